This is an optimization exercise on Yosys and OpenROAD, whose aim is small area, not a production implementation.
At most, simulation tests tie the RTL to the original design; equivalence was not proved.
The runs stand in the order in which they began. Some may have run side by side, so a run need not build on the results above it, and the first need not be the original design.
Some runs may be left out. An edit can pass the tests and still lose a function that they never use.
Only the layout flow was run in runs 2, 3, 5 to 7, 12, 14 to 16, 20 to 22, 27, 28, 32 to 34, 36, 37, 40 and 41; the RTL was not checked for function there.
The flow treats the clock pin as an ideal source. Dropping or thinning the clock tree relies on that and would not hold on a real chip.
Power is estimated from default activity; no workload was simulated.

--- design/flow/design.v ---
module main(in, op, apply, tail, valid, empty, clk, reset);
    parameter WIDTH = 8;
    parameter QUEUE_SIZE = 5;
    input clk, reset, apply;
    input [WIDTH - 1 : 0] in;
    input [2 : 0] op;
    output reg [WIDTH - 1 : 0] tail;
    output reg valid;
    output reg empty;
    reg [WIDTH - 1 : 0] queue [QUEUE_SIZE-1 : 0];
    reg [2 : 0] size;
    reg [WIDTH - 1 : 0] op1, op2;
    integer i;
    always @(posedge clk or posedge reset)
        if (reset) begin
            valid <= 1;
            empty <= 1;
            size <= 0;
        end
        else
            if (apply) begin
                if (op === 0) begin
                    if (size === 5) valid <= 0;
                    else begin
                        size <= size + 1;
                        queue[size] <= in;
                        tail <= in;
                        empty <= 0;
                    end
                end
                else if (op === 1) begin
                    if (size === 0) valid <= 0;
                    else begin
                        for (i = 0; i < QUEUE_SIZE - 1; i = i + 1) begin
                            queue[i] <= queue[i+1];
                        end;
                        queue[size - 1] <= 8'bx;
                        if (size === 1) empty <= 1;
                        size <= size - 1;
                    end
                end
                else if (op === 2) begin
                    if (size < 2) valid <= 0;
                    else begin
                        for (i = 0; i < QUEUE_SIZE - 2; i = i + 1) begin
                            queue[i] <= queue[i+2];
                        end;
                        queue[size - 1] <= 8'bx;
                        queue[size - 2] <= queue[0] + queue[1];
                        size <= size - 1;
                        tail <= queue[0] + queue[1];
                    end
                end
                else if (op === 3) begin
                    if (size < 2) valid <= 0;
                    else begin
                        for (i = 0; i < QUEUE_SIZE - 2; i = i + 1) begin
                            queue[i] <= queue[i+2];
                        end;
                        queue[size - 1] <= 8'bx;
                        queue[size - 2] <= queue[0] * queue[1];
                        size <= size - 1;
                        tail <= queue[0] * queue[1];
                    end
                end
                else if (op === 4) begin
                    if (size < 2) valid <= 0;
                    else begin
                        for (i = 0; i < QUEUE_SIZE - 2; i = i + 1) begin
                            queue[i] <= queue[i+2];
                        end;
                        queue[size - 1] <= 8'bx;
                        queue[size - 2] <= queue[1] - queue[0];
                        size <= size - 1;
                        tail <= queue[1] - queue[0];
                    end
                end
                else if (op === 5) begin
                    if (size < 2) valid <= 0;
                    else begin
                        if (queue[0] === 0) valid <= 0;
                        else begin
                            for (i = 0; i < QUEUE_SIZE - 2; i = i + 1) begin
                                queue[i] <= queue[i+2];
                            end;
                            queue[size - 1] <= 8'bx;
                            queue[size - 2] <= queue[1] / queue[0];
                            size <= size - 1;
                            tail <= queue[1] / queue[0];
                        end
                    end
                end
                else if (op === 6) begin
                    if (size < 2) valid <= 0;
                    else begin
                        if (queue[0] === 0) valid <= 0;
                        else begin
                            for (i = 0; i < QUEUE_SIZE - 2; i = i + 1) begin
                                queue[i] <= queue[i+2];
                            end;
                            queue[size - 1] <= 8'bx;
                            queue[size - 2] <= queue[1] % queue[0];
                            size <= size - 1;
                            tail <= queue[1] % queue[0];
                        end
                    end
                end
                else begin
                    valid <= 0;
                end
            end
endmodule  
--- design/flow/run.sh ---
#!/bin/bash
# synth_recipe.tcl (not shown) runs the flow's synth.tcl, then flattens the netlist and writes it again
# the make line also repeats each setting of config.mk as NAME=value (left out here)
make -C /OpenROAD-flow-scripts/flow DESIGN_CONFIG=/design/flow/config.mk WORK_HOME=/design/flow/orfs CLKGATE_MAP_FILE= SYNTH_SCRIPT=/design/flow/synth_recipe.tcl finish
--- design/flow/config.mk ---
export PLATFORM = sky130hd
export DESIGN_NAME = main
export DESIGN_NICKNAME = main
export VERILOG_FILES = /design/flow/design.v
export SDC_FILE = /design/flow/constraint.sdc
export NUM_CORES = 4
export LEC_CHECK = 0
export CAP_MARGIN = 20
export CORE_MARGIN = 2
export CORE_UTILIZATION = 40
export SLEW_MARGIN = 20
--- design/flow/constraint.sdc ---
create_clock -name core_clock -period 15.0 [get_ports {clk}]
set_input_delay 3.0000 -clock core_clock [delete_from_list [all_inputs] [get_ports {clk}]]
set_output_delay 3.0000 -clock core_clock [all_outputs]
set_load 0.01 [all_outputs]
==> run notes, run 1 <==
MaxCap Viol Count 0; share of flip-flops with an asynchronous set or reset 0.09434; count of unresolved DRC violations after routing 0; total routed wirelength about 22,000 microns; count of vias placed by the detailed router around 6,700; total power per unit cell area 167.6 mW/mm^2; dominant synthesized flop cell sky130_fd_sc_hd__edfxtp_1; Worst IR Drop VDD between 90 and 100 uV; floorplan row count 48; clock sink total 53; Lkg Pwr approximately 0.0030 uW; run status timing/DRC/antenna clean; #FFs+latches synth 53; post-route ant nets 0; final cell utilization of the core 0.4375; # diodes 0; Final Power roughly 1300 uW; setup repair after global routing missed its margin false; wire length per cell after detailed routing between 20 and 25 microns; final-report max-slew violation count 0; floorplan die height 136.1 microns; vias in the first global route 6,228; average footprint of a synthesized cell approximately 8.0 sq um; I/O pins 24; number of nets in the synthesized netlist between 900 and 1,000; input/output buffers 23; switching power between 600 and 700 uW; sequential element share of the synthesized area 0.2249; min Tclk post-route between 10,000 and 15,000 ps; critical-path maximum fanout 10; largest incremental delay on the critical path 930 ps; part of the power in registers 0.191; core area 0.01718 sq mm; Worst-Skew Late Latency ~300 ps; layout overhead on the synthesized area 7.731%; post-detailed-placement half-perimeter wirelength ~17,000 microns; Max clock buf depth 2; post-route setup TNS 0 ps; Final Cycle Share 0.9106; worst min path class flip-flop to flip-flop; width of the chip roughly 140 microns; number of levels the H-tree was split into 2; setup clock skew after layout between 4 and 5 ps; Resized cells post-CTS 0; Startpoint Class flip-flop; 1st-pass router iterations 5; arrival time worst endpoint between 10,000 and 15,000 ps; final hold viol count 0; gate count of the mapped netlist roughly 870; overflow left after global routing 0; GRT Resource Usage Total 0.2436; Most Frequent Cell on Critical Path sky130_fd_sc_hd__ha_1; Syn. warnings 2; part of the power in combinational logic 0.710; cell chosen for the clock root sky130_fd_sc_hd__clkbuf_16; layout cells sized above 1 0.04603; initial antenna violation count 0; Setup Viol. Count Final 0; placer congestion estimate 0.9150; Clk pin slew, worst setup/hold paths around 80 ps; critical path endpoint category flip-flop; setup bufs post-CTS 0; Clk pwr share 0.099; dominant cells by area after synthesis sky130_fd_sc_hd__edfxtp_1 21%, sky130_fd_sc_hd__ha_1 14%, sky130_fd_sc_hd__a21oi_1 5.4%; number of nets in the final layout 973; number of buffers added by the clock tree synthesis step 5; EDFF count, synth 48; Synth Cell Area ~0.007 sq mm; Relative slew margins 0.2776; data required time at the worst endpoint about 15,000 ps; largest net degree at the start of global routing 56; cell type contributing the most total cell area after synthesis sky130_fd_sc_hd__edfxtp_1; Vias per Instance slightly above 6; TritonCTS clock tree yes; number of library cell types mapped by synthesis slightly below 80; first-pass GRT wire length about 35,000 microns; Net Sw Frac 0.5109; master of the slowest instance on the critical path sky130_fd_sc_hd__o41ai_1; initial detailed-routing violation count roughly 620; number of fill cells 1,759; critical path class flip-flop to flip-flop; area share of the largest cell type after synthesis 0.2066; worst-margin pin slew approximately 1100 ps; maximum achievable frequency roughly 73 MHz; die area roughly 0.019 sq mm; effective utilization at floorplan 0.4061; Cell Int Power 615.9 uW; total of hold buffers inserted after clock tree synthesis 0
## metrics by stage
| stage | hold slack, ps | cells | instance area, sq um | worst slack [ps] |
|---|---|---|---|---|
| finish | 467.7 | 1094 | 7515 | 1340 |
| global route | 491.6 | 1094 | 7515 | 340.3 |
| CTS | 469.7 | 1093 | 7503 | 1595 |
| detailed placement | 453.0 | 1085 | 7352 | 1649 |
| global placement | 464.5 | 1085 | 7352 | 1898 |
| floorplan | 466.0 | 874 | 6975 | 3991 |
## area by class of cell
cell class,count,area (sq um),share of cell area
clock inverter,3,26.28,0.003497
clock buffer,5,125.1,0.01665
tap,225,281.5,0.03746
timing repair buffer,28,262.8,0.03497
sequential,53,1569,0.2088
multi-input combinational,721,5029,0.6692
inverter,59,221.5,0.02947
## worst paths after layout
check	start	end	slack [ps]	cells past startpoint
max in group asynchronous	reset	empty	11820	2
min in group asynchronous	reset	size[0]	2940	2
min reg2reg	valid	valid	470	1
max	queue[0][6]	queue[1][3]	1340	46
min	valid	valid	470	1
max reg2reg	queue[0][6]	queue[1][3]	1340	46
## layout by cell type (no fill, tap or decap), drive strengths merged, types with 22 or more instances in the layout
cell / Yosys / layout
a21oi: 79 / 79
clkdlybuf4s50: 0 / 22
edfxtp: 48 / 48
ha: 76 / 76
inv: 59 / 60
nand2: 95 / 95
nor2: 86 / 86
nor3: 28 / 28
o21ai: 48 / 48
xnor2: 27 / 27
## registers in the layout (all words and copies together), names as in the netlist
signal  count
tail        8
valid       1
size        3
empty       1
queue      40
## cells in the mapped netlist (13+ instances only)
cell type and number:
sky130_fd_sc_hd__a211oi_1 15, sky130_fd_sc_hd__nor2b_1 15, sky130_fd_sc_hd__o21a_1 19, sky130_fd_sc_hd__fa_1 15, sky130_fd_sc_hd__nand2_1 95, sky130_fd_sc_hd__edfxtp_1 48
sky130_fd_sc_hd__o21ai_0 27, sky130_fd_sc_hd__ha_1 76, sky130_fd_sc_hd__nand3_1 19, sky130_fd_sc_hd__nor2_1 86, sky130_fd_sc_hd__clkbuf_1 36, sky130_fd_sc_hd__inv_1 59
sky130_fd_sc_hd__a21oi_1 75, sky130_fd_sc_hd__nor3_1 28, sky130_fd_sc_hd__a31oi_1 14, sky130_fd_sc_hd__o21ai_1 20, sky130_fd_sc_hd__and2_1 13, sky130_fd_sc_hd__xnor2_1 27
## power groups by stage
stage                     logic (uW)  registers, uW  clock network, uW
after floorplan                  661            230                  0
after global placement           879            243                  0
after detailed placement         877            243                  0
after CTS                        883            240                125
after global routing             984            244                129
final                            894            241                124
## per-layer routing
layer | part of all wire | up-vias | wire (microns) | GRT usage
li1 | - | 3216 | - | -
met1 | 0.47 | 3195 | 10460 | 0.3609
met2 | 0.46 | 271 | 10200 | 0.3925
met3 | 0.057 | 25 | 1273 | 0.01641
met4 | 0.014 | 0 | 311 | 0.04456
met5 | 0 | - | 0 | 0
## worst max-delay path: cells and delay by family (launching register included)
kind	cells	cell delay (ps)
AND/OR/NAND/NOR	14	3540
AO/OA/AOI/OAI	25	7120
adder cells (fa/ha/maj)	7	2170
flip-flops	1	550
## kinds of logic after synthesis
logic type | synth area share
DFF | 0.2249
adders and majority gates | 0.1794
AOI/OAI and AO/OA | 0.2766
buffers and inverters | 0.05542
xor gates and xnor gates | 0.04520
muxes | 0.01686
and+or+nand+nor | 0.2016
==> inputs of run 2 (changes only) <==
==> design/flow/design.v (replaced) <==
module main(in, op, apply, tail, valid, empty, clk, reset);
    input clk, reset, apply;
    input [7:0] in;
    input [2:0] op;
    output [7:0] tail;
    output reg valid;
    output empty;
    reg [7:0] t, f0, f1, f2, f3;
    reg [2:0] size;
    assign tail = t;
    assign empty = (size == 3'd0);
    wire [7:0] a = f0;                         
    wire [7:0] b = (size == 3'd2) ? t : f1;    
    wire is_add = (op == 3'd2);
    wire is_mul = (op == 3'd3);
    wire is_sub = (op == 3'd4);
    wire is_div = (op == 3'd5) | (op == 3'd6);
    wire is_quo = (op == 3'd5);
    wire is_as  = is_add | is_sub;
    wire [7:0] hz;
    assign hz[0] = 1'b1;
    genvar j;
    generate
        for (j = 1; j < 8; j = j + 1) begin : g_hz
            assign hz[j] = hz[j-1] & ~a[8-j];
        end
    endgenerate
    wire [7:0] rr [0:8];
    wire [7:0] quo;
    assign rr[8] = 8'd0;
    generate
        for (j = 7; j >= 0; j = j - 1) begin : g_row
            localparam W = 8 - j;
            wire [W-1:0] x, y, s, r;
            wire c;
            if (j == 0) begin : g_last
                assign x = is_as ? b : {rr[1][W-2:0], is_div & b[0]};
                assign y = is_add ? a : (is_mul ? (a & {8{b[0]}}) : ~a);
                assign {c, s} = x + y + {7'd0, ~(is_add | is_mul)};
            end else begin : g_mid
                if (W == 1) begin : g_one
                    assign x = is_div & b[j];
                end else begin : g_more
                    assign x = {rr[j+1][W-2:0], is_div & b[j]};
                end
                assign y = is_mul ? (a[W-1:0] & {W{b[j]}}) : ~a[W-1:0];
                assign {c, s} = x + y + {{(W-1){1'b0}}, ~is_mul};
            end
            assign quo[j] = c & hz[j];
            assign r = (~is_div | quo[j]) ? s : x;
            assign rr[j] = r;
        end
    endgenerate
    wire [7:0] res = is_quo ? quo : rr[0];
    wire push = (op == 3'd0);
    wire pop  = (op == 3'd1);
    wire two  = (size[2] | size[1]);           
    wire good = push ? (size != 3'd5) :
                pop  ? (size != 3'd0) :
                (op == 3'd7) ? 1'b0 :
                is_div ? (two & (a != 8'd0)) : two;
    wire ok = apply & good;
    wire arith = ~push & ~pop;
    wire [7:0] nv = push ? in : res;
    always @(posedge clk or posedge reset)
        if (reset) begin
            valid <= 1'b1;
            size <= 3'd0;
        end else if (apply) begin
            if (!good) valid <= 1'b0;
            else size <= push ? size + 3'd1 : size - 3'd1;
        end
    always @(posedge clk)
        if (ok) begin
            if (!pop) t <= nv;
            if (push) begin
                if (size <= 3'd1) f0 <= t;
                if (size <= 3'd2) f1 <= t;
                if (size <= 3'd3) f2 <= t;
                f3 <= t;
            end else if (pop) begin
                f0 <= f1;
                f1 <= f2;
                f2 <= f3;
            end else begin
                f0 <= (size > 3'd3) ? f2 : t;
                f1 <= (size > 3'd4) ? f3 : t;
                f2 <= t;
                f3 <= t;
            end
        end
endmodule
==> run 2 against run 1 <==
Via count shrank 20%; sequential share of layout area shrank 1.2 points; synthesized cell count decreased by 24%; first-iteration DRC count shrank 20%; clock skew up 2.1 ps; still clean; register-to-register slack improved by 1300 ps.
==> run notes, run 2 <==
gate count of the mapped netlist roughly 660; number of library cell types mapped by synthesis 97; floorplan row count 43; 1st-pass router iterations 5; sequential element share of the synthesized area 0.2289; EDFF count, synth 40; floorplan die height between 100 and 150 microns; critical-path maximum fanout 11; layout overhead on the synthesized area 16.45%; GRT Resource Usage Total 0.2281; I/O pins 24; final hold viol count 0; critical path endpoint category flip-flop; number of nets in the final layout between 700 and 800; TritonCTS clock tree yes; final cell utilization of the core 0.4774; startpoint of the most critical setup path op[2]; Register-to-Register Setup Slack 2660 ps; Syn. warnings 1; # diodes 0; maximum achievable frequency around 70 MHz; die area 0.01520 sq mm; largest incremental delay on the critical path about 520 ps; Most Frequent Cell on Critical Path sky130_fd_sc_hd__ha_1; average footprint of a synthesized cell around 8.6 sq um; final critical-path setup slack approximately 640 ps; Clk pin slew, worst setup/hold paths ~70 ps; cell type contributing the most total cell area after synthesis sky130_fd_sc_hd__edfxtp_1; run status timing/DRC/antenna clean; effective utilization at floorplan 0.4100; Vias per Instance roughly 6.1; input/output buffers 23; vias in the first global route approximately 5,300; largest net degree at the start of global routing 31; initial detailed-routing violation count between 400 and 500; #FFs+latches synth 44; overflow left after global routing 0; data required time at the worst endpoint between 15,000 and 20,000 ps; top library cells by usage in the layout, fill and taps aside 62 x sky130_fd_sc_hd__nor2_1, 62 x sky130_fd_sc_hd__a21oi_1, 61 x sky130_fd_sc_hd__nand2_1; dominant cells by area after synthesis sky130_fd_sc_hd__edfxtp_1 21%, sky130_fd_sc_hd__ha_1 6.2%, sky130_fd_sc_hd__a21oi_1 5.8%; share of flip-flops with an asynchronous set or reset 0.09091; width of the chip roughly 120 microns; Startpoint Class input pin; wire length per cell after detailed routing 19.42 microns; launching point of the worst reg2reg path size[0]; Worst setup endpoint t[7]; min Tclk post-route between 10,000 and 15,000 ps; placer congestion estimate ~0.96; total routed wirelength 17,230 microns; critical path class input pin to flip-flop; setup clock skew after layout approximately 7 ps; number of levels the H-tree was split into 2; setup slack after placement -156.7 ps; Worst-Skew Late Latency 280 ps; number of nets in the synthesized netlist between 700 and 800; layout cells sized above 1 0.1825; worst min path class flip-flop to flip-flop; cell chosen for the clock root sky130_fd_sc_hd__clkbuf_16; dominant synthesized flop cell sky130_fd_sc_hd__edfxtp_1; first-pass GRT wire length 27,230 microns; core area 0.01388 sq mm; post-route cell area 0.006626 sq mm; Relative slew margins 0.4271; initial antenna violation count 0; total of hold buffers inserted after clock tree synthesis 0; Synth Cell Area roughly 0.0057 sq mm; master of the slowest instance on the critical path sky130_fd_sc_hd__fa_1; leading cell type by number of instances after synthesis sky130_fd_sc_hd__a21oi_1; R2R depth between 50 and 60; count of unresolved DRC violations after routing 0; Setup Viol. Count Final 0; capturing point of the worst reg2reg path t[7]; post-route ant nets 0; post-detailed-placement half-perimeter wirelength roughly 14,000 microns; Commonest cells post-synth 66 x sky130_fd_sc_hd__a21oi_1, 64 x sky130_fd_sc_hd__nor2_1, 62 x sky130_fd_sc_hd__nand2_1; post-detailed-placement cell area between 0.006 and 0.007 sq mm; Max clock buf depth 2; number of fill cells 1,320; MaxCap Viol Count 0; count of vias placed by the detailed router 5,392; arrival time worst endpoint 14,370 ps; worst-margin pin slew approximately 840 ps; clock sink total 44; final-report max-slew violation count 0; number of buffers added by the clock tree synthesis step 5; area share of the largest cell type after synthesis 0.2111; Final Cycle Share 0.9573
-- run 2: changes by cell type after synthesis, moves of 12 or more --
cell | previous run | this run
sky130_fd_sc_hd__nor2_1 | 86 | 64
sky130_fd_sc_hd__nor3_1 | 28 | 10
sky130_fd_sc_hd__clkbuf_1 | 36 | 18
sky130_fd_sc_hd__o22ai_1 | 6 | 23
sky130_fd_sc_hd__nand2_1 | 95 | 62
sky130_fd_sc_hd__o21ai_1 | 20 | 7
sky130_fd_sc_hd__inv_1 | 59 | 27
sky130_fd_sc_hd__mux2i_1 | 5 | 22
sky130_fd_sc_hd__ha_1 | 76 | 28
sky130_fd_sc_hd__o21a_1 | 19 | 5
sky130_fd_sc_hd__nor2b_1 | 15 | 3
-- run 2: how the worst min path moves through the flow --
stage | end | slack (ps) | cells past startpoint | start
final | valid | 460 | 1 | valid
after global routing | valid | 470 | 1 | valid
after CTS | valid | 460 | 1 | valid
after detailed placement | valid | 450 | 1 | valid
after global placement | valid | 450 | 1 | valid
after floorplan | valid | 470 | 1 | valid
-- run 2: cell type report --
| class | count | area, sq um | area share |
|---|---|---|---|
| multi-input combinational | 564 | 4287 | 0.6469 |
| tap | 180 | 225.2 | 0.03399 |
| sequential | 44 | 1303 | 0.1966 |
| clock inverter | 3 | 46.29 | 0.006986 |
| timing repair buffer | 63 | 535.5 | 0.08082 |
| clock buffer | 5 | 125.1 | 0.01888 |
| inverter | 28 | 105.1 | 0.01586 |
-- run 2: logic make-up after synthesis --
kind of cell | count (synthesis) | synth area share
simple gates | 213 | 0.1906
buf+inv | 56 | 0.04507
flops | 44 | 0.2289
mux | 41 | 0.08091
fa+ha+maj | 41 | 0.1020
compound gates | 232 | 0.2878
xor+xnor | 37 | 0.06465
-- run 2: critical path, delay by kind of cell --
family | cells | cell delay, ps
simple gates | 13 | 1850
buf+inv | 6 | 1070
mux | 2 | 550
fa+ha+maj | 8 | 2870
xor+xnor | 2 | 250
compound gates | 25 | 4780
-- run 2: stage by stage --
stage	instances	hold WS, ps	setup TNS, ps
floorplan	664	466.1	0
global placement	876	446.6	0
detailed placement	876	452.9	-590.7
CTS	884	459.7	0
global route	887	466.5	-70.07
finish	887	458.6	0
-- run 2: per-layer routing --
| layer | vias to the layer above | share of wire | track usage |
|---|---|---|---|
| met2 | 192 | 0.48 | 0.3815 |
| met1 | 2606 | 0.45 | 0.3132 |
| met5 | - | 0 | 0 |
| li1 | 2559 | - | - |
| met4 | 0 | 0.020 | 0.06179 |
| met3 | 35 | 0.046 | 0.02399 |
-- run 2: repair_timing --
action | 4_1_cts | 5_1_grt
gates resized for setup | 0 | 37
setup buffers | 0 | 3
setup endpoints to repair | 0 | 8
Power of run 2 is left out: the tool's default activity adds up to more than one toggle a clock period on the data nets, which glitch-free logic cannot reach.
==> inputs of run 3 (changes only) <==
--- a/design/flow/design.v
+++ b/design/flow/design.v
@@ -32,11 +32,11 @@
         for (j = 7; j >= 0; j = j - 1) begin : g_row
             localparam W = 8 - j;
             wire [W-1:0] x, y, s, r;
-            wire c;
+            wire [W:0] c;
             if (j == 0) begin : g_last
                 assign x = is_as ? b : {rr[1][W-2:0], is_div & b[0]};
                 assign y = is_add ? a : (is_mul ? (a & {8{b[0]}}) : ~a);
-                assign {c, s} = x + y + {7'd0, ~(is_add | is_mul)};
+                assign c[0] = ~(is_add | is_mul);
             end else begin : g_mid
                 if (W == 1) begin : g_one
                     assign x = is_div & b[j];
@@ -44,9 +44,14 @@
                     assign x = {rr[j+1][W-2:0], is_div & b[j]};
                 end
                 assign y = is_mul ? (a[W-1:0] & {W{b[j]}}) : ~a[W-1:0];
-                assign {c, s} = x + y + {{(W-1){1'b0}}, ~is_mul};
+                assign c[0] = ~is_mul;
             end
-            assign quo[j] = c & hz[j];
+            genvar i;
+            for (i = 0; i < W; i = i + 1) begin : g_bit
+                assign s[i] = x[i] ^ y[i] ^ c[i];
+                assign c[i+1] = (x[i] & y[i]) | (c[i] & (x[i] ^ y[i]));
+            end
+            assign quo[j] = c[W] & hz[j];
             assign r = (~is_div | quo[j]) ? s : x;
             assign rr[j] = r;
         end
==> run 3 against run 2 <==
The layout now fails its checks (setup timing); non-clock buffer count grew 95; via count shrank 17%; clock skew shrank 0.95 ps; synthesized area shrank 22%; die area shrank 22%; worst setup slack lost 4300 ps; register-to-register slack lost 4200 ps; critical path depth grew 18; wire length shrank 14%; final cell count shrank 11%; cell area shrank 6.6%; core utilization grew 9.6 points; critical path type unchanged.
==> run notes, run 3 <==
post-detailed-placement half-perimeter wirelength roughly 11,000 microns; dominant cells by area after synthesis sky130_fd_sc_hd__edfxtp_1 27%, sky130_fd_sc_hd__fa_1 15%, sky130_fd_sc_hd__nor2_1 5.9%; Most Frequent Cell on Critical Path sky130_fd_sc_hd__fa_2; critical path endpoint category flip-flop; area share of the largest cell type after synthesis 0.2716; capturing point of the worst reg2reg path t[7]; floorplan row count 38; overflow left after global routing 0; Setup Viol. Count Final 8; input/output buffers 23; floorplan die height 109.1 microns; count of unresolved DRC violations after routing 0; Inst Count DP about 750; R2R depth 76; final hold viol count 0; setup repair after global routing missed its margin true; min Tclk post-route 18,640 ps; initial detailed-routing violation count around 370; die area 0.01191 sq mm; setup clock skew after layout between 6 and 7 ps; average footprint of a synthesized cell around 8.7 sq um; Clk pin slew, worst setup/hold paths 90 ps; Vias per Instance ~5.6; TritonCTS clock tree yes; post-route ant nets 0; I/O pins 24; top library cells by usage in the layout, fill and taps aside 131 x sky130_fd_sc_hd__buf_4, 64 x sky130_fd_sc_hd__nor2_1, 55 x sky130_fd_sc_hd__nand2_1; wire length per cell after detailed routing between 15 and 20 microns; Startpoint Class input pin; share of flip-flops with an asynchronous set or reset 0.09091; layout overhead on the synthesized area 39.90%; critical-path maximum fanout 4; number of nets in the synthesized netlist approximately 560; largest net degree at the start of global routing 29; clock sink total 44; EDFF count, synth 40; cell type contributing the most total cell area after synthesis sky130_fd_sc_hd__edfxtp_1; master of the slowest instance on the critical path sky130_fd_sc_hd__or4_4; GRT Resource Usage Total 0.2642; reasons for failing final setup timing; # diodes 0; total of hold buffers inserted after clock tree synthesis 0; critical path class input pin to flip-flop; number of buffers added by the clock tree synthesis step 5; Register-to-Register Setup Slack -1510 ps; cell chosen for the clock root sky130_fd_sc_hd__clkbuf_8; setup slack after placement -4459 ps; number of library cell types mapped by synthesis 64; Syn. warnings 1; number of levels the H-tree was split into 2; Final Cycle Share 1.243; worst min path class flip-flop to flip-flop; first-pass GRT wire length between 20,000 and 25,000 microns; data required time at the worst endpoint around 15,000 ps; layout cells sized above 1 0.3611; startpoint of the most critical setup path op[1]; sequential element share of the synthesized area 0.2946; largest incremental delay on the critical path around 460 ps; 1st-pass router iterations 5; leading cell type by number of instances after synthesis sky130_fd_sc_hd__nor2_1; final std cells w/o fill 788; MaxCap Viol Count 0; gate count of the mapped netlist about 510; dominant synthesized flop cell sky130_fd_sc_hd__edfxtp_1; most common library cell in the layout ignoring fill and taps sky130_fd_sc_hd__buf_4; initial antenna violation count 0; placer congestion estimate around 0.95; combined area of the multi-input logic cells around 0.0032 sq mm; Relative slew margins 0.3605; final-report max-slew violation count 0; worst-margin pin slew roughly 960 ps; final critical-path setup slack -3642 ps; effective utilization at floorplan 0.4097; launching point of the worst reg2reg path size[0]; #FFs+latches synth between 40 and 50; post-detailed-placement cell area approximately 0.0057 sq mm; FF/Latch Area 0.001303 sq mm; Max clock buf depth 2; vias in the first global route 4,554; Worst setup endpoint t[7]; post-route cell area roughly 0.0062 sq mm; Worst-Skew Late Latency 300 ps; run status complete, but fails checks; maximum achievable frequency ~54 MHz; Commonest cells post-synth 69 x sky130_fd_sc_hd__nor2_1, 59 x sky130_fd_sc_hd__nand2_1, 48 x sky130_fd_sc_hd__a21oi_1; arrival time worst endpoint around 19,000 ps; core area roughly 0.011 sq mm; count of vias placed by the detailed router 4,449; width of the chip 109.1 microns; number of nets in the final layout between 700 and 800; Synth Cell Area approximately 0.0044 sq mm; number of fill cells about 970; total routed wirelength approximately 15,000 microns
run 3: cell count changes after synthesis, moves of 8 or more:
| cell | change |
|---|---|
| sky130_fd_sc_hd__fa_1 | +23 |
| sky130_fd_sc_hd__xnor2_1 | -22 |
| sky130_fd_sc_hd__ha_1 | -19 |
| sky130_fd_sc_hd__a21o_1 | +9 |
| sky130_fd_sc_hd__a21oi_1 | -18 |
| sky130_fd_sc_hd__and2_1 | -8 |
| sky130_fd_sc_hd__mux2_2 | -8 |
| sky130_fd_sc_hd__o21ai_0 | -14 |
| sky130_fd_sc_hd__o211ai_1 | -8 |
run 3: stage by stage:
| step | TNS [ps] | hold WS, ps | util |
|---|---|---|---|
| detailed placement | -34960 | 475.0 | 0.5305 |
| global placement | -32850 | 472.8 | 0.5305 |
| global route | -33610 | 508.7 | 0.5732 |
| floorplan | -27520 | 488.0 | - |
| finish | -28610 | 485.4 | 0.5732 |
| CTS | -27920 | 487.9 | 0.5698 |
run 3: worst min-delay path by stage:
stage,start,to,slack (ps),cells past startpoint
after floorplan,valid,valid,490,1
after global placement,valid,valid,470,1
after detailed placement,valid,valid,470,1
after CTS,valid,valid,490,1
after global routing,valid,valid,510,1
final,valid,valid,490,1
run 3: kinds of logic (layout without fill, tap and decap cells):
kind of cell    after synthesis  in the layout  synth area share
simple gates                188            188            0.2009
compound gates              152            152            0.2190
buf+inv                      54            194           0.04782
flops                        44             44            0.2946
fa+ha+maj                    42             42            0.1749
mux                          21             21           0.04895
xor+xnor                      7              7           0.01387
run 3: critical path, delay by kind of cell:
kind,cells,cell delay (ps)
XOR/XNOR,3,490
AND/OR/NAND/NOR,19,3650
multiplexers,4,680
buffers and inverters,9,520
AO/OA/AOI/OAI,10,1430
adder cells (fa/ha/maj),29,8930
run 3: cell type report:
type | count | share of cell area
well taps | 140 | 0.02832
inverters | 28 | 0.01699
clock buffers | 5 | 0.01112
clock inverters | 3 | 0.006068
flip-flops and latches | 44 | 0.2106
multi-input cells | 410 | 0.5233
repair buffers | 158 | 0.2037
run 3: metal layers:
metal / share of wire / vias to the layer above / GRT usage / wire length (microns)
met2: 0.46 / 168 / 0.4148 / 6839
li1: - / 2098 / - / -
met3: 0.068 / 28 / 0.04124 / 1008
met4: 0.025 / 0 / 0.07692 / 367
met5: 0 / - / 0 / 0
met1: 0.44 / 2155 / 0.3767 / 6515
run 3: what timing repair did:
item                                    in CTS  in global routing
pin swaps                                   56                 14
setup buffers                               25                  2
gates resized for setup                     54                  7
endpoints found under the setup margin       8                  8
Power of run 3 is left out for the same reason.
==> inputs of run 4 (changes only) <==
==> design/flow/design.v (replaced) <==
module main(in, op, apply, tail, valid, empty, clk, reset);
    input clk, reset, apply;
    input [7:0] in;
    input [2:0] op;
    output [7:0] tail;
    output reg valid;
    output empty;
    reg [7:0] t, f0, f1, f2, f3;
    reg [2:0] size;
    assign tail = t;
    assign empty = (size == 3'd0);
    wire [7:0] a = f0;                         
    wire [7:0] b = (size == 3'd2) ? t : f1;    
    wire is_add = (op == 3'd2);
    wire is_mul = (op == 3'd3);
    wire is_sub = (op == 3'd4);
    wire is_quo = (op == 3'd5);
    wire is_rem = (op == 3'd6);
    wire is_div = is_quo | is_rem;
    wire [7:0] hz;
    assign hz[0] = 1'b1;
    assign hz[1] = hz[0] & ~a[7];
    assign hz[2] = hz[1] & ~a[6];
    assign hz[3] = hz[2] & ~a[5];
    assign hz[4] = hz[3] & ~a[4];
    assign hz[5] = hz[4] & ~a[3];
    assign hz[6] = hz[5] & ~a[2];
    assign hz[7] = hz[6] & ~a[1];
    wire [7:0] quo;
    wire [7:0] m0;   
    wire [0:0] d7_x, d7_y, d7_s, d7_r;
    wire [1:0] d7_c;
    assign d7_x = b[7];
    assign d7_y = ~a[0:0];
    assign d7_c[0] = 1'b1;
    assign d7_s[0] = d7_x[0] ^ d7_y[0] ^ d7_c[0];
    assign d7_c[1] = (d7_x[0] & d7_y[0]) | (d7_c[0] & (d7_x[0] ^ d7_y[0]));
    assign quo[7] = d7_c[1] & hz[7];
    assign d7_r = quo[7] ? d7_s : d7_x;
    wire [1:0] d6_x, d6_y, d6_s, d6_r;
    wire [2:0] d6_c;
    assign d6_x = {d7_r, b[6]};
    assign d6_y = ~a[1:0];
    assign d6_c[0] = 1'b1;
    assign d6_s[0] = d6_x[0] ^ d6_y[0] ^ d6_c[0];
    assign d6_c[1] = (d6_x[0] & d6_y[0]) | (d6_c[0] & (d6_x[0] ^ d6_y[0]));
    assign d6_s[1] = d6_x[1] ^ d6_y[1] ^ d6_c[1];
    assign d6_c[2] = (d6_x[1] & d6_y[1]) | (d6_c[1] & (d6_x[1] ^ d6_y[1]));
    assign quo[6] = d6_c[2] & hz[6];
    assign d6_r = quo[6] ? d6_s : d6_x;
    wire [2:0] d5_x, d5_y, d5_s, d5_r;
    wire [3:0] d5_c;
    assign d5_x = {d6_r, b[5]};
    assign d5_y = ~a[2:0];
    assign d5_c[0] = 1'b1;
    assign d5_s[0] = d5_x[0] ^ d5_y[0] ^ d5_c[0];
    assign d5_c[1] = (d5_x[0] & d5_y[0]) | (d5_c[0] & (d5_x[0] ^ d5_y[0]));
    assign d5_s[1] = d5_x[1] ^ d5_y[1] ^ d5_c[1];
    assign d5_c[2] = (d5_x[1] & d5_y[1]) | (d5_c[1] & (d5_x[1] ^ d5_y[1]));
    assign d5_s[2] = d5_x[2] ^ d5_y[2] ^ d5_c[2];
    assign d5_c[3] = (d5_x[2] & d5_y[2]) | (d5_c[2] & (d5_x[2] ^ d5_y[2]));
    assign quo[5] = d5_c[3] & hz[5];
    assign d5_r = quo[5] ? d5_s : d5_x;
    wire [3:0] d4_x, d4_y, d4_s, d4_r;
    wire [4:0] d4_c;
    assign d4_x = {d5_r, b[4]};
    assign d4_y = ~a[3:0];
    assign d4_c[0] = 1'b1;
    assign d4_s[0] = d4_x[0] ^ d4_y[0] ^ d4_c[0];
    assign d4_c[1] = (d4_x[0] & d4_y[0]) | (d4_c[0] & (d4_x[0] ^ d4_y[0]));
    assign d4_s[1] = d4_x[1] ^ d4_y[1] ^ d4_c[1];
    assign d4_c[2] = (d4_x[1] & d4_y[1]) | (d4_c[1] & (d4_x[1] ^ d4_y[1]));
    assign d4_s[2] = d4_x[2] ^ d4_y[2] ^ d4_c[2];
    assign d4_c[3] = (d4_x[2] & d4_y[2]) | (d4_c[2] & (d4_x[2] ^ d4_y[2]));
    assign d4_s[3] = d4_x[3] ^ d4_y[3] ^ d4_c[3];
    assign d4_c[4] = (d4_x[3] & d4_y[3]) | (d4_c[3] & (d4_x[3] ^ d4_y[3]));
    assign quo[4] = d4_c[4] & hz[4];
    assign d4_r = quo[4] ? d4_s : d4_x;
    wire [4:0] d3_x, d3_y, d3_s, d3_r;
    wire [5:0] d3_c;
    assign d3_x = {d4_r, b[3]};
    assign d3_y = ~a[4:0];
    assign d3_c[0] = 1'b1;
    assign d3_s[0] = d3_x[0] ^ d3_y[0] ^ d3_c[0];
    assign d3_c[1] = (d3_x[0] & d3_y[0]) | (d3_c[0] & (d3_x[0] ^ d3_y[0]));
    assign d3_s[1] = d3_x[1] ^ d3_y[1] ^ d3_c[1];
    assign d3_c[2] = (d3_x[1] & d3_y[1]) | (d3_c[1] & (d3_x[1] ^ d3_y[1]));
    assign d3_s[2] = d3_x[2] ^ d3_y[2] ^ d3_c[2];
    assign d3_c[3] = (d3_x[2] & d3_y[2]) | (d3_c[2] & (d3_x[2] ^ d3_y[2]));
    assign d3_s[3] = d3_x[3] ^ d3_y[3] ^ d3_c[3];
    assign d3_c[4] = (d3_x[3] & d3_y[3]) | (d3_c[3] & (d3_x[3] ^ d3_y[3]));
    assign d3_s[4] = d3_x[4] ^ d3_y[4] ^ d3_c[4];
    assign d3_c[5] = (d3_x[4] & d3_y[4]) | (d3_c[4] & (d3_x[4] ^ d3_y[4]));
    assign quo[3] = d3_c[5] & hz[3];
    assign d3_r = quo[3] ? d3_s : d3_x;
    wire [5:0] d2_x, d2_y, d2_s, d2_r;
    wire [6:0] d2_c;
    assign d2_x = {d3_r, b[2]};
    assign d2_y = ~a[5:0];
    assign d2_c[0] = 1'b1;
    assign d2_s[0] = d2_x[0] ^ d2_y[0] ^ d2_c[0];
    assign d2_c[1] = (d2_x[0] & d2_y[0]) | (d2_c[0] & (d2_x[0] ^ d2_y[0]));
    assign d2_s[1] = d2_x[1] ^ d2_y[1] ^ d2_c[1];
    assign d2_c[2] = (d2_x[1] & d2_y[1]) | (d2_c[1] & (d2_x[1] ^ d2_y[1]));
    assign d2_s[2] = d2_x[2] ^ d2_y[2] ^ d2_c[2];
    assign d2_c[3] = (d2_x[2] & d2_y[2]) | (d2_c[2] & (d2_x[2] ^ d2_y[2]));
    assign d2_s[3] = d2_x[3] ^ d2_y[3] ^ d2_c[3];
    assign d2_c[4] = (d2_x[3] & d2_y[3]) | (d2_c[3] & (d2_x[3] ^ d2_y[3]));
    assign d2_s[4] = d2_x[4] ^ d2_y[4] ^ d2_c[4];
    assign d2_c[5] = (d2_x[4] & d2_y[4]) | (d2_c[4] & (d2_x[4] ^ d2_y[4]));
    assign d2_s[5] = d2_x[5] ^ d2_y[5] ^ d2_c[5];
    assign d2_c[6] = (d2_x[5] & d2_y[5]) | (d2_c[5] & (d2_x[5] ^ d2_y[5]));
    assign quo[2] = d2_c[6] & hz[2];
    assign d2_r = quo[2] ? d2_s : d2_x;
    wire [6:0] d1_x, d1_y, d1_s, d1_r;
    wire [7:0] d1_c;
    assign d1_x = {d2_r, b[1]};
    assign d1_y = ~a[6:0];
    assign d1_c[0] = 1'b1;
    assign d1_s[0] = d1_x[0] ^ d1_y[0] ^ d1_c[0];
    assign d1_c[1] = (d1_x[0] & d1_y[0]) | (d1_c[0] & (d1_x[0] ^ d1_y[0]));
    assign d1_s[1] = d1_x[1] ^ d1_y[1] ^ d1_c[1];
    assign d1_c[2] = (d1_x[1] & d1_y[1]) | (d1_c[1] & (d1_x[1] ^ d1_y[1]));
    assign d1_s[2] = d1_x[2] ^ d1_y[2] ^ d1_c[2];
    assign d1_c[3] = (d1_x[2] & d1_y[2]) | (d1_c[2] & (d1_x[2] ^ d1_y[2]));
    assign d1_s[3] = d1_x[3] ^ d1_y[3] ^ d1_c[3];
    assign d1_c[4] = (d1_x[3] & d1_y[3]) | (d1_c[3] & (d1_x[3] ^ d1_y[3]));
    assign d1_s[4] = d1_x[4] ^ d1_y[4] ^ d1_c[4];
    assign d1_c[5] = (d1_x[4] & d1_y[4]) | (d1_c[4] & (d1_x[4] ^ d1_y[4]));
    assign d1_s[5] = d1_x[5] ^ d1_y[5] ^ d1_c[5];
    assign d1_c[6] = (d1_x[5] & d1_y[5]) | (d1_c[5] & (d1_x[5] ^ d1_y[5]));
    assign d1_s[6] = d1_x[6] ^ d1_y[6] ^ d1_c[6];
    assign d1_c[7] = (d1_x[6] & d1_y[6]) | (d1_c[6] & (d1_x[6] ^ d1_y[6]));
    assign quo[1] = d1_c[7] & hz[1];
    assign d1_r = quo[1] ? d1_s : d1_x;
    wire [7:0] d0_x, d0_y, d0_s, d0_r;
    wire [8:0] d0_c;
    assign d0_x = {d1_r, b[0]};
    assign d0_y = ~a[7:0];
    assign d0_c[0] = 1'b1;
    assign d0_s[0] = d0_x[0] ^ d0_y[0] ^ d0_c[0];
    assign d0_c[1] = (d0_x[0] & d0_y[0]) | (d0_c[0] & (d0_x[0] ^ d0_y[0]));
    assign d0_s[1] = d0_x[1] ^ d0_y[1] ^ d0_c[1];
    assign d0_c[2] = (d0_x[1] & d0_y[1]) | (d0_c[1] & (d0_x[1] ^ d0_y[1]));
    assign d0_s[2] = d0_x[2] ^ d0_y[2] ^ d0_c[2];
    assign d0_c[3] = (d0_x[2] & d0_y[2]) | (d0_c[2] & (d0_x[2] ^ d0_y[2]));
    assign d0_s[3] = d0_x[3] ^ d0_y[3] ^ d0_c[3];
    assign d0_c[4] = (d0_x[3] & d0_y[3]) | (d0_c[3] & (d0_x[3] ^ d0_y[3]));
    assign d0_s[4] = d0_x[4] ^ d0_y[4] ^ d0_c[4];
    assign d0_c[5] = (d0_x[4] & d0_y[4]) | (d0_c[4] & (d0_x[4] ^ d0_y[4]));
    assign d0_s[5] = d0_x[5] ^ d0_y[5] ^ d0_c[5];
    assign d0_c[6] = (d0_x[5] & d0_y[5]) | (d0_c[5] & (d0_x[5] ^ d0_y[5]));
    assign d0_s[6] = d0_x[6] ^ d0_y[6] ^ d0_c[6];
    assign d0_c[7] = (d0_x[6] & d0_y[6]) | (d0_c[6] & (d0_x[6] ^ d0_y[6]));
    assign d0_s[7] = d0_x[7] ^ d0_y[7] ^ d0_c[7];
    assign d0_c[8] = (d0_x[7] & d0_y[7]) | (d0_c[7] & (d0_x[7] ^ d0_y[7]));
    assign quo[0] = d0_c[8] & hz[0];
    assign d0_r = quo[0] ? d0_s : d0_x;
    wire [0:0] m7_r;
    assign m7_r = a[0] & b[7];
    wire [1:0] m6_r;
    wire [1:0] m6_s;
    wire [2:0] m6_c;
    assign m6_s[0] = a[0] & b[6];
    assign m6_c[1] = 1'b0;
    assign m6_s[1] = m7_r[0] ^ (a[1] & b[6]) ^ m6_c[1];
    assign m6_c[2] = (m7_r[0] & (a[1] & b[6])) | (m6_c[1] & (m7_r[0] ^ (a[1] & b[6])));
    assign m6_r = m6_s;
    wire [2:0] m5_r;
    wire [2:0] m5_s;
    wire [3:0] m5_c;
    assign m5_s[0] = a[0] & b[5];
    assign m5_c[1] = 1'b0;
    assign m5_s[1] = m6_r[0] ^ (a[1] & b[5]) ^ m5_c[1];
    assign m5_c[2] = (m6_r[0] & (a[1] & b[5])) | (m5_c[1] & (m6_r[0] ^ (a[1] & b[5])));
    assign m5_s[2] = m6_r[1] ^ (a[2] & b[5]) ^ m5_c[2];
    assign m5_c[3] = (m6_r[1] & (a[2] & b[5])) | (m5_c[2] & (m6_r[1] ^ (a[2] & b[5])));
    assign m5_r = m5_s;
    wire [3:0] m4_r;
    wire [3:0] m4_s;
    wire [4:0] m4_c;
    assign m4_s[0] = a[0] & b[4];
    assign m4_c[1] = 1'b0;
    assign m4_s[1] = m5_r[0] ^ (a[1] & b[4]) ^ m4_c[1];
    assign m4_c[2] = (m5_r[0] & (a[1] & b[4])) | (m4_c[1] & (m5_r[0] ^ (a[1] & b[4])));
    assign m4_s[2] = m5_r[1] ^ (a[2] & b[4]) ^ m4_c[2];
    assign m4_c[3] = (m5_r[1] & (a[2] & b[4])) | (m4_c[2] & (m5_r[1] ^ (a[2] & b[4])));
    assign m4_s[3] = m5_r[2] ^ (a[3] & b[4]) ^ m4_c[3];
    assign m4_c[4] = (m5_r[2] & (a[3] & b[4])) | (m4_c[3] & (m5_r[2] ^ (a[3] & b[4])));
    assign m4_r = m4_s;
    wire [4:0] m3_r;
    wire [4:0] m3_s;
    wire [5:0] m3_c;
    assign m3_s[0] = a[0] & b[3];
    assign m3_c[1] = 1'b0;
    assign m3_s[1] = m4_r[0] ^ (a[1] & b[3]) ^ m3_c[1];
    assign m3_c[2] = (m4_r[0] & (a[1] & b[3])) | (m3_c[1] & (m4_r[0] ^ (a[1] & b[3])));
    assign m3_s[2] = m4_r[1] ^ (a[2] & b[3]) ^ m3_c[2];
    assign m3_c[3] = (m4_r[1] & (a[2] & b[3])) | (m3_c[2] & (m4_r[1] ^ (a[2] & b[3])));
    assign m3_s[3] = m4_r[2] ^ (a[3] & b[3]) ^ m3_c[3];
    assign m3_c[4] = (m4_r[2] & (a[3] & b[3])) | (m3_c[3] & (m4_r[2] ^ (a[3] & b[3])));
    assign m3_s[4] = m4_r[3] ^ (a[4] & b[3]) ^ m3_c[4];
    assign m3_c[5] = (m4_r[3] & (a[4] & b[3])) | (m3_c[4] & (m4_r[3] ^ (a[4] & b[3])));
    assign m3_r = m3_s;
    wire [5:0] m2_r;
    wire [5:0] m2_s;
    wire [6:0] m2_c;
    assign m2_s[0] = a[0] & b[2];
    assign m2_c[1] = 1'b0;
    assign m2_s[1] = m3_r[0] ^ (a[1] & b[2]) ^ m2_c[1];
    assign m2_c[2] = (m3_r[0] & (a[1] & b[2])) | (m2_c[1] & (m3_r[0] ^ (a[1] & b[2])));
    assign m2_s[2] = m3_r[1] ^ (a[2] & b[2]) ^ m2_c[2];
    assign m2_c[3] = (m3_r[1] & (a[2] & b[2])) | (m2_c[2] & (m3_r[1] ^ (a[2] & b[2])));
    assign m2_s[3] = m3_r[2] ^ (a[3] & b[2]) ^ m2_c[3];
    assign m2_c[4] = (m3_r[2] & (a[3] & b[2])) | (m2_c[3] & (m3_r[2] ^ (a[3] & b[2])));
    assign m2_s[4] = m3_r[3] ^ (a[4] & b[2]) ^ m2_c[4];
    assign m2_c[5] = (m3_r[3] & (a[4] & b[2])) | (m2_c[4] & (m3_r[3] ^ (a[4] & b[2])));
    assign m2_s[5] = m3_r[4] ^ (a[5] & b[2]) ^ m2_c[5];
    assign m2_c[6] = (m3_r[4] & (a[5] & b[2])) | (m2_c[5] & (m3_r[4] ^ (a[5] & b[2])));
    assign m2_r = m2_s;
    wire [6:0] m1_r;
    wire [6:0] m1_s;
    wire [7:0] m1_c;
    assign m1_s[0] = a[0] & b[1];
    assign m1_c[1] = 1'b0;
    assign m1_s[1] = m2_r[0] ^ (a[1] & b[1]) ^ m1_c[1];
    assign m1_c[2] = (m2_r[0] & (a[1] & b[1])) | (m1_c[1] & (m2_r[0] ^ (a[1] & b[1])));
    assign m1_s[2] = m2_r[1] ^ (a[2] & b[1]) ^ m1_c[2];
    assign m1_c[3] = (m2_r[1] & (a[2] & b[1])) | (m1_c[2] & (m2_r[1] ^ (a[2] & b[1])));
    assign m1_s[3] = m2_r[2] ^ (a[3] & b[1]) ^ m1_c[3];
    assign m1_c[4] = (m2_r[2] & (a[3] & b[1])) | (m1_c[3] & (m2_r[2] ^ (a[3] & b[1])));
    assign m1_s[4] = m2_r[3] ^ (a[4] & b[1]) ^ m1_c[4];
    assign m1_c[5] = (m2_r[3] & (a[4] & b[1])) | (m1_c[4] & (m2_r[3] ^ (a[4] & b[1])));
    assign m1_s[5] = m2_r[4] ^ (a[5] & b[1]) ^ m1_c[5];
    assign m1_c[6] = (m2_r[4] & (a[5] & b[1])) | (m1_c[5] & (m2_r[4] ^ (a[5] & b[1])));
    assign m1_s[6] = m2_r[5] ^ (a[6] & b[1]) ^ m1_c[6];
    assign m1_c[7] = (m2_r[5] & (a[6] & b[1])) | (m1_c[6] & (m2_r[5] ^ (a[6] & b[1])));
    assign m1_r = m1_s;
    wire [7:0] m0_r;
    wire [7:0] m0_s;
    wire [8:0] m0_c;
    assign m0_s[0] = a[0] & b[0];
    assign m0_c[1] = 1'b0;
    assign m0_s[1] = m1_r[0] ^ (a[1] & b[0]) ^ m0_c[1];
    assign m0_c[2] = (m1_r[0] & (a[1] & b[0])) | (m0_c[1] & (m1_r[0] ^ (a[1] & b[0])));
    assign m0_s[2] = m1_r[1] ^ (a[2] & b[0]) ^ m0_c[2];
    assign m0_c[3] = (m1_r[1] & (a[2] & b[0])) | (m0_c[2] & (m1_r[1] ^ (a[2] & b[0])));
    assign m0_s[3] = m1_r[2] ^ (a[3] & b[0]) ^ m0_c[3];
    assign m0_c[4] = (m1_r[2] & (a[3] & b[0])) | (m0_c[3] & (m1_r[2] ^ (a[3] & b[0])));
    assign m0_s[4] = m1_r[3] ^ (a[4] & b[0]) ^ m0_c[4];
    assign m0_c[5] = (m1_r[3] & (a[4] & b[0])) | (m0_c[4] & (m1_r[3] ^ (a[4] & b[0])));
    assign m0_s[5] = m1_r[4] ^ (a[5] & b[0]) ^ m0_c[5];
    assign m0_c[6] = (m1_r[4] & (a[5] & b[0])) | (m0_c[5] & (m1_r[4] ^ (a[5] & b[0])));
    assign m0_s[6] = m1_r[5] ^ (a[6] & b[0]) ^ m0_c[6];
    assign m0_c[7] = (m1_r[5] & (a[6] & b[0])) | (m0_c[6] & (m1_r[5] ^ (a[6] & b[0])));
    assign m0_s[7] = m1_r[6] ^ (a[7] & b[0]) ^ m0_c[7];
    assign m0_c[8] = (m1_r[6] & (a[7] & b[0])) | (m0_c[7] & (m1_r[6] ^ (a[7] & b[0])));
    assign m0_r = m0_s;
    wire [7:0] prod = m0_r;
    wire [7:0] rem = d0_r;
    wire [7:0] as_s;
    wire [8:0] as_c;
    wire [7:0] as_y = a ^ {8{is_sub}};
    assign as_c[0] = is_sub;
    assign as_s[0] = b[0] ^ as_y[0] ^ as_c[0];
    assign as_c[1] = (b[0] & as_y[0]) | (as_c[0] & (b[0] ^ as_y[0]));
    assign as_s[1] = b[1] ^ as_y[1] ^ as_c[1];
    assign as_c[2] = (b[1] & as_y[1]) | (as_c[1] & (b[1] ^ as_y[1]));
    assign as_s[2] = b[2] ^ as_y[2] ^ as_c[2];
    assign as_c[3] = (b[2] & as_y[2]) | (as_c[2] & (b[2] ^ as_y[2]));
    assign as_s[3] = b[3] ^ as_y[3] ^ as_c[3];
    assign as_c[4] = (b[3] & as_y[3]) | (as_c[3] & (b[3] ^ as_y[3]));
    assign as_s[4] = b[4] ^ as_y[4] ^ as_c[4];
    assign as_c[5] = (b[4] & as_y[4]) | (as_c[4] & (b[4] ^ as_y[4]));
    assign as_s[5] = b[5] ^ as_y[5] ^ as_c[5];
    assign as_c[6] = (b[5] & as_y[5]) | (as_c[5] & (b[5] ^ as_y[5]));
    assign as_s[6] = b[6] ^ as_y[6] ^ as_c[6];
    assign as_c[7] = (b[6] & as_y[6]) | (as_c[6] & (b[6] ^ as_y[6]));
    assign as_s[7] = b[7] ^ as_y[7] ^ as_c[7];
    assign as_c[8] = (b[7] & as_y[7]) | (as_c[7] & (b[7] ^ as_y[7]));
    wire [7:0] as = as_s;
    wire [7:0] res = is_quo ? quo : is_rem ? rem : is_mul ? prod : as;
    wire push = (op == 3'd0);
    wire pop  = (op == 3'd1);
    wire two  = size[2] | size[1];             
    wire good = push ? (size != 3'd5) :
                pop  ? (size != 3'd0) :
                (op == 3'd7) ? 1'b0 :
                is_div ? (two & (a != 8'd0)) : two;
    wire ok = apply & good;
    wire [7:0] nv = push ? in : res;
    always @(posedge clk or posedge reset)
        if (reset) begin
            valid <= 1'b1;
            size <= 3'd0;
        end else if (apply) begin
            if (!good) valid <= 1'b0;
            else size <= push ? size + 3'd1 : size - 3'd1;
        end
    always @(posedge clk)
        if (ok) begin
            if (!pop) t <= nv;
            if (push) begin
                if (size <= 3'd1) f0 <= t;
                if (size <= 3'd2) f1 <= t;
                if (size <= 3'd3) f2 <= t;
                f3 <= t;
            end else if (pop) begin
                f0 <= f1;
                f1 <= f2;
                f2 <= f3;
            end else begin
                f0 <= (size > 3'd3) ? f2 : t;
                f1 <= (size > 3'd4) ? f3 : t;
                f2 <= t;
                f3 <= t;
            end
        end
endmodule
==> run 4 against run 3 <==
Now clean on timing, DRC and antenna; global-route usage shrank 5.6 points; via count decreased by 12%; final cell count fell by 11%; synthesized area up 12%; critical path depth decreased by 12; register-to-register slack improved by 2200 ps; critical endpoint unchanged.
==> run notes, run 4 <==
run status timing/DRC/antenna clean; post-detailed-placement cell area roughly 0.0054 sq mm; master of the slowest instance on the critical path sky130_fd_sc_hd__fa_1; gate count of the mapped netlist about 520; sequential element share of the synthesized area 0.2640; overflow left after global routing 0; initial antenna violation count 0; top library cells by usage in the layout, fill and taps aside 87 x sky130_fd_sc_hd__nor2_1, 55 x sky130_fd_sc_hd__nand2_1, 45 x sky130_fd_sc_hd__inv_1; floorplan row count 40; cell chosen for the clock root sky130_fd_sc_hd__clkbuf_16; critical path endpoint category flip-flop; largest incremental delay on the critical path roughly 430 ps; worst-margin pin slew about 990 ps; wire length per cell after detailed routing 18.41 microns; count of vias placed by the detailed router 3,937; Synth Cell Area around 0.0049 sq mm; critical path class flip-flop to flip-flop; dominant cells by area after synthesis sky130_fd_sc_hd__edfxtp_1 24%, sky130_fd_sc_hd__fa_1 20%, sky130_fd_sc_hd__ha_1 7.1%; Setup Viol. Count Final 0; post-route cell area 0.005710 sq mm; total of hold buffers inserted after clock tree synthesis 0; effective utilization at floorplan 0.4107; GRT Resource Usage Total 0.2078; number of buffers added by the clock tree synthesis step 5; number of levels the H-tree was split into 2; largest net degree at the start of global routing 34; dominant synthesized flop cell sky130_fd_sc_hd__edfxtp_1; post-route ant nets 0; Most Frequent Cell on Critical Path sky130_fd_sc_hd__fa_1; core area approximately 0.012 sq mm; die area between 0.01 and 0.015 sq mm; min Tclk post-route approximately 14,000 ps; # diodes 0; most common library cell in the layout ignoring fill and taps sky130_fd_sc_hd__nor2_1; worst min path class flip-flop to flip-flop; setup clock skew after layout 6.036 ps; data required time at the worst endpoint around 15,000 ps; Vias per Instance approximately 5.6; final-layout worst hold slack ~460 ps; #FFs+latches synth 44; layout overhead on the synthesized area 15.75%; 1st-pass router iterations 4; post-detailed-placement half-perimeter wirelength between 10,000 and 15,000 microns; Worst-Skew Late Latency ~290 ps; vias in the first global route slightly above 4,000; EDFF count, synth 40; Inst Count DP around 700; final hold viol count 0; number of fill cells about 1,100; arrival time worst endpoint roughly 14,000 ps; number of library cell types mapped by synthesis between 60 and 70; placer congestion estimate 0.9275; floorplan die height 115.1 microns; share of flip-flops with an asynchronous set or reset 0.09091; first-pass GRT wire length 21,360 microns; layout cells sized above 1 0.1487; average footprint of a synthesized cell around 9.5 sq um; leading cell type by number of instances after synthesis sky130_fd_sc_hd__nor2_1; total routed wirelength 12,980 microns; Relative slew margins 0.3362; Clk pin slew, worst setup/hold paths 60 ps; TritonCTS clock tree yes; final std cells w/o fill around 700; clock sink total 44; final-report max-slew violation count 0; final cell utilization of the core 0.4754; input/output buffers 23; Startpoint Class flip-flop; Syn. warnings 1; number of nets in the synthesized netlist slightly above 600; maximum achievable frequency approximately 70 MHz; Commonest cells post-synth 87 x sky130_fd_sc_hd__nor2_1, 55 x sky130_fd_sc_hd__nand2_1, 49 x sky130_fd_sc_hd__fa_1; critical-path maximum fanout 6; area share of the largest cell type after synthesis 0.2435; cell type contributing the most total cell area after synthesis sky130_fd_sc_hd__edfxtp_1; width of the chip ~120 microns; MaxCap Viol Count 0; initial detailed-routing violation count between 300 and 400; count of unresolved DRC violations after routing 0; number of nets in the final layout 648; Max clock buf depth 2; Final Cycle Share 0.9523; I/O pins 24
## run 4: cell count changes after synthesis, moves of 8 or more
cell / change
sky130_fd_sc_hd__a21oi_1: -25
sky130_fd_sc_hd__a21o_1: -19
sky130_fd_sc_hd__ha_1: +19
sky130_fd_sc_hd__nor2_1: +18
sky130_fd_sc_hd__inv_1: +17
sky130_fd_sc_hd__xnor2_1: +17
sky130_fd_sc_hd__fa_1: +16
sky130_fd_sc_hd__clkbuf_1: -10
sky130_fd_sc_hd__mux2_2: +8
sky130_fd_sc_hd__nor3_1: -8
## run 4: path summary, 6_finish.rpt
path / end / cells past startpoint / slack [ps] / startpoint
max reg2reg: t[7] / 62 / 710 / size[2]
max: t[7] / 62 / 710 / size[2]
min in group asynchronous: size[0] / 2 / 2890 / reset
max in group asynchronous: valid / 2 / 11890 / reset
min: valid / 1 / 460 / valid
min reg2reg: valid / 1 / 460 / valid
## run 4: cell families (layout without fill, tap and decap cells)
kind of cell | Yosys count | after routing | share of synthesized area
AND/OR/NAND/NOR | 175 | 175 | 0.1547
AO/OA/AOI/OAI | 95 | 95 | 0.1268
adder cells (fa/ha/maj) | 82 | 82 | 0.2800
buffers and inverters | 69 | 106 | 0.05478
flip-flops | 44 | 44 | 0.2640
multiplexers | 33 | 33 | 0.07887
XOR/XNOR | 23 | 23 | 0.04083
## run 4: timing repair
action	CTS	global route
setup endpoints to repair	6	8
pin swaps	0	8
gates resized for setup	4	23
setup buffers	0	3
cloned	0	0
## run 4: cell type report
class / count / area (sq um) / share of cell area
Tap cell: 147 / 183.9 / 0.03221
Multi-Input combinational cell: 408 / 3455 / 0.6050
Sequential cell: 44 / 1303 / 0.2281
Clock buffer: 5 / 125.1 / 0.02191
Clock inverter: 3 / 42.54 / 0.007450
Inverter: 51 / 191.4 / 0.03352
Timing Repair Buffer: 47 / 410.4 / 0.07187
## run 4: layer usage
layer,vias to the layer above,routed length [microns],track usage
li1,1850,-,-
met1,1974,5662,0.2763
met2,91,6493,0.3576
met3,22,522,0.02056
met4,0,302,0.06747
met5,-,0,0
## run 4: worst max-delay path, delay by kind of cell (launching register included)
kind | cells | cell delay [ps]
compound gates | 8 | 940
fa+ha+maj | 29 | 9050
buf+inv | 7 | 460
flops | 1 | 400
mux | 4 | 960
simple gates | 14 | 2210
## run 4: per-stage QoR
step	setup TNS (ps)	setup slack [ps]
global placement	0	339.4
floorplan	0	234.8
CTS	0	2.979
finish	0	715.0
global route	-85.01	-58.34
detailed placement	-544.7	-255.0
Power of run 4 is left out for the same reason.
==> inputs of run 5 (changes only) <==
--- a/design/flow/design.v
+++ b/design/flow/design.v
@@ -9,8 +9,14 @@
     reg [2:0] size;
     assign tail = t;
     assign empty = (size == 3'd0);
-    wire [7:0] a = f0;                         
-    wire [7:0] b = (size == 3'd2) ? t : f1;    
+    reg [7:0] a, b;                            
+    always @(*)
+        case (size)
+            3'd2: begin a = f3; b = t;  end
+            3'd3: begin a = f2; b = f3; end
+            3'd4: begin a = f1; b = f2; end
+            default: begin a = f0; b = f1; end
+        endcase
     wire is_add = (op == 3'd2);
     wire is_mul = (op == 3'd3);
     wire is_sub = (op == 3'd4);
@@ -298,22 +304,11 @@
             else size <= push ? size + 3'd1 : size - 3'd1;
         end
     always @(posedge clk)
-        if (ok) begin
-            if (!pop) t <= nv;
-            if (push) begin
-                if (size <= 3'd1) f0 <= t;
-                if (size <= 3'd2) f1 <= t;
-                if (size <= 3'd3) f2 <= t;
-                f3 <= t;
-            end else if (pop) begin
-                f0 <= f1;
-                f1 <= f2;
-                f2 <= f3;
-            end else begin
-                f0 <= (size > 3'd3) ? f2 : t;
-                f1 <= (size > 3'd4) ? f3 : t;
-                f2 <= t;
-                f3 <= t;
-            end
+        if (ok & ~pop) begin
+            t <= nv;
+            f0 <= f1;
+            f1 <= f2;
+            f2 <= f3;
+            f3 <= t;
         end
 endmodule
==> run 5 against run 4 <==
Now fails the layout checks on setup timing; synthesized area increased by 5.2%; worst hold slack improved by 9.7 ps; wire length increased by 25%; first-iteration DRC count increased by 40%; non-clock buffer count increased by 69; final cell count increased by 15%; core utilization increased by 5.6 points; clock skew about the same; highest routed layer unchanged.
==> run notes, run 5 <==
Startpoint Class flip-flop; sequential element share of the synthesized area 0.2510; width of the chip 117.9 microns; dominant cells by area after synthesis sky130_fd_sc_hd__edfxtp_1 23%, sky130_fd_sc_hd__fa_1 19%, sky130_fd_sc_hd__ha_1 5.3%; largest net degree at the start of global routing 26; number of library cell types mapped by synthesis slightly below 80; critical path endpoint category flip-flop; top library cells by usage in the layout, fill and taps aside 85 x sky130_fd_sc_hd__buf_4, 45 x sky130_fd_sc_hd__inv_1, 43 x sky130_fd_sc_hd__nand2_1; final hold viol count 0; floorplan row count ~40; post-route ant nets 0; average footprint of a synthesized cell about 9.5 sq um; cell type contributing the most total cell area after synthesis sky130_fd_sc_hd__edfxtp_1; Most Frequent Cell on Critical Path sky130_fd_sc_hd__fa_2; die area 0.01390 sq mm; Inst Count DP 785; largest incremental delay on the critical path between 400 and 500 ps; master of the slowest instance on the critical path sky130_fd_sc_hd__fa_2; most common library cell in the layout ignoring fill and taps sky130_fd_sc_hd__buf_4; #FFs+latches synth 44; # diodes 0; post-detailed-placement cell area between 0.006 and 0.007 sq mm; final-report max-slew violation count 0; number of fill cells 1,189; Register-to-Register Setup Slack -370 ps; Setup Viol. Count Final 8; GRT Resource Usage Total 0.2346; first-pass GRT wire length ~25,000 microns; number of buffers added by the clock tree synthesis step 5; layout overhead on the synthesized area 29.17%; final-layout worst hold slack around 470 ps; count of vias placed by the detailed router approximately 4,600; FF/Latch Area 0.001303 sq mm; capturing point of the worst reg2reg path t[7]; vias in the first global route 4,620; Final Cycle Share 1.025; area share of the largest cell type after synthesis 0.2314; post-detailed-placement half-perimeter wirelength 12,540 microns; TritonCTS clock tree yes; setup repair after global routing missed its margin true; initial antenna violation count 0; number of levels the H-tree was split into 2; data required time at the worst endpoint 15,010 ps; MaxCap Viol Count 0; Worst setup endpoint t[7]; total of hold buffers inserted after clock tree synthesis 0; number of nets in the synthesized netlist 630; effective utilization at floorplan 0.4113; count of unresolved DRC violations after routing 0; launching point of the worst reg2reg path size[0]; startpoint of the most critical setup path size[0]; Syn. warnings 1; min-delay src valid; maximum achievable frequency approximately 65 MHz; wire length per cell after detailed routing a little under 20 microns; gate count of the mapped netlist 544; share of flip-flops with an asynchronous set or reset 0.09091; overflow left after global routing 0; leading cell type by number of instances after synthesis sky130_fd_sc_hd__inv_1; total routed wirelength 16,160 microns; dominant synthesized flop cell sky130_fd_sc_hd__edfxtp_1; reasons for failing final setup timing; cell chosen for the clock root sky130_fd_sc_hd__clkbuf_16; layout cells sized above 1 0.3027; worst-margin pin slew ~900 ps; initial detailed-routing violation count 441; Commonest cells post-synth 55 x sky130_fd_sc_hd__inv_1, 50 x sky130_fd_sc_hd__fa_1, 43 x sky130_fd_sc_hd__nand2_1; placer congestion estimate around 1; post-route cell area approximately 0.0067 sq mm; worst min path class flip-flop to flip-flop; setup clock skew after layout 6.198 ps; Synth Cell Area between 0.005 and 0.006 sq mm; input/output buffers 23; final std cells w/o fill approximately 800; min Tclk post-route between 15,000 and 20,000 ps; 1st-pass router iterations 5; clock sink total 44; number of nets in the final layout roughly 730; Relative slew margins 0.3861; Clk pin slew, worst setup/hold paths approximately 70 ps; combined area of the multi-input logic cells around 0.0038 sq mm; depth of the worst hold-timing path 1; critical path class flip-flop to flip-flop; post-route setup TNS -2373 ps; Max clock buf depth 2; final critical-path setup slack -368.7 ps; EDFF count, synth 40; R2R depth 64; Vias per Instance ~5.6; core area 0.01262 sq mm; floorplan die height around 120 microns; I/O pins 24; run status complete, but fails checks; Worst-Skew Late Latency roughly 290 ps; arrival time worst endpoint 15,380 ps; critical-path maximum fanout 8
run 5: cell count changes after synthesis, moves of 5 or more:
cell,previous run,this run
sky130_fd_sc_hd__ha_1,28,22
sky130_fd_sc_hd__nor2_1,87,39
sky130_fd_sc_hd__a211oi_1,1,12
sky130_fd_sc_hd__inv_1,45,55
sky130_fd_sc_hd__mux2_2,13,6
sky130_fd_sc_hd__o21ai_0,17,30
sky130_fd_sc_hd__nand2_1,55,43
sky130_fd_sc_hd__nor3_1,2,7
sky130_fd_sc_hd__mux2i_1,14,20
sky130_fd_sc_hd__a31oi_1,2,7
sky130_fd_sc_hd__nor2b_1,1,11
run 5: timing repair:
item	4_1_cts	5_1_grt
endpoints found under the setup margin	8	8
resized for setup	28	12
pin swaps	25	15
buffers inserted	16	4
run 5: worst min-delay path by stage:
stage            end
6_report       valid
4_1_cts        valid
3_3_place_gp   valid
2_1_floorplan  f2[2]
3_5_place_dp   f3[2]
5_1_grt        valid
run 5: layer usage:
| metal | up-vias | global-route usage | routed length [microns] |
|---|---|---|---|
| met5 | - | 0 | 0 |
| met4 | 0 | 0.06627 | 447 |
| met3 | 27 | 0.02665 | 862 |
| met2 | 153 | 0.3924 | 7791 |
| met1 | 2291 | 0.3214 | 7062 |
| li1 | 2118 | - | - |
run 5: final cells by class:
type	instances	share of cell area
Timing Repair Buffer	116	0.1443
Inverter	58	0.03359
Sequential cell	44	0.1943
Tap cell	172	0.03210
Clock inverter	3	0.006346
Clock buffer	5	0.01866
Multi-Input combinational cell	415	0.5707
run 5: worst max-delay path: cells and delay by family, from the launching register on:
kind / cells / cell delay [ps]
buffers and inverters: 12 / 810
and+or+nand+nor: 8 / 1480
adders and majority gates: 28 / 9270
muxes: 3 / 960
DFF: 1 / 410
AOI/OAI and AO/OA: 13 / 2120
run 5: metrics by stage:
| step | util | setup WS (ps) |
|---|---|---|
| finish | 0.5312 | -368.7 |
| floorplan | - | -406.1 |
| global route | 0.5312 | -864.8 |
| CTS | 0.5250 | -383.5 |
| detailed placement | 0.4932 | -696.2 |
| global placement | 0.4932 | -393.2 |
run 5: cell families (layout without fill, tap and decap cells):
group / after synthesis / count (layout) / share of synthesized area
AO/OA/AOI/OAI: 146 / 146 / 0.1909
AND/OR/NAND/NOR: 143 / 143 / 0.1439
buffers and inverters: 85 / 182 / 0.06726
adder cells (fa/ha/maj): 73 / 73 / 0.2478
flip-flops: 44 / 44 / 0.2510
multiplexers: 29 / 29 / 0.05858
XOR/XNOR: 24 / 24 / 0.04050
Power of run 5 is left out for the same reason.
==> inputs of run 6 (changes only) <==
--- a/design/flow/design.v
+++ b/design/flow/design.v
@@ -243,48 +243,31 @@
     assign m1_c[7] = (m2_r[5] & (a[6] & b[1])) | (m1_c[6] & (m2_r[5] ^ (a[6] & b[1])));
     assign m1_r = m1_s;
     wire [7:0] m0_r;
-    wire [7:0] m0_s;
+    wire [7:0] m0_x = is_mul ? {m1_r, 1'b0} : b;
+    wire [7:0] m0_y = is_mul ? (a & {8{b[0]}}) : (a ^ {8{is_sub}});
     wire [8:0] m0_c;
-    assign m0_s[0] = a[0] & b[0];
-    assign m0_c[1] = 1'b0;
-    assign m0_s[1] = m1_r[0] ^ (a[1] & b[0]) ^ m0_c[1];
-    assign m0_c[2] = (m1_r[0] & (a[1] & b[0])) | (m0_c[1] & (m1_r[0] ^ (a[1] & b[0])));
-    assign m0_s[2] = m1_r[1] ^ (a[2] & b[0]) ^ m0_c[2];
-    assign m0_c[3] = (m1_r[1] & (a[2] & b[0])) | (m0_c[2] & (m1_r[1] ^ (a[2] & b[0])));
-    assign m0_s[3] = m1_r[2] ^ (a[3] & b[0]) ^ m0_c[3];
-    assign m0_c[4] = (m1_r[2] & (a[3] & b[0])) | (m0_c[3] & (m1_r[2] ^ (a[3] & b[0])));
-    assign m0_s[4] = m1_r[3] ^ (a[4] & b[0]) ^ m0_c[4];
-    assign m0_c[5] = (m1_r[3] & (a[4] & b[0])) | (m0_c[4] & (m1_r[3] ^ (a[4] & b[0])));
-    assign m0_s[5] = m1_r[4] ^ (a[5] & b[0]) ^ m0_c[5];
-    assign m0_c[6] = (m1_r[4] & (a[5] & b[0])) | (m0_c[5] & (m1_r[4] ^ (a[5] & b[0])));
-    assign m0_s[6] = m1_r[5] ^ (a[6] & b[0]) ^ m0_c[6];
-    assign m0_c[7] = (m1_r[5] & (a[6] & b[0])) | (m0_c[6] & (m1_r[5] ^ (a[6] & b[0])));
-    assign m0_s[7] = m1_r[6] ^ (a[7] & b[0]) ^ m0_c[7];
-    assign m0_c[8] = (m1_r[6] & (a[7] & b[0])) | (m0_c[7] & (m1_r[6] ^ (a[7] & b[0])));
+    wire [7:0] m0_s;
+    assign m0_c[0] = ~is_mul & is_sub;
+    assign m0_s[0] = m0_x[0] ^ m0_y[0] ^ m0_c[0];
+    assign m0_c[1] = (m0_x[0] & m0_y[0]) | (m0_c[0] & (m0_x[0] ^ m0_y[0]));
+    assign m0_s[1] = m0_x[1] ^ m0_y[1] ^ m0_c[1];
+    assign m0_c[2] = (m0_x[1] & m0_y[1]) | (m0_c[1] & (m0_x[1] ^ m0_y[1]));
+    assign m0_s[2] = m0_x[2] ^ m0_y[2] ^ m0_c[2];
+    assign m0_c[3] = (m0_x[2] & m0_y[2]) | (m0_c[2] & (m0_x[2] ^ m0_y[2]));
+    assign m0_s[3] = m0_x[3] ^ m0_y[3] ^ m0_c[3];
+    assign m0_c[4] = (m0_x[3] & m0_y[3]) | (m0_c[3] & (m0_x[3] ^ m0_y[3]));
+    assign m0_s[4] = m0_x[4] ^ m0_y[4] ^ m0_c[4];
+    assign m0_c[5] = (m0_x[4] & m0_y[4]) | (m0_c[4] & (m0_x[4] ^ m0_y[4]));
+    assign m0_s[5] = m0_x[5] ^ m0_y[5] ^ m0_c[5];
+    assign m0_c[6] = (m0_x[5] & m0_y[5]) | (m0_c[5] & (m0_x[5] ^ m0_y[5]));
+    assign m0_s[6] = m0_x[6] ^ m0_y[6] ^ m0_c[6];
+    assign m0_c[7] = (m0_x[6] & m0_y[6]) | (m0_c[6] & (m0_x[6] ^ m0_y[6]));
+    assign m0_s[7] = m0_x[7] ^ m0_y[7] ^ m0_c[7];
+    assign m0_c[8] = (m0_x[7] & m0_y[7]) | (m0_c[7] & (m0_x[7] ^ m0_y[7]));
     assign m0_r = m0_s;
     wire [7:0] prod = m0_r;
     wire [7:0] rem = d0_r;
-    wire [7:0] as_s;
-    wire [8:0] as_c;
-    wire [7:0] as_y = a ^ {8{is_sub}};
-    assign as_c[0] = is_sub;
-    assign as_s[0] = b[0] ^ as_y[0] ^ as_c[0];
-    assign as_c[1] = (b[0] & as_y[0]) | (as_c[0] & (b[0] ^ as_y[0]));
-    assign as_s[1] = b[1] ^ as_y[1] ^ as_c[1];
-    assign as_c[2] = (b[1] & as_y[1]) | (as_c[1] & (b[1] ^ as_y[1]));
-    assign as_s[2] = b[2] ^ as_y[2] ^ as_c[2];
-    assign as_c[3] = (b[2] & as_y[2]) | (as_c[2] & (b[2] ^ as_y[2]));
-    assign as_s[3] = b[3] ^ as_y[3] ^ as_c[3];
-    assign as_c[4] = (b[3] & as_y[3]) | (as_c[3] & (b[3] ^ as_y[3]));
-    assign as_s[4] = b[4] ^ as_y[4] ^ as_c[4];
-    assign as_c[5] = (b[4] & as_y[4]) | (as_c[4] & (b[4] ^ as_y[4]));
-    assign as_s[5] = b[5] ^ as_y[5] ^ as_c[5];
-    assign as_c[6] = (b[5] & as_y[5]) | (as_c[5] & (b[5] ^ as_y[5]));
-    assign as_s[6] = b[6] ^ as_y[6] ^ as_c[6];
-    assign as_c[7] = (b[6] & as_y[6]) | (as_c[6] & (b[6] ^ as_y[6]));
-    assign as_s[7] = b[7] ^ as_y[7] ^ as_c[7];
-    assign as_c[8] = (b[7] & as_y[7]) | (as_c[7] & (b[7] ^ as_y[7]));
-    wire [7:0] as = as_s;
+    wire [7:0] as = m0_r;
     wire [7:0] res = is_quo ? quo : is_rem ? rem : is_mul ? prod : as;
     wire push = (op == 3'd0);
     wire pop  = (op == 3'd1);
==> run 6 against run 5 <==
The layout still fails its checks (setup timing); register-to-register slack got worse by 160 ps; flip-flop and latch count unchanged; wire length is 9.5% lower; sequential share of layout area is 0.42 points higher.
==> run notes, run 6 <==
run status complete, but fails checks; reasons for failing final setup timing; final std cells w/o fill 797; number of library cell types mapped by synthesis 78; final-layout worst hold slack 456.1 ps; Startpoint Class flip-flop; Syn. warnings 1; total of hold buffers inserted after clock tree synthesis 0; wire length per cell after detailed routing roughly 18 microns; Synth Cell Area a little under 0.005 sq mm; Clk pin slew, worst setup/hold paths about 60 ps; number of fill cells around 1,000; area share of the largest cell type after synthesis 0.2423; initial detailed-routing violation count 280; MaxCap Viol Count 0; first-pass GRT wire length roughly 23,000 microns; Max clock buf depth 2; top library cells by usage in the layout, fill and taps aside 105 x sky130_fd_sc_hd__buf_4, 46 x sky130_fd_sc_hd__nand2_1, 46 x sky130_fd_sc_hd__nor2_1; count of unresolved DRC violations after routing 0; dominant cells by area after synthesis sky130_fd_sc_hd__edfxtp_1 24%, sky130_fd_sc_hd__fa_1 19%, sky130_fd_sc_hd__ha_1 5.3%; #FFs+latches synth 44; GRT Resource Usage Total 0.2284; share of flip-flops with an asynchronous set or reset 0.09091; cell type contributing the most total cell area after synthesis sky130_fd_sc_hd__edfxtp_1; floorplan row count 40; Vias per Instance roughly 5.4; vias in the first global route 4,404; sequential element share of the synthesized area 0.2627; average footprint of a synthesized cell ~9.6 sq um; dominant synthesized flop cell sky130_fd_sc_hd__edfxtp_1; total routed wirelength around 15,000 microns; count of vias placed by the detailed router 4,340; Most Frequent Cell on Critical Path sky130_fd_sc_hd__fa_2; arrival time worst endpoint 15,680 ps; largest net degree at the start of global routing a little over 40; setup clock skew after layout 4.425 ps; number of nets in the final layout between 700 and 800; setup repair after global routing missed its margin true; final-report max-slew violation count 0; gate count of the mapped netlist about 510; # diodes 0; critical path class flip-flop to flip-flop; maximum achievable frequency 64.39 MHz; worst-margin pin slew around 970 ps; input/output buffers 23; TritonCTS clock tree yes; EDFF count, synth 40; floorplan die height roughly 120 microns; layout cells sized above 1 0.3625; 1st-pass router iterations 5; critical path endpoint category flip-flop; overflow left after global routing 0; largest incremental delay on the critical path approximately 460 ps; master of the slowest instance on the critical path sky130_fd_sc_hd__dfrtp_2; layout overhead on the synthesized area 32.76%; worst min path class flip-flop to flip-flop; die area about 0.013 sq mm; leading cell type by number of instances after synthesis sky130_fd_sc_hd__inv_1; core area between 0.01 and 0.015 sq mm; initial antenna violation count 0; clock sink total between 40 and 50; data required time at the worst endpoint 15,150 ps; number of nets in the synthesized netlist between 500 and 600; final hold viol count 0; Relative slew margins 0.3536; Worst-Skew Late Latency approximately 290 ps; width of the chip roughly 120 microns; post-detailed-placement half-perimeter wirelength 11,090 microns; Final Cycle Share 1.035; number of buffers added by the clock tree synthesis step 5; min Tclk post-route roughly 16,000 ps; cell chosen for the clock root sky130_fd_sc_hd__clkbuf_16; setup slack after placement -709.1 ps; critical-path maximum fanout 7; Inst Count DP roughly 760; final critical-path setup slack -531.2 ps; placer congestion estimate slightly above 0.9; most common library cell in the layout ignoring fill and taps sky130_fd_sc_hd__buf_4; Commonest cells post-synth 49 x sky130_fd_sc_hd__inv_1, 48 x sky130_fd_sc_hd__nand2_1, 47 x sky130_fd_sc_hd__nor2_1; I/O pins 24; Setup Viol. Count Final 8; effective utilization at floorplan 0.4110; number of levels the H-tree was split into 2; post-route ant nets 0
## run 6: cell types whose count changed after synthesis, moves of 7 or more
cell                       previous run  this run
sky130_fd_sc_hd__nor2_1              39        47
sky130_fd_sc_hd__nor3b_1              0         7
sky130_fd_sc_hd__nor2b_1             11         0
sky130_fd_sc_hd__or3b_1               0         8
sky130_fd_sc_hd__o22ai_1             19         8
sky130_fd_sc_hd__buf_2                4        11
sky130_fd_sc_hd__a211oi_1            12         5
sky130_fd_sc_hd__mux2i_1             20         6
sky130_fd_sc_hd__clkbuf_1            16         9
## run 6: cells by family after synthesis
group / share of synthesized area
AND/OR/NAND/NOR: 0.1716
XOR/XNOR: 0.03483
buffers and inverters: 0.06941
flip-flops: 0.2627
multiplexers: 0.03710
adder cells (fa/ha/maj): 0.2428
AO/OA/AOI/OAI: 0.1815
## run 6: layout make-up
class | count | area (sq um) | share of cell area
repair buffers | 134 | 1086 | 0.1650
clock buffers | 7 | 132.6 | 0.02015
inverters | 51 | 191.4 | 0.02909
clock inverters | 1 | 30.03 | 0.004563
well taps | 168 | 210.2 | 0.03194
flip-flops and latches | 44 | 1306 | 0.1985
multi-input cells | 392 | 3625 | 0.5508
## run 6: timing repair
action / CTS / global route
setup endpoints to repair: 8 / 8
setup buffers: 29 / 3
resized for setup: 29 / 11
cloned: 1 / 0
endpoints found under the hold margin: 0 / 0
pin swaps: 14 / 10
## run 6: worst max-delay path: cells and delay by family (launching register included)
family / cells / cell delay, ps
fa+ha+maj: 28 / 9610
simple gates: 12 / 1820
mux: 5 / 1580
compound gates: 8 / 1190
buf+inv: 9 / 680
flops: 1 / 460
## run 6: worst paths after layout
check	to	start	slack, ps	depth (start not counted)
worst max-delay path	t[1]	size[1]	-530	62
worst max register to register	t[1]	size[1]	-530	62
min in group asynchronous	size[2]	reset	2890	2
worst min-delay path	f2[1]	f3[1]	460	0
max in group asynchronous	valid	reset	11880	2
worst min register to register	f2[1]	f3[1]	460	0
## run 6: routing by layer
layer / track usage / up-vias / share of wire
li1: - / 2040 / -
met1: 0.3003 / 2155 / 0.44
met2: 0.3965 / 119 / 0.50
met3: 0.01898 / 26 / 0.036
met4: 0.07871 / 0 / 0.022
met5: 0 / - / 0
## run 6: stage by stage
stage                     utilization  setup TNS (ps)  cell area (sq um)
after global routing           0.5456           -7479               6581
after detailed placement       0.4982           -4332               6010
after CTS                      0.5398           -3221               6511
final                          0.5456           -3352               6581
after global placement         0.4982           -2821               6010
after floorplan                     -           -1868               5170
Power of run 6 is left out for the same reason.
==> inputs of run 7 (changes only) <==
--- a/design/flow/design.v
+++ b/design/flow/design.v
@@ -84,9 +84,9 @@
     assign d4_r = quo[4] ? d4_s : d4_x;
     wire [4:0] d3_x, d3_y, d3_s, d3_r;
     wire [5:0] d3_c;
-    assign d3_x = {d4_r, b[3]};
-    assign d3_y = ~a[4:0];
-    assign d3_c[0] = 1'b1;
+    assign d3_x = is_div ? {d4_r, b[3]} : {m4_r, 1'b0};
+    assign d3_y = is_div ? ~a[4:0] : (a[4:0] & {5{b[3]}});
+    assign d3_c[0] = is_div;
     assign d3_s[0] = d3_x[0] ^ d3_y[0] ^ d3_c[0];
     assign d3_c[1] = (d3_x[0] & d3_y[0]) | (d3_c[0] & (d3_x[0] ^ d3_y[0]));
     assign d3_s[1] = d3_x[1] ^ d3_y[1] ^ d3_c[1];
@@ -98,12 +98,12 @@
     assign d3_s[4] = d3_x[4] ^ d3_y[4] ^ d3_c[4];
     assign d3_c[5] = (d3_x[4] & d3_y[4]) | (d3_c[4] & (d3_x[4] ^ d3_y[4]));
     assign quo[3] = d3_c[5] & hz[3];
-    assign d3_r = quo[3] ? d3_s : d3_x;
+    assign d3_r = (quo[3] | ~is_div) ? d3_s : d3_x;
     wire [5:0] d2_x, d2_y, d2_s, d2_r;
     wire [6:0] d2_c;
-    assign d2_x = {d3_r, b[2]};
-    assign d2_y = ~a[5:0];
-    assign d2_c[0] = 1'b1;
+    assign d2_x = {d3_r, is_div & b[2]};
+    assign d2_y = is_div ? ~a[5:0] : (a[5:0] & {6{b[2]}});
+    assign d2_c[0] = is_div;
     assign d2_s[0] = d2_x[0] ^ d2_y[0] ^ d2_c[0];
     assign d2_c[1] = (d2_x[0] & d2_y[0]) | (d2_c[0] & (d2_x[0] ^ d2_y[0]));
     assign d2_s[1] = d2_x[1] ^ d2_y[1] ^ d2_c[1];
@@ -117,12 +117,12 @@
     assign d2_s[5] = d2_x[5] ^ d2_y[5] ^ d2_c[5];
     assign d2_c[6] = (d2_x[5] & d2_y[5]) | (d2_c[5] & (d2_x[5] ^ d2_y[5]));
     assign quo[2] = d2_c[6] & hz[2];
-    assign d2_r = quo[2] ? d2_s : d2_x;
+    assign d2_r = (quo[2] | ~is_div) ? d2_s : d2_x;
     wire [6:0] d1_x, d1_y, d1_s, d1_r;
     wire [7:0] d1_c;
-    assign d1_x = {d2_r, b[1]};
-    assign d1_y = ~a[6:0];
-    assign d1_c[0] = 1'b1;
+    assign d1_x = {d2_r, is_div & b[1]};
+    assign d1_y = is_div ? ~a[6:0] : (a[6:0] & {7{b[1]}});
+    assign d1_c[0] = is_div;
     assign d1_s[0] = d1_x[0] ^ d1_y[0] ^ d1_c[0];
     assign d1_c[1] = (d1_x[0] & d1_y[0]) | (d1_c[0] & (d1_x[0] ^ d1_y[0]));
     assign d1_s[1] = d1_x[1] ^ d1_y[1] ^ d1_c[1];
@@ -138,12 +138,12 @@
     assign d1_s[6] = d1_x[6] ^ d1_y[6] ^ d1_c[6];
     assign d1_c[7] = (d1_x[6] & d1_y[6]) | (d1_c[6] & (d1_x[6] ^ d1_y[6]));
     assign quo[1] = d1_c[7] & hz[1];
-    assign d1_r = quo[1] ? d1_s : d1_x;
+    assign d1_r = (quo[1] | ~is_div) ? d1_s : d1_x;
     wire [7:0] d0_x, d0_y, d0_s, d0_r;
     wire [8:0] d0_c;
-    assign d0_x = {d1_r, b[0]};
-    assign d0_y = ~a[7:0];
-    assign d0_c[0] = 1'b1;
+    assign d0_x = {d1_r, is_div & b[0]};
+    assign d0_y = is_div ? ~a[7:0] : (a[7:0] & {8{b[0]}});
+    assign d0_c[0] = is_div;
     assign d0_s[0] = d0_x[0] ^ d0_y[0] ^ d0_c[0];
     assign d0_c[1] = (d0_x[0] & d0_y[0]) | (d0_c[0] & (d0_x[0] ^ d0_y[0]));
     assign d0_s[1] = d0_x[1] ^ d0_y[1] ^ d0_c[1];
@@ -161,7 +161,7 @@
     assign d0_s[7] = d0_x[7] ^ d0_y[7] ^ d0_c[7];
     assign d0_c[8] = (d0_x[7] & d0_y[7]) | (d0_c[7] & (d0_x[7] ^ d0_y[7]));
     assign quo[0] = d0_c[8] & hz[0];
-    assign d0_r = quo[0] ? d0_s : d0_x;
+    assign d0_r = (quo[0] | ~is_div) ? d0_s : d0_x;
     wire [0:0] m7_r;
     assign m7_r = a[0] & b[7];
     wire [1:0] m6_r;
@@ -194,80 +194,29 @@
     assign m4_s[3] = m5_r[2] ^ (a[3] & b[4]) ^ m4_c[3];
     assign m4_c[4] = (m5_r[2] & (a[3] & b[4])) | (m4_c[3] & (m5_r[2] ^ (a[3] & b[4])));
     assign m4_r = m4_s;
-    wire [4:0] m3_r;
-    wire [4:0] m3_s;
-    wire [5:0] m3_c;
-    assign m3_s[0] = a[0] & b[3];
-    assign m3_c[1] = 1'b0;
-    assign m3_s[1] = m4_r[0] ^ (a[1] & b[3]) ^ m3_c[1];
-    assign m3_c[2] = (m4_r[0] & (a[1] & b[3])) | (m3_c[1] & (m4_r[0] ^ (a[1] & b[3])));
-    assign m3_s[2] = m4_r[1] ^ (a[2] & b[3]) ^ m3_c[2];
-    assign m3_c[3] = (m4_r[1] & (a[2] & b[3])) | (m3_c[2] & (m4_r[1] ^ (a[2] & b[3])));
-    assign m3_s[3] = m4_r[2] ^ (a[3] & b[3]) ^ m3_c[3];
-    assign m3_c[4] = (m4_r[2] & (a[3] & b[3])) | (m3_c[3] & (m4_r[2] ^ (a[3] & b[3])));
-    assign m3_s[4] = m4_r[3] ^ (a[4] & b[3]) ^ m3_c[4];
-    assign m3_c[5] = (m4_r[3] & (a[4] & b[3])) | (m3_c[4] & (m4_r[3] ^ (a[4] & b[3])));
-    assign m3_r = m3_s;
-    wire [5:0] m2_r;
-    wire [5:0] m2_s;
-    wire [6:0] m2_c;
-    assign m2_s[0] = a[0] & b[2];
-    assign m2_c[1] = 1'b0;
-    assign m2_s[1] = m3_r[0] ^ (a[1] & b[2]) ^ m2_c[1];
-    assign m2_c[2] = (m3_r[0] & (a[1] & b[2])) | (m2_c[1] & (m3_r[0] ^ (a[1] & b[2])));
-    assign m2_s[2] = m3_r[1] ^ (a[2] & b[2]) ^ m2_c[2];
-    assign m2_c[3] = (m3_r[1] & (a[2] & b[2])) | (m2_c[2] & (m3_r[1] ^ (a[2] & b[2])));
-    assign m2_s[3] = m3_r[2] ^ (a[3] & b[2]) ^ m2_c[3];
-    assign m2_c[4] = (m3_r[2] & (a[3] & b[2])) | (m2_c[3] & (m3_r[2] ^ (a[3] & b[2])));
-    assign m2_s[4] = m3_r[3] ^ (a[4] & b[2]) ^ m2_c[4];
-    assign m2_c[5] = (m3_r[3] & (a[4] & b[2])) | (m2_c[4] & (m3_r[3] ^ (a[4] & b[2])));
-    assign m2_s[5] = m3_r[4] ^ (a[5] & b[2]) ^ m2_c[5];
-    assign m2_c[6] = (m3_r[4] & (a[5] & b[2])) | (m2_c[5] & (m3_r[4] ^ (a[5] & b[2])));
-    assign m2_r = m2_s;
-    wire [6:0] m1_r;
-    wire [6:0] m1_s;
-    wire [7:0] m1_c;
-    assign m1_s[0] = a[0] & b[1];
-    assign m1_c[1] = 1'b0;
-    assign m1_s[1] = m2_r[0] ^ (a[1] & b[1]) ^ m1_c[1];
-    assign m1_c[2] = (m2_r[0] & (a[1] & b[1])) | (m1_c[1] & (m2_r[0] ^ (a[1] & b[1])));
-    assign m1_s[2] = m2_r[1] ^ (a[2] & b[1]) ^ m1_c[2];
-    assign m1_c[3] = (m2_r[1] & (a[2] & b[1])) | (m1_c[2] & (m2_r[1] ^ (a[2] & b[1])));
-    assign m1_s[3] = m2_r[2] ^ (a[3] & b[1]) ^ m1_c[3];
-    assign m1_c[4] = (m2_r[2] & (a[3] & b[1])) | (m1_c[3] & (m2_r[2] ^ (a[3] & b[1])));
-    assign m1_s[4] = m2_r[3] ^ (a[4] & b[1]) ^ m1_c[4];
-    assign m1_c[5] = (m2_r[3] & (a[4] & b[1])) | (m1_c[4] & (m2_r[3] ^ (a[4] & b[1])));
-    assign m1_s[5] = m2_r[4] ^ (a[5] & b[1]) ^ m1_c[5];
-    assign m1_c[6] = (m2_r[4] & (a[5] & b[1])) | (m1_c[5] & (m2_r[4] ^ (a[5] & b[1])));
-    assign m1_s[6] = m2_r[5] ^ (a[6] & b[1]) ^ m1_c[6];
-    assign m1_c[7] = (m2_r[5] & (a[6] & b[1])) | (m1_c[6] & (m2_r[5] ^ (a[6] & b[1])));
-    assign m1_r = m1_s;
-    wire [7:0] m0_r;
-    wire [7:0] m0_x = is_mul ? {m1_r, 1'b0} : b;
-    wire [7:0] m0_y = is_mul ? (a & {8{b[0]}}) : (a ^ {8{is_sub}});
-    wire [8:0] m0_c;
-    wire [7:0] m0_s;
-    assign m0_c[0] = ~is_mul & is_sub;
-    assign m0_s[0] = m0_x[0] ^ m0_y[0] ^ m0_c[0];
-    assign m0_c[1] = (m0_x[0] & m0_y[0]) | (m0_c[0] & (m0_x[0] ^ m0_y[0]));
-    assign m0_s[1] = m0_x[1] ^ m0_y[1] ^ m0_c[1];
-    assign m0_c[2] = (m0_x[1] & m0_y[1]) | (m0_c[1] & (m0_x[1] ^ m0_y[1]));
-    assign m0_s[2] = m0_x[2] ^ m0_y[2] ^ m0_c[2];
-    assign m0_c[3] = (m0_x[2] & m0_y[2]) | (m0_c[2] & (m0_x[2] ^ m0_y[2]));
-    assign m0_s[3] = m0_x[3] ^ m0_y[3] ^ m0_c[3];
-    assign m0_c[4] = (m0_x[3] & m0_y[3]) | (m0_c[3] & (m0_x[3] ^ m0_y[3]));
-    assign m0_s[4] = m0_x[4] ^ m0_y[4] ^ m0_c[4];
-    assign m0_c[5] = (m0_x[4] & m0_y[4]) | (m0_c[4] & (m0_x[4] ^ m0_y[4]));
-    assign m0_s[5] = m0_x[5] ^ m0_y[5] ^ m0_c[5];
-    assign m0_c[6] = (m0_x[5] & m0_y[5]) | (m0_c[5] & (m0_x[5] ^ m0_y[5]));
-    assign m0_s[6] = m0_x[6] ^ m0_y[6] ^ m0_c[6];
-    assign m0_c[7] = (m0_x[6] & m0_y[6]) | (m0_c[6] & (m0_x[6] ^ m0_y[6]));
-    assign m0_s[7] = m0_x[7] ^ m0_y[7] ^ m0_c[7];
-    assign m0_c[8] = (m0_x[7] & m0_y[7]) | (m0_c[7] & (m0_x[7] ^ m0_y[7]));
-    assign m0_r = m0_s;
-    wire [7:0] prod = m0_r;
+    wire [7:0] prod = d0_r;
     wire [7:0] rem = d0_r;
-    wire [7:0] as = m0_r;
+    wire [7:0] as_s;
+    wire [8:0] as_c;
+    wire [7:0] as_y = a ^ {8{is_sub}};
+    assign as_c[0] = is_sub;
+    assign as_s[0] = b[0] ^ as_y[0] ^ as_c[0];
+    assign as_c[1] = (b[0] & as_y[0]) | (as_c[0] & (b[0] ^ as_y[0]));
+    assign as_s[1] = b[1] ^ as_y[1] ^ as_c[1];
+    assign as_c[2] = (b[1] & as_y[1]) | (as_c[1] & (b[1] ^ as_y[1]));
+    assign as_s[2] = b[2] ^ as_y[2] ^ as_c[2];
+    assign as_c[3] = (b[2] & as_y[2]) | (as_c[2] & (b[2] ^ as_y[2]));
+    assign as_s[3] = b[3] ^ as_y[3] ^ as_c[3];
+    assign as_c[4] = (b[3] & as_y[3]) | (as_c[3] & (b[3] ^ as_y[3]));
+    assign as_s[4] = b[4] ^ as_y[4] ^ as_c[4];
+    assign as_c[5] = (b[4] & as_y[4]) | (as_c[4] & (b[4] ^ as_y[4]));
+    assign as_s[5] = b[5] ^ as_y[5] ^ as_c[5];
+    assign as_c[6] = (b[5] & as_y[5]) | (as_c[5] & (b[5] ^ as_y[5]));
+    assign as_s[6] = b[6] ^ as_y[6] ^ as_c[6];
+    assign as_c[7] = (b[6] & as_y[6]) | (as_c[6] & (b[6] ^ as_y[6]));
+    assign as_s[7] = b[7] ^ as_y[7] ^ as_c[7];
+    assign as_c[8] = (b[7] & as_y[7]) | (as_c[7] & (b[7] ^ as_y[7]));
+    wire [7:0] as = as_s;
     wire [7:0] res = is_quo ? quo : is_rem ? rem : is_mul ? prod : as;
     wire push = (op == 3'd0);
     wire pop  = (op == 3'd1);
==> run 7 against run 6 <==
The layout still fails its checks (setup timing); final cell count is 3.9% lower; clock skew is 1.3 ps higher; cell area is 1.9% higher; first-iteration DRC count is 16% higher; synthesized cell count is 3.1% lower; fmax is 2.7% higher.
==> run notes, run 7 <==
leading cell type by number of instances after synthesis sky130_fd_sc_hd__o21ai_0; xor-xnor portion of the synthesized cell area 0.03233; I/O pins 24; die area ~0.013 sq mm; number of levels the H-tree was split into 2; critical-path maximum fanout 6; adder and majority cell fraction of the synthesized area 0.2034; Startpoint Class flip-flop; first-pass GRT wire length roughly 24,000 microns; overflow left after global routing 0; multiplexer share of the synthesized area 0.08778; Relative slew margins 0.3735; sequential element share of the synthesized area 0.2736; Stages on worst setup path just under 70; GRT Resource Usage Total 0.2353; setup slack after placement -590.8 ps; effective utilization at floorplan 0.4134; initial detailed-routing violation count around 330; post-detailed-placement half-perimeter wirelength between 10,000 and 15,000 microns; wire length per cell after detailed routing 19.39 microns; TritonCTS clock tree yes; cell class contributing the biggest share of worst-path delay adder cells; post-route ant nets 0; average footprint of a synthesized cell roughly 9.6 sq um; initial antenna violation count 0; master of the slowest instance on the critical path sky130_fd_sc_hd__dfrtp_2; R2R depth 68; # diodes 0; final hold viol count 0; fraction of the mapped netlist area in simple logic gates 0.1422; area share of the largest cell type after synthesis 0.2523; number of buffers added by the clock tree synthesis step 5; share of flip-flops with an asynchronous set or reset 0.09091; input/output buffers 23; gate count of the mapped netlist about 500; number of nets in the synthesized netlist between 500 and 600; floorplan die height 113.1 microns; Max clock buf depth 2; largest net degree at the start of global routing 28; EDFF count, synth 40; setup clock skew after layout 5.730 ps; number of fill cells 1,006; final critical-path setup slack -119.0 ps; placer congestion estimate 0.9574; count of vias placed by the detailed router 4,360; critical path class flip-flop to flip-flop; #FFs+latches synth 44; Worst-Skew Late Latency around 290 ps; maximum achievable frequency 66.14 MHz; top library cells by usage in the layout, fill and taps aside 115 x sky130_fd_sc_hd__buf_4, 40 x sky130_fd_sc_hd__edfxtp_1, 35 x sky130_fd_sc_hd__nand2_1; worst-margin pin slew 932.6 ps; reasons for failing final setup timing; Syn. warnings 1; arrival time worst endpoint about 15,000 ps; data required time at the worst endpoint 15,040 ps; worst min path class flip-flop to flip-flop; vias in the first global route 4,403; cell type contributing the most total cell area after synthesis sky130_fd_sc_hd__edfxtp_1; number of library cell types mapped by synthesis 71; floorplan row count 39; largest incremental delay on the critical path about 460 ps; Vias per Instance between 5 and 6; critical path endpoint category flip-flop; width of the chip about 110 microns; total routed wirelength 14,850 microns; Synth Cell Area roughly 0.0048 sq mm; total of hold buffers inserted after clock tree synthesis 0; Final Cycle Share 1.008; Setup Viol. Count Final 7; core area 0.01152 sq mm; dominant synthesized flop cell sky130_fd_sc_hd__edfxtp_1; Clk pin slew, worst setup/hold paths 60 ps; cell chosen for the clock root sky130_fd_sc_hd__clkbuf_16; depth of the worst hold-timing path 0; Most Frequent Cell on Critical Path sky130_fd_sc_hd__fa_2; final-report max-slew violation count 0; run status complete, but fails checks; Inst Count DP a little over 700; number of nets in the final layout roughly 690; Commonest cells post-synth 42 x sky130_fd_sc_hd__o21ai_0, 40 x sky130_fd_sc_hd__edfxtp_1, 40 x sky130_fd_sc_hd__fa_1; critical path buffer and inverter count 12; layout cells sized above 1 0.4045; final std cells w/o fill 766; MaxCap Viol Count 0; post-route cell area roughly 0.0067 sq mm; combinational family with the most area after synthesis adder cells; Compound-Gate Fraction of Synth Area 0.2024; dominant cells by area after synthesis sky130_fd_sc_hd__edfxtp_1 25%, sky130_fd_sc_hd__fa_1 17%, sky130_fd_sc_hd__mux2i_1 5.5%; most common library cell in the layout ignoring fill and taps sky130_fd_sc_hd__buf_4; clock sink total between 40 and 50; 1st-pass router iterations 15; setup repair after global routing missed its margin true; count of unresolved DRC violations after routing 0; layout overhead on the synthesized area 40.84%; min Tclk post-route approximately 15,000 ps; post-detailed-placement cell area between 0.006 and 0.007 sq mm
[run 7: worst paths after layout]
path,from,end,slack (ps)
max,size[0],t[4],-120
min,f3[2],f2[2],470
max reg2reg,size[0],t[4],-120
min reg2reg,f3[2],f2[2],470
max in group asynchronous,reset,valid,11870
min in group asynchronous,reset,size[1],2900
[run 7: cells by family after synthesis]
family                     after synthesis
AOI/OAI and AO/OA                      141
and+or+nand+nor                        135
xor gates and xnor gates                16
adders and majority gates               54
muxes                                   39
DFF                                     44
buffers and inverters                   69
[run 7: area by class of cell]
type	instances	area, sq um	share of cell area
flip-flops and latches	44	1305	0.1946
inverters	39	146.4	0.02183
clock inverters	3	13.76	0.002053
repair buffers	146	1204	0.1795
multi-input cells	386	3732	0.5566
well taps	143	178.9	0.02668
clock buffers	5	125.1	0.01866
[run 7: routing by layer]
metal	up-vias	routed length [microns]	GRT usage
li1	2041	-	-
met5	-	0	0
met1	2180	6467	0.3178
met3	17	555	0.02357
met4	0	381	0.07561
met2	122	7448	0.3996
[run 7: stage by stage]
step	hold slack (ps)	setup TNS, ps	utilization
2_1_floorplan	435.7	-320.3	-
3_3_place_gp	444.1	-3172	0.5263
3_5_place_dp	450.3	-3996	0.5263
4_1_cts	465.0	-222.3	0.5668
5_1_grt	481.9	-5138	0.5822
6_report	474.9	-455.2	0.5822
[run 7: repair_timing]
action | in CTS | in global routing
pin swaps | 24 | 15
cloned | 1 | 0
buffers inserted | 22 | 10
gates resized for setup | 47 | 21
setup endpoints to repair | 8 | 8
hold endpoints to repair | 0 | 0
[run 7: worst reg2reg max path, delay by kind of cell (launching register included)]
family	cells	cell delay [ps]
adder cells (fa/ha/maj)	28	9040
AO/OA/AOI/OAI	15	2490
multiplexers	4	1160
AND/OR/NAND/NOR	9	930
buffers and inverters	12	760
flip-flops	1	460
Power of run 7 is left out for the same reason.
==> inputs of run 8 (changes only) <==
==> design/flow/design.v: back to that of run 4 <==
--- a/design/flow/config.mk
+++ b/design/flow/config.mk
@@ -5,6 +5,7 @@
 export SDC_FILE = /design/flow/constraint.sdc
 export NUM_CORES = 4
 export LEC_CHECK = 0
+export ABC_AREA = 1
 export CAP_MARGIN = 20
 export CORE_MARGIN = 2
 export CORE_UTILIZATION = 40
==> run 8 against run 7 <==
The run now finishes clean; global-route usage fell by 1.4 points; flip-flop and latch count did not move; register-to-register slack improved by 830 ps; core utilization fell by 11 points; via count fell by 2.0%; final cell count rose by 5.9%; worst setup slack improved by 830 ps; synthesized area rose by 4.9%; critical path depth fell by 1; fmax rose by 5.8%; critical path type unchanged; critical endpoint is now t[5]; highest routed layer unchanged.
==> run notes, run 8 <==
leading cell type by number of instances after synthesis sky130_fd_sc_hd__nand2_1; number of levels the H-tree was split into 2; Relative slew margins 0.3405; top library cells by usage in the layout, fill and taps aside 120 x sky130_fd_sc_hd__nand2_1, 86 x sky130_fd_sc_hd__inv_1, 56 x sky130_fd_sc_hd__o21ai_0; number of buffers added by the clock tree synthesis step 5; # diodes 0; post-detailed-placement half-perimeter wirelength 10,890 microns; Most Frequent Cell on Critical Path sky130_fd_sc_hd__fa_1; final hold viol count 0; Syn. warnings 1; gate count of the mapped netlist roughly 600; Vias per Instance about 5.3; Worst-Skew Late Latency roughly 290 ps; final critical-path setup slack between 700 and 800 ps; EDFF count, synth 40; total routed wirelength 13,860 microns; critical path endpoint category flip-flop; effective utilization at floorplan 0.4124; depth of the worst hold-timing path 1; vias in the first global route ~4,300; input/output buffers 23; number of nets in the synthesized netlist 701; core area about 0.012 sq mm; worst min path class flip-flop to flip-flop; most common library cell in the layout ignoring fill and taps sky130_fd_sc_hd__nand2_1; 1st-pass router iterations 5; floorplan row count 40; count of vias placed by the detailed router around 4,300; Setup Viol. Count Final 0; critical path class flip-flop to flip-flop; clock sink total between 40 and 50; number of nets in the final layout about 730; dominant cells by area after synthesis sky130_fd_sc_hd__edfxtp_1 24%, sky130_fd_sc_hd__fa_1 20%, sky130_fd_sc_hd__nand2_1 9.2%; master of the slowest instance on the critical path sky130_fd_sc_hd__dfrtp_2; layout overhead on the synthesized area 15.16%; Max clock buf depth 2; area share of the largest cell type after synthesis 0.2405; I/O pins 24; arrival time worst endpoint about 14,000 ps; wire length per cell after detailed routing ~17 microns; run status timing/DRC/antenna clean; overflow left after global routing 0; count of unresolved DRC violations after routing 0; MaxCap Viol Count 0; Inst Count DP between 700 and 800; cell type contributing the most total cell area after synthesis sky130_fd_sc_hd__edfxtp_1; critical-path maximum fanout 14; worst-margin pin slew approximately 1000 ps; layout cells sized above 1 0.1244; Synth Cell Area approximately 0.0050 sq mm; data required time at the worst endpoint roughly 15,000 ps; Commonest cells post-synth 123 x sky130_fd_sc_hd__nand2_1, 88 x sky130_fd_sc_hd__inv_1, 58 x sky130_fd_sc_hd__o21ai_0; largest net degree at the start of global routing 34; #FFs+latches synth 44; number of fill cells 1,245; maximum achievable frequency about 70 MHz; setup slack after placement -255.6 ps; placer congestion estimate 0.8880; Startpoint Class flip-flop; TritonCTS clock tree yes; initial detailed-routing violation count ~380; average footprint of a synthesized cell about 8 sq um; Clk pin slew, worst setup/hold paths ~70 ps; final std cells w/o fill between 800 and 900; number of library cell types mapped by synthesis 47; dominant synthesized flop cell sky130_fd_sc_hd__edfxtp_1; setup clock skew after layout 4.120 ps; die area ~0.013 sq mm; initial antenna violation count 0; largest incremental delay on the critical path 440 ps; Final Cycle Share 0.9523; post-route ant nets 0; share of flip-flops with an asynchronous set or reset 0.09091; final-report max-slew violation count 0; floorplan die height between 100 and 150 microns; first-pass GRT wire length 22,590 microns; width of the chip between 100 and 150 microns; sequential element share of the synthesized area 0.2608; R2R depth between 60 and 70; min Tclk post-route roughly 14,000 ps; cell chosen for the clock root sky130_fd_sc_hd__clkbuf_16; GRT Resource Usage Total 0.2210
-- run 8: cell count changes after synthesis, moves of 16 or more --
cell                      change
sky130_fd_sc_hd__nor2_1      +21
sky130_fd_sc_hd__o21ai_0     +16
sky130_fd_sc_hd__nand2_1     +88
sky130_fd_sc_hd__ha_1        +17
sky130_fd_sc_hd__inv_1       +49
sky130_fd_sc_hd__mux2i_1     -24
sky130_fd_sc_hd__nand3_1     +22
-- run 8: stage by stage --
step / area, sq um / hold slack [ps] / TNS, ps / utilization
2_1_floorplan: 4995 / 488.0 / 0 / -
3_3_place_gp: 5435 / 473.2 / 0 / 0.4488
6_report: 5752 / 482.5 / 0 / 0.4749
3_5_place_dp: 5435 / 475.1 / -1025 / 0.4488
4_1_cts: 5609 / 485.7 / 0 / 0.4631
5_1_grt: 5752 / 512.0 / -82.76 / 0.4749
-- run 8: repair_timing --
action | in CTS | in global routing
endpoints found under the setup margin | 6 | 8
hold buffers | 0 | 0
pin swaps | 0 | 5
resized for setup | 3 | 20
setup buffers | 0 | 8
-- run 8: area by class of cell --
type,count,area [sq um],area share
Multi-Input combinational cell,452,3319,0.5771
Timing Repair Buffer,42,377.9,0.06569
Clock buffer,5,125.1,0.02175
Sequential cell,44,1305,0.2269
Clock inverter,3,46.29,0.008049
Inverter,97,367.9,0.06395
Tap cell,168,210.2,0.03655
-- run 8: logic make-up after synthesis --
group           synth area share
simple gates              0.2172
compound gates            0.1423
buf+inv                  0.08993
fa+ha+maj                 0.2665
flops                     0.2608
xor+xnor                 0.01929
mux                     0.004008
-- run 8: worst paths after layout --
path | to | slack, ps | start
setup / recovery | t[5] | 720 | size[2]
hold / removal | valid | 480 | valid
hold reg to reg | valid | 480 | valid
max in group asynchronous | valid | 11870 | reset
setup reg to reg | t[5] | 720 | size[2]
min in group asynchronous | size[1] | 2900 | reset
-- run 8: critical path, delay by kind of cell, from the launching register on --
kind,cells,cell delay (ps)
buf+inv,16,1410
compound gates,9,990
fa+ha+maj,29,9680
simple gates,13,1530
flops,1,440
-- run 8: per-layer routing --
layer	global-route usage	wire length [microns]
met5	0	0
met2	0.3649	6629
met4	0.08333	510
met3	0.02929	727
met1	0.2980	5995
Power of run 8 is not shown: the default activity estimate is doubtful for this run.
==> inputs of run 9 (changes only) <==
--- a/design/flow/config.mk
+++ b/design/flow/config.mk
@@ -5,8 +5,8 @@
 export SDC_FILE = /design/flow/constraint.sdc
 export NUM_CORES = 4
 export LEC_CHECK = 0
-export ABC_AREA = 1
 export CAP_MARGIN = 20
 export CORE_MARGIN = 2
 export CORE_UTILIZATION = 40
+export CTS_BUF_LIST = sky130_fd_sc_hd__clkbuf_8
 export SLEW_MARGIN = 20
==> run 9 against run 8 <==
Still clean; worst setup slack better by 83 ps; final cell count decreased by 13%; global-route usage decreased by 1.4 points; synthesized cell count is 15% lower; fmax up 0.58%; critical path depth fell by 5.
==> run notes, run 9 <==
setup slack after placement -255.0 ps; Worst-Skew Late Latency roughly 300 ps; maximum achievable frequency between 70 and 80 MHz; dominant synthesized flop cell sky130_fd_sc_hd__edfxtp_1; worst-margin pin slew 1014 ps; first-pass GRT wire length approximately 21,000 microns; cell chosen for the clock root sky130_fd_sc_hd__clkbuf_8; width of the chip ~120 microns; final-report max-slew violation count 0; die area about 0.013 sq mm; number of nets in the synthesized netlist just over 600; Syn. warnings 1; final critical-path setup slack between 700 and 800 ps; vias in the first global route 4,115; Synth Cell Area 0.004933 sq mm; critical-path maximum fanout 6; initial detailed-routing violation count 245; min Tclk post-route ~14,000 ps; Setup Viol. Count Final 0; # diodes 0; 1st-pass router iterations 4; largest net degree at the start of global routing 34; initial antenna violation count 0; Vias per Instance about 5.5; clock sink total 44; dominant cells by area after synthesis sky130_fd_sc_hd__edfxtp_1 24%, sky130_fd_sc_hd__fa_1 20%, sky130_fd_sc_hd__ha_1 7.1%; cell type contributing the most total cell area after synthesis sky130_fd_sc_hd__edfxtp_1; final hold viol count 0; #FFs+latches synth 44; overflow left after global routing 0; setup clock skew after layout ~8.2 ps; final cell utilization of the core 0.4709; average footprint of a synthesized cell about 9.5 sq um; run status timing/DRC/antenna clean; worst min path class flip-flop to flip-flop; post-detailed-placement half-perimeter wirelength slightly above 10,000 microns; setup repair after global routing missed its margin false; Commonest cells post-synth 87 x sky130_fd_sc_hd__nor2_1, 55 x sky130_fd_sc_hd__nand2_1, 49 x sky130_fd_sc_hd__fa_1; EDFF count, synth 40; core area 0.01201 sq mm; Max clock buf depth 2; arrival time worst endpoint 14,250 ps; count of vias placed by the detailed router 3,912; total routed wirelength around 13,000 microns; placer congestion estimate a little over 0.9; final std cells w/o fill between 700 and 800; number of nets in the final layout 648; floorplan die height 115.1 microns; count of unresolved DRC violations after routing 0; top library cells by usage in the layout, fill and taps aside 87 x sky130_fd_sc_hd__nor2_1, 55 x sky130_fd_sc_hd__nand2_1, 45 x sky130_fd_sc_hd__inv_1; layout overhead on the synthesized area 14.66%; input/output buffers 23; GRT Resource Usage Total 0.2068; gate count of the mapped netlist ~520; area share of the largest cell type after synthesis 0.2435; Clk pin slew, worst setup/hold paths ~80 ps; most common library cell in the layout ignoring fill and taps sky130_fd_sc_hd__nor2_1; I/O pins 24; wire length per cell after detailed routing 18.36 microns; number of levels the H-tree was split into 2; data required time at the worst endpoint approximately 15,000 ps; largest incremental delay on the critical path approximately 430 ps; number of library cell types mapped by synthesis 64; critical path class flip-flop to flip-flop; effective utilization at floorplan 0.4107; TritonCTS clock tree yes; Inst Count DP roughly 690; Relative slew margins 0.3219; share of flip-flops with an asynchronous set or reset 0.09091; MaxCap Viol Count 0; floorplan row count 40; leading cell type by number of instances after synthesis sky130_fd_sc_hd__nor2_1; number of buffers added by the clock tree synthesis step 5; Most Frequent Cell on Critical Path sky130_fd_sc_hd__fa_1; Final Cycle Share 0.9468; master of the slowest instance on the critical path sky130_fd_sc_hd__fa_1; layout cells sized above 1 0.1505; critical path endpoint category flip-flop; sequential element share of the synthesized area 0.2640; Startpoint Class flip-flop; post-route ant nets 0
[run 9: cell count changes in the layout (fill, tap and decap cells not counted), moves of 7 or more]
| cell | delta |
|---|---|
| sky130_fd_sc_hd__inv_1 | -41 |
| sky130_fd_sc_hd__xor2_1 | -7 |
| sky130_fd_sc_hd__mux2i_1 | +10 |
| sky130_fd_sc_hd__nand2_1 | -65 |
| sky130_fd_sc_hd__mux2_2 | +13 |
| sky130_fd_sc_hd__o22ai_1 | +12 |
| sky130_fd_sc_hd__nor2_1 | +36 |
| sky130_fd_sc_hd__o21ai_0 | -43 |
| sky130_fd_sc_hd__nand3_1 | -27 |
| sky130_fd_sc_hd__xnor2_1 | +19 |
[run 9: area by class of cell]
cell class | count | area, sq um
inverters | 51 | 191.4
repair buffers | 47 | 410.4
flip-flops and latches | 44 | 1303
fillers | 1140 | 6355
multi-input cells | 408 | 3457
clock buffers | 5 | 68.82
clock inverters | 3 | 42.54
well taps | 147 | 183.9
[run 9: cell families (layout without fill, tap and decap cells)]
kind of cell / Yosys count / after routing / synth area share
adders and majority gates: 82 / 82 / 0.2800
DFF: 44 / 44 / 0.2640
and+or+nand+nor: 175 / 175 / 0.1547
xor gates and xnor gates: 23 / 23 / 0.04083
muxes: 33 / 33 / 0.07887
buffers and inverters: 69 / 106 / 0.05478
AOI/OAI and AO/OA: 95 / 95 / 0.1268
[run 9: critical path, delay by kind of cell (launching register included)]
kind,cells,cell delay [ps]
flops,1,410
mux,4,960
buf+inv,7,460
compound gates,8,910
fa+ha+maj,29,9000
simple gates,14,2210
[run 9: timing repair]
action | in CTS | in global routing
hold buffers | 0 | 0
gates resized for setup | 5 | 24
pin swaps | 0 | 8
buffers inserted | 0 | 3
setup endpoints to repair | 6 | 8
[run 9: path summary, 6_finish.rpt]
path | start | end | slack, ps | depth (start not counted)
min | valid | valid | 460 | 1
max in group asynchronous | reset | valid | 11910 | 2
min reg2reg | valid | valid | 460 | 1
max | size[2] | t[7] | 800 | 62
min in group asynchronous | reset | size[0] | 2870 | 2
max reg2reg | size[2] | t[7] | 800 | 62
[run 9: metal layers]
| metal | track usage | wire length [microns] | vias to the layer above | part of all wire |
|---|---|---|---|---|
| met2 | 0.3573 | 6473 | 90 | 0.50 |
| met4 | 0.06747 | 202 | 0 | 0.016 |
| met3 | 0.01740 | 510 | 14 | 0.039 |
| li1 | - | - | 1859 | - |
| met5 | 0 | 0 | - | 0 |
| met1 | 0.2757 | 5759 | 1949 | 0.44 |
[run 9: stage by stage]
stage	TNS [ps]	instance area [sq um]	hold WS [ps]
floorplan	0	4933	466.1
global placement	0	5426	446.9
detailed placement	-544.7	5426	459.7
CTS	0	5549	471.9
global route	0	5657	473.4
finish	0	5657	464.0
Power of run 9 is not shown: default switching activity piles up to over one toggle a cycle in this logic, so the estimate is an artifact.
==> inputs of run 10 (changes only) <==
==> design/flow/flow/run.sh (new file) <==
#!/bin/bash
# The standard layout (standard.sh: ORFS synthesis to final layout), with two changes:
#  - each port gets a sky130_fd_sc_hd__buf_1 as its buffer (buffer_ports -buffer_cell)
#    instead of the default clkdlybuf4s50_1;
#  - clock tree synthesis builds from clkbuf_8 and adds no dummy loads.
# The make output goes to standard.log in the work folder; ORFS's per-step logs stay under
# orfs/logs/.
set -euo pipefail
export BUFFER_PORTS_ARGS="-buffer_cell sky130_fd_sc_hd__buf_1"
export CTS_ARGS="-sink_clustering_enable -repair_clock_nets -dont_use_dummy_load -buf_list sky130_fd_sc_hd__clkbuf_8"
bash standard.sh finish > standard.log 2>&1
==> design/flow/standard.sh (new file) <==
#!/bin/bash
# synth_recipe.tcl (not shown) runs the flow's synth.tcl, then flattens the netlist and writes it again
# the make line also repeats each setting of config.mk as NAME=value (left out here)
make -C /OpenROAD-flow-scripts/flow DESIGN_CONFIG=/design/flow/config.mk WORK_HOME=/design/flow/orfs CLKGATE_MAP_FILE= SYNTH_SCRIPT=/design/flow/synth_recipe.tcl "${@:-finish}"
--- a/design/flow/config.mk
+++ b/design/flow/config.mk
@@ -8,5 +8,4 @@
 export CAP_MARGIN = 20
 export CORE_MARGIN = 2
 export CORE_UTILIZATION = 40
-export CTS_BUF_LIST = sky130_fd_sc_hd__clkbuf_8
 export SLEW_MARGIN = 20
removed: design/flow/run.sh
==> run 10 against run 9 <==
Core utilization fell by 1.5 points; count of clock-buffer cells in the layout did not move; die area stayed put; critical path depth down 1; cell area fell by 3.3%; sequential share of layout area rose by 0.77 points; non-clock buffer count grew 1; critical path type unchanged.
==> run notes, run 10 <==
Synth Cell Area 0.004933 sq mm; number of fill cells 1,154; Worst-Skew Late Latency 300 ps; Register-to-Register Setup Slack between 600 and 700 ps; xor-xnor portion of the synthesized cell area 0.04083; Vias per Instance roughly 5.5; maximum achievable frequency ~70 MHz; data required time at the worst endpoint about 15,000 ps; critical path endpoint category flip-flop; number of nets in the synthesized netlist approximately 610; fraction of the mapped netlist area in simple logic gates 0.1547; largest incremental delay on the critical path 430 ps; Setup Viol. Count Final 0; final-layout worst hold slack 458.7 ps; master of the slowest instance on the critical path sky130_fd_sc_hd__fa_1; gate count of the mapped netlist 521; number of buffers added by the clock tree synthesis step 5; arrival time worst endpoint 14,370 ps; width of the chip around 120 microns; layout cells sized above 1 0.1475; launching point of the worst reg2reg path size[2]; combinational family with the most area after synthesis adder cells; run status timing/DRC/antenna clean; combined area of the multi-input logic cells 0.003452 sq mm; number of levels the H-tree was split into 2; final hold viol count 0; dominant synthesized flop cell sky130_fd_sc_hd__edfxtp_1; floorplan die height 115.1 microns; floorplan row count 40; count of unresolved DRC violations after routing 0; FF/Latch Area 0.001303 sq mm; GRT Resource Usage Total 0.2004; capturing point of the worst reg2reg path t[7]; MaxCap Viol Count 0; TritonCTS clock tree yes; cell chosen for the clock root sky130_fd_sc_hd__clkbuf_8; Syn. warnings 1; post-route setup TNS 0 ps; core area about 0.012 sq mm; Compound-Gate Fraction of Synth Area 0.1268; final-report max-slew violation count 0; post-detailed-placement half-perimeter wirelength between 9000 and 10,000 microns; Worst setup endpoint t[7]; overflow left after global routing 0; leading cell type by number of instances after synthesis sky130_fd_sc_hd__nor2_1; Max clock buf depth 2; setup slack after placement -125.5 ps; wire length per cell after detailed routing around 18 microns; Final Cycle Share 0.9567; first-pass GRT wire length around 21,000 microns; adder and majority cell fraction of the synthesized area 0.2800; placer congestion estimate 0.9458; vias in the first global route just under 4,000; die area roughly 0.013 sq mm; min Tclk post-route 14,350 ps; Commonest cells post-synth 87 x sky130_fd_sc_hd__nor2_1, 55 x sky130_fd_sc_hd__nand2_1, 49 x sky130_fd_sc_hd__fa_1; dominant cells by area after synthesis sky130_fd_sc_hd__edfxtp_1 24%, sky130_fd_sc_hd__fa_1 20%, sky130_fd_sc_hd__ha_1 7.1%; worst min path class flip-flop to flip-flop; Startpoint Class flip-flop; share of flip-flops with an asynchronous set or reset 0.09091; Relative slew margins 0.4091; R2R depth 61; largest net degree at the start of global routing 34; effective utilization at floorplan 0.4107; initial detailed-routing violation count between 200 and 250; cell type contributing the most total cell area after synthesis sky130_fd_sc_hd__edfxtp_1; #FFs+latches synth 44; min-delay src valid; EDFF count, synth 40; 1st-pass router iterations 7; count of vias placed by the detailed router slightly below 4,000; final critical-path setup slack about 650 ps; total routed wirelength 12,610 microns; # diodes 0; Clk pin slew, worst setup/hold paths around 70 ps; most common library cell in the layout ignoring fill and taps sky130_fd_sc_hd__nor2_1; Most Frequent Cell on Critical Path sky130_fd_sc_hd__fa_1; post-route ant nets 0; number of library cell types mapped by synthesis 64; input/output buffers 23; area share of the largest cell type after synthesis 0.2435; startpoint of the most critical setup path size[2]; initial antenna violation count 0; total of hold buffers inserted after clock tree synthesis 0; number of nets in the final layout 649; worst-margin pin slew 883.1 ps; critical path class flip-flop to flip-flop; multiplexer share of the synthesized area 0.07887; average footprint of a synthesized cell around 9.5 sq um; setup clock skew after layout around 25 ps; critical-path maximum fanout 6; top library cells by usage in the layout, fill and taps aside 87 x sky130_fd_sc_hd__nor2_1, 55 x sky130_fd_sc_hd__nand2_1, 45 x sky130_fd_sc_hd__inv_1, 45 x sky130_fd_sc_hd__fa_1, 40 x sky130_fd_sc_hd__edfxtp_1; layout overhead on the synthesized area 10.93%; clock sink total 44; I/O pins 24; sequential element share of the synthesized area 0.2640
-- run 10: cell counts after synthesis --
No cell type changed its count.
-- run 10: critical path, delay by kind of cell, from the launching register on --
| family | cells | cell delay (ps) |
|---|---|---|
| compound gates | 8 | 1220 |
| fa+ha+maj | 29 | 9010 |
| buf+inv | 7 | 450 |
| flops | 1 | 410 |
| mux | 4 | 950 |
| simple gates | 13 | 2060 |
-- run 10: per-layer routing --
layer / routed length (microns) / vias to the layer above / part of all wire / track usage
li1: - / 1848 / - / -
met1: 5591 / 1879 / 0.44 / 0.2773
met2: 6249 / 120 / 0.50 / 0.3400
met3: 483 / 29 / 0.038 / 0.01792
met4: 282 / 0 / 0.022 / 0.05221
met5: 0 / - / 0 / 0
-- run 10: cells by family (layout without fill, tap and decap cells) --
group / count (synthesis) / in the layout
AO/OA/AOI/OAI: 95 / 95
XOR/XNOR: 23 / 23
buffers and inverters: 69 / 104
AND/OR/NAND/NOR: 175 / 175
multiplexers: 33 / 33
flip-flops: 44 / 44
adder cells (fa/ha/maj): 82 / 82
-- run 10: timing repair --
item / in CTS / in global routing
cloned: 0 / 0
endpoints found under the setup margin: 1 / 8
resized for setup: 5 / 19
pin swaps: 0 / 4
setup buffers: 0 / 3
-- run 10: how the worst min path moves through the flow --
stage                        to  slack, ps  cells past startpoint
after floorplan           valid        470                      1
after CTS                 valid        460                      1
final                     valid        460                      1
after global placement    valid        450                      1
after detailed placement  valid        460                      1
after global routing      valid        460                      1
-- run 10: final cells by class --
| type | count | area share |
|---|---|---|
| multi-input combinational | 408 | 0.6308 |
| tap | 147 | 0.03361 |
| sequential | 44 | 0.2380 |
| timing repair buffer | 48 | 0.05007 |
| clock buffer | 5 | 0.01257 |
| inverter | 51 | 0.03498 |
-- run 10: stage by stage --
| stage | instance area [sq um] | utilization | cells |
|---|---|---|---|
| global placement | 5290 | 0.4404 | 695 |
| floorplan | 4933 | - | 521 |
| CTS | 5370 | 0.4471 | 700 |
| detailed placement | 5290 | 0.4404 | 695 |
| global route | 5473 | 0.4556 | 703 |
| finish | 5473 | 0.4556 | 703 |
Power of run 10 is left out for the same reason.
==> inputs of run 11 (changes only) <==
==> design/flow/flow/run.sh (replaced) <==
#!/bin/bash
# The standard layout (standard.sh: ORFS synthesis to final layout), with two changes:
#  - each port gets a sky130_fd_sc_hd__buf_1 as its buffer (buffer_ports -buffer_cell)
#    instead of the default clkdlybuf4s50_1;
#  - clock tree synthesis builds from clkbuf_4/clkbuf_8 and adds no dummy loads.
# The make output goes to standard.log in the work folder; ORFS's per-step logs stay under
# orfs/logs/.
set -euo pipefail
export BUFFER_PORTS_ARGS="-buffer_cell sky130_fd_sc_hd__buf_1"
export CTS_ARGS="-sink_clustering_enable -repair_clock_nets -dont_use_dummy_load -buf_list {sky130_fd_sc_hd__clkbuf_4 sky130_fd_sc_hd__clkbuf_8}"
bash standard.sh finish > standard.log 2>&1
==> run 11 against run 10 <==
Count of clock-buffer cells in the layout is the same; global-route usage stayed put; synthesized cell count unchanged; die area unchanged; via count stayed put; register-to-register slack about the same; flip-flop and latch count is the same; worst hold slack unchanged; fmax unchanged; sequential share of layout area unchanged; final cell count unchanged; largest cell class unchanged.
==> run notes, run 11 <==
wire length per cell after detailed routing about 18 microns; min Tclk post-route between 10,000 and 15,000 ps; worst min path class flip-flop to flip-flop; Synth Cell Area just under 0.005 sq mm; vias in the first global route 3,929; area share of the largest cell type after synthesis 0.2435; number of buffers added by the clock tree synthesis step 5; Setup Viol. Count Final 0; worst-margin pin slew 883.1 ps; TritonCTS clock tree yes; share of flip-flops with an asynchronous set or reset 0.09091; #FFs+latches synth 44; gate count of the mapped netlist about 520; Register-to-Register Setup Slack between 600 and 700 ps; combined area of the multi-input logic cells between 0.003 and 0.004 sq mm; die area between 0.01 and 0.015 sq mm; initial antenna violation count 0; I/O pins 24; critical-path maximum fanout 6; EDFF count, synth 40; 1st-pass router iterations 7; input/output buffers 23; cell class contributing the biggest share of worst-path delay adder cells; Final Cycle Share 0.9567; number of levels the H-tree was split into 2; core area between 0.01 and 0.015 sq mm; master of the slowest instance on the critical path sky130_fd_sc_hd__fa_1; number of nets in the synthesized netlist a little over 600; Max clock buf depth 2; Startpoint Class flip-flop; count of unresolved DRC violations after routing 0; clock sink total 44; cell chosen for the clock root sky130_fd_sc_hd__clkbuf_8; FF/Latch Area 0.001303 sq mm; critical path endpoint category flip-flop; final hold viol count 0; first-pass GRT wire length just over 20,000 microns; post-route ant nets 0; average footprint of a synthesized cell 9.469 sq um; effective utilization at floorplan 0.4107; top library cells by usage in the layout, fill and taps aside 87 x sky130_fd_sc_hd__nor2_1, 55 x sky130_fd_sc_hd__nand2_1, 45 x sky130_fd_sc_hd__inv_1, 45 x sky130_fd_sc_hd__fa_1, 40 x sky130_fd_sc_hd__edfxtp_1; layout overhead on the synthesized area 10.93%; layout cells sized above 1 0.1475; critical path buffer and inverter count 7; overflow left after global routing 0; cell type contributing the most total cell area after synthesis sky130_fd_sc_hd__edfxtp_1; dominant cells by area after synthesis sky130_fd_sc_hd__edfxtp_1 24%, sky130_fd_sc_hd__fa_1 20%, sky130_fd_sc_hd__ha_1 7.1%; arrival time worst endpoint between 10,000 and 15,000 ps; Syn. warnings 1; floorplan die height around 120 microns; count of vias placed by the detailed router about 3,900; post-route setup TNS 0 ps; most common library cell in the layout ignoring fill and taps sky130_fd_sc_hd__nor2_1; placer congestion estimate 0.9458; Vias per Instance 5.514; run status timing/DRC/antenna clean; floorplan row count 40; Most Frequent Cell on Critical Path sky130_fd_sc_hd__fa_1; largest incremental delay on the critical path about 430 ps; largest net degree at the start of global routing 34; data required time at the worst endpoint between 15,000 and 20,000 ps; final-report max-slew violation count 0; GRT Resource Usage Total 0.2004; leading cell type by number of instances after synthesis sky130_fd_sc_hd__nor2_1; MaxCap Viol Count 0; Commonest cells post-synth 87 x sky130_fd_sc_hd__nor2_1, 55 x sky130_fd_sc_hd__nand2_1, 49 x sky130_fd_sc_hd__fa_1; maximum achievable frequency around 70 MHz; total routed wirelength around 13,000 microns; width of the chip 115.1 microns; initial detailed-routing violation count between 200 and 250; dominant synthesized flop cell sky130_fd_sc_hd__edfxtp_1; number of fill cells 1,154; setup clock skew after layout ~25 ps; number of library cell types mapped by synthesis 64; Worst-Skew Late Latency around 300 ps; Relative slew margins 0.4091; sequential element share of the synthesized area 0.2640; post-detailed-placement half-perimeter wirelength approximately 10000 microns; Clk pin slew, worst setup/hold paths around 70 ps; critical path class flip-flop to flip-flop; number of nets in the final layout ~650; final cell utilization of the core 0.4556; # diodes 0
[run 11: cells by family (layout without fill, tap and decap cells)]
family | count (synthesis) | in the layout | share of synthesized area
mux | 33 | 33 | 0.07887
compound gates | 95 | 95 | 0.1268
fa+ha+maj | 82 | 82 | 0.2800
buf+inv | 69 | 104 | 0.05478
simple gates | 175 | 175 | 0.1547
xor+xnor | 23 | 23 | 0.04083
flops | 44 | 44 | 0.2640
[run 11: worst reg2reg max path, delay by kind of cell, from the launching register on]
kind / cells / cell delay, ps
compound gates: 8 / 1220
fa+ha+maj: 29 / 9010
buf+inv: 7 / 450
flops: 1 / 410
mux: 4 / 960
simple gates: 13 / 2060
[run 11: final timing paths]
kind / start / endpoint / cells after the start
hold reg to reg: valid / valid / 1
max in group asynchronous: reset / valid / 2
min in group asynchronous: reset / size[0] / 2
hold / removal: valid / valid / 1
setup / recovery: size[2] / t[7] / 61
setup reg to reg: size[2] / t[7] / 61
[run 11: stage by stage]
| step | hold slack, ps | cell area, sq um | setup slack (ps) | cells |
|---|---|---|---|---|
| finish | 458.7 | 5473 | 649.2 | 703 |
| global route | 464.1 | 5473 | -61.68 | 703 |
| CTS | 460.6 | 5370 | 52.59 | 700 |
| detailed placement | 455.9 | 5290 | -125.5 | 695 |
| global placement | 446.5 | 5290 | 321.5 | 695 |
| floorplan | 466.1 | 4933 | 234.8 | 521 |
[run 11: final cells by class]
| type | count | area share |
|---|---|---|
| inverters | 51 | 0.03498 |
| repair buffers | 48 | 0.05007 |
| flip-flops and latches | 44 | 0.2380 |
| multi-input cells | 408 | 0.6308 |
| well taps | 147 | 0.03361 |
| clock buffers | 5 | 0.01257 |
[run 11: routing by layer]
| layer | wire length, microns | up-vias | global-route usage |
|---|---|---|---|
| met5 | 0 | - | 0 |
| met4 | 282 | 0 | 0.05221 |
| met3 | 483 | 29 | 0.01792 |
| met2 | 6249 | 120 | 0.3400 |
| met1 | 5591 | 1879 | 0.2773 |
| li1 | - | 1848 | - |
[run 11: repair_timing]
action	in CTS	in global routing
pin swaps	0	4
setup endpoints to repair	1	8
buffers inserted	0	3
hold buffers	0	0
resized for setup	5	19
Power of run 11 is left out for the same reason.
--- run 12: outline of the changes from run 11 ---
design/flow/design.v: 319 -> 326 lines; modules unchanged: 0
  main: edited, 319 -> 326 lines, shown in part
==> module main, changes in run 12, first 35 of 218 lines <==
@@ -6,11 +6,21 @@
     output reg valid;
     output empty;
     reg [7:0] t, f0, f1, f2, f3;
-    reg [2:0] size;
+    reg [2:0] sz;
+    wire n0  = ~sz[2] & ~sz[0];    
+    wire n1  = ~sz[1] &  sz[0];
+    wire n2  = ~sz[2] &  sz[1];
+    wire n5  =  sz[2] & ~sz[1];
+    wire le1 = ~sz[2] & ~sz[1];
+    wire le2 = ~sz[2];
+    wire le3 = ~sz[2] |  sz[0];
+    wire two =  sz[2] |  sz[1];    
+    wire [2:0] sz_up = {sz[1:0], ~sz[2]};
+    wire [2:0] sz_dn = {~sz[0], sz[2:1]};
     assign tail = t;
-    assign empty = (size == 3'd0);
+    assign empty = n0;
     wire [7:0] a = f0;                         
-    wire [7:0] b = (size == 3'd2) ? t : f1;    
+    wire [7:0] b = n2 ? t : f1;                
     wire is_add = (op == 3'd2);
     wire is_mul = (op == 3'd3);
     wire is_sub = (op == 3'd4);
@@ -27,47 +37,43 @@
     assign hz[6] = hz[5] & ~a[2];
     assign hz[7] = hz[6] & ~a[1];
     wire [7:0] quo;
-    wire [7:0] m0;   
     wire [0:0] d7_x, d7_y, d7_s, d7_r;
     wire [1:0] d7_c;
     assign d7_x = b[7];
     assign d7_y = ~a[0:0];
-    assign d7_c[0] = 1'b1;
==> design/flow/flow/run.sh (replaced) <==
#!/bin/bash
# The standard layout (standard.sh: ORFS from synthesis to the final layout), with these
# changes, all made through ORFS's own variables:
#  - each port gets a sky130_fd_sc_hd__buf_1 as its buffer (buffer_ports -buffer_cell)
#    instead of the default clkdlybuf4s50_1;
#  - clock tree synthesis builds from clkbuf_4/clkbuf_8 and adds no dummy loads;
#  - after global routing's timing repair, repair_timing -recover_power downsizes gates
#    that have slack to spare (RECOVER_POWER).
# Synthesis is the standard one, unchanged. The make output goes to standard.log in the
# work folder; ORFS's per-step logs stay under orfs/logs/.
set -euo pipefail
bash standard.sh synth > synth.log 2>&1
export BUFFER_PORTS_ARGS="-buffer_cell sky130_fd_sc_hd__buf_1"
export CTS_ARGS="-sink_clustering_enable -repair_clock_nets -dont_use_dummy_load -buf_list {sky130_fd_sc_hd__clkbuf_4 sky130_fd_sc_hd__clkbuf_8}"
export RECOVER_POWER=${RECOVER_POWER_PCT:-100}
bash standard.sh finish > standard.log 2>&1
==> run 12 against run 11 <==
Synthesized cell count is 5.6% higher; worst hold slack barely moved; cell area shrank 0.27%; clock skew is 5.2 ps lower; still clean; sequential share of layout area increased by 0.065 points; register-to-register slack about the same; first-iteration DRC count rose by 9.8%; critical path depth did not move; non-clock buffer count grew 8.
==> run notes, run 12 <==
run status timing/DRC/antenna clean; floorplan die height between 100 and 150 microns; worst-margin pin slew about 1200 ps; total routed wirelength ~14,000 microns; width of the chip roughly 110 microns; largest incremental delay on the critical path 450 ps; number of nets in the synthesized netlist between 600 and 700; dominant synthesized flop cell sky130_fd_sc_hd__edfxtp_1; sequential element share of the synthesized area 0.2650; layout overhead on the synthesized area 11.02%; effective utilization at floorplan 0.4093; placer congestion estimate around 0.97; final hold viol count 0; Vias per Instance between 5 and 6; xor-xnor portion of the synthesized cell area 0.05447; vias in the first global route 4,294; clock sink total 44; top library cells by usage in the layout, fill and taps aside 96 x sky130_fd_sc_hd__nand2_1, 65 x sky130_fd_sc_hd__nor2_1, 40 x sky130_fd_sc_hd__edfxtp_1; layout cells sized above 1 0.1314; Final Cycle Share 0.9575; largest net degree at the start of global routing 34; total of hold buffers inserted after clock tree synthesis 0; core area around 0.012 sq mm; EDFF count, synth 40; # diodes 0; TritonCTS clock tree yes; critical-path maximum fanout 8; post-detailed-placement half-perimeter wirelength 10,790 microns; Relative slew margins 0.1750; post-route setup TNS 0 ps; leading cell type by number of instances after synthesis sky130_fd_sc_hd__nand2_1; post-detailed-placement cell area around 0.0053 sq mm; adder and majority cell fraction of the synthesized area 0.2240; FF/Latch Area roughly 0.0013 sq mm; arrival time worst endpoint between 10,000 and 15,000 ps; final-report max-slew violation count 0; cell chosen for the clock root sky130_fd_sc_hd__clkbuf_8; combined area of the multi-input logic cells around 0.0034 sq mm; worst min path class flip-flop to flip-flop; post-route cell area between 0.005 and 0.006 sq mm; critical path endpoint category flip-flop; number of levels the H-tree was split into 2; Startpoint Class flip-flop; wire length per cell after detailed routing approximately 20 microns; #FFs+latches synth between 40 and 50; initial antenna violation count 0; Syn. warnings 1; data required time at the worst endpoint 15,040 ps; setup slack after placement -15.95 ps; Met2 Routed Length 7048 microns; most common library cell in the layout ignoring fill and taps sky130_fd_sc_hd__nand2_1; critical path class flip-flop to flip-flop; final-layout worst hold slack 458.5 ps; Synth Cell Area just under 0.005 sq mm; GRT Resource Usage Total 0.2240; setup repair after global routing missed its margin false; initial detailed-routing violation count between 200 and 300; Worst-Skew Late Latency 300 ps; input/output buffers 23; number of buffers added by the clock tree synthesis step 5; die area around 0.013 sq mm; number of library cell types mapped by synthesis between 60 and 70; MaxCap Viol Count 0; setup clock skew after layout between 15 and 20 ps; count of vias placed by the detailed router ~4,200; Clk pin slew, worst setup/hold paths ~70 ps; multiplexer share of the synthesized area 0.04632; min Tclk post-route around 14,000 ps; floorplan row count 40; maximum achievable frequency between 60 and 70 MHz; met3 WL slightly above 600 microns; combinational family with the most area after synthesis adder cells; Max Used Layer met4; count of unresolved DRC violations after routing 0; final critical-path setup slack between 600 and 700 ps; Setup Viol. Count Final 0; share of flip-flops with an asynchronous set or reset 0.09091; first-pass GRT wire length roughly 23,000 microns; I/O pins 24; fraction of the mapped netlist area in simple logic gates 0.1942; Commonest cells post-synth 96 x sky130_fd_sc_hd__nand2_1, 66 x sky130_fd_sc_hd__nor2_1, 49 x sky130_fd_sc_hd__fa_1; overflow left after global routing 0; number of fill cells ~1,200; area share of the largest cell type after synthesis 0.2443; met1 routed wirelength after detailed routing 6198 microns; cell type contributing the most total cell area after synthesis sky130_fd_sc_hd__edfxtp_1; master of the slowest instance on the critical path sky130_fd_sc_hd__fa_2; dominant cells by area after synthesis sky130_fd_sc_hd__edfxtp_1 24%, sky130_fd_sc_hd__fa_1 20%, sky130_fd_sc_hd__nand2_1 7.3%; Max clock buf depth 2; 1st-pass router iterations 6; average footprint of a synthesized cell around 9 sq um; Most Frequent Cell on Critical Path sky130_fd_sc_hd__fa_1; gate count of the mapped netlist between 500 and 600; Compound-Gate Fraction of Synth Area 0.1603; post-route ant nets 0; number of nets in the final layout 659
[run 12: kinds of logic after synthesis]
logic type | count (synthesis)
DFF | 44
xor gates and xnor gates | 29
and+or+nand+nor | 214
muxes | 20
AOI/OAI and AO/OA | 116
buffers and inverters | 68
adders and majority gates | 59
[run 12: timing repair]
item / 4_1_cts / 5_1_grt
gates cloned: 0 / 0
setup endpoints to repair: 3 / 8
gates resized for setup: 1 / 25
endpoints found under the hold margin: 0 / 0
pin swaps: 0 / 9
setup buffers: 0 / 7
[run 12: cell type report]
type | count | area share
clock buffer | 5 | 0.01261
tap | 147 | 0.03370
multi-input combinational | 438 | 0.6263
inverter | 43 | 0.02957
sequential | 44 | 0.2387
timing repair buffer | 56 | 0.05915
[run 12: path summary, 6_finish.rpt]
| check | startpoint | to | slack (ps) | cells past startpoint |
|---|---|---|---|---|
| setup reg to reg | sz[1] | t[3] | 640 | 61 |
| max in group asynchronous | reset | valid | 12230 | 2 |
| hold reg to reg | valid | valid | 460 | 1 |
| hold / removal | valid | valid | 460 | 1 |
| min in group asynchronous | reset | sz[2] | 2550 | 2 |
| setup / recovery | sz[1] | t[3] | 640 | 61 |
[run 12: per-layer routing]
metal  up-vias  global-route usage
met5         -                   0
met1      2087              0.2945
li1       1955                   -
met4         0             0.06667
met3        32             0.02267
met2       138              0.3918
[run 12: per-stage QoR]
stage / instances / util
2_1_floorplan: 550 / -
3_3_place_gp: 721 / 0.4386
3_5_place_dp: 721 / 0.4386
4_1_cts: 726 / 0.4446
5_1_grt: 733 / 0.4544
6_report: 733 / 0.4544
[run 12: critical path, delay by kind of cell (launching register included)]
family	cells	cell delay, ps
AND/OR/NAND/NOR	13	1850
adder cells (fa/ha/maj)	28	9210
flip-flops	1	410
multiplexers	1	190
AO/OA/AOI/OAI	3	620
XOR/XNOR	6	900
buffers and inverters	10	950
Power of run 12 is left out for the same reason.
==> inputs of run 13 (changes only) <==
==> design/flow/design.v: back to that of run 4 <==
==> run 13 against run 12 <==
Still clean on timing, DRC and antenna; worst setup slack better by 8.9 ps; global-route usage down 2.4 points; final cell count is 4.1% lower; sequential share of layout area barely moved; clock skew is 4.0 ps higher; synthesized area rose by 0.36%; critical path depth stayed put; cell area up 0.14%; worst hold slack about the same; via count fell by 8.0%; die area rose by 0.34%.
==> run notes, run 13 <==
run status timing/DRC/antenna clean; input/output buffers 23; maximum achievable frequency 69.67 MHz; gate count of the mapped netlist 521; area share of the largest cell type after synthesis 0.2435; count of unresolved DRC violations after routing 0; Max clock buf depth 2; Startpoint Class flip-flop; Relative slew margins 0.1194; Vias per Instance between 5 and 6; master of the slowest instance on the critical path sky130_fd_sc_hd__fa_1; dominant cells by area after synthesis sky130_fd_sc_hd__edfxtp_1 24%, sky130_fd_sc_hd__fa_1 20%, sky130_fd_sc_hd__ha_1 7.1%; GRT Resource Usage Total 0.2004; initial antenna violation count 0; share of flip-flops with an asynchronous set or reset 0.09091; Setup Viol. Count Final 0; critical-path maximum fanout 6; core area around 0.012 sq mm; largest net degree at the start of global routing 34; Syn. warnings 1; setup clock skew after layout ~23 ps; Commonest cells post-synth 87 x sky130_fd_sc_hd__nor2_1, 55 x sky130_fd_sc_hd__nand2_1, 49 x sky130_fd_sc_hd__fa_1; dominant synthesized flop cell sky130_fd_sc_hd__edfxtp_1; floorplan row count 40; number of buffers added by the clock tree synthesis step 5; layout cells sized above 1 0.1313; clock sink total between 40 and 50; FF/Latch Area approximately 0.0013 sq mm; leading cell type by number of instances after synthesis sky130_fd_sc_hd__nor2_1; most common library cell in the layout ignoring fill and taps sky130_fd_sc_hd__nor2_1; post-detailed-placement cell area 0.005290 sq mm; die area ~0.013 sq mm; effective utilization at floorplan 0.4107; placer congestion estimate 0.9458; number of levels the H-tree was split into 2; met1 track demand over resource 0.2773; # diodes 0; Worst-Skew Late Latency about 300 ps; final cell utilization of the core 0.4550; final-report max-slew violation count 0; total routed wirelength approximately 13,000 microns; Synth Cell Area around 0.0049 sq mm; min Tclk post-route between 10,000 and 15,000 ps; number of nets in the final layout around 650; met3 capacity usage during global routing 0.01792; floorplan die height about 120 microns; worst-margin pin slew around 1300 ps; total of hold buffers inserted after clock tree synthesis 0; number of library cell types mapped by synthesis between 60 and 70; routing usage on met2 0.3400; count of vias placed by the detailed router a little under 4,000; post-route cell area 0.005465 sq mm; wire length per cell after detailed routing approximately 18 microns; overflow left after global routing 0; final hold viol count 0; post-detailed-placement half-perimeter wirelength about 10000 microns; initial detailed-routing violation count roughly 240; Most Frequent Cell on Critical Path sky130_fd_sc_hd__fa_1; number of fill cells ~1,200; width of the chip roughly 120 microns; data required time at the worst endpoint roughly 15,000 ps; cell type contributing the most total cell area after synthesis sky130_fd_sc_hd__edfxtp_1; 1st-pass router iterations 5; cell chosen for the clock root sky130_fd_sc_hd__clkbuf_8; worst min path class flip-flop to flip-flop; TritonCTS clock tree yes; EDFF count, synth 40; Clk pin slew, worst setup/hold paths ~70 ps; average footprint of a synthesized cell 9.469 sq um; arrival time worst endpoint 14,370 ps; I/O pins 24; #FFs+latches synth 44; top library cells by usage in the layout, fill and taps aside 87 x sky130_fd_sc_hd__nor2_1, 55 x sky130_fd_sc_hd__nand2_1, 45 x sky130_fd_sc_hd__inv_1, 45 x sky130_fd_sc_hd__fa_1, 40 x sky130_fd_sc_hd__edfxtp_1; combined area of the multi-input logic cells ~0.0035 sq mm; critical path endpoint category flip-flop; critical path class flip-flop to flip-flop; MaxCap Viol Count 0; sequential element share of the synthesized area 0.2640; post-route ant nets 0; number of nets in the synthesized netlist roughly 600; most crowded layer after global routing met2; layout overhead on the synthesized area 10.78%; Final Cycle Share 0.9569; vias in the first global route around 3,900; largest incremental delay on the critical path between 400 and 500 ps; first-pass GRT wire length ~21,000 microns
## run 13: cell types whose count changed in the layout (fill, tap and decap cells not counted), moves of 9 or more
| cell | delta |
|---|---|
| sky130_fd_sc_hd__ha_1 | +20 |
| sky130_fd_sc_hd__nor2_1 | +22 |
| sky130_fd_sc_hd__a22oi_1 | -18 |
| sky130_fd_sc_hd__nand2_1 | -41 |
| sky130_fd_sc_hd__o22ai_1 | +9 |
## run 13: layout make-up
| cell class | count | share of cell area |
|---|---|---|
| Timing Repair Buffer | 48 | 0.04876 |
| Sequential cell | 44 | 0.2383 |
| Multi-Input combinational cell | 408 | 0.6316 |
| Tap cell | 147 | 0.03365 |
| Clock buffer | 5 | 0.01259 |
| Inverter | 51 | 0.03503 |
## run 13: routing by layer
metal | part of all wire | wire [microns]
met1 | 0.44 | 5531
met2 | 0.50 | 6252
met3 | 0.041 | 520
met4 | 0.022 | 279
met5 | 0 | 0
## run 13: cells by family after synthesis
kind of cell,synth area share
xor gates and xnor gates,0.04083
adders and majority gates,0.2800
AOI/OAI and AO/OA,0.1268
muxes,0.07887
DFF,0.2640
and+or+nand+nor,0.1547
buffers and inverters,0.05478
## run 13: metrics by stage
step,TNS (ps),worst slack (ps),hold WS [ps],std cells
after floorplan,0,234.8,466.1,521
after global placement,0,321.5,446.5,695
after detailed placement,-125.5,-125.5,455.9,695
after CTS,0,52.59,460.6,700
after global routing,-62.55,-62.55,464.1,703
final,0,646.7,458.8,703
## run 13: repair_timing
item,in CTS,in global routing
gates resized for setup,5,19
endpoints found under the hold margin,0,0
pin swaps,0,4
setup buffers,0,3
setup endpoints to repair,1,8
## run 13: path summary, 6_finish.rpt
path | start | depth (start not counted) | to | slack (ps)
max | size[2] | 61 | t[7] | 650
min | valid | 1 | valid | 460
max reg2reg | size[2] | 61 | t[7] | 650
min reg2reg | valid | 1 | valid | 460
max in group asynchronous | reset | 2 | valid | 12220
min in group asynchronous | reset | 2 | size[0] | 2560
## run 13: worst max-delay path: cells and delay by family, from the launching register on
family | cells | cell delay [ps]
compound gates | 8 | 1220
fa+ha+maj | 29 | 9000
buf+inv | 7 | 450
flops | 1 | 410
mux | 4 | 950
simple gates | 13 | 2060
Power of run 13 is left out for the same reason.
==> inputs of run 14 (changes only) <==
--- a/design/flow/design.v
+++ b/design/flow/design.v
@@ -6,11 +6,23 @@
     output reg valid;
     output empty;
     reg [7:0] t, f0, f1, f2, f3;
-    reg [2:0] size;
+    reg [2:0] sz;
+    wire n0  = ~sz[2] & ~sz[0];    
+    wire n1  = ~sz[1] &  sz[0];
+    wire n2  = ~sz[2] &  sz[1];
+    wire n3  =  sz[2] &  sz[0];
+    wire n4  =  sz[1] & ~sz[0];
+    wire n5  =  sz[2] & ~sz[1];
+    wire le1 = ~sz[2] & ~sz[1];
+    wire le2 = ~sz[2];
+    wire le3 = ~sz[2] |  sz[0];
+    wire two =  sz[2] |  sz[1];    
+    wire [2:0] sz_up = {sz[1:0], ~sz[2]};
+    wire [2:0] sz_dn = {~sz[0], sz[2:1]};
     assign tail = t;
-    assign empty = (size == 3'd0);
+    assign empty = n0;
     wire [7:0] a = f0;                         
-    wire [7:0] b = (size == 3'd2) ? t : f1;    
+    wire [7:0] b = f1;                         
     wire is_add = (op == 3'd2);
     wire is_mul = (op == 3'd3);
     wire is_sub = (op == 3'd4);
@@ -27,47 +39,43 @@
     assign hz[6] = hz[5] & ~a[2];
     assign hz[7] = hz[6] & ~a[1];
     wire [7:0] quo;
-    wire [7:0] m0;   
     wire [0:0] d7_x, d7_y, d7_s, d7_r;
     wire [1:0] d7_c;
     assign d7_x = b[7];
     assign d7_y = ~a[0:0];
-    assign d7_c[0] = 1'b1;
-    assign d7_s[0] = d7_x[0] ^ d7_y[0] ^ d7_c[0];
-    assign d7_c[1] = (d7_x[0] & d7_y[0]) | (d7_c[0] & (d7_x[0] ^ d7_y[0]));
+    assign d7_c[1] = d7_x[0] | ~a[0];
     assign quo[7] = d7_c[1] & hz[7];
-    assign d7_r = quo[7] ? d7_s : d7_x;
+    assign d7_s[0] = 1'b0;   
+    assign d7_r[0] = d7_x[0] ^ (quo[7] & a[0]);
     wire [1:0] d6_x, d6_y, d6_s, d6_r;
     wire [2:0] d6_c;
     assign d6_x = {d7_r, b[6]};
     assign d6_y = ~a[1:0];
-    assign d6_c[0] = 1'b1;
-    assign d6_s[0] = d6_x[0] ^ d6_y[0] ^ d6_c[0];
-    assign d6_c[1] = (d6_x[0] & d6_y[0]) | (d6_c[0] & (d6_x[0] ^ d6_y[0]));
+    assign d6_c[1] = d6_x[0] | ~a[0];
     assign d6_s[1] = d6_x[1] ^ d6_y[1] ^ d6_c[1];
     assign d6_c[2] = (d6_x[1] & d6_y[1]) | (d6_c[1] & (d6_x[1] ^ d6_y[1]));
     assign quo[6] = d6_c[2] & hz[6];
-    assign d6_r = quo[6] ? d6_s : d6_x;
+    assign d6_s[0] = 1'b0;   
+    assign d6_r[0] = d6_x[0] ^ (quo[6] & a[0]);
+    assign d6_r[1:1] = quo[6] ? d6_s[1:1] : d6_x[1:1];
     wire [2:0] d5_x, d5_y, d5_s, d5_r;
     wire [3:0] d5_c;
     assign d5_x = {d6_r, b[5]};
     assign d5_y = ~a[2:0];
-    assign d5_c[0] = 1'b1;
-    assign d5_s[0] = d5_x[0] ^ d5_y[0] ^ d5_c[0];
-    assign d5_c[1] = (d5_x[0] & d5_y[0]) | (d5_c[0] & (d5_x[0] ^ d5_y[0]));
+    assign d5_c[1] = d5_x[0] | ~a[0];
     assign d5_s[1] = d5_x[1] ^ d5_y[1] ^ d5_c[1];
     assign d5_c[2] = (d5_x[1] & d5_y[1]) | (d5_c[1] & (d5_x[1] ^ d5_y[1]));
     assign d5_s[2] = d5_x[2] ^ d5_y[2] ^ d5_c[2];
     assign d5_c[3] = (d5_x[2] & d5_y[2]) | (d5_c[2] & (d5_x[2] ^ d5_y[2]));
     assign quo[5] = d5_c[3] & hz[5];
-    assign d5_r = quo[5] ? d5_s : d5_x;
+    assign d5_s[0] = 1'b0;   
+    assign d5_r[0] = d5_x[0] ^ (quo[5] & a[0]);
+    assign d5_r[2:1] = quo[5] ? d5_s[2:1] : d5_x[2:1];
     wire [3:0] d4_x, d4_y, d4_s, d4_r;
     wire [4:0] d4_c;
     assign d4_x = {d5_r, b[4]};
     assign d4_y = ~a[3:0];
-    assign d4_c[0] = 1'b1;
-    assign d4_s[0] = d4_x[0] ^ d4_y[0] ^ d4_c[0];
-    assign d4_c[1] = (d4_x[0] & d4_y[0]) | (d4_c[0] & (d4_x[0] ^ d4_y[0]));
+    assign d4_c[1] = d4_x[0] | ~a[0];
     assign d4_s[1] = d4_x[1] ^ d4_y[1] ^ d4_c[1];
     assign d4_c[2] = (d4_x[1] & d4_y[1]) | (d4_c[1] & (d4_x[1] ^ d4_y[1]));
     assign d4_s[2] = d4_x[2] ^ d4_y[2] ^ d4_c[2];
@@ -75,14 +83,14 @@
     assign d4_s[3] = d4_x[3] ^ d4_y[3] ^ d4_c[3];
     assign d4_c[4] = (d4_x[3] & d4_y[3]) | (d4_c[3] & (d4_x[3] ^ d4_y[3]));
     assign quo[4] = d4_c[4] & hz[4];
-    assign d4_r = quo[4] ? d4_s : d4_x;
+    assign d4_s[0] = 1'b0;   
+    assign d4_r[0] = d4_x[0] ^ (quo[4] & a[0]);
+    assign d4_r[3:1] = quo[4] ? d4_s[3:1] : d4_x[3:1];
     wire [4:0] d3_x, d3_y, d3_s, d3_r;
     wire [5:0] d3_c;
     assign d3_x = {d4_r, b[3]};
     assign d3_y = ~a[4:0];
-    assign d3_c[0] = 1'b1;
-    assign d3_s[0] = d3_x[0] ^ d3_y[0] ^ d3_c[0];
-    assign d3_c[1] = (d3_x[0] & d3_y[0]) | (d3_c[0] & (d3_x[0] ^ d3_y[0]));
+    assign d3_c[1] = d3_x[0] | ~a[0];
     assign d3_s[1] = d3_x[1] ^ d3_y[1] ^ d3_c[1];
     assign d3_c[2] = (d3_x[1] & d3_y[1]) | (d3_c[1] & (d3_x[1] ^ d3_y[1]));
     assign d3_s[2] = d3_x[2] ^ d3_y[2] ^ d3_c[2];
@@ -92,14 +100,14 @@
     assign d3_s[4] = d3_x[4] ^ d3_y[4] ^ d3_c[4];
     assign d3_c[5] = (d3_x[4] & d3_y[4]) | (d3_c[4] & (d3_x[4] ^ d3_y[4]));
     assign quo[3] = d3_c[5] & hz[3];
-    assign d3_r = quo[3] ? d3_s : d3_x;
+    assign d3_s[0] = 1'b0;   
+    assign d3_r[0] = d3_x[0] ^ (quo[3] & a[0]);
+    assign d3_r[4:1] = quo[3] ? d3_s[4:1] : d3_x[4:1];
     wire [5:0] d2_x, d2_y, d2_s, d2_r;
     wire [6:0] d2_c;
     assign d2_x = {d3_r, b[2]};
     assign d2_y = ~a[5:0];
-    assign d2_c[0] = 1'b1;
-    assign d2_s[0] = d2_x[0] ^ d2_y[0] ^ d2_c[0];
-    assign d2_c[1] = (d2_x[0] & d2_y[0]) | (d2_c[0] & (d2_x[0] ^ d2_y[0]));
+    assign d2_c[1] = d2_x[0] | ~a[0];
     assign d2_s[1] = d2_x[1] ^ d2_y[1] ^ d2_c[1];
     assign d2_c[2] = (d2_x[1] & d2_y[1]) | (d2_c[1] & (d2_x[1] ^ d2_y[1]));
     assign d2_s[2] = d2_x[2] ^ d2_y[2] ^ d2_c[2];
@@ -111,14 +119,14 @@
     assign d2_s[5] = d2_x[5] ^ d2_y[5] ^ d2_c[5];
     assign d2_c[6] = (d2_x[5] & d2_y[5]) | (d2_c[5] & (d2_x[5] ^ d2_y[5]));
     assign quo[2] = d2_c[6] & hz[2];
-    assign d2_r = quo[2] ? d2_s : d2_x;
+    assign d2_s[0] = 1'b0;   
+    assign d2_r[0] = d2_x[0] ^ (quo[2] & a[0]);
+    assign d2_r[5:1] = quo[2] ? d2_s[5:1] : d2_x[5:1];
     wire [6:0] d1_x, d1_y, d1_s, d1_r;
     wire [7:0] d1_c;
     assign d1_x = {d2_r, b[1]};
     assign d1_y = ~a[6:0];
-    assign d1_c[0] = 1'b1;
-    assign d1_s[0] = d1_x[0] ^ d1_y[0] ^ d1_c[0];
-    assign d1_c[1] = (d1_x[0] & d1_y[0]) | (d1_c[0] & (d1_x[0] ^ d1_y[0]));
+    assign d1_c[1] = d1_x[0] | ~a[0];
     assign d1_s[1] = d1_x[1] ^ d1_y[1] ^ d1_c[1];
     assign d1_c[2] = (d1_x[1] & d1_y[1]) | (d1_c[1] & (d1_x[1] ^ d1_y[1]));
     assign d1_s[2] = d1_x[2] ^ d1_y[2] ^ d1_c[2];
@@ -132,14 +140,14 @@
     assign d1_s[6] = d1_x[6] ^ d1_y[6] ^ d1_c[6];
     assign d1_c[7] = (d1_x[6] & d1_y[6]) | (d1_c[6] & (d1_x[6] ^ d1_y[6]));
     assign quo[1] = d1_c[7] & hz[1];
-    assign d1_r = quo[1] ? d1_s : d1_x;
+    assign d1_s[0] = 1'b0;   
+    assign d1_r[0] = d1_x[0] ^ (quo[1] & a[0]);
+    assign d1_r[6:1] = quo[1] ? d1_s[6:1] : d1_x[6:1];
     wire [7:0] d0_x, d0_y, d0_s, d0_r;
     wire [8:0] d0_c;
     assign d0_x = {d1_r, b[0]};
     assign d0_y = ~a[7:0];
-    assign d0_c[0] = 1'b1;
-    assign d0_s[0] = d0_x[0] ^ d0_y[0] ^ d0_c[0];
-    assign d0_c[1] = (d0_x[0] & d0_y[0]) | (d0_c[0] & (d0_x[0] ^ d0_y[0]));
+    assign d0_c[1] = d0_x[0] | ~a[0];
     assign d0_s[1] = d0_x[1] ^ d0_y[1] ^ d0_c[1];
     assign d0_c[2] = (d0_x[1] & d0_y[1]) | (d0_c[1] & (d0_x[1] ^ d0_y[1]));
     assign d0_s[2] = d0_x[2] ^ d0_y[2] ^ d0_c[2];
@@ -155,7 +163,9 @@
     assign d0_s[7] = d0_x[7] ^ d0_y[7] ^ d0_c[7];
     assign d0_c[8] = (d0_x[7] & d0_y[7]) | (d0_c[7] & (d0_x[7] ^ d0_y[7]));
     assign quo[0] = d0_c[8] & hz[0];
-    assign d0_r = quo[0] ? d0_s : d0_x;
+    assign d0_s[0] = 1'b0;   
+    assign d0_r[0] = d0_x[0] ^ (quo[0] & a[0]);
+    assign d0_r[7:1] = quo[0] ? d0_s[7:1] : d0_x[7:1];
     wire [0:0] m7_r;
     assign m7_r = a[0] & b[7];
     wire [1:0] m6_r;
@@ -282,9 +292,8 @@
     wire [7:0] res = is_quo ? quo : is_rem ? rem : is_mul ? prod : as;
     wire push = (op == 3'd0);
     wire pop  = (op == 3'd1);
-    wire two  = size[2] | size[1];             
-    wire good = push ? (size != 3'd5) :
-                pop  ? (size != 3'd0) :
+    wire good = push ? ~n5 :
+                pop  ? ~n0 :
                 (op == 3'd7) ? 1'b0 :
                 is_div ? (two & (a != 8'd0)) : two;
     wire ok = apply & good;
@@ -292,26 +301,27 @@
     always @(posedge clk or posedge reset)
         if (reset) begin
             valid <= 1'b1;
-            size <= 3'd0;
+            sz <= 3'd0;
         end else if (apply) begin
             if (!good) valid <= 1'b0;
-            else size <= push ? size + 3'd1 : size - 3'd1;
+            else sz <= push ? sz_up : sz_dn;
         end
+    wire arith = ~push & ~pop;
     always @(posedge clk)
         if (ok) begin
             if (!pop) t <= nv;
             if (push) begin
-                if (size <= 3'd1) f0 <= t;
-                if (size <= 3'd2) f1 <= t;
-                if (size <= 3'd3) f2 <= t;
+                if (le1) f0 <= t;
+                if (le1) f1 <= nv;
+                if (le3) f2 <= t;
                 f3 <= t;
             end else if (pop) begin
                 f0 <= f1;
-                f1 <= f2;
+                f1 <= n3 ? t : f2;
                 f2 <= f3;
             end else begin
-                f0 <= (size > 3'd3) ? f2 : t;
-                f1 <= (size > 3'd4) ? f3 : t;
+                f0 <= le3 ? t : f2;
+                f1 <= n3 ? nv : n4 ? t : f3;
                 f2 <= t;
                 f3 <= t;
             end
==> run 14 against run 13 <==
Still clean; critical endpoint unchanged; via count is 24% higher; clock skew shrank 9.0 ps; worst hold slack better by 30 ps; register-to-register slack worse by 120 ps; synthesized cell count up 18%; final cell count grew 17%.
==> run notes, run 14 <==
run status timing/DRC/antenna clean; arrival time worst endpoint between 10,000 and 15,000 ps; cell type contributing the most total cell area after synthesis sky130_fd_sc_hd__edfxtp_1; largest incremental delay on the critical path approximately 440 ps; worst-margin pin slew approximately 1200 ps; Synth Cell Area roughly 0.0054 sq mm; leading cell type by number of instances after synthesis sky130_fd_sc_hd__nand2_1; worst min path class flip-flop to flip-flop; maximum achievable frequency roughly 69 MHz; Most Frequent Cell on Critical Path sky130_fd_sc_hd__fa_2; critical path class flip-flop to flip-flop; critical-path maximum fanout 6; dominant cells by area after synthesis sky130_fd_sc_hd__edfxtp_1 22%, sky130_fd_sc_hd__fa_1 18%, sky130_fd_sc_hd__nand2_1 6.2%; number of nets in the synthesized netlist 685; clock sink total 44; MaxCap Viol Count 0; floorplan die height ~120 microns; wire length per cell after detailed routing approximately 20 microns; data required time at the worst endpoint about 15,000 ps; area share of the largest cell type after synthesis 0.2239; cell chosen for the clock root sky130_fd_sc_hd__clkbuf_8; Final Cycle Share 0.9651; input/output buffers 23; Clk pin slew, worst setup/hold paths 80 ps; count of unresolved DRC violations after routing 0; Setup Viol. Count Final 0; share of flip-flops with an asynchronous set or reset 0.09091; number of nets in the final layout about 720; Worst-Skew Late Latency 300 ps; total routed wirelength around 17,000 microns; 1st-pass router iterations 5; gate count of the mapped netlist between 600 and 700; initial antenna violation count 0; Commonest cells post-synth 89 x sky130_fd_sc_hd__nand2_1, 85 x sky130_fd_sc_hd__nor2_1, 49 x sky130_fd_sc_hd__fa_1; I/O pins 24; TritonCTS clock tree yes; layout overhead on the synthesized area 12.62%; core area between 0.01 and 0.015 sq mm; top library cells by usage in the layout, fill and taps aside 87 x sky130_fd_sc_hd__nand2_1, 81 x sky130_fd_sc_hd__nor2_1, 41 x sky130_fd_sc_hd__buf_4; initial detailed-routing violation count ~340; dominant synthesized flop cell sky130_fd_sc_hd__edfxtp_1; GRT Resource Usage Total 0.2357; vias in the first global route around 4,800; min Tclk post-route 14,480 ps; sequential element share of the synthesized area 0.2428; critical path endpoint category flip-flop; die area ~0.014 sq mm; average footprint of a synthesized cell about 8.7 sq um; overflow left after global routing 0; largest net degree at the start of global routing 39; layout cells sized above 1 0.1972; #FFs+latches synth 44; setup slack after placement -300.7 ps; post-route ant nets 0; count of vias placed by the detailed router between 4,000 and 5,000; final-report max-slew violation count 0; placer congestion estimate between 0.9 and 1; number of levels the H-tree was split into 2; effective utilization at floorplan 0.4067; final critical-path setup slack 523.9 ps; # diodes 0; Syn. warnings 1; master of the slowest instance on the critical path sky130_fd_sc_hd__edfxtp_1; Startpoint Class flip-flop; post-detailed-placement half-perimeter wirelength about 12,000 microns; final hold viol count 0; setup clock skew after layout around 14 ps; number of buffers added by the clock tree synthesis step 5; Max clock buf depth 2; Relative slew margins 0.1780; floorplan row count 42; width of the chip approximately 120 microns; Vias per Instance a little under 6; number of library cell types mapped by synthesis 75; EDFF count, synth 40; most common library cell in the layout ignoring fill and taps sky130_fd_sc_hd__nand2_1; first-pass GRT wire length about 26,000 microns
==> run 14: final timing paths <==
kind                        from    end  slack (ps)  cells after the start
max                        f0[7]   t[7]         520                     60
min                        valid  valid         490                      1
max reg2reg                f0[7]   t[7]         520                     60
min reg2reg                valid  valid         490                      1
max in group asynchronous  reset  valid       12250                      2
min in group asynchronous  reset  sz[1]        2550                      2
==> run 14: cell type report <==
| class | count | area (sq um) |
|---|---|---|
| fillers | 1286 | 7149 |
| well taps | 176 | 220.2 |
| flip-flops and latches | 44 | 1303 |
| clock buffers | 5 | 68.82 |
| inverters | 42 | 157.7 |
| repair buffers | 67 | 419.2 |
| multi-input cells | 491 | 3872 |
==> run 14: per-stage QoR <==
stage / util / TNS [ps] / hold slack [ps] / std cells / instance area (sq um)
after floorplan: - / 0 / 488.0 / 614 / 5388
after global placement: 0.4283 / 0 / 469.1 / 800 / 5649
after detailed placement: 0.4283 / -1557 / 481.5 / 800 / 5649
after CTS: 0.4424 / 0 / 490.3 / 813 / 5836
after global routing: 0.4580 / -45.54 / 508.5 / 825 / 6041
final: 0.4580 / 0 / 489.1 / 825 / 6041
==> run 14: critical path, delay by kind of cell (launching register included) <==
| kind | cells | cell delay [ps] |
|---|---|---|
| flip-flops | 1 | 440 |
| adder cells (fa/ha/maj) | 27 | 8370 |
| buffers and inverters | 9 | 840 |
| AO/OA/AOI/OAI | 5 | 1350 |
| XOR/XNOR | 4 | 730 |
| AND/OR/NAND/NOR | 15 | 2420 |
==> run 14: cell families (layout without fill, tap and decap cells) <==
group | after synthesis | in the layout | share of synthesized area
AND/OR/NAND/NOR | 243 | 243 | 0.2069
AO/OA/AOI/OAI | 140 | 140 | 0.1794
buffers and inverters | 79 | 114 | 0.06998
adder cells (fa/ha/maj) | 61 | 61 | 0.2090
flip-flops | 44 | 44 | 0.2428
XOR/XNOR | 24 | 24 | 0.04432
multiplexers | 23 | 23 | 0.04759
==> run 14: what timing repair did <==
action,CTS,global route
hold buffers,0,0
setup endpoints to repair,11,16
pin swaps,10,27
setup buffers,8,12
resized for setup,14,35
==> run 14: per-layer routing <==
metal  share of wire  up-vias  GRT usage
met4           0.034        0     0.1096
met5               0        -          0
met2            0.48      189     0.3861
met1            0.43     2385     0.3070
li1                -     2214          -
met3           0.055       31    0.03707
Power of run 14 is not shown: the default activity estimate is doubtful for this run.
==> inputs of run 15 (changes only) <==
--- a/design/flow/design.v
+++ b/design/flow/design.v
@@ -247,48 +247,31 @@
     assign m1_c[7] = (m2_r[5] & (a[6] & b[1])) | (m1_c[6] & (m2_r[5] ^ (a[6] & b[1])));
     assign m1_r = m1_s;
     wire [7:0] m0_r;
-    wire [7:0] m0_s;
+    wire [7:0] m0_x = is_mul ? {m1_r, 1'b0} : b;
+    wire [7:0] m0_y = is_mul ? (a & {8{b[0]}}) : (a ^ {8{is_sub}});
     wire [8:0] m0_c;
-    assign m0_s[0] = a[0] & b[0];
-    assign m0_c[1] = 1'b0;
-    assign m0_s[1] = m1_r[0] ^ (a[1] & b[0]) ^ m0_c[1];
-    assign m0_c[2] = (m1_r[0] & (a[1] & b[0])) | (m0_c[1] & (m1_r[0] ^ (a[1] & b[0])));
-    assign m0_s[2] = m1_r[1] ^ (a[2] & b[0]) ^ m0_c[2];
-    assign m0_c[3] = (m1_r[1] & (a[2] & b[0])) | (m0_c[2] & (m1_r[1] ^ (a[2] & b[0])));
-    assign m0_s[3] = m1_r[2] ^ (a[3] & b[0]) ^ m0_c[3];
-    assign m0_c[4] = (m1_r[2] & (a[3] & b[0])) | (m0_c[3] & (m1_r[2] ^ (a[3] & b[0])));
-    assign m0_s[4] = m1_r[3] ^ (a[4] & b[0]) ^ m0_c[4];
-    assign m0_c[5] = (m1_r[3] & (a[4] & b[0])) | (m0_c[4] & (m1_r[3] ^ (a[4] & b[0])));
-    assign m0_s[5] = m1_r[4] ^ (a[5] & b[0]) ^ m0_c[5];
-    assign m0_c[6] = (m1_r[4] & (a[5] & b[0])) | (m0_c[5] & (m1_r[4] ^ (a[5] & b[0])));
-    assign m0_s[6] = m1_r[5] ^ (a[6] & b[0]) ^ m0_c[6];
-    assign m0_c[7] = (m1_r[5] & (a[6] & b[0])) | (m0_c[6] & (m1_r[5] ^ (a[6] & b[0])));
-    assign m0_s[7] = m1_r[6] ^ (a[7] & b[0]) ^ m0_c[7];
-    assign m0_c[8] = (m1_r[6] & (a[7] & b[0])) | (m0_c[7] & (m1_r[6] ^ (a[7] & b[0])));
+    wire [7:0] m0_s;
+    assign m0_c[0] = ~is_mul & is_sub;
+    assign m0_s[0] = m0_x[0] ^ m0_y[0] ^ m0_c[0];
+    assign m0_c[1] = (m0_x[0] & m0_y[0]) | (m0_c[0] & (m0_x[0] ^ m0_y[0]));
+    assign m0_s[1] = m0_x[1] ^ m0_y[1] ^ m0_c[1];
+    assign m0_c[2] = (m0_x[1] & m0_y[1]) | (m0_c[1] & (m0_x[1] ^ m0_y[1]));
+    assign m0_s[2] = m0_x[2] ^ m0_y[2] ^ m0_c[2];
+    assign m0_c[3] = (m0_x[2] & m0_y[2]) | (m0_c[2] & (m0_x[2] ^ m0_y[2]));
+    assign m0_s[3] = m0_x[3] ^ m0_y[3] ^ m0_c[3];
+    assign m0_c[4] = (m0_x[3] & m0_y[3]) | (m0_c[3] & (m0_x[3] ^ m0_y[3]));
+    assign m0_s[4] = m0_x[4] ^ m0_y[4] ^ m0_c[4];
+    assign m0_c[5] = (m0_x[4] & m0_y[4]) | (m0_c[4] & (m0_x[4] ^ m0_y[4]));
+    assign m0_s[5] = m0_x[5] ^ m0_y[5] ^ m0_c[5];
+    assign m0_c[6] = (m0_x[5] & m0_y[5]) | (m0_c[5] & (m0_x[5] ^ m0_y[5]));
+    assign m0_s[6] = m0_x[6] ^ m0_y[6] ^ m0_c[6];
+    assign m0_c[7] = (m0_x[6] & m0_y[6]) | (m0_c[6] & (m0_x[6] ^ m0_y[6]));
+    assign m0_s[7] = m0_x[7] ^ m0_y[7] ^ m0_c[7];
+    assign m0_c[8] = (m0_x[7] & m0_y[7]) | (m0_c[7] & (m0_x[7] ^ m0_y[7]));
     assign m0_r = m0_s;
     wire [7:0] prod = m0_r;
     wire [7:0] rem = d0_r;
-    wire [7:0] as_s;
-    wire [8:0] as_c;
-    wire [7:0] as_y = a ^ {8{is_sub}};
-    assign as_c[0] = is_sub;
-    assign as_s[0] = b[0] ^ as_y[0] ^ as_c[0];
-    assign as_c[1] = (b[0] & as_y[0]) | (as_c[0] & (b[0] ^ as_y[0]));
-    assign as_s[1] = b[1] ^ as_y[1] ^ as_c[1];
-    assign as_c[2] = (b[1] & as_y[1]) | (as_c[1] & (b[1] ^ as_y[1]));
-    assign as_s[2] = b[2] ^ as_y[2] ^ as_c[2];
-    assign as_c[3] = (b[2] & as_y[2]) | (as_c[2] & (b[2] ^ as_y[2]));
-    assign as_s[3] = b[3] ^ as_y[3] ^ as_c[3];
-    assign as_c[4] = (b[3] & as_y[3]) | (as_c[3] & (b[3] ^ as_y[3]));
-    assign as_s[4] = b[4] ^ as_y[4] ^ as_c[4];
-    assign as_c[5] = (b[4] & as_y[4]) | (as_c[4] & (b[4] ^ as_y[4]));
-    assign as_s[5] = b[5] ^ as_y[5] ^ as_c[5];
-    assign as_c[6] = (b[5] & as_y[5]) | (as_c[5] & (b[5] ^ as_y[5]));
-    assign as_s[6] = b[6] ^ as_y[6] ^ as_c[6];
-    assign as_c[7] = (b[6] & as_y[6]) | (as_c[6] & (b[6] ^ as_y[6]));
-    assign as_s[7] = b[7] ^ as_y[7] ^ as_c[7];
-    assign as_c[8] = (b[7] & as_y[7]) | (as_c[7] & (b[7] ^ as_y[7]));
-    wire [7:0] as = as_s;
+    wire [7:0] as = m0_r;
     wire [7:0] res = is_quo ? quo : is_rem ? rem : is_mul ? prod : as;
     wire push = (op == 3'd0);
     wire pop  = (op == 3'd1);
==> run 15 against run 14 <==
Fmax rose by 1.1%; critical path depth decreased by 7; non-clock buffer count increased by 7; core utilization rose by 0.092 points; synthesized area shrank 6.0%.
==> run notes, run 15 <==
run status timing/DRC/antenna clean; Clk pin slew, worst setup/hold paths ~80 ps; R2R depth between 50 and 60; post-route setup TNS 0 ps; # diodes 0; MaxCap Viol Count 0; initial antenna violation count 0; data required time at the worst endpoint about 15,000 ps; placer congestion estimate approximately 0.94; critical-path maximum fanout 8; Most Frequent Cell on Critical Path sky130_fd_sc_hd__fa_1; Setup Viol. Count Final 0; Syn. warnings 1; launching point of the worst reg2reg path f0[5]; final cell utilization of the core 0.4589; area share of the largest cell type after synthesis 0.2383; 1st-pass router iterations 6; layout cells sized above 1 0.1726; post-route ant nets 0; effective utilization at floorplan 0.4043; dominant synthesized flop cell sky130_fd_sc_hd__edfxtp_1; Commonest cells post-synth 86 x sky130_fd_sc_hd__nand2_1, 57 x sky130_fd_sc_hd__nor2_1, 45 x sky130_fd_sc_hd__fa_1; worst min path class flip-flop to flip-flop; min-delay src valid; capturing point of the worst reg2reg path f1[7]; largest incremental delay on the critical path about 460 ps; maximum achievable frequency 69.81 MHz; Synth Cell Area 0.005040 sq mm; TritonCTS clock tree yes; number of levels the H-tree was split into 2; input/output buffers 23; final hold viol count 0; first-pass GRT wire length around 25,000 microns; GRT Resource Usage Total 0.2394; dominant cells by area after synthesis sky130_fd_sc_hd__edfxtp_1 24%, sky130_fd_sc_hd__fa_1 18%, sky130_fd_sc_hd__nand2_1 6.4%; post-detailed-placement half-perimeter wirelength roughly 11,000 microns; post-detailed-placement cell area around 0.0054 sq mm; top library cells by usage in the layout, fill and taps aside 85 x sky130_fd_sc_hd__nand2_1, 56 x sky130_fd_sc_hd__nor2_1, 51 x sky130_fd_sc_hd__buf_4; die area ~0.014 sq mm; number of nets in the synthesized netlist 642; Final Cycle Share 0.9550; post-route cell area 0.005720 sq mm; min Tclk post-route 14,330 ps; Relative slew margins 0.1491; EDFF count, synth 40; I/O pins 24; core area about 0.012 sq mm; sequential element share of the synthesized area 0.2584; clock sink total between 40 and 50; setup clock skew after layout about 19 ps; critical path endpoint category flip-flop; count of unresolved DRC violations after routing 0; arrival time worst endpoint 14,400 ps; Max clock buf depth 2; leading cell type by number of instances after synthesis sky130_fd_sc_hd__nand2_1; Worst-Skew Late Latency between 300 and 400 ps; Vias per Instance 5.848; initial detailed-routing violation count 361; number of library cell types mapped by synthesis 64; worst-margin pin slew roughly 1300 ps; wire length per cell after detailed routing 19.65 microns; FF/Latch Area around 0.0013 sq mm; final-report max-slew violation count 0; number of fill cells roughly 1,200; number of buffers added by the clock tree synthesis step 5; Startpoint Class flip-flop; critical path class flip-flop to flip-flop; overflow left after global routing 0; combined area of the multi-input logic cells approximately 0.0035 sq mm; width of the chip between 100 and 150 microns; Register-to-Register Setup Slack roughly 670 ps; #FFs+latches synth 44; cell type contributing the most total cell area after synthesis sky130_fd_sc_hd__edfxtp_1; most common library cell in the layout ignoring fill and taps sky130_fd_sc_hd__nand2_1; floorplan row count 41; share of flip-flops with an asynchronous set or reset 0.09091; total routed wirelength about 16,000 microns; number of nets in the final layout roughly 700; cell chosen for the clock root sky130_fd_sc_hd__clkbuf_8; largest net degree at the start of global routing 53; layout overhead on the synthesized area 13.51%; depth of the worst hold-timing path 1; count of vias placed by the detailed router between 4,000 and 5,000; setup repair after global routing missed its margin false; endpoint with the worst hold slack valid; average footprint of a synthesized cell between 8 and 9 sq um; floorplan die height around 120 microns; gate count of the mapped netlist ~580; master of the slowest instance on the critical path sky130_fd_sc_hd__fa_2; vias in the first global route around 4,600
-- run 15: changes by cell type after synthesis, sizes merged, moves of 5 or more --
cell | previous run | this run
nor2 | 85 | 57
a21oi | 36 | 24
xor2 | 1 | 6
nand3 | 6 | 19
xnor2 | 21 | 12
nand2b | 13 | 4
o21ai | 12 | 34
and2 | 11 | 17
-- run 15: how the worst max path moves through the flow --
| stage | start | to | slack [ps] |
|---|---|---|---|
| floorplan | f0[2] | f1[7] | 40 |
| global placement | f0[5] | f1[7] | 70 |
| detailed placement | f0[5] | f1[7] | -390 |
| CTS | f0[5] | f1[7] | 110 |
| global route | f0[5] | f1[0] | 30 |
| finish | f0[5] | f1[7] | 670 |
-- run 15: critical path, delay by kind of cell, from the launching register on --
family / cells / cell delay [ps]
AOI/OAI and AO/OA: 8 / 1690
xor gates and xnor gates: 3 / 620
adders and majority gates: 26 / 9190
buffers and inverters: 5 / 270
DFF: 1 / 410
and+or+nand+nor: 11 / 1850
-- run 15: cell families (layout without fill, tap and decap cells) --
| kind of cell | after synthesis | in the layout | synth area share |
|---|---|---|---|
| AO/OA/AOI/OAI | 140 | 140 | 0.1822 |
| XOR/XNOR | 19 | 19 | 0.03575 |
| adder cells (fa/ha/maj) | 50 | 50 | 0.1912 |
| buffers and inverters | 77 | 119 | 0.06008 |
| flip-flops | 44 | 44 | 0.2584 |
| multiplexers | 30 | 30 | 0.06380 |
| AND/OR/NAND/NOR | 218 | 218 | 0.2085 |
-- run 15: final cells by class --
type,count,area share
multi-input cells,457,0.6142
flip-flops and latches,44,0.2277
repair buffers,74,0.08224
well taps,172,0.03762
inverters,40,0.02625
clock buffers,5,0.01203
-- run 15: metrics by stage --
step	cells	setup WS [ps]	hold slack [ps]
3_3_place_gp	762	67.38	444.9
6_report	792	674.5	467.5
3_5_place_dp	762	-389.6	458.5
4_1_cts	788	115.0	468.0
2_1_floorplan	578	37.01	466.1
5_1_grt	792	29.48	474.8
-- run 15: routing by layer --
metal | vias to the layer above | GRT usage | share of wire
met3 | 30 | 0.03010 | 0.060
li1 | 2112 | - | -
met2 | 209 | 0.4008 | 0.49
met1 | 2281 | 0.3238 | 0.43
met5 | - | 0 | 0
met4 | 0 | 0.07778 | 0.022
-- run 15: timing repair --
item / in CTS / in global routing
pin swaps: 3 / 7
hold buffers: 0 / 0
endpoints found under the setup margin: 14 / 16
gates resized for setup: 9 / 14
setup buffers: 21 / 4
hold endpoints to repair: 0 / 0
Power of run 15 is not shown: the default activity estimate is doubtful for this run.
==> inputs of run 16 (changes only) <==
--- a/design/flow/design.v
+++ b/design/flow/design.v
@@ -22,7 +22,7 @@
     assign tail = t;
     assign empty = n0;
     wire [7:0] a = f0;                         
-    wire [7:0] b = f1;                         
+    wire [7:0] b = n2 ? t : f1;                
     wire is_add = (op == 3'd2);
     wire is_mul = (op == 3'd3);
     wire is_sub = (op == 3'd4);
@@ -148,24 +148,24 @@
     assign d0_x = {d1_r, b[0]};
     assign d0_y = ~a[7:0];
     assign d0_c[1] = d0_x[0] | ~a[0];
-    assign d0_s[1] = d0_x[1] ^ d0_y[1] ^ d0_c[1];
-    assign d0_c[2] = (d0_x[1] & d0_y[1]) | (d0_c[1] & (d0_x[1] ^ d0_y[1]));
-    assign d0_s[2] = d0_x[2] ^ d0_y[2] ^ d0_c[2];
-    assign d0_c[3] = (d0_x[2] & d0_y[2]) | (d0_c[2] & (d0_x[2] ^ d0_y[2]));
-    assign d0_s[3] = d0_x[3] ^ d0_y[3] ^ d0_c[3];
-    assign d0_c[4] = (d0_x[3] & d0_y[3]) | (d0_c[3] & (d0_x[3] ^ d0_y[3]));
-    assign d0_s[4] = d0_x[4] ^ d0_y[4] ^ d0_c[4];
-    assign d0_c[5] = (d0_x[4] & d0_y[4]) | (d0_c[4] & (d0_x[4] ^ d0_y[4]));
-    assign d0_s[5] = d0_x[5] ^ d0_y[5] ^ d0_c[5];
-    assign d0_c[6] = (d0_x[5] & d0_y[5]) | (d0_c[5] & (d0_x[5] ^ d0_y[5]));
-    assign d0_s[6] = d0_x[6] ^ d0_y[6] ^ d0_c[6];
-    assign d0_c[7] = (d0_x[6] & d0_y[6]) | (d0_c[6] & (d0_x[6] ^ d0_y[6]));
-    assign d0_s[7] = d0_x[7] ^ d0_y[7] ^ d0_c[7];
-    assign d0_c[8] = (d0_x[7] & d0_y[7]) | (d0_c[7] & (d0_x[7] ^ d0_y[7]));
+    assign d0_c[2] = (d0_x[1] ^ d0_y[1]) ? d0_c[1] : d0_x[1];
+    assign d0_s[1] = 1'b0;   
+    assign d0_c[3] = (d0_x[2] ^ d0_y[2]) ? d0_c[2] : d0_x[2];
+    assign d0_s[2] = 1'b0;   
+    assign d0_c[4] = (d0_x[3] ^ d0_y[3]) ? d0_c[3] : d0_x[3];
+    assign d0_s[3] = 1'b0;   
+    assign d0_c[5] = (d0_x[4] ^ d0_y[4]) ? d0_c[4] : d0_x[4];
+    assign d0_s[4] = 1'b0;   
+    assign d0_c[6] = (d0_x[5] ^ d0_y[5]) ? d0_c[5] : d0_x[5];
+    assign d0_s[5] = 1'b0;   
+    assign d0_c[7] = (d0_x[6] ^ d0_y[6]) ? d0_c[6] : d0_x[6];
+    assign d0_s[6] = 1'b0;   
+    assign d0_c[8] = (d0_x[7] ^ d0_y[7]) ? d0_c[7] : d0_x[7];
+    assign d0_s[7] = 1'b0;   
     assign quo[0] = d0_c[8] & hz[0];
     assign d0_s[0] = 1'b0;   
     assign d0_r[0] = d0_x[0] ^ (quo[0] & a[0]);
-    assign d0_r[7:1] = quo[0] ? d0_s[7:1] : d0_x[7:1];
+    assign d0_r[7:1] = d0_x[7:1] ^ ({7{quo[0]}} & (d0_y[7:1] ^ d0_c[7:1]));
     wire [0:0] m7_r;
     assign m7_r = a[0] & b[7];
     wire [1:0] m6_r;
@@ -247,31 +247,48 @@
     assign m1_c[7] = (m2_r[5] & (a[6] & b[1])) | (m1_c[6] & (m2_r[5] ^ (a[6] & b[1])));
     assign m1_r = m1_s;
     wire [7:0] m0_r;
-    wire [7:0] m0_x = is_mul ? {m1_r, 1'b0} : b;
-    wire [7:0] m0_y = is_mul ? (a & {8{b[0]}}) : (a ^ {8{is_sub}});
-    wire [8:0] m0_c;
     wire [7:0] m0_s;
-    assign m0_c[0] = ~is_mul & is_sub;
-    assign m0_s[0] = m0_x[0] ^ m0_y[0] ^ m0_c[0];
-    assign m0_c[1] = (m0_x[0] & m0_y[0]) | (m0_c[0] & (m0_x[0] ^ m0_y[0]));
-    assign m0_s[1] = m0_x[1] ^ m0_y[1] ^ m0_c[1];
-    assign m0_c[2] = (m0_x[1] & m0_y[1]) | (m0_c[1] & (m0_x[1] ^ m0_y[1]));
-    assign m0_s[2] = m0_x[2] ^ m0_y[2] ^ m0_c[2];
-    assign m0_c[3] = (m0_x[2] & m0_y[2]) | (m0_c[2] & (m0_x[2] ^ m0_y[2]));
-    assign m0_s[3] = m0_x[3] ^ m0_y[3] ^ m0_c[3];
-    assign m0_c[4] = (m0_x[3] & m0_y[3]) | (m0_c[3] & (m0_x[3] ^ m0_y[3]));
-    assign m0_s[4] = m0_x[4] ^ m0_y[4] ^ m0_c[4];
-    assign m0_c[5] = (m0_x[4] & m0_y[4]) | (m0_c[4] & (m0_x[4] ^ m0_y[4]));
-    assign m0_s[5] = m0_x[5] ^ m0_y[5] ^ m0_c[5];
-    assign m0_c[6] = (m0_x[5] & m0_y[5]) | (m0_c[5] & (m0_x[5] ^ m0_y[5]));
-    assign m0_s[6] = m0_x[6] ^ m0_y[6] ^ m0_c[6];
-    assign m0_c[7] = (m0_x[6] & m0_y[6]) | (m0_c[6] & (m0_x[6] ^ m0_y[6]));
-    assign m0_s[7] = m0_x[7] ^ m0_y[7] ^ m0_c[7];
-    assign m0_c[8] = (m0_x[7] & m0_y[7]) | (m0_c[7] & (m0_x[7] ^ m0_y[7]));
+    wire [8:0] m0_c;
+    assign m0_s[0] = a[0] & b[0];
+    assign m0_c[1] = 1'b0;
+    assign m0_s[1] = m1_r[0] ^ (a[1] & b[0]) ^ m0_c[1];
+    assign m0_c[2] = (m1_r[0] & (a[1] & b[0])) | (m0_c[1] & (m1_r[0] ^ (a[1] & b[0])));
+    assign m0_s[2] = m1_r[1] ^ (a[2] & b[0]) ^ m0_c[2];
+    assign m0_c[3] = (m1_r[1] & (a[2] & b[0])) | (m0_c[2] & (m1_r[1] ^ (a[2] & b[0])));
+    assign m0_s[3] = m1_r[2] ^ (a[3] & b[0]) ^ m0_c[3];
+    assign m0_c[4] = (m1_r[2] & (a[3] & b[0])) | (m0_c[3] & (m1_r[2] ^ (a[3] & b[0])));
+    assign m0_s[4] = m1_r[3] ^ (a[4] & b[0]) ^ m0_c[4];
+    assign m0_c[5] = (m1_r[3] & (a[4] & b[0])) | (m0_c[4] & (m1_r[3] ^ (a[4] & b[0])));
+    assign m0_s[5] = m1_r[4] ^ (a[5] & b[0]) ^ m0_c[5];
+    assign m0_c[6] = (m1_r[4] & (a[5] & b[0])) | (m0_c[5] & (m1_r[4] ^ (a[5] & b[0])));
+    assign m0_s[6] = m1_r[5] ^ (a[6] & b[0]) ^ m0_c[6];
+    assign m0_c[7] = (m1_r[5] & (a[6] & b[0])) | (m0_c[6] & (m1_r[5] ^ (a[6] & b[0])));
+    assign m0_s[7] = m1_r[6] ^ (a[7] & b[0]) ^ m0_c[7];
+    assign m0_c[8] = (m1_r[6] & (a[7] & b[0])) | (m0_c[7] & (m1_r[6] ^ (a[7] & b[0])));
     assign m0_r = m0_s;
     wire [7:0] prod = m0_r;
     wire [7:0] rem = d0_r;
-    wire [7:0] as = m0_r;
+    wire [7:0] as_s;
+    wire [8:0] as_c;
+    wire [7:0] as_y = a ^ {8{is_sub}};
+    assign as_c[0] = is_sub;
+    assign as_s[0] = b[0] ^ as_y[0] ^ as_c[0];
+    assign as_c[1] = (b[0] & as_y[0]) | (as_c[0] & (b[0] ^ as_y[0]));
+    assign as_s[1] = b[1] ^ as_y[1] ^ as_c[1];
+    assign as_c[2] = (b[1] & as_y[1]) | (as_c[1] & (b[1] ^ as_y[1]));
+    assign as_s[2] = b[2] ^ as_y[2] ^ as_c[2];
+    assign as_c[3] = (b[2] & as_y[2]) | (as_c[2] & (b[2] ^ as_y[2]));
+    assign as_s[3] = b[3] ^ as_y[3] ^ as_c[3];
+    assign as_c[4] = (b[3] & as_y[3]) | (as_c[3] & (b[3] ^ as_y[3]));
+    assign as_s[4] = b[4] ^ as_y[4] ^ as_c[4];
+    assign as_c[5] = (b[4] & as_y[4]) | (as_c[4] & (b[4] ^ as_y[4]));
+    assign as_s[5] = b[5] ^ as_y[5] ^ as_c[5];
+    assign as_c[6] = (b[5] & as_y[5]) | (as_c[5] & (b[5] ^ as_y[5]));
+    assign as_s[6] = b[6] ^ as_y[6] ^ as_c[6];
+    assign as_c[7] = (b[6] & as_y[6]) | (as_c[6] & (b[6] ^ as_y[6]));
+    assign as_s[7] = b[7] ^ as_y[7] ^ as_c[7];
+    assign as_c[8] = (b[7] & as_y[7]) | (as_c[7] & (b[7] ^ as_y[7]));
+    wire [7:0] as = as_s;
     wire [7:0] res = is_quo ? quo : is_rem ? rem : is_mul ? prod : as;
     wire push = (op == 3'd0);
     wire pop  = (op == 3'd1);
@@ -289,22 +306,21 @@
             if (!good) valid <= 1'b0;
             else sz <= push ? sz_up : sz_dn;
         end
-    wire arith = ~push & ~pop;
     always @(posedge clk)
         if (ok) begin
             if (!pop) t <= nv;
             if (push) begin
                 if (le1) f0 <= t;
-                if (le1) f1 <= nv;
+                if (le2) f1 <= t;
                 if (le3) f2 <= t;
                 f3 <= t;
             end else if (pop) begin
                 f0 <= f1;
-                f1 <= n3 ? t : f2;
+                f1 <= f2;
                 f2 <= f3;
             end else begin
                 f0 <= le3 ? t : f2;
-                f1 <= n3 ? nv : n4 ? t : f3;
+                f1 <= n5 ? f3 : t;
                 f2 <= t;
                 f3 <= t;
             end
==> run 16 against run 15 <==
Still clean on timing, DRC and antenna; wire length down 10%; cell area down 6.6%; critical path depth down 3; count of clock-buffer cells in the layout unchanged; clock skew down 3.2 ps; worst hold slack better by 18 ps; final cell count down 4.5%; core utilization down 1.6 points; non-clock buffer count down 35; critical path type unchanged; highest routed layer unchanged.
==> run notes, run 16 <==
I/O pins 24; width of the chip around 120 microns; Worst-Skew Late Latency approximately 300 ps; Max clock buf depth 2; critical path endpoint category flip-flop; cell chosen for the clock root sky130_fd_sc_hd__clkbuf_8; min Tclk post-route 14,180 ps; # diodes 0; count of vias placed by the detailed router around 4,300; met3 WL 920 microns; min-delay src valid; overflow left after global routing 0; critical path class flip-flop to flip-flop; number of nets in the final layout 654; final-layout worst hold slack around 490 ps; Syn. warnings 1; dominant cells by area after synthesis sky130_fd_sc_hd__edfxtp_1 24%, sky130_fd_sc_hd__fa_1 17%, sky130_fd_sc_hd__nor2_1 6.5%; post-route cell area about 0.0053 sq mm; gate count of the mapped netlist about 570; first-pass GRT wire length between 20,000 and 25,000 microns; Relative slew margins 0.3950; leading cell type by number of instances after synthesis sky130_fd_sc_hd__nor2_1; FF/Latch Area around 0.0013 sq mm; Met2 Routed Length roughly 6300 microns; met1 routed wirelength after detailed routing approximately 6500 microns; final hold viol count 0; run status timing/DRC/antenna clean; final-report max-slew violation count 0; Startpoint Class flip-flop; number of library cell types mapped by synthesis 66; Max Used Layer met4; Clk pin slew, worst setup/hold paths 80 ps; floorplan row count 40; initial detailed-routing violation count between 300 and 400; floorplan die height 115.3 microns; post-route ant nets 0; data required time at the worst endpoint between 15,000 and 20,000 ps; final cell utilization of the core 0.4429; #FFs+latches synth 44; setup clock skew after layout roughly 16 ps; combined area of the multi-input logic cells approximately 0.0034 sq mm; maximum achievable frequency 70.52 MHz; core area 0.01206 sq mm; setup repair after global routing missed its margin false; post-detailed-placement cell area 0.005204 sq mm; critical-path maximum fanout 13; placer congestion estimate around 0.9; largest net degree at the start of global routing 46; sequential element share of the synthesized area 0.2627; share of flip-flops with an asynchronous set or reset 0.09091; largest incremental delay on the critical path about 540 ps; EDFF count, synth 40; effective utilization at floorplan 0.4110; worst-margin pin slew about 910 ps; dominant synthesized flop cell sky130_fd_sc_hd__edfxtp_1; die area about 0.013 sq mm; worst min path class flip-flop to flip-flop; initial antenna violation count 0; GRT Resource Usage Total 0.2206; number of levels the H-tree was split into 2; total routed wirelength 13,950 microns; layout overhead on the synthesized area 7.774%; post-route setup TNS 0 ps; number of buffers added by the clock tree synthesis step 5; average footprint of a synthesized cell around 8.7 sq um; top library cells by usage in the layout, fill and taps aside 86 x sky130_fd_sc_hd__nor2_1, 78 x sky130_fd_sc_hd__nand2_1, 41 x sky130_fd_sc_hd__fa_1; wire length per cell after detailed routing ~18 microns; post-detailed-placement half-perimeter wirelength around 11,000 microns; Final Cycle Share 0.9454; Commonest cells post-synth 86 x sky130_fd_sc_hd__nor2_1, 78 x sky130_fd_sc_hd__nand2_1, 42 x sky130_fd_sc_hd__fa_1; total of hold buffers inserted after clock tree synthesis 0; number of fill cells 1,192; Vias per Instance 5.677; vias in the first global route between 4,000 and 5,000; layout cells sized above 1 0.08163; Setup Viol. Count Final 0; master of the slowest instance on the critical path sky130_fd_sc_hd__or4_1; launching point of the worst reg2reg path sz[2]; count of unresolved DRC violations after routing 0; MaxCap Viol Count 0; arrival time worst endpoint 14,230 ps; area share of the largest cell type after synthesis 0.2423; startpoint of the most critical setup path sz[2]; cell type contributing the most total cell area after synthesis sky130_fd_sc_hd__edfxtp_1; most common library cell in the layout ignoring fill and taps sky130_fd_sc_hd__nor2_1; input/output buffers 23; number of nets in the synthesized netlist ~640; clock sink total 44; Synth Cell Area 0.004957 sq mm; TritonCTS clock tree yes; Most Frequent Cell on Critical Path sky130_fd_sc_hd__fa_1; 1st-pass router iterations 5
[run 16: cell types whose count changed in the layout (fill, tap and decap cells not counted), moves of 7 or more]
cell / previous run / this run
sky130_fd_sc_hd__xnor2_1: 12 / 32
sky130_fd_sc_hd__nand2_1: 85 / 78
sky130_fd_sc_hd__o21ai_0: 33 / 17
sky130_fd_sc_hd__and2_1: 16 / 7
sky130_fd_sc_hd__mux2_2: 17 / 5
sky130_fd_sc_hd__nor3_1: 3 / 14
sky130_fd_sc_hd__fa_2: 10 / 1
sky130_fd_sc_hd__nand3_1: 18 / 9
sky130_fd_sc_hd__nor2_1: 56 / 86
sky130_fd_sc_hd__buf_4: 51 / 16
[run 16: worst paths after layout]
check                      cells after the start  slack [ps]    end
setup reg to reg                              50         820   t[4]
max in group asynchronous                      2       12230  valid
hold / removal                                 1         490  valid
min in group asynchronous                      2        2540  sz[0]
hold reg to reg                                1         490  valid
setup / recovery                              50         820   t[4]
[run 16: critical path, delay by kind of cell, from the launching register on]
| family | cells | cell delay [ps] |
|---|---|---|
| adders and majority gates | 25 | 8730 |
| buffers and inverters | 4 | 300 |
| muxes | 1 | 250 |
| DFF | 1 | 530 |
| AOI/OAI and AO/OA | 5 | 1200 |
| xor gates and xnor gates | 6 | 1030 |
| and+or+nand+nor | 9 | 1850 |
[run 16: through the flow]
step	setup slack [ps]	cells
after floorplan	1715	573
after global placement	548.3	744
after detailed placement	174.1	744
after CTS	170.8	749
after global routing	26.28	756
final	818.7	756
[run 16: area by class of cell]
type | instances | share of cell area
timing repair buffer | 39 | 0.03888
sequential | 44 | 0.2438
clock buffer | 5 | 0.01288
inverter | 36 | 0.02529
multi-input combinational | 464 | 0.6398
tap | 168 | 0.03934
[run 16: timing repair]
| action | in CTS | in global routing |
|---|---|---|
| buffers inserted | 0 | 7 |
| setup endpoints to repair | 0 | 8 |
| resized for setup | 0 | 5 |
[run 16: layer usage]
layer  vias up  global-route usage
li1       2013                   -
met2       169              0.3396
met1      2089              0.3279
met4         0             0.05382
met5         -                   0
met3        21             0.03057
[run 16: cells by family (layout without fill, tap and decap cells)]
kind of cell / after synthesis / in the layout / share of synthesized area
buffers and inverters: 65 / 80 / 0.05124
DFF: 44 / 44 / 0.2627
muxes: 15 / 15 / 0.03912
xor gates and xnor gates: 40 / 40 / 0.07067
adders and majority gates: 55 / 55 / 0.2009
and+or+nand+nor: 240 / 240 / 0.2236
AOI/OAI and AO/OA: 114 / 114 / 0.1517
Power of run 16 is not shown: default switching activity piles up to over one toggle a cycle in this logic, so the estimate is an artifact.
==> inputs of run 17 (changes only) <==
--- a/design/flow/design.v
+++ b/design/flow/design.v
@@ -52,12 +52,12 @@
     assign d6_x = {d7_r, b[6]};
     assign d6_y = ~a[1:0];
     assign d6_c[1] = d6_x[0] | ~a[0];
-    assign d6_s[1] = d6_x[1] ^ d6_y[1] ^ d6_c[1];
-    assign d6_c[2] = (d6_x[1] & d6_y[1]) | (d6_c[1] & (d6_x[1] ^ d6_y[1]));
+    assign d6_c[2] = (d6_x[1] ^ d6_y[1]) ? d6_c[1] : d6_x[1];
+    assign d6_s[1] = 1'b0;   
     assign quo[6] = d6_c[2] & hz[6];
     assign d6_s[0] = 1'b0;   
     assign d6_r[0] = d6_x[0] ^ (quo[6] & a[0]);
-    assign d6_r[1:1] = quo[6] ? d6_s[1:1] : d6_x[1:1];
+    assign d6_r[1:1] = d6_x[1:1] ^ ({1{quo[6]}} & (d6_y[1:1] ^ d6_c[1:1]));
     wire [2:0] d5_x, d5_y, d5_s, d5_r;
     wire [3:0] d5_c;
     assign d5_x = {d6_r, b[5]};
==> run 17 against run 16 <==
Non-clock buffer count decreased by 6; sequential share of layout area grew 0.60 points; die area fell by 0.59%; via count shrank 0.12%; global-route usage increased by 0.68 points; critical path depth fell by 2; worst setup slack better by 110 ps; first-iteration DRC count shrank 6.9%; critical endpoint is now t[2]; largest cell class unchanged; highest routed layer unchanged.
==> run notes, run 17 <==
met1 track demand over resource 0.3077; Startpoint Class flip-flop; critical path endpoint category flip-flop; run status timing/DRC/antenna clean; met3 capacity usage during global routing 0.02478; floorplan die height 115.0 microns; total routed wirelength approximately 14,000 microns; sequential element share of the synthesized area 0.2643; cell type contributing the most total cell area after synthesis sky130_fd_sc_hd__edfxtp_1; GRT Resource Usage Total 0.2274; leading cell type by number of instances after synthesis sky130_fd_sc_hd__nor2_1; number of nets in the final layout roughly 650; Worst setup endpoint t[2]; critical path buffer and inverter count 5; wire length per cell after detailed routing between 15 and 20 microns; number of nets in the synthesized netlist roughly 640; master of the slowest instance on the critical path sky130_fd_sc_hd__mux2i_2; setup repair after global routing missed its margin false; maximum achievable frequency between 70 and 80 MHz; largest net degree at the start of global routing 34; I/O pins 24; input/output buffers 23; Most Frequent Cell on Critical Path sky130_fd_sc_hd__fa_1; width of the chip 115.0 microns; clock sink total between 40 and 50; final-report max-slew violation count 0; cell class contributing the biggest share of worst-path delay adder cells; number of fill cells 1,214; number of buffers added by the clock tree synthesis step 5; launching point of the worst reg2reg path sz[2]; final hold viol count 0; Clk pin slew, worst setup/hold paths approximately 70 ps; final cell utilization of the core 0.4342; post-detailed-placement half-perimeter wirelength about 11,000 microns; TritonCTS clock tree yes; #FFs+latches synth 44; post-route setup TNS 0 ps; most crowded layer after global routing met2; arrival time worst endpoint about 14,000 ps; capturing point of the worst reg2reg path t[2]; floorplan row count 40; critical-path maximum fanout 16; # diodes 0; 1st-pass router iterations 5; Relative slew margins 0.3516; setup slack after placement between 900 and 1000 ps; Max clock buf depth 2; setup clock skew after layout about 17 ps; worst min path class flip-flop to flip-flop; post-route ant nets 0; vias in the first global route about 4,300; Syn. warnings 1; Register-to-Register Setup Slack about 930 ps; dominant cells by area after synthesis sky130_fd_sc_hd__edfxtp_1 24%, sky130_fd_sc_hd__fa_1 17%, sky130_fd_sc_hd__nor2_1 6.6%; routing usage on met2 0.3847; first-pass GRT wire length 23,380 microns; placer congestion estimate about 0.95; gate count of the mapped netlist 574; Stages on worst setup path 48; Final Cycle Share 0.9381; FF/Latch Area around 0.0013 sq mm; startpoint of the most critical setup path sz[2]; layout overhead on the synthesized area 5.840%; Setup Viol. Count Final 0; Vias per Instance between 5 and 6; number of levels the H-tree was split into 2; share of flip-flops with an asynchronous set or reset 0.09091; core area 0.01201 sq mm; final critical-path setup slack just over 900 ps; Worst-Skew Late Latency ~300 ps; combined area of the multi-input logic cells roughly 0.0033 sq mm; total of hold buffers inserted after clock tree synthesis 0; MaxCap Viol Count 0; initial antenna violation count 0; count of vias placed by the detailed router 4,287; min Tclk post-route between 10,000 and 15,000 ps; die area between 0.01 and 0.015 sq mm; critical path class flip-flop to flip-flop; largest incremental delay on the critical path ~630 ps; Synth Cell Area approximately 0.005 sq mm; number of library cell types mapped by synthesis 69; worst-margin pin slew 972.6 ps; cell chosen for the clock root sky130_fd_sc_hd__clkbuf_8; EDFF count, synth 40; overflow left after global routing 0; most common library cell in the layout ignoring fill and taps sky130_fd_sc_hd__nor2_1; layout cells sized above 1 0.05651; count of unresolved DRC violations after routing 0; dominant synthesized flop cell sky130_fd_sc_hd__edfxtp_1; data required time at the worst endpoint roughly 15,000 ps; average footprint of a synthesized cell about 8.6 sq um; Commonest cells post-synth 86 x sky130_fd_sc_hd__nor2_1, 80 x sky130_fd_sc_hd__nand2_1, 41 x sky130_fd_sc_hd__fa_1; effective utilization at floorplan 0.4102; area share of the largest cell type after synthesis 0.2438; initial detailed-routing violation count ~310; top library cells by usage in the layout, fill and taps aside 86 x sky130_fd_sc_hd__nor2_1, 80 x sky130_fd_sc_hd__nand2_1, 41 x sky130_fd_sc_hd__fa_1; R2R depth 48
-- run 17: logic make-up after synthesis --
| kind of cell | share of synthesized area |
|---|---|
| DFF | 0.2643 |
| adders and majority gates | 0.1958 |
| buffers and inverters | 0.05510 |
| muxes | 0.02438 |
| xor gates and xnor gates | 0.07110 |
| and+or+nand+nor | 0.2158 |
| AOI/OAI and AO/OA | 0.1734 |
-- run 17: worst register-to-register path, delay by kind of cell, from the launching register on --
kind / cells / cell delay, ps
DFF: 1 / 550
adders and majority gates: 21 / 7680
AOI/OAI and AO/OA: 4 / 950
and+or+nand+nor: 13 / 2860
buffers and inverters: 5 / 490
xor gates and xnor gates: 4 / 640
muxes: 1 / 630
-- run 17: cell type report --
type                       instances  area share
inverter                          40     0.02879
tap                              147     0.03527
sequential                        44      0.2498
clock buffer                       5     0.01320
multi-input combinational        462      0.6420
timing repair buffer              33     0.03095
-- run 17: worst min-delay path by stage --
stage / startpoint / slack [ps] / to / depth (start not counted)
2_1_floorplan: valid / 490 / valid / 1
3_3_place_gp: valid / 470 / valid / 1
3_5_place_dp: valid / 470 / valid / 1
4_1_cts: valid / 490 / valid / 1
5_1_grt: valid / 510 / valid / 1
6_report: valid / 490 / valid / 1
-- run 17: metal layers --
layer	vias to the layer above	part of all wire	wire (microns)
met2	134	0.49	7110
met1	2120	0.44	6369
met5	-	0	0
met4	0	0.020	284
met3	20	0.046	663
li1	2013	-	-
-- run 17: per-stage QoR --
step / instance area (sq um) / instances / hold slack (ps)
after floorplan: 4927 / 574 / 488.0
after detailed placement: 5151 / 726 / 474.0
final: 5215 / 731 / 486.7
after CTS: 5220 / 731 / 488.3
after global placement: 5151 / 726 / 471.2
after global routing: 5215 / 731 / 512.8
-- run 17: repair_timing --
item / 4_1_cts / 5_1_grt
setup endpoints to repair: 0 / 2
resized for setup: 0 / 1
setup buffers: 0 / 0
Power of run 17 is not shown: the default activity estimate is doubtful for this run.
==> inputs of run 18 (changes only) <==
--- a/design/flow/config.mk
+++ b/design/flow/config.mk
@@ -7,5 +7,6 @@
 export LEC_CHECK = 0
 export CAP_MARGIN = 20
 export CORE_MARGIN = 2
-export CORE_UTILIZATION = 40
+export CORE_UTILIZATION = 60
+export PLACE_DENSITY = 0.7
 export SLEW_MARGIN = 20
==> run 18 against run 17 <==
The layout now fails its checks (capacitance limit, slew limit); final cell count fell by 5.7%; largest cell class unchanged; sequential share of layout area rose by 0.27 points; core utilization rose by 20 points; die area fell by 32%; non-clock buffer count did not move; synthesized cell count did not move; global-route usage rose by 8.9 points; worst hold slack improved by 4.7 ps; worst setup slack got worse by 250 ps; critical path type unchanged; highest routed layer unchanged; flip-flop and latch count did not move; first-iteration DRC count fell by 6.4%; via count rose by 0.12%.
==> run notes, run 18 <==
wire length per cell after detailed routing 19.67 microns; setup repair after global routing missed its margin false; leading cell type by number of instances after synthesis sky130_fd_sc_hd__nor2_1; post-route ant nets 0; capturing point of the worst reg2reg path t[1]; Most Frequent Cell on Critical Path sky130_fd_sc_hd__fa_1; number of nets in the synthesized netlist between 600 and 700; final hold viol count 0; # diodes 0; setup bufs post-CTS 0; I/O pins 24; Syn. warnings 1; number of fill cells around 740; R2R depth 46; area share of the largest cell type after synthesis 0.2438; most common library cell in the layout ignoring fill and taps sky130_fd_sc_hd__nor2_1; min-delay src valid; min Tclk post-route between 10,000 and 15,000 ps; Register-to-Register Setup Slack just under 700 ps; layout cells sized above 1 0.05651; launching point of the worst reg2reg path sz[1]; clock sink total 44; arrival time worst endpoint roughly 14,000 ps; average footprint of a synthesized cell around 8.6 sq um; maximum achievable frequency approximately 70 MHz; Final Cycle Share 0.9547; Met2 Routed Length between 6000 and 7000 microns; met3 WL 800 microns; total routed wirelength ~14,000 microns; Clk pin slew, worst setup/hold paths roughly 70 ps; Commonest cells post-synth 86 x sky130_fd_sc_hd__nor2_1, 80 x sky130_fd_sc_hd__nand2_1, 41 x sky130_fd_sc_hd__fa_1; #FFs+latches synth 44; Startpoint Class flip-flop; largest incremental delay on the critical path 730 ps; worst-margin pin slew around 1500 ps; Synth Cell Area 0.004927 sq mm; Vias per Instance 6.229; cell chosen for the clock root sky130_fd_sc_hd__clkbuf_8; post-route setup TNS 0 ps; critical path endpoint category flip-flop; Worst-Skew Late Latency approximately 300 ps; largest net degree at the start of global routing 34; FF/Latch Area 0.001303 sq mm; Max clock buf depth 2; reasons for failing layout checks capacitance limit, slew limit; number of library cell types mapped by synthesis 69; endpoint with the worst hold slack valid; MaxCap Viol Count 1; post-detailed-placement half-perimeter wirelength 10,240 microns; die area between 0.008 and 0.009 sq mm; TritonCTS clock tree yes; run status complete, but fails checks; Resized cells post-CTS 0; combined area of the multi-input logic cells approximately 0.0034 sq mm; total of hold buffers inserted after clock tree synthesis 0; worst min path class flip-flop to flip-flop; floorplan row count 33; met1 routed wirelength after detailed routing between 5000 and 6000 microns; share of flip-flops with an asynchronous set or reset 0.09091; input/output buffers 23; width of the chip ~95 microns; sequential element share of the synthesized area 0.2643; depth of the worst hold-timing path 1; core area approximately 0.008 sq mm; initial detailed-routing violation count about 300; initial antenna violation count 0; count of vias placed by the detailed router between 4,000 and 5,000; gate count of the mapped netlist approximately 570; dominant cells by area after synthesis sky130_fd_sc_hd__edfxtp_1 24%, sky130_fd_sc_hd__fa_1 17%, sky130_fd_sc_hd__nor2_1 6.6%; count of unresolved DRC violations after routing 0; critical-path maximum fanout 12; data required time at the worst endpoint around 15,000 ps; EDFF count, synth 40; Max Used Layer met4; floorplan die height about 95 microns; first-pass GRT wire length around 22,000 microns; layout overhead on the synthesized area 4.723%; overflow left after global routing 0; vias in the first global route 4,182; number of levels the H-tree was split into 2; GRT Resource Usage Total 0.3161; number of nets in the final layout 649; number of buffers added by the clock tree synthesis step 5; Relative slew margins -0.02569; critical path class flip-flop to flip-flop; setup clock skew after layout approximately 26 ps; placer congestion estimate ~0.95; final-report max-slew violation count 34; 1st-pass router iterations 7; top library cells by usage in the layout, fill and taps aside 86 x sky130_fd_sc_hd__nor2_1, 80 x sky130_fd_sc_hd__nand2_1, 41 x sky130_fd_sc_hd__fa_1; master of the slowest instance on the critical path sky130_fd_sc_hd__nor3b_1; dominant synthesized flop cell sky130_fd_sc_hd__edfxtp_1; cell type contributing the most total cell area after synthesis sky130_fd_sc_hd__edfxtp_1; effective utilization at floorplan 0.6088; Setup Viol. Count Final 0
run 18: cell counts after synthesis:
No cell type changed its count.
run 18: worst max path at each step:
stage / startpoint / to / slack (ps) / cells after the start
6_report: sz[1] / t[1] / 680 / 46
5_1_grt: sz[1] / t[5] / 40 / 46
4_1_cts: sz[1] / t[1] / 820 / 46
3_5_place_dp: sz[1] / t[2] / 820 / 46
3_3_place_gp: sz[1] / t[3] / 1050 / 46
2_1_floorplan: f0[2] / t[2] / 2580 / 49
run 18: critical path, delay by kind of cell, from the launching register on:
kind / cells / cell delay [ps]
AOI/OAI and AO/OA: 5 / 900
and+or+nand+nor: 12 / 3760
adders and majority gates: 20 / 7220
muxes: 1 / 570
DFF: 1 / 520
xor gates and xnor gates: 4 / 770
buffers and inverters: 4 / 280
run 18: final cells by class:
class	instances	area share
multi-input cells	462	0.6499
flip-flops and latches	44	0.2524
repair buffers	33	0.02983
inverters	40	0.02910
well taps	105	0.02546
clock buffers	5	0.01334
run 18: kinds of logic (layout without fill, tap and decap cells):
logic type                 after synthesis  after routing  share of synthesized area
AOI/OAI and AO/OA                      124            124                     0.1734
DFF                                     44             44                     0.2643
and+or+nand+nor                        234            234                     0.2158
xor gates and xnor gates                40             40                    0.07110
adders and majority gates               53             53                     0.1958
muxes                                   11             11                    0.02438
buffers and inverters                   68             78                    0.05510
run 18: metal layers:
layer  track usage  up-vias
met5             0        -
met4        0.1232        0
met1        0.4056     2077
met3       0.02713       31
met2        0.5538      171
li1              -     2013
run 18: metrics by stage:
stage | util | hold slack (ps) | setup WS (ps) | std cells | cell area (sq um)
after floorplan | - | 488.0 | 2582 | 574 | 4927
after global placement | 0.6300 | 472.0 | 1052 | 684 | 5099
after detailed placement | 0.6300 | 476.4 | 821.1 | 684 | 5099
after CTS | 0.6385 | 493.5 | 822.3 | 689 | 5167
after global routing | 0.6376 | 505.4 | 37.60 | 689 | 5160
final | 0.6376 | 491.4 | 679.3 | 689 | 5160
Power of run 18 is not shown: the default activity estimate is doubtful for this run.
==> inputs of run 19 (changes only) <==
--- a/design/flow/config.mk
+++ b/design/flow/config.mk
@@ -7,6 +7,6 @@
 export LEC_CHECK = 0
 export CAP_MARGIN = 20
 export CORE_MARGIN = 2
-export CORE_UTILIZATION = 60
-export PLACE_DENSITY = 0.7
+export CORE_UTILIZATION = 40
+export GPL_TIMING_DRIVEN = 0
 export SLEW_MARGIN = 20
==> run 19 against run 18 <==
Now clean on timing, DRC and antenna; first-iteration DRC count grew 37%; critical endpoint is now t[2]; clock skew grew 4.1 ps; critical path type unchanged; final cell count grew 8.7%.
==> run notes, run 19 <==
xor-xnor portion of the synthesized cell area 0.07110; dominant synthesized flop cell sky130_fd_sc_hd__edfxtp_1; worst min path class flip-flop to flip-flop; clock sink total between 40 and 50; layout cells sized above 1 0.05648; GRT Resource Usage Total 0.2250; critical path class flip-flop to flip-flop; core area ~0.012 sq mm; first-pass GRT wire length 23,280 microns; number of library cell types mapped by synthesis 69; number of buffers added by the clock tree synthesis step 5; I/O pins 24; initial antenna violation count 0; Max clock buf depth 2; critical-path maximum fanout 10; final-layout worst hold slack between 400 and 500 ps; Vias per Instance 5.866; wire length per cell after detailed routing 19.14 microns; count of unresolved DRC violations after routing 0; area share of the largest cell type after synthesis 0.2438; # diodes 0; effective utilization at floorplan 0.4102; data required time at the worst endpoint 15,020 ps; final-report max-slew violation count 0; count of vias placed by the detailed router about 4,400; launching point of the worst reg2reg path f0[7]; leading cell type by number of instances after synthesis sky130_fd_sc_hd__nor2_1; worst-margin pin slew ~800 ps; floorplan row count 40; number of nets in the synthesized netlist between 600 and 700; #FFs+latches synth between 40 and 50; largest net degree at the start of global routing 17; sequential element share of the synthesized area 0.2643; top library cells by usage in the layout, fill and taps aside 86 x sky130_fd_sc_hd__nor2_1, 80 x sky130_fd_sc_hd__nand2_1, 41 x sky130_fd_sc_hd__fa_1; post-route setup TNS 0 ps; floorplan die height 115.0 microns; post-route cell area between 0.005 and 0.006 sq mm; width of the chip between 100 and 150 microns; share of flip-flops with an asynchronous set or reset 0.09091; combinational family with the most area after synthesis simple AND/OR/NAND/NOR gates; setup repair after global routing missed its margin false; EDFF count, synth 40; TritonCTS clock tree yes; overflow left after global routing 0; most common library cell in the layout ignoring fill and taps sky130_fd_sc_hd__nor2_1; initial detailed-routing violation count between 300 and 400; Compound-Gate Fraction of Synth Area 0.1734; arrival time worst endpoint between 10,000 and 15,000 ps; min-delay src valid; Syn. warnings 1; Setup Viol. Count Final 0; post-detailed-placement cell area about 0.0052 sq mm; setup clock skew after layout ~30 ps; number of levels the H-tree was split into 2; Clk pin slew, worst setup/hold paths 80 ps; maximum achievable frequency approximately 70 MHz; Startpoint Class flip-flop; depth of the worst hold-timing path 1; total routed wirelength 14,340 microns; layout overhead on the synthesized area 7.085%; largest incremental delay on the critical path 640 ps; placer congestion estimate roughly 0.9; 1st-pass router iterations 5; final cell utilization of the core 0.4393; Final Cycle Share 0.9508; adder and majority cell fraction of the synthesized area 0.1958; number of nets in the final layout between 600 and 700; vias in the first global route around 4,400; final hold viol count 0; post-route ant nets 0; dominant cells by area after synthesis sky130_fd_sc_hd__edfxtp_1 24%, sky130_fd_sc_hd__fa_1 17%, sky130_fd_sc_hd__nor2_1 6.6%; critical path endpoint category flip-flop; input/output buffers 22; average footprint of a synthesized cell roughly 8.6 sq um; run status timing/DRC/antenna clean; Most Frequent Cell on Critical Path sky130_fd_sc_hd__fa_1; Commonest cells post-synth 86 x sky130_fd_sc_hd__nor2_1, 80 x sky130_fd_sc_hd__nand2_1, 41 x sky130_fd_sc_hd__fa_1; setup bufs post-CTS 0; multiplexer share of the synthesized area 0.02438; fraction of the mapped netlist area in simple logic gates 0.2158; master of the slowest instance on the critical path sky130_fd_sc_hd__or4b_2; min Tclk post-route approximately 14,000 ps; cell chosen for the clock root sky130_fd_sc_hd__clkbuf_8; gate count of the mapped netlist 574; R2R depth 49; MaxCap Viol Count 0; post-detailed-placement half-perimeter wirelength between 10,000 and 15,000 microns; Relative slew margins 0.4410; startpoint of the most critical setup path f0[7]; die area 0.01322 sq mm; cell type contributing the most total cell area after synthesis sky130_fd_sc_hd__edfxtp_1; Synth Cell Area about 0.0049 sq mm; Worst-Skew Late Latency 300 ps
[run 19: cell count changes in the layout (fill, tap and decap cells not counted), sizes merged]
cell,delta
clkbuf,+21
buf,-3
clkinvlp,+1
inv,-1
[run 19: cell families after synthesis]
logic type,after synthesis
compound gates,124
buf+inv,68
xor+xnor,40
mux,11
fa+ha+maj,53
simple gates,234
flops,44
[run 19: cell type report]
cell class                 count  area (sq um)
timing repair buffer          23         90.09
tap                          147         183.9
inverter                      40         153.9
fill                        1209          6735
sequential                    44          1303
buffer                        28         121.4
multi-input combinational    462          3356
clock buffer                   5         68.82
[run 19: path summary, 6_finish.rpt]
check | to | slack (ps)
worst max-delay path | t[2] | 740
worst min-delay path | valid | 490
worst max register to register | t[2] | 740
worst min register to register | valid | 490
max in group asynchronous | valid | 12220
min in group asynchronous | sz[2] | 2550
[run 19: metal layers]
metal / vias up / GRT usage / wire (microns)
li1: 2052 / - / -
met1: 2149 / 0.3038 / 6303
met2: 168 / 0.3831 / 6941
met3: 25 / 0.02319 / 702
met4: 0 / 0.06827 / 391
met5: - / 0 / 0
[run 19: what timing repair did]
| item | in CTS | in global routing |
|---|---|---|
| hold buffers | 0 | 0 |
| gates resized for setup | 0 | 3 |
| endpoints found under the setup margin | 0 | 7 |
[run 19: stage by stage]
stage / setup slack [ps] / std cells
global route: 58.42 / 749
global placement: 706.8 / 743
floorplan: 2582 / 574
CTS: 510.6 / 749
detailed placement: 627.2 / 744
finish: 737.4 / 749
[run 19: worst max-delay path: cells and delay by family, from the launching register on]
kind	cells	cell delay [ps]
AOI/OAI and AO/OA	6	1160
DFF	1	510
xor gates and xnor gates	4	630
adders and majority gates	21	7650
and+or+nand+nor	13	3390
buffers and inverters	5	600
Power of run 19 is not shown: the default activity estimate is doubtful for this run.
==> inputs of run 20 (changes only) <==
--- a/design/flow/design.v
+++ b/design/flow/design.v
@@ -21,8 +21,14 @@
     wire [2:0] sz_dn = {~sz[0], sz[2:1]};
     assign tail = t;
     assign empty = n0;
-    wire [7:0] a = f0;                         
-    wire [7:0] b = n2 ? t : f1;                
+    reg [7:0] a, b;
+    always @(*)
+        case (1'b1)
+            n2: begin a = f3; b = t;  end
+            n3: begin a = f2; b = f3; end
+            n4: begin a = f1; b = f2; end
+            default: begin a = f0; b = f1; end
+        endcase
     wire is_add = (op == 3'd2);
     wire is_mul = (op == 3'd3);
     wire is_sub = (op == 3'd4);
@@ -307,22 +313,11 @@
             else sz <= push ? sz_up : sz_dn;
         end
     always @(posedge clk)
-        if (ok) begin
-            if (!pop) t <= nv;
-            if (push) begin
-                if (le1) f0 <= t;
-                if (le2) f1 <= t;
-                if (le3) f2 <= t;
-                f3 <= t;
-            end else if (pop) begin
-                f0 <= f1;
-                f1 <= f2;
-                f2 <= f3;
-            end else begin
-                f0 <= le3 ? t : f2;
-                f1 <= n5 ? f3 : t;
-                f2 <= t;
-                f3 <= t;
-            end
+        if (ok & ~pop) begin
+            t <= nv;
+            f0 <= f1;
+            f1 <= f2;
+            f2 <= f3;
+            f3 <= t;
         end
 endmodule
--- a/design/flow/config.mk
+++ b/design/flow/config.mk
@@ -8,5 +8,4 @@
 export CAP_MARGIN = 20
 export CORE_MARGIN = 2
 export CORE_UTILIZATION = 40
-export GPL_TIMING_DRIVEN = 0
 export SLEW_MARGIN = 20
==> run 20 against run 19 <==
The layout now fails its checks (capacitance limit, slew limit); synthesized cell count is 13% lower; fmax shrank 0.80%; count of clock-buffer cells in the layout did not move; cell area is 3.7% higher; non-clock buffer count grew 14; synthesized area shrank 3.5%; first-iteration DRC count grew 23%; worst hold slack worse by 27 ps; register-to-register slack got worse by 110 ps; sequential share of layout area shrank 0.82 points; critical endpoint is now t[3].
==> run notes, run 20 <==
run status complete, but fails checks; reasons for failing layout checks capacitance limit, slew limit; first-pass GRT wire length 23,000 microns; average footprint of a synthesized cell 9.490 sq um; most common library cell in the layout ignoring fill and taps sky130_fd_sc_hd__nand2_1; setup slack after placement -124.6 ps; gate count of the mapped netlist around 500; effective utilization at floorplan 0.4129; layout cells sized above 1 0.1868; top library cells by usage in the layout, fill and taps aside 51 x sky130_fd_sc_hd__nand2_1, 45 x sky130_fd_sc_hd__nor2_1, 42 x sky130_fd_sc_hd__inv_1; dominant synthesized flop cell sky130_fd_sc_hd__edfxtp_1; vias in the first global route ~4,300; met1 routed wirelength after detailed routing 6451 microns; met3 WL 1064 microns; Syn. warnings 1; setup clock skew after layout between 15 and 20 ps; arrival time worst endpoint ~14,000 ps; Final Cycle Share 0.9585; Commonest cells post-synth 52 x sky130_fd_sc_hd__nand2_1, 48 x sky130_fd_sc_hd__nor2_1, 43 x sky130_fd_sc_hd__inv_1; Setup Viol. Count Final 0; initial antenna violation count 1; die area 0.01277 sq mm; placer congestion estimate 0.9473; total of hold buffers inserted after clock tree synthesis 0; master of the slowest instance on the critical path sky130_fd_sc_hd__nor3_2; number of buffers added by the clock tree synthesis step 5; #FFs+latches synth 44; Relative slew margins -0.8153; Vias per Instance slightly above 6; number of fill cells 1,116; dominant cells by area after synthesis sky130_fd_sc_hd__edfxtp_1 25%, sky130_fd_sc_hd__fa_1 17%, sky130_fd_sc_hd__xnor2_1 5.3%; floorplan row count 39; number of library cell types mapped by synthesis between 70 and 80; layout overhead on the synthesized area 15.03%; data required time at the worst endpoint between 15,000 and 20,000 ps; core area roughly 0.012 sq mm; post-route ant nets 0; worst-margin pin slew approximately 2700 ps; maximum achievable frequency between 60 and 70 MHz; depth of the worst hold-timing path 1; total routed wirelength 14,940 microns; Startpoint Class flip-flop; clock sink total 44; initial detailed-routing violation count between 400 and 500; count of vias placed by the detailed router about 4,300; area share of the largest cell type after synthesis 0.2526; number of nets in the final layout a little over 600; final-report max-slew violation count 19; leading cell type by number of instances after synthesis sky130_fd_sc_hd__nand2_1; largest incremental delay on the critical path 670 ps; Synth Cell Area 0.004755 sq mm; critical path class flip-flop to flip-flop; floorplan die height about 110 microns; wire length per cell after detailed routing about 22 microns; share of flip-flops with an asynchronous set or reset 0.09091; worst min path class flip-flop to flip-flop; number of nets in the synthesized netlist 564; Max clock buf depth 2; final critical-path setup slack about 620 ps; Worst-Skew Late Latency ~300 ps; cell chosen for the clock root sky130_fd_sc_hd__clkbuf_8; Clk pin slew, worst setup/hold paths 80 ps; critical path endpoint category flip-flop; cell type contributing the most total cell area after synthesis sky130_fd_sc_hd__edfxtp_1; TritonCTS clock tree yes; final hold viol count 0; I/O pins 24; largest net degree at the start of global routing 24; MaxCap Viol Count 1; critical-path maximum fanout 12; Met2 Routed Length 7096 microns; input/output buffers 23; R2R depth 57; setup repair after global routing missed its margin false; Max Used Layer met4; EDFF count, synth 40; sequential element share of the synthesized area 0.2739; count of unresolved DRC violations after routing 0; 1st-pass router iterations 18; GRT Resource Usage Total 0.2316; Most Frequent Cell on Critical Path sky130_fd_sc_hd__fa_1; width of the chip roughly 110 microns; post-detailed-placement half-perimeter wirelength ~11,000 microns; overflow left after global routing 0; Register-to-Register Setup Slack 620 ps; number of levels the H-tree was split into 2; min Tclk post-route roughly 14,000 ps
[run 20: changes by cell type after synthesis, moves of 8 or more]
| cell | previous run | this run |
|---|---|---|
| sky130_fd_sc_hd__a21oi_1 | 18 | 8 |
| sky130_fd_sc_hd__a222oi_1 | 0 | 9 |
| sky130_fd_sc_hd__clkbuf_1 | 21 | 13 |
| sky130_fd_sc_hd__nand2_1 | 80 | 52 |
| sky130_fd_sc_hd__nor2_1 | 86 | 48 |
| sky130_fd_sc_hd__o22ai_1 | 21 | 6 |
[run 20: logic make-up (layout without fill, tap and decap cells)]
group	Yosys count	after routing	synth area share
simple gates	165	165	0.1674
compound gates	114	115	0.1855
buf+inv	74	118	0.06737
fa+ha+maj	56	56	0.2097
flops	44	44	0.2739
xor+xnor	35	35	0.06447
mux	13	13	0.03158
other cells	0	1	0
[run 20: per-stage QoR]
step                      setup TNS (ps)  std cells  utilization  hold WS [ps]  instance area, sq um
after floorplan                        0        501            -         441.7                  4755
after global placement                 0        674       0.4473         443.5                  5151
after detailed placement          -124.6        674       0.4473         456.8                  5151
after CTS                              0        679       0.4552         466.1                  5243
after global routing                   0        689       0.4747         477.1                  5466
final                                  0        690       0.4749         463.8                  5469
[run 20: worst paths after layout]
path                            start  endpoint
worst max-delay path            sz[2]      t[3]
min in group asynchronous       reset     sz[0]
max in group asynchronous       reset     valid
worst min register to register  valid     valid
worst max register to register  sz[2]      t[3]
worst min-delay path            valid     valid
[run 20: worst max-delay path, delay by kind of cell (launching register included)]
kind	cells	cell delay, ps
adder cells (fa/ha/maj)	23	7760
AND/OR/NAND/NOR	17	3050
AO/OA/AOI/OAI	6	1500
buffers and inverters	8	680
XOR/XNOR	3	620
flip-flops	1	450
[run 20: area by class of cell]
class                           instances  area [sq um]  share of cell area
Multi-Input combinational cell        384          3276              0.5989
Sequential cell                        44          1305              0.2386
Timing Repair Buffer                   65         457.9             0.08373
Tap cell                              143         178.9             0.03272
Inverter                               48         180.2             0.03294
Clock buffer                            5         68.82             0.01258
Antenna cell                            1         2.502           0.0004576
[run 20: layer usage]
| metal | GRT usage | vias to the layer above |
|---|---|---|
| li1 | - | 1900 |
| met5 | 0 | - |
| met4 | 0.06992 | 0 |
| met1 | 0.3193 | 2170 |
| met3 | 0.04499 | 28 |
| met2 | 0.3717 | 174 |
[run 20: what timing repair did]
action,CTS,global route
pin swaps,0,13
setup endpoints to repair,6,8
gates cloned,0,3
resized for setup,5,37
setup buffers,0,7
Power of run 20 is left out: the tool's default activity adds up to more than one toggle a clock period on the data nets, which glitch-free logic cannot reach.
==> inputs of run 21 (changes only) <==
--- a/design/flow/design.v
+++ b/design/flow/design.v
@@ -69,14 +69,14 @@
     assign d5_x = {d6_r, b[5]};
     assign d5_y = ~a[2:0];
     assign d5_c[1] = d5_x[0] | ~a[0];
-    assign d5_s[1] = d5_x[1] ^ d5_y[1] ^ d5_c[1];
-    assign d5_c[2] = (d5_x[1] & d5_y[1]) | (d5_c[1] & (d5_x[1] ^ d5_y[1]));
-    assign d5_s[2] = d5_x[2] ^ d5_y[2] ^ d5_c[2];
-    assign d5_c[3] = (d5_x[2] & d5_y[2]) | (d5_c[2] & (d5_x[2] ^ d5_y[2]));
+    assign d5_c[2] = (d5_x[1] ^ d5_y[1]) ? d5_c[1] : d5_x[1];
+    assign d5_s[1] = 1'b0;   
+    assign d5_c[3] = (d5_x[2] ^ d5_y[2]) ? d5_c[2] : d5_x[2];
+    assign d5_s[2] = 1'b0;   
     assign quo[5] = d5_c[3] & hz[5];
     assign d5_s[0] = 1'b0;   
     assign d5_r[0] = d5_x[0] ^ (quo[5] & a[0]);
-    assign d5_r[2:1] = quo[5] ? d5_s[2:1] : d5_x[2:1];
+    assign d5_r[2:1] = d5_x[2:1] ^ ({2{quo[5]}} & (d5_y[2:1] ^ d5_c[2:1]));
     wire [3:0] d4_x, d4_y, d4_s, d4_r;
     wire [4:0] d4_c;
     assign d4_x = {d5_r, b[4]};
==> run 21 against run 20 <==
Still fails the layout checks on capacitance limit, slew limit; sequential share of layout area decreased by 0.89 points; flip-flop and latch count stayed put; worst setup slack better by 10 ps; largest cell class unchanged.
==> run notes, run 21 <==
met1 routed wirelength after detailed routing between 6000 and 7000 microns; number of nets in the final layout between 600 and 700; floorplan die height around 120 microns; floorplan row count 41; Worst-Skew Late Latency 290 ps; #FFs+latches synth 44; Startpoint Class flip-flop; placer congestion estimate 0.9757; final critical-path setup slack roughly 630 ps; first-pass GRT wire length ~25,000 microns; post-route cell area around 0.0057 sq mm; count of vias placed by the detailed router between 4,000 and 5,000; number of levels the H-tree was split into 2; initial detailed-routing violation count between 500 and 600; 1st-pass router iterations 6; master of the slowest instance on the critical path sky130_fd_sc_hd__a32oi_1; top library cells by usage in the layout, fill and taps aside 63 x sky130_fd_sc_hd__nor2_1, 59 x sky130_fd_sc_hd__nand2_1, 41 x sky130_fd_sc_hd__inv_1; setup slack after placement ~90 ps; layout cells sized above 1 0.1462; dominant cells by area after synthesis sky130_fd_sc_hd__edfxtp_1 23%, sky130_fd_sc_hd__fa_1 15%, sky130_fd_sc_hd__xnor2_1 5.6%; run status complete, but fails checks; effective utilization at floorplan 0.4089; # diodes 0; Met2 Routed Length around 7000 microns; met3 WL 1206 microns; data required time at the worst endpoint between 15,000 and 20,000 ps; post-route setup TNS 0 ps; area share of the largest cell type after synthesis 0.2337; cell type contributing the most total cell area after synthesis sky130_fd_sc_hd__edfxtp_1; post-detailed-placement half-perimeter wirelength 12,130 microns; sequential element share of the synthesized area 0.2535; overflow left after global routing 0; final-report max-slew violation count 34; die area between 0.01 and 0.015 sq mm; reasons for failing layout checks capacitance limit, slew limit; input/output buffers 23; launching point of the worst reg2reg path sz[1]; critical path class flip-flop to flip-flop; min Tclk post-route 14,370 ps; Syn. warnings 1; Most Frequent Cell on Critical Path sky130_fd_sc_hd__fa_1; dominant synthesized flop cell sky130_fd_sc_hd__edfxtp_1; leading cell type by number of instances after synthesis sky130_fd_sc_hd__nor2_1; critical path buffer and inverter count 7; share of flip-flops with an asynchronous set or reset 0.09091; number of buffers added by the clock tree synthesis step 5; total routed wirelength between 15,000 and 20,000 microns; setup clock skew after layout slightly above 20 ps; MaxCap Viol Count 1; startpoint of the most critical setup path sz[1]; GRT Resource Usage Total 0.2248; critical-path maximum fanout 12; width of the chip about 120 microns; post-detailed-placement cell area around 0.0055 sq mm; Clk pin slew, worst setup/hold paths roughly 80 ps; worst min path class flip-flop to flip-flop; largest net degree at the start of global routing 34; final hold viol count 0; Max Used Layer met4; number of library cell types mapped by synthesis 89; cell chosen for the clock root sky130_fd_sc_hd__clkbuf_8; largest incremental delay on the critical path 560 ps; critical path endpoint category flip-flop; maximum achievable frequency 69.60 MHz; Stages on worst setup path 56; post-route ant nets 0; core area 0.01257 sq mm; cell class contributing the biggest share of worst-path delay adder cells; initial antenna violation count 0; Setup Viol. Count Final 0; most common library cell in the layout ignoring fill and taps sky130_fd_sc_hd__nor2_1; depth of the worst hold-timing path 1; TritonCTS clock tree yes; R2R depth between 50 and 60; wire length per cell after detailed routing 20.29 microns; EDFF count, synth 40; min-delay src valid; total of hold buffers inserted after clock tree synthesis 0; average footprint of a synthesized cell a little over 9 sq um; Final Cycle Share 0.9578; arrival time worst endpoint ~14,000 ps; gate count of the mapped netlist around 570; Relative slew margins -0.1669; number of nets in the synthesized netlist between 600 and 700; Max clock buf depth 2; count of unresolved DRC violations after routing 0; worst-margin pin slew 1750 ps; Vias per Instance between 6 and 7; layout overhead on the synthesized area 10.64%; Commonest cells post-synth 64 x sky130_fd_sc_hd__nor2_1, 59 x sky130_fd_sc_hd__nand2_1, 41 x sky130_fd_sc_hd__inv_1; Synth Cell Area approximately 0.0051 sq mm; clock sink total 44; I/O pins 24; vias in the first global route roughly 4,400
run 21: cell count changes after synthesis, sizes merged, moves of 7 or more:
| cell | change |
|---|---|
| a21oi | +18 |
| a21o | +7 |
| a222oi | -9 |
| nand2 | +7 |
| nor2 | +16 |
| o21ai | +8 |
run 21: routing by layer:
layer / track usage / up-vias
li1: - / 2116
met1: 0.3252 / 2269
met2: 0.3538 / 211
met3: 0.03794 / 23
met4: 0.05045 / 0
met5: 0 / -
run 21: final timing paths:
| kind | slack, ps | endpoint |
|---|---|---|
| max in group asynchronous | 12230 | valid |
| hold reg to reg | 470 | valid |
| hold / removal | 470 | valid |
| min in group asynchronous | 2540 | sz[2] |
| setup / recovery | 630 | t[3] |
| setup reg to reg | 630 | t[3] |
run 21: logic make-up (layout without fill, tap and decap cells):
| family | after synthesis | after routing | synth area share |
|---|---|---|---|
| fa+ha+maj | 51 | 51 | 0.1795 |
| flops | 44 | 44 | 0.2535 |
| mux | 12 | 12 | 0.02532 |
| compound gates | 152 | 152 | 0.2243 |
| simple gates | 198 | 198 | 0.1953 |
| xor+xnor | 36 | 36 | 0.06136 |
| buf+inv | 75 | 102 | 0.06087 |
run 21: timing repair:
item | 4_1_cts | 5_1_grt
resized for setup | 0 | 26
setup buffers | 0 | 3
endpoints found under the setup margin | 0 | 8
run 21: worst register-to-register path, delay by kind of cell (launching register included):
kind                       cells  cell delay [ps]
buffers and inverters          7              580
DFF                            1              510
AOI/OAI and AO/OA             13             3000
adders and majority gates     20             7240
and+or+nand+nor               12             2160
xor gates and xnor gates       4              600
run 21: cell type report:
type	count	area, sq um
Fill cell	1250	6883
Clock buffer	5	68.82
Tap cell	172	215.2
Sequential cell	44	1306
Timing Repair Buffer	51	290.3
Multi-Input combinational cell	449	3632
Inverter	46	172.7
run 21: per-stage QoR:
stage	hold WS (ps)	util	std cells
2_1_floorplan	442.0	-	568
3_3_place_gp	446.1	0.4369	758
3_5_place_dp	455.7	0.4373	759
4_1_cts	467.8	0.4428	764
5_1_grt	475.7	0.4524	767
6_report	465.7	0.4524	767
Power of run 21 is left out for the same reason.
==> inputs of run 22 (changes only) <==
==> design/flow/flow/run.sh (replaced) <==
#!/bin/bash
# The standard layout (standard.sh: ORFS from synthesis to the final layout), with these
# changes, all made through ORFS's own variables:
#  - each port gets a sky130_fd_sc_hd__buf_1 as its buffer (buffer_ports -buffer_cell)
#    instead of the default clkdlybuf4s50_1;
#  - clock tree synthesis builds from clkbuf_4/clkbuf_8 and adds no dummy loads.
# Synthesis is the standard one, unchanged. The make output goes to standard.log in the
# work folder; ORFS's per-step logs stay under orfs/logs/.
set -euo pipefail
bash standard.sh synth > synth.log 2>&1
export BUFFER_PORTS_ARGS="-buffer_cell sky130_fd_sc_hd__buf_1"
export CTS_ARGS="-sink_clustering_enable -repair_clock_nets -dont_use_dummy_load -buf_list {sky130_fd_sc_hd__clkbuf_4 sky130_fd_sc_hd__clkbuf_8}"
bash standard.sh finish > standard.log 2>&1
==> run 22 against run 21 <==
Now clean on timing, DRC and antenna; clock skew barely moved; synthesized cell count unchanged; flip-flop and latch count stayed put; largest cell class unchanged; highest routed layer unchanged.
==> run notes, run 22 <==
placer congestion estimate 0.9757; Startpoint Class flip-flop; MaxCap Viol Count 0; capturing point of the worst reg2reg path t[3]; layout overhead on the synthesized area 10.93%; endpoint with the worst hold slack valid; min Tclk post-route 14,340 ps; share of flip-flops with an asynchronous set or reset 0.09091; Most Frequent Cell on Critical Path sky130_fd_sc_hd__fa_1; data required time at the worst endpoint 15,030 ps; setup slack after placement about 90 ps; Commonest cells post-synth 64 x sky130_fd_sc_hd__nor2_1, 59 x sky130_fd_sc_hd__nand2_1, 41 x sky130_fd_sc_hd__inv_1; maximum achievable frequency around 70 MHz; min-delay src valid; post-route cell area 0.005700 sq mm; count of vias placed by the detailed router between 4,000 and 5,000; final hold viol count 0; I/O pins 24; Vias per Instance about 6.1; Relative slew margins 0.3637; post-detailed-placement cell area 0.005497 sq mm; GRT Resource Usage Total 0.2248; layout cells sized above 1 0.1496; worst-margin pin slew about 950 ps; 1st-pass router iterations 5; Setup Viol. Count Final 0; #FFs+latches synth 44; wire length per cell after detailed routing between 20 and 25 microns; number of library cell types mapped by synthesis 89; count of unresolved DRC violations after routing 0; arrival time worst endpoint between 10,000 and 15,000 ps; Synth Cell Area between 0.005 and 0.006 sq mm; post-route ant nets 0; worst min path class flip-flop to flip-flop; number of nets in the final layout approximately 660; R2R depth 56; vias in the first global route 4,375; critical-path maximum fanout 12; gate count of the mapped netlist between 500 and 600; critical path class flip-flop to flip-flop; floorplan row count 41; number of buffers added by the clock tree synthesis step 5; total routed wirelength 15,570 microns; floorplan die height around 120 microns; EDFF count, synth 40; # diodes 0; post-detailed-placement half-perimeter wirelength ~12,000 microns; cell chosen for the clock root sky130_fd_sc_hd__clkbuf_8; TritonCTS clock tree yes; effective utilization at floorplan 0.4089; overflow left after global routing 0; input/output buffers 23; sequential element share of the synthesized area 0.2535; area share of the largest cell type after synthesis 0.2337; core area 0.01257 sq mm; Max clock buf depth 2; run status timing/DRC/antenna clean; number of levels the H-tree was split into 2; largest incremental delay on the critical path 560 ps; setup clock skew after layout ~20 ps; launching point of the worst reg2reg path sz[1]; initial antenna violation count 0; die area about 0.014 sq mm; first-pass GRT wire length 24,670 microns; clock sink total between 40 and 50; total of hold buffers inserted after clock tree synthesis 0; Register-to-Register Setup Slack between 600 and 700 ps; critical path endpoint category flip-flop; dominant synthesized flop cell sky130_fd_sc_hd__edfxtp_1; average footprint of a synthesized cell roughly 9 sq um; final critical-path setup slack between 600 and 700 ps; largest net degree at the start of global routing 34; number of nets in the synthesized netlist about 630; most common library cell in the layout ignoring fill and taps sky130_fd_sc_hd__nor2_1; dominant cells by area after synthesis sky130_fd_sc_hd__edfxtp_1 23%, sky130_fd_sc_hd__fa_1 15%, sky130_fd_sc_hd__xnor2_1 5.6%; master of the slowest instance on the critical path sky130_fd_sc_hd__a32oi_1; initial detailed-routing violation count ~670; Clk pin slew, worst setup/hold paths around 80 ps; Syn. warnings 1; top library cells by usage in the layout, fill and taps aside 63 x sky130_fd_sc_hd__nor2_1, 59 x sky130_fd_sc_hd__nand2_1, 41 x sky130_fd_sc_hd__inv_1; depth of the worst hold-timing path 1; Worst-Skew Late Latency ~290 ps; final-report max-slew violation count 0; width of the chip approximately 120 microns; cell type contributing the most total cell area after synthesis sky130_fd_sc_hd__edfxtp_1; Final Cycle Share 0.9560; leading cell type by number of instances after synthesis sky130_fd_sc_hd__nor2_1
==> run 22: cell counts after synthesis <==
No cell type changed its count.
==> run 22: through the flow <==
stage,std cells,hold slack [ps],TNS (ps),util
finish,767,463.6,0,0.4536
CTS,764,467.8,0,0.4428
floorplan,568,442.0,0,-
global route,767,475.7,-176.7,0.4536
detailed placement,759,455.7,0,0.4373
global placement,758,446.1,0,0.4369
==> run 22: worst max-delay path by stage <==
stage | startpoint | cells after the start | end | slack, ps
floorplan | sz[2] | 59 | t[3] | 1090
detailed placement | sz[0] | 55 | t[3] | 90
CTS | sz[0] | 55 | t[3] | 50
finish | sz[1] | 56 | t[3] | 660
global placement | sz[0] | 55 | t[3] | 440
global route | sz[2] | 56 | t[3] | -100
==> run 22: cells by family after synthesis <==
| family | Yosys count | synth area share |
|---|---|---|
| AO/OA/AOI/OAI | 152 | 0.2243 |
| XOR/XNOR | 36 | 0.06136 |
| adder cells (fa/ha/maj) | 51 | 0.1795 |
| buffers and inverters | 75 | 0.06087 |
| flip-flops | 44 | 0.2535 |
| multiplexers | 12 | 0.02532 |
| AND/OR/NAND/NOR | 198 | 0.1953 |
==> run 22: what timing repair did <==
item,4_1_cts,5_1_grt
gates resized for setup,0,26
endpoints found under the setup margin,0,8
setup buffers,0,3
==> run 22: final cells by class <==
| type | instances | area, sq um |
|---|---|---|
| fillers | 1248 | 6868 |
| multi-input cells | 449 | 3643 |
| flip-flops and latches | 44 | 1306 |
| repair buffers | 51 | 294.0 |
| well taps | 172 | 215.2 |
| inverters | 46 | 172.7 |
| clock buffers | 5 | 68.82 |
==> run 22: worst max-delay path, delay by kind of cell, from the launching register on <==
| kind | cells | cell delay [ps] |
|---|---|---|
| simple gates | 12 | 2140 |
| buf+inv | 7 | 580 |
| xor+xnor | 4 | 600 |
| compound gates | 13 | 2990 |
| flops | 1 | 510 |
| fa+ha+maj | 20 | 7230 |
==> run 22: routing by layer <==
metal	track usage	vias to the layer above	wire (microns)
met3	0.03794	27	1251
met1	0.3252	2277	6866
met4	0.05045	0	283
met2	0.3538	231	7171
li1	-	2119	-
met5	0	-	0
Power of run 22 is left out for the same reason.
==> inputs of run 23 (changes only) <==
--- a/design/flow/design.v
+++ b/design/flow/design.v
@@ -21,14 +21,8 @@
     wire [2:0] sz_dn = {~sz[0], sz[2:1]};
     assign tail = t;
     assign empty = n0;
-    reg [7:0] a, b;
-    always @(*)
-        case (1'b1)
-            n2: begin a = f3; b = t;  end
-            n3: begin a = f2; b = f3; end
-            n4: begin a = f1; b = f2; end
-            default: begin a = f0; b = f1; end
-        endcase
+    wire [7:0] a = f0;                         
+    wire [7:0] b = n2 ? t : f1;                
     wire is_add = (op == 3'd2);
     wire is_mul = (op == 3'd3);
     wire is_sub = (op == 3'd4);
@@ -69,14 +63,14 @@
     assign d5_x = {d6_r, b[5]};
     assign d5_y = ~a[2:0];
     assign d5_c[1] = d5_x[0] | ~a[0];
-    assign d5_c[2] = (d5_x[1] ^ d5_y[1]) ? d5_c[1] : d5_x[1];
-    assign d5_s[1] = 1'b0;   
-    assign d5_c[3] = (d5_x[2] ^ d5_y[2]) ? d5_c[2] : d5_x[2];
-    assign d5_s[2] = 1'b0;   
+    assign d5_s[1] = d5_x[1] ^ d5_y[1] ^ d5_c[1];
+    assign d5_c[2] = (d5_x[1] & d5_y[1]) | (d5_c[1] & (d5_x[1] ^ d5_y[1]));
+    assign d5_s[2] = d5_x[2] ^ d5_y[2] ^ d5_c[2];
+    assign d5_c[3] = (d5_x[2] & d5_y[2]) | (d5_c[2] & (d5_x[2] ^ d5_y[2]));
     assign quo[5] = d5_c[3] & hz[5];
     assign d5_s[0] = 1'b0;   
     assign d5_r[0] = d5_x[0] ^ (quo[5] & a[0]);
-    assign d5_r[2:1] = d5_x[2:1] ^ ({2{quo[5]}} & (d5_y[2:1] ^ d5_c[2:1]));
+    assign d5_r[2:1] = quo[5] ? d5_s[2:1] : d5_x[2:1];
     wire [3:0] d4_x, d4_y, d4_s, d4_r;
     wire [4:0] d4_c;
     assign d4_x = {d5_r, b[4]};
@@ -313,11 +307,22 @@
             else sz <= push ? sz_up : sz_dn;
         end
     always @(posedge clk)
-        if (ok & ~pop) begin
-            t <= nv;
-            f0 <= f1;
-            f1 <= f2;
-            f2 <= f3;
-            f3 <= t;
+        if (ok) begin
+            if (!pop) t <= nv;
+            if (push) begin
+                if (le1) f0 <= t;
+                if (le2) f1 <= t;
+                if (le3) f2 <= t;
+                f3 <= t;
+            end else if (pop) begin
+                f0 <= f1;
+                f1 <= f2;
+                f2 <= f3;
+            end else begin
+                f0 <= le3 ? t : f2;
+                f1 <= n5 ? f3 : t;
+                f2 <= t;
+                f3 <= t;
+            end
         end
 endmodule
==> design/flow/flow/run.sh (replaced) <==
#!/bin/bash
# The standard layout (standard.sh: ORFS from synthesis to the final layout), with these
# changes, all made through ORFS's own variables:
#  - each port gets a sky130_fd_sc_hd__buf_1 as its buffer (buffer_ports -buffer_cell)
#    instead of the default clkdlybuf4s50_1;
#  - clock tree synthesis builds from clkbuf_4/clkbuf_8 and adds no dummy loads, with clusters of up to 30 sinks.
# Synthesis is the standard one, unchanged. The make output goes to standard.log in the
# work folder; ORFS's per-step logs stay under orfs/logs/.
set -euo pipefail
bash standard.sh synth > synth.log 2>&1
export BUFFER_PORTS_ARGS="-buffer_cell sky130_fd_sc_hd__buf_1"
export CTS_ARGS="-sink_clustering_enable -repair_clock_nets -dont_use_dummy_load -sink_clustering_size 30 -sink_clustering_max_diameter 120 -buf_list {sky130_fd_sc_hd__clkbuf_4 sky130_fd_sc_hd__clkbuf_8}"
bash standard.sh finish > standard.log 2>&1
==> run 23 against run 22 <==
Still clean on timing, DRC and antenna; clock skew decreased by 3.3 ps; synthesized area shrank 4.1%; sequential share of layout area rose by 2.0 points; fmax rose by 3.1%; register-to-register slack better by 430 ps; wire length down 7.6%; worst hold slack gained 23 ps; non-clock buffer count shrank 18; core utilization shrank 1.9 points; cell area is 8.3% lower; final cell count shrank 4.7%; critical endpoint is now t[2].
==> run notes, run 23 <==
run status timing/DRC/antenna clean; sequential element share of the synthesized area 0.2643; combinational family with the most area after synthesis simple AND/OR/NAND/NOR gates; 1st-pass router iterations 5; initial detailed-routing violation count 280; number of nets in the final layout about 650; MaxCap Viol Count 0; Compound-Gate Fraction of Synth Area 0.1734; total routed wirelength around 14,000 microns; core area roughly 0.012 sq mm; Worst-Skew Late Latency approximately 300 ps; post-route setup TNS 0 ps; count of unresolved DRC violations after routing 0; number of levels the H-tree was split into 2; leading cell type by number of instances after synthesis sky130_fd_sc_hd__nor2_1; worst min path class flip-flop to flip-flop; total of hold buffers inserted after clock tree synthesis 0; Final Cycle Share 0.9272; maximum achievable frequency 71.90 MHz; initial antenna violation count 0; dominant synthesized flop cell sky130_fd_sc_hd__edfxtp_1; Relative slew margins 0.4062; largest incremental delay on the critical path between 600 and 700 ps; Max clock buf depth 2; count of vias placed by the detailed router roughly 4,300; top library cells by usage in the layout, fill and taps aside 86 x sky130_fd_sc_hd__nor2_1, 80 x sky130_fd_sc_hd__nand2_1, 41 x sky130_fd_sc_hd__fa_1; Setup Viol. Count Final 0; gate count of the mapped netlist about 570; xor-xnor portion of the synthesized cell area 0.07110; multiplexer share of the synthesized area 0.02438; setup clock skew after layout 17.09 ps; critical path endpoint category flip-flop; share of flip-flops with an asynchronous set or reset 0.09091; data required time at the worst endpoint 15,030 ps; die area 0.01322 sq mm; average footprint of a synthesized cell around 8.6 sq um; min Tclk post-route ~14,000 ps; Synth Cell Area roughly 0.0049 sq mm; post-detailed-placement half-perimeter wirelength roughly 11,000 microns; worst-margin pin slew between 800 and 900 ps; floorplan row count 40; Commonest cells post-synth 86 x sky130_fd_sc_hd__nor2_1, 80 x sky130_fd_sc_hd__nand2_1, 41 x sky130_fd_sc_hd__fa_1; Vias per Instance between 5 and 6; # diodes 0; layout cells sized above 1 0.06164; cell chosen for the clock root sky130_fd_sc_hd__clkbuf_8; number of buffers added by the clock tree synthesis step 5; Syn. warnings 1; Startpoint Class flip-flop; critical path class flip-flop to flip-flop; width of the chip between 100 and 150 microns; wire length per cell after detailed routing around 20 microns; post-route ant nets 0; dominant cells by area after synthesis sky130_fd_sc_hd__edfxtp_1 24%, sky130_fd_sc_hd__fa_1 17%, sky130_fd_sc_hd__nor2_1 6.6%; clock sink total 44; setup slack after placement about 900 ps; area share of the largest cell type after synthesis 0.2438; setup repair after global routing missed its margin false; TritonCTS clock tree yes; vias in the first global route about 4,300; adder and majority cell fraction of the synthesized area 0.1958; EDFF count, synth 40; floorplan die height ~110 microns; effective utilization at floorplan 0.4102; layout overhead on the synthesized area 6.044%; placer congestion estimate between 0.9 and 1; overflow left after global routing 0; most common library cell in the layout ignoring fill and taps sky130_fd_sc_hd__nor2_1; GRT Resource Usage Total 0.2274; number of library cell types mapped by synthesis between 60 and 70; number of nets in the synthesized netlist ~640; final-report max-slew violation count 0; I/O pins 24; Most Frequent Cell on Critical Path sky130_fd_sc_hd__fa_1; #FFs+latches synth 44; cell type contributing the most total cell area after synthesis sky130_fd_sc_hd__edfxtp_1; final hold viol count 0; fraction of the mapped netlist area in simple logic gates 0.2158; input/output buffers 23; arrival time worst endpoint roughly 14,000 ps; first-pass GRT wire length ~23,000 microns; critical-path maximum fanout 16; master of the slowest instance on the critical path sky130_fd_sc_hd__or4b_2; final critical-path setup slack 1092 ps; largest net degree at the start of global routing 34; Clk pin slew, worst setup/hold paths roughly 70 ps
## run 23: cell types whose count changed after synthesis, moves of 6 or more
cell	change
sky130_fd_sc_hd__a21o_1	-8
sky130_fd_sc_hd__nand2_1	+21
sky130_fd_sc_hd__nor2_1	+22
sky130_fd_sc_hd__a21oi_1	-6
sky130_fd_sc_hd__nor3_1	-6
sky130_fd_sc_hd__clkbuf_1	+6
sky130_fd_sc_hd__nand4_1	-8
sky130_fd_sc_hd__o22ai_1	+14
## run 23: path summary, 6_finish.rpt
kind / startpoint / to / slack (ps) / cells past startpoint
worst min register to register: valid / valid / 490 / 1
worst min-delay path: valid / valid / 490 / 1
worst max register to register: sz[2] / t[2] / 1090 / 47
worst max-delay path: sz[2] / t[2] / 1090 / 47
min in group asynchronous: reset / sz[1] / 2540 / 2
max in group asynchronous: reset / valid / 12240 / 2
## run 23: logic make-up after synthesis
family          Yosys count
compound gates          124
simple gates            234
flops                    44
mux                      11
fa+ha+maj                53
buf+inv                  68
xor+xnor                 40
## run 23: final cells by class
| class | instances | area (sq um) |
|---|---|---|
| fillers | 1213 | 6787 |
| multi-input cells | 462 | 3358 |
| flip-flops and latches | 44 | 1303 |
| well taps | 147 | 183.9 |
| repair buffers | 33 | 161.4 |
| inverters | 40 | 150.1 |
| clock buffers | 5 | 68.82 |
## run 23: critical path: cells and delay by family (launching register included)
kind                       cells  cell delay (ps)
adders and majority gates     20             7300
and+or+nand+nor               12             3020
AOI/OAI and AO/OA              5             1040
xor gates and xnor gates       4              630
muxes                          1              610
DFF                            1              550
buffers and inverters          5              490
## run 23: metrics by stage
| step | area (sq um) | hold slack [ps] | util | cells |
|---|---|---|---|---|
| 2_1_floorplan | 4927 | 488.0 | - | 574 |
| 3_3_place_gp | 5151 | 471.2 | 0.4289 | 726 |
| 3_5_place_dp | 5151 | 474.0 | 0.4289 | 726 |
| 4_1_cts | 5220 | 488.3 | 0.4346 | 731 |
| 5_1_grt | 5225 | 512.8 | 0.4350 | 731 |
| 6_report | 5225 | 486.7 | 0.4350 | 731 |
## run 23: what timing repair did
item / in CTS / in global routing
setup endpoints to repair: 0 / 2
setup buffers: 0 / 0
hold endpoints to repair: 0 / 0
resized for setup: 0 / 1
## run 23: metal layers
metal	part of all wire	vias to the layer above	GRT usage	wire length (microns)
met1	0.45	2099	0.3077	6403
met2	0.49	130	0.3847	7064
li1	-	2010	-	-
met4	0.021	0	0.07068	308
met5	0	-	0	0
met3	0.042	25	0.02478	610
Power of run 23 is not shown: the default activity estimate is doubtful for this run.
==> inputs of run 24 (changes only) <==
==> design/flow/flow/run.sh (replaced) <==
#!/bin/bash
# The standard layout (standard.sh: ORFS from synthesis to the final layout), with these
# changes, all made through ORFS's own variables:
#  - each port gets a sky130_fd_sc_hd__buf_1 as its buffer (buffer_ports -buffer_cell)
#    instead of the default clkdlybuf4s50_1;
#  - clock tree synthesis builds from clkbuf_4/clkbuf_8 and adds no dummy loads.
# Synthesis is the standard one, unchanged. The make output goes to standard.log in the
# work folder; ORFS's per-step logs stay under orfs/logs/.
set -euo pipefail
bash standard.sh synth > synth.log 2>&1
export BUFFER_PORTS_ARGS="-buffer_cell sky130_fd_sc_hd__buf_1"
export CTS_ARGS="-sink_clustering_enable -repair_clock_nets -dont_use_dummy_load -buf_list {sky130_fd_sc_hd__clkbuf_4 sky130_fd_sc_hd__clkbuf_8}"
bash standard.sh finish > standard.log 2>&1
==> run 24 against run 23 <==
Final cell count stayed put; via count unchanged; fmax stayed put; highest routed layer unchanged; flip-flop and latch count did not move; first-iteration DRC count is the same; critical path depth unchanged; still clean; worst setup slack unchanged; worst hold slack unchanged; core utilization unchanged; synthesized cell count did not move; sequential share of layout area stayed put; die area did not move.
==> run notes, run 24 <==
initial detailed-routing violation count 280; setup clock skew after layout 17.09 ps; I/O pins 24; die area between 0.01 and 0.015 sq mm; #FFs+latches synth 44; min-delay src valid; Synth Cell Area 0.004927 sq mm; placer congestion estimate about 0.95; final-layout worst hold slack a little under 500 ps; wire length per cell after detailed routing between 15 and 20 microns; post-route setup TNS 0 ps; count of unresolved DRC violations after routing 0; dominant cells by area after synthesis sky130_fd_sc_hd__edfxtp_1 24%, sky130_fd_sc_hd__fa_1 17%, sky130_fd_sc_hd__nor2_1 6.6%; average footprint of a synthesized cell around 8.6 sq um; min Tclk post-route between 10,000 and 15,000 ps; run status timing/DRC/antenna clean; cell type contributing the most total cell area after synthesis sky130_fd_sc_hd__edfxtp_1; met1 track demand over resource 0.3077; layout cells sized above 1 0.06164; number of nets in the final layout between 600 and 700; share of flip-flops with an asynchronous set or reset 0.09091; maximum achievable frequency about 72 MHz; arrival time worst endpoint 13,940 ps; area share of the largest cell type after synthesis 0.2438; count of vias placed by the detailed router 4,264; worst-margin pin slew a little under 900 ps; Setup Viol. Count Final 0; master of the slowest instance on the critical path sky130_fd_sc_hd__or4b_2; most common library cell in the layout ignoring fill and taps sky130_fd_sc_hd__nor2_1; final critical-path setup slack 1092 ps; number of levels the H-tree was split into 2; critical path buffer and inverter count 5; R2R depth 47; sequential element share of the synthesized area 0.2643; final-report max-slew violation count 0; clock sink total 44; setup slack after placement slightly above 900 ps; launching point of the worst reg2reg path sz[2]; met3 capacity usage during global routing 0.02478; layout overhead on the synthesized area 6.044%; initial antenna violation count 0; floorplan die height 115.0 microns; depth of the worst hold-timing path 1; TritonCTS clock tree yes; Stages on worst setup path 47; routing usage on met2 0.3847; input/output buffers 23; number of library cell types mapped by synthesis between 60 and 70; final hold viol count 0; number of buffers added by the clock tree synthesis step 5; vias in the first global route around 4,300; overflow left after global routing 0; critical path endpoint category flip-flop; first-pass GRT wire length between 20,000 and 25,000 microns; Vias per Instance between 5 and 6; cell chosen for the clock root sky130_fd_sc_hd__clkbuf_8; total of hold buffers inserted after clock tree synthesis 0; most crowded layer after global routing met2; post-detailed-placement half-perimeter wirelength between 10,000 and 15,000 microns; Worst-Skew Late Latency 300 ps; Clk pin slew, worst setup/hold paths approximately 70 ps; critical-path maximum fanout 16; leading cell type by number of instances after synthesis sky130_fd_sc_hd__nor2_1; largest incremental delay on the critical path ~640 ps; largest net degree at the start of global routing 34; gate count of the mapped netlist between 500 and 600; Syn. warnings 1; Most Frequent Cell on Critical Path sky130_fd_sc_hd__fa_1; capturing point of the worst reg2reg path t[2]; Max clock buf depth 2; endpoint with the worst hold slack valid; post-route ant nets 0; Register-to-Register Setup Slack between 1000 and 1500 ps; total routed wirelength about 14,000 microns; core area between 0.01 and 0.015 sq mm; setup bufs post-CTS 0; effective utilization at floorplan 0.4102; top library cells by usage in the layout, fill and taps aside 86 x sky130_fd_sc_hd__nor2_1, 80 x sky130_fd_sc_hd__nand2_1, 41 x sky130_fd_sc_hd__fa_1; width of the chip 115.0 microns; Relative slew margins 0.4062; dominant synthesized flop cell sky130_fd_sc_hd__edfxtp_1; EDFF count, synth 40; setup repair after global routing missed its margin false; 1st-pass router iterations 5; GRT Resource Usage Total 0.2274; floorplan row count 40; Resized cells post-CTS 0; Startpoint Class flip-flop; data required time at the worst endpoint around 15,000 ps; Final Cycle Share 0.9272; critical path class flip-flop to flip-flop; cell class contributing the biggest share of worst-path delay adder cells; Commonest cells post-synth 86 x sky130_fd_sc_hd__nor2_1, 80 x sky130_fd_sc_hd__nand2_1, 41 x sky130_fd_sc_hd__fa_1; # diodes 0; number of nets in the synthesized netlist around 640; MaxCap Viol Count 0; final cell utilization of the core 0.4350; worst min path class flip-flop to flip-flop
[run 24: final cells by class]
class	count	area [sq um]
flip-flops and latches	44	1303
fillers	1213	6787
multi-input cells	462	3358
well taps	147	183.9
clock buffers	5	68.82
repair buffers	33	161.4
inverters	40	150.1
[run 24: per-stage QoR]
step,std cells,instance area [sq um]
6_report,731,5225
5_1_grt,731,5225
4_1_cts,731,5220
3_5_place_dp,726,5151
3_3_place_gp,726,5151
2_1_floorplan,574,4927
[run 24: kinds of logic after synthesis]
group	count (synthesis)	synth area share
simple gates	234	0.2158
compound gates	124	0.1734
buf+inv	68	0.05510
fa+ha+maj	53	0.1958
flops	44	0.2643
xor+xnor	40	0.07110
mux	11	0.02438
[run 24: worst max path at each step]
stage,startpoint,end
after global routing,sz[1],t[5]
after global placement,sz[1],t[2]
final,sz[2],t[2]
after detailed placement,sz[1],t[2]
after CTS,sz[1],t[2]
after floorplan,f0[2],t[2]
[run 24: per-layer routing]
metal	wire length, microns	share of wire
met3	610	0.042
met4	308	0.021
met5	0	0
met2	7064	0.49
met1	6403	0.45
[run 24: worst register-to-register path, delay by kind of cell, from the launching register on]
kind,cells,cell delay [ps]
AO/OA/AOI/OAI,5,1040
XOR/XNOR,4,630
adder cells (fa/ha/maj),20,7300
buffers and inverters,5,490
flip-flops,1,550
multiplexers,1,610
AND/OR/NAND/NOR,12,3030
Power of run 24 is not shown: the default activity estimate is doubtful for this run.
==> inputs of run 25 (changes only) <==
==> design/flow/flow/run.sh (replaced) <==
#!/bin/bash
# The standard layout (standard.sh: ORFS from synthesis to the final layout), with these
# changes, all made through ORFS's own variables:
#  - each port gets a sky130_fd_sc_hd__buf_1 as its buffer (buffer_ports -buffer_cell)
#    instead of the default clkdlybuf4s50_1;
#  - clock tree synthesis runs with these arguments (CTS_ARGS), adding no dummy loads:
#    -repair_clock_nets -dont_use_dummy_load -root_buf sky130_fd_sc_hd__clkbuf_16 -buf_list {sky130_fd_sc_hd__clkbuf_16}
# Synthesis is the standard one, unchanged. The make output goes to standard.log in the
# work folder; ORFS's per-step logs stay under orfs/logs/.
set -euo pipefail
bash standard.sh synth > synth.log 2>&1
export BUFFER_PORTS_ARGS="-buffer_cell sky130_fd_sc_hd__buf_1"
export CTS_ARGS="-repair_clock_nets -dont_use_dummy_load -root_buf sky130_fd_sc_hd__clkbuf_16 -buf_list {sky130_fd_sc_hd__clkbuf_16}"
bash standard.sh finish > standard.log 2>&1
==> run 25 against run 24 <==
Highest routed layer unchanged; wire length grew 0.42%; die area is the same; sequential share of layout area shrank 0.24 points; global-route usage grew 0.067 points; via count grew 0.40%; critical path depth is the same; register-to-register slack lost 310 ps; worst hold slack lost 2.3 ps; synthesized area is the same; still clean.
==> run notes, run 25 <==
number of levels the H-tree was split into 2; routing usage on met2 0.3875; setup clock skew after layout between 10 and 15 ps; cell type contributing the most total cell area after synthesis sky130_fd_sc_hd__edfxtp_1; Worst-Skew Late Latency between 200 and 300 ps; first-pass GRT wire length 23,480 microns; dominant cells by area after synthesis sky130_fd_sc_hd__edfxtp_1 24%, sky130_fd_sc_hd__fa_1 17%, sky130_fd_sc_hd__nor2_1 6.6%; critical path buffer and inverter count 5; number of nets in the synthesized netlist between 600 and 700; layout overhead on the synthesized area 7.085%; dominant synthesized flop cell sky130_fd_sc_hd__edfxtp_1; initial antenna violation count 0; most crowded layer after global routing met2; die area between 0.01 and 0.015 sq mm; share of flip-flops with an asynchronous set or reset 0.09091; #FFs+latches synth between 40 and 50; most common library cell in the layout ignoring fill and taps sky130_fd_sc_hd__nor2_1; TritonCTS clock tree yes; R2R depth 47; post-route setup TNS 0 ps; total routed wirelength about 14,000 microns; Max clock buf depth 2; gate count of the mapped netlist roughly 570; overflow left after global routing 0; placer congestion estimate roughly 0.95; Setup Viol. Count Final 0; floorplan row count 40; run status timing/DRC/antenna clean; worst min path class flip-flop to flip-flop; Most Frequent Cell on Critical Path sky130_fd_sc_hd__fa_1; MaxCap Viol Count 0; Synth Cell Area between 0.004 and 0.005 sq mm; cell class contributing the biggest share of worst-path delay adder cells; arrival time worst endpoint around 14,000 ps; core area 0.01201 sq mm; data required time at the worst endpoint between 15,000 and 20,000 ps; Vias per Instance about 6; largest net degree at the start of global routing 34; GRT Resource Usage Total 0.2281; Stages on worst setup path 47; maximum achievable frequency 70.34 MHz; master of the slowest instance on the critical path sky130_fd_sc_hd__nor3b_1; Clk pin slew, worst setup/hold paths ~60 ps; cell chosen for the clock root sky130_fd_sc_hd__clkbuf_16; # diodes 0; width of the chip roughly 110 microns; setup repair after global routing missed its margin false; count of unresolved DRC violations after routing 0; number of library cell types mapped by synthesis 69; worst-margin pin slew 947.5 ps; post-detailed-placement half-perimeter wirelength roughly 11,000 microns; number of buffers added by the clock tree synthesis step 5; vias in the first global route 4,282; final-report max-slew violation count 0; top library cells by usage in the layout, fill and taps aside 86 x sky130_fd_sc_hd__nor2_1, 80 x sky130_fd_sc_hd__nand2_1, 41 x sky130_fd_sc_hd__fa_1; min Tclk post-route between 10,000 and 15,000 ps; I/O pins 24; final hold viol count 0; effective utilization at floorplan 0.4102; Final Cycle Share 0.9478; area share of the largest cell type after synthesis 0.2438; Startpoint Class flip-flop; average footprint of a synthesized cell 8.584 sq um; setup bufs post-CTS 0; Syn. warnings 1; critical path class flip-flop to flip-flop; input/output buffers 23; count of vias placed by the detailed router 4,281; number of nets in the final layout between 600 and 700; total of hold buffers inserted after clock tree synthesis 0; met1 track demand over resource 0.3074; floorplan die height between 100 and 150 microns; EDFF count, synth 40; Resized cells post-CTS 0; critical-path maximum fanout 12; layout cells sized above 1 0.05993; depth of the worst hold-timing path 1; leading cell type by number of instances after synthesis sky130_fd_sc_hd__nor2_1; critical path endpoint category flip-flop; initial detailed-routing violation count ~300; wire length per cell after detailed routing ~20 microns; 1st-pass router iterations 5; clock sink total between 40 and 50; largest incremental delay on the critical path just under 800 ps; sequential element share of the synthesized area 0.2643; met3 capacity usage during global routing 0.02319; Relative slew margins 0.3670; post-route ant nets 0; Commonest cells post-synth 86 x sky130_fd_sc_hd__nor2_1, 80 x sky130_fd_sc_hd__nand2_1, 41 x sky130_fd_sc_hd__fa_1
==> run 25: cell count changes in the layout (fill, tap and decap cells not counted) <==
cell | previous run | this run
sky130_fd_sc_hd__clkbuf_16 | 0 | 5
sky130_fd_sc_hd__clkbuf_8 | 5 | 0
sky130_fd_sc_hd__nor3b_1 | 3 | 4
sky130_fd_sc_hd__nor3b_2 | 1 | 0
==> run 25: area by class of cell <==
| type | count | area [sq um] |
|---|---|---|
| repair buffers | 33 | 161.4 |
| flip-flops and latches | 44 | 1303 |
| well taps | 147 | 183.9 |
| clock buffers | 5 | 125.1 |
| inverters | 40 | 150.1 |
| multi-input cells | 462 | 3353 |
| fillers | 1205 | 6735 |
==> run 25: final timing paths <==
path	from	endpoint	slack, ps
worst min-delay path	valid	valid	480
worst max-delay path	sz[1]	t[2]	780
min in group asynchronous	reset	sz[1]	2550
max in group asynchronous	reset	valid	12230
worst max register to register	sz[1]	t[2]	780
worst min register to register	valid	valid	480
==> run 25: cells by family (layout without fill, tap and decap cells) <==
logic type | Yosys count | in the layout | synth area share
DFF | 44 | 44 | 0.2643
AOI/OAI and AO/OA | 124 | 124 | 0.1734
muxes | 11 | 11 | 0.02438
buffers and inverters | 68 | 78 | 0.05510
adders and majority gates | 53 | 53 | 0.1958
and+or+nand+nor | 234 | 234 | 0.2158
xor gates and xnor gates | 40 | 40 | 0.07110
==> run 25: per-layer routing <==
metal  part of all wire  vias up
met4              0.028        0
met5                  0        -
met3              0.047       36
met2               0.49      139
li1                   -     2014
met1               0.44     2092
==> run 25: through the flow <==
| step | hold WS [ps] | setup WS, ps | cell area [sq um] | cells | utilization |
|---|---|---|---|---|---|
| after global routing | 509.5 | 1.160 | 5276 | 731 | 0.4393 |
| after floorplan | 488.0 | 2582 | 4927 | 574 | - |
| after global placement | 471.2 | 1093 | 5151 | 726 | 0.4289 |
| after detailed placement | 474.0 | 906.8 | 5151 | 726 | 0.4289 |
| after CTS | 485.5 | 839.9 | 5276 | 731 | 0.4393 |
| final | 484.3 | 783.4 | 5276 | 731 | 0.4393 |
Power of run 25 is not shown: the default activity estimate is doubtful for this run.
==> inputs of run 26 (changes only) <==
--- a/design/flow/design.v
+++ b/design/flow/design.v
@@ -306,23 +306,23 @@
             if (!good) valid <= 1'b0;
             else sz <= push ? sz_up : sz_dn;
         end
-    always @(posedge clk)
-        if (ok) begin
-            if (!pop) t <= nv;
-            if (push) begin
-                if (le1) f0 <= t;
-                if (le2) f1 <= t;
-                if (le3) f2 <= t;
-                f3 <= t;
-            end else if (pop) begin
-                f0 <= f1;
-                f1 <= f2;
-                f2 <= f3;
-            end else begin
-                f0 <= le3 ? t : f2;
-                f1 <= n5 ? f3 : t;
-                f2 <= t;
-                f3 <= t;
-            end
-        end
+    wire arith = ~push & ~pop;
+    wire p_ok = ok & push, o_ok = ok & pop, r_ok = ok & arith;
+    wire f0_f1 = o_ok, f0_f2 = r_ok & ~le3, f0_t = (p_ok & le1) | (r_ok & le3);
+    wire f1_f2 = o_ok, f1_f3 = r_ok & n5, f1_t = (p_ok & le2) | (r_ok & ~n5);
+    wire f2_f3 = o_ok, f2_t = (p_ok & le3) | r_ok;
+    wire f3_t = ok & ~pop;
+    wire t_in = p_ok, t_res = r_ok;
+    wire f0_h = ~(f0_f1 | f0_f2 | f0_t);
+    wire f1_h = ~(f1_f2 | f1_f3 | f1_t);
+    wire f2_h = ~(f2_f3 | f2_t);
+    wire f3_h = ~f3_t;
+    wire t_h = ~(t_in | t_res);
+    always @(posedge clk) begin
+        f0 <= ({8{f0_h}} & f0) | ({8{f0_f1}} & f1) | ({8{f0_f2}} & f2) | ({8{f0_t}} & t);
+        f1 <= ({8{f1_h}} & f1) | ({8{f1_f2}} & f2) | ({8{f1_f3}} & f3) | ({8{f1_t}} & t);
+        f2 <= ({8{f2_h}} & f2) | ({8{f2_f3}} & f3) | ({8{f2_t}} & t);
+        f3 <= ({8{f3_h}} & f3) | ({8{f3_t}} & t);
+        t  <= ({8{t_h}} & t) | ({8{t_in}} & in) | ({8{t_res}} & res);
+    end
 endmodule
==> design/flow/flow/run.sh (replaced) <==
#!/bin/bash
# The standard layout (standard.sh: ORFS from synthesis to the final layout), with these
# changes, all made through ORFS's own variables:
#  - each port gets a sky130_fd_sc_hd__buf_1 as its buffer (buffer_ports -buffer_cell)
#    instead of the default clkdlybuf4s50_1;
#  - clock tree synthesis builds from clkbuf_4/clkbuf_8 and adds no dummy loads.
# Synthesis is the standard one, unchanged. The make output goes to standard.log in the
# work folder; ORFS's per-step logs stay under orfs/logs/.
set -euo pipefail
bash standard.sh synth > synth.log 2>&1
export BUFFER_PORTS_ARGS="-buffer_cell sky130_fd_sc_hd__buf_1"
export CTS_ARGS="-sink_clustering_enable -repair_clock_nets -dont_use_dummy_load -buf_list {sky130_fd_sc_hd__clkbuf_4 sky130_fd_sc_hd__clkbuf_8}"
bash standard.sh finish > standard.log 2>&1
==> run 26 against run 25 <==
Via count down 0.93%; critical path depth up 1; cell area down 5.9%; non-clock buffer count down 1; count of clock-buffer cells in the layout unchanged; first-iteration DRC count up 69%; register-to-register slack better by 150 ps; global-route usage down 0.72 points; core utilization down 0.45 points; wire length down 5.9%; synthesized cell count down 1.9%; die area down 4.9%.
==> run notes, run 26 <==
post-route cell area about 0.005 sq mm; number of buffers added by the clock tree synthesis step 5; dominant synthesized flop cell sky130_fd_sc_hd__dfxtp_1; first-pass GRT wire length ~23,000 microns; 1st-pass router iterations 5; cell chosen for the clock root sky130_fd_sc_hd__clkbuf_8; post-route ant nets 0; R2R depth between 40 and 50; total of hold buffers inserted after clock tree synthesis 0; number of nets in the final layout 638; worst-margin pin slew approximately 900 ps; Worst-Skew Late Latency approximately 300 ps; dominant cells by area after synthesis sky130_fd_sc_hd__fa_1 18%, sky130_fd_sc_hd__dfxtp_1 14%, sky130_fd_sc_hd__nand2_1 6.9%; MaxCap Viol Count 0; placer congestion estimate between 0.9 and 1; GRT Resource Usage Total 0.2209; sequential element share of the synthesized area 0.2101; top library cells by usage in the layout, fill and taps aside 86 x sky130_fd_sc_hd__nand2_1, 64 x sky130_fd_sc_hd__nor2_1, 44 x sky130_fd_sc_hd__inv_1; critical path class flip-flop to flip-flop; clock sink total 44; number of nets in the synthesized netlist 626; critical path endpoint category flip-flop; floorplan row count 39; #FFs+latches synth 44; leading cell type by number of instances after synthesis sky130_fd_sc_hd__nand2_1; number of levels the H-tree was split into 2; Final Cycle Share 0.9381; floorplan die height around 110 microns; arrival time worst endpoint approximately 14,000 ps; effective utilization at floorplan 0.4095; total routed wirelength 13,600 microns; Most Frequent Cell on Critical Path sky130_fd_sc_hd__fa_1; layout overhead on the synthesized area 6.181%; setup bufs post-CTS 0; most common library cell in the layout ignoring fill and taps sky130_fd_sc_hd__nand2_1; final critical-path setup slack just over 900 ps; cell type contributing the most total cell area after synthesis sky130_fd_sc_hd__fa_1; post-detailed-placement cell area roughly 0.0049 sq mm; final hold viol count 0; master of the slowest instance on the critical path sky130_fd_sc_hd__nor4b_2; vias in the first global route about 4,300; Syn. warnings 1; layout cells sized above 1 0.07155; setup repair after global routing missed its margin false; width of the chip approximately 110 microns; combined area of the multi-input logic cells roughly 0.0034 sq mm; I/O pins 24; final cell utilization of the core 0.4348; worst min path class flip-flop to flip-flop; share of flip-flops with an asynchronous set or reset 0.09091; Max clock buf depth 2; number of fill cells approximately 1,200; depth of the worst hold-timing path 1; final-report max-slew violation count 0; # diodes 0; initial detailed-routing violation count around 500; gate count of the mapped netlist ~560; count of unresolved DRC violations after routing 0; core area between 0.01 and 0.015 sq mm; critical-path maximum fanout 12; Setup Viol. Count Final 0; min Tclk post-route between 10,000 and 15,000 ps; average footprint of a synthesized cell around 8.3 sq um; maximum achievable frequency roughly 71 MHz; die area around 0.013 sq mm; largest incremental delay on the critical path 720 ps; overflow left after global routing 0; Startpoint Class flip-flop; run status timing/DRC/antenna clean; Commonest cells post-synth 86 x sky130_fd_sc_hd__nand2_1, 64 x sky130_fd_sc_hd__nor2_1, 44 x sky130_fd_sc_hd__inv_1; wire length per cell after detailed routing between 15 and 20 microns; setup slack after placement approximately 940 ps; number of library cell types mapped by synthesis 67; FF/Latch Area around 980 sq um; setup clock skew after layout 18.32 ps; post-detailed-placement half-perimeter wirelength approximately 11,000 microns; TritonCTS clock tree yes; Synth Cell Area between 0.004 and 0.005 sq mm; input/output buffers 23; data required time at the worst endpoint 15,240 ps; Clk pin slew, worst setup/hold paths 90 ps; count of vias placed by the detailed router around 4,200; area share of the largest cell type after synthesis 0.1755; Vias per Instance about 6; Resized cells post-CTS 0; post-route setup TNS 0 ps; Relative slew margins 0.4052; EDFF count, synth 8; largest net degree at the start of global routing 25; initial antenna violation count 0
-- run 26: metal layers --
layer / share of wire / track usage / vias to the layer above
li1: - / - / 1996
met3: 0.070 / 0.02538 / 30
met1: 0.44 / 0.3106 / 2047
met5: 0 / 0 / -
met4: 0.027 / 0.07236 / 0
met2: 0.46 / 0.3566 / 168
-- run 26: cell type report --
cell class | count | share of cell area
clock buffers | 5 | 0.01386
inverters | 47 | 0.03553
multi-input cells | 445 | 0.6857
flip-flops and latches | 44 | 0.1978
well taps | 143 | 0.03604
repair buffers | 32 | 0.03100
-- run 26: logic make-up (layout without fill, tap and decap cells) --
kind of cell / count (synthesis) / in the layout / share of synthesized area
AO/OA/AOI/OAI: 118 / 118 / 0.1871
XOR/XNOR: 33 / 33 / 0.06181
adder cells (fa/ha/maj): 54 / 54 / 0.2090
buffers and inverters: 74 / 84 / 0.06288
flip-flops: 44 / 44 / 0.2101
multiplexers: 21 / 21 / 0.05298
AND/OR/NAND/NOR: 219 / 219 / 0.2162
-- run 26: final timing paths --
kind                       start     to  slack, ps
max in group asynchronous  reset  valid      12240
min in group asynchronous  reset  sz[0]       2540
setup / recovery           sz[2]   t[2]        930
hold / removal             valid  valid        460
hold reg to reg            valid  valid        460
setup reg to reg           sz[2]   t[2]        930
-- run 26: worst max-delay path, delay by kind of cell (launching register included) --
family                   cells  cell delay [ps]
AO/OA/AOI/OAI                2              390
XOR/XNOR                     5              930
adder cells (fa/ha/maj)     24             7790
buffers and inverters        4              330
flip-flops                   1              520
multiplexers                 2              930
AND/OR/NAND/NOR             11             3130
-- run 26: stage by stage --
step	hold WS, ps	cells
floorplan	451.3	563
finish	464.9	716
detailed placement	453.7	711
global placement	449.6	711
CTS	466.7	716
global route	478.5	716
Power of run 26 is left out: the tool's default activity adds up to more than one toggle a clock period on the data nets, which glitch-free logic cannot reach.
==> inputs of run 27 (changes only) <==
--- a/design/flow/design.v
+++ b/design/flow/design.v
@@ -52,12 +52,12 @@
     assign d6_x = {d7_r, b[6]};
     assign d6_y = ~a[1:0];
     assign d6_c[1] = d6_x[0] | ~a[0];
-    assign d6_c[2] = (d6_x[1] ^ d6_y[1]) ? d6_c[1] : d6_x[1];
-    assign d6_s[1] = 1'b0;   
+    assign d6_s[1] = d6_x[1] ^ d6_y[1] ^ d6_c[1];
+    assign d6_c[2] = (d6_x[1] & d6_y[1]) | (d6_c[1] & (d6_x[1] ^ d6_y[1]));
     assign quo[6] = d6_c[2] & hz[6];
     assign d6_s[0] = 1'b0;   
     assign d6_r[0] = d6_x[0] ^ (quo[6] & a[0]);
-    assign d6_r[1:1] = d6_x[1:1] ^ ({1{quo[6]}} & (d6_y[1:1] ^ d6_c[1:1]));
+    assign d6_r[1:1] = quo[6] ? d6_s[1:1] : d6_x[1:1];
     wire [2:0] d5_x, d5_y, d5_s, d5_r;
     wire [3:0] d5_c;
     assign d5_x = {d6_r, b[5]};
@@ -76,16 +76,16 @@
     assign d4_x = {d5_r, b[4]};
     assign d4_y = ~a[3:0];
     assign d4_c[1] = d4_x[0] | ~a[0];
-    assign d4_s[1] = d4_x[1] ^ d4_y[1] ^ d4_c[1];
-    assign d4_c[2] = (d4_x[1] & d4_y[1]) | (d4_c[1] & (d4_x[1] ^ d4_y[1]));
-    assign d4_s[2] = d4_x[2] ^ d4_y[2] ^ d4_c[2];
-    assign d4_c[3] = (d4_x[2] & d4_y[2]) | (d4_c[2] & (d4_x[2] ^ d4_y[2]));
-    assign d4_s[3] = d4_x[3] ^ d4_y[3] ^ d4_c[3];
-    assign d4_c[4] = (d4_x[3] & d4_y[3]) | (d4_c[3] & (d4_x[3] ^ d4_y[3]));
+    assign d4_c[2] = (d4_x[1] ^ d4_y[1]) ? d4_c[1] : d4_x[1];
+    assign d4_s[1] = 1'b0;   
+    assign d4_c[3] = (d4_x[2] ^ d4_y[2]) ? d4_c[2] : d4_x[2];
+    assign d4_s[2] = 1'b0;   
+    assign d4_c[4] = (d4_x[3] ^ d4_y[3]) ? d4_c[3] : d4_x[3];
+    assign d4_s[3] = 1'b0;   
     assign quo[4] = d4_c[4] & hz[4];
     assign d4_s[0] = 1'b0;   
     assign d4_r[0] = d4_x[0] ^ (quo[4] & a[0]);
-    assign d4_r[3:1] = quo[4] ? d4_s[3:1] : d4_x[3:1];
+    assign d4_r[3:1] = d4_x[3:1] ^ ({3{quo[4]}} & (d4_y[3:1] ^ d4_c[3:1]));
     wire [4:0] d3_x, d3_y, d3_s, d3_r;
     wire [5:0] d3_c;
     assign d3_x = {d4_r, b[3]};
==> run 27 against run 26 <==
Still clean; count of clock-buffer cells in the layout unchanged; sequential share of layout area decreased by 0.18 points; worst hold slack about the same.
==> run notes, run 27 <==
top library cells by usage in the layout, fill and taps aside 109 x sky130_fd_sc_hd__nand2_1, 74 x sky130_fd_sc_hd__nor2_1, 38 x sky130_fd_sc_hd__fa_1; sequential element share of the synthesized area 0.2112; wire length per cell after detailed routing a little under 20 microns; dominant cells by area after synthesis sky130_fd_sc_hd__fa_1 17%, sky130_fd_sc_hd__dfxtp_1 14%, sky130_fd_sc_hd__nand2_1 8.8%; critical path endpoint category flip-flop; floorplan die height 111.8 microns; dominant synthesized flop cell sky130_fd_sc_hd__dfxtp_1; Register-to-Register Setup Slack about 670 ps; floorplan row count 39; Worst-Skew Late Latency roughly 300 ps; setup clock skew after layout 23.06 ps; largest net degree at the start of global routing 26; #FFs+latches synth 44; Startpoint Class flip-flop; worst-margin pin slew ~1100 ps; leading cell type by number of instances after synthesis sky130_fd_sc_hd__nand2_1; post-route ant nets 0; Max clock buf depth 2; critical path class flip-flop to flip-flop; largest incremental delay on the critical path about 600 ps; die area between 0.01 and 0.015 sq mm; min Tclk post-route about 14,000 ps; Clk pin slew, worst setup/hold paths about 90 ps; area share of the largest cell type after synthesis 0.1679; Synth Cell Area about 0.0046 sq mm; number of buffers added by the clock tree synthesis step 5; maximum achievable frequency roughly 70 MHz; gate count of the mapped netlist roughly 590; critical-path maximum fanout 9; 1st-pass router iterations 8; EDFF count, synth 8; Commonest cells post-synth 109 x sky130_fd_sc_hd__nand2_1, 74 x sky130_fd_sc_hd__nor2_1, 39 x sky130_fd_sc_hd__fa_1; setup repair after global routing missed its margin false; worst min path class flip-flop to flip-flop; number of nets in the final layout 666; average footprint of a synthesized cell between 7 and 8 sq um; overflow left after global routing 0; Setup Viol. Count Final 0; input/output buffers 23; clock sink total between 40 and 50; total routed wirelength between 10,000 and 15,000 microns; cell chosen for the clock root sky130_fd_sc_hd__clkbuf_8; setup bufs post-CTS 0; layout cells sized above 1 0.08955; arrival time worst endpoint 14,580 ps; GRT Resource Usage Total 0.2318; Vias per Instance between 5 and 6; effective utilization at floorplan 0.4089; core area between 0.01 and 0.015 sq mm; post-detailed-placement half-perimeter wirelength ~11,000 microns; # diodes 0; data required time at the worst endpoint approximately 15,000 ps; cell type contributing the most total cell area after synthesis sky130_fd_sc_hd__fa_1; final-layout worst hold slack approximately 460 ps; run status timing/DRC/antenna clean; number of fill cells ~1,200; I/O pins 24; vias in the first global route around 4,300; most common library cell in the layout ignoring fill and taps sky130_fd_sc_hd__nand2_1; number of library cell types mapped by synthesis between 60 and 70; number of nets in the synthesized netlist around 650; share of flip-flops with an asynchronous set or reset 0.09091; final-report max-slew violation count 0; width of the chip roughly 110 microns; post-route setup TNS 0 ps; MaxCap Viol Count 0; Syn. warnings 1; Relative slew margins 0.2645; layout overhead on the synthesized area 8.046%; final hold viol count 0; master of the slowest instance on the critical path sky130_fd_sc_hd__nor4_4; Final Cycle Share 0.9554; count of unresolved DRC violations after routing 0; placer congestion estimate around 0.97; TritonCTS clock tree yes; initial antenna violation count 0; number of levels the H-tree was split into 2; count of vias placed by the detailed router around 4,400; first-pass GRT wire length 23,230 microns; Most Frequent Cell on Critical Path sky130_fd_sc_hd__fa_1; initial detailed-routing violation count 375
## run 27: cell count changes after synthesis, sizes merged, moves of 4 or more
cell    change
a222oi      -8
o21ai       +8
inv         -8
mux2        -7
a21oi       +6
nor2       +10
a22oi      +11
and2       -13
nand2      +23
or3         +4
o22ai       +4
o21a        -4
## run 27: path summary, 6_finish.rpt
check,start,endpoint,cells past startpoint
setup / recovery,f0[7],t[5],54
hold / removal,valid,valid,1
setup reg to reg,f0[7],t[5],54
hold reg to reg,valid,valid,1
max in group asynchronous,reset,valid,2
min in group asynchronous,reset,sz[0],2
## run 27: cells by family after synthesis
| kind of cell | synth area share |
|---|---|
| XOR/XNOR | 0.07131 |
| flip-flops | 0.2112 |
| AO/OA/AOI/OAI | 0.1964 |
| AND/OR/NAND/NOR | 0.2226 |
| buffers and inverters | 0.05840 |
| multiplexers | 0.03875 |
| adder cells (fa/ha/maj) | 0.2013 |
## run 27: metal layers
layer / GRT usage / vias up / share of wire
met5: 0 / - / 0
met1: 0.3155 / 2106 / 0.44
li1: - / 2081 / -
met2: 0.3745 / 176 / 0.46
met3: 0.02940 / 34 / 0.064
met4: 0.09383 / 0 / 0.036
## run 27: cell type report
cell class                 instances  area, sq um  share of cell area
timing repair buffer              40        214.0             0.04259
sequential                        44        984.7              0.1960
inverter                          40        150.1             0.02989
clock buffer                       5        68.82             0.01370
tap                              143        178.9             0.03562
multi-input combinational        474         3427              0.6822
## run 27: what timing repair did
| action | in CTS | in global routing |
|---|---|---|
| hold buffers | 0 | 0 |
| resized for setup | 0 | 8 |
| setup endpoints to repair | 0 | 7 |
## run 27: metrics by stage
stage | worst slack, ps | area, sq um | std cells | utilization
3_5_place_dp | 380.3 | 4926 | 741 | 0.4333
6_report | 668.3 | 5024 | 746 | 0.4418
4_1_cts | 309.9 | 4995 | 746 | 0.4393
2_1_floorplan | 1099 | 4649 | 586 | -
5_1_grt | 13.32 | 5024 | 746 | 0.4418
3_3_place_gp | 772.5 | 4926 | 741 | 0.4333
## run 27: worst max-delay path: cells and delay by family (launching register included)
family / cells / cell delay, ps
DFF: 1 / 350
buffers and inverters: 3 / 200
xor gates and xnor gates: 6 / 890
muxes: 1 / 310
adders and majority gates: 21 / 7380
and+or+nand+nor: 18 / 3760
AOI/OAI and AO/OA: 5 / 1360
Power of run 27 is left out for the same reason.
==> inputs of run 28 (changes only) <==
--- a/design/flow/design.v
+++ b/design/flow/design.v
@@ -52,12 +52,12 @@
     assign d6_x = {d7_r, b[6]};
     assign d6_y = ~a[1:0];
     assign d6_c[1] = d6_x[0] | ~a[0];
-    assign d6_s[1] = d6_x[1] ^ d6_y[1] ^ d6_c[1];
-    assign d6_c[2] = (d6_x[1] & d6_y[1]) | (d6_c[1] & (d6_x[1] ^ d6_y[1]));
+    assign d6_c[2] = (d6_x[1] ^ d6_y[1]) ? d6_c[1] : d6_x[1];
+    assign d6_s[1] = 1'b0;   
     assign quo[6] = d6_c[2] & hz[6];
     assign d6_s[0] = 1'b0;   
     assign d6_r[0] = d6_x[0] ^ (quo[6] & a[0]);
-    assign d6_r[1:1] = quo[6] ? d6_s[1:1] : d6_x[1:1];
+    assign d6_r[1:1] = d6_x[1:1] ^ ({1{quo[6]}} & (d6_y[1:1] ^ d6_c[1:1]));
     wire [2:0] d5_x, d5_y, d5_s, d5_r;
     wire [3:0] d5_c;
     assign d5_x = {d6_r, b[5]};
@@ -76,16 +76,16 @@
     assign d4_x = {d5_r, b[4]};
     assign d4_y = ~a[3:0];
     assign d4_c[1] = d4_x[0] | ~a[0];
-    assign d4_c[2] = (d4_x[1] ^ d4_y[1]) ? d4_c[1] : d4_x[1];
-    assign d4_s[1] = 1'b0;   
-    assign d4_c[3] = (d4_x[2] ^ d4_y[2]) ? d4_c[2] : d4_x[2];
-    assign d4_s[2] = 1'b0;   
-    assign d4_c[4] = (d4_x[3] ^ d4_y[3]) ? d4_c[3] : d4_x[3];
-    assign d4_s[3] = 1'b0;   
+    assign d4_s[1] = d4_x[1] ^ d4_y[1] ^ d4_c[1];
+    assign d4_c[2] = (d4_x[1] & d4_y[1]) | (d4_c[1] & (d4_x[1] ^ d4_y[1]));
+    assign d4_s[2] = d4_x[2] ^ d4_y[2] ^ d4_c[2];
+    assign d4_c[3] = (d4_x[2] & d4_y[2]) | (d4_c[2] & (d4_x[2] ^ d4_y[2]));
+    assign d4_s[3] = d4_x[3] ^ d4_y[3] ^ d4_c[3];
+    assign d4_c[4] = (d4_x[3] & d4_y[3]) | (d4_c[3] & (d4_x[3] ^ d4_y[3]));
     assign quo[4] = d4_c[4] & hz[4];
     assign d4_s[0] = 1'b0;   
     assign d4_r[0] = d4_x[0] ^ (quo[4] & a[0]);
-    assign d4_r[3:1] = d4_x[3:1] ^ ({3{quo[4]}} & (d4_y[3:1] ^ d4_c[3:1]));
+    assign d4_r[3:1] = quo[4] ? d4_s[3:1] : d4_x[3:1];
     wire [4:0] d3_x, d3_y, d3_s, d3_r;
     wire [5:0] d3_c;
     assign d3_x = {d4_r, b[3]};
@@ -289,7 +289,8 @@
     assign as_s[7] = b[7] ^ as_y[7] ^ as_c[7];
     assign as_c[8] = (b[7] & as_y[7]) | (as_c[7] & (b[7] ^ as_y[7]));
     wire [7:0] as = as_s;
-    wire [7:0] res = is_quo ? quo : is_rem ? rem : is_mul ? prod : as;
+    wire is_as = is_add | is_sub;
+    wire [7:0] res = ({8{is_quo}} & quo) | ({8{is_rem}} & rem) | ({8{is_mul}} & prod) | ({8{is_as}} & as);
     wire push = (op == 3'd0);
     wire pop  = (op == 3'd1);
     wire good = push ? ~n5 :
==> run 28 against run 27 <==
Non-clock buffer count fell by 8; clock skew decreased by 6.1 ps; core utilization shrank 1.1 points; via count down 3.6%; synthesized cell count decreased by 6.5%; die area decreased by 1.2%; wire length shrank 3.0%; worst setup slack better by 200 ps; still clean.
==> run notes, run 28 <==
placer congestion estimate between 0.9 and 1; dominant cells by area after synthesis sky130_fd_sc_hd__fa_1 18%, sky130_fd_sc_hd__dfxtp_1 14%, sky130_fd_sc_hd__nand2_1 7.8%; final-report max-slew violation count 0; number of nets in the synthesized netlist 611; arrival time worst endpoint about 14,000 ps; Setup Viol. Count Final 0; critical-path maximum fanout 10; width of the chip 111.2 microns; Synth Cell Area about 0.0046 sq mm; MaxCap Viol Count 0; master of the slowest instance on the critical path sky130_fd_sc_hd__nor4_2; wire length per cell after detailed routing between 15 and 20 microns; Final Cycle Share 0.9419; largest net degree at the start of global routing 26; cell chosen for the clock root sky130_fd_sc_hd__clkbuf_8; floorplan die height 111.2 microns; Commonest cells post-synth 96 x sky130_fd_sc_hd__nand2_1, 62 x sky130_fd_sc_hd__nor2_1, 41 x sky130_fd_sc_hd__fa_1; worst-margin pin slew between 1000 and 1500 ps; dominant synthesized flop cell sky130_fd_sc_hd__dfxtp_1; core area approximately 0.011 sq mm; TritonCTS clock tree yes; number of library cell types mapped by synthesis between 60 and 70; Vias per Instance between 6 and 7; initial antenna violation count 0; data required time at the worst endpoint between 15,000 and 20,000 ps; critical path class flip-flop to flip-flop; clock sink total 44; leading cell type by number of instances after synthesis sky130_fd_sc_hd__nand2_1; post-detailed-placement half-perimeter wirelength 10,890 microns; sequential element share of the synthesized area 0.2138; EDFF count, synth 8; layout cells sized above 1 0.06643; Startpoint Class flip-flop; total routed wirelength roughly 14,000 microns; count of vias placed by the detailed router roughly 4,200; Syn. warnings 1; area share of the largest cell type after synthesis 0.1787; count of unresolved DRC violations after routing 0; effective utilization at floorplan 0.4057; # diodes 0; GRT Resource Usage Total 0.2278; #FFs+latches synth 44; gate count of the mapped netlist between 500 and 600; floorplan row count 39; post-route ant nets 0; Compound-Gate Fraction of Synth Area 0.2087; xor-xnor portion of the synthesized cell area 0.06483; most common library cell in the layout ignoring fill and taps sky130_fd_sc_hd__nand2_1; met1 routed wirelength after detailed routing approximately 6000 microns; number of nets in the final layout just over 600; initial detailed-routing violation count approximately 450; cell type contributing the most total cell area after synthesis sky130_fd_sc_hd__fa_1; maximum achievable frequency 70.78 MHz; 1st-pass router iterations 8; Max Used Layer met4; setup repair after global routing missed its margin false; layout overhead on the synthesized area 6.129%; average footprint of a synthesized cell about 8.4 sq um; final hold viol count 0; Clk pin slew, worst setup/hold paths 70 ps; setup clock skew after layout 16.97 ps; overflow left after global routing 0; combinational family with the most area after synthesis compound AO/OA/AOI/OAI gates; worst min path class flip-flop to flip-flop; critical path endpoint category flip-flop; run status timing/DRC/antenna clean; met3 WL around 820 microns; post-route setup TNS 0 ps; number of buffers added by the clock tree synthesis step 5; Max clock buf depth 2; input/output buffers 23; largest incremental delay on the critical path 800 ps; min Tclk post-route between 10,000 and 15,000 ps; setup bufs post-CTS 0; first-pass GRT wire length between 20,000 and 25,000 microns; Worst-Skew Late Latency 300 ps; share of flip-flops with an asynchronous set or reset 0.09091; die area between 0.01 and 0.015 sq mm; adder and majority cell fraction of the synthesized area 0.2076; vias in the first global route between 4,000 and 5,000; fraction of the mapped netlist area in simple logic gates 0.2057; top library cells by usage in the layout, fill and taps aside 96 x sky130_fd_sc_hd__nand2_1, 62 x sky130_fd_sc_hd__nor2_1, 41 x sky130_fd_sc_hd__fa_1; Met2 Routed Length between 6000 and 7000 microns; I/O pins 24; Relative slew margins 0.2979; number of levels the H-tree was split into 2; multiplexer share of the synthesized area 0.04113; Most Frequent Cell on Critical Path sky130_fd_sc_hd__fa_1
run 28: changes by cell type after synthesis, moves of 7 or more:
cell	change
sky130_fd_sc_hd__a211oi_1	+8
sky130_fd_sc_hd__a21oi_1	-11
sky130_fd_sc_hd__nand2_1	-13
sky130_fd_sc_hd__nor2_1	-12
sky130_fd_sc_hd__nor3_1	-12
sky130_fd_sc_hd__o21a_1	+7
sky130_fd_sc_hd__o21ai_0	-16
run 28: repair_timing:
action                                  in CTS  in global routing
hold buffers                                 0                  0
endpoints found under the setup margin       0                  7
gates resized for setup                      0                  1
run 28: final cells by class:
| class | count | area, sq um |
|---|---|---|
| Inverter | 38 | 142.6 |
| Sequential cell | 44 | 982.2 |
| Clock buffer | 5 | 68.82 |
| Tap cell | 143 | 178.9 |
| Multi-Input combinational cell | 438 | 3348 |
| Fill cell | 1161 | 6446 |
| Timing Repair Buffer | 32 | 153.9 |
run 28: final timing paths:
kind / startpoint / to / slack, ps / cells after the start
max in group asynchronous: reset / valid / 12220 / 2
hold reg to reg: valid / valid / 460 / 1
hold / removal: valid / valid / 460 / 1
setup reg to reg: f0[4] / t[1] / 870 / 49
min in group asynchronous: reset / sz[0] / 2550 / 2
setup / recovery: f0[4] / t[1] / 870 / 49
run 28: per-stage QoR:
stage / setup slack [ps] / hold WS [ps] / util / instance area (sq um) / instances
after floorplan: 1851 / 434.5 / - / 4593 / 548
after global placement: 1082 / 444.6 / 0.4241 / 4801 / 695
after detailed placement: 674.3 / 448.3 / 0.4241 / 4801 / 695
after CTS: 627.2 / 458.5 / 0.4302 / 4870 / 700
after global routing: 58.85 / 473.2 / 0.4306 / 4875 / 700
final: 870.9 / 456.6 / 0.4306 / 4875 / 700
run 28: worst max-delay path: cells and delay by family (launching register included):
kind	cells	cell delay [ps]
fa+ha+maj	22	7680
xor+xnor	5	980
buf+inv	4	360
compound gates	5	1070
flops	1	300
simple gates	13	3670
run 28: logic make-up after synthesis:
group                    count (synthesis)
AO/OA/AOI/OAI                          126
multiplexers                            16
adder cells (fa/ha/maj)                 52
flip-flops                              44
AND/OR/NAND/NOR                        210
buffers and inverters                   66
XOR/XNOR                                34
run 28: routing by layer:
layer,global-route usage,vias up
met5,0,-
li1,-,1946
met3,0.02624,38
met1,0.2978,2070
met2,0.3817,183
met4,0.09794,0
Power of run 28 is left out for the same reason.
==> inputs of run 29 (changes only) <==
--- a/design/flow/design.v
+++ b/design/flow/design.v
@@ -63,14 +63,14 @@
     assign d5_x = {d6_r, b[5]};
     assign d5_y = ~a[2:0];
     assign d5_c[1] = d5_x[0] | ~a[0];
-    assign d5_s[1] = d5_x[1] ^ d5_y[1] ^ d5_c[1];
-    assign d5_c[2] = (d5_x[1] & d5_y[1]) | (d5_c[1] & (d5_x[1] ^ d5_y[1]));
-    assign d5_s[2] = d5_x[2] ^ d5_y[2] ^ d5_c[2];
-    assign d5_c[3] = (d5_x[2] & d5_y[2]) | (d5_c[2] & (d5_x[2] ^ d5_y[2]));
+    assign d5_c[2] = (d5_x[1] ^ d5_y[1]) ? d5_c[1] : d5_x[1];
+    assign d5_s[1] = 1'b0;   
+    assign d5_c[3] = (d5_x[2] ^ d5_y[2]) ? d5_c[2] : d5_x[2];
+    assign d5_s[2] = 1'b0;   
     assign quo[5] = d5_c[3] & hz[5];
     assign d5_s[0] = 1'b0;   
     assign d5_r[0] = d5_x[0] ^ (quo[5] & a[0]);
-    assign d5_r[2:1] = quo[5] ? d5_s[2:1] : d5_x[2:1];
+    assign d5_r[2:1] = d5_x[2:1] ^ ({2{quo[5]}} & (d5_y[2:1] ^ d5_c[2:1]));
     wire [3:0] d4_x, d4_y, d4_s, d4_r;
     wire [4:0] d4_c;
     assign d4_x = {d5_r, b[4]};
==> run 29 against run 28 <==
Cell area decreased by 3.1%; register-to-register slack better by 70 ps; flip-flop and latch count is the same; wire length down 7.3%; clock skew rose by 4.2 ps; fmax rose by 0.50%; global-route usage down 0.080 points; still clean; worst hold slack improved by 5.4 ps.
==> run notes, run 29 <==
cell chosen for the clock root sky130_fd_sc_hd__clkbuf_8; number of levels the H-tree was split into 2; MaxCap Viol Count 0; critical-path maximum fanout 12; worst-margin pin slew 824.7 ps; Clk pin slew, worst setup/hold paths 70 ps; Most Frequent Cell on Critical Path sky130_fd_sc_hd__fa_1; Vias per Instance a little under 6; vias in the first global route about 3,900; Worst-Skew Late Latency 300 ps; share of flip-flops with an asynchronous set or reset 0.09091; sequential element share of the synthesized area 0.2199; post-detailed-placement half-perimeter wirelength approximately 10000 microns; setup slack after placement 888.0 ps; floorplan row count 38; worst min path class flip-flop to flip-flop; data required time at the worst endpoint roughly 15,000 ps; core area ~0.011 sq mm; Synth Cell Area roughly 0.0045 sq mm; input/output buffers 23; Max Used Layer met4; post-route ant nets 0; final critical-path setup slack ~940 ps; average footprint of a synthesized cell about 8.6 sq um; met3 WL approximately 700 microns; Setup Viol. Count Final 0; # diodes 0; number of library cell types mapped by synthesis 63; first-pass GRT wire length around 21,000 microns; critical path endpoint category flip-flop; Met2 Routed Length between 5000 and 6000 microns; TritonCTS clock tree yes; final-report max-slew violation count 0; number of buffers added by the clock tree synthesis step 5; total routed wirelength ~13,000 microns; depth of the worst hold-timing path 1; number of nets in the synthesized netlist 579; GRT Resource Usage Total 0.2270; #FFs+latches synth 44; number of nets in the final layout about 600; R2R depth 47; count of vias placed by the detailed router 3,943; die area ~0.012 sq mm; Startpoint Class flip-flop; width of the chip 109.7 microns; Syn. warnings 1; post-route setup TNS 0 ps; dominant synthesized flop cell sky130_fd_sc_hd__dfxtp_1; wire length per cell after detailed routing between 15 and 20 microns; cell type contributing the most total cell area after synthesis sky130_fd_sc_hd__fa_1; final hold viol count 0; count of unresolved DRC violations after routing 0; layout cells sized above 1 0.06310; 1st-pass router iterations 5; floorplan die height about 110 microns; Relative slew margins 0.4465; dominant cells by area after synthesis sky130_fd_sc_hd__fa_1 17%, sky130_fd_sc_hd__dfxtp_1 14%, sky130_fd_sc_hd__xnor2_1 6.1%; overflow left after global routing 0; top library cells by usage in the layout, fill and taps aside 68 x sky130_fd_sc_hd__nor2_1, 46 x sky130_fd_sc_hd__nand2_1, 39 x sky130_fd_sc_hd__fa_1; Final Cycle Share 0.9373; post-route cell area roughly 0.0047 sq mm; arrival time worst endpoint between 10,000 and 15,000 ps; met1 routed wirelength after detailed routing roughly 5700 microns; leading cell type by number of instances after synthesis sky130_fd_sc_hd__nor2_1; setup bufs post-CTS 0; setup clock skew after layout between 20 and 25 ps; initial detailed-routing violation count 336; EDFF count, synth 8; final-layout worst hold slack roughly 460 ps; most common library cell in the layout ignoring fill and taps sky130_fd_sc_hd__nor2_1; gate count of the mapped netlist slightly above 500; area share of the largest cell type after synthesis 0.1748; min Tclk post-route 14,060 ps; setup repair after global routing missed its margin false; effective utilization at floorplan 0.4103; clock sink total 44; Commonest cells post-synth 68 x sky130_fd_sc_hd__nor2_1, 46 x sky130_fd_sc_hd__nand2_1, 39 x sky130_fd_sc_hd__fa_1; placer congestion estimate about 0.95; I/O pins 24; post-detailed-placement cell area ~0.0046 sq mm; run status timing/DRC/antenna clean; initial antenna violation count 0; maximum achievable frequency about 71 MHz; largest incremental delay on the critical path between 500 and 600 ps; master of the slowest instance on the critical path sky130_fd_sc_hd__nor2b_2; critical path class flip-flop to flip-flop; largest net degree at the start of global routing 26; layout overhead on the synthesized area 5.714%; Max clock buf depth 2
run 29: cell count changes after synthesis, moves of 6 or more:
cell,change
sky130_fd_sc_hd__nand2_1,-50
sky130_fd_sc_hd__nor2_1,+6
sky130_fd_sc_hd__a222oi_1,-16
sky130_fd_sc_hd__a22o_1,+15
sky130_fd_sc_hd__a221o_1,+26
sky130_fd_sc_hd__o21ai_0,+7
sky130_fd_sc_hd__nor3_1,+10
sky130_fd_sc_hd__a211oi_1,-10
sky130_fd_sc_hd__a22oi_1,-11
sky130_fd_sc_hd__o211ai_1,-6
run 29: repair_timing:
action	in CTS	in global routing
gates resized for setup	0	1
hold buffers	0	0
setup endpoints to repair	0	3
run 29: area by class of cell:
type | instances | area [sq um]
Clock buffer | 5 | 68.82
Fill cell | 1115 | 6166
Inverter | 41 | 155.1
Multi-Input combinational cell | 407 | 3232
Sequential cell | 44 | 982.2
Tap cell | 140 | 175.2
Timing Repair Buffer | 26 | 108.9
run 29: worst paths after layout:
| kind | from | to | slack [ps] |
|---|---|---|---|
| worst max-delay path | sz[1] | t[2] | 940 |
| worst min-delay path | valid | valid | 460 |
| worst max register to register | sz[1] | t[2] | 940 |
| worst min register to register | valid | valid | 460 |
| max in group asynchronous | reset | valid | 12210 |
| min in group asynchronous | reset | sz[0] | 2560 |
run 29: kinds of logic after synthesis:
family / count (synthesis) / synth area share
simple gates: 176 / 0.1818
compound gates: 129 / 0.2218
buf+inv: 67 / 0.05882
fa+ha+maj: 52 / 0.2098
flops: 44 / 0.2199
xor+xnor: 35 / 0.06863
mux: 15 / 0.03922
run 29: metal layers:
layer / global-route usage / vias to the layer above
li1: - / 1856
met1: 0.3001 / 1907
met2: 0.3779 / 142
met3: 0.02430 / 38
met4: 0.09403 / 0
met5: 0 / -
run 29: per-stage QoR:
| step | cells | util |
|---|---|---|
| global placement | 658 | 0.4270 |
| detailed placement | 658 | 0.4270 |
| finish | 663 | 0.4337 |
| CTS | 663 | 0.4333 |
| floorplan | 518 | - |
| global route | 663 | 0.4337 |
run 29: critical path, delay by kind of cell (launching register included):
family                   cells  cell delay, ps
AO/OA/AOI/OAI                6            1460
XOR/XNOR                     4             740
adder cells (fa/ha/maj)     21            7700
buffers and inverters        4             500
flip-flops                   1             510
multiplexers                 1             470
AND/OR/NAND/NOR             11            2500
Power of run 29 is left out for the same reason.
==> inputs of run 30 (changes only) <==
--- a/design/flow/design.v
+++ b/design/flow/design.v
@@ -247,48 +247,31 @@
     assign m1_c[7] = (m2_r[5] & (a[6] & b[1])) | (m1_c[6] & (m2_r[5] ^ (a[6] & b[1])));
     assign m1_r = m1_s;
     wire [7:0] m0_r;
-    wire [7:0] m0_s;
+    wire [7:0] m0_x = is_mul ? {m1_r, 1'b0} : b;
+    wire [7:0] m0_y = is_mul ? (a & {8{b[0]}}) : (a ^ {8{is_sub}});
     wire [8:0] m0_c;
-    assign m0_s[0] = a[0] & b[0];
-    assign m0_c[1] = 1'b0;
-    assign m0_s[1] = m1_r[0] ^ (a[1] & b[0]) ^ m0_c[1];
-    assign m0_c[2] = (m1_r[0] & (a[1] & b[0])) | (m0_c[1] & (m1_r[0] ^ (a[1] & b[0])));
-    assign m0_s[2] = m1_r[1] ^ (a[2] & b[0]) ^ m0_c[2];
-    assign m0_c[3] = (m1_r[1] & (a[2] & b[0])) | (m0_c[2] & (m1_r[1] ^ (a[2] & b[0])));
-    assign m0_s[3] = m1_r[2] ^ (a[3] & b[0]) ^ m0_c[3];
-    assign m0_c[4] = (m1_r[2] & (a[3] & b[0])) | (m0_c[3] & (m1_r[2] ^ (a[3] & b[0])));
-    assign m0_s[4] = m1_r[3] ^ (a[4] & b[0]) ^ m0_c[4];
-    assign m0_c[5] = (m1_r[3] & (a[4] & b[0])) | (m0_c[4] & (m1_r[3] ^ (a[4] & b[0])));
-    assign m0_s[5] = m1_r[4] ^ (a[5] & b[0]) ^ m0_c[5];
-    assign m0_c[6] = (m1_r[4] & (a[5] & b[0])) | (m0_c[5] & (m1_r[4] ^ (a[5] & b[0])));
-    assign m0_s[6] = m1_r[5] ^ (a[6] & b[0]) ^ m0_c[6];
-    assign m0_c[7] = (m1_r[5] & (a[6] & b[0])) | (m0_c[6] & (m1_r[5] ^ (a[6] & b[0])));
-    assign m0_s[7] = m1_r[6] ^ (a[7] & b[0]) ^ m0_c[7];
-    assign m0_c[8] = (m1_r[6] & (a[7] & b[0])) | (m0_c[7] & (m1_r[6] ^ (a[7] & b[0])));
+    wire [7:0] m0_s;
+    assign m0_c[0] = ~is_mul & is_sub;
+    assign m0_s[0] = m0_x[0] ^ m0_y[0] ^ m0_c[0];
+    assign m0_c[1] = (m0_x[0] & m0_y[0]) | (m0_c[0] & (m0_x[0] ^ m0_y[0]));
+    assign m0_s[1] = m0_x[1] ^ m0_y[1] ^ m0_c[1];
+    assign m0_c[2] = (m0_x[1] & m0_y[1]) | (m0_c[1] & (m0_x[1] ^ m0_y[1]));
+    assign m0_s[2] = m0_x[2] ^ m0_y[2] ^ m0_c[2];
+    assign m0_c[3] = (m0_x[2] & m0_y[2]) | (m0_c[2] & (m0_x[2] ^ m0_y[2]));
+    assign m0_s[3] = m0_x[3] ^ m0_y[3] ^ m0_c[3];
+    assign m0_c[4] = (m0_x[3] & m0_y[3]) | (m0_c[3] & (m0_x[3] ^ m0_y[3]));
+    assign m0_s[4] = m0_x[4] ^ m0_y[4] ^ m0_c[4];
+    assign m0_c[5] = (m0_x[4] & m0_y[4]) | (m0_c[4] & (m0_x[4] ^ m0_y[4]));
+    assign m0_s[5] = m0_x[5] ^ m0_y[5] ^ m0_c[5];
+    assign m0_c[6] = (m0_x[5] & m0_y[5]) | (m0_c[5] & (m0_x[5] ^ m0_y[5]));
+    assign m0_s[6] = m0_x[6] ^ m0_y[6] ^ m0_c[6];
+    assign m0_c[7] = (m0_x[6] & m0_y[6]) | (m0_c[6] & (m0_x[6] ^ m0_y[6]));
+    assign m0_s[7] = m0_x[7] ^ m0_y[7] ^ m0_c[7];
+    assign m0_c[8] = (m0_x[7] & m0_y[7]) | (m0_c[7] & (m0_x[7] ^ m0_y[7]));
     assign m0_r = m0_s;
     wire [7:0] prod = m0_r;
     wire [7:0] rem = d0_r;
-    wire [7:0] as_s;
-    wire [8:0] as_c;
-    wire [7:0] as_y = a ^ {8{is_sub}};
-    assign as_c[0] = is_sub;
-    assign as_s[0] = b[0] ^ as_y[0] ^ as_c[0];
-    assign as_c[1] = (b[0] & as_y[0]) | (as_c[0] & (b[0] ^ as_y[0]));
-    assign as_s[1] = b[1] ^ as_y[1] ^ as_c[1];
-    assign as_c[2] = (b[1] & as_y[1]) | (as_c[1] & (b[1] ^ as_y[1]));
-    assign as_s[2] = b[2] ^ as_y[2] ^ as_c[2];
-    assign as_c[3] = (b[2] & as_y[2]) | (as_c[2] & (b[2] ^ as_y[2]));
-    assign as_s[3] = b[3] ^ as_y[3] ^ as_c[3];
-    assign as_c[4] = (b[3] & as_y[3]) | (as_c[3] & (b[3] ^ as_y[3]));
-    assign as_s[4] = b[4] ^ as_y[4] ^ as_c[4];
-    assign as_c[5] = (b[4] & as_y[4]) | (as_c[4] & (b[4] ^ as_y[4]));
-    assign as_s[5] = b[5] ^ as_y[5] ^ as_c[5];
-    assign as_c[6] = (b[5] & as_y[5]) | (as_c[5] & (b[5] ^ as_y[5]));
-    assign as_s[6] = b[6] ^ as_y[6] ^ as_c[6];
-    assign as_c[7] = (b[6] & as_y[6]) | (as_c[6] & (b[6] ^ as_y[6]));
-    assign as_s[7] = b[7] ^ as_y[7] ^ as_c[7];
-    assign as_c[8] = (b[7] & as_y[7]) | (as_c[7] & (b[7] ^ as_y[7]));
-    wire [7:0] as = as_s;
+    wire [7:0] as = m0_r;
     wire is_as = is_add | is_sub;
     wire [7:0] res = ({8{is_quo}} & quo) | ({8{is_rem}} & rem) | ({8{is_mul}} & prod) | ({8{is_as}} & as);
     wire push = (op == 3'd0);
==> run 30 against run 29 <==
Core utilization shrank 0.39 points; clock skew shrank 8.4 ps; flip-flop and latch count stayed put; count of clock-buffer cells in the layout did not move; critical path depth unchanged; critical path type unchanged; highest routed layer unchanged.
==> run notes, run 30 <==
gate count of the mapped netlist 530; MaxCap Viol Count 0; number of nets in the final layout approximately 600; core area 0.01070 sq mm; count of vias placed by the detailed router just over 4,000; worst min path class flip-flop to flip-flop; total of hold buffers inserted after clock tree synthesis 0; sequential element share of the synthesized area 0.2265; run status timing/DRC/antenna clean; total routed wirelength roughly 13,000 microns; die area ~0.012 sq mm; data required time at the worst endpoint between 15,000 and 20,000 ps; dominant synthesized flop cell sky130_fd_sc_hd__dfxtp_1; final-report max-slew violation count 0; maximum achievable frequency just over 70 MHz; width of the chip 108.1 microns; setup repair after global routing missed its margin false; master of the slowest instance on the critical path sky130_fd_sc_hd__dfrtp_1; min Tclk post-route 14,040 ps; Most Frequent Cell on Critical Path sky130_fd_sc_hd__fa_1; initial detailed-routing violation count about 520; Worst-Skew Late Latency 290 ps; floorplan row count 38; post-detailed-placement half-perimeter wirelength about 10000 microns; critical path endpoint category flip-flop; TritonCTS clock tree yes; EDFF count, synth 8; # diodes 0; critical path class flip-flop to flip-flop; setup clock skew after layout 12.74 ps; I/O pins 24; largest net degree at the start of global routing 28; average footprint of a synthesized cell around 8.2 sq um; Vias per Instance between 6 and 7; dominant cells by area after synthesis sky130_fd_sc_hd__fa_1 16%, sky130_fd_sc_hd__dfxtp_1 15%, sky130_fd_sc_hd__nand2_1 7.8%; Final Cycle Share 0.9360; cell chosen for the clock root sky130_fd_sc_hd__clkbuf_8; Commonest cells post-synth 90 x sky130_fd_sc_hd__nand2_1, 57 x sky130_fd_sc_hd__nor2_1, 35 x sky130_fd_sc_hd__fa_1; input/output buffers 23; Startpoint Class flip-flop; count of unresolved DRC violations after routing 0; wire length per cell after detailed routing around 19 microns; layout overhead on the synthesized area 6.030%; leading cell type by number of instances after synthesis sky130_fd_sc_hd__nand2_1; 1st-pass router iterations 6; #FFs+latches synth 44; placer congestion estimate approximately 0.94; number of fill cells about 1,100; initial antenna violation count 0; number of library cell types mapped by synthesis 71; Relative slew margins 0.2764; combined area of the multi-input logic cells between 0.003 and 0.004 sq mm; final hold viol count 0; Synth Cell Area between 0.004 and 0.005 sq mm; overflow left after global routing 0; FF/Latch Area a little under 0.001 sq mm; floorplan die height about 110 microns; vias in the first global route 3,826; cell type contributing the most total cell area after synthesis sky130_fd_sc_hd__fa_1; number of nets in the synthesized netlist about 600; Setup Viol. Count Final 0; share of flip-flops with an asynchronous set or reset 0.09091; first-pass GRT wire length around 20,000 microns; post-route setup TNS 0 ps; top library cells by usage in the layout, fill and taps aside 90 x sky130_fd_sc_hd__nand2_1, 57 x sky130_fd_sc_hd__nor2_1, 35 x sky130_fd_sc_hd__fa_1; layout cells sized above 1 0.05805; most common library cell in the layout ignoring fill and taps sky130_fd_sc_hd__nand2_1; clock sink total 44; worst-margin pin slew about 1100 ps; largest incremental delay on the critical path between 500 and 600 ps; area share of the largest cell type after synthesis 0.1616; Clk pin slew, worst setup/hold paths approximately 80 ps; effective utilization at floorplan 0.4054; critical-path maximum fanout 16; Syn. warnings 1; arrival time worst endpoint between 10,000 and 15,000 ps; number of levels the H-tree was split into 2; number of buffers added by the clock tree synthesis step 5; GRT Resource Usage Total 0.2233; post-route ant nets 0; Max clock buf depth 2
==> run 30: what timing repair did <==
item	4_1_cts	5_1_grt
buffers inserted	0	0
setup endpoints to repair	0	3
gates resized for setup	0	2
==> run 30: metal layers <==
| layer | up-vias | global-route usage | wire length [microns] |
|---|---|---|---|
| met5 | - | 0 | 0 |
| met2 | 166 | 0.3531 | 5821 |
| met3 | 15 | 0.02471 | 941 |
| met1 | 1998 | 0.3288 | 5770 |
| met4 | 0 | 0.04853 | 190 |
| li1 | 1886 | - | - |
==> run 30: kinds of logic (layout without fill, tap and decap cells) <==
group,after synthesis,count (layout),synth area share
AND/OR/NAND/NOR,204,204,0.2138
buffers and inverters,61,65,0.05366
AO/OA/AOI/OAI,130,130,0.2141
multiplexers,15,15,0.04097
adder cells (fa/ha/maj),45,45,0.1884
flip-flops,44,44,0.2265
XOR/XNOR,31,31,0.06261
==> run 30: final timing paths <==
path | startpoint | end | slack, ps | depth (start not counted)
worst max-delay path | sz[2] | t[1] | 960 | 47
worst min-delay path | f2[7] | f2[7] | 470 | 2
worst max register to register | sz[2] | t[1] | 960 | 47
worst min register to register | f2[7] | f2[7] | 470 | 2
max in group asynchronous | reset | valid | 12230 | 2
min in group asynchronous | reset | sz[0] | 2550 | 2
==> run 30: area by class of cell <==
type	instances	share of cell area
Inverter	33	0.02694
Clock buffer	5	0.01497
Multi-Input combinational cell	425	0.6811
Timing Repair Buffer	27	0.02531
Sequential cell	44	0.2136
Tap cell	140	0.03810
==> run 30: metrics by stage <==
step / instance area [sq um] / worst slack (ps) / std cells / utilization / hold slack, ps
final: 4598 / 959.7 / 674 / 0.4298 / 469.5
after global routing: 4598 / 39.34 / 674 / 0.4298 / 491.7
after CTS: 4588 / 976.3 / 674 / 0.4289 / 470.9
after detailed placement: 4519 / 1066 / 669 / 0.4225 / 458.2
after global placement: 4519 / 1386 / 669 / 0.4225 / 454.5
after floorplan: 4337 / 2176 / 530 / - / 434.4
==> run 30: critical path: cells and delay by family (launching register included) <==
family	cells	cell delay, ps
DFF	1	570
adders and majority gates	21	7110
buffers and inverters	4	280
xor gates and xnor gates	4	800
AOI/OAI and AO/OA	6	1970
and+or+nand+nor	11	2810
muxes	1	360
Power of run 30 is left out for the same reason.
==> inputs of run 31 (changes only) <==
==> design/flow/flow/run.sh (replaced) <==
#!/bin/bash
# The standard layout (standard.sh: ORFS from synthesis to the final layout), with these
# changes, all made through ORFS's own variables:
#  - each port gets a sky130_fd_sc_hd__buf_1 as its buffer (buffer_ports -buffer_cell)
#    instead of the default clkdlybuf4s50_1;
#  - clock tree synthesis runs with these arguments (CTS_ARGS), adding no dummy loads:
#    -sink_clustering_enable -sink_clustering_size 50 -sink_clustering_max_diameter 1000 -repair_clock_nets -dont_use_dummy_load -buf_list {sky130_fd_sc_hd__clkbuf_8}
# Synthesis is the standard one, unchanged. The make output goes to standard.log in the
# work folder; ORFS's per-step logs stay under orfs/logs/.
set -euo pipefail
bash standard.sh synth > synth.log 2>&1
export BUFFER_PORTS_ARGS="-buffer_cell sky130_fd_sc_hd__buf_1"
export CTS_ARGS="-sink_clustering_enable -sink_clustering_size 50 -sink_clustering_max_diameter 1000 -repair_clock_nets -dont_use_dummy_load -buf_list {sky130_fd_sc_hd__clkbuf_8}"
bash standard.sh finish > standard.log 2>&1
==> run 31 against run 30 <==
Synthesized area unchanged; final cell count unchanged; die area unchanged; first-iteration DRC count unchanged; synthesized cell count unchanged; wire length unchanged; clock skew unchanged; still clean on timing, DRC and antenna; non-clock buffer count unchanged; count of clock-buffer cells in the layout unchanged; flip-flop and latch count unchanged.
==> run notes, run 31 <==
average footprint of a synthesized cell 8.182 sq um; arrival time worst endpoint approximately 14,000 ps; critical path class flip-flop to flip-flop; gate count of the mapped netlist 530; core area around 0.011 sq mm; # diodes 0; critical path buffer and inverter count 4; post-route setup TNS 0 ps; Compound-Gate Fraction of Synth Area 0.2141; number of library cell types mapped by synthesis between 70 and 80; number of nets in the final layout 590; input/output buffers 23; width of the chip between 100 and 150 microns; TritonCTS clock tree yes; cell type contributing the most total cell area after synthesis sky130_fd_sc_hd__fa_1; post-detailed-placement half-perimeter wirelength between 9000 and 10,000 microns; Relative slew margins 0.2764; count of vias placed by the detailed router approximately 4,100; initial detailed-routing violation count 524; largest incremental delay on the critical path between 500 and 600 ps; 1st-pass router iterations 6; MaxCap Viol Count 0; #FFs+latches synth 44; master of the slowest instance on the critical path sky130_fd_sc_hd__dfrtp_1; total of hold buffers inserted after clock tree synthesis 0; leading cell type by number of instances after synthesis sky130_fd_sc_hd__nand2_1; setup repair after global routing missed its margin false; floorplan die height around 110 microns; multiplexer share of the synthesized area 0.04097; I/O pins 24; final hold viol count 0; fraction of the mapped netlist area in simple logic gates 0.2138; overflow left after global routing 0; floorplan row count 38; area share of the largest cell type after synthesis 0.1616; effective utilization at floorplan 0.4054; most common library cell in the layout ignoring fill and taps sky130_fd_sc_hd__nand2_1; clock sink total 44; worst min path class flip-flop to flip-flop; GRT Resource Usage Total 0.2233; layout overhead on the synthesized area 6.030%; Clk pin slew, worst setup/hold paths approximately 80 ps; post-route ant nets 0; adder and majority cell fraction of the synthesized area 0.1884; Syn. warnings 1; critical path endpoint category flip-flop; initial antenna violation count 0; xor-xnor portion of the synthesized cell area 0.06261; vias in the first global route about 3,800; cell chosen for the clock root sky130_fd_sc_hd__clkbuf_8; Setup Viol. Count Final 0; die area 0.01169 sq mm; critical-path maximum fanout 16; run status timing/DRC/antenna clean; layout cells sized above 1 0.05805; setup clock skew after layout between 10 and 15 ps; Vias per Instance 6.031; Final Cycle Share 0.9360; Most Frequent Cell on Critical Path sky130_fd_sc_hd__fa_1; final-layout worst hold slack about 470 ps; Synth Cell Area around 0.0043 sq mm; first-pass GRT wire length 20,420 microns; largest net degree at the start of global routing 28; top library cells by usage in the layout, fill and taps aside 90 x sky130_fd_sc_hd__nand2_1, 57 x sky130_fd_sc_hd__nor2_1, 35 x sky130_fd_sc_hd__fa_1; cell class contributing the biggest share of worst-path delay adder cells; combined area of the multi-input logic cells 0.003132 sq mm; total routed wirelength approximately 13,000 microns; FF/Latch Area 982.2 sq um; wire length per cell after detailed routing 18.88 microns; min Tclk post-route between 10,000 and 15,000 ps; final-report max-slew violation count 0; combinational family with the most area after synthesis compound AO/OA/AOI/OAI gates; Max clock buf depth 2; number of fill cells ~1,100; Startpoint Class flip-flop; number of nets in the synthesized netlist ~580; count of unresolved DRC violations after routing 0; sequential element share of the synthesized area 0.2265; share of flip-flops with an asynchronous set or reset 0.09091; EDFF count, synth 8; worst-margin pin slew between 1000 and 1500 ps; number of buffers added by the clock tree synthesis step 5; maximum achievable frequency between 70 and 80 MHz; dominant cells by area after synthesis sky130_fd_sc_hd__fa_1 16%, sky130_fd_sc_hd__dfxtp_1 15%, sky130_fd_sc_hd__nand2_1 7.8%; Commonest cells post-synth 90 x sky130_fd_sc_hd__nand2_1, 57 x sky130_fd_sc_hd__nor2_1, 35 x sky130_fd_sc_hd__fa_1; Worst-Skew Late Latency 290 ps; dominant synthesized flop cell sky130_fd_sc_hd__dfxtp_1; data required time at the worst endpoint 15,170 ps; placer congestion estimate 0.9385; number of levels the H-tree was split into 2
[run 31: cell counts in the layout (fill, tap and decap cells not counted)]
No cell type changed its count.
[run 31: stage by stage]
step | setup slack [ps] | std cells | instance area (sq um) | utilization
2_1_floorplan | 2176 | 530 | 4337 | -
3_3_place_gp | 1386 | 669 | 4519 | 0.4225
5_1_grt | 39.34 | 674 | 4598 | 0.4298
3_5_place_dp | 1066 | 669 | 4519 | 0.4225
6_report | 959.7 | 674 | 4598 | 0.4298
4_1_cts | 976.3 | 674 | 4588 | 0.4289
[run 31: repair_timing]
| item | 4_1_cts | 5_1_grt |
|---|---|---|
| buffers inserted | 0 | 0 |
| resized for setup | 0 | 2 |
| endpoints found under the setup margin | 0 | 3 |
[run 31: worst min-delay path: stages (launching register included)]
cell and delay [ps]:
sky130_fd_sc_hd__dfxtp_1 320, sky130_fd_sc_hd__nand2_1 60, sky130_fd_sc_hd__nand2_1 50
[run 31: routing by layer]
layer	vias up	part of all wire	global-route usage
li1	1886	-	-
met1	1998	0.45	0.3288
met2	166	0.46	0.3531
met3	15	0.074	0.02471
met4	0	0.015	0.04853
met5	-	0	0
[run 31: path summary, 6_finish.rpt]
kind | cells after the start | startpoint | endpoint | slack (ps)
min in group asynchronous | 2 | reset | sz[0] | 2550
setup reg to reg | 47 | sz[2] | t[1] | 960
hold / removal | 2 | f2[7] | f2[7] | 470
hold reg to reg | 2 | f2[7] | f2[7] | 470
setup / recovery | 47 | sz[2] | t[1] | 960
max in group asynchronous | 2 | reset | valid | 12230
[run 31: cell families after synthesis]
kind of cell / count (synthesis)
buffers and inverters: 61
DFF: 44
xor gates and xnor gates: 31
and+or+nand+nor: 204
AOI/OAI and AO/OA: 130
adders and majority gates: 45
muxes: 15
[run 31: cell type report]
cell class | instances | share of cell area
Multi-Input combinational cell | 425 | 0.6811
Sequential cell | 44 | 0.2136
Tap cell | 140 | 0.03810
Inverter | 33 | 0.02694
Timing Repair Buffer | 27 | 0.02531
Clock buffer | 5 | 0.01497
Power of run 31 is left out for the same reason.
==> inputs of run 32 (changes only) <==
--- a/design/flow/design.v
+++ b/design/flow/design.v
@@ -63,14 +63,14 @@
     assign d5_x = {d6_r, b[5]};
     assign d5_y = ~a[2:0];
     assign d5_c[1] = d5_x[0] | ~a[0];
-    assign d5_c[2] = (d5_x[1] ^ d5_y[1]) ? d5_c[1] : d5_x[1];
-    assign d5_s[1] = 1'b0;   
-    assign d5_c[3] = (d5_x[2] ^ d5_y[2]) ? d5_c[2] : d5_x[2];
-    assign d5_s[2] = 1'b0;   
+    assign d5_s[1] = d5_x[1] ^ d5_y[1] ^ d5_c[1];
+    assign d5_c[2] = (d5_x[1] & d5_y[1]) | (d5_c[1] & (d5_x[1] ^ d5_y[1]));
+    assign d5_s[2] = d5_x[2] ^ d5_y[2] ^ d5_c[2];
+    assign d5_c[3] = (d5_x[2] & d5_y[2]) | (d5_c[2] & (d5_x[2] ^ d5_y[2]));
     assign quo[5] = d5_c[3] & hz[5];
     assign d5_s[0] = 1'b0;   
     assign d5_r[0] = d5_x[0] ^ (quo[5] & a[0]);
-    assign d5_r[2:1] = d5_x[2:1] ^ ({2{quo[5]}} & (d5_y[2:1] ^ d5_c[2:1]));
+    assign d5_r[2:1] = quo[5] ? d5_s[2:1] : d5_x[2:1];
     wire [3:0] d4_x, d4_y, d4_s, d4_r;
     wire [4:0] d4_c;
     assign d4_x = {d5_r, b[4]};
==> design/flow/flow/run.sh (replaced) <==
#!/bin/bash
# The standard layout (standard.sh: ORFS from synthesis to the final layout), with these
# changes, all made through ORFS's own variables:
#  - each port gets a sky130_fd_sc_hd__buf_1 as its buffer (buffer_ports -buffer_cell)
#    instead of the default clkdlybuf4s50_1;
#  - clock tree synthesis builds from clkbuf_4/clkbuf_8 and adds no dummy loads.
# Synthesis is the standard one, unchanged. The make output goes to standard.log in the
# work folder; ORFS's per-step logs stay under orfs/logs/.
set -euo pipefail
bash standard.sh synth > synth.log 2>&1
export BUFFER_PORTS_ARGS="-buffer_cell sky130_fd_sc_hd__buf_1"
export CTS_ARGS="-sink_clustering_enable -repair_clock_nets -dont_use_dummy_load -buf_list {sky130_fd_sc_hd__clkbuf_4 sky130_fd_sc_hd__clkbuf_8}"
bash standard.sh finish > standard.log 2>&1
--- a/design/flow/config.mk
+++ b/design/flow/config.mk
@@ -5,6 +5,7 @@
 export SDC_FILE = /design/flow/constraint.sdc
 export NUM_CORES = 4
 export LEC_CHECK = 0
+export ABC_AREA = 1
 export CAP_MARGIN = 20
 export CORE_MARGIN = 2
 export CORE_UTILIZATION = 40
==> run 32 against run 31 <==
Cell area is 0.76% lower; global-route usage is 0.48 points higher; first-iteration DRC count is 37% lower; via count is 0.25% higher; fmax is 8.7% higher; critical path depth is 16 higher.
==> run notes, run 32 <==
input/output buffers 23; Clk pin slew, worst setup/hold paths 80 ps; Startpoint Class flip-flop; data required time at the worst endpoint ~15,000 ps; setup repair after global routing missed its margin false; cell type contributing the most total cell area after synthesis sky130_fd_sc_hd__fa_1; Most Frequent Cell on Critical Path sky130_fd_sc_hd__fa_1; initial detailed-routing violation count about 330; Resized cells post-CTS 0; post-route setup TNS 0 ps; initial antenna violation count 0; xor-xnor portion of the synthesized cell area 0.03888; combinational family with the most area after synthesis simple AND/OR/NAND/NOR gates; largest net degree at the start of global routing 23; final cell utilization of the core 0.4400; Commonest cells post-synth 180 x sky130_fd_sc_hd__nand2_1, 82 x sky130_fd_sc_hd__inv_1, 53 x sky130_fd_sc_hd__nand3_1; sequential element share of the synthesized area 0.2295; setup clock skew after layout roughly 11 ps; top library cells by usage in the layout, fill and taps aside 180 x sky130_fd_sc_hd__nand2_1, 82 x sky130_fd_sc_hd__inv_1, 53 x sky130_fd_sc_hd__nand3_1; setup bufs post-CTS 0; #FFs+latches synth 44; post-detailed-placement half-perimeter wirelength around 9700 microns; layout cells sized above 1 0.05760; met1 routed wirelength after detailed routing roughly 5700 microns; leading cell type by number of instances after synthesis sky130_fd_sc_hd__nand2_1; Synth Cell Area around 0.0043 sq mm; adder and majority cell fraction of the synthesized area 0.1877; maximum achievable frequency a little under 80 MHz; master of the slowest instance on the critical path sky130_fd_sc_hd__dfxtp_1; core area 0.01037 sq mm; arrival time worst endpoint ~13,000 ps; critical-path maximum fanout 20; dominant synthesized flop cell sky130_fd_sc_hd__dfxtp_1; overflow left after global routing 0; floorplan die height around 110 microns; number of levels the H-tree was split into 2; EDFF count, synth 8; final critical-path setup slack a little over 2000 ps; share of flip-flops with an asynchronous set or reset 0.09091; 1st-pass router iterations 5; number of nets in the synthesized netlist between 600 and 700; Max Used Layer met4; total of hold buffers inserted after clock tree synthesis 0; number of fill cells between 1,000 and 1,500; vias in the first global route between 4,000 and 5,000; multiplexer share of the synthesized area 0.002338; floorplan row count 37; number of buffers added by the clock tree synthesis step 5; Worst-Skew Late Latency around 290 ps; dominant cells by area after synthesis sky130_fd_sc_hd__fa_1 17%, sky130_fd_sc_hd__nand2_1 16%, sky130_fd_sc_hd__dfxtp_1 15%; Register-to-Register Setup Slack roughly 2100 ps; cell chosen for the clock root sky130_fd_sc_hd__clkbuf_8; layout overhead on the synthesized area 6.606%; met3 WL approximately 720 microns; effective utilization at floorplan 0.4128; Met2 Routed Length about 5700 microns; largest incremental delay on the critical path about 570 ps; final-report max-slew violation count 0; width of the chip 107.4 microns; fraction of the mapped netlist area in simple logic gates 0.3040; number of library cell types mapped by synthesis 42; startpoint of the most critical setup path f0[0]; die area between 0.01 and 0.015 sq mm; min-delay src f1[0]; launching point of the worst reg2reg path f0[0]; area share of the largest cell type after synthesis 0.1730; TritonCTS clock tree yes; Compound-Gate Fraction of Synth Area 0.1470; most common library cell in the layout ignoring fill and taps sky130_fd_sc_hd__nand2_1; worst min path class flip-flop to flip-flop; Setup Viol. Count Final 0; number of nets in the final layout 683; setup slack after placement about 2200 ps; wire length per cell after detailed routing 16.11 microns; placer congestion estimate about 0.96; critical path class flip-flop to flip-flop; run status timing/DRC/antenna clean; first-pass GRT wire length about 21,000 microns; GRT Resource Usage Total 0.2281; # diodes 0; total routed wirelength 12,260 microns; final-layout worst hold slack ~460 ps; average footprint of a synthesized cell 7.075 sq um; final hold viol count 0; Relative slew margins 0.3818; clock sink total 44; I/O pins 24; min Tclk post-route 12,920 ps; critical path endpoint category flip-flop; count of unresolved DRC violations after routing 0; Final Cycle Share 0.8614; gate count of the mapped netlist between 600 and 700; Max clock buf depth 2; Vias per Instance between 5 and 6; count of vias placed by the detailed router 4,075; worst-margin pin slew 923.9 ps; MaxCap Viol Count 0; Syn. warnings 1; post-route ant nets 0
## run 32: changes by cell type after synthesis, sizes merged, moves of 14 or more
cell	before	now
a21oi	27	9
a222oi	16	0
a22oi	12	27
clkbuf	23	6
inv	31	84
nand2	90	190
nand3	11	56
xnor2	29	3
xor2	2	16
## run 32: layout make-up
class,count,area (sq um),area share
flip-flops and latches,44,982.2,0.2152
repair buffers,24,93.84,0.02056
clock buffers,5,68.82,0.01508
well taps,136,170.2,0.03729
inverters,90,337.8,0.07403
multi-input cells,462,2910,0.6378
## run 32: metrics by stage
stage	std cells	area [sq um]
2_1_floorplan	605	4280
3_3_place_gp	756	4494
3_5_place_dp	756	4494
4_1_cts	761	4563
5_1_grt	761	4563
6_report	761	4563
## run 32: cell families after synthesis
group	after synthesis
XOR/XNOR	19
adder cells (fa/ha/maj)	42
AND/OR/NAND/NOR	308
multiplexers	1
flip-flops	44
buffers and inverters	99
AO/OA/AOI/OAI	92
## run 32: worst paths after layout
kind | end | cells past startpoint
max | t[3] | 63
min | f1[0] | 2
min reg2reg | f1[0] | 2
min in group asynchronous | sz[1] | 2
max reg2reg | t[3] | 63
max in group asynchronous | valid | 2
## run 32: layer usage
layer / track usage / up-vias
met5: 0 / -
met4: 0.05128 / 0
met3: 0.03995 / 18
met2: 0.3734 / 127
met1: 0.3156 / 1939
li1: - / 1991
## run 32: worst max-delay path: cells and delay by family (launching register included)
kind,cells,cell delay (ps)
and+or+nand+nor,28,3010
xor gates and xnor gates,5,1030
adders and majority gates,19,6490
AOI/OAI and AO/OA,3,800
buffers and inverters,8,890
DFF,1,570
Power of run 32 is left out for the same reason.
==> inputs of run 33 (changes only) <==
--- a/design/flow/design.v
+++ b/design/flow/design.v
@@ -52,12 +52,12 @@
     assign d6_x = {d7_r, b[6]};
     assign d6_y = ~a[1:0];
     assign d6_c[1] = d6_x[0] | ~a[0];
-    assign d6_c[2] = (d6_x[1] ^ d6_y[1]) ? d6_c[1] : d6_x[1];
-    assign d6_s[1] = 1'b0;   
+    assign d6_s[1] = d6_x[1] ^ d6_y[1] ^ d6_c[1];
+    assign d6_c[2] = (d6_x[1] & d6_y[1]) | (d6_c[1] & (d6_x[1] ^ d6_y[1]));
     assign quo[6] = d6_c[2] & hz[6];
     assign d6_s[0] = 1'b0;   
     assign d6_r[0] = d6_x[0] ^ (quo[6] & a[0]);
-    assign d6_r[1:1] = d6_x[1:1] ^ ({1{quo[6]}} & (d6_y[1:1] ^ d6_c[1:1]));
+    assign d6_r[1:1] = quo[6] ? d6_s[1:1] : d6_x[1:1];
     wire [2:0] d5_x, d5_y, d5_s, d5_r;
     wire [3:0] d5_c;
     assign d5_x = {d6_r, b[5]};
@@ -148,24 +148,24 @@
     assign d0_x = {d1_r, b[0]};
     assign d0_y = ~a[7:0];
     assign d0_c[1] = d0_x[0] | ~a[0];
-    assign d0_c[2] = (d0_x[1] ^ d0_y[1]) ? d0_c[1] : d0_x[1];
-    assign d0_s[1] = 1'b0;   
-    assign d0_c[3] = (d0_x[2] ^ d0_y[2]) ? d0_c[2] : d0_x[2];
-    assign d0_s[2] = 1'b0;   
-    assign d0_c[4] = (d0_x[3] ^ d0_y[3]) ? d0_c[3] : d0_x[3];
-    assign d0_s[3] = 1'b0;   
-    assign d0_c[5] = (d0_x[4] ^ d0_y[4]) ? d0_c[4] : d0_x[4];
-    assign d0_s[4] = 1'b0;   
-    assign d0_c[6] = (d0_x[5] ^ d0_y[5]) ? d0_c[5] : d0_x[5];
-    assign d0_s[5] = 1'b0;   
-    assign d0_c[7] = (d0_x[6] ^ d0_y[6]) ? d0_c[6] : d0_x[6];
-    assign d0_s[6] = 1'b0;   
-    assign d0_c[8] = (d0_x[7] ^ d0_y[7]) ? d0_c[7] : d0_x[7];
-    assign d0_s[7] = 1'b0;   
+    assign d0_s[1] = d0_x[1] ^ d0_y[1] ^ d0_c[1];
+    assign d0_c[2] = (d0_x[1] & d0_y[1]) | (d0_c[1] & (d0_x[1] ^ d0_y[1]));
+    assign d0_s[2] = d0_x[2] ^ d0_y[2] ^ d0_c[2];
+    assign d0_c[3] = (d0_x[2] & d0_y[2]) | (d0_c[2] & (d0_x[2] ^ d0_y[2]));
+    assign d0_s[3] = d0_x[3] ^ d0_y[3] ^ d0_c[3];
+    assign d0_c[4] = (d0_x[3] & d0_y[3]) | (d0_c[3] & (d0_x[3] ^ d0_y[3]));
+    assign d0_s[4] = d0_x[4] ^ d0_y[4] ^ d0_c[4];
+    assign d0_c[5] = (d0_x[4] & d0_y[4]) | (d0_c[4] & (d0_x[4] ^ d0_y[4]));
+    assign d0_s[5] = d0_x[5] ^ d0_y[5] ^ d0_c[5];
+    assign d0_c[6] = (d0_x[5] & d0_y[5]) | (d0_c[5] & (d0_x[5] ^ d0_y[5]));
+    assign d0_s[6] = d0_x[6] ^ d0_y[6] ^ d0_c[6];
+    assign d0_c[7] = (d0_x[6] & d0_y[6]) | (d0_c[6] & (d0_x[6] ^ d0_y[6]));
+    assign d0_s[7] = d0_x[7] ^ d0_y[7] ^ d0_c[7];
+    assign d0_c[8] = (d0_x[7] & d0_y[7]) | (d0_c[7] & (d0_x[7] ^ d0_y[7]));
     assign quo[0] = d0_c[8] & hz[0];
     assign d0_s[0] = 1'b0;   
     assign d0_r[0] = d0_x[0] ^ (quo[0] & a[0]);
-    assign d0_r[7:1] = d0_x[7:1] ^ ({7{quo[0]}} & (d0_y[7:1] ^ d0_c[7:1]));
+    assign d0_r[7:1] = quo[0] ? d0_s[7:1] : d0_x[7:1];
     wire [0:0] m7_r;
     assign m7_r = a[0] & b[7];
     wire [1:0] m6_r;
==> run 33 against run 32 <==
Still clean on timing, DRC and antenna; clock skew grew 9.2 ps; final cell count grew 4.2%; sequential share of layout area shrank 1.2 points; global-route usage grew 0.17 points; non-clock buffer count grew 13; die area grew 2.8%; flip-flop and latch count is the same; register-to-register slack lost 1300 ps.
==> run notes, run 33 <==
count of vias placed by the detailed router 4,256; run status timing/DRC/antenna clean; top library cells by usage in the layout, fill and taps aside 190 x sky130_fd_sc_hd__nand2_1, 75 x sky130_fd_sc_hd__nand3_1, 69 x sky130_fd_sc_hd__inv_1; data required time at the worst endpoint 15,190 ps; average footprint of a synthesized cell around 7.1 sq um; wire length per cell after detailed routing 16.40 microns; GRT Resource Usage Total 0.2299; initial detailed-routing violation count a little over 400; Clk pin slew, worst setup/hold paths approximately 80 ps; first-pass GRT wire length 21,120 microns; Relative slew margins 0.2565; effective utilization at floorplan 0.4083; floorplan die height roughly 110 microns; post-detailed-placement half-perimeter wirelength 10,190 microns; dominant cells by area after synthesis sky130_fd_sc_hd__fa_1 20%, sky130_fd_sc_hd__nand2_1 16%, sky130_fd_sc_hd__dfxtp_1 15%; core area 0.01079 sq mm; vias in the first global route approximately 4,200; cell chosen for the clock root sky130_fd_sc_hd__clkbuf_8; worst min path class flip-flop to flip-flop; critical-path maximum fanout 11; Most Frequent Cell on Critical Path sky130_fd_sc_hd__fa_1; number of levels the H-tree was split into 2; Synth Cell Area 0.004407 sq mm; sequential element share of the synthesized area 0.2229; post-detailed-placement cell area between 0.004 and 0.005 sq mm; share of flip-flops with an asynchronous set or reset 0.09091; largest net degree at the start of global routing 20; critical path class flip-flop to flip-flop; Startpoint Class flip-flop; largest incremental delay on the critical path 490 ps; number of nets in the final layout just over 700; post-route cell area 0.004841 sq mm; placer congestion estimate about 0.9; critical path endpoint category flip-flop; gate count of the mapped netlist approximately 620; floorplan row count 38; final-layout worst hold slack ~480 ps; min Tclk post-route roughly 14,000 ps; leading cell type by number of instances after synthesis sky130_fd_sc_hd__nand2_1; total routed wirelength about 13,000 microns; number of buffers added by the clock tree synthesis step 5; MaxCap Viol Count 0; die area 0.01187 sq mm; Syn. warnings 1; width of the chip approximately 110 microns; maximum achievable frequency approximately 70 MHz; 1st-pass router iterations 5; master of the slowest instance on the critical path sky130_fd_sc_hd__dfrtp_2; TritonCTS clock tree yes; Setup Viol. Count Final 0; arrival time worst endpoint roughly 14,000 ps; number of library cell types mapped by synthesis 44; Final Cycle Share 0.9478; dominant synthesized flop cell sky130_fd_sc_hd__dfxtp_1; final hold viol count 0; number of nets in the synthesized netlist slightly below 700; # diodes 0; Worst-Skew Late Latency slightly above 300 ps; Commonest cells post-synth 192 x sky130_fd_sc_hd__nand2_1, 76 x sky130_fd_sc_hd__nand3_1, 71 x sky130_fd_sc_hd__inv_1; cell type contributing the most total cell area after synthesis sky130_fd_sc_hd__fa_1; Max clock buf depth 2; final-report max-slew violation count 0; most common library cell in the layout ignoring fill and taps sky130_fd_sc_hd__nand2_1; initial antenna violation count 0; I/O pins 24; worst-margin pin slew 1106 ps; count of unresolved DRC violations after routing 0; #FFs+latches synth 44; input/output buffers 23; clock sink total 44; setup clock skew after layout 20.00 ps; EDFF count, synth 8; post-route ant nets 0; Vias per Instance 5.367; layout cells sized above 1 0.09648; overflow left after global routing 0; area share of the largest cell type after synthesis 0.2044; layout overhead on the synthesized area 9.852%
[run 33: cell types whose count changed in the layout (fill, tap and decap cells not counted), moves of 4 or more]
cell	before	now
sky130_fd_sc_hd__nand3_1	53	75
sky130_fd_sc_hd__buf_4	1	14
sky130_fd_sc_hd__inv_1	82	69
sky130_fd_sc_hd__a21oi_1	7	18
sky130_fd_sc_hd__o21ai_0	25	14
sky130_fd_sc_hd__xor2_1	16	5
sky130_fd_sc_hd__nand2_1	180	190
sky130_fd_sc_hd__inv_2	2	9
sky130_fd_sc_hd__fa_1	37	43
sky130_fd_sc_hd__nand2_2	9	3
sky130_fd_sc_hd__nor3_1	5	1
[run 33: metal layers]
metal / vias up / track usage / wire (microns)
met5: - / 0 / 0
met4: 0 / 0.06410 / 259
met3: 23 / 0.03646 / 899
met2: 153 / 0.3598 / 5783
met1: 2014 / 0.3287 / 6060
li1: 2066 / - / -
[run 33: kinds of logic after synthesis]
logic type,share of synthesized area
buffers and inverters,0.08546
AO/OA/AOI/OAI,0.1113
AND/OR/NAND/NOR,0.3438
flip-flops,0.2229
XOR/XNOR,0.01789
adder cells (fa/ha/maj),0.2186
[run 33: path summary, 6_finish.rpt]
path / startpoint / endpoint / slack [ps] / cells after the start
setup / recovery: sz[1] / t[1] / 780 / 63
hold / removal: f2[4] / f2[4] / 480 / 2
setup reg to reg: sz[1] / t[1] / 780 / 63
hold reg to reg: f2[4] / f2[4] / 480 / 2
max in group asynchronous: reset / valid / 12220 / 2
min in group asynchronous: reset / sz[0] / 2560 / 2
[run 33: per-stage QoR]
stage / util / setup TNS, ps / std cells / worst slack [ps]
global route: 0.4485 / -44.71 / 793 / -37.06
finish: 0.4485 / 0 / 793 / 782.5
floorplan: - / 0 / 621 / 1069
CTS: 0.4402 / 0 / 789 / 88.89
global placement: 0.4338 / 0 / 784 / 478.2
detailed placement: 0.4338 / 0 / 784 / 91.91
[run 33: final cells by class]
class / count / area, sq um
sequential: 44 / 984.7
fill: 1091 / 5952
tap: 140 / 175.2
timing repair buffer: 37 / 191.4
multi-input combinational: 483 / 3098
inverter: 84 / 322.8
clock buffer: 5 / 68.82
[run 33: what timing repair did]
item | in CTS | in global routing
buffers inserted | 0 | 4
resized for setup | 0 | 19
setup endpoints to repair | 0 | 8
hold buffers | 0 | 0
[run 33: critical path, delay by kind of cell, from the launching register on]
family                   cells  cell delay [ps]
adder cells (fa/ha/maj)     28             9770
AND/OR/NAND/NOR             17             1800
XOR/XNOR                     5              830
AO/OA/AOI/OAI                5              650
buffers and inverters        8              560
flip-flops                   1              490
Power of run 33 is left out for the same reason.
==> inputs of run 34 (changes only) <==
--- a/design/flow/design.v
+++ b/design/flow/design.v
@@ -52,12 +52,12 @@
     assign d6_x = {d7_r, b[6]};
     assign d6_y = ~a[1:0];
     assign d6_c[1] = d6_x[0] | ~a[0];
-    assign d6_s[1] = d6_x[1] ^ d6_y[1] ^ d6_c[1];
-    assign d6_c[2] = (d6_x[1] & d6_y[1]) | (d6_c[1] & (d6_x[1] ^ d6_y[1]));
+    assign d6_c[2] = (d6_x[1] ^ d6_y[1]) ? d6_c[1] : d6_x[1];
+    assign d6_s[1] = 1'b0;   
     assign quo[6] = d6_c[2] & hz[6];
     assign d6_s[0] = 1'b0;   
     assign d6_r[0] = d6_x[0] ^ (quo[6] & a[0]);
-    assign d6_r[1:1] = quo[6] ? d6_s[1:1] : d6_x[1:1];
+    assign d6_r[1:1] = d6_x[1:1] ^ ({1{quo[6]}} & (d6_y[1:1] ^ d6_c[1:1]));
     wire [2:0] d5_x, d5_y, d5_s, d5_r;
     wire [3:0] d5_c;
     assign d5_x = {d6_r, b[5]};
@@ -108,20 +108,20 @@
     assign d2_x = {d3_r, b[2]};
     assign d2_y = ~a[5:0];
     assign d2_c[1] = d2_x[0] | ~a[0];
-    assign d2_s[1] = d2_x[1] ^ d2_y[1] ^ d2_c[1];
-    assign d2_c[2] = (d2_x[1] & d2_y[1]) | (d2_c[1] & (d2_x[1] ^ d2_y[1]));
-    assign d2_s[2] = d2_x[2] ^ d2_y[2] ^ d2_c[2];
-    assign d2_c[3] = (d2_x[2] & d2_y[2]) | (d2_c[2] & (d2_x[2] ^ d2_y[2]));
-    assign d2_s[3] = d2_x[3] ^ d2_y[3] ^ d2_c[3];
-    assign d2_c[4] = (d2_x[3] & d2_y[3]) | (d2_c[3] & (d2_x[3] ^ d2_y[3]));
-    assign d2_s[4] = d2_x[4] ^ d2_y[4] ^ d2_c[4];
-    assign d2_c[5] = (d2_x[4] & d2_y[4]) | (d2_c[4] & (d2_x[4] ^ d2_y[4]));
-    assign d2_s[5] = d2_x[5] ^ d2_y[5] ^ d2_c[5];
-    assign d2_c[6] = (d2_x[5] & d2_y[5]) | (d2_c[5] & (d2_x[5] ^ d2_y[5]));
+    assign d2_c[2] = (d2_x[1] ^ d2_y[1]) ? d2_c[1] : d2_x[1];
+    assign d2_s[1] = 1'b0;   
+    assign d2_c[3] = (d2_x[2] ^ d2_y[2]) ? d2_c[2] : d2_x[2];
+    assign d2_s[2] = 1'b0;   
+    assign d2_c[4] = (d2_x[3] ^ d2_y[3]) ? d2_c[3] : d2_x[3];
+    assign d2_s[3] = 1'b0;   
+    assign d2_c[5] = (d2_x[4] ^ d2_y[4]) ? d2_c[4] : d2_x[4];
+    assign d2_s[4] = 1'b0;   
+    assign d2_c[6] = (d2_x[5] ^ d2_y[5]) ? d2_c[5] : d2_x[5];
+    assign d2_s[5] = 1'b0;   
     assign quo[2] = d2_c[6] & hz[2];
     assign d2_s[0] = 1'b0;   
     assign d2_r[0] = d2_x[0] ^ (quo[2] & a[0]);
-    assign d2_r[5:1] = quo[2] ? d2_s[5:1] : d2_x[5:1];
+    assign d2_r[5:1] = d2_x[5:1] ^ ({5{quo[2]}} & (d2_y[5:1] ^ d2_c[5:1]));
     wire [6:0] d1_x, d1_y, d1_s, d1_r;
     wire [7:0] d1_c;
     assign d1_x = {d2_r, b[1]};
@@ -148,24 +148,24 @@
     assign d0_x = {d1_r, b[0]};
     assign d0_y = ~a[7:0];
     assign d0_c[1] = d0_x[0] | ~a[0];
-    assign d0_s[1] = d0_x[1] ^ d0_y[1] ^ d0_c[1];
-    assign d0_c[2] = (d0_x[1] & d0_y[1]) | (d0_c[1] & (d0_x[1] ^ d0_y[1]));
-    assign d0_s[2] = d0_x[2] ^ d0_y[2] ^ d0_c[2];
-    assign d0_c[3] = (d0_x[2] & d0_y[2]) | (d0_c[2] & (d0_x[2] ^ d0_y[2]));
-    assign d0_s[3] = d0_x[3] ^ d0_y[3] ^ d0_c[3];
-    assign d0_c[4] = (d0_x[3] & d0_y[3]) | (d0_c[3] & (d0_x[3] ^ d0_y[3]));
-    assign d0_s[4] = d0_x[4] ^ d0_y[4] ^ d0_c[4];
-    assign d0_c[5] = (d0_x[4] & d0_y[4]) | (d0_c[4] & (d0_x[4] ^ d0_y[4]));
-    assign d0_s[5] = d0_x[5] ^ d0_y[5] ^ d0_c[5];
-    assign d0_c[6] = (d0_x[5] & d0_y[5]) | (d0_c[5] & (d0_x[5] ^ d0_y[5]));
-    assign d0_s[6] = d0_x[6] ^ d0_y[6] ^ d0_c[6];
-    assign d0_c[7] = (d0_x[6] & d0_y[6]) | (d0_c[6] & (d0_x[6] ^ d0_y[6]));
-    assign d0_s[7] = d0_x[7] ^ d0_y[7] ^ d0_c[7];
-    assign d0_c[8] = (d0_x[7] & d0_y[7]) | (d0_c[7] & (d0_x[7] ^ d0_y[7]));
+    assign d0_c[2] = (d0_x[1] ^ d0_y[1]) ? d0_c[1] : d0_x[1];
+    assign d0_s[1] = 1'b0;   
+    assign d0_c[3] = (d0_x[2] ^ d0_y[2]) ? d0_c[2] : d0_x[2];
+    assign d0_s[2] = 1'b0;   
+    assign d0_c[4] = (d0_x[3] ^ d0_y[3]) ? d0_c[3] : d0_x[3];
+    assign d0_s[3] = 1'b0;   
+    assign d0_c[5] = (d0_x[4] ^ d0_y[4]) ? d0_c[4] : d0_x[4];
+    assign d0_s[4] = 1'b0;   
+    assign d0_c[6] = (d0_x[5] ^ d0_y[5]) ? d0_c[5] : d0_x[5];
+    assign d0_s[5] = 1'b0;   
+    assign d0_c[7] = (d0_x[6] ^ d0_y[6]) ? d0_c[6] : d0_x[6];
+    assign d0_s[6] = 1'b0;   
+    assign d0_c[8] = (d0_x[7] ^ d0_y[7]) ? d0_c[7] : d0_x[7];
+    assign d0_s[7] = 1'b0;   
     assign quo[0] = d0_c[8] & hz[0];
     assign d0_s[0] = 1'b0;   
     assign d0_r[0] = d0_x[0] ^ (quo[0] & a[0]);
-    assign d0_r[7:1] = quo[0] ? d0_s[7:1] : d0_x[7:1];
+    assign d0_r[7:1] = d0_x[7:1] ^ ({7{quo[0]}} & (d0_y[7:1] ^ d0_c[7:1]));
     wire [0:0] m7_r;
     assign m7_r = a[0] & b[7];
     wire [1:0] m6_r;
==> run 34 against run 33 <==
Final cell count shrank 0.38%; fmax rose by 28%; worst setup slack gained 3100 ps; sequential share of layout area increased by 0.59 points; clock skew decreased by 1.1 ps; worst hold slack improved by 3.8 ps; via count up 2.7%; non-clock buffer count decreased by 10; core utilization down 1.4 points; synthesized area is 0.23% lower; critical endpoint is now t[0].
==> run notes, run 34 <==
number of levels the H-tree was split into 2; maximum achievable frequency around 90 MHz; Most Frequent Cell on Critical Path sky130_fd_sc_hd__nand2_1; run status timing/DRC/antenna clean; setup bufs post-CTS 0; count of unresolved DRC violations after routing 0; dominant synthesized flop cell sky130_fd_sc_hd__dfxtp_1; most common library cell in the layout ignoring fill and taps sky130_fd_sc_hd__nand2_1; final-report max-slew violation count 0; initial antenna violation count 0; placer congestion estimate 0.9566; Register-to-Register Setup Slack about 3900 ps; worst-margin pin slew 915.6 ps; FF/Latch Area approximately 1000 sq um; arrival time worst endpoint about 11,000 ps; TritonCTS clock tree yes; Final Cycle Share 0.7414; average footprint of a synthesized cell ~7 sq um; Vias per Instance 5.535; overflow left after global routing 0; Synth Cell Area 0.004397 sq mm; Commonest cells post-synth 204 x sky130_fd_sc_hd__nand2_1, 65 x sky130_fd_sc_hd__inv_1, 48 x sky130_fd_sc_hd__nand3_1; input/output buffers 23; initial detailed-routing violation count between 300 and 400; startpoint of the most critical setup path f0[6]; #FFs+latches synth 44; # diodes 0; sequential element share of the synthesized area 0.2234; dominant cells by area after synthesis sky130_fd_sc_hd__nand2_1 17%, sky130_fd_sc_hd__dfxtp_1 15%, sky130_fd_sc_hd__fa_1 15%; number of fill cells about 1,100; core area ~0.011 sq mm; min-delay src f1[3]; floorplan die height 108.8 microns; critical-path maximum fanout 15; final hold viol count 0; count of vias placed by the detailed router approximately 4,400; width of the chip around 110 microns; first-pass GRT wire length 21,640 microns; die area ~0.012 sq mm; largest net degree at the start of global routing 20; total routed wirelength between 10,000 and 15,000 microns; number of library cell types mapped by synthesis 46; share of flip-flops with an asynchronous set or reset 0.09091; launching point of the worst reg2reg path f0[6]; I/O pins 24; largest incremental delay on the critical path between 400 and 500 ps; floorplan row count 38; top library cells by usage in the layout, fill and taps aside 204 x sky130_fd_sc_hd__nand2_1, 65 x sky130_fd_sc_hd__inv_1, 48 x sky130_fd_sc_hd__nand3_1; MaxCap Viol Count 0; leading cell type by number of instances after synthesis sky130_fd_sc_hd__nand2_1; cell chosen for the clock root sky130_fd_sc_hd__clkbuf_8; post-route setup TNS 0 ps; data required time at the worst endpoint around 15,000 ps; layout overhead on the synthesized area 6.716%; wire length per cell after detailed routing 16.46 microns; Relative slew margins 0.3873; min Tclk post-route 11,120 ps; setup clock skew after layout between 15 and 20 ps; capturing point of the worst reg2reg path t[0]; GRT Resource Usage Total 0.2349; critical path endpoint category flip-flop; EDFF count, synth 8; combined area of the multi-input logic cells between 0.003 and 0.004 sq mm; Clk pin slew, worst setup/hold paths roughly 80 ps; Worst-Skew Late Latency between 200 and 300 ps; Max clock buf depth 2; gate count of the mapped netlist 630; worst min path class flip-flop to flip-flop; total of hold buffers inserted after clock tree synthesis 0; layout cells sized above 1 0.08308; cell type contributing the most total cell area after synthesis sky130_fd_sc_hd__nand2_1; Resized cells post-CTS 0; Startpoint Class flip-flop; number of nets in the synthesized netlist between 600 and 700; critical path class flip-flop to flip-flop; 1st-pass router iterations 5; R2R depth around 60; Worst setup endpoint t[0]; post-route ant nets 0; clock sink total 44; area share of the largest cell type after synthesis 0.1742; setup slack after placement approximately 3900 ps; Syn. warnings 1; setup repair after global routing missed its margin false; effective utilization at floorplan 0.4074; vias in the first global route ~4,200; number of nets in the final layout around 700; Setup Viol. Count Final 0; post-detailed-placement half-perimeter wirelength just over 10,000 microns; master of the slowest instance on the critical path sky130_fd_sc_hd__fa_1; final critical-path setup slack ~3900 ps; number of buffers added by the clock tree synthesis step 5
## run 34: cell types whose count changed after synthesis, sizes merged, moves of 5 or more
cell,delta
nand2,+19
o221ai,+7
nand3,-23
nand4,+8
o21ai,+16
inv,-8
fa,-13
nor2,-8
a22oi,+5
xor2,+7
## run 34: how the worst min path moves through the flow
stage / to / depth (start not counted)
3_3_place_gp: f2[6] / 2
6_report: f1[3] / 2
5_1_grt: valid / 1
2_1_floorplan: f2[0] / 2
3_5_place_dp: f2[6] / 2
4_1_cts: f2[6] / 2
## run 34: critical path, delay by kind of cell, from the launching register on
family                   cells  cell delay [ps]
AO/OA/AOI/OAI                3              520
AND/OR/NAND/NOR             37             4330
flip-flops                   1              380
adder cells (fa/ha/maj)     15             5190
buffers and inverters        5              370
XOR/XNOR                     1              220
## run 34: cell type report
class / count / share of cell area
tap: 140 / 0.03733
inverter: 75 / 0.06000
timing repair buffer: 27 / 0.02480
clock buffer: 5 / 0.01467
multi-input combinational: 499 / 0.6539
sequential: 44 / 0.2093
## run 34: routing by layer
| layer | vias to the layer above | track usage | routed length, microns |
|---|---|---|---|
| met5 | - | 0 | 0 |
| met2 | 153 | 0.3906 | 6028 |
| li1 | 2120 | - | - |
| met1 | 2082 | 0.3281 | 6015 |
| met3 | 18 | 0.02391 | 767 |
| met4 | 0 | 0.05769 | 195 |
## run 34: logic make-up (layout without fill, tap and decap cells)
kind of cell             after synthesis  count (layout)  synth area share
AO/OA/AOI/OAI                        100             100            0.1528
flip-flops                            44              44            0.2234
adder cells (fa/ha/maj)               37              37            0.1599
buffers and inverters                 87             107           0.07882
XOR/XNOR                              18              18           0.03586
AND/OR/NAND/NOR                      344             344            0.3492
## run 34: metrics by stage
stage	hold slack, ps	instance area (sq um)	std cells	utilization
CTS	479.1	4692	790	0.4347
global route	500.3	4692	790	0.4347
floorplan	444.6	4397	630	-
finish	482.9	4692	790	0.4347
global placement	469.1	4623	785	0.4284
detailed placement	468.4	4623	785	0.4284
Power of run 34 is left out for the same reason.
==> inputs of run 35 (changes only) <==
--- a/design/flow/design.v
+++ b/design/flow/design.v
@@ -63,14 +63,14 @@
     assign d5_x = {d6_r, b[5]};
     assign d5_y = ~a[2:0];
     assign d5_c[1] = d5_x[0] | ~a[0];
-    assign d5_s[1] = d5_x[1] ^ d5_y[1] ^ d5_c[1];
-    assign d5_c[2] = (d5_x[1] & d5_y[1]) | (d5_c[1] & (d5_x[1] ^ d5_y[1]));
-    assign d5_s[2] = d5_x[2] ^ d5_y[2] ^ d5_c[2];
-    assign d5_c[3] = (d5_x[2] & d5_y[2]) | (d5_c[2] & (d5_x[2] ^ d5_y[2]));
+    assign d5_c[2] = (d5_x[1] ^ d5_y[1]) ? d5_c[1] : d5_x[1];
+    assign d5_s[1] = 1'b0;   
+    assign d5_c[3] = (d5_x[2] ^ d5_y[2]) ? d5_c[2] : d5_x[2];
+    assign d5_s[2] = 1'b0;   
     assign quo[5] = d5_c[3] & hz[5];
     assign d5_s[0] = 1'b0;   
     assign d5_r[0] = d5_x[0] ^ (quo[5] & a[0]);
-    assign d5_r[2:1] = quo[5] ? d5_s[2:1] : d5_x[2:1];
+    assign d5_r[2:1] = d5_x[2:1] ^ ({2{quo[5]}} & (d5_y[2:1] ^ d5_c[2:1]));
     wire [3:0] d4_x, d4_y, d4_s, d4_r;
     wire [4:0] d4_c;
     assign d4_x = {d5_r, b[4]};
@@ -108,20 +108,20 @@
     assign d2_x = {d3_r, b[2]};
     assign d2_y = ~a[5:0];
     assign d2_c[1] = d2_x[0] | ~a[0];
-    assign d2_c[2] = (d2_x[1] ^ d2_y[1]) ? d2_c[1] : d2_x[1];
-    assign d2_s[1] = 1'b0;   
-    assign d2_c[3] = (d2_x[2] ^ d2_y[2]) ? d2_c[2] : d2_x[2];
-    assign d2_s[2] = 1'b0;   
-    assign d2_c[4] = (d2_x[3] ^ d2_y[3]) ? d2_c[3] : d2_x[3];
-    assign d2_s[3] = 1'b0;   
-    assign d2_c[5] = (d2_x[4] ^ d2_y[4]) ? d2_c[4] : d2_x[4];
-    assign d2_s[4] = 1'b0;   
-    assign d2_c[6] = (d2_x[5] ^ d2_y[5]) ? d2_c[5] : d2_x[5];
-    assign d2_s[5] = 1'b0;   
+    assign d2_s[1] = d2_x[1] ^ d2_y[1] ^ d2_c[1];
+    assign d2_c[2] = (d2_x[1] & d2_y[1]) | (d2_c[1] & (d2_x[1] ^ d2_y[1]));
+    assign d2_s[2] = d2_x[2] ^ d2_y[2] ^ d2_c[2];
+    assign d2_c[3] = (d2_x[2] & d2_y[2]) | (d2_c[2] & (d2_x[2] ^ d2_y[2]));
+    assign d2_s[3] = d2_x[3] ^ d2_y[3] ^ d2_c[3];
+    assign d2_c[4] = (d2_x[3] & d2_y[3]) | (d2_c[3] & (d2_x[3] ^ d2_y[3]));
+    assign d2_s[4] = d2_x[4] ^ d2_y[4] ^ d2_c[4];
+    assign d2_c[5] = (d2_x[4] & d2_y[4]) | (d2_c[4] & (d2_x[4] ^ d2_y[4]));
+    assign d2_s[5] = d2_x[5] ^ d2_y[5] ^ d2_c[5];
+    assign d2_c[6] = (d2_x[5] & d2_y[5]) | (d2_c[5] & (d2_x[5] ^ d2_y[5]));
     assign quo[2] = d2_c[6] & hz[2];
     assign d2_s[0] = 1'b0;   
     assign d2_r[0] = d2_x[0] ^ (quo[2] & a[0]);
-    assign d2_r[5:1] = d2_x[5:1] ^ ({5{quo[2]}} & (d2_y[5:1] ^ d2_c[5:1]));
+    assign d2_r[5:1] = quo[2] ? d2_s[5:1] : d2_x[5:1];
     wire [6:0] d1_x, d1_y, d1_s, d1_r;
     wire [7:0] d1_c;
     assign d1_x = {d2_r, b[1]};
@@ -148,24 +148,24 @@
     assign d0_x = {d1_r, b[0]};
     assign d0_y = ~a[7:0];
     assign d0_c[1] = d0_x[0] | ~a[0];
-    assign d0_c[2] = (d0_x[1] ^ d0_y[1]) ? d0_c[1] : d0_x[1];
-    assign d0_s[1] = 1'b0;   
-    assign d0_c[3] = (d0_x[2] ^ d0_y[2]) ? d0_c[2] : d0_x[2];
-    assign d0_s[2] = 1'b0;   
-    assign d0_c[4] = (d0_x[3] ^ d0_y[3]) ? d0_c[3] : d0_x[3];
-    assign d0_s[3] = 1'b0;   
-    assign d0_c[5] = (d0_x[4] ^ d0_y[4]) ? d0_c[4] : d0_x[4];
-    assign d0_s[4] = 1'b0;   
-    assign d0_c[6] = (d0_x[5] ^ d0_y[5]) ? d0_c[5] : d0_x[5];
-    assign d0_s[5] = 1'b0;   
-    assign d0_c[7] = (d0_x[6] ^ d0_y[6]) ? d0_c[6] : d0_x[6];
-    assign d0_s[6] = 1'b0;   
-    assign d0_c[8] = (d0_x[7] ^ d0_y[7]) ? d0_c[7] : d0_x[7];
-    assign d0_s[7] = 1'b0;   
+    assign d0_s[1] = d0_x[1] ^ d0_y[1] ^ d0_c[1];
+    assign d0_c[2] = (d0_x[1] & d0_y[1]) | (d0_c[1] & (d0_x[1] ^ d0_y[1]));
+    assign d0_s[2] = d0_x[2] ^ d0_y[2] ^ d0_c[2];
+    assign d0_c[3] = (d0_x[2] & d0_y[2]) | (d0_c[2] & (d0_x[2] ^ d0_y[2]));
+    assign d0_s[3] = d0_x[3] ^ d0_y[3] ^ d0_c[3];
+    assign d0_c[4] = (d0_x[3] & d0_y[3]) | (d0_c[3] & (d0_x[3] ^ d0_y[3]));
+    assign d0_s[4] = d0_x[4] ^ d0_y[4] ^ d0_c[4];
+    assign d0_c[5] = (d0_x[4] & d0_y[4]) | (d0_c[4] & (d0_x[4] ^ d0_y[4]));
+    assign d0_s[5] = d0_x[5] ^ d0_y[5] ^ d0_c[5];
+    assign d0_c[6] = (d0_x[5] & d0_y[5]) | (d0_c[5] & (d0_x[5] ^ d0_y[5]));
+    assign d0_s[6] = d0_x[6] ^ d0_y[6] ^ d0_c[6];
+    assign d0_c[7] = (d0_x[6] & d0_y[6]) | (d0_c[6] & (d0_x[6] ^ d0_y[6]));
+    assign d0_s[7] = d0_x[7] ^ d0_y[7] ^ d0_c[7];
+    assign d0_c[8] = (d0_x[7] & d0_y[7]) | (d0_c[7] & (d0_x[7] ^ d0_y[7]));
     assign quo[0] = d0_c[8] & hz[0];
     assign d0_s[0] = 1'b0;   
     assign d0_r[0] = d0_x[0] ^ (quo[0] & a[0]);
-    assign d0_r[7:1] = d0_x[7:1] ^ ({7{quo[0]}} & (d0_y[7:1] ^ d0_c[7:1]));
+    assign d0_r[7:1] = quo[0] ? d0_s[7:1] : d0_x[7:1];
     wire [0:0] m7_r;
     assign m7_r = a[0] & b[7];
     wire [1:0] m6_r;
@@ -276,10 +276,7 @@
     wire [7:0] res = ({8{is_quo}} & quo) | ({8{is_rem}} & rem) | ({8{is_mul}} & prod) | ({8{is_as}} & as);
     wire push = (op == 3'd0);
     wire pop  = (op == 3'd1);
-    wire good = push ? ~n5 :
-                pop  ? ~n0 :
-                (op == 3'd7) ? 1'b0 :
-                is_div ? (two & (a != 8'd0)) : two;
+    wire good = (push & ~n5) | (pop & ~n0) | (two & (is_add | is_mul | is_sub)) | (two & is_div & (a != 8'd0));
     wire ok = apply & good;
     wire [7:0] nv = push ? in : res;
     always @(posedge clk or posedge reset)
==> run 35 against run 34 <==
Critical path depth is 3 lower; non-clock buffer count is 14 higher; global-route usage is 1.6 points lower; clock skew is 0.85 ps lower; cell area is 1.7% lower; wire length is 8.7% lower; first-iteration DRC count is 34% lower; synthesized cell count is 10% lower; flip-flop and latch count stayed put; count of clock-buffer cells in the layout stayed put; synthesized area is 4.7% lower; highest routed layer unchanged.
==> run notes, run 35 <==
run status timing/DRC/antenna clean; arrival time worst endpoint approximately 14,000 ps; effective utilization at floorplan 0.4094; cell chosen for the clock root sky130_fd_sc_hd__clkbuf_8; # diodes 0; Relative slew margins 0.4213; I/O pins 24; most common library cell in the layout ignoring fill and taps sky130_fd_sc_hd__nand2_1; adder and majority cell fraction of the synthesized area 0.2157; depth of the worst hold-timing path 2; number of library cell types mapped by synthesis 48; layout cells sized above 1 0.09651; layout overhead on the synthesized area 10.10%; floorplan row count 37; combinational family with the most area after synthesis simple AND/OR/NAND/NOR gates; endpoint with the worst hold slack f2[7]; count of vias placed by the detailed router 3,867; die area between 0.01 and 0.015 sq mm; critical path endpoint category flip-flop; number of buffers added by the clock tree synthesis step 5; total of hold buffers inserted after clock tree synthesis 0; MaxCap Viol Count 0; initial detailed-routing violation count 260; final-report max-slew violation count 0; top library cells by usage in the layout, fill and taps aside 153 x sky130_fd_sc_hd__nand2_1, 69 x sky130_fd_sc_hd__inv_1, 57 x sky130_fd_sc_hd__nor2_1; TritonCTS clock tree yes; number of fill cells ~1,100; width of the chip about 110 microns; number of nets in the final layout 664; min Tclk post-route 13,660 ps; total routed wirelength 11,880 microns; number of levels the H-tree was split into 2; master of the slowest instance on the critical path sky130_fd_sc_hd__dfrtp_1; worst min path class flip-flop to flip-flop; Clk pin slew, worst setup/hold paths 70 ps; multiplexer share of the synthesized area 0; data required time at the worst endpoint roughly 15,000 ps; Synth Cell Area approximately 0.0042 sq mm; Compound-Gate Fraction of Synth Area 0.1610; largest incremental delay on the critical path 440 ps; input/output buffers 23; critical-path maximum fanout 15; Vias per Instance approximately 5.2; post-detailed-placement half-perimeter wirelength 9264 microns; post-route ant nets 0; dominant cells by area after synthesis sky130_fd_sc_hd__fa_1 20%, sky130_fd_sc_hd__dfxtp_1 15%, sky130_fd_sc_hd__nand2_1 14%; xor-xnor portion of the synthesized cell area 0.03524; first-pass GRT wire length a little under 20,000 microns; Syn. warnings 1; post-route setup TNS 0 ps; worst-margin pin slew about 860 ps; share of flip-flops with an asynchronous set or reset 0.09091; sequential element share of the synthesized area 0.2345; capturing point of the worst reg2reg path t[0]; Startpoint Class flip-flop; dominant synthesized flop cell sky130_fd_sc_hd__dfxtp_1; Setup Viol. Count Final 0; leading cell type by number of instances after synthesis sky130_fd_sc_hd__nand2_1; area share of the largest cell type after synthesis 0.2007; maximum achievable frequency approximately 73 MHz; Most Frequent Cell on Critical Path sky130_fd_sc_hd__fa_1; vias in the first global route 3,751; setup clock skew after layout roughly 18 ps; fraction of the mapped netlist area in simple logic gates 0.2715; largest net degree at the start of global routing 23; Max clock buf depth 2; min-delay src f2[7]; floorplan die height 106.3 microns; R2R depth 58; #FFs+latches synth 44; Register-to-Register Setup Slack 1340 ps; critical path class flip-flop to flip-flop; number of nets in the synthesized netlist 627; Commonest cells post-synth 154 x sky130_fd_sc_hd__nand2_1, 71 x sky130_fd_sc_hd__inv_1, 57 x sky130_fd_sc_hd__nor2_1; GRT Resource Usage Total 0.2188; 1st-pass router iterations 5; count of unresolved DRC violations after routing 0; setup repair after global routing missed its margin false; gate count of the mapped netlist between 500 and 600; average footprint of a synthesized cell 7.401 sq um; overflow left after global routing 0; startpoint of the most critical setup path sz[2]; initial antenna violation count 0; Worst-Skew Late Latency 300 ps; final hold viol count 0; Final Cycle Share 0.9104; clock sink total 44; core area 0.01023 sq mm; launching point of the worst reg2reg path sz[2]; cell type contributing the most total cell area after synthesis sky130_fd_sc_hd__fa_1; wire length per cell after detailed routing between 15 and 20 microns; EDFF count, synth 8; placer congestion estimate roughly 0.92
run 35: cell families (layout without fill, tap and decap cells):
group,Yosys count,after routing
XOR/XNOR,16,16
flip-flops,44,44
AND/OR/NAND/NOR,270,270
buffers and inverters,89,124
AO/OA/AOI/OAI,100,100
adder cells (fa/ha/maj),47,47
run 35: per-layer routing:
layer	share of wire	global-route usage	wire (microns)
met5	0	0	0
met4	0.015	0.05733	180
met3	0.054	0.02330	638
met2	0.48	0.3677	5685
met1	0.45	0.3002	5373
run 35: final cells by class:
type | count | area, sq um | area share
multi-input combinational | 433 | 2865 | 0.6213
sequential | 44 | 982.2 | 0.2130
inverter | 78 | 304.0 | 0.06593
timing repair buffer | 41 | 221.5 | 0.04802
tap | 136 | 170.2 | 0.03690
clock buffer | 5 | 68.82 | 0.01492
run 35: worst max path at each step:
stage,to,slack [ps]
6_report,t[0],1340
5_1_grt,t[0],70
4_1_cts,t[0],1010
3_5_place_dp,t[0],1070
3_3_place_gp,t[0],1440
2_1_floorplan,t[7],2540
run 35: metrics by stage:
step / utilization / hold WS, ps / setup WS (ps) / cells / area (sq um)
after floorplan: - / 442.1 / 2539 / 566 / 4189
after global placement: 0.4339 / 451.1 / 1442 / 720 / 4439
after detailed placement: 0.4339 / 457.8 / 1069 / 720 / 4439
after CTS: 0.4406 / 475.4 / 1005 / 725 / 4508
after global routing: 0.4508 / 511.8 / 71.25 / 737 / 4612
final: 0.4508 / 477.4 / 1344 / 737 / 4612
run 35: worst max-delay path, delay by kind of cell (launching register included):
kind | cells | cell delay, ps
buffers and inverters | 7 | 730
adders and majority gates | 25 | 8520
xor gates and xnor gates | 4 | 880
AOI/OAI and AO/OA | 3 | 680
and+or+nand+nor | 19 | 2280
DFF | 1 | 440
run 35: repair_timing:
item	in CTS	in global routing
resized for setup	0	4
buffers inserted	0	12
setup endpoints to repair	0	8
Power of run 35 is left out for the same reason.
==> run 36: too many edits to list; what changed since run 35 <==
design/flow/design.v: 309 -> 245 lines; modules unchanged: 0
  main: edited, 309 -> 245 lines, shown in part
==> module main, changes in run 36, first 47 of 324 lines <==
@@ -41,56 +41,59 @@
     wire [7:0] quo;
     wire [0:0] d7_x, d7_y, d7_s, d7_r;
     wire [1:0] d7_c;
-    assign d7_x = b[7];
-    assign d7_y = ~a[0:0];
-    assign d7_c[1] = d7_x[0] | ~a[0];
-    assign quo[7] = d7_c[1] & hz[7];
+    assign d7_x = ~b[7];
+    assign d7_y = a[0:0];
+    assign d7_c[1] = d7_x[0] & d7_y[0];
+    assign quo[7] = ~d7_c[1] & hz[7];
     assign d7_s[0] = 1'b0;   
-    assign d7_r[0] = d7_x[0] ^ (quo[7] & a[0]);
+    assign d7_r[0] = d7_x[0] ^ (quo[7] & d7_y[0]);
     wire [1:0] d6_x, d6_y, d6_s, d6_r;
     wire [2:0] d6_c;
-    assign d6_x = {d7_r, b[6]};
-    assign d6_y = ~a[1:0];
-    assign d6_c[1] = d6_x[0] | ~a[0];
+    assign d6_x = {d7_r, ~b[6]};
+    assign d6_y = a[1:0];
+    assign d6_c[1] = d6_x[0] & d6_y[0];
     assign d6_c[2] = (d6_x[1] ^ d6_y[1]) ? d6_c[1] : d6_x[1];
     assign d6_s[1] = 1'b0;   
-    assign quo[6] = d6_c[2] & hz[6];
+    assign quo[6] = ~d6_c[2] & hz[6];
     assign d6_s[0] = 1'b0;   
-    assign d6_r[0] = d6_x[0] ^ (quo[6] & a[0]);
+    assign d6_r[0] = d6_x[0] ^ (quo[6] & d6_y[0]);
     assign d6_r[1:1] = d6_x[1:1] ^ ({1{quo[6]}} & (d6_y[1:1] ^ d6_c[1:1]));
     wire [2:0] d5_x, d5_y, d5_s, d5_r;
     wire [3:0] d5_c;
-    assign d5_x = {d6_r, b[5]};
-    assign d5_y = ~a[2:0];
-    assign d5_c[1] = d5_x[0] | ~a[0];
+    assign d5_x = is_div ? {d6_r, ~b[5]} : {m6_r, 1'b0};
+    assign d5_y = a[2:0] & {3{b[5] | is_div}};
+    wire d5_k = quo[5] | ~is_div;   
+    assign d5_c[1] = d5_x[0] & d5_y[0];
     assign d5_c[2] = (d5_x[1] ^ d5_y[1]) ? d5_c[1] : d5_x[1];
     assign d5_s[1] = 1'b0;   
     assign d5_c[3] = (d5_x[2] ^ d5_y[2]) ? d5_c[2] : d5_x[2];
     assign d5_s[2] = 1'b0;   
-    assign quo[5] = d5_c[3] & hz[5];
+    assign quo[5] = ~d5_c[3] & hz[5];
     assign d5_s[0] = 1'b0;   
==> run 36 against run 35 <==
Still clean on timing, DRC and antenna; sequential share of layout area fell by 1.4 points; core utilization increased by 5.4 points; clock skew increased by 1.0 ps; non-clock buffer count grew 35; synthesized area fell by 3.7%; die area decreased by 3.6%; global-route usage shrank 0.43 points; via count is 7.1% higher; first-iteration DRC count fell by 14%; final cell count is 11% higher; worst hold slack got worse by 3.7 ps; critical path type is now input pin to flip-flop.
==> run notes, run 36 <==
critical path endpoint category flip-flop; average footprint of a synthesized cell about 6.6 sq um; dominant cells by area after synthesis sky130_fd_sc_hd__nand2_1 20%, sky130_fd_sc_hd__dfxtp_1 16%, sky130_fd_sc_hd__fa_1 12%; Max clock buf depth 2; number of library cell types mapped by synthesis 50; fraction of the mapped netlist area in simple logic gates 0.3840; initial detailed-routing violation count approximately 220; core area approximately 0.0098 sq mm; Inst Count DP about 800; data required time at the worst endpoint ~15,000 ps; leading cell type by number of instances after synthesis sky130_fd_sc_hd__nand2_1; clock sink total between 40 and 50; Syn. warnings 1; top library cells by usage in the layout, fill and taps aside 199 x sky130_fd_sc_hd__nand2_1, 64 x sky130_fd_sc_hd__inv_1, 54 x sky130_fd_sc_hd__buf_4; 1st-pass router iterations 5; wire length per cell after detailed routing roughly 14 microns; combinational family with the most area after synthesis simple AND/OR/NAND/NOR gates; floorplan row count 36; Startpoint Class input pin; most crowded layer after global routing met2; area share of the largest cell type after synthesis 0.2029; effective utilization at floorplan 0.4127; routing usage on met2 0.3637; overflow left after global routing 0; final-report max-slew violation count 0; worst min path class flip-flop to flip-flop; layout cells sized above 1 0.2255; MaxCap Viol Count 0; Vias per Instance about 5.1; number of nets in the final layout ~720; post-route ant nets 0; Clk pin slew, worst setup/hold paths approximately 70 ps; post-route cell area between 0.004 and 0.005 sq mm; total routed wirelength 11,540 microns; count of unresolved DRC violations after routing 0; number of buffers added by the clock tree synthesis step 5; master of the slowest instance on the critical path sky130_fd_sc_hd__fa_1; I/O pins 24; count of vias placed by the detailed router ~4,100; Final Cycle Share 0.9558; worst-margin pin slew 991.6 ps; post-detailed-placement half-perimeter wirelength just under 9000 microns; final hold viol count 0; met1 track demand over resource 0.2936; multiplexer share of the synthesized area 0; adder and majority cell fraction of the synthesized area 0.1191; setup clock skew after layout 19.06 ps; largest net degree at the start of global routing 27; gate count of the mapped netlist approximately 600; maximum achievable frequency 69.75 MHz; critical path class input pin to flip-flop; GRT Resource Usage Total 0.2145; Relative slew margins 0.3339; # diodes 0; critical-path maximum fanout 5; Synth Cell Area 0.004034 sq mm; initial antenna violation count 0; met3 capacity usage during global routing 0.01880; number of nets in the synthesized netlist 650; layout overhead on the synthesized area 22.36%; first-pass GRT wire length ~19,000 microns; final critical-path setup slack ~660 ps; input/output buffers 23; width of the chip between 100 and 150 microns; EDFF count, synth 8; largest incremental delay on the critical path 400 ps; min Tclk post-route approximately 14,000 ps; share of flip-flops with an asynchronous set or reset 0.09091; Commonest cells post-synth 218 x sky130_fd_sc_hd__nand2_1, 73 x sky130_fd_sc_hd__inv_1, 54 x sky130_fd_sc_hd__nand3_1; vias in the first global route between 4,000 and 5,000; setup slack after placement -381.9 ps; cell chosen for the clock root sky130_fd_sc_hd__clkbuf_8; placer congestion estimate 0.8423; dominant synthesized flop cell sky130_fd_sc_hd__dfxtp_1; Most Frequent Cell on Critical Path sky130_fd_sc_hd__fa_2; die area between 0.01 and 0.015 sq mm; #FFs+latches synth 44; sequential element share of the synthesized area 0.2435; xor-xnor portion of the synthesized cell area 0.02388; TritonCTS clock tree yes; floorplan die height about 100 microns; Worst-Skew Late Latency 300 ps; most common library cell in the layout ignoring fill and taps sky130_fd_sc_hd__nand2_1; post-detailed-placement cell area between 0.004 and 0.005 sq mm; number of levels the H-tree was split into 2; run status timing/DRC/antenna clean; arrival time worst endpoint around 15,000 ps; Compound-Gate Fraction of Synth Area 0.1309; Setup Viol. Count Final 0; cell type contributing the most total cell area after synthesis sky130_fd_sc_hd__nand2_1; final std cells w/o fill 816
-- run 36: changes by cell type in the layout (fill, tap and decap cells not counted), moves of 15 or more --
cell	change
sky130_fd_sc_hd__fa_1	-33
sky130_fd_sc_hd__nand3_1	+19
sky130_fd_sc_hd__o21ai_0	-21
sky130_fd_sc_hd__nand2_1	+46
sky130_fd_sc_hd__buf_4	+36
sky130_fd_sc_hd__fa_2	+15
-- run 36: worst paths after layout --
check / startpoint / endpoint / slack [ps] / cells past startpoint
max in group asynchronous: reset / valid / 12220 / 2
max: op[0] / t[7] / 660 / 86
min: f2[6] / f2[6] / 470 / 2
min in group asynchronous: reset / sz[0] / 2560 / 2
min reg2reg: f2[6] / f2[6] / 470 / 2
max reg2reg: f0[0] / t[7] / 2030 / 80
-- run 36: critical path, delay by kind of cell --
kind            cells  cell delay [ps]
buf+inv            18             1250
simple gates       43             3990
fa+ha+maj          18             5410
compound gates      6              710
xor+xnor            1              120
-- run 36: area by class of cell --
type	count	area [sq um]
Sequential cell	44	982.2
Multi-Input combinational cell	470	2889
Tap cell	133	166.4
Inverter	88	339.1
Clock buffer	5	68.82
Timing Repair Buffer	76	490.5
Fill cell	999	4838
-- run 36: cell families (layout without fill, tap and decap cells) --
group	count (synthesis)	after routing
and+or+nand+nor	357	357
buffers and inverters	98	169
AOI/OAI and AO/OA	78	78
DFF	44	44
adders and majority gates	24	24
xor gates and xnor gates	11	11
-- run 36: per-stage QoR --
step	utilization	TNS (ps)	hold slack [ps]
after detailed placement	0.4658	-2941	465.9
after global placement	0.4658	-1282	459.9
final	0.5050	0	473.7
after global routing	0.5050	-298.3	504.9
after floorplan	-	0	444.6
after CTS	0.4775	0	476.7
-- run 36: timing repair --
| action | in CTS | in global routing |
|---|---|---|
| endpoints found under the setup margin | 8 | 8 |
| setup buffers | 1 | 8 |
| hold buffers | 0 | 0 |
| pin swaps | 3 | 43 |
| gates resized for setup | 10 | 69 |
-- run 36: routing by layer --
metal | part of all wire | vias up
li1 | - | 2114
met1 | 0.46 | 1911
met2 | 0.48 | 101
met3 | 0.040 | 14
met4 | 0.014 | 0
met5 | 0 | -
Power of run 36 is not shown: the default activity estimate is doubtful for this run.
==> inputs of run 37 (changes only) <==
--- a/design/flow/design.v
+++ b/design/flow/design.v
@@ -78,16 +78,16 @@
     assign d4_y = a[3:0] & {4{b[4] | is_div}};
     wire d4_k = quo[4] | ~is_div;   
     assign d4_c[1] = d4_x[0] & d4_y[0];
-    assign d4_s[1] = d4_x[1] ^ d4_y[1] ^ d4_c[1];
-    assign d4_c[2] = (d4_x[1] & d4_y[1]) | (d4_c[1] & (d4_x[1] ^ d4_y[1]));
-    assign d4_s[2] = d4_x[2] ^ d4_y[2] ^ d4_c[2];
-    assign d4_c[3] = (d4_x[2] & d4_y[2]) | (d4_c[2] & (d4_x[2] ^ d4_y[2]));
-    assign d4_s[3] = d4_x[3] ^ d4_y[3] ^ d4_c[3];
-    assign d4_c[4] = (d4_x[3] & d4_y[3]) | (d4_c[3] & (d4_x[3] ^ d4_y[3]));
+    assign d4_c[2] = (d4_x[1] ^ d4_y[1]) ? d4_c[1] : d4_x[1];
+    assign d4_s[1] = 1'b0;   
+    assign d4_c[3] = (d4_x[2] ^ d4_y[2]) ? d4_c[2] : d4_x[2];
+    assign d4_s[2] = 1'b0;   
+    assign d4_c[4] = (d4_x[3] ^ d4_y[3]) ? d4_c[3] : d4_x[3];
+    assign d4_s[3] = 1'b0;   
     assign quo[4] = ~d4_c[4] & hz[4];
     assign d4_s[0] = 1'b0;   
     assign d4_r[0] = d4_x[0] ^ (d4_k & d4_y[0]);
-    assign d4_r[3:1] = d4_k ? d4_s[3:1] : d4_x[3:1];
+    assign d4_r[3:1] = d4_x[3:1] ^ ({3{d4_k}} & (d4_y[3:1] ^ d4_c[3:1]));
     wire [4:0] d3_x, d3_y, d3_s, d3_r;
     wire [5:0] d3_c;
     assign d3_x = {d4_r, is_div & ~b[3]};
==> run 37 against run 36 <==
Cell area decreased by 4.5%; via count increased by 3.1%; synthesized cell count grew 4.7%; final cell count decreased by 0.74%; core utilization fell by 4.8 points; worst setup slack better by 440 ps; wire length up 2.6%; global-route usage increased by 0.33 points; still clean.
==> run notes, run 37 <==
run status timing/DRC/antenna clean; number of levels the H-tree was split into 2; Final Cycle Share 0.9267; Vias per Instance 5.269; master of the slowest instance on the critical path sky130_fd_sc_hd__fa_1; gate count of the mapped netlist 641; EDFF count, synth 8; Max clock buf depth 2; dominant cells by area after synthesis sky130_fd_sc_hd__nand2_1 17%, sky130_fd_sc_hd__dfxtp_1 15%, sky130_fd_sc_hd__fa_1 9.9%; Worst-Skew Late Latency 310 ps; post-detailed-placement half-perimeter wirelength about 9400 microns; count of unresolved DRC violations after routing 0; total of hold buffers inserted after clock tree synthesis 0; floorplan die height between 100 and 150 microns; Startpoint Class input pin; worst min path class flip-flop to flip-flop; sequential element share of the synthesized area 0.2303; share of flip-flops with an asynchronous set or reset 0.09091; TritonCTS clock tree yes; input/output buffers 23; count of vias placed by the detailed router about 4,300; startpoint of the most critical setup path op[0]; core area ~0.010 sq mm; wire length per cell after detailed routing between 10 and 15 microns; largest incremental delay on the critical path 420 ps; cell type contributing the most total cell area after synthesis sky130_fd_sc_hd__nand2_1; first-pass GRT wire length ~20,000 microns; critical path buffer and inverter count 19; Setup Viol. Count Final 0; data required time at the worst endpoint between 15,000 and 20,000 ps; most common library cell in the layout ignoring fill and taps sky130_fd_sc_hd__nand2_1; Commonest cells post-synth 189 x sky130_fd_sc_hd__nand2_1, 87 x sky130_fd_sc_hd__inv_1, 56 x sky130_fd_sc_hd__nand3_1; die area around 0.012 sq mm; maximum achievable frequency 71.94 MHz; effective utilization at floorplan 0.4130; floorplan row count 37; top library cells by usage in the layout, fill and taps aside 188 x sky130_fd_sc_hd__nand2_1, 87 x sky130_fd_sc_hd__inv_1, 56 x sky130_fd_sc_hd__nand3_1; 1st-pass router iterations 6; worst-margin pin slew roughly 1100 ps; leading cell type by number of instances after synthesis sky130_fd_sc_hd__nand2_1; number of buffers added by the clock tree synthesis step 5; clock sink total between 40 and 50; # diodes 0; final std cells w/o fill 810; layout cells sized above 1 0.1588; arrival time worst endpoint between 10,000 and 15,000 ps; final-report max-slew violation count 0; layout overhead on the synthesized area 10.53%; min-delay src f1[5]; width of the chip ~110 microns; number of nets in the synthesized netlist between 600 and 700; Clk pin slew, worst setup/hold paths approximately 70 ps; number of nets in the final layout about 700; initial antenna violation count 0; number of library cell types mapped by synthesis 49; post-route ant nets 0; overflow left after global routing 0; launching point of the worst reg2reg path f0[0]; final hold viol count 0; I/O pins 24; setup clock skew after layout approximately 19 ps; Inst Count DP 800; critical path class input pin to flip-flop; vias in the first global route just over 4,000; Syn. warnings 1; cell class contributing the biggest share of worst-path delay adder cells; total routed wirelength roughly 12,000 microns; placer congestion estimate 0.9551; MaxCap Viol Count 0; dominant synthesized flop cell sky130_fd_sc_hd__dfxtp_1; final cell utilization of the core 0.4566; cell chosen for the clock root sky130_fd_sc_hd__clkbuf_8; Relative slew margins 0.2700; average footprint of a synthesized cell roughly 6.7 sq um; min Tclk post-route 13,900 ps; Synth Cell Area roughly 0.0043 sq mm; critical-path maximum fanout 7; largest net degree at the start of global routing 22; critical path endpoint category flip-flop; GRT Resource Usage Total 0.2178; #FFs+latches synth 44; area share of the largest cell type after synthesis 0.1664; initial detailed-routing violation count 350
-- run 37: cell count changes after synthesis, sizes merged, moves of 3 or more --
cell / delta
nor2: +7
a22oi: -9
o21ai: +16
clkinv: -4
a221o: +4
xnor2: +3
o22ai: +4
nand2: -12
inv: +18
fa: -3
nand3: +9
-- run 37: worst paths after layout --
path | cells past startpoint | slack, ps | to
max | 82 | 1100 | t[5]
min | 2 | 470 | f1[5]
max reg2reg | 73 | 2850 | t[5]
min reg2reg | 2 | 470 | f1[5]
max in group asynchronous | 2 | 12230 | valid
min in group asynchronous | 2 | 2540 | sz[0]
-- run 37: stage by stage --
| step | hold WS, ps | worst slack (ps) | cell area (sq um) | TNS, ps |
|---|---|---|---|---|
| floorplan | 428.9 | 1042 | 4264 | 0 |
| global placement | 441.7 | 481.5 | 4541 | 0 |
| detailed placement | 443.2 | 152.3 | 4541 | 0 |
| CTS | 466.6 | 421.3 | 4609 | 0 |
| global route | 484.9 | -20.84 | 4713 | -20.84 |
| finish | 467.7 | 1099 | 4713 | 0 |
-- run 37: tightest hold or removal path, cell delays in order (launching register included) --
cell and delay, ps:
sky130_fd_sc_hd__dfxtp_1 330, sky130_fd_sc_hd__nand2_1 50, sky130_fd_sc_hd__nand4_1 60
-- run 37: area by class of cell --
type                    instances  area, sq um
clock buffers                   5        68.82
flip-flops and latches         44        982.2
multi-input cells             484         2899
repair buffers                 39        210.2
inverters                     102        382.9
fillers                      1054         5610
well taps                     136        170.2
-- run 37: cell families after synthesis --
kind of cell | share of synthesized area
simple gates | 0.3885
buf+inv | 0.1062
compound gates | 0.1441
flops | 0.2303
fa+ha+maj | 0.09859
xor+xnor | 0.03228
-- run 37: per-layer routing --
layer  track usage  vias up  routed length, microns
li1              -     2132                       -
met3       0.02603       29                     484
met5             0        -                       0
met4       0.08720        0                     335
met2        0.3703      106                    5804
met1        0.2808     2001                    5220
-- run 37: timing repair --
item,CTS,global route
setup buffers,0,4
setup endpoints to repair,0,8
resized for setup,0,23
Power of run 37 is not shown: the default activity estimate is doubtful for this run.
==> inputs of run 38 (changes only) <==
==> design/flow/design.v: back to that of run 35 <==
==> design/flow/flow/run.sh (replaced) <==
#!/bin/bash
# The standard layout (standard.sh: ORFS from synthesis to the final layout), with these
# changes, all made through ORFS's own variables:
#  - each port gets a sky130_fd_sc_hd__buf_1 as its buffer (buffer_ports -buffer_cell)
#    instead of the default clkdlybuf4s50_1;
#  - clock tree synthesis builds from clkbuf_4/clkbuf_8 and adds no dummy loads;
#  - after synthesis, the larger plain buffers (buf_4 and up) are marked don't-use, so the
#    buffering that placement and repair add uses small buffers.
# Synthesis is the standard one, unchanged. The make output goes to synth.log and
# standard.log in the work folder; ORFS's per-step logs stay under orfs/logs/.
set -euo pipefail
bash standard.sh synth > synth.log 2>&1
export BUFFER_PORTS_ARGS="-buffer_cell sky130_fd_sc_hd__buf_1"
export CTS_ARGS="-sink_clustering_enable -repair_clock_nets -dont_use_dummy_load -buf_list {sky130_fd_sc_hd__clkbuf_4 sky130_fd_sc_hd__clkbuf_8}"
export DONT_USE_CELLS="sky130_fd_sc_hd__buf_4 sky130_fd_sc_hd__buf_6 sky130_fd_sc_hd__buf_8 sky130_fd_sc_hd__buf_12 sky130_fd_sc_hd__buf_16 sky130_fd_sc_hd__bufbuf_8 sky130_fd_sc_hd__bufbuf_16"
bash standard.sh finish > standard.log 2>&1
==> run 38 against run 37 <==
Sequential share of layout area increased by 0.46 points; flip-flop and latch count unchanged; critical path depth decreased by 24; via count decreased by 9.4%; wire length up 0.29%; die area shrank 1.7%; cell area is 2.2% lower; critical endpoint is now t[0]; count of clock-buffer cells in the layout stayed put; worst setup slack gained 240 ps; core utilization decreased by 0.58 points; final cell count shrank 9.0%; still clean on timing, DRC and antenna.
==> run notes, run 38 <==
share of flip-flops with an asynchronous set or reset 0.09091; vias in the first global route around 3,800; launching point of the worst reg2reg path sz[2]; master of the slowest instance on the critical path sky130_fd_sc_hd__dfrtp_1; cell type contributing the most total cell area after synthesis sky130_fd_sc_hd__fa_1; Register-to-Register Setup Slack approximately 1300 ps; number of nets in the synthesized netlist ~630; Most Frequent Cell on Critical Path sky130_fd_sc_hd__fa_1; Worst-Skew Late Latency roughly 300 ps; Max clock buf depth 2; post-route setup TNS 0 ps; number of levels the H-tree was split into 2; number of library cell types mapped by synthesis 48; largest incremental delay on the critical path roughly 440 ps; core area between 0.01 and 0.015 sq mm; layout cells sized above 1 0.09651; layout overhead on the synthesized area 10.10%; largest net degree at the start of global routing 23; effective utilization at floorplan 0.4094; sequential element share of the synthesized area 0.2345; floorplan row count 37; width of the chip around 110 microns; critical-path maximum fanout 15; clock sink total between 40 and 50; setup repair after global routing missed its margin false; leading cell type by number of instances after synthesis sky130_fd_sc_hd__nand2_1; first-pass GRT wire length ~20,000 microns; count of unresolved DRC violations after routing 0; 1st-pass router iterations 5; most common library cell in the layout ignoring fill and taps sky130_fd_sc_hd__nand2_1; critical path endpoint category flip-flop; area share of the largest cell type after synthesis 0.2007; Synth Cell Area approximately 0.0042 sq mm; final-report max-slew violation count 0; setup clock skew after layout approximately 18 ps; input/output buffers 23; post-detailed-placement half-perimeter wirelength approximately 9000 microns; maximum achievable frequency about 73 MHz; average footprint of a synthesized cell about 7.4 sq um; number of buffers added by the clock tree synthesis step 5; run status timing/DRC/antenna clean; placer congestion estimate 0.9231; worst min path class flip-flop to flip-flop; number of nets in the final layout between 600 and 700; Syn. warnings 1; Setup Viol. Count Final 0; total of hold buffers inserted after clock tree synthesis 0; wire length per cell after detailed routing approximately 16 microns; initial antenna violation count 0; worst-margin pin slew around 860 ps; floorplan die height about 110 microns; Commonest cells post-synth 154 x sky130_fd_sc_hd__nand2_1, 71 x sky130_fd_sc_hd__inv_1, 57 x sky130_fd_sc_hd__nor2_1; count of vias placed by the detailed router slightly below 4,000; Startpoint Class flip-flop; #FFs+latches synth 44; initial detailed-routing violation count 260; Worst setup endpoint t[0]; startpoint of the most critical setup path sz[2]; cell chosen for the clock root sky130_fd_sc_hd__clkbuf_8; arrival time worst endpoint 13,830 ps; # diodes 0; data required time at the worst endpoint around 15,000 ps; Final Cycle Share 0.9104; I/O pins 24; post-route ant nets 0; overflow left after global routing 0; MaxCap Viol Count 0; min Tclk post-route 13,660 ps; critical path class flip-flop to flip-flop; dominant cells by area after synthesis sky130_fd_sc_hd__fa_1 20%, sky130_fd_sc_hd__dfxtp_1 15%, sky130_fd_sc_hd__nand2_1 14%; Relative slew margins 0.4213; gate count of the mapped netlist approximately 570; TritonCTS clock tree yes; capturing point of the worst reg2reg path t[0]; EDFF count, synth 8; final hold viol count 0; R2R depth 58; Vias per Instance 5.247; total routed wirelength approximately 12,000 microns; GRT Resource Usage Total 0.2188; dominant synthesized flop cell sky130_fd_sc_hd__dfxtp_1; Clk pin slew, worst setup/hold paths 70 ps; die area approximately 0.011 sq mm; top library cells by usage in the layout, fill and taps aside 153 x sky130_fd_sc_hd__nand2_1, 69 x sky130_fd_sc_hd__inv_1, 57 x sky130_fd_sc_hd__nor2_1
[run 38: cell count changes in the layout (fill, tap and decap cells not counted), sizes merged, moves of 4 or more]
cell	previous run	this run
a31oi	1	5
inv	100	72
o21ai	34	38
nand3	70	29
nor2	57	62
a21oi	8	16
fa	21	42
o22ai	7	2
nand2	210	159
ha	0	5
buf	36	41
[run 38: repair_timing]
action                                  CTS  global route
buffers inserted                          0            12
endpoints found under the setup margin    0             8
hold endpoints to repair                  0             0
gates resized for setup                   0             4
[run 38: logic make-up after synthesis]
family                   synth area share
flip-flops                         0.2345
AO/OA/AOI/OAI                      0.1610
adder cells (fa/ha/maj)            0.2157
AND/OR/NAND/NOR                    0.2715
buffers and inverters             0.08214
XOR/XNOR                          0.03525
[run 38: how the worst min path moves through the flow]
stage | from | slack, ps | cells past startpoint | end
floorplan | f1[0] | 440 | 2 | f1[0]
detailed placement | f1[1] | 460 | 2 | f1[1]
finish | f2[7] | 480 | 2 | f2[7]
global route | f2[7] | 510 | 2 | f2[7]
global placement | valid | 450 | 2 | valid
CTS | f2[7] | 480 | 2 | f2[7]
[run 38: layer usage]
metal | global-route usage | routed length [microns]
met1 | 0.3002 | 5373
met2 | 0.3677 | 5685
met3 | 0.02330 | 638
met4 | 0.05733 | 180
met5 | 0 | 0
[run 38: layout make-up]
type | count | area [sq um]
inverter | 78 | 304.0
fill | 1103 | 5619
tap | 136 | 170.2
clock buffer | 5 | 68.82
timing repair buffer | 41 | 221.5
multi-input combinational | 433 | 2865
sequential | 44 | 982.2
[run 38: critical path, delay by kind of cell (launching register included)]
| family | cells | cell delay, ps |
|---|---|---|
| adder cells (fa/ha/maj) | 25 | 8520 |
| AND/OR/NAND/NOR | 19 | 2280 |
| flip-flops | 1 | 440 |
| AO/OA/AOI/OAI | 3 | 680 |
| XOR/XNOR | 4 | 880 |
| buffers and inverters | 7 | 730 |
[run 38: per-stage QoR]
step                  util  cells  hold WS (ps)  cell area [sq um]  worst slack [ps]
floorplan                -    566         442.1               4189              2539
global placement    0.4339    720         451.1               4439              1442
detailed placement  0.4339    720         457.8               4439              1069
CTS                 0.4406    725         475.4               4508              1005
global route        0.4508    737         511.8               4612             71.25
finish              0.4508    737         477.4               4612              1344
Power of run 38 is left out: the tool's default activity adds up to more than one toggle a clock period on the data nets, which glitch-free logic cannot reach.
==> inputs of run 39 (changes only) <==
==> design/flow/flow/run.sh (replaced) <==
#!/bin/bash
# The standard layout (standard.sh: ORFS from synthesis to the final layout), with these
# changes, all made through ORFS's own variables:
#  - each port gets a sky130_fd_sc_hd__buf_1 as its buffer (buffer_ports -buffer_cell)
#    instead of the default clkdlybuf4s50_1;
#  - clock tree synthesis builds from clkbuf_4/clkbuf_8 and adds no dummy loads.
# Synthesis is the standard one, unchanged. The make output goes to standard.log in the
# work folder; ORFS's per-step logs stay under orfs/logs/.
set -euo pipefail
bash standard.sh synth > synth.log 2>&1
export BUFFER_PORTS_ARGS="-buffer_cell sky130_fd_sc_hd__buf_1"
export CTS_ARGS="-sink_clustering_enable -repair_clock_nets -dont_use_dummy_load -buf_list {sky130_fd_sc_hd__clkbuf_4 sky130_fd_sc_hd__clkbuf_8}"
bash standard.sh finish > standard.log 2>&1
--- a/design/flow/config.mk
+++ b/design/flow/config.mk
@@ -9,4 +9,5 @@
 export CAP_MARGIN = 20
 export CORE_MARGIN = 2
 export CORE_UTILIZATION = 40
+export GPL_TIMING_DRIVEN = 0
 export SLEW_MARGIN = 20
==> run 39 against run 38 <==
Still clean on timing, DRC and antenna; clock skew is 6.2 ps higher; worst hold slack worse by 7.4 ps; register-to-register slack got worse by 380 ps; count of clock-buffer cells in the layout did not move; non-clock buffer count is 7 lower; sequential share of layout area grew 0.44 points; worst setup slack got worse by 380 ps; die area did not move; core utilization is 0.92 points lower; fmax is 2.7% lower; global-route usage increased by 0.10 points; first-iteration DRC count up 0.77%; critical path type unchanged; critical endpoint is now t[3].
==> run notes, run 39 <==
floorplan die height ~110 microns; critical path buffer and inverter count 7; vias in the first global route 3,843; critical-path maximum fanout 10; 1st-pass router iterations 4; cell chosen for the clock root sky130_fd_sc_hd__clkbuf_8; wire length per cell after detailed routing roughly 16 microns; EDFF count, synth 8; min-delay src valid; Final Cycle Share 0.9360; Synth Cell Area ~0.0042 sq mm; arrival time worst endpoint approximately 14,000 ps; initial detailed-routing violation count 262; final hold viol count 0; first-pass GRT wire length 19,640 microns; Clk pin slew, worst setup/hold paths 90 ps; core area 0.01023 sq mm; startpoint of the most critical setup path f0[3]; largest incremental delay on the critical path 530 ps; Vias per Instance approximately 5.3; input/output buffers 23; post-route setup TNS 0 ps; area share of the largest cell type after synthesis 0.2007; layout cells sized above 1 0.06734; clock sink total 44; post-detailed-placement half-perimeter wirelength roughly 9200 microns; number of buffers added by the clock tree synthesis step 5; setup clock skew after layout approximately 24 ps; largest net degree at the start of global routing 15; worst min path class flip-flop to flip-flop; effective utilization at floorplan 0.4094; critical path class flip-flop to flip-flop; data required time at the worst endpoint ~15,000 ps; number of library cell types mapped by synthesis 48; dominant synthesized flop cell sky130_fd_sc_hd__dfxtp_1; cell type contributing the most total cell area after synthesis sky130_fd_sc_hd__fa_1; critical path endpoint category flip-flop; leading cell type by number of instances after synthesis sky130_fd_sc_hd__nand2_1; setup repair after global routing missed its margin false; total routed wirelength 11,580 microns; Syn. warnings 1; Setup Viol. Count Final 0; share of flip-flops with an asynchronous set or reset 0.09091; Max clock buf depth 2; sequential element share of the synthesized area 0.2345; Commonest cells post-synth 154 x sky130_fd_sc_hd__nand2_1, 71 x sky130_fd_sc_hd__inv_1, 57 x sky130_fd_sc_hd__nor2_1; Startpoint Class flip-flop; count of unresolved DRC violations after routing 0; width of the chip between 100 and 150 microns; initial antenna violation count 0; average footprint of a synthesized cell roughly 7.4 sq um; number of nets in the synthesized netlist roughly 630; master of the slowest instance on the critical path sky130_fd_sc_hd__dfxtp_1; GRT Resource Usage Total 0.2198; most common library cell in the layout ignoring fill and taps sky130_fd_sc_hd__nand2_1; die area ~0.011 sq mm; launching point of the worst reg2reg path f0[3]; post-route ant nets 0; top library cells by usage in the layout, fill and taps aside 154 x sky130_fd_sc_hd__nand2_1, 71 x sky130_fd_sc_hd__inv_1, 57 x sky130_fd_sc_hd__nor2_1; number of fill cells about 1,100; overflow left after global routing 0; final-report max-slew violation count 0; Worst-Skew Late Latency slightly above 300 ps; TritonCTS clock tree yes; maximum achievable frequency 71.22 MHz; number of levels the H-tree was split into 2; count of vias placed by the detailed router 3,897; worst-margin pin slew ~940 ps; # diodes 0; layout overhead on the synthesized area 7.855%; dominant cells by area after synthesis sky130_fd_sc_hd__fa_1 20%, sky130_fd_sc_hd__dfxtp_1 15%, sky130_fd_sc_hd__nand2_1 14%; number of nets in the final layout roughly 660; run status timing/DRC/antenna clean; Most Frequent Cell on Critical Path sky130_fd_sc_hd__fa_1; cell class contributing the biggest share of worst-path delay adder cells; #FFs+latches synth between 40 and 50; gate count of the mapped netlist ~570; MaxCap Viol Count 0; I/O pins 24; min Tclk post-route between 10,000 and 15,000 ps; floorplan row count 37; Relative slew margins 0.3733; placer congestion estimate between 0.8 and 0.9
==> run 39: repair_timing <==
item / in CTS / in global routing
hold endpoints to repair: 0 / 0
buffers inserted: 0 / 0
gates resized for setup: 0 / 1
hold buffers: 0 / 0
setup endpoints to repair: 0 / 7
==> run 39: logic make-up after synthesis <==
kind of cell,Yosys count,synth area share
xor gates and xnor gates,16,0.03525
and+or+nand+nor,270,0.2715
buffers and inverters,89,0.08214
adders and majority gates,47,0.2157
DFF,44,0.2345
AOI/OAI and AO/OA,100,0.1610
==> run 39: cell type report <==
cell class,count,area (sq um),share of cell area
Multi-Input combinational cell,433,2863,0.6336
Sequential cell,44,982.2,0.2174
Inverter,78,296.5,0.06563
Tap cell,136,170.2,0.03766
Timing Repair Buffer,23,86.33,0.01911
Clock buffer,5,68.82,0.01523
Buffer,11,51.30,0.01135
==> run 39: through the flow <==
stage	std cells	instance area [sq um]	setup WS [ps]	util	hold WS (ps)
2_1_floorplan	566	4189	2539	-	442.1
3_3_place_gp	725	4446	1020	0.4345	451.9
3_5_place_dp	725	4446	798.6	0.4345	459.6
4_1_cts	730	4514	803.5	0.4412	474.7
5_1_grt	730	4518	22.88	0.4416	517.8
6_report	730	4518	959.3	0.4416	470.0
==> run 39: worst reg2reg max path, delay by kind of cell, from the launching register on <==
kind / cells / cell delay (ps)
adder cells (fa/ha/maj): 25 / 8640
AND/OR/NAND/NOR: 18 / 2300
buffers and inverters: 7 / 990
XOR/XNOR: 4 / 890
AO/OA/AOI/OAI: 4 / 690
flip-flops: 1 / 530
==> run 39: path summary, 6_finish.rpt <==
| path | end | slack [ps] | cells after the start |
|---|---|---|---|
| hold reg to reg | valid | 470 | 2 |
| max in group asynchronous | valid | 12230 | 2 |
| setup / recovery | t[3] | 960 | 58 |
| min in group asynchronous | sz[0] | 2550 | 2 |
| hold / removal | valid | 470 | 2 |
| setup reg to reg | t[3] | 960 | 58 |
==> run 39: metal layers <==
| metal | track usage | routed length (microns) | up-vias |
|---|---|---|---|
| met5 | 0 | 0 | - |
| met4 | 0.07519 | 250 | 0 |
| met3 | 0.03863 | 688 | 18 |
| met2 | 0.3700 | 5555 | 119 |
| met1 | 0.2847 | 5085 | 1872 |
| li1 | - | - | 1888 |
Power of run 39 is left out for the same reason.
==> run 40: too many edits to list; what changed since run 39 <==
design/flow/design.v: 309 -> 275 lines; modules unchanged: 0
  main: edited, 309 -> 275 lines, shown in part
==> module main, changes in run 40, first 47 of 252 lines <==
@@ -41,56 +41,56 @@
     wire [7:0] quo;
     wire [0:0] d7_x, d7_y, d7_s, d7_r;
     wire [1:0] d7_c;
-    assign d7_x = b[7];
-    assign d7_y = ~a[0:0];
-    assign d7_c[1] = d7_x[0] | ~a[0];
-    assign quo[7] = d7_c[1] & hz[7];
+    assign d7_x = ~b[7];
+    assign d7_y = a[0:0];
+    assign d7_c[1] = d7_x[0] & d7_y[0];
+    assign quo[7] = ~d7_c[1] & hz[7];
     assign d7_s[0] = 1'b0;   
-    assign d7_r[0] = d7_x[0] ^ (quo[7] & a[0]);
+    assign d7_r[0] = d7_x[0] ^ (quo[7] & d7_y[0]);
     wire [1:0] d6_x, d6_y, d6_s, d6_r;
     wire [2:0] d6_c;
-    assign d6_x = {d7_r, b[6]};
-    assign d6_y = ~a[1:0];
-    assign d6_c[1] = d6_x[0] | ~a[0];
+    assign d6_x = {d7_r, ~b[6]};
+    assign d6_y = a[1:0];
+    assign d6_c[1] = d6_x[0] & d6_y[0];
     assign d6_c[2] = (d6_x[1] ^ d6_y[1]) ? d6_c[1] : d6_x[1];
     assign d6_s[1] = 1'b0;   
-    assign quo[6] = d6_c[2] & hz[6];
+    assign quo[6] = ~d6_c[2] & hz[6];
     assign d6_s[0] = 1'b0;   
-    assign d6_r[0] = d6_x[0] ^ (quo[6] & a[0]);
+    assign d6_r[0] = d6_x[0] ^ (quo[6] & d6_y[0]);
     assign d6_r[1:1] = d6_x[1:1] ^ ({1{quo[6]}} & (d6_y[1:1] ^ d6_c[1:1]));
     wire [2:0] d5_x, d5_y, d5_s, d5_r;
     wire [3:0] d5_c;
-    assign d5_x = {d6_r, b[5]};
-    assign d5_y = ~a[2:0];
-    assign d5_c[1] = d5_x[0] | ~a[0];
+    assign d5_x = {d6_r, ~b[5]};
+    assign d5_y = a[2:0];
+    assign d5_c[1] = d5_x[0] & d5_y[0];
     assign d5_c[2] = (d5_x[1] ^ d5_y[1]) ? d5_c[1] : d5_x[1];
     assign d5_s[1] = 1'b0;   
     assign d5_c[3] = (d5_x[2] ^ d5_y[2]) ? d5_c[2] : d5_x[2];
     assign d5_s[2] = 1'b0;   
-    assign quo[5] = d5_c[3] & hz[5];
+    assign quo[5] = ~d5_c[3] & hz[5];
     assign d5_s[0] = 1'b0;   
-    assign d5_r[0] = d5_x[0] ^ (quo[5] & a[0]);
==> run 40 against run 39 <==
Final cell count up 3.3%; count of clock-buffer cells in the layout unchanged; worst hold slack improved by 10 ps; global-route usage shrank 0.73 points; critical endpoint is now t[2].
==> run notes, run 40 <==
arrival time worst endpoint between 10,000 and 15,000 ps; critical path endpoint category flip-flop; Relative slew margins 0.4585; final-report max-slew violation count 0; Worst-Skew Late Latency 300 ps; #FFs+latches synth 44; capturing point of the worst reg2reg path t[2]; layout overhead on the synthesized area 12.12%; Register-to-Register Setup Slack roughly 860 ps; master of the slowest instance on the critical path sky130_fd_sc_hd__fa_1; min-delay src f1[0]; I/O pins 24; MaxCap Viol Count 0; post-route ant nets 0; total routed wirelength between 10,000 and 15,000 microns; effective utilization at floorplan 0.4065; placer congestion estimate about 0.9; average footprint of a synthesized cell between 7 and 8 sq um; depth of the worst hold-timing path 2; top library cells by usage in the layout, fill and taps aside 160 x sky130_fd_sc_hd__nand2_1, 81 x sky130_fd_sc_hd__inv_1, 52 x sky130_fd_sc_hd__nor2_1; cell type contributing the most total cell area after synthesis sky130_fd_sc_hd__fa_1; Synth Cell Area a little over 0.004 sq mm; width of the chip around 110 microns; input/output buffers 23; setup clock skew after layout 19.62 ps; count of unresolved DRC violations after routing 0; wire length per cell after detailed routing about 15 microns; core area approximately 0.010 sq mm; clock sink total 44; floorplan die height ~110 microns; dominant cells by area after synthesis sky130_fd_sc_hd__fa_1 16%, sky130_fd_sc_hd__dfxtp_1 15%, sky130_fd_sc_hd__nand2_1 15%; die area between 0.01 and 0.015 sq mm; number of buffers added by the clock tree synthesis step 5; EDFF count, synth 8; first-pass GRT wire length 18,860 microns; min Tclk post-route approximately 14,000 ps; Startpoint Class flip-flop; initial detailed-routing violation count roughly 160; Setup Viol. Count Final 0; cell chosen for the clock root sky130_fd_sc_hd__clkbuf_8; final std cells w/o fill ~750; overflow left after global routing 0; # diodes 0; Final Cycle Share 0.9427; floorplan row count 37; area share of the largest cell type after synthesis 0.1637; Most Frequent Cell on Critical Path sky130_fd_sc_hd__fa_1; critical path class flip-flop to flip-flop; Commonest cells post-synth 162 x sky130_fd_sc_hd__nand2_1, 83 x sky130_fd_sc_hd__inv_1, 56 x sky130_fd_sc_hd__nor2_1; Inst Count DP 742; largest incremental delay on the critical path 480 ps; initial antenna violation count 0; GRT Resource Usage Total 0.2124; 1st-pass router iterations 5; run status timing/DRC/antenna clean; critical-path maximum fanout 10; data required time at the worst endpoint ~15,000 ps; TritonCTS clock tree yes; share of flip-flops with an asynchronous set or reset 0.09091; layout cells sized above 1 0.1262; R2R depth 73; worst min path class flip-flop to flip-flop; endpoint with the worst hold slack f1[0]; count of vias placed by the detailed router 3,859; number of nets in the synthesized netlist between 600 and 700; largest net degree at the start of global routing 15; launching point of the worst reg2reg path f0[4]; Syn. warnings 1; Clk pin slew, worst setup/hold paths 90 ps; Max clock buf depth 2; vias in the first global route roughly 3,800; leading cell type by number of instances after synthesis sky130_fd_sc_hd__nand2_1; number of nets in the final layout around 670; worst-margin pin slew 809.3 ps; dominant synthesized flop cell sky130_fd_sc_hd__dfxtp_1; final hold viol count 0; number of library cell types mapped by synthesis 48; Vias per Instance slightly above 5; number of levels the H-tree was split into 2; gate count of the mapped netlist 583; maximum achievable frequency ~71 MHz; post-detailed-placement half-perimeter wirelength between 9000 and 10,000 microns; sequential element share of the synthesized area 0.2362; most common library cell in the layout ignoring fill and taps sky130_fd_sc_hd__nand2_1
run 40: cell count changes in the layout (fill, tap and decap cells not counted), sizes merged, moves of 4 or more:
cell     before  now
o2111ai       2    7
nand3        29   42
inv          74   89
nand2       159  168
o211ai        5    1
fa           42   34
a22oi        19   15
buf          26   37
clkbuf       13    8
run 40: final cells by class:
class,instances,area [sq um]
fill,1089,5568
clock buffer,5,68.82
sequential,44,983.4
buffer,10,56.30
inverter,91,352.8
multi-input combinational,438,2893
tap,136,170.2
timing repair buffer,30,138.9
run 40: worst max-delay path by stage:
stage	from	to
2_1_floorplan	sz[2]	t[0]
3_5_place_dp	sz[2]	t[2]
6_report	f0[4]	t[2]
5_1_grt	f0[7]	t[2]
3_3_place_gp	sz[2]	t[0]
4_1_cts	sz[2]	t[2]
run 40: repair_timing:
action / 4_1_cts / 5_1_grt
setup buffers: 0 / 7
endpoints found under the setup margin: 0 / 8
hold buffers: 0 / 0
hold endpoints to repair: 0 / 0
gates resized for setup: 0 / 34
run 40: through the flow:
step	hold slack [ps]	worst slack, ps	util	TNS, ps	area [sq um]
3_3_place_gp	450.5	330.0	0.4316	0	4415
4_1_cts	480.7	45.55	0.4383	0	4484
3_5_place_dp	457.7	111.9	0.4316	0	4415
5_1_grt	512.8	-27.44	0.4558	-77.61	4663
6_report	480.2	859.0	0.4558	0	4663
2_1_floorplan	441.8	1720	-	0	4159
run 40: critical path: cells and delay by family (launching register included):
family,cells,cell delay [ps]
and+or+nand+nor,21,2270
DFF,1,410
AOI/OAI and AO/OA,8,1000
adders and majority gates,25,8460
xor gates and xnor gates,1,130
buffers and inverters,18,1720
run 40: cells by family after synthesis:
group	count (synthesis)	synth area share
and+or+nand+nor	290	0.3081
xor gates and xnor gates	16	0.03369
DFF	44	0.2362
adders and majority gates	38	0.1751
buffers and inverters	101	0.09537
muxes	1	0.002407
AOI/OAI and AO/OA	93	0.1492
run 40: routing by layer:
metal,wire length [microns],global-route usage,vias up
met5,0,0,-
met2,5592,0.3719,84
met4,119,0.03383,0
li1,-,-,1939
met1,5312,0.2906,1822
met3,528,0.02023,14
Power of run 40 is not shown: the default activity estimate is doubtful for this run.
==> inputs of run 41 (changes only) <==
--- a/design/flow/design.v
+++ b/design/flow/design.v
@@ -63,14 +63,14 @@
     assign d5_x = {d6_r, ~b[5]};
     assign d5_y = a[2:0];
     assign d5_c[1] = d5_x[0] & d5_y[0];
-    assign d5_c[2] = (d5_x[1] ^ d5_y[1]) ? d5_c[1] : d5_x[1];
-    assign d5_s[1] = 1'b0;   
-    assign d5_c[3] = (d5_x[2] ^ d5_y[2]) ? d5_c[2] : d5_x[2];
-    assign d5_s[2] = 1'b0;   
+    assign d5_s[1] = d5_x[1] ^ d5_y[1] ^ d5_c[1];
+    assign d5_c[2] = (d5_x[1] & d5_y[1]) | (d5_c[1] & (d5_x[1] ^ d5_y[1]));
+    assign d5_s[2] = d5_x[2] ^ d5_y[2] ^ d5_c[2];
+    assign d5_c[3] = (d5_x[2] & d5_y[2]) | (d5_c[2] & (d5_x[2] ^ d5_y[2]));
     assign quo[5] = ~d5_c[3] & hz[5];
     assign d5_s[0] = 1'b0;   
     assign d5_r[0] = d5_x[0] ^ (quo[5] & d5_y[0]);
-    assign d5_r[2:1] = d5_x[2:1] ^ ({2{quo[5]}} & (d5_y[2:1] ^ d5_c[2:1]));
+    assign d5_r[2:1] = quo[5] ? d5_s[2:1] : d5_x[2:1];
     wire [3:0] d4_x, d4_y, d4_s, d4_r;
     wire [4:0] d4_c;
     assign d4_x = {d5_r, ~b[4]};
@@ -88,8 +88,9 @@
     assign d4_r[3:1] = quo[4] ? d4_s[3:1] : d4_x[3:1];
     wire [4:0] d3_x, d3_y, d3_s, d3_r;
     wire [5:0] d3_c;
-    assign d3_x = {d4_r, ~b[3]};
-    assign d3_y = a[4:0];
+    assign d3_x = is_div ? {d4_r, ~b[3]} : {m4_r, 1'b0};
+    assign d3_y = a[4:0] & {5{b[3] | is_div}};
+    wire d3_k = quo[3] | ~is_div;   
     assign d3_c[1] = d3_x[0] & d3_y[0];
     assign d3_s[1] = d3_x[1] ^ d3_y[1] ^ d3_c[1];
     assign d3_c[2] = (d3_x[1] & d3_y[1]) | (d3_c[1] & (d3_x[1] ^ d3_y[1]));
@@ -101,11 +102,11 @@
     assign d3_c[5] = (d3_x[4] & d3_y[4]) | (d3_c[4] & (d3_x[4] ^ d3_y[4]));
     assign quo[3] = ~d3_c[5] & hz[3];
     assign d3_s[0] = 1'b0;   
-    assign d3_r[0] = d3_x[0] ^ (quo[3] & d3_y[0]);
-    assign d3_r[4:1] = quo[3] ? d3_s[4:1] : d3_x[4:1];
+    assign d3_r[0] = d3_x[0] ^ (d3_k & d3_y[0]);
+    assign d3_r[4:1] = d3_k ? d3_s[4:1] : d3_x[4:1];
     wire [5:0] d2_x, d2_y, d2_s, d2_r;
     wire [6:0] d2_c;
-    assign d2_x = is_div ? {d3_r, ~b[2]} : {m3_r, 1'b0};
+    assign d2_x = {d3_r, is_div & ~b[2]};
     assign d2_y = a[5:0] & {6{b[2] | is_div}};
     wire d2_k = quo[2] | ~is_div;   
     assign d2_c[1] = d2_x[0] & d2_y[0];
@@ -201,20 +202,6 @@
     assign m4_s[3] = m5_r[2] ^ (a[3] & b[4]) ^ m4_c[3];
     assign m4_c[4] = (m5_r[2] & (a[3] & b[4])) | (m4_c[3] & (m5_r[2] ^ (a[3] & b[4])));
     assign m4_r = m4_s;
-    wire [4:0] m3_r;
-    wire [4:0] m3_s;
-    wire [5:0] m3_c;
-    assign m3_s[0] = a[0] & b[3];
-    assign m3_c[1] = 1'b0;
-    assign m3_s[1] = m4_r[0] ^ (a[1] & b[3]) ^ m3_c[1];
-    assign m3_c[2] = (m4_r[0] & (a[1] & b[3])) | (m3_c[1] & (m4_r[0] ^ (a[1] & b[3])));
-    assign m3_s[2] = m4_r[1] ^ (a[2] & b[3]) ^ m3_c[2];
-    assign m3_c[3] = (m4_r[1] & (a[2] & b[3])) | (m3_c[2] & (m4_r[1] ^ (a[2] & b[3])));
-    assign m3_s[3] = m4_r[2] ^ (a[3] & b[3]) ^ m3_c[3];
-    assign m3_c[4] = (m4_r[2] & (a[3] & b[3])) | (m3_c[3] & (m4_r[2] ^ (a[3] & b[3])));
-    assign m3_s[4] = m4_r[3] ^ (a[4] & b[3]) ^ m3_c[4];
-    assign m3_c[5] = (m4_r[3] & (a[4] & b[3])) | (m3_c[4] & (m4_r[3] ^ (a[4] & b[3])));
-    assign m3_r = m3_s;
     wire [7:0] prod = d0_r;
     wire [7:0] rem = ~d0_r;
     wire [7:0] as_s;
==> run 41 against run 40 <==
Highest routed layer unchanged; synthesized cell count fell by 2.2%; critical endpoint is now t[4]; wire length rose by 3.5%; final cell count fell by 1.9%; global-route usage rose by 0.74 points; flip-flop and latch count did not move; worst hold slack got worse by 3.8 ps; via count fell by 0.78%; worst setup slack got worse by 130 ps; critical path depth fell by 10; fmax fell by 0.89%; register-to-register slack got worse by 40 ps.
==> run notes, run 41 <==
run status timing/DRC/antenna clean; I/O pins 24; Synth Cell Area about 0.0040 sq mm; initial detailed-routing violation count around 280; number of nets in the final layout approximately 660; final hold viol count 0; layout overhead on the synthesized area 13.65%; capturing point of the worst reg2reg path t[4]; gate count of the mapped netlist between 500 and 600; critical path buffer and inverter count 18; launching point of the worst reg2reg path f0[4]; min-delay src valid; worst min path class flip-flop to flip-flop; width of the chip roughly 100 microns; cell type contributing the most total cell area after synthesis sky130_fd_sc_hd__fa_1; vias in the first global route about 3,800; most common library cell in the layout ignoring fill and taps sky130_fd_sc_hd__nand2_1; post-detailed-placement half-perimeter wirelength 9335 microns; number of levels the H-tree was split into 2; startpoint of the most critical setup path op[2]; final-report max-slew violation count 0; arrival time worst endpoint ~14,000 ps; placer congestion estimate a little over 0.9; MaxCap Viol Count 0; 1st-pass router iterations 5; top library cells by usage in the layout, fill and taps aside 155 x sky130_fd_sc_hd__nand2_1, 79 x sky130_fd_sc_hd__inv_1, 51 x sky130_fd_sc_hd__nor2_1; master of the slowest instance on the critical path sky130_fd_sc_hd__fa_1; # diodes 0; floorplan die height 104.3 microns; Syn. warnings 1; Max clock buf depth 2; Final Cycle Share 0.9512; EDFF count, synth 8; count of vias placed by the detailed router 3,829; post-route setup TNS 0 ps; overflow left after global routing 0; TritonCTS clock tree yes; die area between 0.01 and 0.015 sq mm; Stages on worst setup path between 60 and 70; dominant cells by area after synthesis sky130_fd_sc_hd__fa_1 17%, sky130_fd_sc_hd__dfxtp_1 16%, sky130_fd_sc_hd__nand2_1 15%; Register-to-Register Setup Slack 820 ps; Worst setup endpoint t[4]; count of unresolved DRC violations after routing 0; largest incremental delay on the critical path about 440 ps; wire length per cell after detailed routing between 15 and 20 microns; Inst Count DP 726; total of hold buffers inserted after clock tree synthesis 0; first-pass GRT wire length 19,160 microns; leading cell type by number of instances after synthesis sky130_fd_sc_hd__nand2_1; cell chosen for the clock root sky130_fd_sc_hd__clkbuf_8; post-route ant nets 0; worst-margin pin slew 858.6 ps; sequential element share of the synthesized area 0.2442; R2R depth 75; critical path class input pin to flip-flop; layout cells sized above 1 0.1466; min Tclk post-route 14,270 ps; floorplan row count 36; #FFs+latches synth 44; number of library cell types mapped by synthesis between 40 and 50; Vias per Instance around 5.2; input/output buffers 23; Setup Viol. Count Final 0; final std cells w/o fill 740; GRT Resource Usage Total 0.2199; setup clock skew after layout approximately 16 ps; final-layout worst hold slack 476.4 ps; number of buffers added by the clock tree synthesis step 5; Worst-Skew Late Latency about 300 ps; clock sink total 44; final critical-path setup slack roughly 730 ps; number of nets in the synthesized netlist 620; critical-path maximum fanout 10; data required time at the worst endpoint around 15,000 ps; core area between 0.009 and 0.01 sq mm; setup slack after placement -882.8 ps; total routed wirelength 11,960 microns; average footprint of a synthesized cell approximately 7.1 sq um; Clk pin slew, worst setup/hold paths 80 ps; Startpoint Class input pin; cell class contributing the biggest share of worst-path delay adder cells; Commonest cells post-synth 160 x sky130_fd_sc_hd__nand2_1, 82 x sky130_fd_sc_hd__inv_1, 55 x sky130_fd_sc_hd__nor2_1; share of flip-flops with an asynchronous set or reset 0.09091; initial antenna violation count 0; critical path endpoint category flip-flop; Most Frequent Cell on Critical Path sky130_fd_sc_hd__inv_1; dominant synthesized flop cell sky130_fd_sc_hd__dfxtp_1; Relative slew margins 0.4255; area share of the largest cell type after synthesis 0.1692; effective utilization at floorplan 0.4115; largest net degree at the start of global routing 15; maximum achievable frequency about 70 MHz
run 41: changes by cell type after synthesis, moves of 3 or more:
cell                       before  now
sky130_fd_sc_hd__o21ai_0       27   17
sky130_fd_sc_hd__nand3_1       40   49
sky130_fd_sc_hd__o211ai_1       1    8
sky130_fd_sc_hd__or2_2          4   11
sky130_fd_sc_hd__and2_1         5    2
sky130_fd_sc_hd__inv_2          6    3
sky130_fd_sc_hd__o21ai_1        5    8
sky130_fd_sc_hd__xnor2_1        4    1
run 41: kinds of logic after synthesis:
logic type	after synthesis	synth area share
compound gates	90	0.1493
xor+xnor	14	0.03048
fa+ha+maj	36	0.1754
buf+inv	96	0.09238
flops	44	0.2442
mux	1	0.002488
simple gates	289	0.3058
run 41: per-layer routing:
layer	wire, microns	track usage	vias up
met2	5809	0.3819	104
met5	0	0	-
li1	-	-	1911
met3	544	0.01754	22
met1	5367	0.2924	1792
met4	236	0.06274	0
run 41: metrics by stage:
stage	utilization	area [sq um]
6_report	0.4677	4572
2_1_floorplan	-	4023
3_5_place_dp	0.4374	4275
5_1_grt	0.4677	4572
3_3_place_gp	0.4374	4275
4_1_cts	0.4507	4405
run 41: timing repair:
action | 4_1_cts | 5_1_grt
pin swaps | 0 | 12
setup buffers | 2 | 7
setup endpoints to repair | 8 | 8
gates resized for setup | 17 | 41
run 41: layout make-up:
cell class | instances | area [sq um]
fill | 999 | 5202
multi-input combinational | 430 | 2814
sequential | 44 | 985.9
inverter | 86 | 322.8
tap | 133 | 166.4
timing repair buffer | 32 | 153.9
clock buffer | 5 | 68.82
buffer | 10 | 60.06
run 41: worst reg2reg max path, delay by kind of cell, from the launching register on:
family,cells,cell delay (ps)
XOR/XNOR,1,150
adder cells (fa/ha/maj),27,8860
flip-flops,1,450
buffers and inverters,18,1690
AND/OR/NAND/NOR,21,1990
AO/OA/AOI/OAI,8,950
run 41: worst min-delay path by stage:
stage | to | slack (ps) | cells past startpoint
after global routing | valid | 510 | 2
after global placement | valid | 450 | 2
final | valid | 480 | 2
after CTS | valid | 470 | 2
after floorplan | f2[5] | 440 | 2
after detailed placement | valid | 460 | 2
Power of run 41 is not shown: the default activity estimate is doubtful for this run.
==> inputs of run 42 (changes only) <==
==> design/flow/design.v: back to that of run 35 <==
==> design/flow/flow/run.sh (replaced) <==
#!/bin/bash
# The standard layout (standard.sh: ORFS from synthesis to the final layout), with these
# changes:
#  - each port gets a sky130_fd_sc_hd__buf_1 as its buffer (buffer_ports -buffer_cell)
#    instead of the default clkdlybuf4s50_1;
#  - clock tree synthesis adds no dummy loads, and after it two_leaves.tcl shrinks the tree
#    from four leaf buffers to two (a clkbuf_4 root drives two clkbuf_16, each driving
#    about half of the flip-flops; the clock port still drives only the root).
# Synthesis is the standard one, unchanged. Each step's output goes to its own log in the
# work folder (synth.log, cts.log, two_leaves.log, standard.log); ORFS's per-step logs stay
# under orfs/logs/.
set -euo pipefail
bash standard.sh synth > synth.log 2>&1
export BUFFER_PORTS_ARGS="-buffer_cell sky130_fd_sc_hd__buf_1"
export CTS_ARGS="-sink_clustering_enable -repair_clock_nets -dont_use_dummy_load -buf_list {sky130_fd_sc_hd__clkbuf_4 sky130_fd_sc_hd__clkbuf_8}"
bash standard.sh cts > cts.log 2>&1
CTS_ODB=orfs/results/$FLOW_PLATFORM/main/base/4_cts.odb openroad -no_init -exit -threads 1 flow/two_leaves.tcl > two_leaves.log 2>&1 || true
bash standard.sh finish > standard.log 2>&1
==> design/flow/flow/two_leaves.tcl (new file) <==
# Shrinks the clock tree that CTS built (a root buffer driving four leaf buffers) to a root
# buffer driving two leaf buffers: the leaves are paired by position, each pair's sinks are
# moved onto one of its buffers, the other is removed, the two kept leaves become clkbuf_16
# and the root clkbuf_4, and the placement is legalized again.
# Reads and rewrites the CTS result in place ($CTS_ODB).
read_db $::env(CTS_ODB)
set block [ord::get_db_block]
set clk_port_net [$block findNet clk]
set root ""
foreach it [$clk_port_net getITerms] {
  set inst [$it getInst]
  if {[string match "sky130_fd_sc_hd__clkbuf_*" [[$inst getMaster] getName]]} { set root $inst }
}
if {$root eq ""} { error "no root clock buffer found" }
set root_net [[$root findITerm X] getNet]
set leaves {}
foreach it [$root_net getITerms] {
  set inst [$it getInst]
  if {$inst eq $root} continue
  if {[string match "sky130_fd_sc_hd__clkbuf_*" [[$inst getMaster] getName]] && [$it isInputSignal]} {
    lappend leaves [list [lindex [$inst getLocation] 0] $inst]
  }
}
if {[llength $leaves] != 4} { error "expected 4 leaf buffers, found [llength $leaves]" }
set leaves [lsort -integer -index 0 $leaves]
foreach {keep drop} [list [lindex $leaves 0 1] [lindex $leaves 1 1] [lindex $leaves 2 1] [lindex $leaves 3 1]] {
  set knet [[$keep findITerm X] getNet]
  set dnet [[$drop findITerm X] getNet]
  set sinks {}
  foreach it [$dnet getITerms] {
    if {[$it getInst] ne $drop} { lappend sinks $it }
  }
  foreach it $sinks {
    $it disconnect
    $it connect $knet
  }
  puts "moved [llength $sinks] sinks from [$drop getName] to [$keep getName]"
  odb::dbInst_destroy $drop
  odb::dbNet_destroy $dnet
}
# the two leaves each drive about half of the flip-flops: make them clkbuf_16; the root
# drives only the two leaves: make it clkbuf_4
set db [ord::get_db]
foreach {keep drop} [list [lindex $leaves 0 1] [lindex $leaves 1 1] [lindex $leaves 2 1] [lindex $leaves 3 1]] {
  $keep swapMaster [$db findMaster sky130_fd_sc_hd__clkbuf_16]
}
$root swapMaster [$db findMaster sky130_fd_sc_hd__clkbuf_4]
detailed_placement
check_placement
write_db $::env(CTS_ODB)
==> run 42 against run 41 <==
Still clean; global-route usage down 0.28 points; first-iteration DRC count increased by 4.0%; cell area fell by 1.4%; die area up 4.0%; synthesized cell count shrank 0.70%; worst setup slack improved by 180 ps; flip-flop and latch count did not move; critical path type is now flip-flop to flip-flop; critical endpoint is now t[7]; highest routed layer unchanged.
==> run notes, run 42 <==
run status timing/DRC/antenna clean; effective utilization at floorplan 0.4094; Vias per Instance between 5 and 6; placer congestion estimate around 0.87; Synth Cell Area 0.004189 sq mm; top library cells by usage in the layout, fill and taps aside 154 x sky130_fd_sc_hd__nand2_1, 71 x sky130_fd_sc_hd__inv_1, 57 x sky130_fd_sc_hd__nor2_1; maximum achievable frequency a little over 70 MHz; Clk pin slew, worst setup/hold paths roughly 90 ps; cell type contributing the most total cell area after synthesis sky130_fd_sc_hd__fa_1; Final Cycle Share 0.9392; # diodes 0; master of the slowest instance on the critical path sky130_fd_sc_hd__dfxtp_1; count of unresolved DRC violations after routing 0; floorplan die height approximately 110 microns; Worst-Skew Late Latency approximately 340 ps; cell class contributing the biggest share of worst-path delay adder cells; 1st-pass router iterations 5; most common library cell in the layout ignoring fill and taps sky130_fd_sc_hd__nand2_1; post-route setup TNS 0 ps; post-route ant nets 0; setup repair after global routing missed its margin false; dominant cells by area after synthesis sky130_fd_sc_hd__fa_1 20%, sky130_fd_sc_hd__dfxtp_1 15%, sky130_fd_sc_hd__nand2_1 14%; MaxCap Viol Count 0; routing usage on met2 0.3741; die area 0.01131 sq mm; total routed wirelength about 11,000 microns; arrival time worst endpoint ~14,000 ps; critical path endpoint category flip-flop; area share of the largest cell type after synthesis 0.2007; largest incremental delay on the critical path ~540 ps; Most Frequent Cell on Critical Path sky130_fd_sc_hd__fa_1; number of library cell types mapped by synthesis 48; core area around 0.01 sq mm; I/O pins 24; GRT Resource Usage Total 0.2170; EDFF count, synth 8; gate count of the mapped netlist ~570; largest net degree at the start of global routing 23; met3 capacity usage during global routing 0.02698; Startpoint Class flip-flop; data required time at the worst endpoint between 15,000 and 20,000 ps; critical-path maximum fanout 10; dominant synthesized flop cell sky130_fd_sc_hd__dfxtp_1; #FFs+latches synth 44; final cell utilization of the core 0.4405; worst min path class flip-flop to flip-flop; number of nets in the synthesized netlist 627; wire length per cell after detailed routing around 16 microns; critical path buffer and inverter count 7; layout cells sized above 1 0.06419; input/output buffers 23; leading cell type by number of instances after synthesis sky130_fd_sc_hd__nand2_1; post-detailed-placement half-perimeter wirelength 9150 microns; clock sink total 44; setup clock skew after layout about 5.4 ps; final hold viol count 0; layout overhead on the synthesized area 7.587%; min Tclk post-route ~14,000 ps; floorplan row count 37; width of the chip ~110 microns; Relative slew margins 0.3648; final-layout worst hold slack roughly 480 ps; met1 track demand over resource 0.2847; overflow left after global routing 0; first-pass GRT wire length between 15,000 and 20,000 microns; Syn. warnings 1; critical path class flip-flop to flip-flop; count of vias placed by the detailed router 3,841; share of flip-flops with an asynchronous set or reset 0.09091; worst-margin pin slew ~950 ps; number of nets in the final layout 655; most crowded layer after global routing met2; sequential element share of the synthesized area 0.2345; final-report max-slew violation count 0; average footprint of a synthesized cell ~7.4 sq um; initial antenna violation count 0; Setup Viol. Count Final 0; initial detailed-routing violation count 289; Commonest cells post-synth 154 x sky130_fd_sc_hd__nand2_1, 71 x sky130_fd_sc_hd__inv_1, 57 x sky130_fd_sc_hd__nor2_1; vias in the first global route 3,833
## run 42: changes by cell type in the layout (fill, tap and decap cells not counted), sizes merged, moves of 8 or more
| cell | delta |
|---|---|
| fa | +8 |
| inv | -11 |
| nand3 | -20 |
| buf | -15 |
| o21ai | +8 |
## run 42: worst paths after layout
kind | to | slack, ps | cells after the start | start
setup / recovery | t[7] | 910 | 60 | f0[3]
hold / removal | valid | 480 | 2 | valid
setup reg to reg | t[7] | 910 | 60 | f0[3]
hold reg to reg | valid | 480 | 2 | valid
max in group asynchronous | valid | 12290 | 2 | reset
min in group asynchronous | sz[0] | 2490 | 2 | reset
## run 42: metal layers
| layer | part of all wire | wire length, microns |
|---|---|---|
| met1 | 0.46 | 5270 |
| met4 | 0.021 | 239 |
| met5 | 0 | 0 |
| met2 | 0.48 | 5542 |
| met3 | 0.038 | 440 |
## run 42: cells by family (layout without fill, tap and decap cells)
family                   count (synthesis)  in the layout  synth area share
buffers and inverters                   89            115           0.08214
adder cells (fa/ha/maj)                 47             47            0.2157
AND/OR/NAND/NOR                        270            270            0.2715
XOR/XNOR                                16             16           0.03525
AO/OA/AOI/OAI                          100            100            0.1610
flip-flops                              44             44            0.2345
## run 42: worst reg2reg max path: cells and delay by family, from the launching register on
family                     cells  cell delay [ps]
adders and majority gates     25             8640
and+or+nand+nor               22             2560
buffers and inverters          7              970
xor gates and xnor gates       4              900
DFF                            1              540
AOI/OAI and AO/OA              2              380
## run 42: through the flow
step	setup WS (ps)	std cells	instance area, sq um
3_5_place_dp	798.6	725	4446
6_report	911.7	728	4507
5_1_grt	19.13	728	4507
4_1_cts	803.5	730	4514
2_1_floorplan	2539	566	4189
3_3_place_gp	1020	725	4446
## run 42: layout make-up
| cell class | instances | area [sq um] |
|---|---|---|
| Buffer | 11 | 51.30 |
| Clock buffer | 3 | 57.56 |
| Fill cell | 1076 | 5724 |
| Inverter | 78 | 296.5 |
| Multi-Input combinational cell | 433 | 2863 |
| Sequential cell | 44 | 982.2 |
| Tap cell | 136 | 170.2 |
| Timing Repair Buffer | 23 | 86.33 |
## run 42: what timing repair did
item	CTS	global route
hold buffers	0	0
endpoints found under the setup margin	0	7
buffers inserted	0	0
endpoints found under the hold margin	0	0
gates resized for setup	0	1
Power of run 42 is left out: the tool's default activity adds up to more than one toggle a clock period on the data nets, which glitch-free logic cannot reach.

## afterwards: timing with drivers on the ports
Ports are ideal in the flow. The routed layouts listed here were re-timed in OpenROAD.
Step 1, drivers: a clkbuf_16 drives clk and a buf_2 each remaining input, both assumed.
Step 2, shift: input delay + t, output delay - t, t = (earliest + latest rising clock arrival at the registers) / 2. This alone moves slack from input paths to output paths.
Three values: ideal ports, drivers, drivers and shift; two values: the first two.
run	t (ns)	setup WS [ns]	hold WS [ns]
run 1	0.334	1.340 / 1.340 / 1.340	0.468 / 0.468 / 0.468
run 2	0.316	0.641 / 0.649 / 0.333	0.459 / 0.459 / 0.459
run 3	0.326	-3.642 / -3.656 / -3.982	0.485 / 0.485 / 0.485
run 4	0.312	0.715 / 0.715 / 0.715	0.461 / 0.461 / 0.461
run 5	0.316	-0.369 / -0.369 / -0.369	0.471 / 0.471 / 0.471
run 6	0.320	-0.531 / -0.531 / -0.531	0.456 / 0.456 / 0.456
run 7	0.324	-0.119 / -0.119 / -0.119	0.475 / 0.475 / 0.475
run 8	0.324	0.715 / 0.715 / 0.715	0.483 / 0.483 / 0.483
run 9	0.321	0.798 / 0.798 / 0.798	0.464 / 0.464 / 0.464
run 10	0.311	0.649 / 0.649 / 0.649	0.459 / 0.459 / 0.459
run 11	0.311	0.649 / 0.649 / 0.649	0.459 / 0.459 / 0.459
run 12	0.315	0.638 / 0.638 / 0.638	0.458 / 0.458 / 0.458
run 13	0.310	0.647 / 0.647 / 0.647	0.459 / 0.459 / 0.459
run 14	0.326	0.524 / 0.524 / 0.524	0.489 / 0.489 / 0.489
run 15	0.331	0.675 / 0.675 / 0.675	0.467 / 0.467 / 0.467
run 16	0.323	0.819 / 0.819 / 0.819	0.486 / 0.486 / 0.486
run 17	0.321	0.928 / 0.928 / 0.928	0.487 / 0.487 / 0.487
run 18	0.315	0.679 / 0.679 / 0.679	0.491 / 0.491 / 0.491
run 19	0.316	0.737 / 0.737 / 0.737	0.490 / 0.490 / 0.490
run 20	0.325	0.623 / 0.623 / 0.623	0.464 / 0.464 / 0.464
run 21	0.312	0.633 / 0.633 / 0.633	0.466 / 0.466 / 0.466
run 22	0.311	0.659 / 0.659 / 0.659	0.464 / 0.464 / 0.464
run 23	0.321	1.092 / 1.092 / 1.092	0.487 / 0.487 / 0.487
run 24	0.321	1.092 / 1.092 / 1.092	0.487 / 0.487 / 0.487
run 25	0.314	0.783 / 0.783 / 0.783	0.484 / 0.484 / 0.484
run 26	0.314	0.929 / 0.929 / 0.929	0.465 / 0.465 / 0.465
run 27	0.319	0.668 / 0.668 / 0.668	0.464 / 0.464 / 0.464
run 28	0.320	0.871 / 0.871 / 0.871	0.457 / 0.457 / 0.457
run 29	0.315	0.941 / 0.941 / 0.941	0.462 / 0.462 / 0.462
run 30	0.309	0.960 / 0.960 / 0.960	0.469 / 0.469 / 0.469
run 31	0.309	0.960 / 0.960 / 0.960	0.469 / 0.469 / 0.469
run 32	0.320	2.078 / 2.078 / 2.078	0.465 / 0.465 / 0.465
run 33	0.330	0.783 / 0.783 / 0.783	0.479 / 0.479 / 0.479
run 34	0.315	3.879 / 3.879 / 3.879	0.483 / 0.483 / 0.483
run 35	0.318	1.344 / 1.344 / 1.344	0.477 / 0.477 / 0.477
run 36	0.314	0.663 / 0.670 / 0.356	0.474 / 0.474 / 0.474
run 37	0.325	1.099 / 1.102 / 0.777	0.468 / 0.468 / 0.468
run 38	0.318	1.344 / 1.344 / 1.344	0.477 / 0.477 / 0.477
run 39	0.328	0.959 / 0.959 / 0.959	0.470 / 0.470 / 0.470
run 40	0.316	0.859 / 0.859 / 0.859	0.480 / 0.480 / 0.480
run 41	0.315	0.733 / 0.738 / 0.423	0.476 / 0.476 / 0.476
run 42	0.363	0.912 / 0.912 / 0.912	0.476 / 0.476 / 0.476
For run 3, which loses most, drivers alone change the setup slack by -0.014 ns; drivers and shift together by -0.340 ns.
